This is an optimization exercise on Yosys and OpenROAD, whose aim is small area, not a production implementation.
RTL that was checked went through simulation tests only; none was proved equivalent to the original.
Order is by start time. A run may have started before the one above it ended, and the first run may already hold edits.
The series may have gaps, and a smaller design here may also do less where the tests do not look.
No functional check of the RTL was part of runs 1 and 3 to 7.

**design/flow/config.mk**
```make
export PLATFORM = sky130hd
export DESIGN_NAME = audio_lpf
export DESIGN_NICKNAME = audio_lpf
export VERILOG_FILES = /design/flow/design.v
export SDC_FILE = /design/flow/constraint.sdc
export NUM_CORES = 4
export LEC_CHECK = 0
export CAP_MARGIN = 20
export CORE_MARGIN = 2
export CORE_UTILIZATION = 40
export SLEW_MARGIN = 20
```
**design/flow/constraint.sdc**
```tcl
create_clock -name core_clock -period 10.0 [get_ports {clk}]
set_input_delay 2.0000 -clock core_clock [delete_from_list [all_inputs] [get_ports {clk}]]
set_output_delay 2.0000 -clock core_clock [all_outputs]
set_load 0.01 [all_outputs]
```
**design/flow/design.v**
```verilog
module fir (
    input  wire               clk,
    input  wire               rst_n,
    input  wire               valid_in,
    input  wire signed [31:0] x_in,
    output reg                valid_out,
    output wire signed [31:0] y_out
);
    reg  [2:0]  ph;             
    reg  [18:0] acc0;
    reg  [18:0] acc1;
    reg  [17:0] acc2;
    reg  [13:0] acc3;
    wire [18:0] nxt0;
    wire [18:0] nxt1;
    wire [17:0] nxt2;
    wire [13:0] nxt3;
    wire vin = valid_in;
    wire [15:0] xv = x_in[15:0];
    wire ph0 = vin & (ph == 3'd0);
    wire ph1 = vin & (ph == 3'd1);
    wire ph2 = vin & (ph == 3'd2);
    wire ph3 = vin & (ph == 3'd3);
    wire ph4 = vin & (ph == 3'd4);
    wire ph5 = vin & (ph == 3'd5);
    wire ph6 = vin & (ph == 3'd6);
    wire ph7 = vin & (ph == 3'd7);
    wire shift = ph0;
    wire s0_one0 = (ph0 | ph2 | ph3 | ph4 | ph7);
    wire s0_two0 = (ph1 | ph6);
    wire s0_neg0 = (ph0 | ph1 | ph2 | ph6);
    wire n4 = (((s0_one0 & xv[0])) ^ s0_neg0);
    wire n5 = (((s0_one0 & xv[1]) | (s0_two0 & xv[0])) ^ s0_neg0);
    wire n6 = (((s0_one0 & xv[2]) | (s0_two0 & xv[1])) ^ s0_neg0);
    wire n7 = (((s0_one0 & xv[3]) | (s0_two0 & xv[2])) ^ s0_neg0);
    wire n8 = (((s0_one0 & xv[4]) | (s0_two0 & xv[3])) ^ s0_neg0);
    wire n9 = (((s0_one0 & xv[5]) | (s0_two0 & xv[4])) ^ s0_neg0);
    wire n10 = (((s0_one0 & xv[6]) | (s0_two0 & xv[5])) ^ s0_neg0);
    wire n11 = (((s0_one0 & xv[7]) | (s0_two0 & xv[6])) ^ s0_neg0);
    wire n12 = (((s0_one0 & xv[8]) | (s0_two0 & xv[7])) ^ s0_neg0);
    wire n13 = (((s0_one0 & xv[9]) | (s0_two0 & xv[8])) ^ s0_neg0);
    wire n14 = (((s0_one0 & xv[10]) | (s0_two0 & xv[9])) ^ s0_neg0);
    wire n15 = (((s0_one0 & xv[11]) | (s0_two0 & xv[10])) ^ s0_neg0);
    wire n16 = (((s0_one0 & xv[12]) | (s0_two0 & xv[11])) ^ s0_neg0);
    wire n17 = (((s0_one0 & xv[13]) | (s0_two0 & xv[12])) ^ s0_neg0);
    wire n18 = (((s0_one0 & xv[14]) | (s0_two0 & xv[13])) ^ s0_neg0);
    wire n19 = (((s0_one0 & xv[15]) | (s0_two0 & xv[14])) ^ s0_neg0);
    wire n20 = (((s0_one0 & xv[15]) | (s0_two0 & xv[15])) ^ s0_neg0);
    wire n21 = ~((((s0_one0 & xv[15]) | (s0_two0 & xv[15])) ^ s0_neg0));
    wire s0_one1 = (ph0 | ph1 | ph3 | ph4 | ph5 | ph6 | ph7);
    wire s0_two1 = 1'b0;
    wire s0_neg1 = (ph4 | ph6 | ph7);
    wire n25 = (((s0_one1 & xv[0])) ^ s0_neg1);
    wire n26 = (((s0_one1 & xv[1])) ^ s0_neg1);
    wire n27 = (((s0_one1 & xv[2])) ^ s0_neg1);
    wire n28 = (((s0_one1 & xv[3])) ^ s0_neg1);
    wire n29 = (((s0_one1 & xv[4])) ^ s0_neg1);
    wire n30 = (((s0_one1 & xv[5])) ^ s0_neg1);
    wire n31 = (((s0_one1 & xv[6])) ^ s0_neg1);
    wire n32 = (((s0_one1 & xv[7])) ^ s0_neg1);
    wire n33 = (((s0_one1 & xv[8])) ^ s0_neg1);
    wire n34 = (((s0_one1 & xv[9])) ^ s0_neg1);
    wire n35 = (((s0_one1 & xv[10])) ^ s0_neg1);
    wire n36 = (((s0_one1 & xv[11])) ^ s0_neg1);
    wire n37 = (((s0_one1 & xv[12])) ^ s0_neg1);
    wire n38 = (((s0_one1 & xv[13])) ^ s0_neg1);
    wire n39 = (((s0_one1 & xv[14])) ^ s0_neg1);
    wire n40 = (((s0_one1 & xv[15])) ^ s0_neg1);
    wire n41 = (((s0_one1 & xv[15])) ^ s0_neg1);
    wire n42 = ~((((s0_one1 & xv[15])) ^ s0_neg1));
    wire s0_one2 = (ph0 | ph4 | ph5);
    wire s0_two2 = (ph1 | ph2 | ph3);
    wire s0_neg2 = (ph0 | ph1 | ph2 | ph3 | ph4 | ph5);
    wire n46 = (((s0_one2 & xv[0])) ^ s0_neg2);
    wire n47 = (((s0_one2 & xv[1]) | (s0_two2 & xv[0])) ^ s0_neg2);
    wire n48 = (((s0_one2 & xv[2]) | (s0_two2 & xv[1])) ^ s0_neg2);
    wire n49 = (((s0_one2 & xv[3]) | (s0_two2 & xv[2])) ^ s0_neg2);
    wire n50 = (((s0_one2 & xv[4]) | (s0_two2 & xv[3])) ^ s0_neg2);
    wire n51 = (((s0_one2 & xv[5]) | (s0_two2 & xv[4])) ^ s0_neg2);
    wire n52 = (((s0_one2 & xv[6]) | (s0_two2 & xv[5])) ^ s0_neg2);
    wire n53 = (((s0_one2 & xv[7]) | (s0_two2 & xv[6])) ^ s0_neg2);
    wire n54 = (((s0_one2 & xv[8]) | (s0_two2 & xv[7])) ^ s0_neg2);
    wire n55 = (((s0_one2 & xv[9]) | (s0_two2 & xv[8])) ^ s0_neg2);
    wire n56 = (((s0_one2 & xv[10]) | (s0_two2 & xv[9])) ^ s0_neg2);
    wire n57 = (((s0_one2 & xv[11]) | (s0_two2 & xv[10])) ^ s0_neg2);
    wire n58 = (((s0_one2 & xv[12]) | (s0_two2 & xv[11])) ^ s0_neg2);
    wire n59 = (((s0_one2 & xv[13]) | (s0_two2 & xv[12])) ^ s0_neg2);
    wire n60 = (((s0_one2 & xv[14]) | (s0_two2 & xv[13])) ^ s0_neg2);
    wire n61 = (((s0_one2 & xv[15]) | (s0_two2 & xv[14])) ^ s0_neg2);
    wire n62 = (((s0_one2 & xv[15]) | (s0_two2 & xv[15])) ^ s0_neg2);
    wire n63 = ~((((s0_one2 & xv[15]) | (s0_two2 & xv[15])) ^ s0_neg2));
    wire s0_sb = vin & ~xv[15];
    wire n65 = ~s0_sb;
    wire n66 = (shift ? acc1[0] : acc0[0]);
    wire n67 = (shift ? acc1[1] : acc0[1]);
    wire n68 = (shift ? acc1[2] : acc0[2]);
    wire n69 = (shift ? acc1[3] : acc0[3]);
    wire n70 = (shift ? acc1[4] : acc0[4]);
    wire n71 = (shift ? acc1[5] : acc0[5]);
    wire n72 = (shift ? acc1[6] : acc0[6]);
    wire n73 = (shift ? acc1[7] : acc0[7]);
    wire n74 = (shift ? acc1[8] : acc0[8]);
    wire n75 = (shift ? acc1[9] : acc0[9]);
    wire n76 = (shift ? acc1[10] : acc0[10]);
    wire n77 = (shift ? acc1[11] : acc0[11]);
    wire n78 = (shift ? acc1[12] : acc0[12]);
    wire n79 = (shift ? acc1[13] : acc0[13]);
    wire n80 = (shift ? acc1[14] : acc0[14]);
    wire n81 = (shift ? acc1[15] : acc0[15]);
    wire n82 = (shift ? acc1[16] : acc0[16]);
    wire n83 = (shift ? acc1[17] : acc0[17]);
    wire n84 = ~(shift ? acc1[18] : acc0[18]);
    wire n85 = n8 ^ n27;
    wire n86 = n8 & n27;
    wire n87 = n9 ^ n28;
    wire n88 = n9 & n28;
    wire n89 = n10 ^ n29;
    wire n90 = n10 & n29;
    wire n91 = n11 ^ n30;
    wire n92 = n11 & n30;
    wire n93 = n12 ^ n31;
    wire n94 = n12 & n31;
    wire n95 = n13 ^ n32;
    wire n96 = n13 & n32;
    wire n97 = n14 ^ n33 ^ n52;
    wire n98 = (n14 & n33) | (n14 & n52) | (n33 & n52);
    wire n99 = s0_sb ^ n66;
    wire n100 = s0_sb & n66;
    wire n101 = n15 ^ n34 ^ n53;
    wire n102 = (n15 & n34) | (n15 & n53) | (n34 & n53);
    wire n103 = n67 ^ 1'b1;
    wire n104 = n67 & 1'b1;
    wire n105 = n16 ^ n35 ^ n54;
    wire n106 = (n16 & n35) | (n16 & n54) | (n35 & n54);
    wire n107 = n68 ^ 1'b1;
    wire n108 = n68 & 1'b1;
    wire n109 = n17 ^ n36 ^ n55;
    wire n110 = (n17 & n36) | (n17 & n55) | (n36 & n55);
    wire n111 = n69 ^ 1'b1;
    wire n112 = n69 & 1'b1;
    wire n113 = n18 ^ n37 ^ n56;
    wire n114 = (n18 & n37) | (n18 & n56) | (n37 & n56);
    wire n115 = n70 ^ 1'b1;
    wire n116 = n70 & 1'b1;
    wire n117 = n19 ^ n38 ^ n57;
    wire n118 = (n19 & n38) | (n19 & n57) | (n38 & n57);
    wire n119 = n71 ^ 1'b1;
    wire n120 = n71 & 1'b1;
    wire n121 = n20 ^ n39 ^ n58;
    wire n122 = (n20 & n39) | (n20 & n58) | (n39 & n58);
    wire n123 = n72 ^ 1'b1;
    wire n124 = n72 & 1'b1;
    wire n125 = n21 ^ n40 ^ n59;
    wire n126 = (n21 & n40) | (n21 & n59) | (n40 & n59);
    wire n127 = n41 ^ n60;
    wire n128 = n41 & n60;
    wire n129 = n4 ^ s0_neg0;
    wire n130 = n4 & s0_neg0;
    wire n131 = n6 ^ n25;
    wire n132 = n6 & n25;
    wire n133 = n7 ^ n26;
    wire n134 = n7 & n26;
    wire n135 = n85 ^ n46 ^ s0_neg2;
    wire n136 = (n85 & n46) | (n85 & s0_neg2) | (n46 & s0_neg2);
    wire n137 = n87 ^ n47 ^ 1'b1;
    wire n138 = (n87 & n47) | (n87 & 1'b1) | (n47 & 1'b1);
    wire n139 = n89 ^ n48 ^ 1'b1;
    wire n140 = (n89 & n48) | (n89 & 1'b1) | (n48 & 1'b1);
    wire n141 = n91 ^ n49 ^ 1'b1;
    wire n142 = (n91 & n49) | (n91 & 1'b1) | (n49 & 1'b1);
    wire n143 = n93 ^ n50 ^ 1'b1;
    wire n144 = (n93 & n50) | (n93 & 1'b1) | (n50 & 1'b1);
    wire n145 = n95 ^ n51 ^ 1'b1;
    wire n146 = (n95 & n51) | (n95 & 1'b1) | (n51 & 1'b1);
    wire n147 = n97 ^ n99 ^ 1'b1;
    wire n148 = (n97 & n99) | (n97 & 1'b1) | (n99 & 1'b1);
    wire n149 = n101 ^ n103 ^ n98;
    wire n150 = (n101 & n103) | (n101 & n98) | (n103 & n98);
    wire n151 = n105 ^ n107 ^ n102;
    wire n152 = (n105 & n107) | (n105 & n102) | (n107 & n102);
    wire n153 = n109 ^ n111 ^ n106;
    wire n154 = (n109 & n111) | (n109 & n106) | (n111 & n106);
    wire n155 = n113 ^ n115 ^ n110;
    wire n156 = (n113 & n115) | (n113 & n110) | (n115 & n110);
    wire n157 = n117 ^ n119 ^ n114;
    wire n158 = (n117 & n119) | (n117 & n114) | (n119 & n114);
    wire n159 = n121 ^ n123 ^ n118;
    wire n160 = (n121 & n123) | (n121 & n118) | (n123 & n118);
    wire n161 = n125 ^ n73 ^ n122;
    wire n162 = (n125 & n73) | (n125 & n122) | (n73 & n122);
    wire n163 = n127 ^ n74 ^ 1'b1;
    wire n164 = (n127 & n74) | (n127 & 1'b1) | (n74 & 1'b1);
    wire n165 = n42 ^ n61 ^ n75;
    wire n166 = (n42 & n61) | (n42 & n75) | (n61 & n75);
    wire n167 = n62 ^ n76;
    wire n168 = n62 & n76;
    wire n169 = n129 ^ n65;
    wire n170 = n129 & n65;
    wire n171 = n5 ^ 1'b1 ^ n130;
    wire n172 = (n5 & 1'b1) | (n5 & n130) | (1'b1 & n130);
    wire n173 = n131 ^ s0_neg1 ^ 1'b1;
    wire n174 = (n131 & s0_neg1) | (n131 & 1'b1) | (s0_neg1 & 1'b1);
    wire n175 = n133 ^ 1'b1 ^ n132;
    wire n176 = (n133 & 1'b1) | (n133 & n132) | (1'b1 & n132);
    wire n177 = n135 ^ 1'b1 ^ n134;
    wire n178 = (n135 & 1'b1) | (n135 & n134) | (1'b1 & n134);
    wire n179 = n137 ^ n86 ^ n136;
    wire n180 = (n137 & n86) | (n137 & n136) | (n86 & n136);
    wire n181 = n139 ^ n88 ^ n138;
    wire n182 = (n139 & n88) | (n139 & n138) | (n88 & n138);
    wire n183 = n141 ^ n90 ^ n140;
    wire n184 = (n141 & n90) | (n141 & n140) | (n90 & n140);
    wire n185 = n143 ^ n92 ^ n142;
    wire n186 = (n143 & n92) | (n143 & n142) | (n92 & n142);
    wire n187 = n145 ^ n94 ^ n144;
    wire n188 = (n145 & n94) | (n145 & n144) | (n94 & n144);
    wire n189 = n147 ^ n96 ^ n146;
    wire n190 = (n147 & n96) | (n147 & n146) | (n96 & n146);
    wire n191 = n149 ^ n100 ^ n148;
    wire n192 = (n149 & n100) | (n149 & n148) | (n100 & n148);
    wire n193 = n151 ^ n104 ^ n150;
    wire n194 = (n151 & n104) | (n151 & n150) | (n104 & n150);
    wire n195 = n153 ^ n108 ^ n152;
    wire n196 = (n153 & n108) | (n153 & n152) | (n108 & n152);
    wire n197 = n155 ^ n112 ^ n154;
    wire n198 = (n155 & n112) | (n155 & n154) | (n112 & n154);
    wire n199 = n157 ^ n116 ^ n156;
    wire n200 = (n157 & n116) | (n157 & n156) | (n116 & n156);
    wire n201 = n159 ^ n120 ^ n158;
    wire n202 = (n159 & n120) | (n159 & n158) | (n120 & n158);
    wire n203 = n161 ^ n124 ^ n160;
    wire n204 = (n161 & n124) | (n161 & n160) | (n124 & n160);
    wire n205 = n163 ^ n126 ^ n162;
    wire n206 = (n163 & n126) | (n163 & n162) | (n126 & n162);
    wire n207 = n165 ^ n128 ^ n164;
    wire n208 = (n165 & n128) | (n165 & n164) | (n128 & n164);
    wire n209 = n167 ^ 1'b1 ^ n166;
    wire n210 = (n167 & 1'b1) | (n167 & n166) | (1'b1 & n166);
    wire n211 = n63 ^ n77 ^ n168;
    wire n212 = (n63 & n77) | (n63 & n168) | (n77 & n168);
    wire n213 = n78 ^ 1'b1;
    wire n214 = n78 & 1'b1;
    wire n215 = n79 ^ 1'b1;
    wire n216 = n79 & 1'b1;
    wire n217 = n80 ^ 1'b1;
    wire n218 = n80 & 1'b1;
    wire n219 = n81 ^ 1'b1;
    wire n220 = n81 & 1'b1;
    wire n221 = n82 ^ 1'b1;
    wire n222 = n82 & 1'b1;
    wire n223 = n83 ^ 1'b1;
    wire n224 = n83 & 1'b1;
    wire n225 = n169 & 1'b1;
    wire n226 = (n171 & n170) | (n171 & n225) | (n170 & n225);
    wire n227 = (n173 & n172) | (n173 & n226) | (n172 & n226);
    wire n228 = (n175 & n174) | (n175 & n227) | (n174 & n227);
    wire n229 = (n177 & n176) | (n177 & n228) | (n176 & n228);
    wire n230 = (n179 & n178) | (n179 & n229) | (n178 & n229);
    wire n231 = (n181 & n180) | (n181 & n230) | (n180 & n230);
    wire n232 = (n183 & n182) | (n183 & n231) | (n182 & n231);
    wire n233 = (n185 & n184) | (n185 & n232) | (n184 & n232);
    wire n234 = (n187 & n186) | (n187 & n233) | (n186 & n233);
    wire n235 = n189 ^ n188 ^ n234;
    wire n236 = (n189 & n188) | (n189 & n234) | (n188 & n234);
    wire n237 = n191 ^ n190 ^ n236;
    wire n238 = (n191 & n190) | (n191 & n236) | (n190 & n236);
    wire n239 = n193 ^ n192 ^ n238;
    wire n240 = (n193 & n192) | (n193 & n238) | (n192 & n238);
    wire n241 = n195 ^ n194 ^ n240;
    wire n242 = (n195 & n194) | (n195 & n240) | (n194 & n240);
    wire n243 = n197 ^ n196 ^ n242;
    wire n244 = (n197 & n196) | (n197 & n242) | (n196 & n242);
    wire n245 = n199 ^ n198 ^ n244;
    wire n246 = (n199 & n198) | (n199 & n244) | (n198 & n244);
    wire n247 = n201 ^ n200 ^ n246;
    wire n248 = (n201 & n200) | (n201 & n246) | (n200 & n246);
    wire n249 = n203 ^ n202 ^ n248;
    wire n250 = (n203 & n202) | (n203 & n248) | (n202 & n248);
    wire n251 = n205 ^ n204 ^ n250;
    wire n252 = (n205 & n204) | (n205 & n250) | (n204 & n250);
    wire n253 = n207 ^ n206 ^ n252;
    wire n254 = (n207 & n206) | (n207 & n252) | (n206 & n252);
    wire n255 = n209 ^ n208 ^ n254;
    wire n256 = (n209 & n208) | (n209 & n254) | (n208 & n254);
    wire n257 = n211 ^ n210 ^ n256;
    wire n258 = (n211 & n210) | (n211 & n256) | (n210 & n256);
    wire n259 = n213 ^ n212 ^ n258;
    wire n260 = (n213 & n212) | (n213 & n258) | (n212 & n258);
    wire n261 = n215 ^ n214 ^ n260;
    wire n262 = (n215 & n214) | (n215 & n260) | (n214 & n260);
    wire n263 = n217 ^ n216 ^ n262;
    wire n264 = (n217 & n216) | (n217 & n262) | (n216 & n262);
    wire n265 = n219 ^ n218 ^ n264;
    wire n266 = (n219 & n218) | (n219 & n264) | (n218 & n264);
    wire n267 = n221 ^ n220 ^ n266;
    wire n268 = (n221 & n220) | (n221 & n266) | (n220 & n266);
    wire n269 = n223 ^ n222 ^ n268;
    wire n270 = (n223 & n222) | (n223 & n268) | (n222 & n268);
    wire n271 = n84 ^ n224 ^ n270;
    wire n272 = (n84 & n224) | (n84 & n270) | (n224 & n270);
    wire s1_one0 = (ph0 | ph3 | ph4 | ph5 | ph7);
    wire s1_two0 = (ph1 | ph2 | ph6);
    wire s1_neg0 = (ph0 | ph1 | ph2 | ph5 | ph6);
    wire n276 = (((s1_one0 & xv[0])) ^ s1_neg0);
    wire n277 = (((s1_one0 & xv[1]) | (s1_two0 & xv[0])) ^ s1_neg0);
    wire n278 = (((s1_one0 & xv[2]) | (s1_two0 & xv[1])) ^ s1_neg0);
    wire n279 = (((s1_one0 & xv[3]) | (s1_two0 & xv[2])) ^ s1_neg0);
    wire n280 = (((s1_one0 & xv[4]) | (s1_two0 & xv[3])) ^ s1_neg0);
    wire n281 = (((s1_one0 & xv[5]) | (s1_two0 & xv[4])) ^ s1_neg0);
    wire n282 = (((s1_one0 & xv[6]) | (s1_two0 & xv[5])) ^ s1_neg0);
    wire n283 = (((s1_one0 & xv[7]) | (s1_two0 & xv[6])) ^ s1_neg0);
    wire n284 = (((s1_one0 & xv[8]) | (s1_two0 & xv[7])) ^ s1_neg0);
    wire n285 = (((s1_one0 & xv[9]) | (s1_two0 & xv[8])) ^ s1_neg0);
    wire n286 = (((s1_one0 & xv[10]) | (s1_two0 & xv[9])) ^ s1_neg0);
    wire n287 = (((s1_one0 & xv[11]) | (s1_two0 & xv[10])) ^ s1_neg0);
    wire n288 = (((s1_one0 & xv[12]) | (s1_two0 & xv[11])) ^ s1_neg0);
    wire n289 = (((s1_one0 & xv[13]) | (s1_two0 & xv[12])) ^ s1_neg0);
    wire n290 = (((s1_one0 & xv[14]) | (s1_two0 & xv[13])) ^ s1_neg0);
    wire n291 = (((s1_one0 & xv[15]) | (s1_two0 & xv[14])) ^ s1_neg0);
    wire n292 = (((s1_one0 & xv[15]) | (s1_two0 & xv[15])) ^ s1_neg0);
    wire n293 = ~((((s1_one0 & xv[15]) | (s1_two0 & xv[15])) ^ s1_neg0));
    wire s1_one1 = (ph0 | ph3 | ph5 | ph7);
    wire s1_two1 = (ph4);
    wire s1_neg1 = (ph3 | ph4 | ph5);
    wire n297 = (((s1_one1 & xv[0])) ^ s1_neg1);
    wire n298 = (((s1_one1 & xv[1]) | (s1_two1 & xv[0])) ^ s1_neg1);
    wire n299 = (((s1_one1 & xv[2]) | (s1_two1 & xv[1])) ^ s1_neg1);
    wire n300 = (((s1_one1 & xv[3]) | (s1_two1 & xv[2])) ^ s1_neg1);
    wire n301 = (((s1_one1 & xv[4]) | (s1_two1 & xv[3])) ^ s1_neg1);
    wire n302 = (((s1_one1 & xv[5]) | (s1_two1 & xv[4])) ^ s1_neg1);
    wire n303 = (((s1_one1 & xv[6]) | (s1_two1 & xv[5])) ^ s1_neg1);
    wire n304 = (((s1_one1 & xv[7]) | (s1_two1 & xv[6])) ^ s1_neg1);
    wire n305 = (((s1_one1 & xv[8]) | (s1_two1 & xv[7])) ^ s1_neg1);
    wire n306 = (((s1_one1 & xv[9]) | (s1_two1 & xv[8])) ^ s1_neg1);
    wire n307 = (((s1_one1 & xv[10]) | (s1_two1 & xv[9])) ^ s1_neg1);
    wire n308 = (((s1_one1 & xv[11]) | (s1_two1 & xv[10])) ^ s1_neg1);
    wire n309 = (((s1_one1 & xv[12]) | (s1_two1 & xv[11])) ^ s1_neg1);
    wire n310 = (((s1_one1 & xv[13]) | (s1_two1 & xv[12])) ^ s1_neg1);
    wire n311 = (((s1_one1 & xv[14]) | (s1_two1 & xv[13])) ^ s1_neg1);
    wire n312 = (((s1_one1 & xv[15]) | (s1_two1 & xv[14])) ^ s1_neg1);
    wire n313 = (((s1_one1 & xv[15]) | (s1_two1 & xv[15])) ^ s1_neg1);
    wire n314 = ~((((s1_one1 & xv[15]) | (s1_two1 & xv[15])) ^ s1_neg1));
    wire s1_one2 = (ph1 | ph6 | ph7);
    wire s1_two2 = (ph3 | ph5);
    wire s1_neg2 = (ph3 | ph5);
    wire n318 = (((s1_one2 & xv[0])) ^ s1_neg2);
    wire n319 = (((s1_one2 & xv[1]) | (s1_two2 & xv[0])) ^ s1_neg2);
    wire n320 = (((s1_one2 & xv[2]) | (s1_two2 & xv[1])) ^ s1_neg2);
    wire n321 = (((s1_one2 & xv[3]) | (s1_two2 & xv[2])) ^ s1_neg2);
    wire n322 = (((s1_one2 & xv[4]) | (s1_two2 & xv[3])) ^ s1_neg2);
    wire n323 = (((s1_one2 & xv[5]) | (s1_two2 & xv[4])) ^ s1_neg2);
    wire n324 = (((s1_one2 & xv[6]) | (s1_two2 & xv[5])) ^ s1_neg2);
    wire n325 = (((s1_one2 & xv[7]) | (s1_two2 & xv[6])) ^ s1_neg2);
    wire n326 = (((s1_one2 & xv[8]) | (s1_two2 & xv[7])) ^ s1_neg2);
    wire n327 = (((s1_one2 & xv[9]) | (s1_two2 & xv[8])) ^ s1_neg2);
    wire n328 = (((s1_one2 & xv[10]) | (s1_two2 & xv[9])) ^ s1_neg2);
    wire n329 = (((s1_one2 & xv[11]) | (s1_two2 & xv[10])) ^ s1_neg2);
    wire n330 = (((s1_one2 & xv[12]) | (s1_two2 & xv[11])) ^ s1_neg2);
    wire n331 = (((s1_one2 & xv[13]) | (s1_two2 & xv[12])) ^ s1_neg2);
    wire n332 = (((s1_one2 & xv[14]) | (s1_two2 & xv[13])) ^ s1_neg2);
    wire n333 = (((s1_one2 & xv[15]) | (s1_two2 & xv[14])) ^ s1_neg2);
    wire n334 = (((s1_one2 & xv[15]) | (s1_two2 & xv[15])) ^ s1_neg2);
    wire n335 = ~((((s1_one2 & xv[15]) | (s1_two2 & xv[15])) ^ s1_neg2));
    wire s1_one3 = (ph0 | ph2 | ph5 | ph6);
    wire s1_two3 = (ph3);
    wire s1_neg3 = (ph2 | ph3 | ph5);
    wire n339 = (((s1_one3 & xv[0])) ^ s1_neg3);
    wire n340 = (((s1_one3 & xv[1]) | (s1_two3 & xv[0])) ^ s1_neg3);
    wire n341 = (((s1_one3 & xv[2]) | (s1_two3 & xv[1])) ^ s1_neg3);
    wire n342 = (((s1_one3 & xv[3]) | (s1_two3 & xv[2])) ^ s1_neg3);
    wire n343 = (((s1_one3 & xv[4]) | (s1_two3 & xv[3])) ^ s1_neg3);
    wire n344 = (((s1_one3 & xv[5]) | (s1_two3 & xv[4])) ^ s1_neg3);
    wire n345 = (((s1_one3 & xv[6]) | (s1_two3 & xv[5])) ^ s1_neg3);
    wire n346 = (((s1_one3 & xv[7]) | (s1_two3 & xv[6])) ^ s1_neg3);
    wire n347 = (((s1_one3 & xv[8]) | (s1_two3 & xv[7])) ^ s1_neg3);
    wire n348 = (((s1_one3 & xv[9]) | (s1_two3 & xv[8])) ^ s1_neg3);
    wire n349 = (((s1_one3 & xv[10]) | (s1_two3 & xv[9])) ^ s1_neg3);
    wire n350 = (((s1_one3 & xv[11]) | (s1_two3 & xv[10])) ^ s1_neg3);
    wire n351 = (((s1_one3 & xv[12]) | (s1_two3 & xv[11])) ^ s1_neg3);
    wire n352 = (((s1_one3 & xv[13]) | (s1_two3 & xv[12])) ^ s1_neg3);
    wire n353 = (((s1_one3 & xv[14]) | (s1_two3 & xv[13])) ^ s1_neg3);
    wire n354 = (((s1_one3 & xv[15]) | (s1_two3 & xv[14])) ^ s1_neg3);
    wire n355 = (((s1_one3 & xv[15]) | (s1_two3 & xv[15])) ^ s1_neg3);
    wire n356 = ~((((s1_one3 & xv[15]) | (s1_two3 & xv[15])) ^ s1_neg3));
    wire s1_one4 = (ph4 | ph5);
    wire s1_two4 = (ph0 | ph1 | ph2 | ph3);
    wire s1_neg4 = 1'b0;
    wire n360 = (s1_one4 & xv[0]);
    wire n361 = (s1_one4 & xv[1]) | (s1_two4 & xv[0]);
    wire n362 = (s1_one4 & xv[2]) | (s1_two4 & xv[1]);
    wire n363 = (s1_one4 & xv[3]) | (s1_two4 & xv[2]);
    wire n364 = (s1_one4 & xv[4]) | (s1_two4 & xv[3]);
    wire n365 = (s1_one4 & xv[5]) | (s1_two4 & xv[4]);
    wire n366 = (s1_one4 & xv[6]) | (s1_two4 & xv[5]);
    wire n367 = (s1_one4 & xv[7]) | (s1_two4 & xv[6]);
    wire n368 = (s1_one4 & xv[8]) | (s1_two4 & xv[7]);
    wire n369 = (s1_one4 & xv[9]) | (s1_two4 & xv[8]);
    wire n370 = (s1_one4 & xv[10]) | (s1_two4 & xv[9]);
    wire n371 = (s1_one4 & xv[11]) | (s1_two4 & xv[10]);
    wire n372 = (s1_one4 & xv[12]) | (s1_two4 & xv[11]);
    wire n373 = (s1_one4 & xv[13]) | (s1_two4 & xv[12]);
    wire n374 = (s1_one4 & xv[14]) | (s1_two4 & xv[13]);
    wire n375 = (s1_one4 & xv[15]) | (s1_two4 & xv[14]);
    wire n376 = (s1_one4 & xv[15]) | (s1_two4 & xv[15]);
    wire n377 = ~((s1_one4 & xv[15]) | (s1_two4 & xv[15]));
    wire s1_sb = vin & xv[15];
    wire n379 = ~s1_sb;
    wire n380 = (shift ? acc2[0] : acc1[0]);
    wire n381 = (shift ? acc2[1] : acc1[1]);
    wire n382 = (shift ? acc2[2] : acc1[2]);
    wire n383 = (shift ? acc2[3] : acc1[3]);
    wire n384 = (shift ? acc2[4] : acc1[4]);
    wire n385 = (shift ? acc2[5] : acc1[5]);
    wire n386 = (shift ? acc2[6] : acc1[6]);
    wire n387 = (shift ? acc2[7] : acc1[7]);
    wire n388 = (shift ? acc2[8] : acc1[8]);
    wire n389 = (shift ? acc2[9] : acc1[9]);
    wire n390 = (shift ? acc2[10] : acc1[10]);
    wire n391 = (shift ? acc2[11] : acc1[11]);
    wire n392 = (shift ? acc2[12] : acc1[12]);
    wire n393 = (shift ? acc2[13] : acc1[13]);
    wire n394 = (shift ? acc2[14] : acc1[14]);
    wire n395 = (shift ? acc2[15] : acc1[15]);
    wire n396 = (shift ? acc2[16] : acc1[16]);
    wire n397 = (shift ? acc2[17] : acc1[17]);
    wire n398 = ~(shift ? acc2[17] : acc1[18]);
    wire n399 = n286 ^ n305 ^ n324;
    wire n400 = (n286 & n305) | (n286 & n324) | (n305 & n324);
    wire n401 = n287 ^ n306 ^ n325;
    wire n402 = (n287 & n306) | (n287 & n325) | (n306 & n325);
    wire n403 = n288 ^ n307 ^ n326;
    wire n404 = (n288 & n307) | (n288 & n326) | (n307 & n326);
    wire n405 = n289 ^ n308 ^ n327;
    wire n406 = (n289 & n308) | (n289 & n327) | (n308 & n327);
    wire n407 = n290 ^ n309 ^ n328;
    wire n408 = (n290 & n309) | (n290 & n328) | (n309 & n328);
    wire n409 = n291 ^ n310 ^ n329;
    wire n410 = (n291 & n310) | (n291 & n329) | (n310 & n329);
    wire n411 = n292 ^ n311 ^ n330;
    wire n412 = (n292 & n311) | (n292 & n330) | (n311 & n330);
    wire n413 = n293 ^ n312;
    wire n414 = n293 & n312;
    wire n415 = n313 ^ n332;
    wire n416 = n313 & n332;
    wire n417 = n280 ^ n299;
    wire n418 = n280 & n299;
    wire n419 = n281 ^ n300;
    wire n420 = n281 & n300;
    wire n421 = n282 ^ n301 ^ n320;
    wire n422 = (n282 & n301) | (n282 & n320) | (n301 & n320);
    wire n423 = n339 ^ s1_neg3;
    wire n424 = n339 & s1_neg3;
    wire n425 = n283 ^ n302 ^ n321;
    wire n426 = (n283 & n302) | (n283 & n321) | (n302 & n321);
    wire n427 = n340 ^ 1'b1;
    wire n428 = n340 & 1'b1;
    wire n429 = n284 ^ n303 ^ n322;
    wire n430 = (n284 & n303) | (n284 & n322) | (n303 & n322);
    wire n431 = n341 ^ n360 ^ 1'b1;
    wire n432 = (n341 & n360) | (n341 & 1'b1) | (n360 & 1'b1);
    wire n433 = n285 ^ n304 ^ n323;
    wire n434 = (n285 & n304) | (n285 & n323) | (n304 & n323);
    wire n435 = n342 ^ n361 ^ 1'b1;
    wire n436 = (n342 & n361) | (n342 & 1'b1) | (n361 & 1'b1);
    wire n437 = n399 ^ n343 ^ n362;
    wire n438 = (n399 & n343) | (n399 & n362) | (n343 & n362);
    wire n439 = s1_sb ^ n380 ^ 1'b1;
    wire n440 = (s1_sb & n380) | (s1_sb & 1'b1) | (n380 & 1'b1);
    wire n441 = n401 ^ n344 ^ n363;
    wire n442 = (n401 & n344) | (n401 & n363) | (n344 & n363);
    wire n443 = n381 ^ 1'b1 ^ n400;
    wire n444 = (n381 & 1'b1) | (n381 & n400) | (1'b1 & n400);
    wire n445 = n403 ^ n345 ^ n364;
    wire n446 = (n403 & n345) | (n403 & n364) | (n345 & n364);
    wire n447 = n382 ^ 1'b1 ^ n402;
    wire n448 = (n382 & 1'b1) | (n382 & n402) | (1'b1 & n402);
    wire n449 = n405 ^ n346 ^ n365;
    wire n450 = (n405 & n346) | (n405 & n365) | (n346 & n365);
    wire n451 = n383 ^ 1'b1 ^ n404;
    wire n452 = (n383 & 1'b1) | (n383 & n404) | (1'b1 & n404);
    wire n453 = n407 ^ n347 ^ n366;
    wire n454 = (n407 & n347) | (n407 & n366) | (n347 & n366);
    wire n455 = n384 ^ 1'b1 ^ n406;
    wire n456 = (n384 & 1'b1) | (n384 & n406) | (1'b1 & n406);
    wire n457 = n409 ^ n348 ^ n367;
    wire n458 = (n409 & n348) | (n409 & n367) | (n348 & n367);
    wire n459 = n385 ^ 1'b1 ^ n408;
    wire n460 = (n385 & 1'b1) | (n385 & n408) | (1'b1 & n408);
    wire n461 = n411 ^ n349 ^ n368;
    wire n462 = (n411 & n349) | (n411 & n368) | (n349 & n368);
    wire n463 = n386 ^ 1'b1 ^ n410;
    wire n464 = (n386 & 1'b1) | (n386 & n410) | (1'b1 & n410);
    wire n465 = n413 ^ n331 ^ n350;
    wire n466 = (n413 & n331) | (n413 & n350) | (n331 & n350);
    wire n467 = n369 ^ n387 ^ n412;
    wire n468 = (n369 & n387) | (n369 & n412) | (n387 & n412);
    wire n469 = n415 ^ n351 ^ n370;
    wire n470 = (n415 & n351) | (n415 & n370) | (n351 & n370);
    wire n471 = n388 ^ 1'b1 ^ n414;
    wire n472 = (n388 & 1'b1) | (n388 & n414) | (1'b1 & n414);
    wire n473 = n314 ^ n333 ^ n352;
    wire n474 = (n314 & n333) | (n314 & n352) | (n333 & n352);
    wire n475 = n371 ^ n389 ^ n416;
    wire n476 = (n371 & n389) | (n371 & n416) | (n389 & n416);
    wire n477 = n334 ^ n353 ^ n372;
    wire n478 = (n334 & n353) | (n334 & n372) | (n353 & n372);
    wire n479 = n390 ^ 1'b1;
    wire n480 = n390 & 1'b1;
    wire n481 = n335 ^ n354 ^ n373;
    wire n482 = (n335 & n354) | (n335 & n373) | (n354 & n373);
    wire n483 = n355 ^ n374;
    wire n484 = n355 & n374;
    wire n485 = n276 ^ s1_neg0;
    wire n486 = n276 & s1_neg0;
    wire n487 = n278 ^ n297;
    wire n488 = n278 & n297;
    wire n489 = n279 ^ n298;
    wire n490 = n279 & n298;
    wire n491 = n417 ^ n318 ^ s1_neg2;
    wire n492 = (n417 & n318) | (n417 & s1_neg2) | (n318 & s1_neg2);
    wire n493 = n419 ^ n319 ^ 1'b1;
    wire n494 = (n419 & n319) | (n419 & 1'b1) | (n319 & 1'b1);
    wire n495 = n421 ^ n423 ^ 1'b1;
    wire n496 = (n421 & n423) | (n421 & 1'b1) | (n423 & 1'b1);
    wire n497 = n425 ^ n427 ^ n422;
    wire n498 = (n425 & n427) | (n425 & n422) | (n427 & n422);
    wire n499 = n429 ^ n431 ^ n426;
    wire n500 = (n429 & n431) | (n429 & n426) | (n431 & n426);
    wire n501 = n433 ^ n435 ^ n430;
    wire n502 = (n433 & n435) | (n433 & n430) | (n435 & n430);
    wire n503 = n437 ^ n439 ^ n434;
    wire n504 = (n437 & n439) | (n437 & n434) | (n439 & n434);
    wire n505 = n441 ^ n443 ^ n438;
    wire n506 = (n441 & n443) | (n441 & n438) | (n443 & n438);
    wire n507 = n445 ^ n447 ^ n442;
    wire n508 = (n445 & n447) | (n445 & n442) | (n447 & n442);
    wire n509 = n449 ^ n451 ^ n446;
    wire n510 = (n449 & n451) | (n449 & n446) | (n451 & n446);
    wire n511 = n453 ^ n455 ^ n450;
    wire n512 = (n453 & n455) | (n453 & n450) | (n455 & n450);
    wire n513 = n457 ^ n459 ^ n454;
    wire n514 = (n457 & n459) | (n457 & n454) | (n459 & n454);
    wire n515 = n461 ^ n463 ^ n458;
    wire n516 = (n461 & n463) | (n461 & n458) | (n463 & n458);
    wire n517 = n465 ^ n467 ^ n462;
    wire n518 = (n465 & n467) | (n465 & n462) | (n467 & n462);
    wire n519 = n469 ^ n471 ^ n466;
    wire n520 = (n469 & n471) | (n469 & n466) | (n471 & n466);
    wire n521 = n473 ^ n475 ^ n470;
    wire n522 = (n473 & n475) | (n473 & n470) | (n475 & n470);
    wire n523 = n477 ^ n479 ^ n474;
    wire n524 = (n477 & n479) | (n477 & n474) | (n479 & n474);
    wire n525 = n481 ^ n391 ^ n478;
    wire n526 = (n481 & n391) | (n481 & n478) | (n391 & n478);
    wire n527 = n483 ^ n392 ^ 1'b1;
    wire n528 = (n483 & n392) | (n483 & 1'b1) | (n392 & 1'b1);
    wire n529 = n356 ^ n375 ^ n393;
    wire n530 = (n356 & n375) | (n356 & n393) | (n375 & n393);
    wire n531 = n376 ^ n394;
    wire n532 = n376 & n394;
    wire n533 = n485 ^ n379;
    wire n534 = n485 & n379;
    wire n535 = n277 ^ 1'b1 ^ n486;
    wire n536 = (n277 & 1'b1) | (n277 & n486) | (1'b1 & n486);
    wire n537 = n487 ^ s1_neg1 ^ 1'b1;
    wire n538 = (n487 & s1_neg1) | (n487 & 1'b1) | (s1_neg1 & 1'b1);
    wire n539 = n489 ^ 1'b1 ^ n488;
    wire n540 = (n489 & 1'b1) | (n489 & n488) | (1'b1 & n488);
    wire n541 = n491 ^ 1'b1 ^ n490;
    wire n542 = (n491 & 1'b1) | (n491 & n490) | (1'b1 & n490);
    wire n543 = n493 ^ n418 ^ n492;
    wire n544 = (n493 & n418) | (n493 & n492) | (n418 & n492);
    wire n545 = n495 ^ n420 ^ n494;
    wire n546 = (n495 & n420) | (n495 & n494) | (n420 & n494);
    wire n547 = n497 ^ n424 ^ n496;
    wire n548 = (n497 & n424) | (n497 & n496) | (n424 & n496);
    wire n549 = n499 ^ n428 ^ n498;
    wire n550 = (n499 & n428) | (n499 & n498) | (n428 & n498);
    wire n551 = n501 ^ n432 ^ n500;
    wire n552 = (n501 & n432) | (n501 & n500) | (n432 & n500);
    wire n553 = n503 ^ n436 ^ n502;
    wire n554 = (n503 & n436) | (n503 & n502) | (n436 & n502);
    wire n555 = n505 ^ n440 ^ n504;
    wire n556 = (n505 & n440) | (n505 & n504) | (n440 & n504);
    wire n557 = n507 ^ n444 ^ n506;
    wire n558 = (n507 & n444) | (n507 & n506) | (n444 & n506);
    wire n559 = n509 ^ n448 ^ n508;
    wire n560 = (n509 & n448) | (n509 & n508) | (n448 & n508);
    wire n561 = n511 ^ n452 ^ n510;
    wire n562 = (n511 & n452) | (n511 & n510) | (n452 & n510);
    wire n563 = n513 ^ n456 ^ n512;
    wire n564 = (n513 & n456) | (n513 & n512) | (n456 & n512);
    wire n565 = n515 ^ n460 ^ n514;
    wire n566 = (n515 & n460) | (n515 & n514) | (n460 & n514);
    wire n567 = n517 ^ n464 ^ n516;
    wire n568 = (n517 & n464) | (n517 & n516) | (n464 & n516);
    wire n569 = n519 ^ n468 ^ n518;
    wire n570 = (n519 & n468) | (n519 & n518) | (n468 & n518);
    wire n571 = n521 ^ n472 ^ n520;
    wire n572 = (n521 & n472) | (n521 & n520) | (n472 & n520);
    wire n573 = n523 ^ n476 ^ n522;
    wire n574 = (n523 & n476) | (n523 & n522) | (n476 & n522);
    wire n575 = n525 ^ n480 ^ n524;
    wire n576 = (n525 & n480) | (n525 & n524) | (n480 & n524);
    wire n577 = n527 ^ n482 ^ n526;
    wire n578 = (n527 & n482) | (n527 & n526) | (n482 & n526);
    wire n579 = n529 ^ n484 ^ n528;
    wire n580 = (n529 & n484) | (n529 & n528) | (n484 & n528);
    wire n581 = n531 ^ 1'b1 ^ n530;
    wire n582 = (n531 & 1'b1) | (n531 & n530) | (1'b1 & n530);
    wire n583 = n377 ^ n395 ^ n532;
    wire n584 = (n377 & n395) | (n377 & n532) | (n395 & n532);
    wire n585 = n396 ^ 1'b1;
    wire n586 = n396 & 1'b1;
    wire n587 = n397 ^ 1'b1;
    wire n588 = n397 & 1'b1;
    wire n589 = n533 & 1'b1;
    wire n590 = (n535 & n534) | (n535 & n589) | (n534 & n589);
    wire n591 = (n537 & n536) | (n537 & n590) | (n536 & n590);
    wire n592 = (n539 & n538) | (n539 & n591) | (n538 & n591);
    wire n593 = (n541 & n540) | (n541 & n592) | (n540 & n592);
    wire n594 = (n543 & n542) | (n543 & n593) | (n542 & n593);
    wire n595 = (n545 & n544) | (n545 & n594) | (n544 & n594);
    wire n596 = (n547 & n546) | (n547 & n595) | (n546 & n595);
    wire n597 = (n549 & n548) | (n549 & n596) | (n548 & n596);
    wire n598 = (n551 & n550) | (n551 & n597) | (n550 & n597);
    wire n599 = n553 ^ n552 ^ n598;
    wire n600 = (n553 & n552) | (n553 & n598) | (n552 & n598);
    wire n601 = n555 ^ n554 ^ n600;
    wire n602 = (n555 & n554) | (n555 & n600) | (n554 & n600);
    wire n603 = n557 ^ n556 ^ n602;
    wire n604 = (n557 & n556) | (n557 & n602) | (n556 & n602);
    wire n605 = n559 ^ n558 ^ n604;
    wire n606 = (n559 & n558) | (n559 & n604) | (n558 & n604);
    wire n607 = n561 ^ n560 ^ n606;
    wire n608 = (n561 & n560) | (n561 & n606) | (n560 & n606);
    wire n609 = n563 ^ n562 ^ n608;
    wire n610 = (n563 & n562) | (n563 & n608) | (n562 & n608);
    wire n611 = n565 ^ n564 ^ n610;
    wire n612 = (n565 & n564) | (n565 & n610) | (n564 & n610);
    wire n613 = n567 ^ n566 ^ n612;
    wire n614 = (n567 & n566) | (n567 & n612) | (n566 & n612);
    wire n615 = n569 ^ n568 ^ n614;
    wire n616 = (n569 & n568) | (n569 & n614) | (n568 & n614);
    wire n617 = n571 ^ n570 ^ n616;
    wire n618 = (n571 & n570) | (n571 & n616) | (n570 & n616);
    wire n619 = n573 ^ n572 ^ n618;
    wire n620 = (n573 & n572) | (n573 & n618) | (n572 & n618);
    wire n621 = n575 ^ n574 ^ n620;
    wire n622 = (n575 & n574) | (n575 & n620) | (n574 & n620);
    wire n623 = n577 ^ n576 ^ n622;
    wire n624 = (n577 & n576) | (n577 & n622) | (n576 & n622);
    wire n625 = n579 ^ n578 ^ n624;
    wire n626 = (n579 & n578) | (n579 & n624) | (n578 & n624);
    wire n627 = n581 ^ n580 ^ n626;
    wire n628 = (n581 & n580) | (n581 & n626) | (n580 & n626);
    wire n629 = n583 ^ n582 ^ n628;
    wire n630 = (n583 & n582) | (n583 & n628) | (n582 & n628);
    wire n631 = n585 ^ n584 ^ n630;
    wire n632 = (n585 & n584) | (n585 & n630) | (n584 & n630);
    wire n633 = n587 ^ n586 ^ n632;
    wire n634 = (n587 & n586) | (n587 & n632) | (n586 & n632);
    wire n635 = n398 ^ n588 ^ n634;
    wire n636 = (n398 & n588) | (n398 & n634) | (n588 & n634);
    wire s2_one0 = (ph0 | ph2 | ph3 | ph4 | ph7);
    wire s2_two0 = (ph1 | ph5 | ph6);
    wire s2_neg0 = (ph1 | ph2 | ph5 | ph6 | ph7);
    wire n640 = (((s2_one0 & xv[0])) ^ s2_neg0);
    wire n641 = (((s2_one0 & xv[1]) | (s2_two0 & xv[0])) ^ s2_neg0);
    wire n642 = (((s2_one0 & xv[2]) | (s2_two0 & xv[1])) ^ s2_neg0);
    wire n643 = (((s2_one0 & xv[3]) | (s2_two0 & xv[2])) ^ s2_neg0);
    wire n644 = (((s2_one0 & xv[4]) | (s2_two0 & xv[3])) ^ s2_neg0);
    wire n645 = (((s2_one0 & xv[5]) | (s2_two0 & xv[4])) ^ s2_neg0);
    wire n646 = (((s2_one0 & xv[6]) | (s2_two0 & xv[5])) ^ s2_neg0);
    wire n647 = (((s2_one0 & xv[7]) | (s2_two0 & xv[6])) ^ s2_neg0);
    wire n648 = (((s2_one0 & xv[8]) | (s2_two0 & xv[7])) ^ s2_neg0);
    wire n649 = (((s2_one0 & xv[9]) | (s2_two0 & xv[8])) ^ s2_neg0);
    wire n650 = (((s2_one0 & xv[10]) | (s2_two0 & xv[9])) ^ s2_neg0);
    wire n651 = (((s2_one0 & xv[11]) | (s2_two0 & xv[10])) ^ s2_neg0);
    wire n652 = (((s2_one0 & xv[12]) | (s2_two0 & xv[11])) ^ s2_neg0);
    wire n653 = (((s2_one0 & xv[13]) | (s2_two0 & xv[12])) ^ s2_neg0);
    wire n654 = (((s2_one0 & xv[14]) | (s2_two0 & xv[13])) ^ s2_neg0);
    wire n655 = (((s2_one0 & xv[15]) | (s2_two0 & xv[14])) ^ s2_neg0);
    wire n656 = (((s2_one0 & xv[15]) | (s2_two0 & xv[15])) ^ s2_neg0);
    wire n657 = ~((((s2_one0 & xv[15]) | (s2_two0 & xv[15])) ^ s2_neg0));
    wire s2_one1 = (ph0 | ph2 | ph4 | ph7);
    wire s2_two1 = (ph3);
    wire s2_neg1 = (ph2 | ph3 | ph4);
    wire n661 = (((s2_one1 & xv[0])) ^ s2_neg1);
    wire n662 = (((s2_one1 & xv[1]) | (s2_two1 & xv[0])) ^ s2_neg1);
    wire n663 = (((s2_one1 & xv[2]) | (s2_two1 & xv[1])) ^ s2_neg1);
    wire n664 = (((s2_one1 & xv[3]) | (s2_two1 & xv[2])) ^ s2_neg1);
    wire n665 = (((s2_one1 & xv[4]) | (s2_two1 & xv[3])) ^ s2_neg1);
    wire n666 = (((s2_one1 & xv[5]) | (s2_two1 & xv[4])) ^ s2_neg1);
    wire n667 = (((s2_one1 & xv[6]) | (s2_two1 & xv[5])) ^ s2_neg1);
    wire n668 = (((s2_one1 & xv[7]) | (s2_two1 & xv[6])) ^ s2_neg1);
    wire n669 = (((s2_one1 & xv[8]) | (s2_two1 & xv[7])) ^ s2_neg1);
    wire n670 = (((s2_one1 & xv[9]) | (s2_two1 & xv[8])) ^ s2_neg1);
    wire n671 = (((s2_one1 & xv[10]) | (s2_two1 & xv[9])) ^ s2_neg1);
    wire n672 = (((s2_one1 & xv[11]) | (s2_two1 & xv[10])) ^ s2_neg1);
    wire n673 = (((s2_one1 & xv[12]) | (s2_two1 & xv[11])) ^ s2_neg1);
    wire n674 = (((s2_one1 & xv[13]) | (s2_two1 & xv[12])) ^ s2_neg1);
    wire n675 = (((s2_one1 & xv[14]) | (s2_two1 & xv[13])) ^ s2_neg1);
    wire n676 = (((s2_one1 & xv[15]) | (s2_two1 & xv[14])) ^ s2_neg1);
    wire n677 = (((s2_one1 & xv[15]) | (s2_two1 & xv[15])) ^ s2_neg1);
    wire n678 = ~((((s2_one1 & xv[15]) | (s2_two1 & xv[15])) ^ s2_neg1));
    wire s2_one2 = (ph0 | ph1 | ph6);
    wire s2_two2 = (ph2 | ph4);
    wire s2_neg2 = (ph2 | ph4);
    wire n682 = (((s2_one2 & xv[0])) ^ s2_neg2);
    wire n683 = (((s2_one2 & xv[1]) | (s2_two2 & xv[0])) ^ s2_neg2);
    wire n684 = (((s2_one2 & xv[2]) | (s2_two2 & xv[1])) ^ s2_neg2);
    wire n685 = (((s2_one2 & xv[3]) | (s2_two2 & xv[2])) ^ s2_neg2);
    wire n686 = (((s2_one2 & xv[4]) | (s2_two2 & xv[3])) ^ s2_neg2);
    wire n687 = (((s2_one2 & xv[5]) | (s2_two2 & xv[4])) ^ s2_neg2);
    wire n688 = (((s2_one2 & xv[6]) | (s2_two2 & xv[5])) ^ s2_neg2);
    wire n689 = (((s2_one2 & xv[7]) | (s2_two2 & xv[6])) ^ s2_neg2);
    wire n690 = (((s2_one2 & xv[8]) | (s2_two2 & xv[7])) ^ s2_neg2);
    wire n691 = (((s2_one2 & xv[9]) | (s2_two2 & xv[8])) ^ s2_neg2);
    wire n692 = (((s2_one2 & xv[10]) | (s2_two2 & xv[9])) ^ s2_neg2);
    wire n693 = (((s2_one2 & xv[11]) | (s2_two2 & xv[10])) ^ s2_neg2);
    wire n694 = (((s2_one2 & xv[12]) | (s2_two2 & xv[11])) ^ s2_neg2);
    wire n695 = (((s2_one2 & xv[13]) | (s2_two2 & xv[12])) ^ s2_neg2);
    wire n696 = (((s2_one2 & xv[14]) | (s2_two2 & xv[13])) ^ s2_neg2);
    wire n697 = (((s2_one2 & xv[15]) | (s2_two2 & xv[14])) ^ s2_neg2);
    wire n698 = (((s2_one2 & xv[15]) | (s2_two2 & xv[15])) ^ s2_neg2);
    wire n699 = ~((((s2_one2 & xv[15]) | (s2_two2 & xv[15])) ^ s2_neg2));
    wire s2_one3 = (ph1 | ph2 | ph5 | ph7);
    wire s2_two3 = (ph4);
    wire s2_neg3 = (ph2 | ph4 | ph5);
    wire n703 = (((s2_one3 & xv[0])) ^ s2_neg3);
    wire n704 = (((s2_one3 & xv[1]) | (s2_two3 & xv[0])) ^ s2_neg3);
    wire n705 = (((s2_one3 & xv[2]) | (s2_two3 & xv[1])) ^ s2_neg3);
    wire n706 = (((s2_one3 & xv[3]) | (s2_two3 & xv[2])) ^ s2_neg3);
    wire n707 = (((s2_one3 & xv[4]) | (s2_two3 & xv[3])) ^ s2_neg3);
    wire n708 = (((s2_one3 & xv[5]) | (s2_two3 & xv[4])) ^ s2_neg3);
    wire n709 = (((s2_one3 & xv[6]) | (s2_two3 & xv[5])) ^ s2_neg3);
    wire n710 = (((s2_one3 & xv[7]) | (s2_two3 & xv[6])) ^ s2_neg3);
    wire n711 = (((s2_one3 & xv[8]) | (s2_two3 & xv[7])) ^ s2_neg3);
    wire n712 = (((s2_one3 & xv[9]) | (s2_two3 & xv[8])) ^ s2_neg3);
    wire n713 = (((s2_one3 & xv[10]) | (s2_two3 & xv[9])) ^ s2_neg3);
    wire n714 = (((s2_one3 & xv[11]) | (s2_two3 & xv[10])) ^ s2_neg3);
    wire n715 = (((s2_one3 & xv[12]) | (s2_two3 & xv[11])) ^ s2_neg3);
    wire n716 = (((s2_one3 & xv[13]) | (s2_two3 & xv[12])) ^ s2_neg3);
    wire n717 = (((s2_one3 & xv[14]) | (s2_two3 & xv[13])) ^ s2_neg3);
    wire n718 = (((s2_one3 & xv[15]) | (s2_two3 & xv[14])) ^ s2_neg3);
    wire n719 = (((s2_one3 & xv[15]) | (s2_two3 & xv[15])) ^ s2_neg3);
    wire n720 = ~((((s2_one3 & xv[15]) | (s2_two3 & xv[15])) ^ s2_neg3));
    wire s2_one4 = (ph2 | ph3);
    wire s2_two4 = (ph4 | ph5 | ph6 | ph7);
    wire s2_neg4 = 1'b0;
    wire n724 = (s2_one4 & xv[0]);
    wire n725 = (s2_one4 & xv[1]) | (s2_two4 & xv[0]);
    wire n726 = (s2_one4 & xv[2]) | (s2_two4 & xv[1]);
    wire n727 = (s2_one4 & xv[3]) | (s2_two4 & xv[2]);
    wire n728 = (s2_one4 & xv[4]) | (s2_two4 & xv[3]);
    wire n729 = (s2_one4 & xv[5]) | (s2_two4 & xv[4]);
    wire n730 = (s2_one4 & xv[6]) | (s2_two4 & xv[5]);
    wire n731 = (s2_one4 & xv[7]) | (s2_two4 & xv[6]);
    wire n732 = (s2_one4 & xv[8]) | (s2_two4 & xv[7]);
    wire n733 = (s2_one4 & xv[9]) | (s2_two4 & xv[8]);
    wire n734 = (s2_one4 & xv[10]) | (s2_two4 & xv[9]);
    wire n735 = (s2_one4 & xv[11]) | (s2_two4 & xv[10]);
    wire n736 = (s2_one4 & xv[12]) | (s2_two4 & xv[11]);
    wire n737 = (s2_one4 & xv[13]) | (s2_two4 & xv[12]);
    wire n738 = (s2_one4 & xv[14]) | (s2_two4 & xv[13]);
    wire n739 = (s2_one4 & xv[15]) | (s2_two4 & xv[14]);
    wire n740 = (s2_one4 & xv[15]) | (s2_two4 & xv[15]);
    wire n741 = ~((s2_one4 & xv[15]) | (s2_two4 & xv[15]));
    wire s2_sb = vin & xv[15];
    wire n743 = ~s2_sb;
    wire n744 = (shift ? acc3[0] : acc2[0]);
    wire n745 = (shift ? acc3[1] : acc2[1]);
    wire n746 = (shift ? acc3[2] : acc2[2]);
    wire n747 = (shift ? acc3[3] : acc2[3]);
    wire n748 = (shift ? acc3[4] : acc2[4]);
    wire n749 = (shift ? acc3[5] : acc2[5]);
    wire n750 = (shift ? acc3[6] : acc2[6]);
    wire n751 = (shift ? acc3[7] : acc2[7]);
    wire n752 = (shift ? acc3[8] : acc2[8]);
    wire n753 = (shift ? acc3[9] : acc2[9]);
    wire n754 = (shift ? acc3[10] : acc2[10]);
    wire n755 = (shift ? acc3[11] : acc2[11]);
    wire n756 = (shift ? acc3[12] : acc2[12]);
    wire n757 = (shift ? acc3[13] : acc2[13]);
    wire n758 = (shift ? acc3[13] : acc2[14]);
    wire n759 = (shift ? acc3[13] : acc2[15]);
    wire n760 = (shift ? acc3[13] : acc2[16]);
    wire n761 = ~(shift ? acc3[13] : acc2[17]);
    wire n762 = n650 ^ n669 ^ n688;
    wire n763 = (n650 & n669) | (n650 & n688) | (n669 & n688);
    wire n764 = n651 ^ n670 ^ n689;
    wire n765 = (n651 & n670) | (n651 & n689) | (n670 & n689);
    wire n766 = n652 ^ n671 ^ n690;
    wire n767 = (n652 & n671) | (n652 & n690) | (n671 & n690);
    wire n768 = n653 ^ n672 ^ n691;
    wire n769 = (n653 & n672) | (n653 & n691) | (n672 & n691);
    wire n770 = n654 ^ n673 ^ n692;
    wire n771 = (n654 & n673) | (n654 & n692) | (n673 & n692);
    wire n772 = n655 ^ n674 ^ n693;
    wire n773 = (n655 & n674) | (n655 & n693) | (n674 & n693);
    wire n774 = n656 ^ n675 ^ n694;
    wire n775 = (n656 & n675) | (n656 & n694) | (n675 & n694);
    wire n776 = n657 ^ n676;
    wire n777 = n657 & n676;
    wire n778 = n677 ^ n696;
    wire n779 = n677 & n696;
    wire n780 = n644 ^ n663;
    wire n781 = n644 & n663;
    wire n782 = n645 ^ n664;
    wire n783 = n645 & n664;
    wire n784 = n646 ^ n665 ^ n684;
    wire n785 = (n646 & n665) | (n646 & n684) | (n665 & n684);
    wire n786 = n703 ^ s2_neg3;
    wire n787 = n703 & s2_neg3;
    wire n788 = n647 ^ n666 ^ n685;
    wire n789 = (n647 & n666) | (n647 & n685) | (n666 & n685);
    wire n790 = n704 ^ 1'b1;
    wire n791 = n704 & 1'b1;
    wire n792 = n648 ^ n667 ^ n686;
    wire n793 = (n648 & n667) | (n648 & n686) | (n667 & n686);
    wire n794 = n705 ^ n724 ^ 1'b1;
    wire n795 = (n705 & n724) | (n705 & 1'b1) | (n724 & 1'b1);
    wire n796 = n649 ^ n668 ^ n687;
    wire n797 = (n649 & n668) | (n649 & n687) | (n668 & n687);
    wire n798 = n706 ^ n725 ^ 1'b1;
    wire n799 = (n706 & n725) | (n706 & 1'b1) | (n725 & 1'b1);
    wire n800 = n762 ^ n707 ^ n726;
    wire n801 = (n762 & n707) | (n762 & n726) | (n707 & n726);
    wire n802 = s2_sb ^ n744 ^ 1'b1;
    wire n803 = (s2_sb & n744) | (s2_sb & 1'b1) | (n744 & 1'b1);
    wire n804 = n764 ^ n708 ^ n727;
    wire n805 = (n764 & n708) | (n764 & n727) | (n708 & n727);
    wire n806 = n745 ^ 1'b1 ^ n763;
    wire n807 = (n745 & 1'b1) | (n745 & n763) | (1'b1 & n763);
    wire n808 = n766 ^ n709 ^ n728;
    wire n809 = (n766 & n709) | (n766 & n728) | (n709 & n728);
    wire n810 = n746 ^ 1'b1 ^ n765;
    wire n811 = (n746 & 1'b1) | (n746 & n765) | (1'b1 & n765);
    wire n812 = n768 ^ n710 ^ n729;
    wire n813 = (n768 & n710) | (n768 & n729) | (n710 & n729);
    wire n814 = n747 ^ 1'b1 ^ n767;
    wire n815 = (n747 & 1'b1) | (n747 & n767) | (1'b1 & n767);
    wire n816 = n770 ^ n711 ^ n730;
    wire n817 = (n770 & n711) | (n770 & n730) | (n711 & n730);
    wire n818 = n748 ^ 1'b1 ^ n769;
    wire n819 = (n748 & 1'b1) | (n748 & n769) | (1'b1 & n769);
    wire n820 = n772 ^ n712 ^ n731;
    wire n821 = (n772 & n712) | (n772 & n731) | (n712 & n731);
    wire n822 = n749 ^ 1'b1 ^ n771;
    wire n823 = (n749 & 1'b1) | (n749 & n771) | (1'b1 & n771);
    wire n824 = n774 ^ n713 ^ n732;
    wire n825 = (n774 & n713) | (n774 & n732) | (n713 & n732);
    wire n826 = n750 ^ 1'b1 ^ n773;
    wire n827 = (n750 & 1'b1) | (n750 & n773) | (1'b1 & n773);
    wire n828 = n776 ^ n695 ^ n714;
    wire n829 = (n776 & n695) | (n776 & n714) | (n695 & n714);
    wire n830 = n733 ^ n751 ^ n775;
    wire n831 = (n733 & n751) | (n733 & n775) | (n751 & n775);
    wire n832 = n778 ^ n715 ^ n734;
    wire n833 = (n778 & n715) | (n778 & n734) | (n715 & n734);
    wire n834 = n752 ^ 1'b1 ^ n777;
    wire n835 = (n752 & 1'b1) | (n752 & n777) | (1'b1 & n777);
    wire n836 = n678 ^ n697 ^ n716;
    wire n837 = (n678 & n697) | (n678 & n716) | (n697 & n716);
    wire n838 = n735 ^ n753 ^ n779;
    wire n839 = (n735 & n753) | (n735 & n779) | (n753 & n779);
    wire n840 = n698 ^ n717 ^ n736;
    wire n841 = (n698 & n717) | (n698 & n736) | (n717 & n736);
    wire n842 = n754 ^ 1'b1;
    wire n843 = n754 & 1'b1;
    wire n844 = n699 ^ n718 ^ n737;
    wire n845 = (n699 & n718) | (n699 & n737) | (n718 & n737);
    wire n846 = n719 ^ n738;
    wire n847 = n719 & n738;
    wire n848 = n640 ^ s2_neg0;
    wire n849 = n640 & s2_neg0;
    wire n850 = n642 ^ n661;
    wire n851 = n642 & n661;
    wire n852 = n643 ^ n662;
    wire n853 = n643 & n662;
    wire n854 = n780 ^ n682 ^ s2_neg2;
    wire n855 = (n780 & n682) | (n780 & s2_neg2) | (n682 & s2_neg2);
    wire n856 = n782 ^ n683 ^ 1'b1;
    wire n857 = (n782 & n683) | (n782 & 1'b1) | (n683 & 1'b1);
    wire n858 = n784 ^ n786 ^ 1'b1;
    wire n859 = (n784 & n786) | (n784 & 1'b1) | (n786 & 1'b1);
    wire n860 = n788 ^ n790 ^ n785;
    wire n861 = (n788 & n790) | (n788 & n785) | (n790 & n785);
    wire n862 = n792 ^ n794 ^ n789;
    wire n863 = (n792 & n794) | (n792 & n789) | (n794 & n789);
    wire n864 = n796 ^ n798 ^ n793;
    wire n865 = (n796 & n798) | (n796 & n793) | (n798 & n793);
    wire n866 = n800 ^ n802 ^ n797;
    wire n867 = (n800 & n802) | (n800 & n797) | (n802 & n797);
    wire n868 = n804 ^ n806 ^ n801;
    wire n869 = (n804 & n806) | (n804 & n801) | (n806 & n801);
    wire n870 = n808 ^ n810 ^ n805;
    wire n871 = (n808 & n810) | (n808 & n805) | (n810 & n805);
    wire n872 = n812 ^ n814 ^ n809;
    wire n873 = (n812 & n814) | (n812 & n809) | (n814 & n809);
    wire n874 = n816 ^ n818 ^ n813;
    wire n875 = (n816 & n818) | (n816 & n813) | (n818 & n813);
    wire n876 = n820 ^ n822 ^ n817;
    wire n877 = (n820 & n822) | (n820 & n817) | (n822 & n817);
    wire n878 = n824 ^ n826 ^ n821;
    wire n879 = (n824 & n826) | (n824 & n821) | (n826 & n821);
    wire n880 = n828 ^ n830 ^ n825;
    wire n881 = (n828 & n830) | (n828 & n825) | (n830 & n825);
    wire n882 = n832 ^ n834 ^ n829;
    wire n883 = (n832 & n834) | (n832 & n829) | (n834 & n829);
    wire n884 = n836 ^ n838 ^ n833;
    wire n885 = (n836 & n838) | (n836 & n833) | (n838 & n833);
    wire n886 = n840 ^ n842 ^ n837;
    wire n887 = (n840 & n842) | (n840 & n837) | (n842 & n837);
    wire n888 = n844 ^ n755 ^ n841;
    wire n889 = (n844 & n755) | (n844 & n841) | (n755 & n841);
    wire n890 = n846 ^ n756 ^ 1'b1;
    wire n891 = (n846 & n756) | (n846 & 1'b1) | (n756 & 1'b1);
    wire n892 = n720 ^ n739 ^ n757;
    wire n893 = (n720 & n739) | (n720 & n757) | (n739 & n757);
    wire n894 = n740 ^ n758;
    wire n895 = n740 & n758;
    wire n896 = n848 ^ n743;
    wire n897 = n848 & n743;
    wire n898 = n641 ^ 1'b1 ^ n849;
    wire n899 = (n641 & 1'b1) | (n641 & n849) | (1'b1 & n849);
    wire n900 = n850 ^ s2_neg1 ^ 1'b1;
    wire n901 = (n850 & s2_neg1) | (n850 & 1'b1) | (s2_neg1 & 1'b1);
    wire n902 = n852 ^ 1'b1 ^ n851;
    wire n903 = (n852 & 1'b1) | (n852 & n851) | (1'b1 & n851);
    wire n904 = n854 ^ 1'b1 ^ n853;
    wire n905 = (n854 & 1'b1) | (n854 & n853) | (1'b1 & n853);
    wire n906 = n856 ^ n781 ^ n855;
    wire n907 = (n856 & n781) | (n856 & n855) | (n781 & n855);
    wire n908 = n858 ^ n783 ^ n857;
    wire n909 = (n858 & n783) | (n858 & n857) | (n783 & n857);
    wire n910 = n860 ^ n787 ^ n859;
    wire n911 = (n860 & n787) | (n860 & n859) | (n787 & n859);
    wire n912 = n862 ^ n791 ^ n861;
    wire n913 = (n862 & n791) | (n862 & n861) | (n791 & n861);
    wire n914 = n864 ^ n795 ^ n863;
    wire n915 = (n864 & n795) | (n864 & n863) | (n795 & n863);
    wire n916 = n866 ^ n799 ^ n865;
    wire n917 = (n866 & n799) | (n866 & n865) | (n799 & n865);
    wire n918 = n868 ^ n803 ^ n867;
    wire n919 = (n868 & n803) | (n868 & n867) | (n803 & n867);
    wire n920 = n870 ^ n807 ^ n869;
    wire n921 = (n870 & n807) | (n870 & n869) | (n807 & n869);
    wire n922 = n872 ^ n811 ^ n871;
    wire n923 = (n872 & n811) | (n872 & n871) | (n811 & n871);
    wire n924 = n874 ^ n815 ^ n873;
    wire n925 = (n874 & n815) | (n874 & n873) | (n815 & n873);
    wire n926 = n876 ^ n819 ^ n875;
    wire n927 = (n876 & n819) | (n876 & n875) | (n819 & n875);
    wire n928 = n878 ^ n823 ^ n877;
    wire n929 = (n878 & n823) | (n878 & n877) | (n823 & n877);
    wire n930 = n880 ^ n827 ^ n879;
    wire n931 = (n880 & n827) | (n880 & n879) | (n827 & n879);
    wire n932 = n882 ^ n831 ^ n881;
    wire n933 = (n882 & n831) | (n882 & n881) | (n831 & n881);
    wire n934 = n884 ^ n835 ^ n883;
    wire n935 = (n884 & n835) | (n884 & n883) | (n835 & n883);
    wire n936 = n886 ^ n839 ^ n885;
    wire n937 = (n886 & n839) | (n886 & n885) | (n839 & n885);
    wire n938 = n888 ^ n843 ^ n887;
    wire n939 = (n888 & n843) | (n888 & n887) | (n843 & n887);
    wire n940 = n890 ^ n845 ^ n889;
    wire n941 = (n890 & n845) | (n890 & n889) | (n845 & n889);
    wire n942 = n892 ^ n847 ^ n891;
    wire n943 = (n892 & n847) | (n892 & n891) | (n847 & n891);
    wire n944 = n894 ^ 1'b1 ^ n893;
    wire n945 = (n894 & 1'b1) | (n894 & n893) | (1'b1 & n893);
    wire n946 = n741 ^ n759 ^ n895;
    wire n947 = (n741 & n759) | (n741 & n895) | (n759 & n895);
    wire n948 = n760 ^ 1'b1;
    wire n949 = n760 & 1'b1;
    wire n950 = n896 & 1'b1;
    wire n951 = (n898 & n897) | (n898 & n950) | (n897 & n950);
    wire n952 = (n900 & n899) | (n900 & n951) | (n899 & n951);
    wire n953 = (n902 & n901) | (n902 & n952) | (n901 & n952);
    wire n954 = (n904 & n903) | (n904 & n953) | (n903 & n953);
    wire n955 = (n906 & n905) | (n906 & n954) | (n905 & n954);
    wire n956 = (n908 & n907) | (n908 & n955) | (n907 & n955);
    wire n957 = (n910 & n909) | (n910 & n956) | (n909 & n956);
    wire n958 = (n912 & n911) | (n912 & n957) | (n911 & n957);
    wire n959 = (n914 & n913) | (n914 & n958) | (n913 & n958);
    wire n960 = n916 ^ n915 ^ n959;
    wire n961 = (n916 & n915) | (n916 & n959) | (n915 & n959);
    wire n962 = n918 ^ n917 ^ n961;
    wire n963 = (n918 & n917) | (n918 & n961) | (n917 & n961);
    wire n964 = n920 ^ n919 ^ n963;
    wire n965 = (n920 & n919) | (n920 & n963) | (n919 & n963);
    wire n966 = n922 ^ n921 ^ n965;
    wire n967 = (n922 & n921) | (n922 & n965) | (n921 & n965);
    wire n968 = n924 ^ n923 ^ n967;
    wire n969 = (n924 & n923) | (n924 & n967) | (n923 & n967);
    wire n970 = n926 ^ n925 ^ n969;
    wire n971 = (n926 & n925) | (n926 & n969) | (n925 & n969);
    wire n972 = n928 ^ n927 ^ n971;
    wire n973 = (n928 & n927) | (n928 & n971) | (n927 & n971);
    wire n974 = n930 ^ n929 ^ n973;
    wire n975 = (n930 & n929) | (n930 & n973) | (n929 & n973);
    wire n976 = n932 ^ n931 ^ n975;
    wire n977 = (n932 & n931) | (n932 & n975) | (n931 & n975);
    wire n978 = n934 ^ n933 ^ n977;
    wire n979 = (n934 & n933) | (n934 & n977) | (n933 & n977);
    wire n980 = n936 ^ n935 ^ n979;
    wire n981 = (n936 & n935) | (n936 & n979) | (n935 & n979);
    wire n982 = n938 ^ n937 ^ n981;
    wire n983 = (n938 & n937) | (n938 & n981) | (n937 & n981);
    wire n984 = n940 ^ n939 ^ n983;
    wire n985 = (n940 & n939) | (n940 & n983) | (n939 & n983);
    wire n986 = n942 ^ n941 ^ n985;
    wire n987 = (n942 & n941) | (n942 & n985) | (n941 & n985);
    wire n988 = n944 ^ n943 ^ n987;
    wire n989 = (n944 & n943) | (n944 & n987) | (n943 & n987);
    wire n990 = n946 ^ n945 ^ n989;
    wire n991 = (n946 & n945) | (n946 & n989) | (n945 & n989);
    wire n992 = n948 ^ n947 ^ n991;
    wire n993 = (n948 & n947) | (n948 & n991) | (n947 & n991);
    wire n994 = n761 ^ n949 ^ n993;
    wire n995 = (n761 & n949) | (n761 & n993) | (n949 & n993);
    wire s3_one0 = (ph0 | ph3 | ph4 | ph5 | ph7);
    wire s3_two0 = (ph1 | ph6);
    wire s3_neg0 = (ph1 | ph5 | ph6 | ph7);
    wire n999 = (((s3_one0 & xv[0])) ^ s3_neg0);
    wire n1000 = (((s3_one0 & xv[1]) | (s3_two0 & xv[0])) ^ s3_neg0);
    wire n1001 = (((s3_one0 & xv[2]) | (s3_two0 & xv[1])) ^ s3_neg0);
    wire n1002 = (((s3_one0 & xv[3]) | (s3_two0 & xv[2])) ^ s3_neg0);
    wire n1003 = (((s3_one0 & xv[4]) | (s3_two0 & xv[3])) ^ s3_neg0);
    wire n1004 = (((s3_one0 & xv[5]) | (s3_two0 & xv[4])) ^ s3_neg0);
    wire n1005 = (((s3_one0 & xv[6]) | (s3_two0 & xv[5])) ^ s3_neg0);
    wire n1006 = (((s3_one0 & xv[7]) | (s3_two0 & xv[6])) ^ s3_neg0);
    wire n1007 = (((s3_one0 & xv[8]) | (s3_two0 & xv[7])) ^ s3_neg0);
    wire n1008 = (((s3_one0 & xv[9]) | (s3_two0 & xv[8])) ^ s3_neg0);
    wire n1009 = (((s3_one0 & xv[10]) | (s3_two0 & xv[9])) ^ s3_neg0);
    wire n1010 = (((s3_one0 & xv[11]) | (s3_two0 & xv[10])) ^ s3_neg0);
    wire n1011 = (((s3_one0 & xv[12]) | (s3_two0 & xv[11])) ^ s3_neg0);
    wire n1012 = (((s3_one0 & xv[13]) | (s3_two0 & xv[12])) ^ s3_neg0);
    wire n1013 = (((s3_one0 & xv[14]) | (s3_two0 & xv[13])) ^ s3_neg0);
    wire n1014 = (((s3_one0 & xv[15]) | (s3_two0 & xv[14])) ^ s3_neg0);
    wire n1015 = (((s3_one0 & xv[15]) | (s3_two0 & xv[15])) ^ s3_neg0);
    wire n1016 = ~((((s3_one0 & xv[15]) | (s3_two0 & xv[15])) ^ s3_neg0));
    wire s3_one1 = (ph0 | ph1 | ph2 | ph3 | ph4 | ph6 | ph7);
    wire s3_two1 = 1'b0;
    wire s3_neg1 = (ph0 | ph1 | ph3);
    wire n1020 = (((s3_one1 & xv[0])) ^ s3_neg1);
    wire n1021 = (((s3_one1 & xv[1])) ^ s3_neg1);
    wire n1022 = (((s3_one1 & xv[2])) ^ s3_neg1);
    wire n1023 = (((s3_one1 & xv[3])) ^ s3_neg1);
    wire n1024 = (((s3_one1 & xv[4])) ^ s3_neg1);
    wire n1025 = (((s3_one1 & xv[5])) ^ s3_neg1);
    wire n1026 = (((s3_one1 & xv[6])) ^ s3_neg1);
    wire n1027 = (((s3_one1 & xv[7])) ^ s3_neg1);
    wire n1028 = (((s3_one1 & xv[8])) ^ s3_neg1);
    wire n1029 = (((s3_one1 & xv[9])) ^ s3_neg1);
    wire n1030 = (((s3_one1 & xv[10])) ^ s3_neg1);
    wire n1031 = (((s3_one1 & xv[11])) ^ s3_neg1);
    wire n1032 = (((s3_one1 & xv[12])) ^ s3_neg1);
    wire n1033 = (((s3_one1 & xv[13])) ^ s3_neg1);
    wire n1034 = (((s3_one1 & xv[14])) ^ s3_neg1);
    wire n1035 = (((s3_one1 & xv[15])) ^ s3_neg1);
    wire n1036 = (((s3_one1 & xv[15])) ^ s3_neg1);
    wire n1037 = ~((((s3_one1 & xv[15])) ^ s3_neg1));
    wire s3_one2 = (ph2 | ph3 | ph7);
    wire s3_two2 = (ph4 | ph5 | ph6);
    wire s3_neg2 = (ph2 | ph3 | ph4 | ph5 | ph6 | ph7);
    wire n1041 = (((s3_one2 & xv[0])) ^ s3_neg2);
    wire n1042 = (((s3_one2 & xv[1]) | (s3_two2 & xv[0])) ^ s3_neg2);
    wire n1043 = (((s3_one2 & xv[2]) | (s3_two2 & xv[1])) ^ s3_neg2);
    wire n1044 = (((s3_one2 & xv[3]) | (s3_two2 & xv[2])) ^ s3_neg2);
    wire n1045 = (((s3_one2 & xv[4]) | (s3_two2 & xv[3])) ^ s3_neg2);
    wire n1046 = (((s3_one2 & xv[5]) | (s3_two2 & xv[4])) ^ s3_neg2);
    wire n1047 = (((s3_one2 & xv[6]) | (s3_two2 & xv[5])) ^ s3_neg2);
    wire n1048 = (((s3_one2 & xv[7]) | (s3_two2 & xv[6])) ^ s3_neg2);
    wire n1049 = (((s3_one2 & xv[8]) | (s3_two2 & xv[7])) ^ s3_neg2);
    wire n1050 = (((s3_one2 & xv[9]) | (s3_two2 & xv[8])) ^ s3_neg2);
    wire n1051 = (((s3_one2 & xv[10]) | (s3_two2 & xv[9])) ^ s3_neg2);
    wire n1052 = (((s3_one2 & xv[11]) | (s3_two2 & xv[10])) ^ s3_neg2);
    wire n1053 = (((s3_one2 & xv[12]) | (s3_two2 & xv[11])) ^ s3_neg2);
    wire n1054 = (((s3_one2 & xv[13]) | (s3_two2 & xv[12])) ^ s3_neg2);
    wire n1055 = (((s3_one2 & xv[14]) | (s3_two2 & xv[13])) ^ s3_neg2);
    wire n1056 = (((s3_one2 & xv[15]) | (s3_two2 & xv[14])) ^ s3_neg2);
    wire n1057 = (((s3_one2 & xv[15]) | (s3_two2 & xv[15])) ^ s3_neg2);
    wire n1058 = ~((((s3_one2 & xv[15]) | (s3_two2 & xv[15])) ^ s3_neg2));
    wire s3_sb = vin & ~xv[15];
    wire n1060 = ~s3_sb;
    wire n1061 = (~shift & acc3[0]);
    wire n1062 = (~shift & acc3[1]);
    wire n1063 = (~shift & acc3[2]);
    wire n1064 = (~shift & acc3[3]);
    wire n1065 = (~shift & acc3[4]);
    wire n1066 = (~shift & acc3[5]);
    wire n1067 = (~shift & acc3[6]);
    wire n1068 = (~shift & acc3[7]);
    wire n1069 = (~shift & acc3[8]);
    wire n1070 = (~shift & acc3[9]);
    wire n1071 = (~shift & acc3[10]);
    wire n1072 = (~shift & acc3[11]);
    wire n1073 = (~shift & acc3[12]);
    wire n1074 = ~(~shift & acc3[13]);
    wire n1075 = n1003 ^ n1022;
    wire n1076 = n1003 & n1022;
    wire n1077 = n1004 ^ n1023;
    wire n1078 = n1004 & n1023;
    wire n1079 = n1005 ^ n1024;
    wire n1080 = n1005 & n1024;
    wire n1081 = n1006 ^ n1025;
    wire n1082 = n1006 & n1025;
    wire n1083 = n1007 ^ n1026;
    wire n1084 = n1007 & n1026;
    wire n1085 = n1008 ^ n1027;
    wire n1086 = n1008 & n1027;
    wire n1087 = n1009 ^ n1028 ^ n1047;
    wire n1088 = (n1009 & n1028) | (n1009 & n1047) | (n1028 & n1047);
    wire n1089 = s3_sb ^ n1061;
    wire n1090 = s3_sb & n1061;
    wire n1091 = n1010 ^ n1029 ^ n1048;
    wire n1092 = (n1010 & n1029) | (n1010 & n1048) | (n1029 & n1048);
    wire n1093 = n1062 ^ 1'b1;
    wire n1094 = n1062 & 1'b1;
    wire n1095 = n1011 ^ n1030 ^ n1049;
    wire n1096 = (n1011 & n1030) | (n1011 & n1049) | (n1030 & n1049);
    wire n1097 = n1063 ^ 1'b1;
    wire n1098 = n1063 & 1'b1;
    wire n1099 = n1012 ^ n1031 ^ n1050;
    wire n1100 = (n1012 & n1031) | (n1012 & n1050) | (n1031 & n1050);
    wire n1101 = n1064 ^ 1'b1;
    wire n1102 = n1064 & 1'b1;
    wire n1103 = n1013 ^ n1032 ^ n1051;
    wire n1104 = (n1013 & n1032) | (n1013 & n1051) | (n1032 & n1051);
    wire n1105 = n1065 ^ 1'b1;
    wire n1106 = n1065 & 1'b1;
    wire n1107 = n1014 ^ n1033 ^ n1052;
    wire n1108 = (n1014 & n1033) | (n1014 & n1052) | (n1033 & n1052);
    wire n1109 = n1066 ^ 1'b1;
    wire n1110 = n1066 & 1'b1;
    wire n1111 = n1015 ^ n1034 ^ n1053;
    wire n1112 = (n1015 & n1034) | (n1015 & n1053) | (n1034 & n1053);
    wire n1113 = n1067 ^ 1'b1;
    wire n1114 = n1067 & 1'b1;
    wire n1115 = n1016 ^ n1035 ^ n1054;
    wire n1116 = (n1016 & n1035) | (n1016 & n1054) | (n1035 & n1054);
    wire n1117 = n1036 ^ n1055;
    wire n1118 = n1036 & n1055;
    wire n1119 = n999 ^ s3_neg0;
    wire n1120 = n999 & s3_neg0;
    wire n1121 = n1001 ^ n1020;
    wire n1122 = n1001 & n1020;
    wire n1123 = n1002 ^ n1021;
    wire n1124 = n1002 & n1021;
    wire n1125 = n1075 ^ n1041 ^ s3_neg2;
    wire n1126 = (n1075 & n1041) | (n1075 & s3_neg2) | (n1041 & s3_neg2);
    wire n1127 = n1077 ^ n1042 ^ 1'b1;
    wire n1128 = (n1077 & n1042) | (n1077 & 1'b1) | (n1042 & 1'b1);
    wire n1129 = n1079 ^ n1043 ^ 1'b1;
    wire n1130 = (n1079 & n1043) | (n1079 & 1'b1) | (n1043 & 1'b1);
    wire n1131 = n1081 ^ n1044 ^ 1'b1;
    wire n1132 = (n1081 & n1044) | (n1081 & 1'b1) | (n1044 & 1'b1);
    wire n1133 = n1083 ^ n1045 ^ 1'b1;
    wire n1134 = (n1083 & n1045) | (n1083 & 1'b1) | (n1045 & 1'b1);
    wire n1135 = n1085 ^ n1046 ^ 1'b1;
    wire n1136 = (n1085 & n1046) | (n1085 & 1'b1) | (n1046 & 1'b1);
    wire n1137 = n1087 ^ n1089 ^ 1'b1;
    wire n1138 = (n1087 & n1089) | (n1087 & 1'b1) | (n1089 & 1'b1);
    wire n1139 = n1091 ^ n1093 ^ n1088;
    wire n1140 = (n1091 & n1093) | (n1091 & n1088) | (n1093 & n1088);
    wire n1141 = n1095 ^ n1097 ^ n1092;
    wire n1142 = (n1095 & n1097) | (n1095 & n1092) | (n1097 & n1092);
    wire n1143 = n1099 ^ n1101 ^ n1096;
    wire n1144 = (n1099 & n1101) | (n1099 & n1096) | (n1101 & n1096);
    wire n1145 = n1103 ^ n1105 ^ n1100;
    wire n1146 = (n1103 & n1105) | (n1103 & n1100) | (n1105 & n1100);
    wire n1147 = n1107 ^ n1109 ^ n1104;
    wire n1148 = (n1107 & n1109) | (n1107 & n1104) | (n1109 & n1104);
    wire n1149 = n1111 ^ n1113 ^ n1108;
    wire n1150 = (n1111 & n1113) | (n1111 & n1108) | (n1113 & n1108);
    wire n1151 = n1115 ^ n1068 ^ n1112;
    wire n1152 = (n1115 & n1068) | (n1115 & n1112) | (n1068 & n1112);
    wire n1153 = n1117 ^ n1069 ^ 1'b1;
    wire n1154 = (n1117 & n1069) | (n1117 & 1'b1) | (n1069 & 1'b1);
    wire n1155 = n1037 ^ n1056 ^ n1070;
    wire n1156 = (n1037 & n1056) | (n1037 & n1070) | (n1056 & n1070);
    wire n1157 = n1057 ^ n1071;
    wire n1158 = n1057 & n1071;
    wire n1159 = n1119 ^ n1060;
    wire n1160 = n1119 & n1060;
    wire n1161 = n1000 ^ 1'b1 ^ n1120;
    wire n1162 = (n1000 & 1'b1) | (n1000 & n1120) | (1'b1 & n1120);
    wire n1163 = n1121 ^ s3_neg1 ^ 1'b1;
    wire n1164 = (n1121 & s3_neg1) | (n1121 & 1'b1) | (s3_neg1 & 1'b1);
    wire n1165 = n1123 ^ 1'b1 ^ n1122;
    wire n1166 = (n1123 & 1'b1) | (n1123 & n1122) | (1'b1 & n1122);
    wire n1167 = n1125 ^ 1'b1 ^ n1124;
    wire n1168 = (n1125 & 1'b1) | (n1125 & n1124) | (1'b1 & n1124);
    wire n1169 = n1127 ^ n1076 ^ n1126;
    wire n1170 = (n1127 & n1076) | (n1127 & n1126) | (n1076 & n1126);
    wire n1171 = n1129 ^ n1078 ^ n1128;
    wire n1172 = (n1129 & n1078) | (n1129 & n1128) | (n1078 & n1128);
    wire n1173 = n1131 ^ n1080 ^ n1130;
    wire n1174 = (n1131 & n1080) | (n1131 & n1130) | (n1080 & n1130);
    wire n1175 = n1133 ^ n1082 ^ n1132;
    wire n1176 = (n1133 & n1082) | (n1133 & n1132) | (n1082 & n1132);
    wire n1177 = n1135 ^ n1084 ^ n1134;
    wire n1178 = (n1135 & n1084) | (n1135 & n1134) | (n1084 & n1134);
    wire n1179 = n1137 ^ n1086 ^ n1136;
    wire n1180 = (n1137 & n1086) | (n1137 & n1136) | (n1086 & n1136);
    wire n1181 = n1139 ^ n1090 ^ n1138;
    wire n1182 = (n1139 & n1090) | (n1139 & n1138) | (n1090 & n1138);
    wire n1183 = n1141 ^ n1094 ^ n1140;
    wire n1184 = (n1141 & n1094) | (n1141 & n1140) | (n1094 & n1140);
    wire n1185 = n1143 ^ n1098 ^ n1142;
    wire n1186 = (n1143 & n1098) | (n1143 & n1142) | (n1098 & n1142);
    wire n1187 = n1145 ^ n1102 ^ n1144;
    wire n1188 = (n1145 & n1102) | (n1145 & n1144) | (n1102 & n1144);
    wire n1189 = n1147 ^ n1106 ^ n1146;
    wire n1190 = (n1147 & n1106) | (n1147 & n1146) | (n1106 & n1146);
    wire n1191 = n1149 ^ n1110 ^ n1148;
    wire n1192 = (n1149 & n1110) | (n1149 & n1148) | (n1110 & n1148);
    wire n1193 = n1151 ^ n1114 ^ n1150;
    wire n1194 = (n1151 & n1114) | (n1151 & n1150) | (n1114 & n1150);
    wire n1195 = n1153 ^ n1116 ^ n1152;
    wire n1196 = (n1153 & n1116) | (n1153 & n1152) | (n1116 & n1152);
    wire n1197 = n1155 ^ n1118 ^ n1154;
    wire n1198 = (n1155 & n1118) | (n1155 & n1154) | (n1118 & n1154);
    wire n1199 = n1157 ^ 1'b1 ^ n1156;
    wire n1200 = (n1157 & 1'b1) | (n1157 & n1156) | (1'b1 & n1156);
    wire n1201 = n1058 ^ n1072 ^ n1158;
    wire n1202 = (n1058 & n1072) | (n1058 & n1158) | (n1072 & n1158);
    wire n1203 = n1073 ^ 1'b1;
    wire n1204 = n1073 & 1'b1;
    wire n1205 = n1159 & 1'b1;
    wire n1206 = (n1161 & n1160) | (n1161 & n1205) | (n1160 & n1205);
    wire n1207 = (n1163 & n1162) | (n1163 & n1206) | (n1162 & n1206);
    wire n1208 = (n1165 & n1164) | (n1165 & n1207) | (n1164 & n1207);
    wire n1209 = (n1167 & n1166) | (n1167 & n1208) | (n1166 & n1208);
    wire n1210 = (n1169 & n1168) | (n1169 & n1209) | (n1168 & n1209);
    wire n1211 = (n1171 & n1170) | (n1171 & n1210) | (n1170 & n1210);
    wire n1212 = (n1173 & n1172) | (n1173 & n1211) | (n1172 & n1211);
    wire n1213 = (n1175 & n1174) | (n1175 & n1212) | (n1174 & n1212);
    wire n1214 = (n1177 & n1176) | (n1177 & n1213) | (n1176 & n1213);
    wire n1215 = n1179 ^ n1178 ^ n1214;
    wire n1216 = (n1179 & n1178) | (n1179 & n1214) | (n1178 & n1214);
    wire n1217 = n1181 ^ n1180 ^ n1216;
    wire n1218 = (n1181 & n1180) | (n1181 & n1216) | (n1180 & n1216);
    wire n1219 = n1183 ^ n1182 ^ n1218;
    wire n1220 = (n1183 & n1182) | (n1183 & n1218) | (n1182 & n1218);
    wire n1221 = n1185 ^ n1184 ^ n1220;
    wire n1222 = (n1185 & n1184) | (n1185 & n1220) | (n1184 & n1220);
    wire n1223 = n1187 ^ n1186 ^ n1222;
    wire n1224 = (n1187 & n1186) | (n1187 & n1222) | (n1186 & n1222);
    wire n1225 = n1189 ^ n1188 ^ n1224;
    wire n1226 = (n1189 & n1188) | (n1189 & n1224) | (n1188 & n1224);
    wire n1227 = n1191 ^ n1190 ^ n1226;
    wire n1228 = (n1191 & n1190) | (n1191 & n1226) | (n1190 & n1226);
    wire n1229 = n1193 ^ n1192 ^ n1228;
    wire n1230 = (n1193 & n1192) | (n1193 & n1228) | (n1192 & n1228);
    wire n1231 = n1195 ^ n1194 ^ n1230;
    wire n1232 = (n1195 & n1194) | (n1195 & n1230) | (n1194 & n1230);
    wire n1233 = n1197 ^ n1196 ^ n1232;
    wire n1234 = (n1197 & n1196) | (n1197 & n1232) | (n1196 & n1232);
    wire n1235 = n1199 ^ n1198 ^ n1234;
    wire n1236 = (n1199 & n1198) | (n1199 & n1234) | (n1198 & n1234);
    wire n1237 = n1201 ^ n1200 ^ n1236;
    wire n1238 = (n1201 & n1200) | (n1201 & n1236) | (n1200 & n1236);
    wire n1239 = n1203 ^ n1202 ^ n1238;
    wire n1240 = (n1203 & n1202) | (n1203 & n1238) | (n1202 & n1238);
    wire n1241 = n1074 ^ n1204 ^ n1240;
    wire n1242 = (n1074 & n1204) | (n1074 & n1240) | (n1204 & n1240);
    assign nxt0 = {n271, n269, n267, n265, n263, n261, n259, n257, n255, n253, n251, n249, n247, n245, n243, n241, n239, n237, n235};
    assign nxt1 = {n635, n633, n631, n629, n627, n625, n623, n621, n619, n617, n615, n613, n611, n609, n607, n605, n603, n601, n599};
    assign nxt2 = {n994, n992, n990, n988, n986, n984, n982, n980, n978, n976, n974, n972, n970, n968, n966, n964, n962, n960};
    assign nxt3 = {n1241, n1239, n1237, n1235, n1233, n1231, n1229, n1227, n1225, n1223, n1221, n1219, n1217, n1215};
    always @(posedge clk) begin
        acc0 <= nxt0;
    end
    always @(posedge clk or negedge rst_n) begin
        if (!rst_n) begin
            ph        <= 3'd0;
            acc1      <= 19'd0;
            acc2      <= 18'd0;
            acc3      <= 14'd0;
            valid_out <= 1'b0;
        end else begin
            if (vin) ph <= ph + 3'd1;
            acc1      <= nxt1;
            acc2      <= nxt2;
            acc3      <= nxt3;
            valid_out <= ph7;
        end
    end
    assign y_out = {{13{acc0[18]}}, acc0};
endmodule
module audio_lpf (
    input  wire               clk,
    input  wire               rst_n,
    input  wire               valid_in,
    input  wire signed [31:0] x_in,
    output wire               valid_out,
    output wire signed [31:0] y_out
);
    fir u_fir_lpr (
        .clk(clk), .rst_n(rst_n), .valid_in(valid_in), .x_in(x_in),
        .valid_out(valid_out), .y_out(y_out));
endmodule
```
**design/flow/run.sh**
```bash
#!/bin/bash
# synth_recipe.tcl (not shown) runs the flow's synth.tcl, then flattens the netlist and writes it again
# the make line also repeats each setting of config.mk as NAME=value (left out here)
make -C /OpenROAD-flow-scripts/flow DESIGN_CONFIG=/design/flow/config.mk WORK_HOME=/design/flow/orfs CLKGATE_MAP_FILE= SYNTH_SCRIPT=/design/flow/synth_recipe.tcl finish
```
==> results.txt, run 1 <==
* Status: finished with violations
* Layout Check Failures: setup timing
* CP Depth at 35
* Antenna Cells at 0
* Worst setup SP type: primary input
* Num CTS Buffers at 9
* CTS max path bufs at 2
* Synth unique cells at 69
* FILL cells at 3564
* Initial core utilization at 40.5%
* Critical R2R Capture: u_fir_lpr.acc1[17]
* Die ar. at 39700 sq um
* Post-route ant nets at 0
* Clk_skew at 0.0115 ns
* Endpoints failing hold at 0
* Post-Place Setup Slack at -2.24 ns
* Site Rows at 71
* Flop-to-flop setup slack at -0.65 ns
* Setup crit start: valid_in
* Worst r2r path cells at 38
* Critical path's top delay family: adder cells
* CP arrival at 11.57 ns
* Clock transition at path regs at 0.06 ns
* Commonest non-fill, non-tap cell in the layout: inv_1
* Syn_nets at 2039
* Area grow syn2layout at 22.4%
* Synthesized area per cell at 9.29 sq um
* Area post-placement at 17800 sq um
* Finished Layout Cells at 2328
* CP Capture Type: flop
* HPWL after DPL at 36.2 mm
* Clk Latency, worst-skew pair at 0.36 ns
* Synth Cell Area at 15300 sq um
* Worst r2r src: u_fir_lpr.ph[0]
* # IOs at 68
* WL per Instance at 19.6 microns
* Synth Instances at 1644
* Slew at the pin closest to its max-slew limit at 0.825 ns
* CP max FO at 7
* CTS Sinks at 74
* I/O Buffers at 51
* Tcrit/Tclk final at 113%
* Placed Cells at 2288
* Yosys top cell area share at 33.0%
* Post-route setup slack at -1.28 ns
* DR DRC count at 0
* Total Routed Length at 45.6 mm
* Hold buffers post-CTS at 0
* Vias per inst at 5.36
* Fmax achieved at 88.7 MHz
* Compound-Gate Fraction of Synth Area at 17.7%
* Worst slew margin at 45.0%
* Register bit count reported by yosys at 74
* Slowest CP cell: fa_1
* Chip Height at 199 microns
* End of the critical path: u_fir_lpr.acc1[17]
* Total of max-cap violations at 0
* Placer Congestion at 0.911
* GRT Resource Usage Total at 24.1%
* Worst path most repeated cell: fa_2
* GR Overflow Total at 0
* Share of layout cells above drive strength 1 at 26.9%
* Main combinational cell family by area after synthesis: adder cells
* Vias at 12479
* Most frequent cells in the layout: inv_1 (249), buf_4 (245), fa_1 (190)
* Setup CP Type: in2reg
* Hold Path Class: reg2reg
* Yosys top cell by area: fa_1
* Crit-path max cell delay at 0.56 ns
* # H-tree levels at 3
* Fin util at 49.6%
* Number of DRC markers in iteration 0 at 687
* Largest net degree at the start of global routing at 56
* Final Instance Area at 18700 sq um
* Mux share of post-synthesis cell area at 4.34%
* RSZ-0062 raised after global routing: yes
* Initial antenna violation count at 1
* Post-synthesis adder-cell area fraction at 42.1%
* First-pass GRT wire length at 73.0 mm
* Width of the die at 199 microns
* Fraction of registers with async set/reset at 74.3%
* Max-slew violations at 0
* Ys Warns at 1
* CTS tree: yes
* CP required at 10.30 ns
* Area share of and/or/nand/nor cells after synthesis at 6.75%
* Main synth FF type: dfrtp_1
* Sequential fraction of the synthesis area at 11.5%
* Top post-synthesis cells by area: fa_1 (33%), dfrtp_1 (9.0%), ha_1 (8.9%)
* Bufs and invs on worst path at 9
* Final setup vio count at 15
* Placeable core region at 37700 sq um
* 1st-pass router iterations at 5
* Root buf cell: clkbuf_16
* Min Clock Period, post-route at 11.28 ns
* Final net count at 2207
* Number of global-route vias before repair at 13240
* Number of synthesized flops with an enable pin at 0
* Post-synthesis xor/xnor area fraction at 5.62%
through the flow:
step                      setup TNS (ns)  hold WS (ns)
after floorplan                    -9.00         0.491
after global placement            -29.82         0.588
after detailed placement          -31.51         0.593
after CTS                         -11.57         0.610
after global routing              -12.95         0.653
final                              -9.16         0.591
layout make-up:
| class | instances | area [sq um] | area share, % |
|---|---|---|---|
| clock buffer | 10 | 239 | 1.28 |
| clock inverter | 6 | 73.8 | 0.395 |
| inverter | 278 | 1040 | 5.58 |
| multi-input combinational | 1127 | 12200 | 65.4 |
| sequential | 74 | 1760 | 9.40 |
| tap | 511 | 639 | 3.42 |
| timing repair buffer | 322 | 2720 | 14.5 |
timing repair:
action | CTS | global route
buffers inserted | 20 | 7
gates resized for setup | 68 | 52
gates cloned | 1 | 1
pin swaps | 18 | 31
endpoints found under the setup margin | 24 | 20
metal layers:
layer	routed length [microns]	up-vias	GRT usage [%]
met2	20900	442	39.4
li1	-	5728	-
met4	1880	2	9.33
met3	3340	93	4.05
met5	13	-	0
met1	19500	6214	32.1
cells by family (layout without fill, tap and decap cells):
kind of cell	after synthesis	after routing
xor+xnor	98	98
compound gates	375	375
mux	63	63
flops	74	74
buf+inv	443	616
simple gates	228	228
fa+ha+maj	363	363
how the worst min path moves through the flow:
stage	start	slack, ns	end	cells past startpoint
detailed placement	u_fir_lpr.acc2[17]	0.59	u_fir_lpr.acc2[17]	3
CTS	u_fir_lpr.acc2[17]	0.61	u_fir_lpr.acc2[17]	3
floorplan	u_fir_lpr.ph[0]	0.49	u_fir_lpr.ph[0]	1
global placement	u_fir_lpr.acc1[18]	0.59	u_fir_lpr.acc1[18]	3
finish	u_fir_lpr.acc2[17]	0.59	u_fir_lpr.acc2[17]	3
global route	u_fir_lpr.ph[0]	0.65	u_fir_lpr.ph[0]	2
Yosys cell counts (all sizes together), types with 19 or more instances:
| library cell | instances |
|---|---|
| a21oi | 65 |
| ha | 108 |
| dfrtp | 55 |
| nand2 | 117 |
| and2 | 21 |
| a211oi | 32 |
| xnor2 | 57 |
| xor2 | 41 |
| o21ai | 41 |
| inv | 278 |
| clkbuf | 82 |
| nor2 | 39 |
| mux2 | 22 |
| fa | 252 |
| mux2i | 41 |
| a22oi | 76 |
| dfxtp | 19 |
| a221oi | 25 |
| a221o | 25 |
| buf | 83 |
worst reg2reg max path, delay by kind of cell, from the launching register on:
kind                       cells  cell delay [ns]
adders and majority gates     23             8.37
AOI/OAI and AO/OA              5             0.75
buffers and inverters          7             0.61
DFF                            1             0.42
and+or+nand+nor                2             0.29
xor gates and xnor gates       1             0.14
sequential cells by signal (all words and copies together), names as in the netlist:
signal	count
u_fir_lpr.acc0	19
u_fir_lpr.ph	3
u_fir_lpr.acc1	19
u_fir_lpr.valid_out	1
u_fir_lpr.acc2	18
u_fir_lpr.acc3	14
Power of run 1 is left out: the tool's default activity adds up to more than one toggle a clock period on the data nets, which glitch-free logic cannot reach.
==> inputs of run 2 (changes only) <==
==> design/flow/design.v (replaced) <==
module fir (
    input  wire               clk,
    input  wire               rst_n,
    input  wire               valid_in,
    input  wire signed [31:0] x_in,
    output reg                valid_out,
    output wire signed [31:0] y_out
);
    reg  [2:0]  ph;             
    reg  [18:0] acc0;
    wire [18:0] nxt0;
    reg  pl0, pm0;    
    reg  [18:0] acc1;
    wire [18:0] nxt1;
    reg  pl1, pm1;    
    reg  [17:0] acc2;
    wire [17:0] nxt2;
    reg  pl2, pm2;    
    reg  [13:0] acc3;
    wire [13:0] nxt3;
    reg  pl3, pm3;    
    wire vin = valid_in;
    wire [15:0] xv = x_in[15:0] & {16{vin}};    
    wire p0 = (ph == 3'd0);
    wire p1 = (ph == 3'd1);
    wire p2 = (ph == 3'd2);
    wire p3 = (ph == 3'd3);
    wire p4 = (ph == 3'd4);
    wire p5 = (ph == 3'd5);
    wire p6 = (ph == 3'd6);
    wire p7 = (ph == 3'd7);
    wire shift = vin & p0;
    wire s0_one0 = (p0 | p2 | p3 | p4 | p7);
    wire s0_two0 = (p1 | p6);
    wire s0_neg0 = (p0 | p1 | p2 | p6);
    wire n1 = (((s0_one0 & xv[0])) ^ s0_neg0);
    wire n2 = (((s0_one0 & xv[1]) | (s0_two0 & xv[0])) ^ s0_neg0);
    wire n3 = (((s0_one0 & xv[2]) | (s0_two0 & xv[1])) ^ s0_neg0);
    wire n4 = (((s0_one0 & xv[3]) | (s0_two0 & xv[2])) ^ s0_neg0);
    wire n5 = (((s0_one0 & xv[4]) | (s0_two0 & xv[3])) ^ s0_neg0);
    wire n6 = (((s0_one0 & xv[5]) | (s0_two0 & xv[4])) ^ s0_neg0);
    wire n7 = (((s0_one0 & xv[6]) | (s0_two0 & xv[5])) ^ s0_neg0);
    wire n8 = (((s0_one0 & xv[7]) | (s0_two0 & xv[6])) ^ s0_neg0);
    wire n9 = (((s0_one0 & xv[8]) | (s0_two0 & xv[7])) ^ s0_neg0);
    wire n10 = (((s0_one0 & xv[9]) | (s0_two0 & xv[8])) ^ s0_neg0);
    wire n11 = (((s0_one0 & xv[10]) | (s0_two0 & xv[9])) ^ s0_neg0);
    wire n12 = (((s0_one0 & xv[11]) | (s0_two0 & xv[10])) ^ s0_neg0);
    wire n13 = (((s0_one0 & xv[12]) | (s0_two0 & xv[11])) ^ s0_neg0);
    wire n14 = (((s0_one0 & xv[13]) | (s0_two0 & xv[12])) ^ s0_neg0);
    wire n15 = (((s0_one0 & xv[14]) | (s0_two0 & xv[13])) ^ s0_neg0);
    wire n16 = (((s0_one0 & xv[15]) | (s0_two0 & xv[14])) ^ s0_neg0);
    wire n17 = (((s0_one0 & xv[15]) | (s0_two0 & xv[15])) ^ s0_neg0);
    wire n18 = ~((((s0_one0 & xv[15]) | (s0_two0 & xv[15])) ^ s0_neg0));
    wire s0_one1 = (p0 | p1 | p3 | p4 | p5 | p6 | p7);
    wire s0_two1 = 1'b0;
    wire s0_neg1 = (p4 | p6 | p7);
    wire n19 = (((s0_one1 & xv[0])) ^ s0_neg1);
    wire n20 = (((s0_one1 & xv[1])) ^ s0_neg1);
    wire n21 = (((s0_one1 & xv[2])) ^ s0_neg1);
    wire n22 = (((s0_one1 & xv[3])) ^ s0_neg1);
    wire n23 = (((s0_one1 & xv[4])) ^ s0_neg1);
    wire n24 = (((s0_one1 & xv[5])) ^ s0_neg1);
    wire n25 = (((s0_one1 & xv[6])) ^ s0_neg1);
    wire n26 = (((s0_one1 & xv[7])) ^ s0_neg1);
    wire n27 = (((s0_one1 & xv[8])) ^ s0_neg1);
    wire n28 = (((s0_one1 & xv[9])) ^ s0_neg1);
    wire n29 = (((s0_one1 & xv[10])) ^ s0_neg1);
    wire n30 = (((s0_one1 & xv[11])) ^ s0_neg1);
    wire n31 = (((s0_one1 & xv[12])) ^ s0_neg1);
    wire n32 = (((s0_one1 & xv[13])) ^ s0_neg1);
    wire n33 = (((s0_one1 & xv[14])) ^ s0_neg1);
    wire n34 = (((s0_one1 & xv[15])) ^ s0_neg1);
    wire n35 = (((s0_one1 & xv[15])) ^ s0_neg1);
    wire n36 = ~((((s0_one1 & xv[15])) ^ s0_neg1));
    wire s0_one2 = (p0 | p4 | p5);
    wire s0_two2 = (p1 | p2 | p3);
    wire s0_neg2 = (p0 | p1 | p2 | p3 | p4 | p5);
    wire n37 = (((s0_one2 & xv[0])) ^ s0_neg2);
    wire n38 = (((s0_one2 & xv[1]) | (s0_two2 & xv[0])) ^ s0_neg2);
    wire n39 = (((s0_one2 & xv[2]) | (s0_two2 & xv[1])) ^ s0_neg2);
    wire n40 = (((s0_one2 & xv[3]) | (s0_two2 & xv[2])) ^ s0_neg2);
    wire n41 = (((s0_one2 & xv[4]) | (s0_two2 & xv[3])) ^ s0_neg2);
    wire n42 = (((s0_one2 & xv[5]) | (s0_two2 & xv[4])) ^ s0_neg2);
    wire n43 = (((s0_one2 & xv[6]) | (s0_two2 & xv[5])) ^ s0_neg2);
    wire n44 = (((s0_one2 & xv[7]) | (s0_two2 & xv[6])) ^ s0_neg2);
    wire n45 = (((s0_one2 & xv[8]) | (s0_two2 & xv[7])) ^ s0_neg2);
    wire n46 = (((s0_one2 & xv[9]) | (s0_two2 & xv[8])) ^ s0_neg2);
    wire n47 = (((s0_one2 & xv[10]) | (s0_two2 & xv[9])) ^ s0_neg2);
    wire n48 = (((s0_one2 & xv[11]) | (s0_two2 & xv[10])) ^ s0_neg2);
    wire n49 = (((s0_one2 & xv[12]) | (s0_two2 & xv[11])) ^ s0_neg2);
    wire n50 = (((s0_one2 & xv[13]) | (s0_two2 & xv[12])) ^ s0_neg2);
    wire n51 = (((s0_one2 & xv[14]) | (s0_two2 & xv[13])) ^ s0_neg2);
    wire n52 = (((s0_one2 & xv[15]) | (s0_two2 & xv[14])) ^ s0_neg2);
    wire n53 = (((s0_one2 & xv[15]) | (s0_two2 & xv[15])) ^ s0_neg2);
    wire n54 = ~((((s0_one2 & xv[15]) | (s0_two2 & xv[15])) ^ s0_neg2));
    wire s0_sb = ~xv[15];
    wire n55 = (shift ? acc1[0] : acc0[0]);
    wire n56 = (shift ? acc1[1] : acc0[1]);
    wire n57 = (shift ? acc1[2] : acc0[2]);
    wire n58 = (shift ? acc1[3] : acc0[3]);
    wire n59 = (shift ? acc1[4] : acc0[4]);
    wire n60 = (shift ? acc1[5] : acc0[5]);
    wire n61 = (shift ? acc1[6] : acc0[6]);
    wire n62 = (shift ? acc1[7] : acc0[7]);
    wire n63 = (shift ? acc1[8] : acc0[8]);
    wire n64 = (shift ? acc1[9] : acc0[9]);
    wire n65 = (shift ? acc1[10] : acc0[10]);
    wire n66 = (shift ? acc1[11] : acc0[11]);
    wire n67 = (shift ? acc1[12] : acc0[12]);
    wire n68 = (shift ? acc1[13] : acc0[13]);
    wire n69 = (shift ? acc1[14] : acc0[14]);
    wire n70 = (shift ? acc1[15] : acc0[15]);
    wire n71 = (shift ? acc1[16] : acc0[16]);
    wire n72 = (shift ? acc1[17] : acc0[17]);
    wire n73 = ~(shift ? acc1[18] : acc0[18]);
    wire n74 = (shift ? pl1 : pl0);
    wire n75 = (shift ? pm1 : pm0);
    wire n76 = ~n62;
    wire n77 = ~n62;
    wire n78 = ~n75;
    wire n79 = ~n67;
    wire n80 = ~n67;
    wire n81 = ~n67;
    wire n82 = ~n67;
    wire n83 = ~n67;
    wire n84 = ~n67;
    wire n85, n86;
    wire n87, n88;
    wire n89, n90;
    wire n91, n92;
    wire n93, n94;
    wire n95, n96;
    wire n97, n98;
    wire n99, n100;
    wire n101, n102;
    wire n103, n104;
    wire n105, n106;
    wire n107, n108;
    wire n109, n110;
    wire n111, n112;
    wire n113, n114;
    wire n115, n116;
    wire n117, n118;
    wire n119, n120;
    wire n121, n122;
    wire n123, n124;
    wire n125, n126;
    wire n127, n128;
    wire n129, n130;
    wire n131, n132;
    wire n133, n134;
    wire n135, n136;
    wire n137, n138;
    wire n139, n140;
    wire n141, n142;
    wire n143, n144;
    wire n145, n146;
    wire n147, n148;
    wire n149, n150;
    wire n151, n152;
    wire n153, n154;
    wire n155, n156;
    wire n157, n158;
    wire n159, n160;
    wire n161, n162;
    wire n163, n164;
    wire n165, n166;
    wire n167, n168;
    wire n169, n170;
    wire n171, n172;
    wire n173, n174;
    wire n175, n176;
    wire n177, n178;
    wire n179, n180;
    wire n181, n182;
    wire n183, n184;
    wire n185, n186;
    wire n187, n188;
    wire n189, n190;
    wire n191, n192;
    wire n193, n194;
    wire n195, n196;
    wire n197, n198;
    wire n199, n200;
    wire n201, n202;
    wire n203, n204;
    wire n205, n206;
    wire n207, n208;
    wire n209, n210;
    wire n211, n212;
    wire n213, n214;
    wire n215 = n157 & s0_sb;
    wire n216 = (n159 & n158) | (n159 & n215) | (n158 & n215);
    wire n217 = (n161 & n160) | (n161 & n216) | (n160 & n216);
    wire n218 = (n163 & n162) | (n163 & n217) | (n162 & n217);
    wire n219 = (n165 & n164) | (n165 & n218) | (n164 & n218);
    wire n220 = (n167 & n166) | (n167 & n219) | (n166 & n219);
    wire n221 = (n169 & n168) | (n169 & n220) | (n168 & n220);
    wire n222 = (n171 & n170) | (n171 & n221) | (n170 & n221);
    wire n223 = (n173 & n172) | (n173 & n222) | (n172 & n222);
    wire n224 = (n175 & n174) | (n175 & n223) | (n174 & n223);
    wire n225, n226;
    wire n227, n228;
    wire n229, n230;
    wire n231, n232;
    wire n233, n234;
    wire n235, n236;
    wire n237, n238;
    wire n239, n240;
    wire n241, n242;
    wire n243, n244;
    wire n245, n246;
    wire n247, n248;
    wire n249, n250;
    wire n251, n252;
    wire n253, n254;
    wire n255, n256;
    wire n257, n258;
    wire n259, n260;
    wire n261 = n213 ^ n212 ^ n260;
    wire s1_one0 = (p0 | p3 | p4 | p5 | p7);
    wire s1_two0 = (p1 | p2 | p6);
    wire s1_neg0 = (p0 | p1 | p2 | p5 | p6);
    wire n262 = (((s1_one0 & xv[0])) ^ s1_neg0);
    wire n263 = (((s1_one0 & xv[1]) | (s1_two0 & xv[0])) ^ s1_neg0);
    wire n264 = (((s1_one0 & xv[2]) | (s1_two0 & xv[1])) ^ s1_neg0);
    wire n265 = (((s1_one0 & xv[3]) | (s1_two0 & xv[2])) ^ s1_neg0);
    wire n266 = (((s1_one0 & xv[4]) | (s1_two0 & xv[3])) ^ s1_neg0);
    wire n267 = (((s1_one0 & xv[5]) | (s1_two0 & xv[4])) ^ s1_neg0);
    wire n268 = (((s1_one0 & xv[6]) | (s1_two0 & xv[5])) ^ s1_neg0);
    wire n269 = (((s1_one0 & xv[7]) | (s1_two0 & xv[6])) ^ s1_neg0);
    wire n270 = (((s1_one0 & xv[8]) | (s1_two0 & xv[7])) ^ s1_neg0);
    wire n271 = (((s1_one0 & xv[9]) | (s1_two0 & xv[8])) ^ s1_neg0);
    wire n272 = (((s1_one0 & xv[10]) | (s1_two0 & xv[9])) ^ s1_neg0);
    wire n273 = (((s1_one0 & xv[11]) | (s1_two0 & xv[10])) ^ s1_neg0);
    wire n274 = (((s1_one0 & xv[12]) | (s1_two0 & xv[11])) ^ s1_neg0);
    wire n275 = (((s1_one0 & xv[13]) | (s1_two0 & xv[12])) ^ s1_neg0);
    wire n276 = (((s1_one0 & xv[14]) | (s1_two0 & xv[13])) ^ s1_neg0);
    wire n277 = (((s1_one0 & xv[15]) | (s1_two0 & xv[14])) ^ s1_neg0);
    wire n278 = (((s1_one0 & xv[15]) | (s1_two0 & xv[15])) ^ s1_neg0);
    wire n279 = ~((((s1_one0 & xv[15]) | (s1_two0 & xv[15])) ^ s1_neg0));
    wire s1_one1 = (p0 | p3 | p5 | p7);
    wire s1_two1 = (p4);
    wire s1_neg1 = (p3 | p4 | p5);
    wire n280 = (((s1_one1 & xv[0])) ^ s1_neg1);
    wire n281 = (((s1_one1 & xv[1]) | (s1_two1 & xv[0])) ^ s1_neg1);
    wire n282 = (((s1_one1 & xv[2]) | (s1_two1 & xv[1])) ^ s1_neg1);
    wire n283 = (((s1_one1 & xv[3]) | (s1_two1 & xv[2])) ^ s1_neg1);
    wire n284 = (((s1_one1 & xv[4]) | (s1_two1 & xv[3])) ^ s1_neg1);
    wire n285 = (((s1_one1 & xv[5]) | (s1_two1 & xv[4])) ^ s1_neg1);
    wire n286 = (((s1_one1 & xv[6]) | (s1_two1 & xv[5])) ^ s1_neg1);
    wire n287 = (((s1_one1 & xv[7]) | (s1_two1 & xv[6])) ^ s1_neg1);
    wire n288 = (((s1_one1 & xv[8]) | (s1_two1 & xv[7])) ^ s1_neg1);
    wire n289 = (((s1_one1 & xv[9]) | (s1_two1 & xv[8])) ^ s1_neg1);
    wire n290 = (((s1_one1 & xv[10]) | (s1_two1 & xv[9])) ^ s1_neg1);
    wire n291 = (((s1_one1 & xv[11]) | (s1_two1 & xv[10])) ^ s1_neg1);
    wire n292 = (((s1_one1 & xv[12]) | (s1_two1 & xv[11])) ^ s1_neg1);
    wire n293 = (((s1_one1 & xv[13]) | (s1_two1 & xv[12])) ^ s1_neg1);
    wire n294 = (((s1_one1 & xv[14]) | (s1_two1 & xv[13])) ^ s1_neg1);
    wire n295 = (((s1_one1 & xv[15]) | (s1_two1 & xv[14])) ^ s1_neg1);
    wire n296 = (((s1_one1 & xv[15]) | (s1_two1 & xv[15])) ^ s1_neg1);
    wire n297 = ~((((s1_one1 & xv[15]) | (s1_two1 & xv[15])) ^ s1_neg1));
    wire s1_one2 = (p1 | p6 | p7);
    wire s1_two2 = (p3 | p5);
    wire s1_neg2 = (p3 | p5);
    wire n298 = (((s1_one2 & xv[0])) ^ s1_neg2);
    wire n299 = (((s1_one2 & xv[1]) | (s1_two2 & xv[0])) ^ s1_neg2);
    wire n300 = (((s1_one2 & xv[2]) | (s1_two2 & xv[1])) ^ s1_neg2);
    wire n301 = (((s1_one2 & xv[3]) | (s1_two2 & xv[2])) ^ s1_neg2);
    wire n302 = (((s1_one2 & xv[4]) | (s1_two2 & xv[3])) ^ s1_neg2);
    wire n303 = (((s1_one2 & xv[5]) | (s1_two2 & xv[4])) ^ s1_neg2);
    wire n304 = (((s1_one2 & xv[6]) | (s1_two2 & xv[5])) ^ s1_neg2);
    wire n305 = (((s1_one2 & xv[7]) | (s1_two2 & xv[6])) ^ s1_neg2);
    wire n306 = (((s1_one2 & xv[8]) | (s1_two2 & xv[7])) ^ s1_neg2);
    wire n307 = (((s1_one2 & xv[9]) | (s1_two2 & xv[8])) ^ s1_neg2);
    wire n308 = (((s1_one2 & xv[10]) | (s1_two2 & xv[9])) ^ s1_neg2);
    wire n309 = (((s1_one2 & xv[11]) | (s1_two2 & xv[10])) ^ s1_neg2);
    wire n310 = (((s1_one2 & xv[12]) | (s1_two2 & xv[11])) ^ s1_neg2);
    wire n311 = (((s1_one2 & xv[13]) | (s1_two2 & xv[12])) ^ s1_neg2);
    wire n312 = (((s1_one2 & xv[14]) | (s1_two2 & xv[13])) ^ s1_neg2);
    wire n313 = (((s1_one2 & xv[15]) | (s1_two2 & xv[14])) ^ s1_neg2);
    wire n314 = (((s1_one2 & xv[15]) | (s1_two2 & xv[15])) ^ s1_neg2);
    wire n315 = ~((((s1_one2 & xv[15]) | (s1_two2 & xv[15])) ^ s1_neg2));
    wire s1_one3 = (p0 | p2 | p5 | p6);
    wire s1_two3 = (p3);
    wire s1_neg3 = (p2 | p3 | p5);
    wire n316 = (((s1_one3 & xv[0])) ^ s1_neg3);
    wire n317 = (((s1_one3 & xv[1]) | (s1_two3 & xv[0])) ^ s1_neg3);
    wire n318 = (((s1_one3 & xv[2]) | (s1_two3 & xv[1])) ^ s1_neg3);
    wire n319 = (((s1_one3 & xv[3]) | (s1_two3 & xv[2])) ^ s1_neg3);
    wire n320 = (((s1_one3 & xv[4]) | (s1_two3 & xv[3])) ^ s1_neg3);
    wire n321 = (((s1_one3 & xv[5]) | (s1_two3 & xv[4])) ^ s1_neg3);
    wire n322 = (((s1_one3 & xv[6]) | (s1_two3 & xv[5])) ^ s1_neg3);
    wire n323 = (((s1_one3 & xv[7]) | (s1_two3 & xv[6])) ^ s1_neg3);
    wire n324 = (((s1_one3 & xv[8]) | (s1_two3 & xv[7])) ^ s1_neg3);
    wire n325 = (((s1_one3 & xv[9]) | (s1_two3 & xv[8])) ^ s1_neg3);
    wire n326 = (((s1_one3 & xv[10]) | (s1_two3 & xv[9])) ^ s1_neg3);
    wire n327 = (((s1_one3 & xv[11]) | (s1_two3 & xv[10])) ^ s1_neg3);
    wire n328 = (((s1_one3 & xv[12]) | (s1_two3 & xv[11])) ^ s1_neg3);
    wire n329 = (((s1_one3 & xv[13]) | (s1_two3 & xv[12])) ^ s1_neg3);
    wire n330 = (((s1_one3 & xv[14]) | (s1_two3 & xv[13])) ^ s1_neg3);
    wire n331 = (((s1_one3 & xv[15]) | (s1_two3 & xv[14])) ^ s1_neg3);
    wire n332 = (((s1_one3 & xv[15]) | (s1_two3 & xv[15])) ^ s1_neg3);
    wire n333 = ~((((s1_one3 & xv[15]) | (s1_two3 & xv[15])) ^ s1_neg3));
    wire s1_one4 = (p4 | p5);
    wire s1_two4 = (p0 | p1 | p2 | p3);
    wire s1_neg4 = 1'b0;
    wire n334 = (s1_one4 & xv[0]);
    wire n335 = (s1_one4 & xv[1]) | (s1_two4 & xv[0]);
    wire n336 = (s1_one4 & xv[2]) | (s1_two4 & xv[1]);
    wire n337 = (s1_one4 & xv[3]) | (s1_two4 & xv[2]);
    wire n338 = (s1_one4 & xv[4]) | (s1_two4 & xv[3]);
    wire n339 = (s1_one4 & xv[5]) | (s1_two4 & xv[4]);
    wire n340 = (s1_one4 & xv[6]) | (s1_two4 & xv[5]);
    wire n341 = (s1_one4 & xv[7]) | (s1_two4 & xv[6]);
    wire n342 = (s1_one4 & xv[8]) | (s1_two4 & xv[7]);
    wire n343 = (s1_one4 & xv[9]) | (s1_two4 & xv[8]);
    wire n344 = (s1_one4 & xv[10]) | (s1_two4 & xv[9]);
    wire n345 = (s1_one4 & xv[11]) | (s1_two4 & xv[10]);
    wire n346 = (s1_one4 & xv[12]) | (s1_two4 & xv[11]);
    wire n347 = (s1_one4 & xv[13]) | (s1_two4 & xv[12]);
    wire n348 = (s1_one4 & xv[14]) | (s1_two4 & xv[13]);
    wire n349 = (s1_one4 & xv[15]) | (s1_two4 & xv[14]);
    wire n350 = (s1_one4 & xv[15]) | (s1_two4 & xv[15]);
    wire n351 = ~((s1_one4 & xv[15]) | (s1_two4 & xv[15]));
    wire s1_sb = xv[15];
    wire n352 = (shift ? acc2[0] : acc1[0]);
    wire n353 = (shift ? acc2[1] : acc1[1]);
    wire n354 = (shift ? acc2[2] : acc1[2]);
    wire n355 = (shift ? acc2[3] : acc1[3]);
    wire n356 = (shift ? acc2[4] : acc1[4]);
    wire n357 = (shift ? acc2[5] : acc1[5]);
    wire n358 = (shift ? acc2[6] : acc1[6]);
    wire n359 = (shift ? acc2[7] : acc1[7]);
    wire n360 = (shift ? acc2[8] : acc1[8]);
    wire n361 = (shift ? acc2[9] : acc1[9]);
    wire n362 = (shift ? acc2[10] : acc1[10]);
    wire n363 = (shift ? acc2[11] : acc1[11]);
    wire n364 = (shift ? acc2[12] : acc1[12]);
    wire n365 = (shift ? acc2[13] : acc1[13]);
    wire n366 = (shift ? acc2[14] : acc1[14]);
    wire n367 = (shift ? acc2[15] : acc1[15]);
    wire n368 = (shift ? acc2[16] : acc1[16]);
    wire n369 = (shift ? acc2[17] : acc1[17]);
    wire n370 = ~(shift ? acc2[17] : acc1[18]);
    wire n371 = (shift ? pl2 : pl1);
    wire n372 = (shift ? pm2 : pm1);
    wire n373 = ~n359;
    wire n374 = ~n359;
    wire n375 = ~n372;
    wire n376 = ~n364;
    wire n377 = ~n366;
    wire n378 = ~n368;
    wire n379 = ~n368;
    wire n380, n381;
    wire n382, n383;
    wire n384, n385;
    wire n386, n387;
    wire n388, n389;
    wire n390, n391;
    wire n392, n393;
    wire n394, n395;
    wire n396, n397;
    wire n398, n399;
    wire n400, n401;
    wire n402, n403;
    wire n404, n405;
    wire n406, n407;
    wire n408, n409;
    wire n410, n411;
    wire n412, n413;
    wire n414, n415;
    wire n416, n417;
    wire n418, n419;
    wire n420, n421;
    wire n422, n423;
    wire n424, n425;
    wire n426, n427;
    wire n428, n429;
    wire n430, n431;
    wire n432, n433;
    wire n434, n435;
    wire n436, n437;
    wire n438, n439;
    wire n440, n441;
    wire n442, n443;
    wire n444, n445;
    wire n446, n447;
    wire n448, n449;
    wire n450, n451;
    wire n452, n453;
    wire n454, n455;
    wire n456, n457;
    wire n458, n459;
    wire n460, n461;
    wire n462, n463;
    wire n464, n465;
    wire n466, n467;
    wire n468, n469;
    wire n470, n471;
    wire n472, n473;
    wire n474, n475;
    wire n476, n477;
    wire n478, n479;
    wire n480, n481;
    wire n482, n483;
    wire n484, n485;
    wire n486, n487;
    wire n488, n489;
    wire n490, n491;
    wire n492, n493;
    wire n494, n495;
    wire n496, n497;
    wire n498, n499;
    wire n500, n501;
    wire n502, n503;
    wire n504, n505;
    wire n506, n507;
    wire n508, n509;
    wire n510, n511;
    wire n512, n513;
    wire n514, n515;
    wire n516, n517;
    wire n518, n519;
    wire n520, n521;
    wire n522, n523;
    wire n524, n525;
    wire n526, n527;
    wire n528, n529;
    wire n530, n531;
    wire n532, n533;
    wire n534, n535;
    wire n536, n537;
    wire n538, n539;
    wire n540, n541;
    wire n542, n543;
    wire n544, n545;
    wire n546, n547;
    wire n548, n549;
    wire n550, n551;
    wire n552, n553;
    wire n554, n555;
    wire n556, n557;
    wire n558, n559;
    wire n560, n561;
    wire n562, n563;
    wire n564, n565;
    wire n566, n567;
    wire n568, n569;
    wire n570, n571;
    wire n572, n573;
    wire n574, n575;
    wire n576, n577;
    wire n578 = n520 & s1_sb;
    wire n579 = (n522 & n521) | (n522 & n578) | (n521 & n578);
    wire n580 = (n524 & n523) | (n524 & n579) | (n523 & n579);
    wire n581 = (n526 & n525) | (n526 & n580) | (n525 & n580);
    wire n582 = (n528 & n527) | (n528 & n581) | (n527 & n581);
    wire n583 = (n530 & n529) | (n530 & n582) | (n529 & n582);
    wire n584 = (n532 & n531) | (n532 & n583) | (n531 & n583);
    wire n585 = (n534 & n533) | (n534 & n584) | (n533 & n584);
    wire n586 = (n536 & n535) | (n536 & n585) | (n535 & n585);
    wire n587 = (n538 & n537) | (n538 & n586) | (n537 & n586);
    wire n588, n589;
    wire n590, n591;
    wire n592, n593;
    wire n594, n595;
    wire n596, n597;
    wire n598, n599;
    wire n600, n601;
    wire n602, n603;
    wire n604, n605;
    wire n606, n607;
    wire n608, n609;
    wire n610, n611;
    wire n612, n613;
    wire n614, n615;
    wire n616, n617;
    wire n618, n619;
    wire n620, n621;
    wire n622, n623;
    wire n624 = n576 ^ n575 ^ n623;
    wire s2_one0 = (p0 | p2 | p3 | p4 | p7);
    wire s2_two0 = (p1 | p5 | p6);
    wire s2_neg0 = (p1 | p2 | p5 | p6 | p7);
    wire n625 = (((s2_one0 & xv[0])) ^ s2_neg0);
    wire n626 = (((s2_one0 & xv[1]) | (s2_two0 & xv[0])) ^ s2_neg0);
    wire n627 = (((s2_one0 & xv[2]) | (s2_two0 & xv[1])) ^ s2_neg0);
    wire n628 = (((s2_one0 & xv[3]) | (s2_two0 & xv[2])) ^ s2_neg0);
    wire n629 = (((s2_one0 & xv[4]) | (s2_two0 & xv[3])) ^ s2_neg0);
    wire n630 = (((s2_one0 & xv[5]) | (s2_two0 & xv[4])) ^ s2_neg0);
    wire n631 = (((s2_one0 & xv[6]) | (s2_two0 & xv[5])) ^ s2_neg0);
    wire n632 = (((s2_one0 & xv[7]) | (s2_two0 & xv[6])) ^ s2_neg0);
    wire n633 = (((s2_one0 & xv[8]) | (s2_two0 & xv[7])) ^ s2_neg0);
    wire n634 = (((s2_one0 & xv[9]) | (s2_two0 & xv[8])) ^ s2_neg0);
    wire n635 = (((s2_one0 & xv[10]) | (s2_two0 & xv[9])) ^ s2_neg0);
    wire n636 = (((s2_one0 & xv[11]) | (s2_two0 & xv[10])) ^ s2_neg0);
    wire n637 = (((s2_one0 & xv[12]) | (s2_two0 & xv[11])) ^ s2_neg0);
    wire n638 = (((s2_one0 & xv[13]) | (s2_two0 & xv[12])) ^ s2_neg0);
    wire n639 = (((s2_one0 & xv[14]) | (s2_two0 & xv[13])) ^ s2_neg0);
    wire n640 = (((s2_one0 & xv[15]) | (s2_two0 & xv[14])) ^ s2_neg0);
    wire n641 = (((s2_one0 & xv[15]) | (s2_two0 & xv[15])) ^ s2_neg0);
    wire n642 = ~((((s2_one0 & xv[15]) | (s2_two0 & xv[15])) ^ s2_neg0));
    wire s2_one1 = (p0 | p2 | p4 | p7);
    wire s2_two1 = (p3);
    wire s2_neg1 = (p2 | p3 | p4);
    wire n643 = (((s2_one1 & xv[0])) ^ s2_neg1);
    wire n644 = (((s2_one1 & xv[1]) | (s2_two1 & xv[0])) ^ s2_neg1);
    wire n645 = (((s2_one1 & xv[2]) | (s2_two1 & xv[1])) ^ s2_neg1);
    wire n646 = (((s2_one1 & xv[3]) | (s2_two1 & xv[2])) ^ s2_neg1);
    wire n647 = (((s2_one1 & xv[4]) | (s2_two1 & xv[3])) ^ s2_neg1);
    wire n648 = (((s2_one1 & xv[5]) | (s2_two1 & xv[4])) ^ s2_neg1);
    wire n649 = (((s2_one1 & xv[6]) | (s2_two1 & xv[5])) ^ s2_neg1);
    wire n650 = (((s2_one1 & xv[7]) | (s2_two1 & xv[6])) ^ s2_neg1);
    wire n651 = (((s2_one1 & xv[8]) | (s2_two1 & xv[7])) ^ s2_neg1);
    wire n652 = (((s2_one1 & xv[9]) | (s2_two1 & xv[8])) ^ s2_neg1);
    wire n653 = (((s2_one1 & xv[10]) | (s2_two1 & xv[9])) ^ s2_neg1);
    wire n654 = (((s2_one1 & xv[11]) | (s2_two1 & xv[10])) ^ s2_neg1);
    wire n655 = (((s2_one1 & xv[12]) | (s2_two1 & xv[11])) ^ s2_neg1);
    wire n656 = (((s2_one1 & xv[13]) | (s2_two1 & xv[12])) ^ s2_neg1);
    wire n657 = (((s2_one1 & xv[14]) | (s2_two1 & xv[13])) ^ s2_neg1);
    wire n658 = (((s2_one1 & xv[15]) | (s2_two1 & xv[14])) ^ s2_neg1);
    wire n659 = (((s2_one1 & xv[15]) | (s2_two1 & xv[15])) ^ s2_neg1);
    wire n660 = ~((((s2_one1 & xv[15]) | (s2_two1 & xv[15])) ^ s2_neg1));
    wire s2_one2 = (p0 | p1 | p6);
    wire s2_two2 = (p2 | p4);
    wire s2_neg2 = (p2 | p4);
    wire n661 = (((s2_one2 & xv[0])) ^ s2_neg2);
    wire n662 = (((s2_one2 & xv[1]) | (s2_two2 & xv[0])) ^ s2_neg2);
    wire n663 = (((s2_one2 & xv[2]) | (s2_two2 & xv[1])) ^ s2_neg2);
    wire n664 = (((s2_one2 & xv[3]) | (s2_two2 & xv[2])) ^ s2_neg2);
    wire n665 = (((s2_one2 & xv[4]) | (s2_two2 & xv[3])) ^ s2_neg2);
    wire n666 = (((s2_one2 & xv[5]) | (s2_two2 & xv[4])) ^ s2_neg2);
    wire n667 = (((s2_one2 & xv[6]) | (s2_two2 & xv[5])) ^ s2_neg2);
    wire n668 = (((s2_one2 & xv[7]) | (s2_two2 & xv[6])) ^ s2_neg2);
    wire n669 = (((s2_one2 & xv[8]) | (s2_two2 & xv[7])) ^ s2_neg2);
    wire n670 = (((s2_one2 & xv[9]) | (s2_two2 & xv[8])) ^ s2_neg2);
    wire n671 = (((s2_one2 & xv[10]) | (s2_two2 & xv[9])) ^ s2_neg2);
    wire n672 = (((s2_one2 & xv[11]) | (s2_two2 & xv[10])) ^ s2_neg2);
    wire n673 = (((s2_one2 & xv[12]) | (s2_two2 & xv[11])) ^ s2_neg2);
    wire n674 = (((s2_one2 & xv[13]) | (s2_two2 & xv[12])) ^ s2_neg2);
    wire n675 = (((s2_one2 & xv[14]) | (s2_two2 & xv[13])) ^ s2_neg2);
    wire n676 = (((s2_one2 & xv[15]) | (s2_two2 & xv[14])) ^ s2_neg2);
    wire n677 = (((s2_one2 & xv[15]) | (s2_two2 & xv[15])) ^ s2_neg2);
    wire n678 = ~((((s2_one2 & xv[15]) | (s2_two2 & xv[15])) ^ s2_neg2));
    wire s2_one3 = (p1 | p2 | p5 | p7);
    wire s2_two3 = (p4);
    wire s2_neg3 = (p2 | p4 | p5);
    wire n679 = (((s2_one3 & xv[0])) ^ s2_neg3);
    wire n680 = (((s2_one3 & xv[1]) | (s2_two3 & xv[0])) ^ s2_neg3);
    wire n681 = (((s2_one3 & xv[2]) | (s2_two3 & xv[1])) ^ s2_neg3);
    wire n682 = (((s2_one3 & xv[3]) | (s2_two3 & xv[2])) ^ s2_neg3);
    wire n683 = (((s2_one3 & xv[4]) | (s2_two3 & xv[3])) ^ s2_neg3);
    wire n684 = (((s2_one3 & xv[5]) | (s2_two3 & xv[4])) ^ s2_neg3);
    wire n685 = (((s2_one3 & xv[6]) | (s2_two3 & xv[5])) ^ s2_neg3);
    wire n686 = (((s2_one3 & xv[7]) | (s2_two3 & xv[6])) ^ s2_neg3);
    wire n687 = (((s2_one3 & xv[8]) | (s2_two3 & xv[7])) ^ s2_neg3);
    wire n688 = (((s2_one3 & xv[9]) | (s2_two3 & xv[8])) ^ s2_neg3);
    wire n689 = (((s2_one3 & xv[10]) | (s2_two3 & xv[9])) ^ s2_neg3);
    wire n690 = (((s2_one3 & xv[11]) | (s2_two3 & xv[10])) ^ s2_neg3);
    wire n691 = (((s2_one3 & xv[12]) | (s2_two3 & xv[11])) ^ s2_neg3);
    wire n692 = (((s2_one3 & xv[13]) | (s2_two3 & xv[12])) ^ s2_neg3);
    wire n693 = (((s2_one3 & xv[14]) | (s2_two3 & xv[13])) ^ s2_neg3);
    wire n694 = (((s2_one3 & xv[15]) | (s2_two3 & xv[14])) ^ s2_neg3);
    wire n695 = (((s2_one3 & xv[15]) | (s2_two3 & xv[15])) ^ s2_neg3);
    wire n696 = ~((((s2_one3 & xv[15]) | (s2_two3 & xv[15])) ^ s2_neg3));
    wire s2_one4 = (p2 | p3);
    wire s2_two4 = (p4 | p5 | p6 | p7);
    wire s2_neg4 = 1'b0;
    wire n697 = (s2_one4 & xv[0]);
    wire n698 = (s2_one4 & xv[1]) | (s2_two4 & xv[0]);
    wire n699 = (s2_one4 & xv[2]) | (s2_two4 & xv[1]);
    wire n700 = (s2_one4 & xv[3]) | (s2_two4 & xv[2]);
    wire n701 = (s2_one4 & xv[4]) | (s2_two4 & xv[3]);
    wire n702 = (s2_one4 & xv[5]) | (s2_two4 & xv[4]);
    wire n703 = (s2_one4 & xv[6]) | (s2_two4 & xv[5]);
    wire n704 = (s2_one4 & xv[7]) | (s2_two4 & xv[6]);
    wire n705 = (s2_one4 & xv[8]) | (s2_two4 & xv[7]);
    wire n706 = (s2_one4 & xv[9]) | (s2_two4 & xv[8]);
    wire n707 = (s2_one4 & xv[10]) | (s2_two4 & xv[9]);
    wire n708 = (s2_one4 & xv[11]) | (s2_two4 & xv[10]);
    wire n709 = (s2_one4 & xv[12]) | (s2_two4 & xv[11]);
    wire n710 = (s2_one4 & xv[13]) | (s2_two4 & xv[12]);
    wire n711 = (s2_one4 & xv[14]) | (s2_two4 & xv[13]);
    wire n712 = (s2_one4 & xv[15]) | (s2_two4 & xv[14]);
    wire n713 = (s2_one4 & xv[15]) | (s2_two4 & xv[15]);
    wire n714 = ~((s2_one4 & xv[15]) | (s2_two4 & xv[15]));
    wire s2_sb = xv[15];
    wire n715 = (shift ? acc3[0] : acc2[0]);
    wire n716 = (shift ? acc3[1] : acc2[1]);
    wire n717 = (shift ? acc3[2] : acc2[2]);
    wire n718 = (shift ? acc3[3] : acc2[3]);
    wire n719 = (shift ? acc3[4] : acc2[4]);
    wire n720 = (shift ? acc3[5] : acc2[5]);
    wire n721 = (shift ? acc3[6] : acc2[6]);
    wire n722 = (shift ? acc3[7] : acc2[7]);
    wire n723 = (shift ? acc3[8] : acc2[8]);
    wire n724 = (shift ? acc3[9] : acc2[9]);
    wire n725 = (shift ? acc3[10] : acc2[10]);
    wire n726 = (shift ? acc3[11] : acc2[11]);
    wire n727 = (shift ? acc3[12] : acc2[12]);
    wire n728 = (shift ? acc3[13] : acc2[13]);
    wire n729 = (shift ? acc3[13] : acc2[14]);
    wire n730 = (shift ? acc3[13] : acc2[15]);
    wire n731 = (shift ? acc3[13] : acc2[16]);
    wire n732 = ~(shift ? acc3[13] : acc2[17]);
    wire n733 = (shift ? pl3 : pl2);
    wire n734 = (shift ? pm3 : pm2);
    wire n735 = ~n722;
    wire n736 = ~n722;
    wire n737 = ~n734;
    wire n738 = ~n727;
    wire n739 = ~n729;
    wire n740 = ~n731;
    wire n741, n742;
    wire n743, n744;
    wire n745, n746;
    wire n747, n748;
    wire n749, n750;
    wire n751, n752;
    wire n753, n754;
    wire n755, n756;
    wire n757, n758;
    wire n759, n760;
    wire n761, n762;
    wire n763, n764;
    wire n765, n766;
    wire n767, n768;
    wire n769, n770;
    wire n771, n772;
    wire n773, n774;
    wire n775, n776;
    wire n777, n778;
    wire n779, n780;
    wire n781, n782;
    wire n783, n784;
    wire n785, n786;
    wire n787, n788;
    wire n789, n790;
    wire n791, n792;
    wire n793, n794;
    wire n795, n796;
    wire n797, n798;
    wire n799, n800;
    wire n801, n802;
    wire n803, n804;
    wire n805, n806;
    wire n807, n808;
    wire n809, n810;
    wire n811, n812;
    wire n813, n814;
    wire n815, n816;
    wire n817, n818;
    wire n819, n820;
    wire n821, n822;
    wire n823, n824;
    wire n825, n826;
    wire n827, n828;
    wire n829, n830;
    wire n831, n832;
    wire n833, n834;
    wire n835, n836;
    wire n837, n838;
    wire n839, n840;
    wire n841, n842;
    wire n843, n844;
    wire n845, n846;
    wire n847, n848;
    wire n849, n850;
    wire n851, n852;
    wire n853, n854;
    wire n855, n856;
    wire n857, n858;
    wire n859, n860;
    wire n861, n862;
    wire n863, n864;
    wire n865, n866;
    wire n867, n868;
    wire n869, n870;
    wire n871, n872;
    wire n873, n874;
    wire n875, n876;
    wire n877, n878;
    wire n879, n880;
    wire n881, n882;
    wire n883, n884;
    wire n885, n886;
    wire n887, n888;
    wire n889, n890;
    wire n891, n892;
    wire n893, n894;
    wire n895, n896;
    wire n897, n898;
    wire n899, n900;
    wire n901, n902;
    wire n903, n904;
    wire n905, n906;
    wire n907, n908;
    wire n909, n910;
    wire n911, n912;
    wire n913, n914;
    wire n915, n916;
    wire n917, n918;
    wire n919, n920;
    wire n921, n922;
    wire n923, n924;
    wire n925, n926;
    wire n927, n928;
    wire n929, n930;
    wire n931, n932;
    wire n933, n934;
    wire n935, n936;
    wire n937 = n881 & s2_sb;
    wire n938 = (n883 & n882) | (n883 & n937) | (n882 & n937);
    wire n939 = (n885 & n884) | (n885 & n938) | (n884 & n938);
    wire n940 = (n887 & n886) | (n887 & n939) | (n886 & n939);
    wire n941 = (n889 & n888) | (n889 & n940) | (n888 & n940);
    wire n942 = (n891 & n890) | (n891 & n941) | (n890 & n941);
    wire n943 = (n893 & n892) | (n893 & n942) | (n892 & n942);
    wire n944 = (n895 & n894) | (n895 & n943) | (n894 & n943);
    wire n945 = (n897 & n896) | (n897 & n944) | (n896 & n944);
    wire n946 = (n899 & n898) | (n899 & n945) | (n898 & n945);
    wire n947, n948;
    wire n949, n950;
    wire n951, n952;
    wire n953, n954;
    wire n955, n956;
    wire n957, n958;
    wire n959, n960;
    wire n961, n962;
    wire n963, n964;
    wire n965, n966;
    wire n967, n968;
    wire n969, n970;
    wire n971, n972;
    wire n973, n974;
    wire n975, n976;
    wire n977, n978;
    wire n979, n980;
    wire n981 = n935 ^ n934 ^ n980;
    wire s3_one0 = (p0 | p3 | p4 | p5 | p7);
    wire s3_two0 = (p1 | p6);
    wire s3_neg0 = (p1 | p5 | p6 | p7);
    wire n982 = (((s3_one0 & xv[0])) ^ s3_neg0);
    wire n983 = (((s3_one0 & xv[1]) | (s3_two0 & xv[0])) ^ s3_neg0);
    wire n984 = (((s3_one0 & xv[2]) | (s3_two0 & xv[1])) ^ s3_neg0);
    wire n985 = (((s3_one0 & xv[3]) | (s3_two0 & xv[2])) ^ s3_neg0);
    wire n986 = (((s3_one0 & xv[4]) | (s3_two0 & xv[3])) ^ s3_neg0);
    wire n987 = (((s3_one0 & xv[5]) | (s3_two0 & xv[4])) ^ s3_neg0);
    wire n988 = (((s3_one0 & xv[6]) | (s3_two0 & xv[5])) ^ s3_neg0);
    wire n989 = (((s3_one0 & xv[7]) | (s3_two0 & xv[6])) ^ s3_neg0);
    wire n990 = (((s3_one0 & xv[8]) | (s3_two0 & xv[7])) ^ s3_neg0);
    wire n991 = (((s3_one0 & xv[9]) | (s3_two0 & xv[8])) ^ s3_neg0);
    wire n992 = (((s3_one0 & xv[10]) | (s3_two0 & xv[9])) ^ s3_neg0);
    wire n993 = (((s3_one0 & xv[11]) | (s3_two0 & xv[10])) ^ s3_neg0);
    wire n994 = (((s3_one0 & xv[12]) | (s3_two0 & xv[11])) ^ s3_neg0);
    wire n995 = (((s3_one0 & xv[13]) | (s3_two0 & xv[12])) ^ s3_neg0);
    wire n996 = (((s3_one0 & xv[14]) | (s3_two0 & xv[13])) ^ s3_neg0);
    wire n997 = (((s3_one0 & xv[15]) | (s3_two0 & xv[14])) ^ s3_neg0);
    wire n998 = (((s3_one0 & xv[15]) | (s3_two0 & xv[15])) ^ s3_neg0);
    wire n999 = ~((((s3_one0 & xv[15]) | (s3_two0 & xv[15])) ^ s3_neg0));
    wire s3_one1 = (p0 | p1 | p2 | p3 | p4 | p6 | p7);
    wire s3_two1 = 1'b0;
    wire s3_neg1 = (p0 | p1 | p3);
    wire n1000 = (((s3_one1 & xv[0])) ^ s3_neg1);
    wire n1001 = (((s3_one1 & xv[1])) ^ s3_neg1);
    wire n1002 = (((s3_one1 & xv[2])) ^ s3_neg1);
    wire n1003 = (((s3_one1 & xv[3])) ^ s3_neg1);
    wire n1004 = (((s3_one1 & xv[4])) ^ s3_neg1);
    wire n1005 = (((s3_one1 & xv[5])) ^ s3_neg1);
    wire n1006 = (((s3_one1 & xv[6])) ^ s3_neg1);
    wire n1007 = (((s3_one1 & xv[7])) ^ s3_neg1);
    wire n1008 = (((s3_one1 & xv[8])) ^ s3_neg1);
    wire n1009 = (((s3_one1 & xv[9])) ^ s3_neg1);
    wire n1010 = (((s3_one1 & xv[10])) ^ s3_neg1);
    wire n1011 = (((s3_one1 & xv[11])) ^ s3_neg1);
    wire n1012 = (((s3_one1 & xv[12])) ^ s3_neg1);
    wire n1013 = (((s3_one1 & xv[13])) ^ s3_neg1);
    wire n1014 = (((s3_one1 & xv[14])) ^ s3_neg1);
    wire n1015 = (((s3_one1 & xv[15])) ^ s3_neg1);
    wire n1016 = (((s3_one1 & xv[15])) ^ s3_neg1);
    wire n1017 = ~((((s3_one1 & xv[15])) ^ s3_neg1));
    wire s3_one2 = (p2 | p3 | p7);
    wire s3_two2 = (p4 | p5 | p6);
    wire s3_neg2 = (p2 | p3 | p4 | p5 | p6 | p7);
    wire n1018 = (((s3_one2 & xv[0])) ^ s3_neg2);
    wire n1019 = (((s3_one2 & xv[1]) | (s3_two2 & xv[0])) ^ s3_neg2);
    wire n1020 = (((s3_one2 & xv[2]) | (s3_two2 & xv[1])) ^ s3_neg2);
    wire n1021 = (((s3_one2 & xv[3]) | (s3_two2 & xv[2])) ^ s3_neg2);
    wire n1022 = (((s3_one2 & xv[4]) | (s3_two2 & xv[3])) ^ s3_neg2);
    wire n1023 = (((s3_one2 & xv[5]) | (s3_two2 & xv[4])) ^ s3_neg2);
    wire n1024 = (((s3_one2 & xv[6]) | (s3_two2 & xv[5])) ^ s3_neg2);
    wire n1025 = (((s3_one2 & xv[7]) | (s3_two2 & xv[6])) ^ s3_neg2);
    wire n1026 = (((s3_one2 & xv[8]) | (s3_two2 & xv[7])) ^ s3_neg2);
    wire n1027 = (((s3_one2 & xv[9]) | (s3_two2 & xv[8])) ^ s3_neg2);
    wire n1028 = (((s3_one2 & xv[10]) | (s3_two2 & xv[9])) ^ s3_neg2);
    wire n1029 = (((s3_one2 & xv[11]) | (s3_two2 & xv[10])) ^ s3_neg2);
    wire n1030 = (((s3_one2 & xv[12]) | (s3_two2 & xv[11])) ^ s3_neg2);
    wire n1031 = (((s3_one2 & xv[13]) | (s3_two2 & xv[12])) ^ s3_neg2);
    wire n1032 = (((s3_one2 & xv[14]) | (s3_two2 & xv[13])) ^ s3_neg2);
    wire n1033 = (((s3_one2 & xv[15]) | (s3_two2 & xv[14])) ^ s3_neg2);
    wire n1034 = (((s3_one2 & xv[15]) | (s3_two2 & xv[15])) ^ s3_neg2);
    wire n1035 = ~((((s3_one2 & xv[15]) | (s3_two2 & xv[15])) ^ s3_neg2));
    wire s3_sb = ~xv[15];
    wire n1036 = (~shift & acc3[0]);
    wire n1037 = (~shift & acc3[1]);
    wire n1038 = (~shift & acc3[2]);
    wire n1039 = (~shift & acc3[3]);
    wire n1040 = (~shift & acc3[4]);
    wire n1041 = (~shift & acc3[5]);
    wire n1042 = (~shift & acc3[6]);
    wire n1043 = (~shift & acc3[7]);
    wire n1044 = (~shift & acc3[8]);
    wire n1045 = (~shift & acc3[9]);
    wire n1046 = (~shift & acc3[10]);
    wire n1047 = (~shift & acc3[11]);
    wire n1048 = (~shift & acc3[12]);
    wire n1049 = ~(~shift & acc3[13]);
    wire n1050 = (~shift & pl3);
    wire n1051 = (~shift & pm3);
    wire n1052 = ~n1043;
    wire n1053 = ~n1043;
    wire n1054 = ~n1051;
    wire n1055 = ~n1048;
    wire n1056, n1057;
    wire n1058, n1059;
    wire n1060, n1061;
    wire n1062, n1063;
    wire n1064, n1065;
    wire n1066, n1067;
    wire n1068, n1069;
    wire n1070, n1071;
    wire n1072, n1073;
    wire n1074, n1075;
    wire n1076, n1077;
    wire n1078, n1079;
    wire n1080, n1081;
    wire n1082, n1083;
    wire n1084, n1085;
    wire n1086, n1087;
    wire n1088, n1089;
    wire n1090, n1091;
    wire n1092, n1093;
    wire n1094, n1095;
    wire n1096, n1097;
    wire n1098, n1099;
    wire n1100, n1101;
    wire n1102, n1103;
    wire n1104, n1105;
    wire n1106, n1107;
    wire n1108, n1109;
    wire n1110, n1111;
    wire n1112, n1113;
    wire n1114, n1115;
    wire n1116, n1117;
    wire n1118, n1119;
    wire n1120, n1121;
    wire n1122, n1123;
    wire n1124, n1125;
    wire n1126, n1127;
    wire n1128, n1129;
    wire n1130, n1131;
    wire n1132, n1133;
    wire n1134, n1135;
    wire n1136, n1137;
    wire n1138, n1139;
    wire n1140, n1141;
    wire n1142, n1143;
    wire n1144, n1145;
    wire n1146, n1147;
    wire n1148, n1149;
    wire n1150, n1151;
    wire n1152, n1153;
    wire n1154, n1155;
    wire n1156, n1157;
    wire n1158, n1159;
    wire n1160, n1161;
    wire n1162, n1163;
    wire n1164, n1165;
    wire n1166, n1167;
    wire n1168, n1169;
    wire n1170, n1171;
    wire n1172, n1173;
    wire n1174, n1175;
    wire n1176 = n1128 & s3_sb;
    wire n1177 = (n1130 & n1129) | (n1130 & n1176) | (n1129 & n1176);
    wire n1178 = (n1132 & n1131) | (n1132 & n1177) | (n1131 & n1177);
    wire n1179 = (n1134 & n1133) | (n1134 & n1178) | (n1133 & n1178);
    wire n1180 = (n1136 & n1135) | (n1136 & n1179) | (n1135 & n1179);
    wire n1181 = (n1138 & n1137) | (n1138 & n1180) | (n1137 & n1180);
    wire n1182 = (n1140 & n1139) | (n1140 & n1181) | (n1139 & n1181);
    wire n1183 = (n1142 & n1141) | (n1142 & n1182) | (n1141 & n1182);
    wire n1184 = (n1144 & n1143) | (n1144 & n1183) | (n1143 & n1183);
    wire n1185 = (n1146 & n1145) | (n1146 & n1184) | (n1145 & n1184);
    wire n1186, n1187;
    wire n1188, n1189;
    wire n1190, n1191;
    wire n1192, n1193;
    wire n1194, n1195;
    wire n1196, n1197;
    wire n1198, n1199;
    wire n1200, n1201;
    wire n1202, n1203;
    wire n1204, n1205;
    wire n1206, n1207;
    wire n1208, n1209;
    wire n1210, n1211;
    wire n1212 = n1174 ^ n1173 ^ n1211;
    wire n1213, n1214;
    wire n1215, n1216;
    wire n1217, n1218;
    wire n1219, n1220;
    wire n1221, n1222;
    wire n1223, n1224;
    wire n1225, n1226;
    wire n1227, n1228;
    wire n1229, n1230;
    wire n1231, n1232;
    wire n1233, n1234;
    wire n1235, n1236;
    wire n1237, n1238;
    wire n1239, n1240;
    wire n1241, n1242;
    wire n1243, n1244;
    wire n1245, n1246;
    wire n1247, n1248;
    wire n1249 = acc0[18] ^ n1248;
    ha u_ha1 (.a(n5), .b(n21), .s(n85), .co(n86));
    ha u_ha2 (.a(n6), .b(n22), .s(n87), .co(n88));
    ha u_ha3 (.a(n7), .b(n23), .s(n89), .co(n90));
    ha u_ha4 (.a(n8), .b(n24), .s(n91), .co(n92));
    ha u_ha5 (.a(n9), .b(n25), .s(n93), .co(n94));
    ha u_ha6 (.a(n10), .b(n26), .s(n95), .co(n96));
    fa u_fa1 (.a(n11), .b(n27), .c(n43), .s(n97), .co(n98));
    ha u_ha7 (.a(n12), .b(n28), .s(n99), .co(n100));
    ha u_ha8 (.a(n13), .b(n29), .s(n101), .co(n102));
    ha u_ha9 (.a(n14), .b(n30), .s(n103), .co(n104));
    ha u_ha10 (.a(n15), .b(n31), .s(n105), .co(n106));
    ha u_ha11 (.a(n16), .b(n32), .s(n107), .co(n108));
    ha u_ha12 (.a(n17), .b(n33), .s(n109), .co(n110));
    ha u_ha13 (.a(n18), .b(n34), .s(n111), .co(n112));
    ha u_ha14 (.a(n35), .b(n51), .s(n113), .co(n114));
    ha u_ha15 (.a(n36), .b(n52), .s(n115), .co(n116));
    ha u_ha16 (.a(n3), .b(n19), .s(n117), .co(n118));
    ha u_ha17 (.a(n4), .b(n20), .s(n119), .co(n120));
    fa u_fa2 (.a(n85), .b(n37), .c(s0_neg2), .s(n121), .co(n122));
    fa u_fa3 (.a(n87), .b(n38), .c(s0_sb), .s(n123), .co(n124));
    fa u_fa4 (.a(n89), .b(n39), .c(s0_sb), .s(n125), .co(n126));
    fa u_fa5 (.a(n91), .b(n40), .c(s0_sb), .s(n127), .co(n128));
    fa u_fa6 (.a(n93), .b(n41), .c(s0_sb), .s(n129), .co(n130));
    fa u_fa7 (.a(n95), .b(n42), .c(s0_sb), .s(n131), .co(n132));
    fa u_fa8 (.a(n97), .b(n55), .c(n74), .s(n133), .co(n134));
    fa u_fa9 (.a(n99), .b(n44), .c(n56), .s(n135), .co(n136));
    fa u_fa10 (.a(n101), .b(n45), .c(n57), .s(n137), .co(n138));
    fa u_fa11 (.a(n103), .b(n46), .c(n58), .s(n139), .co(n140));
    fa u_fa12 (.a(n105), .b(n47), .c(n59), .s(n141), .co(n142));
    fa u_fa13 (.a(n107), .b(n48), .c(n60), .s(n143), .co(n144));
    fa u_fa14 (.a(n109), .b(n49), .c(n61), .s(n145), .co(n146));
    fa u_fa15 (.a(n111), .b(n50), .c(n76), .s(n147), .co(n148));
    fa u_fa16 (.a(n113), .b(n63), .c(n77), .s(n149), .co(n150));
    fa u_fa17 (.a(n115), .b(n64), .c(n62), .s(n151), .co(n152));
    fa u_fa18 (.a(n53), .b(n65), .c(n78), .s(n153), .co(n154));
    ha u_ha18 (.a(n54), .b(n66), .s(n155), .co(n156));
    ha u_ha19 (.a(n1), .b(s0_neg0), .s(n157), .co(n158));
    ha u_ha20 (.a(n2), .b(s0_sb), .s(n159), .co(n160));
    fa u_fa19 (.a(n117), .b(s0_neg1), .c(s0_sb), .s(n161), .co(n162));
    fa u_fa20 (.a(n119), .b(s0_sb), .c(n118), .s(n163), .co(n164));
    fa u_fa21 (.a(n121), .b(s0_sb), .c(n120), .s(n165), .co(n166));
    fa u_fa22 (.a(n123), .b(n86), .c(n122), .s(n167), .co(n168));
    fa u_fa23 (.a(n125), .b(n88), .c(n124), .s(n169), .co(n170));
    fa u_fa24 (.a(n127), .b(n90), .c(n126), .s(n171), .co(n172));
    fa u_fa25 (.a(n129), .b(n92), .c(n128), .s(n173), .co(n174));
    fa u_fa26 (.a(n131), .b(n94), .c(n130), .s(n175), .co(n176));
    fa u_fa27 (.a(n133), .b(n96), .c(n132), .s(n177), .co(n178));
    fa u_fa28 (.a(n135), .b(n98), .c(n134), .s(n179), .co(n180));
    fa u_fa29 (.a(n137), .b(n100), .c(n136), .s(n181), .co(n182));
    fa u_fa30 (.a(n139), .b(n102), .c(n138), .s(n183), .co(n184));
    fa u_fa31 (.a(n141), .b(n104), .c(n140), .s(n185), .co(n186));
    fa u_fa32 (.a(n143), .b(n106), .c(n142), .s(n187), .co(n188));
    fa u_fa33 (.a(n145), .b(n108), .c(n144), .s(n189), .co(n190));
    fa u_fa34 (.a(n147), .b(n110), .c(n146), .s(n191), .co(n192));
    fa u_fa35 (.a(n149), .b(n112), .c(n148), .s(n193), .co(n194));
    fa u_fa36 (.a(n151), .b(n114), .c(n150), .s(n195), .co(n196));
    fa u_fa37 (.a(n153), .b(n116), .c(n152), .s(n197), .co(n198));
    fa u_fa38 (.a(n155), .b(n75), .c(n154), .s(n199), .co(n200));
    ha u_ha21 (.a(n79), .b(n156), .s(n201), .co(n202));
    ha u_ha22 (.a(n68), .b(n80), .s(n203), .co(n204));
    ha u_ha23 (.a(n69), .b(n81), .s(n205), .co(n206));
    ha u_ha24 (.a(n70), .b(n82), .s(n207), .co(n208));
    ha u_ha25 (.a(n71), .b(n83), .s(n209), .co(n210));
    ha u_ha26 (.a(n72), .b(n84), .s(n211), .co(n212));
    ha u_ha27 (.a(n73), .b(n67), .s(n213), .co(n214));
    ha u_ha28 (.a(n177), .b(n176), .s(n225), .co(n226));
    fa u_fa39 (.a(n179), .b(n178), .c(n226), .s(n227), .co(n228));
    fa u_fa40 (.a(n181), .b(n180), .c(n228), .s(n229), .co(n230));
    fa u_fa41 (.a(n183), .b(n182), .c(n230), .s(n231), .co(n232));
    fa u_fa42 (.a(n185), .b(n184), .c(n232), .s(n233), .co(n234));
    fa u_fa43 (.a(n187), .b(n186), .c(n234), .s(n235), .co(n236));
    fa u_fa44 (.a(n189), .b(n188), .c(n236), .s(n237), .co(n238));
    fa u_fa45 (.a(n191), .b(n190), .c(n238), .s(n239), .co(n240));
    fa u_fa46 (.a(n193), .b(n192), .c(n240), .s(n241), .co(n242));
    fa u_fa47 (.a(n195), .b(n194), .c(n242), .s(n243), .co(n244));
    ha u_ha29 (.a(n197), .b(n196), .s(n245), .co(n246));
    fa u_fa48 (.a(n199), .b(n198), .c(n246), .s(n247), .co(n248));
    fa u_fa49 (.a(n201), .b(n200), .c(n248), .s(n249), .co(n250));
    fa u_fa50 (.a(n203), .b(n202), .c(n250), .s(n251), .co(n252));
    fa u_fa51 (.a(n205), .b(n204), .c(n252), .s(n253), .co(n254));
    fa u_fa52 (.a(n207), .b(n206), .c(n254), .s(n255), .co(n256));
    fa u_fa53 (.a(n209), .b(n208), .c(n256), .s(n257), .co(n258));
    fa u_fa54 (.a(n211), .b(n210), .c(n258), .s(n259), .co(n260));
    ha u_ha30 (.a(n272), .b(n288), .s(n380), .co(n381));
    ha u_ha31 (.a(n273), .b(n289), .s(n382), .co(n383));
    ha u_ha32 (.a(n274), .b(n290), .s(n384), .co(n385));
    ha u_ha33 (.a(n275), .b(n291), .s(n386), .co(n387));
    ha u_ha34 (.a(n276), .b(n292), .s(n388), .co(n389));
    ha u_ha35 (.a(n277), .b(n293), .s(n390), .co(n391));
    ha u_ha36 (.a(n278), .b(n294), .s(n392), .co(n393));
    ha u_ha37 (.a(n279), .b(n295), .s(n394), .co(n395));
    ha u_ha38 (.a(n296), .b(n312), .s(n396), .co(n397));
    ha u_ha39 (.a(n297), .b(n313), .s(n398), .co(n399));
    ha u_ha40 (.a(n266), .b(n282), .s(n400), .co(n401));
    ha u_ha41 (.a(n267), .b(n283), .s(n402), .co(n403));
    fa u_fa55 (.a(n268), .b(n284), .c(n300), .s(n404), .co(n405));
    ha u_ha42 (.a(n316), .b(s1_neg3), .s(n406), .co(n407));
    fa u_fa56 (.a(n269), .b(n285), .c(n301), .s(n408), .co(n409));
    ha u_ha43 (.a(n317), .b(s1_sb), .s(n410), .co(n411));
    fa u_fa57 (.a(n270), .b(n286), .c(n302), .s(n412), .co(n413));
    fa u_fa58 (.a(n318), .b(n334), .c(s1_sb), .s(n414), .co(n415));
    fa u_fa59 (.a(n271), .b(n287), .c(n303), .s(n416), .co(n417));
    fa u_fa60 (.a(n319), .b(n335), .c(s1_sb), .s(n418), .co(n419));
    fa u_fa61 (.a(n380), .b(n304), .c(n320), .s(n420), .co(n421));
    fa u_fa62 (.a(n336), .b(n352), .c(n371), .s(n422), .co(n423));
    fa u_fa63 (.a(n382), .b(n305), .c(n321), .s(n424), .co(n425));
    fa u_fa64 (.a(n337), .b(n353), .c(n381), .s(n426), .co(n427));
    fa u_fa65 (.a(n384), .b(n306), .c(n322), .s(n428), .co(n429));
    fa u_fa66 (.a(n338), .b(n354), .c(n383), .s(n430), .co(n431));
    fa u_fa67 (.a(n386), .b(n307), .c(n323), .s(n432), .co(n433));
    fa u_fa68 (.a(n339), .b(n355), .c(n385), .s(n434), .co(n435));
    fa u_fa69 (.a(n388), .b(n308), .c(n324), .s(n436), .co(n437));
    fa u_fa70 (.a(n340), .b(n356), .c(n387), .s(n438), .co(n439));
    fa u_fa71 (.a(n390), .b(n309), .c(n325), .s(n440), .co(n441));
    fa u_fa72 (.a(n341), .b(n357), .c(n389), .s(n442), .co(n443));
    fa u_fa73 (.a(n392), .b(n310), .c(n326), .s(n444), .co(n445));
    fa u_fa74 (.a(n342), .b(n358), .c(n391), .s(n446), .co(n447));
    fa u_fa75 (.a(n394), .b(n311), .c(n327), .s(n448), .co(n449));
    fa u_fa76 (.a(n343), .b(n373), .c(n393), .s(n450), .co(n451));
    fa u_fa77 (.a(n396), .b(n328), .c(n344), .s(n452), .co(n453));
    fa u_fa78 (.a(n360), .b(n374), .c(n395), .s(n454), .co(n455));
    fa u_fa79 (.a(n398), .b(n329), .c(n345), .s(n456), .co(n457));
    fa u_fa80 (.a(n361), .b(n359), .c(n397), .s(n458), .co(n459));
    fa u_fa81 (.a(n314), .b(n330), .c(n346), .s(n460), .co(n461));
    fa u_fa82 (.a(n362), .b(n375), .c(n399), .s(n462), .co(n463));
    fa u_fa83 (.a(n315), .b(n331), .c(n347), .s(n464), .co(n465));
    ha u_ha44 (.a(n363), .b(n372), .s(n466), .co(n467));
    ha u_ha45 (.a(n332), .b(n348), .s(n468), .co(n469));
    ha u_ha46 (.a(n333), .b(n349), .s(n470), .co(n471));
    ha u_ha47 (.a(n264), .b(n280), .s(n472), .co(n473));
    ha u_ha48 (.a(n265), .b(n281), .s(n474), .co(n475));
    fa u_fa84 (.a(n400), .b(n298), .c(s1_neg2), .s(n476), .co(n477));
    fa u_fa85 (.a(n402), .b(n299), .c(s1_sb), .s(n478), .co(n479));
    fa u_fa86 (.a(n404), .b(n406), .c(s1_sb), .s(n480), .co(n481));
    fa u_fa87 (.a(n408), .b(n410), .c(n405), .s(n482), .co(n483));
    fa u_fa88 (.a(n412), .b(n414), .c(n409), .s(n484), .co(n485));
    fa u_fa89 (.a(n416), .b(n418), .c(n413), .s(n486), .co(n487));
    fa u_fa90 (.a(n420), .b(n422), .c(n417), .s(n488), .co(n489));
    fa u_fa91 (.a(n424), .b(n426), .c(n421), .s(n490), .co(n491));
    fa u_fa92 (.a(n428), .b(n430), .c(n425), .s(n492), .co(n493));
    fa u_fa93 (.a(n432), .b(n434), .c(n429), .s(n494), .co(n495));
    fa u_fa94 (.a(n436), .b(n438), .c(n433), .s(n496), .co(n497));
    fa u_fa95 (.a(n440), .b(n442), .c(n437), .s(n498), .co(n499));
    fa u_fa96 (.a(n444), .b(n446), .c(n441), .s(n500), .co(n501));
    fa u_fa97 (.a(n448), .b(n450), .c(n445), .s(n502), .co(n503));
    fa u_fa98 (.a(n452), .b(n454), .c(n449), .s(n504), .co(n505));
    fa u_fa99 (.a(n456), .b(n458), .c(n453), .s(n506), .co(n507));
    fa u_fa100 (.a(n460), .b(n462), .c(n457), .s(n508), .co(n509));
    fa u_fa101 (.a(n464), .b(n466), .c(n461), .s(n510), .co(n511));
    fa u_fa102 (.a(n468), .b(n376), .c(n465), .s(n512), .co(n513));
    fa u_fa103 (.a(n470), .b(n365), .c(n364), .s(n514), .co(n515));
    ha u_ha49 (.a(n350), .b(n377), .s(n516), .co(n517));
    ha u_ha50 (.a(n351), .b(n367), .s(n518), .co(n519));
    ha u_ha51 (.a(n262), .b(s1_neg0), .s(n520), .co(n521));
    ha u_ha52 (.a(n263), .b(s1_sb), .s(n522), .co(n523));
    fa u_fa104 (.a(n472), .b(s1_neg1), .c(s1_sb), .s(n524), .co(n525));
    fa u_fa105 (.a(n474), .b(s1_sb), .c(n473), .s(n526), .co(n527));
    fa u_fa106 (.a(n476), .b(s1_sb), .c(n475), .s(n528), .co(n529));
    fa u_fa107 (.a(n478), .b(n401), .c(n477), .s(n530), .co(n531));
    fa u_fa108 (.a(n480), .b(n403), .c(n479), .s(n532), .co(n533));
    fa u_fa109 (.a(n482), .b(n407), .c(n481), .s(n534), .co(n535));
    fa u_fa110 (.a(n484), .b(n411), .c(n483), .s(n536), .co(n537));
    fa u_fa111 (.a(n486), .b(n415), .c(n485), .s(n538), .co(n539));
    fa u_fa112 (.a(n488), .b(n419), .c(n487), .s(n540), .co(n541));
    fa u_fa113 (.a(n490), .b(n423), .c(n489), .s(n542), .co(n543));
    fa u_fa114 (.a(n492), .b(n427), .c(n491), .s(n544), .co(n545));
    fa u_fa115 (.a(n494), .b(n431), .c(n493), .s(n546), .co(n547));
    fa u_fa116 (.a(n496), .b(n435), .c(n495), .s(n548), .co(n549));
    fa u_fa117 (.a(n498), .b(n439), .c(n497), .s(n550), .co(n551));
    fa u_fa118 (.a(n500), .b(n443), .c(n499), .s(n552), .co(n553));
    fa u_fa119 (.a(n502), .b(n447), .c(n501), .s(n554), .co(n555));
    fa u_fa120 (.a(n504), .b(n451), .c(n503), .s(n556), .co(n557));
    fa u_fa121 (.a(n506), .b(n455), .c(n505), .s(n558), .co(n559));
    fa u_fa122 (.a(n508), .b(n459), .c(n507), .s(n560), .co(n561));
    fa u_fa123 (.a(n510), .b(n463), .c(n509), .s(n562), .co(n563));
    fa u_fa124 (.a(n512), .b(n467), .c(n511), .s(n564), .co(n565));
    fa u_fa125 (.a(n514), .b(n469), .c(n513), .s(n566), .co(n567));
    fa u_fa126 (.a(n516), .b(n471), .c(n515), .s(n568), .co(n569));
    fa u_fa127 (.a(n518), .b(n366), .c(n517), .s(n570), .co(n571));
    ha u_ha53 (.a(n378), .b(n519), .s(n572), .co(n573));
    ha u_ha54 (.a(n369), .b(n379), .s(n574), .co(n575));
    ha u_ha55 (.a(n370), .b(n368), .s(n576), .co(n577));
    ha u_ha56 (.a(n540), .b(n539), .s(n588), .co(n589));
    fa u_fa128 (.a(n542), .b(n541), .c(n589), .s(n590), .co(n591));
    fa u_fa129 (.a(n544), .b(n543), .c(n591), .s(n592), .co(n593));
    fa u_fa130 (.a(n546), .b(n545), .c(n593), .s(n594), .co(n595));
    fa u_fa131 (.a(n548), .b(n547), .c(n595), .s(n596), .co(n597));
    fa u_fa132 (.a(n550), .b(n549), .c(n597), .s(n598), .co(n599));
    fa u_fa133 (.a(n552), .b(n551), .c(n599), .s(n600), .co(n601));
    fa u_fa134 (.a(n554), .b(n553), .c(n601), .s(n602), .co(n603));
    fa u_fa135 (.a(n556), .b(n555), .c(n603), .s(n604), .co(n605));
    fa u_fa136 (.a(n558), .b(n557), .c(n605), .s(n606), .co(n607));
    ha u_ha57 (.a(n560), .b(n559), .s(n608), .co(n609));
    fa u_fa137 (.a(n562), .b(n561), .c(n609), .s(n610), .co(n611));
    fa u_fa138 (.a(n564), .b(n563), .c(n611), .s(n612), .co(n613));
    fa u_fa139 (.a(n566), .b(n565), .c(n613), .s(n614), .co(n615));
    fa u_fa140 (.a(n568), .b(n567), .c(n615), .s(n616), .co(n617));
    fa u_fa141 (.a(n570), .b(n569), .c(n617), .s(n618), .co(n619));
    fa u_fa142 (.a(n572), .b(n571), .c(n619), .s(n620), .co(n621));
    fa u_fa143 (.a(n574), .b(n573), .c(n621), .s(n622), .co(n623));
    ha u_ha58 (.a(n635), .b(n651), .s(n741), .co(n742));
    ha u_ha59 (.a(n636), .b(n652), .s(n743), .co(n744));
    ha u_ha60 (.a(n637), .b(n653), .s(n745), .co(n746));
    ha u_ha61 (.a(n638), .b(n654), .s(n747), .co(n748));
    ha u_ha62 (.a(n639), .b(n655), .s(n749), .co(n750));
    ha u_ha63 (.a(n640), .b(n656), .s(n751), .co(n752));
    ha u_ha64 (.a(n641), .b(n657), .s(n753), .co(n754));
    ha u_ha65 (.a(n642), .b(n658), .s(n755), .co(n756));
    ha u_ha66 (.a(n659), .b(n675), .s(n757), .co(n758));
    ha u_ha67 (.a(n660), .b(n676), .s(n759), .co(n760));
    ha u_ha68 (.a(n629), .b(n645), .s(n761), .co(n762));
    ha u_ha69 (.a(n630), .b(n646), .s(n763), .co(n764));
    fa u_fa144 (.a(n631), .b(n647), .c(n663), .s(n765), .co(n766));
    ha u_ha70 (.a(n679), .b(s2_neg3), .s(n767), .co(n768));
    fa u_fa145 (.a(n632), .b(n648), .c(n664), .s(n769), .co(n770));
    ha u_ha71 (.a(n680), .b(s2_sb), .s(n771), .co(n772));
    fa u_fa146 (.a(n633), .b(n649), .c(n665), .s(n773), .co(n774));
    fa u_fa147 (.a(n681), .b(n697), .c(s2_sb), .s(n775), .co(n776));
    fa u_fa148 (.a(n634), .b(n650), .c(n666), .s(n777), .co(n778));
    fa u_fa149 (.a(n682), .b(n698), .c(s2_sb), .s(n779), .co(n780));
    fa u_fa150 (.a(n741), .b(n667), .c(n683), .s(n781), .co(n782));
    fa u_fa151 (.a(n699), .b(n715), .c(n733), .s(n783), .co(n784));
    fa u_fa152 (.a(n743), .b(n668), .c(n684), .s(n785), .co(n786));
    fa u_fa153 (.a(n700), .b(n716), .c(n742), .s(n787), .co(n788));
    fa u_fa154 (.a(n745), .b(n669), .c(n685), .s(n789), .co(n790));
    fa u_fa155 (.a(n701), .b(n717), .c(n744), .s(n791), .co(n792));
    fa u_fa156 (.a(n747), .b(n670), .c(n686), .s(n793), .co(n794));
    fa u_fa157 (.a(n702), .b(n718), .c(n746), .s(n795), .co(n796));
    fa u_fa158 (.a(n749), .b(n671), .c(n687), .s(n797), .co(n798));
    fa u_fa159 (.a(n703), .b(n719), .c(n748), .s(n799), .co(n800));
    fa u_fa160 (.a(n751), .b(n672), .c(n688), .s(n801), .co(n802));
    fa u_fa161 (.a(n704), .b(n720), .c(n750), .s(n803), .co(n804));
    fa u_fa162 (.a(n753), .b(n673), .c(n689), .s(n805), .co(n806));
    fa u_fa163 (.a(n705), .b(n721), .c(n752), .s(n807), .co(n808));
    fa u_fa164 (.a(n755), .b(n674), .c(n690), .s(n809), .co(n810));
    fa u_fa165 (.a(n706), .b(n735), .c(n754), .s(n811), .co(n812));
    fa u_fa166 (.a(n757), .b(n691), .c(n707), .s(n813), .co(n814));
    fa u_fa167 (.a(n723), .b(n736), .c(n756), .s(n815), .co(n816));
    fa u_fa168 (.a(n759), .b(n692), .c(n708), .s(n817), .co(n818));
    fa u_fa169 (.a(n724), .b(n722), .c(n758), .s(n819), .co(n820));
    fa u_fa170 (.a(n677), .b(n693), .c(n709), .s(n821), .co(n822));
    fa u_fa171 (.a(n725), .b(n737), .c(n760), .s(n823), .co(n824));
    fa u_fa172 (.a(n678), .b(n694), .c(n710), .s(n825), .co(n826));
    ha u_ha72 (.a(n726), .b(n734), .s(n827), .co(n828));
    ha u_ha73 (.a(n695), .b(n711), .s(n829), .co(n830));
    ha u_ha74 (.a(n696), .b(n712), .s(n831), .co(n832));
    ha u_ha75 (.a(n627), .b(n643), .s(n833), .co(n834));
    ha u_ha76 (.a(n628), .b(n644), .s(n835), .co(n836));
    fa u_fa173 (.a(n761), .b(n661), .c(s2_neg2), .s(n837), .co(n838));
    fa u_fa174 (.a(n763), .b(n662), .c(s2_sb), .s(n839), .co(n840));
    fa u_fa175 (.a(n765), .b(n767), .c(s2_sb), .s(n841), .co(n842));
    fa u_fa176 (.a(n769), .b(n771), .c(n766), .s(n843), .co(n844));
    fa u_fa177 (.a(n773), .b(n775), .c(n770), .s(n845), .co(n846));
    fa u_fa178 (.a(n777), .b(n779), .c(n774), .s(n847), .co(n848));
    fa u_fa179 (.a(n781), .b(n783), .c(n778), .s(n849), .co(n850));
    fa u_fa180 (.a(n785), .b(n787), .c(n782), .s(n851), .co(n852));
    fa u_fa181 (.a(n789), .b(n791), .c(n786), .s(n853), .co(n854));
    fa u_fa182 (.a(n793), .b(n795), .c(n790), .s(n855), .co(n856));
    fa u_fa183 (.a(n797), .b(n799), .c(n794), .s(n857), .co(n858));
    fa u_fa184 (.a(n801), .b(n803), .c(n798), .s(n859), .co(n860));
    fa u_fa185 (.a(n805), .b(n807), .c(n802), .s(n861), .co(n862));
    fa u_fa186 (.a(n809), .b(n811), .c(n806), .s(n863), .co(n864));
    fa u_fa187 (.a(n813), .b(n815), .c(n810), .s(n865), .co(n866));
    fa u_fa188 (.a(n817), .b(n819), .c(n814), .s(n867), .co(n868));
    fa u_fa189 (.a(n821), .b(n823), .c(n818), .s(n869), .co(n870));
    fa u_fa190 (.a(n825), .b(n827), .c(n822), .s(n871), .co(n872));
    fa u_fa191 (.a(n829), .b(n738), .c(n826), .s(n873), .co(n874));
    fa u_fa192 (.a(n831), .b(n728), .c(n727), .s(n875), .co(n876));
    ha u_ha77 (.a(n713), .b(n739), .s(n877), .co(n878));
    ha u_ha78 (.a(n714), .b(n730), .s(n879), .co(n880));
    ha u_ha79 (.a(n625), .b(s2_neg0), .s(n881), .co(n882));
    ha u_ha80 (.a(n626), .b(s2_sb), .s(n883), .co(n884));
    fa u_fa193 (.a(n833), .b(s2_neg1), .c(s2_sb), .s(n885), .co(n886));
    fa u_fa194 (.a(n835), .b(s2_sb), .c(n834), .s(n887), .co(n888));
    fa u_fa195 (.a(n837), .b(s2_sb), .c(n836), .s(n889), .co(n890));
    fa u_fa196 (.a(n839), .b(n762), .c(n838), .s(n891), .co(n892));
    fa u_fa197 (.a(n841), .b(n764), .c(n840), .s(n893), .co(n894));
    fa u_fa198 (.a(n843), .b(n768), .c(n842), .s(n895), .co(n896));
    fa u_fa199 (.a(n845), .b(n772), .c(n844), .s(n897), .co(n898));
    fa u_fa200 (.a(n847), .b(n776), .c(n846), .s(n899), .co(n900));
    fa u_fa201 (.a(n849), .b(n780), .c(n848), .s(n901), .co(n902));
    fa u_fa202 (.a(n851), .b(n784), .c(n850), .s(n903), .co(n904));
    fa u_fa203 (.a(n853), .b(n788), .c(n852), .s(n905), .co(n906));
    fa u_fa204 (.a(n855), .b(n792), .c(n854), .s(n907), .co(n908));
    fa u_fa205 (.a(n857), .b(n796), .c(n856), .s(n909), .co(n910));
    fa u_fa206 (.a(n859), .b(n800), .c(n858), .s(n911), .co(n912));
    fa u_fa207 (.a(n861), .b(n804), .c(n860), .s(n913), .co(n914));
    fa u_fa208 (.a(n863), .b(n808), .c(n862), .s(n915), .co(n916));
    fa u_fa209 (.a(n865), .b(n812), .c(n864), .s(n917), .co(n918));
    fa u_fa210 (.a(n867), .b(n816), .c(n866), .s(n919), .co(n920));
    fa u_fa211 (.a(n869), .b(n820), .c(n868), .s(n921), .co(n922));
    fa u_fa212 (.a(n871), .b(n824), .c(n870), .s(n923), .co(n924));
    fa u_fa213 (.a(n873), .b(n828), .c(n872), .s(n925), .co(n926));
    fa u_fa214 (.a(n875), .b(n830), .c(n874), .s(n927), .co(n928));
    fa u_fa215 (.a(n877), .b(n832), .c(n876), .s(n929), .co(n930));
    fa u_fa216 (.a(n879), .b(n729), .c(n878), .s(n931), .co(n932));
    ha u_ha81 (.a(n740), .b(n880), .s(n933), .co(n934));
    ha u_ha82 (.a(n732), .b(n731), .s(n935), .co(n936));
    ha u_ha83 (.a(n901), .b(n900), .s(n947), .co(n948));
    fa u_fa217 (.a(n903), .b(n902), .c(n948), .s(n949), .co(n950));
    fa u_fa218 (.a(n905), .b(n904), .c(n950), .s(n951), .co(n952));
    fa u_fa219 (.a(n907), .b(n906), .c(n952), .s(n953), .co(n954));
    fa u_fa220 (.a(n909), .b(n908), .c(n954), .s(n955), .co(n956));
    fa u_fa221 (.a(n911), .b(n910), .c(n956), .s(n957), .co(n958));
    fa u_fa222 (.a(n913), .b(n912), .c(n958), .s(n959), .co(n960));
    fa u_fa223 (.a(n915), .b(n914), .c(n960), .s(n961), .co(n962));
    fa u_fa224 (.a(n917), .b(n916), .c(n962), .s(n963), .co(n964));
    fa u_fa225 (.a(n919), .b(n918), .c(n964), .s(n965), .co(n966));
    ha u_ha84 (.a(n921), .b(n920), .s(n967), .co(n968));
    fa u_fa226 (.a(n923), .b(n922), .c(n968), .s(n969), .co(n970));
    fa u_fa227 (.a(n925), .b(n924), .c(n970), .s(n971), .co(n972));
    fa u_fa228 (.a(n927), .b(n926), .c(n972), .s(n973), .co(n974));
    fa u_fa229 (.a(n929), .b(n928), .c(n974), .s(n975), .co(n976));
    fa u_fa230 (.a(n931), .b(n930), .c(n976), .s(n977), .co(n978));
    fa u_fa231 (.a(n933), .b(n932), .c(n978), .s(n979), .co(n980));
    ha u_ha85 (.a(n986), .b(n1002), .s(n1056), .co(n1057));
    ha u_ha86 (.a(n987), .b(n1003), .s(n1058), .co(n1059));
    ha u_ha87 (.a(n988), .b(n1004), .s(n1060), .co(n1061));
    ha u_ha88 (.a(n989), .b(n1005), .s(n1062), .co(n1063));
    ha u_ha89 (.a(n990), .b(n1006), .s(n1064), .co(n1065));
    ha u_ha90 (.a(n991), .b(n1007), .s(n1066), .co(n1067));
    fa u_fa232 (.a(n992), .b(n1008), .c(n1024), .s(n1068), .co(n1069));
    ha u_ha91 (.a(n993), .b(n1009), .s(n1070), .co(n1071));
    ha u_ha92 (.a(n994), .b(n1010), .s(n1072), .co(n1073));
    ha u_ha93 (.a(n995), .b(n1011), .s(n1074), .co(n1075));
    ha u_ha94 (.a(n996), .b(n1012), .s(n1076), .co(n1077));
    ha u_ha95 (.a(n997), .b(n1013), .s(n1078), .co(n1079));
    ha u_ha96 (.a(n998), .b(n1014), .s(n1080), .co(n1081));
    ha u_ha97 (.a(n999), .b(n1015), .s(n1082), .co(n1083));
    ha u_ha98 (.a(n1016), .b(n1032), .s(n1084), .co(n1085));
    ha u_ha99 (.a(n1017), .b(n1033), .s(n1086), .co(n1087));
    ha u_ha100 (.a(n984), .b(n1000), .s(n1088), .co(n1089));
    ha u_ha101 (.a(n985), .b(n1001), .s(n1090), .co(n1091));
    fa u_fa233 (.a(n1056), .b(n1018), .c(s3_neg2), .s(n1092), .co(n1093));
    fa u_fa234 (.a(n1058), .b(n1019), .c(s3_sb), .s(n1094), .co(n1095));
    fa u_fa235 (.a(n1060), .b(n1020), .c(s3_sb), .s(n1096), .co(n1097));
    fa u_fa236 (.a(n1062), .b(n1021), .c(s3_sb), .s(n1098), .co(n1099));
    fa u_fa237 (.a(n1064), .b(n1022), .c(s3_sb), .s(n1100), .co(n1101));
    fa u_fa238 (.a(n1066), .b(n1023), .c(s3_sb), .s(n1102), .co(n1103));
    fa u_fa239 (.a(n1068), .b(n1036), .c(n1050), .s(n1104), .co(n1105));
    fa u_fa240 (.a(n1070), .b(n1025), .c(n1037), .s(n1106), .co(n1107));
    fa u_fa241 (.a(n1072), .b(n1026), .c(n1038), .s(n1108), .co(n1109));
    fa u_fa242 (.a(n1074), .b(n1027), .c(n1039), .s(n1110), .co(n1111));
    fa u_fa243 (.a(n1076), .b(n1028), .c(n1040), .s(n1112), .co(n1113));
    fa u_fa244 (.a(n1078), .b(n1029), .c(n1041), .s(n1114), .co(n1115));
    fa u_fa245 (.a(n1080), .b(n1030), .c(n1042), .s(n1116), .co(n1117));
    fa u_fa246 (.a(n1082), .b(n1031), .c(n1052), .s(n1118), .co(n1119));
    fa u_fa247 (.a(n1084), .b(n1044), .c(n1053), .s(n1120), .co(n1121));
    fa u_fa248 (.a(n1086), .b(n1045), .c(n1043), .s(n1122), .co(n1123));
    fa u_fa249 (.a(n1034), .b(n1046), .c(n1054), .s(n1124), .co(n1125));
    ha u_ha102 (.a(n1035), .b(n1047), .s(n1126), .co(n1127));
    ha u_ha103 (.a(n982), .b(s3_neg0), .s(n1128), .co(n1129));
    ha u_ha104 (.a(n983), .b(s3_sb), .s(n1130), .co(n1131));
    fa u_fa250 (.a(n1088), .b(s3_neg1), .c(s3_sb), .s(n1132), .co(n1133));
    fa u_fa251 (.a(n1090), .b(s3_sb), .c(n1089), .s(n1134), .co(n1135));
    fa u_fa252 (.a(n1092), .b(s3_sb), .c(n1091), .s(n1136), .co(n1137));
    fa u_fa253 (.a(n1094), .b(n1057), .c(n1093), .s(n1138), .co(n1139));
    fa u_fa254 (.a(n1096), .b(n1059), .c(n1095), .s(n1140), .co(n1141));
    fa u_fa255 (.a(n1098), .b(n1061), .c(n1097), .s(n1142), .co(n1143));
    fa u_fa256 (.a(n1100), .b(n1063), .c(n1099), .s(n1144), .co(n1145));
    fa u_fa257 (.a(n1102), .b(n1065), .c(n1101), .s(n1146), .co(n1147));
    fa u_fa258 (.a(n1104), .b(n1067), .c(n1103), .s(n1148), .co(n1149));
    fa u_fa259 (.a(n1106), .b(n1069), .c(n1105), .s(n1150), .co(n1151));
    fa u_fa260 (.a(n1108), .b(n1071), .c(n1107), .s(n1152), .co(n1153));
    fa u_fa261 (.a(n1110), .b(n1073), .c(n1109), .s(n1154), .co(n1155));
    fa u_fa262 (.a(n1112), .b(n1075), .c(n1111), .s(n1156), .co(n1157));
    fa u_fa263 (.a(n1114), .b(n1077), .c(n1113), .s(n1158), .co(n1159));
    fa u_fa264 (.a(n1116), .b(n1079), .c(n1115), .s(n1160), .co(n1161));
    fa u_fa265 (.a(n1118), .b(n1081), .c(n1117), .s(n1162), .co(n1163));
    fa u_fa266 (.a(n1120), .b(n1083), .c(n1119), .s(n1164), .co(n1165));
    fa u_fa267 (.a(n1122), .b(n1085), .c(n1121), .s(n1166), .co(n1167));
    fa u_fa268 (.a(n1124), .b(n1087), .c(n1123), .s(n1168), .co(n1169));
    fa u_fa269 (.a(n1126), .b(n1051), .c(n1125), .s(n1170), .co(n1171));
    ha u_ha105 (.a(n1055), .b(n1127), .s(n1172), .co(n1173));
    ha u_ha106 (.a(n1049), .b(n1048), .s(n1174), .co(n1175));
    ha u_ha107 (.a(n1148), .b(n1147), .s(n1186), .co(n1187));
    fa u_fa270 (.a(n1150), .b(n1149), .c(n1187), .s(n1188), .co(n1189));
    fa u_fa271 (.a(n1152), .b(n1151), .c(n1189), .s(n1190), .co(n1191));
    fa u_fa272 (.a(n1154), .b(n1153), .c(n1191), .s(n1192), .co(n1193));
    fa u_fa273 (.a(n1156), .b(n1155), .c(n1193), .s(n1194), .co(n1195));
    fa u_fa274 (.a(n1158), .b(n1157), .c(n1195), .s(n1196), .co(n1197));
    fa u_fa275 (.a(n1160), .b(n1159), .c(n1197), .s(n1198), .co(n1199));
    fa u_fa276 (.a(n1162), .b(n1161), .c(n1199), .s(n1200), .co(n1201));
    fa u_fa277 (.a(n1164), .b(n1163), .c(n1201), .s(n1202), .co(n1203));
    fa u_fa278 (.a(n1166), .b(n1165), .c(n1203), .s(n1204), .co(n1205));
    ha u_ha108 (.a(n1168), .b(n1167), .s(n1206), .co(n1207));
    fa u_fa279 (.a(n1170), .b(n1169), .c(n1207), .s(n1208), .co(n1209));
    fa u_fa280 (.a(n1172), .b(n1171), .c(n1209), .s(n1210), .co(n1211));
    ha u_ha109 (.a(acc0[0]), .b(pl0), .s(n1213), .co(n1214));
    ha u_ha110 (.a(acc0[1]), .b(n1214), .s(n1215), .co(n1216));
    ha u_ha111 (.a(acc0[2]), .b(n1216), .s(n1217), .co(n1218));
    ha u_ha112 (.a(acc0[3]), .b(n1218), .s(n1219), .co(n1220));
    ha u_ha113 (.a(acc0[4]), .b(n1220), .s(n1221), .co(n1222));
    ha u_ha114 (.a(acc0[5]), .b(n1222), .s(n1223), .co(n1224));
    ha u_ha115 (.a(acc0[6]), .b(n1224), .s(n1225), .co(n1226));
    ha u_ha116 (.a(acc0[7]), .b(n1226), .s(n1227), .co(n1228));
    ha u_ha117 (.a(acc0[8]), .b(n1228), .s(n1229), .co(n1230));
    ha u_ha118 (.a(acc0[9]), .b(n1230), .s(n1231), .co(n1232));
    fa u_fa281 (.a(acc0[10]), .b(n1232), .c(pm0), .s(n1233), .co(n1234));
    ha u_ha119 (.a(acc0[11]), .b(n1234), .s(n1235), .co(n1236));
    ha u_ha120 (.a(acc0[12]), .b(n1236), .s(n1237), .co(n1238));
    ha u_ha121 (.a(acc0[13]), .b(n1238), .s(n1239), .co(n1240));
    ha u_ha122 (.a(acc0[14]), .b(n1240), .s(n1241), .co(n1242));
    ha u_ha123 (.a(acc0[15]), .b(n1242), .s(n1243), .co(n1244));
    ha u_ha124 (.a(acc0[16]), .b(n1244), .s(n1245), .co(n1246));
    ha u_ha125 (.a(acc0[17]), .b(n1246), .s(n1247), .co(n1248));
    assign nxt0 = {n261, n259, n257, n255, n253, n251, n249, n247, n245, n243, n241, n239, n237, n235, n233, n231, n229, n227, n225};
    assign nxt1 = {n624, n622, n620, n618, n616, n614, n612, n610, n608, n606, n604, n602, n600, n598, n596, n594, n592, n590, n588};
    assign nxt2 = {n981, n979, n977, n975, n973, n971, n969, n967, n965, n963, n961, n959, n957, n955, n953, n951, n949, n947};
    assign nxt3 = {n1212, n1210, n1208, n1206, n1204, n1202, n1200, n1198, n1196, n1194, n1192, n1190, n1188, n1186};
    always @(posedge clk) begin
        acc0 <= nxt0;
        pl0  <= n224;
        pm0  <= n244;
    end
    always @(posedge clk or negedge rst_n) begin
        if (!rst_n) begin
            ph        <= 3'd0;
            acc1 <= 19'd0;
            pl1 <= 1'b0;
            pm1 <= 1'b0;
            acc2 <= 18'd0;
            pl2 <= 1'b0;
            pm2 <= 1'b0;
            acc3 <= 14'd0;
            pl3 <= 1'b0;
            pm3 <= 1'b0;
            valid_out <= 1'b0;
        end else begin
            if (vin) ph <= ph + 3'd1;
            acc1 <= nxt1;
            pl1 <= n587;
            pm1 <= n607;
            acc2 <= nxt2;
            pl2 <= n946;
            pm2 <= n966;
            acc3 <= nxt3;
            pl3 <= n1185;
            pm3 <= n1205;
            valid_out <= vin & p7;
        end
    end
    wire [18:0] y = {n1249, n1247, n1245, n1243, n1241, n1239, n1237, n1235, n1233, n1231, n1229, n1227, n1225, n1223, n1221, n1219, n1217, n1215, n1213};
    assign y_out = {{13{y[18]}}, y};
endmodule
module fa (input wire a, input wire b, input wire c, output wire s, output wire co);
    assign s  = a ^ b ^ c;
    assign co = (a & b) | (a & c) | (b & c);
endmodule
module ha (input wire a, input wire b, output wire s, output wire co);
    assign s  = a ^ b;
    assign co = a & b;
endmodule
module audio_lpf (
    input  wire               clk,
    input  wire               rst_n,
    input  wire               valid_in,
    input  wire signed [31:0] x_in,
    output wire               valid_out,
    output wire signed [31:0] y_out
);
    fir u_fir_lpr (
        .clk(clk), .rst_n(rst_n), .valid_in(valid_in), .x_in(x_in),
        .valid_out(valid_out), .y_out(y_out));
endmodule
--- a/design/flow/config.mk
+++ b/design/flow/config.mk
@@ -9,3 +9,4 @@
 export CORE_MARGIN = 2
 export CORE_UTILIZATION = 40
 export SLEW_MARGIN = 20
+export SYNTH_HIERARCHICAL = 1
==> run 2 against run 1 <==
Against the previous run: now clean on timing, DRC and antenna; fmax rose by 20%; critical path depth fell by 17; sequential share of layout area rose by 2.1 points; largest cell class unchanged.
==> results.txt, run 2 <==
* Status: complete, no violations
* Largest regs: u_fir_lpr.acc0 x19, u_fir_lpr.acc1 x19, u_fir_lpr.acc2 x18
* Fraction of registers with async set/reset at 74.4%
* Antenna Cells at 0
* Post-Route Setup TNS at 0 ns
* Top-count cell post-synth: fa_1
* Vias per inst at 5.81
* Placer Congestion at 0.915
* Ys Warns at 7
* Post-CTS Setup Repair Bufs at 0
* Endpoints failing hold at 0
* Clk_skew at 0.00664 ns
* Synth unique cells at 52
* Number of synthesized flops with an enable pin at 0
* Area grow syn2layout at 7.30%
* GRT Resource Usage Total at 21.1%
* Slowest CP cell: clkdlybuf4s50_1
* Hold Path Class: reg2reg
* Vias at 11623
* Largest net degree at the start of global routing at 62
* GR Overflow Total at 0
* CP max FO at 17
* Metal2 WL at 19.7 mm
* Commonest cells in the netlist: fa_1 (281), o22ai_1 (153), xnor2_1 (143)
* HPWL after DPL at 32.6 mm
* Width of the die at 203 microns
* Worst path most repeated cell: fa_1
* Tcrit/Tclk final at 93.9%
* Min Clock Period, post-route at 9.39 ns
* WL per Instance at 20.9 microns
* Synthesized area per cell at 10.4 sq um
* # H-tree levels at 3
* CP Capture Type: flop
* Site Rows at 72
* Synth Instances at 1517
* Most frequent cells in the layout: fa_1 (281), o22ai_1 (153), xnor2_1 (143)
* Worst setup SP type: primary input
* Clock transition at path regs at 0.07 ns
* CTS tree: yes
* Reg area at 1950 sq um
* Sequential fraction of the synthesis area at 12.3%
* Num CTS Buffers at 9
* RSZ-0062 raised after global routing: no
* Commonest non-fill, non-tap cell in the layout: fa_1
* Setup CP Type: in2reg
* CP required at 10.23 ns
* Number of global-route vias before repair at 12450
* Total of max-cap violations at 0
* Final setup vio count at 0
* Register bit count reported by yosys at 82
* Slew at the pin closest to its max-slew limit at 1.07 ns
* Initial core utilization at 40.8%
* Worst-path cell chain: clkdlybuf4s50_1 -> nand2_1 -> o22ai_1 -> xnor2_1 -> ha_1 -> fa_1 -> fa_1 -> fa_1 -> ha_1 -> fa_1 -> fa_1 -> fa_1 -> fa_1 -> fa_1 -> fa_1 -> fa_1 -> fa_1 -> fa_1
* CTS Sinks at 82
* Total Routed Length at 41.8 mm
* # IOs at 68
* Placeable core region at 38800 sq um
* CTS max path bufs at 2
* Main synth FF type: dfrtp_1
* Initial antenna violation count at 0
* Yosys top cell by area: fa_1
* Number of DRC markers in iteration 0 at 998
* DRT met1 WL at 18.4 mm
* FILL cells at 3570
* First-pass GRT wire length at 68.1 mm
* Hold buffers post-CTS at 0
* Post_cts resized at 0
* 1st-pass router iterations at 5
* I/O Buffers at 51
* DR DRC count at 0
* Root buf cell: clkbuf_16
* Share of layout cells above drive strength 1 at 11.8%
* Met3 wire length at 2.39 mm
* Max-slew violations at 0
* Syn_nets at 1965
* Crit-path max cell delay at 0.91 ns
* Critical path's top delay family: adder cells
* Bufs and invs on worst path at 1
* Clk Latency, worst-skew pair at 0.35 ns
* Die ar. at 41200 sq um
* Synth Cell Area at 15800 sq um
* Worst slew margin at 28.4%
* Yosys top cell area share at 35.5%
* Fmax achieved at 106 MHz
* Chip Height at 203 microns
* Multi-input logic area at 12900 sq um
* Top sig layer: met4
* CP arrival at 9.62 ns
* Top post-synthesis cells by area: fa_1 (36%), ha_1 (10%), dfrtp_1 (9.6%)
* Post-route ant nets at 0
* Final net count at 1927
[run 2: cell count changes after synthesis, sizes merged, moves of 33 or more]
cell   change
nor2      +35
inv      -241
a22oi     -51
nand2     -33
o22ai    +147
xnor2     +86
a21oi     -43
[run 2: cell families (layout without fill, tap and decap cells)]
group	after synthesis	in the layout	synth area share, %
buf+inv	209	176	6.55
simple gates	258	258	7.81
fa+ha+maj	413	413	46.0
xor+xnor	162	162	8.97
mux	58	58	4.02
compound gates	335	335	14.4
flops	82	82	12.3
[run 2: layout make-up]
type | count | area share (%)
multi-input combinational | 1226 | 75.9
sequential | 82 | 11.5
timing repair buffer | 123 | 6.23
tap | 518 | 3.82
clock buffer | 11 | 1.55
inverter | 37 | 0.818
clock inverter | 5 | 0.243
[run 2: modules after synthesis (local to each module, per instance), a selection]
module	area, sq um	cells inside	copies in the design	flip-flops and latches
fir	8640	1111	1	82
ha	12.5	1	125	0
fa	20.0	1	281	0
[run 2: metal layers]
| layer | GRT usage (%) | up-vias |
|---|---|---|
| met4 | 8.16 | 0 |
| met2 | 34.1 | 406 |
| met3 | 2.55 | 66 |
| met5 | 0 | - |
| li1 | - | 5194 |
| met1 | 29.1 | 5957 |
[run 2: path summary, 6_finish.rpt]
kind                            startpoint                  to  slack (ns)  depth (start not counted)
max in group asynchronous            rst_n   u_fir_lpr.acc1[4]        7.65                          2
setup reg to reg           u_fir_lpr.ph[2]   u_fir_lpr.acc1[9]        1.44                         19
hold / removal             u_fir_lpr.ph[0]     u_fir_lpr.ph[0]        0.71                          1
setup / recovery                  valid_in   u_fir_lpr.acc1[9]        0.61                         18
hold reg to reg            u_fir_lpr.ph[0]     u_fir_lpr.ph[0]        0.71                          1
min in group asynchronous            rst_n  u_fir_lpr.acc2[12]        1.82                          2
[run 2: metrics by stage]
step	utilization (%)	worst slack, ns	instances	hold WS, ns	cell area [sq um]
floorplan	-	1.48	1517	0.644	15800
global placement	42.9	0.381	1986	0.697	16700
detailed placement	42.9	0.342	1986	0.700	16700
CTS	43.7	0.718	2002	0.710	17000
global route	43.7	0.392	2002	0.765	17000
finish	43.7	0.609	2002	0.708	17000
Power of run 2 is left out for the same reason.
## Run 3: large edit since run 2, in outline
design/flow/design.v: 1392 -> 1156 lines; modules unchanged: 3
  fir: edited, 1372 -> 1136 lines, shown in part
==> module fir, changes in run 3, first 62 of 1981 lines <==
@@ -115,34 +115,39 @@
     wire n73 = ~(shift ? acc1[18] : acc0[18]);
     wire n74 = (shift ? pl1 : pl0);
     wire n75 = (shift ? pm1 : pm0);
-    wire n76 = ~n62;
-    wire n77 = ~n62;
-    wire n78 = ~n75;
+    wire n76 = ~n18;
+    wire n77 = ~n35;
+    wire n78 = ~n53;
     wire n79 = ~n67;
-    wire n80 = ~n67;
-    wire n81 = ~n67;
-    wire n82 = ~n67;
-    wire n83 = ~n67;
-    wire n84 = ~n67;
-    wire n85, n86;
+    wire n80 = ~n68;
+    wire n81 = ~n69;
+    wire n82 = ~n70;
+    wire n83 = ~n71;
+    wire n84 = ~n72;
+    wire n85 = (s0_neg0 & s0_sb) | (s0_neg0 & n1) | (s0_sb & n1);
+    wire n86 = (s0_sb & n2) | (s0_sb & n85) | (n2 & n85);
     wire n87, n88;
-    wire n89, n90;
-    wire n91, n92;
+    wire n89 = (n19 & n87) | (n19 & n86) | (n87 & n86);
+    wire n90, n91;
+    wire n92 = (n88 & n90) | (n88 & n89) | (n90 & n89);
     wire n93, n94;
     wire n95, n96;
-    wire n97, n98;
-    wire n99, n100;
-    wire n101, n102;
+    wire n97 = (n93 & n95) | (n93 & n92) | (n95 & n92);
+    wire n98, n99;
+    wire n100, n101;
+    wire n102 = (n96 & n100) | (n96 & n97) | (n100 & n97);
     wire n103, n104;
     wire n105, n106;
-    wire n107, n108;
-    wire n109, n110;
-    wire n111, n112;
+    wire n107 = (n101 & n105) | (n101 & n102) | (n105 & n102);
+    wire n108, n109;
+    wire n110, n111;
+    wire n112 = (n106 & n110) | (n106 & n107) | (n110 & n107);
     wire n113, n114;
     wire n115, n116;
-    wire n117, n118;
-    wire n119, n120;
-    wire n121, n122;
+    wire n117 = (n111 & n115) | (n111 & n112) | (n115 & n112);
+    wire n118, n119;
+    wire n120, n121;
+    wire n122 = (n116 & n120) | (n116 & n117) | (n120 & n117);
     wire n123, n124;
     wire n125, n126;
     wire n127, n128;
@@ -183,175 +188,173 @@
     wire n197, n198;
==> run 3 against run 2 <==
Against the previous run: still clean; synthesized area fell by 12%; count of clock-buffer cells in the layout fell by 2; utilization rose by 0.15 points; critical endpoint unchanged.
==> results.txt, run 3 <==
* Status: complete, no violations
* Metal2 WL at 17.9 mm
* CP max FO at 17
* Hold buffers post-CTS at 0
* CP required at 10.23 ns
* Slew at the pin closest to its max-slew limit at 0.985 ns
* Number of DRC markers in iteration 0 at 806
* Num CTS Buffers at 9
* Syn_nets at 1664
* Setup CP Type: in2reg
* Commonest non-fill, non-tap cell in the layout: fa_1
* Final net count at 1633
* Clock transition at path regs at 0.07 ns
* Synthesized area per cell at 10.5 sq um
* CTS Sinks at 82
* Yosys top cell by area: fa_1
* Hold Path Class: reg2reg
* GR Overflow Total at 0
* Worst slew margin at 33.0%
* Vias per inst at 5.81
* Worst r2r src: u_fir_lpr.ph[1]
* Top sig layer: met4
* Total of max-cap violations at 0
* Post_cts resized at 0
* Worst r2r path cells at 21
* Sequential fraction of the synthesis area at 14.0%
* Min Clock Period, post-route at 9.18 ns
* RSZ-0062 raised after global routing: no
* Register bit count reported by yosys at 82
* Critical R2R Capture: u_fir_lpr.acc1[9]
* Commonest cells in the netlist: fa_1 (275), o22ai_1 (150), xnor2_1 (98)
* Max-slew violations at 0
* Die ar. at 36300 sq um
* End of the critical path: u_fir_lpr.acc1[9]
* 1st-pass router iterations at 5
* Post-Route Setup TNS at 0 ns
* Share of layout cells above drive strength 1 at 12.4%
* Number of synthesized flops with an enable pin at 0
* DR DRC count at 0
* Synth Instances at 1330
* Setup crit start: valid_in
* Root buf cell: clkbuf_16
* Worst setup SP type: primary input
* Synth Cell Area at 13900 sq um
* Fraction of registers with async set/reset at 74.4%
* Width of the die at 190 microns
* Most frequent cells in the layout: fa_1 (275), o22ai_1 (150), xnor2_1 (98)
* HPWL after DPL at 29.1 mm
* Vias at 10216
* Synth unique cells at 60
* DRT met1 WL at 16.6 mm
* # IOs at 68
* Main synth FF type: dfrtp_1
* Fmax achieved at 109 MHz
* GRT Resource Usage Total at 22.3%
* Placeable core region at 34400 sq um
* Tcrit/Tclk final at 91.8%
* Site Rows at 68
* Post-route ant nets at 0
* Antenna Cells at 0
* Chip Height at 190 microns
* Number of global-route vias before repair at 11129
* First-pass GRT wire length at 62.9 mm
* Flop-to-flop setup slack at 1.68 ns
* Total Routed Length at 38.7 mm
* Ys Warns at 7
* CTS max path bufs at 2
* Largest regs: u_fir_lpr.acc0 x19, u_fir_lpr.acc1 x19, u_fir_lpr.acc2 x18
* CP Capture Type: flop
* Top post-synthesis cells by area: fa_1 (40%), dfrtp_1 (11%), o22ai_1 (6.7%)
* WL per Instance at 22.0 microns
* Area grow syn2layout at 8.49%
* Largest net degree at the start of global routing at 62
* Clk Latency, worst-skew pair at 0.36 ns
* Clk_skew at 0.00955 ns
* Placer Congestion at 0.911
* Endpoints failing hold at 0
* I/O Buffers at 51
* Met3 wire length at 3.53 mm
* Initial core utilization at 40.5%
* Initial antenna violation count at 0
* # H-tree levels at 3
* Final setup vio count at 0
* Top-count cell post-synth: fa_1
* Post-CTS Setup Repair Bufs at 0
* CP arrival at 9.42 ns
* Yosys top cell area share at 39.6%
* CTS tree: yes
==> run 3: cell types whose count changed after synthesis, moves of 25 or more <==
cell	change
ha_1	-108
xor2_1	+52
xnor2_1	-45
a21oi_1	+35
o21ai_0	-33
buf_2	-25
clkbuf_1	+25
==> run 3: kinds of logic (layout without fill, tap and decap cells) <==
family          Yosys count  count (layout)  synth area share [%]
flops                    82              82                  14.0
xor+xnor                169             169                  10.6
buf+inv                 203             177                  6.69
fa+ha+maj               309             309                  42.5
mux                      64              64                  5.11
simple gates            207             207                  6.95
compound gates          296             296                  14.1
==> run 3: worst min path at each step <==
stage / startpoint / end / slack [ns] / cells after the start
6_report: u_fir_lpr.acc2[17] / u_fir_lpr.acc2[17] / 0.60 / 3
2_1_floorplan: u_fir_lpr.acc1[18] / u_fir_lpr.acc1[18] / 0.56 / 3
3_5_place_dp: u_fir_lpr.acc1[18] / u_fir_lpr.acc1[18] / 0.59 / 3
4_1_cts: u_fir_lpr.acc2[17] / u_fir_lpr.acc2[17] / 0.60 / 3
5_1_grt: u_fir_lpr.acc1[18] / u_fir_lpr.acc1[18] / 0.63 / 3
3_3_place_gp: u_fir_lpr.acc1[18] / u_fir_lpr.acc1[18] / 0.59 / 3
==> run 3: area by class of cell <==
type	count	area, sq um
repair buffers	124	1050
flip-flops and latches	82	1950
clock buffers	9	225
well taps	455	569
inverters	37	139
clock inverters	7	78.8
fillers	3272	19300
multi-input cells	1045	11100
==> run 3: modules after synthesis, one instance, submodules excluded, excerpt <==
module,times used,flip-flops and latches
fa,275,0
fir,1,82
ha,17,0
==> run 3: per-layer routing <==
metal,track usage (%),vias to the layer above
met5,0,-
met3,4.56,51
met2,34.9,450
li1,-,4458
met4,6.20,0
met1,31.5,5257
==> run 3: worst max-delay path, cell delays in order <==
cell and delay (ns):
clkdlybuf4s50_1 0.90, nand2_1 0.54, o22ai_1 0.35, xnor2_1 0.18, fa_1 0.46, fa_1 0.46, fa_1 0.41, fa_1 0.43
fa_1 0.44, fa_1 0.41, fa_1 0.40, fa_1 0.39, fa_1 0.42, fa_1 0.40, fa_1 0.39, fa_1 0.39
fa_1 0.43
==> run 3: per-stage QoR <==
step / hold WS, ns / std cells / worst slack [ns] / area, sq um / utilization [%]
2_1_floorplan: 0.561 / 1330 / 1.23 / 13900 / -
3_3_place_gp: 0.589 / 1743 / 0.594 / 14800 / 43.0
3_5_place_dp: 0.592 / 1743 / 0.525 / 14800 / 43.0
5_1_grt: 0.630 / 1759 / 0.648 / 15100 / 43.9
4_1_cts: 0.605 / 1759 / 0.912 / 15100 / 43.9
6_report: 0.600 / 1759 / 0.817 / 15100 / 43.9
Power of run 3 is left out for the same reason.
==> inputs of run 4 (changes only) <==
==> design/flow/design.v (replaced) <==
module fir (
    input  wire               clk,
    input  wire               rst_n,
    input  wire               valid_in,
    input  wire signed [31:0] x_in,
    output reg                valid_out,
    output wire signed [31:0] y_out
);
    reg  [2:0]  ph;             
    reg  [18:0] acc0;    
    wire [18:0] nxt0;
    reg  pl0, pm0;    
    reg  [18:0] acc1;    
    wire [18:0] nxt1;
    reg  pl1, pm1;    
    reg  [17:0] acc2;    
    wire [17:0] nxt2;
    reg  pl2, pm2;    
    reg  [13:0] acc3;    
    wire [13:0] nxt3;
    reg  pl3, pm3;    
    wire vin = valid_in;
    wire [15:0] xv = x_in[15:0] & {16{vin}};    
    wire [15:0] xn = ~xv;
    wire p0 = (ph == 3'd0);
    wire p1 = (ph == 3'd1);
    wire p2 = (ph == 3'd2);
    wire p3 = (ph == 3'd3);
    wire p4 = (ph == 3'd4);
    wire p5 = (ph == 3'd5);
    wire p6 = (ph == 3'd6);
    wire p7 = (ph == 3'd7);
    wire shift = vin & p0;
    wire n1 = (p3 | p4 | p7);
    wire n2 = (p0 | p2);
    wire n3 = (p1 | p6);
    wire n4 = (p0 | p1 | p2 | p6);
    wire n5 = ~((n1 & xv[0]) | (n2 & xn[0]) | n3);
    wire n6 = ~((n1 & xv[1]) | (n2 & xn[1]) | (n3 & xn[0]));
    wire n7 = ~((n1 & xv[2]) | (n2 & xn[2]) | (n3 & xn[1]));
    wire n8 = ~((n1 & xv[3]) | (n2 & xn[3]) | (n3 & xn[2]));
    wire n9 = ~((n1 & xv[4]) | (n2 & xn[4]) | (n3 & xn[3]));
    wire n10 = ~((n1 & xv[5]) | (n2 & xn[5]) | (n3 & xn[4]));
    wire n11 = ~((n1 & xv[6]) | (n2 & xn[6]) | (n3 & xn[5]));
    wire n12 = ~((n1 & xv[7]) | (n2 & xn[7]) | (n3 & xn[6]));
    wire n13 = ~((n1 & xv[8]) | (n2 & xn[8]) | (n3 & xn[7]));
    wire n14 = ~((n1 & xv[9]) | (n2 & xn[9]) | (n3 & xn[8]));
    wire n15 = ~((n1 & xv[10]) | (n2 & xn[10]) | (n3 & xn[9]));
    wire n16 = ~((n1 & xv[11]) | (n2 & xn[11]) | (n3 & xn[10]));
    wire n17 = ~((n1 & xv[12]) | (n2 & xn[12]) | (n3 & xn[11]));
    wire n18 = ~((n1 & xv[13]) | (n2 & xn[13]) | (n3 & xn[12]));
    wire n19 = ~((n1 & xv[14]) | (n2 & xn[14]) | (n3 & xn[13]));
    wire n20 = ~((n1 & xv[15]) | (n2 & xn[15]) | (n3 & xn[14]));
    wire n21 = ~((n1 & xv[15]) | (n2 & xn[15]) | (n3 & xn[15]));
    wire n22 = (n1 & xv[15]) | (n2 & xn[15]) | (n3 & xn[15]);
    wire n23 = ~n4;
    wire n24 = (p0 | p1 | p3 | p5);
    wire n25 = (p4 | p6 | p7);
    wire n26 = (p4 | p6 | p7);
    wire n27 = ~((n24 & xv[0]) | (n25 & xn[0]));
    wire n28 = ~((n24 & xv[1]) | (n25 & xn[1]));
    wire n29 = ~((n24 & xv[2]) | (n25 & xn[2]));
    wire n30 = ~((n24 & xv[3]) | (n25 & xn[3]));
    wire n31 = ~((n24 & xv[4]) | (n25 & xn[4]));
    wire n32 = ~((n24 & xv[5]) | (n25 & xn[5]));
    wire n33 = ~((n24 & xv[6]) | (n25 & xn[6]));
    wire n34 = ~((n24 & xv[7]) | (n25 & xn[7]));
    wire n35 = ~((n24 & xv[8]) | (n25 & xn[8]));
    wire n36 = ~((n24 & xv[9]) | (n25 & xn[9]));
    wire n37 = ~((n24 & xv[10]) | (n25 & xn[10]));
    wire n38 = ~((n24 & xv[11]) | (n25 & xn[11]));
    wire n39 = ~((n24 & xv[12]) | (n25 & xn[12]));
    wire n40 = ~((n24 & xv[13]) | (n25 & xn[13]));
    wire n41 = ~((n24 & xv[14]) | (n25 & xn[14]));
    wire n42 = ~((n24 & xv[15]) | (n25 & xn[15]));
    wire n43 = ~((n24 & xv[15]) | (n25 & xn[15]));
    wire n44 = (n24 & xv[15]) | (n25 & xn[15]);
    wire n45 = ~n26;
    wire n46 = (p0 | p4 | p5);
    wire n47 = (p1 | p2 | p3);
    wire n48 = (p0 | p1 | p2 | p3 | p4 | p5);
    wire n49 = ~((n46 & xn[0]) | n47);
    wire n50 = ~((n46 & xn[1]) | (n47 & xn[0]));
    wire n51 = ~((n46 & xn[2]) | (n47 & xn[1]));
    wire n52 = ~((n46 & xn[3]) | (n47 & xn[2]));
    wire n53 = ~((n46 & xn[4]) | (n47 & xn[3]));
    wire n54 = ~((n46 & xn[5]) | (n47 & xn[4]));
    wire n55 = ~((n46 & xn[6]) | (n47 & xn[5]));
    wire n56 = ~((n46 & xn[7]) | (n47 & xn[6]));
    wire n57 = ~((n46 & xn[8]) | (n47 & xn[7]));
    wire n58 = ~((n46 & xn[9]) | (n47 & xn[8]));
    wire n59 = ~((n46 & xn[10]) | (n47 & xn[9]));
    wire n60 = ~((n46 & xn[11]) | (n47 & xn[10]));
    wire n61 = ~((n46 & xn[12]) | (n47 & xn[11]));
    wire n62 = ~((n46 & xn[13]) | (n47 & xn[12]));
    wire n63 = ~((n46 & xn[14]) | (n47 & xn[13]));
    wire n64 = ~((n46 & xn[15]) | (n47 & xn[14]));
    wire n65 = ~((n46 & xn[15]) | (n47 & xn[15]));
    wire n66 = (n46 & xn[15]) | (n47 & xn[15]);
    wire n67 = ~n48;
    wire s0_sbn = xv[15];
    wire n68 = (shift ? acc1[0] : acc0[0]);
    wire n69 = (shift ? acc1[1] : acc0[1]);
    wire n70 = (shift ? acc1[2] : acc0[2]);
    wire n71 = (shift ? acc1[3] : acc0[3]);
    wire n72 = (shift ? acc1[4] : acc0[4]);
    wire n73 = (shift ? acc1[5] : acc0[5]);
    wire n74 = (shift ? acc1[6] : acc0[6]);
    wire n75 = (shift ? acc1[7] : acc0[7]);
    wire n76 = (shift ? acc1[8] : acc0[8]);
    wire n77 = (shift ? acc1[9] : acc0[9]);
    wire n78 = (shift ? acc1[10] : acc0[10]);
    wire n79 = (shift ? acc1[11] : acc0[11]);
    wire n80 = (shift ? acc1[12] : acc0[12]);
    wire n81 = (shift ? acc1[13] : acc0[13]);
    wire n82 = (shift ? acc1[14] : acc0[14]);
    wire n83 = (shift ? acc1[15] : acc0[15]);
    wire n84 = (shift ? acc1[16] : acc0[16]);
    wire n85 = (shift ? acc1[17] : acc0[17]);
    wire n86 = ~(shift ? acc1[18] : acc0[18]);
    wire n87 = (shift ? pl1 : pl0);
    wire n88 = (shift ? pm1 : pm0);
    wire n89 = ~n22;
    wire n90 = ~n43;
    wire n91 = ~n65;
    wire n92 = ~n80;
    wire n93 = ~n81;
    wire n94 = ~n82;
    wire n95 = ~n83;
    wire n96 = ~n84;
    wire n97 = ~n85;
    wire n98 = (n23 & s0_sbn) | (n23 & n5) | (s0_sbn & n5);
    wire n99 = (s0_sbn & n6) | (s0_sbn & n98) | (n6 & n98);
    wire n100, n101;
    wire n102 = (n27 & n100) | (n27 & n99) | (n100 & n99);
    wire n103, n104;
    wire n105 = (n101 & n103) | (n101 & n102) | (n103 & n102);
    wire n106, n107;
    wire n108, n109;
    wire n110 = (n106 & n108) | (n106 & n105) | (n108 & n105);
    wire n111, n112;
    wire n113, n114;
    wire n115 = (n109 & n113) | (n109 & n110) | (n113 & n110);
    wire n116, n117;
    wire n118, n119;
    wire n120 = (n114 & n118) | (n114 & n115) | (n118 & n115);
    wire n121, n122;
    wire n123, n124;
    wire n125 = (n119 & n123) | (n119 & n120) | (n123 & n120);
    wire n126, n127;
    wire n128, n129;
    wire n130 = (n124 & n128) | (n124 & n125) | (n128 & n125);
    wire n131, n132;
    wire n133, n134;
    wire n135 = (n129 & n133) | (n129 & n130) | (n133 & n130);
    wire n136, n137;
    wire n138, n139;
    wire n140, n141;
    wire n142, n143;
    wire n144, n145;
    wire n146, n147;
    wire n148, n149;
    wire n150, n151;
    wire n152, n153;
    wire n154, n155;
    wire n156, n157;
    wire n158, n159;
    wire n160, n161;
    wire n162, n163;
    wire n164, n165;
    wire n166, n167;
    wire n168, n169;
    wire n170, n171;
    wire n172, n173;
    wire n174, n175;
    wire n176, n177;
    wire n178, n179;
    wire n180, n181;
    wire n182, n183;
    wire n184, n185;
    wire n186, n187;
    wire n188, n189;
    wire n190, n191;
    wire n192, n193;
    wire n194, n195;
    wire n196, n197;
    wire n198, n199;
    wire n200, n201;
    wire n202, n203;
    wire n204, n205;
    wire n206, n207;
    wire n208, n209;
    wire n210, n211;
    wire n212, n213;
    wire n214, n215;
    wire n216 = n86 ^ n85 ^ n215;
    wire n217 = (p3 | p4 | p7);
    wire n218 = (p0 | p5);
    wire n219 = (p1 | p2 | p6);
    wire n220 = (p0 | p5);
    wire n221 = ~((n217 & xv[0]) | (n218 & xn[0]));
    wire n222 = ~((n217 & xv[1]) | (n218 & xn[1]) | (n219 & xv[0]));
    wire n223 = ~((n217 & xv[2]) | (n218 & xn[2]) | (n219 & xv[1]));
    wire n224 = ~((n217 & xv[3]) | (n218 & xn[3]) | (n219 & xv[2]));
    wire n225 = ~((n217 & xv[4]) | (n218 & xn[4]) | (n219 & xv[3]));
    wire n226 = ~((n217 & xv[5]) | (n218 & xn[5]) | (n219 & xv[4]));
    wire n227 = ~((n217 & xv[6]) | (n218 & xn[6]) | (n219 & xv[5]));
    wire n228 = ~((n217 & xv[7]) | (n218 & xn[7]) | (n219 & xv[6]));
    wire n229 = ~((n217 & xv[8]) | (n218 & xn[8]) | (n219 & xv[7]));
    wire n230 = ~((n217 & xv[9]) | (n218 & xn[9]) | (n219 & xv[8]));
    wire n231 = ~((n217 & xv[10]) | (n218 & xn[10]) | (n219 & xv[9]));
    wire n232 = ~((n217 & xv[11]) | (n218 & xn[11]) | (n219 & xv[10]));
    wire n233 = ~((n217 & xv[12]) | (n218 & xn[12]) | (n219 & xv[11]));
    wire n234 = ~((n217 & xv[13]) | (n218 & xn[13]) | (n219 & xv[12]));
    wire n235 = ~((n217 & xv[14]) | (n218 & xn[14]) | (n219 & xv[13]));
    wire n236 = ~((n217 & xv[15]) | (n218 & xn[15]) | (n219 & xv[14]));
    wire n237 = (n217 & xv[15]) | (n218 & xn[15]) | (n219 & xv[15]);
    wire n238 = ~n220;
    wire n239 = (p0 | p7);
    wire n240 = (p1 | p2 | p3 | p5 | p6);
    wire n241 = (p4);
    wire n242 = (p1 | p2 | p3 | p5 | p6);
    wire n243 = ~((n239 & xv[0]) | (n240 & xn[0]));
    wire n244 = ~((n239 & xv[1]) | (n240 & xn[1]) | (n241 & xv[0]));
    wire n245 = ~((n239 & xv[2]) | (n240 & xn[2]) | (n241 & xv[1]));
    wire n246 = ~((n239 & xv[3]) | (n240 & xn[3]) | (n241 & xv[2]));
    wire n247 = ~((n239 & xv[4]) | (n240 & xn[4]) | (n241 & xv[3]));
    wire n248 = ~((n239 & xv[5]) | (n240 & xn[5]) | (n241 & xv[4]));
    wire n249 = ~((n239 & xv[6]) | (n240 & xn[6]) | (n241 & xv[5]));
    wire n250 = ~((n239 & xv[7]) | (n240 & xn[7]) | (n241 & xv[6]));
    wire n251 = ~((n239 & xv[8]) | (n240 & xn[8]) | (n241 & xv[7]));
    wire n252 = ~((n239 & xv[9]) | (n240 & xn[9]) | (n241 & xv[8]));
    wire n253 = ~((n239 & xv[10]) | (n240 & xn[10]) | (n241 & xv[9]));
    wire n254 = ~((n239 & xv[11]) | (n240 & xn[11]) | (n241 & xv[10]));
    wire n255 = ~((n239 & xv[12]) | (n240 & xn[12]) | (n241 & xv[11]));
    wire n256 = ~((n239 & xv[13]) | (n240 & xn[13]) | (n241 & xv[12]));
    wire n257 = ~((n239 & xv[14]) | (n240 & xn[14]) | (n241 & xv[13]));
    wire n258 = ~((n239 & xv[15]) | (n240 & xn[15]) | (n241 & xv[14]));
    wire n259 = (n239 & xv[15]) | (n240 & xn[15]) | (n241 & xv[15]);
    wire n260 = ~n242;
    wire n261 = (p1 | p6 | p7);
    wire n262 = (p4);
    wire n263 = (p3 | p5);
    wire n264 = (p4);
    wire n265 = ~((n261 & xv[0]) | (n262 & xn[0]));
    wire n266 = ~((n261 & xv[1]) | (n262 & xn[1]) | (n263 & xv[0]));
    wire n267 = ~((n261 & xv[2]) | (n262 & xn[2]) | (n263 & xv[1]));
    wire n268 = ~((n261 & xv[3]) | (n262 & xn[3]) | (n263 & xv[2]));
    wire n269 = ~((n261 & xv[4]) | (n262 & xn[4]) | (n263 & xv[3]));
    wire n270 = ~((n261 & xv[5]) | (n262 & xn[5]) | (n263 & xv[4]));
    wire n271 = ~((n261 & xv[6]) | (n262 & xn[6]) | (n263 & xv[5]));
    wire n272 = ~((n261 & xv[7]) | (n262 & xn[7]) | (n263 & xv[6]));
    wire n273 = ~((n261 & xv[8]) | (n262 & xn[8]) | (n263 & xv[7]));
    wire n274 = ~((n261 & xv[9]) | (n262 & xn[9]) | (n263 & xv[8]));
    wire n275 = ~((n261 & xv[10]) | (n262 & xn[10]) | (n263 & xv[9]));
    wire n276 = ~((n261 & xv[11]) | (n262 & xn[11]) | (n263 & xv[10]));
    wire n277 = ~((n261 & xv[12]) | (n262 & xn[12]) | (n263 & xv[11]));
    wire n278 = ~((n261 & xv[13]) | (n262 & xn[13]) | (n263 & xv[12]));
    wire n279 = ~((n261 & xv[14]) | (n262 & xn[14]) | (n263 & xv[13]));
    wire n280 = ~((n261 & xv[15]) | (n262 & xn[15]) | (n263 & xv[14]));
    wire n281 = (n261 & xv[15]) | (n262 & xn[15]) | (n263 & xv[15]);
    wire n282 = ~n264;
    wire n283 = (p0 | p3 | p6);
    wire n284 = (p2);
    wire n285 = (p5);
    wire n286 = (p2);
    wire n287 = ~((n283 & xv[0]) | (n284 & xn[0]));
    wire n288 = ~((n283 & xv[1]) | (n284 & xn[1]) | (n285 & xv[0]));
    wire n289 = ~((n283 & xv[2]) | (n284 & xn[2]) | (n285 & xv[1]));
    wire n290 = ~((n283 & xv[3]) | (n284 & xn[3]) | (n285 & xv[2]));
    wire n291 = ~((n283 & xv[4]) | (n284 & xn[4]) | (n285 & xv[3]));
    wire n292 = ~((n283 & xv[5]) | (n284 & xn[5]) | (n285 & xv[4]));
    wire n293 = ~((n283 & xv[6]) | (n284 & xn[6]) | (n285 & xv[5]));
    wire n294 = ~((n283 & xv[7]) | (n284 & xn[7]) | (n285 & xv[6]));
    wire n295 = ~((n283 & xv[8]) | (n284 & xn[8]) | (n285 & xv[7]));
    wire n296 = ~((n283 & xv[9]) | (n284 & xn[9]) | (n285 & xv[8]));
    wire n297 = ~((n283 & xv[10]) | (n284 & xn[10]) | (n285 & xv[9]));
    wire n298 = ~((n283 & xv[11]) | (n284 & xn[11]) | (n285 & xv[10]));
    wire n299 = ~((n283 & xv[12]) | (n284 & xn[12]) | (n285 & xv[11]));
    wire n300 = ~((n283 & xv[13]) | (n284 & xn[13]) | (n285 & xv[12]));
    wire n301 = ~((n283 & xv[14]) | (n284 & xn[14]) | (n285 & xv[13]));
    wire n302 = ~((n283 & xv[15]) | (n284 & xn[15]) | (n285 & xv[14]));
    wire n303 = (n283 & xv[15]) | (n284 & xn[15]) | (n285 & xv[15]);
    wire n304 = ~n286;
    wire n305 = (p3 | p4);
    wire n306 = (p0 | p1 | p2);
    wire n307 = ~((n305 & xv[0]));
    wire n308 = ~((n305 & xv[1]) | (n306 & xv[0]));
    wire n309 = ~((n305 & xv[2]) | (n306 & xv[1]));
    wire n310 = ~((n305 & xv[3]) | (n306 & xv[2]));
    wire n311 = ~((n305 & xv[4]) | (n306 & xv[3]));
    wire n312 = ~((n305 & xv[5]) | (n306 & xv[4]));
    wire n313 = ~((n305 & xv[6]) | (n306 & xv[5]));
    wire n314 = ~((n305 & xv[7]) | (n306 & xv[6]));
    wire n315 = ~((n305 & xv[8]) | (n306 & xv[7]));
    wire n316 = ~((n305 & xv[9]) | (n306 & xv[8]));
    wire n317 = ~((n305 & xv[10]) | (n306 & xv[9]));
    wire n318 = ~((n305 & xv[11]) | (n306 & xv[10]));
    wire n319 = ~((n305 & xv[12]) | (n306 & xv[11]));
    wire n320 = ~((n305 & xv[13]) | (n306 & xv[12]));
    wire n321 = ~((n305 & xv[14]) | (n306 & xv[13]));
    wire n322 = ~((n305 & xv[15]) | (n306 & xv[14]));
    wire n323 = (n305 & xv[15]) | (n306 & xv[15]);
    wire s1_sbn = xn[15];
    wire n324 = (shift ? acc2[0] : acc1[0]);
    wire n325 = (shift ? acc2[1] : acc1[1]);
    wire n326 = (shift ? acc2[2] : acc1[2]);
    wire n327 = (shift ? acc2[3] : acc1[3]);
    wire n328 = (shift ? acc2[4] : acc1[4]);
    wire n329 = (shift ? acc2[5] : acc1[5]);
    wire n330 = (shift ? acc2[6] : acc1[6]);
    wire n331 = (shift ? acc2[7] : acc1[7]);
    wire n332 = (shift ? acc2[8] : acc1[8]);
    wire n333 = (shift ? acc2[9] : acc1[9]);
    wire n334 = (shift ? acc2[10] : acc1[10]);
    wire n335 = (shift ? acc2[11] : acc1[11]);
    wire n336 = (shift ? acc2[12] : acc1[12]);
    wire n337 = (shift ? acc2[13] : acc1[13]);
    wire n338 = (shift ? acc2[14] : acc1[14]);
    wire n339 = (shift ? acc2[15] : acc1[15]);
    wire n340 = (shift ? acc2[16] : acc1[16]);
    wire n341 = (shift ? acc2[17] : acc1[17]);
    wire n342 = ~(shift ? acc2[17] : acc1[18]);
    wire n343 = (shift ? pl2 : pl1);
    wire n344 = (shift ? pm2 : pm1);
    wire n345 = ~n237;
    wire n346 = ~n258;
    wire n347 = ~n280;
    wire n348 = ~n302;
    wire n349 = ~n322;
    wire n350 = ~n339;
    wire n351 = ~n340;
    wire n352 = ~n341;
    wire n353 = (n238 & s1_sbn) | (n238 & n221) | (s1_sbn & n221);
    wire n354 = (s1_sbn & n222) | (s1_sbn & n353) | (n222 & n353);
    wire n355, n356;
    wire n357 = (n243 & n355) | (n243 & n354) | (n355 & n354);
    wire n358, n359;
    wire n360 = (n356 & n358) | (n356 & n357) | (n358 & n357);
    wire n361, n362;
    wire n363, n364;
    wire n365 = (n361 & n363) | (n361 & n360) | (n363 & n360);
    wire n366, n367;
    wire n368, n369;
    wire n370 = (n364 & n368) | (n364 & n365) | (n368 & n365);
    wire n371, n372;
    wire n373, n374;
    wire n375, n376;
    wire n377 = (n369 & n375) | (n369 & n370) | (n375 & n370);
    wire n378, n379;
    wire n380, n381;
    wire n382, n383;
    wire n384 = (n380 & n382) | (n380 & n377) | (n382 & n377);
    wire n385, n386;
    wire n387, n388;
    wire n389, n390;
    wire n391, n392;
    wire n393 = n391 | n384;
    wire n394, n395;
    wire n396, n397;
    wire n398, n399;
    wire n400, n401;
    wire n402 = (n400 & n392) | (n400 & n393) | (n392 & n393);
    wire n403, n404;
    wire n405, n406;
    wire n407, n408;
    wire n409, n410;
    wire n411, n412;
    wire n413, n414;
    wire n415, n416;
    wire n417, n418;
    wire n419, n420;
    wire n421, n422;
    wire n423, n424;
    wire n425, n426;
    wire n427, n428;
    wire n429, n430;
    wire n431, n432;
    wire n433, n434;
    wire n435, n436;
    wire n437, n438;
    wire n439, n440;
    wire n441, n442;
    wire n443, n444;
    wire n445, n446;
    wire n447, n448;
    wire n449, n450;
    wire n451, n452;
    wire n453, n454;
    wire n455, n456;
    wire n457, n458;
    wire n459, n460;
    wire n461, n462;
    wire n463, n464;
    wire n465, n466;
    wire n467, n468;
    wire n469, n470;
    wire n471, n472;
    wire n473, n474;
    wire n475, n476;
    wire n477, n478;
    wire n479, n480;
    wire n481, n482;
    wire n483, n484;
    wire n485, n486;
    wire n487, n488;
    wire n489, n490;
    wire n491, n492;
    wire n493, n494;
    wire n495, n496;
    wire n497, n498;
    wire n499, n500;
    wire n501, n502;
    wire n503, n504;
    wire n505, n506;
    wire n507, n508;
    wire n509, n510;
    wire n511, n512;
    wire n513, n514;
    wire n515, n516;
    wire n517, n518;
    wire n519, n520;
    wire n521, n522;
    wire n523, n524;
    wire n525, n526;
    wire n527, n528;
    wire n529, n530;
    wire n531, n532;
    wire n533, n534;
    wire n535 = n342 ^ n341 ^ n534;
    wire n536 = (p0 | p3 | p4);
    wire n537 = (p2 | p7);
    wire n538 = (p1 | p5 | p6);
    wire n539 = (p2 | p7);
    wire n540 = ~((n536 & xv[0]) | (n537 & xn[0]));
    wire n541 = ~((n536 & xv[1]) | (n537 & xn[1]) | (n538 & xv[0]));
    wire n542 = ~((n536 & xv[2]) | (n537 & xn[2]) | (n538 & xv[1]));
    wire n543 = ~((n536 & xv[3]) | (n537 & xn[3]) | (n538 & xv[2]));
    wire n544 = ~((n536 & xv[4]) | (n537 & xn[4]) | (n538 & xv[3]));
    wire n545 = ~((n536 & xv[5]) | (n537 & xn[5]) | (n538 & xv[4]));
    wire n546 = ~((n536 & xv[6]) | (n537 & xn[6]) | (n538 & xv[5]));
    wire n547 = ~((n536 & xv[7]) | (n537 & xn[7]) | (n538 & xv[6]));
    wire n548 = ~((n536 & xv[8]) | (n537 & xn[8]) | (n538 & xv[7]));
    wire n549 = ~((n536 & xv[9]) | (n537 & xn[9]) | (n538 & xv[8]));
    wire n550 = ~((n536 & xv[10]) | (n537 & xn[10]) | (n538 & xv[9]));
    wire n551 = ~((n536 & xv[11]) | (n537 & xn[11]) | (n538 & xv[10]));
    wire n552 = ~((n536 & xv[12]) | (n537 & xn[12]) | (n538 & xv[11]));
    wire n553 = ~((n536 & xv[13]) | (n537 & xn[13]) | (n538 & xv[12]));
    wire n554 = ~((n536 & xv[14]) | (n537 & xn[14]) | (n538 & xv[13]));
    wire n555 = ~((n536 & xv[15]) | (n537 & xn[15]) | (n538 & xv[14]));
    wire n556 = (n536 & xv[15]) | (n537 & xn[15]) | (n538 & xv[15]);
    wire n557 = ~n539;
    wire n558 = (p0 | p7);
    wire n559 = (p1 | p2 | p4 | p5 | p6);
    wire n560 = (p3);
    wire n561 = (p1 | p2 | p4 | p5 | p6);
    wire n562 = ~((n558 & xv[0]) | (n559 & xn[0]));
    wire n563 = ~((n558 & xv[1]) | (n559 & xn[1]) | (n560 & xv[0]));
    wire n564 = ~((n558 & xv[2]) | (n559 & xn[2]) | (n560 & xv[1]));
    wire n565 = ~((n558 & xv[3]) | (n559 & xn[3]) | (n560 & xv[2]));
    wire n566 = ~((n558 & xv[4]) | (n559 & xn[4]) | (n560 & xv[3]));
    wire n567 = ~((n558 & xv[5]) | (n559 & xn[5]) | (n560 & xv[4]));
    wire n568 = ~((n558 & xv[6]) | (n559 & xn[6]) | (n560 & xv[5]));
    wire n569 = ~((n558 & xv[7]) | (n559 & xn[7]) | (n560 & xv[6]));
    wire n570 = ~((n558 & xv[8]) | (n559 & xn[8]) | (n560 & xv[7]));
    wire n571 = ~((n558 & xv[9]) | (n559 & xn[9]) | (n560 & xv[8]));
    wire n572 = ~((n558 & xv[10]) | (n559 & xn[10]) | (n560 & xv[9]));
    wire n573 = ~((n558 & xv[11]) | (n559 & xn[11]) | (n560 & xv[10]));
    wire n574 = ~((n558 & xv[12]) | (n559 & xn[12]) | (n560 & xv[11]));
    wire n575 = ~((n558 & xv[13]) | (n559 & xn[13]) | (n560 & xv[12]));
    wire n576 = ~((n558 & xv[14]) | (n559 & xn[14]) | (n560 & xv[13]));
    wire n577 = ~((n558 & xv[15]) | (n559 & xn[15]) | (n560 & xv[14]));
    wire n578 = (n558 & xv[15]) | (n559 & xn[15]) | (n560 & xv[15]);
    wire n579 = ~n561;
    wire n580 = (p0 | p1 | p6);
    wire n581 = (p3);
    wire n582 = (p2 | p4);
    wire n583 = (p3);
    wire n584 = ~((n580 & xv[0]) | (n581 & xn[0]));
    wire n585 = ~((n580 & xv[1]) | (n581 & xn[1]) | (n582 & xv[0]));
    wire n586 = ~((n580 & xv[2]) | (n581 & xn[2]) | (n582 & xv[1]));
    wire n587 = ~((n580 & xv[3]) | (n581 & xn[3]) | (n582 & xv[2]));
    wire n588 = ~((n580 & xv[4]) | (n581 & xn[4]) | (n582 & xv[3]));
    wire n589 = ~((n580 & xv[5]) | (n581 & xn[5]) | (n582 & xv[4]));
    wire n590 = ~((n580 & xv[6]) | (n581 & xn[6]) | (n582 & xv[5]));
    wire n591 = ~((n580 & xv[7]) | (n581 & xn[7]) | (n582 & xv[6]));
    wire n592 = ~((n580 & xv[8]) | (n581 & xn[8]) | (n582 & xv[7]));
    wire n593 = ~((n580 & xv[9]) | (n581 & xn[9]) | (n582 & xv[8]));
    wire n594 = ~((n580 & xv[10]) | (n581 & xn[10]) | (n582 & xv[9]));
    wire n595 = ~((n580 & xv[11]) | (n581 & xn[11]) | (n582 & xv[10]));
    wire n596 = ~((n580 & xv[12]) | (n581 & xn[12]) | (n582 & xv[11]));
    wire n597 = ~((n580 & xv[13]) | (n581 & xn[13]) | (n582 & xv[12]));
    wire n598 = ~((n580 & xv[14]) | (n581 & xn[14]) | (n582 & xv[13]));
    wire n599 = ~((n580 & xv[15]) | (n581 & xn[15]) | (n582 & xv[14]));
    wire n600 = (n580 & xv[15]) | (n581 & xn[15]) | (n582 & xv[15]);
    wire n601 = ~n583;
    wire n602 = (p1 | p4 | p7);
    wire n603 = (p5);
    wire n604 = (p2);
    wire n605 = (p5);
    wire n606 = ~((n602 & xv[0]) | (n603 & xn[0]));
    wire n607 = ~((n602 & xv[1]) | (n603 & xn[1]) | (n604 & xv[0]));
    wire n608 = ~((n602 & xv[2]) | (n603 & xn[2]) | (n604 & xv[1]));
    wire n609 = ~((n602 & xv[3]) | (n603 & xn[3]) | (n604 & xv[2]));
    wire n610 = ~((n602 & xv[4]) | (n603 & xn[4]) | (n604 & xv[3]));
    wire n611 = ~((n602 & xv[5]) | (n603 & xn[5]) | (n604 & xv[4]));
    wire n612 = ~((n602 & xv[6]) | (n603 & xn[6]) | (n604 & xv[5]));
    wire n613 = ~((n602 & xv[7]) | (n603 & xn[7]) | (n604 & xv[6]));
    wire n614 = ~((n602 & xv[8]) | (n603 & xn[8]) | (n604 & xv[7]));
    wire n615 = ~((n602 & xv[9]) | (n603 & xn[9]) | (n604 & xv[8]));
    wire n616 = ~((n602 & xv[10]) | (n603 & xn[10]) | (n604 & xv[9]));
    wire n617 = ~((n602 & xv[11]) | (n603 & xn[11]) | (n604 & xv[10]));
    wire n618 = ~((n602 & xv[12]) | (n603 & xn[12]) | (n604 & xv[11]));
    wire n619 = ~((n602 & xv[13]) | (n603 & xn[13]) | (n604 & xv[12]));
    wire n620 = ~((n602 & xv[14]) | (n603 & xn[14]) | (n604 & xv[13]));
    wire n621 = ~((n602 & xv[15]) | (n603 & xn[15]) | (n604 & xv[14]));
    wire n622 = (n602 & xv[15]) | (n603 & xn[15]) | (n604 & xv[15]);
    wire n623 = ~n605;
    wire n624 = (p3 | p4);
    wire n625 = (p5 | p6 | p7);
    wire n626 = ~((n624 & xv[0]));
    wire n627 = ~((n624 & xv[1]) | (n625 & xv[0]));
    wire n628 = ~((n624 & xv[2]) | (n625 & xv[1]));
    wire n629 = ~((n624 & xv[3]) | (n625 & xv[2]));
    wire n630 = ~((n624 & xv[4]) | (n625 & xv[3]));
    wire n631 = ~((n624 & xv[5]) | (n625 & xv[4]));
    wire n632 = ~((n624 & xv[6]) | (n625 & xv[5]));
    wire n633 = ~((n624 & xv[7]) | (n625 & xv[6]));
    wire n634 = ~((n624 & xv[8]) | (n625 & xv[7]));
    wire n635 = ~((n624 & xv[9]) | (n625 & xv[8]));
    wire n636 = ~((n624 & xv[10]) | (n625 & xv[9]));
    wire n637 = ~((n624 & xv[11]) | (n625 & xv[10]));
    wire n638 = ~((n624 & xv[12]) | (n625 & xv[11]));
    wire n639 = ~((n624 & xv[13]) | (n625 & xv[12]));
    wire n640 = ~((n624 & xv[14]) | (n625 & xv[13]));
    wire n641 = ~((n624 & xv[15]) | (n625 & xv[14]));
    wire n642 = (n624 & xv[15]) | (n625 & xv[15]);
    wire s2_sbn = xn[15];
    wire n643 = (shift ? acc3[0] : acc2[0]);
    wire n644 = (shift ? acc3[1] : acc2[1]);
    wire n645 = (shift ? acc3[2] : acc2[2]);
    wire n646 = (shift ? acc3[3] : acc2[3]);
    wire n647 = (shift ? acc3[4] : acc2[4]);
    wire n648 = (shift ? acc3[5] : acc2[5]);
    wire n649 = (shift ? acc3[6] : acc2[6]);
    wire n650 = (shift ? acc3[7] : acc2[7]);
    wire n651 = (shift ? acc3[8] : acc2[8]);
    wire n652 = (shift ? acc3[9] : acc2[9]);
    wire n653 = (shift ? acc3[10] : acc2[10]);
    wire n654 = (shift ? acc3[11] : acc2[11]);
    wire n655 = (shift ? acc3[12] : acc2[12]);
    wire n656 = (shift ? acc3[13] : acc2[13]);
    wire n657 = (shift ? acc3[13] : acc2[14]);
    wire n658 = (shift ? acc3[13] : acc2[15]);
    wire n659 = (shift ? acc3[13] : acc2[16]);
    wire n660 = ~(shift ? acc3[13] : acc2[17]);
    wire n661 = (shift ? pl3 : pl2);
    wire n662 = (shift ? pm3 : pm2);
    wire n663 = ~n556;
    wire n664 = ~n577;
    wire n665 = ~n599;
    wire n666 = ~n621;
    wire n667 = ~n641;
    wire n668 = ~n658;
    wire n669 = ~n659;
    wire n670 = (n557 & s2_sbn) | (n557 & n540) | (s2_sbn & n540);
    wire n671 = (s2_sbn & n541) | (s2_sbn & n670) | (n541 & n670);
    wire n672, n673;
    wire n674 = (n562 & n672) | (n562 & n671) | (n672 & n671);
    wire n675, n676;
    wire n677 = (n673 & n675) | (n673 & n674) | (n675 & n674);
    wire n678, n679;
    wire n680, n681;
    wire n682 = (n678 & n680) | (n678 & n677) | (n680 & n677);
    wire n683, n684;
    wire n685, n686;
    wire n687 = (n681 & n685) | (n681 & n682) | (n685 & n682);
    wire n688, n689;
    wire n690, n691;
    wire n692, n693;
    wire n694 = (n686 & n692) | (n686 & n687) | (n692 & n687);
    wire n695, n696;
    wire n697, n698;
    wire n699, n700;
    wire n701 = (n697 & n699) | (n697 & n694) | (n699 & n694);
    wire n702, n703;
    wire n704, n705;
    wire n706, n707;
    wire n708, n709;
    wire n710 = n708 | n701;
    wire n711, n712;
    wire n713, n714;
    wire n715, n716;
    wire n717, n718;
    wire n719 = (n717 & n709) | (n717 & n710) | (n709 & n710);
    wire n720, n721;
    wire n722, n723;
    wire n724, n725;
    wire n726, n727;
    wire n728, n729;
    wire n730, n731;
    wire n732, n733;
    wire n734, n735;
    wire n736, n737;
    wire n738, n739;
    wire n740, n741;
    wire n742, n743;
    wire n744, n745;
    wire n746, n747;
    wire n748, n749;
    wire n750, n751;
    wire n752, n753;
    wire n754, n755;
    wire n756, n757;
    wire n758, n759;
    wire n760, n761;
    wire n762, n763;
    wire n764, n765;
    wire n766, n767;
    wire n768, n769;
    wire n770, n771;
    wire n772, n773;
    wire n774, n775;
    wire n776, n777;
    wire n778, n779;
    wire n780, n781;
    wire n782, n783;
    wire n784, n785;
    wire n786, n787;
    wire n788, n789;
    wire n790, n791;
    wire n792, n793;
    wire n794, n795;
    wire n796, n797;
    wire n798, n799;
    wire n800, n801;
    wire n802, n803;
    wire n804, n805;
    wire n806, n807;
    wire n808, n809;
    wire n810, n811;
    wire n812, n813;
    wire n814, n815;
    wire n816, n817;
    wire n818, n819;
    wire n820, n821;
    wire n822, n823;
    wire n824, n825;
    wire n826, n827;
    wire n828, n829;
    wire n830, n831;
    wire n832, n833;
    wire n834, n835;
    wire n836, n837;
    wire n838, n839;
    wire n840, n841;
    wire n842, n843;
    wire n844, n845;
    wire n846, n847;
    wire n848, n849;
    wire n850 = n660 ^ n659 ^ n849;
    wire n851 = (p0 | p3 | p4);
    wire n852 = (p5 | p7);
    wire n853 = (p1 | p6);
    wire n854 = (p1 | p5 | p6 | p7);
    wire n855 = ~((n851 & xv[0]) | (n852 & xn[0]) | n853);
    wire n856 = ~((n851 & xv[1]) | (n852 & xn[1]) | (n853 & xn[0]));
    wire n857 = ~((n851 & xv[2]) | (n852 & xn[2]) | (n853 & xn[1]));
    wire n858 = ~((n851 & xv[3]) | (n852 & xn[3]) | (n853 & xn[2]));
    wire n859 = ~((n851 & xv[4]) | (n852 & xn[4]) | (n853 & xn[3]));
    wire n860 = ~((n851 & xv[5]) | (n852 & xn[5]) | (n853 & xn[4]));
    wire n861 = ~((n851 & xv[6]) | (n852 & xn[6]) | (n853 & xn[5]));
    wire n862 = ~((n851 & xv[7]) | (n852 & xn[7]) | (n853 & xn[6]));
    wire n863 = ~((n851 & xv[8]) | (n852 & xn[8]) | (n853 & xn[7]));
    wire n864 = ~((n851 & xv[9]) | (n852 & xn[9]) | (n853 & xn[8]));
    wire n865 = ~((n851 & xv[10]) | (n852 & xn[10]) | (n853 & xn[9]));
    wire n866 = ~((n851 & xv[11]) | (n852 & xn[11]) | (n853 & xn[10]));
    wire n867 = ~((n851 & xv[12]) | (n852 & xn[12]) | (n853 & xn[11]));
    wire n868 = ~((n851 & xv[13]) | (n852 & xn[13]) | (n853 & xn[12]));
    wire n869 = ~((n851 & xv[14]) | (n852 & xn[14]) | (n853 & xn[13]));
    wire n870 = ~((n851 & xv[15]) | (n852 & xn[15]) | (n853 & xn[14]));
    wire n871 = ~((n851 & xv[15]) | (n852 & xn[15]) | (n853 & xn[15]));
    wire n872 = (n851 & xv[15]) | (n852 & xn[15]) | (n853 & xn[15]);
    wire n873 = ~n854;
    wire n874 = (p2 | p4 | p6 | p7);
    wire n875 = (p0 | p1 | p3);
    wire n876 = (p0 | p1 | p3);
    wire n877 = ~((n874 & xv[0]) | (n875 & xn[0]));
    wire n878 = ~((n874 & xv[1]) | (n875 & xn[1]));
    wire n879 = ~((n874 & xv[2]) | (n875 & xn[2]));
    wire n880 = ~((n874 & xv[3]) | (n875 & xn[3]));
    wire n881 = ~((n874 & xv[4]) | (n875 & xn[4]));
    wire n882 = ~((n874 & xv[5]) | (n875 & xn[5]));
    wire n883 = ~((n874 & xv[6]) | (n875 & xn[6]));
    wire n884 = ~((n874 & xv[7]) | (n875 & xn[7]));
    wire n885 = ~((n874 & xv[8]) | (n875 & xn[8]));
    wire n886 = ~((n874 & xv[9]) | (n875 & xn[9]));
    wire n887 = ~((n874 & xv[10]) | (n875 & xn[10]));
    wire n888 = ~((n874 & xv[11]) | (n875 & xn[11]));
    wire n889 = ~((n874 & xv[12]) | (n875 & xn[12]));
    wire n890 = ~((n874 & xv[13]) | (n875 & xn[13]));
    wire n891 = ~((n874 & xv[14]) | (n875 & xn[14]));
    wire n892 = ~((n874 & xv[15]) | (n875 & xn[15]));
    wire n893 = ~((n874 & xv[15]) | (n875 & xn[15]));
    wire n894 = (n874 & xv[15]) | (n875 & xn[15]);
    wire n895 = ~n876;
    wire n896 = (p2 | p3 | p7);
    wire n897 = (p4 | p5 | p6);
    wire n898 = (p2 | p3 | p4 | p5 | p6 | p7);
    wire n899 = ~((n896 & xn[0]) | n897);
    wire n900 = ~((n896 & xn[1]) | (n897 & xn[0]));
    wire n901 = ~((n896 & xn[2]) | (n897 & xn[1]));
    wire n902 = ~((n896 & xn[3]) | (n897 & xn[2]));
    wire n903 = ~((n896 & xn[4]) | (n897 & xn[3]));
    wire n904 = ~((n896 & xn[5]) | (n897 & xn[4]));
    wire n905 = ~((n896 & xn[6]) | (n897 & xn[5]));
    wire n906 = ~((n896 & xn[7]) | (n897 & xn[6]));
    wire n907 = ~((n896 & xn[8]) | (n897 & xn[7]));
    wire n908 = ~((n896 & xn[9]) | (n897 & xn[8]));
    wire n909 = ~((n896 & xn[10]) | (n897 & xn[9]));
    wire n910 = ~((n896 & xn[11]) | (n897 & xn[10]));
    wire n911 = ~((n896 & xn[12]) | (n897 & xn[11]));
    wire n912 = ~((n896 & xn[13]) | (n897 & xn[12]));
    wire n913 = ~((n896 & xn[14]) | (n897 & xn[13]));
    wire n914 = ~((n896 & xn[15]) | (n897 & xn[14]));
    wire n915 = ~((n896 & xn[15]) | (n897 & xn[15]));
    wire n916 = (n896 & xn[15]) | (n897 & xn[15]);
    wire n917 = ~n898;
    wire s3_sbn = xv[15];
    wire n918 = (shift | acc3[0]);
    wire n919 = (shift | acc3[1]);
    wire n920 = (shift | acc3[2]);
    wire n921 = (shift | acc3[3]);
    wire n922 = (shift | acc3[4]);
    wire n923 = (shift | acc3[5]);
    wire n924 = (shift | acc3[6]);
    wire n925 = (shift | acc3[7]);
    wire n926 = (shift | acc3[8]);
    wire n927 = (shift | acc3[9]);
    wire n928 = (shift | acc3[10]);
    wire n929 = (shift | acc3[11]);
    wire n930 = (shift | acc3[12]);
    wire n931 = ~(shift | acc3[13]);
    wire n932 = (shift | pl3);
    wire n933 = (shift | pm3);
    wire n934 = ~n872;
    wire n935 = ~n893;
    wire n936 = ~n915;
    wire n937 = ~n930;
    wire n938 = (n873 & s3_sbn) | (n873 & n855) | (s3_sbn & n855);
    wire n939 = (s3_sbn & n856) | (s3_sbn & n938) | (n856 & n938);
    wire n940, n941;
    wire n942 = (n877 & n940) | (n877 & n939) | (n940 & n939);
    wire n943, n944;
    wire n945 = (n941 & n943) | (n941 & n942) | (n943 & n942);
    wire n946, n947;
    wire n948, n949;
    wire n950 = (n946 & n948) | (n946 & n945) | (n948 & n945);
    wire n951, n952;
    wire n953, n954;
    wire n955 = (n949 & n953) | (n949 & n950) | (n953 & n950);
    wire n956, n957;
    wire n958, n959;
    wire n960 = (n954 & n958) | (n954 & n955) | (n958 & n955);
    wire n961, n962;
    wire n963, n964;
    wire n965 = (n959 & n963) | (n959 & n960) | (n963 & n960);
    wire n966, n967;
    wire n968, n969;
    wire n970 = (n964 & n968) | (n964 & n965) | (n968 & n965);
    wire n971, n972;
    wire n973, n974;
    wire n975 = (n969 & n973) | (n969 & n970) | (n973 & n970);
    wire n976, n977;
    wire n978, n979;
    wire n980, n981;
    wire n982, n983;
    wire n984, n985;
    wire n986, n987;
    wire n988, n989;
    wire n990, n991;
    wire n992, n993;
    wire n994, n995;
    wire n996, n997;
    wire n998, n999;
    wire n1000, n1001;
    wire n1002, n1003;
    wire n1004, n1005;
    wire n1006, n1007;
    wire n1008, n1009;
    wire n1010, n1011;
    wire n1012, n1013;
    wire n1014, n1015;
    wire n1016, n1017;
    wire n1018, n1019;
    wire n1020, n1021;
    wire n1022, n1023;
    wire n1024, n1025;
    wire n1026, n1027;
    wire n1028, n1029;
    wire n1030, n1031;
    wire n1032, n1033;
    wire n1034, n1035;
    wire n1036, n1037;
    wire n1038, n1039;
    wire n1040, n1041;
    wire n1042, n1043;
    wire n1044, n1045;
    wire n1046 = n931 ^ n930 ^ n1045;
    wire n1047 = acc0[0] ^ pl0;
    wire n1048 = acc0[0] | pl0;
    wire n1049 = acc0[1] ^ n1048;
    wire n1050 = acc0[1] | n1048;
    wire n1051 = acc0[2] ^ n1050;
    wire n1052 = acc0[2] | n1050;
    wire n1053 = acc0[3] ^ n1052;
    wire n1054 = acc0[3] | n1052;
    wire n1055 = acc0[4] ^ n1054;
    wire n1056 = acc0[4] | n1054;
    wire n1057 = acc0[5] ^ n1056;
    wire n1058 = acc0[5] | n1056;
    wire n1059 = acc0[6] ^ n1058;
    wire n1060 = acc0[6] | n1058;
    wire n1061 = acc0[7] ^ n1060;
    wire n1062 = acc0[7] | n1060;
    wire n1063 = acc0[8] ^ n1062;
    wire n1064 = acc0[8] | n1062;
    wire n1065 = acc0[9] ^ n1064;
    wire n1066 = acc0[9] | n1064;
    wire n1067, n1068;
    wire n1069 = ~n1067;
    wire n1070 = acc0[11] ^ n1068;
    wire n1071 = acc0[11] | n1068;
    wire n1072 = acc0[12] ^ n1071;
    wire n1073 = acc0[12] | n1071;
    wire n1074 = acc0[13] ^ n1073;
    wire n1075 = acc0[13] | n1073;
    wire n1076 = acc0[14] ^ n1075;
    wire n1077 = acc0[14] | n1075;
    wire n1078 = acc0[15] ^ n1077;
    wire n1079 = acc0[15] | n1077;
    wire n1080 = acc0[16] ^ n1079;
    wire n1081 = acc0[16] | n1079;
    wire n1082 = acc0[17] ^ n1081;
    wire n1083 = acc0[17] | n1081;
    wire n1084 = acc0[18] ^ n1083;
    fa u_fa1 (.a(n45), .b(s0_sbn), .c(n7), .s(n100), .co(n101));
    fa u_fa2 (.a(s0_sbn), .b(n8), .c(n28), .s(n103), .co(n104));
    fa u_fa3 (.a(n67), .b(s0_sbn), .c(n9), .s(n106), .co(n107));
    fa u_fa4 (.a(n29), .b(n49), .c(n104), .s(n108), .co(n109));
    fa u_fa5 (.a(s0_sbn), .b(n10), .c(n30), .s(n111), .co(n112));
    fa u_fa6 (.a(n50), .b(n107), .c(n111), .s(n113), .co(n114));
    fa u_fa7 (.a(s0_sbn), .b(n11), .c(n31), .s(n116), .co(n117));
    fa u_fa8 (.a(n51), .b(n112), .c(n116), .s(n118), .co(n119));
    fa u_fa9 (.a(s0_sbn), .b(n12), .c(n32), .s(n121), .co(n122));
    fa u_fa10 (.a(n52), .b(n117), .c(n121), .s(n123), .co(n124));
    fa u_fa11 (.a(s0_sbn), .b(n13), .c(n33), .s(n126), .co(n127));
    fa u_fa12 (.a(n53), .b(n122), .c(n126), .s(n128), .co(n129));
    fa u_fa13 (.a(s0_sbn), .b(n14), .c(n34), .s(n131), .co(n132));
    fa u_fa14 (.a(n54), .b(n127), .c(n131), .s(n133), .co(n134));
    fa u_fa15 (.a(n15), .b(n35), .c(n55), .s(n136), .co(n137));
    fa u_fa16 (.a(n68), .b(n87), .c(n132), .s(n138), .co(n139));
    fa u_fa17 (.a(n136), .b(n134), .c(n138), .s(n140), .co(n141));
    fa u_fa18 (.a(n16), .b(n36), .c(n56), .s(n142), .co(n143));
    fa u_fa19 (.a(n69), .b(n137), .c(n142), .s(n144), .co(n145));
    fa u_fa20 (.a(n139), .b(n144), .c(n141), .s(n146), .co(n147));
    fa u_fa21 (.a(n17), .b(n37), .c(n57), .s(n148), .co(n149));
    fa u_fa22 (.a(n70), .b(n143), .c(n148), .s(n150), .co(n151));
    fa u_fa23 (.a(n145), .b(n150), .c(n147), .s(n152), .co(n153));
    fa u_fa24 (.a(n18), .b(n38), .c(n58), .s(n154), .co(n155));
    fa u_fa25 (.a(n71), .b(n149), .c(n154), .s(n156), .co(n157));
    fa u_fa26 (.a(n151), .b(n156), .c(n153), .s(n158), .co(n159));
    fa u_fa27 (.a(n19), .b(n39), .c(n59), .s(n160), .co(n161));
    fa u_fa28 (.a(n72), .b(n155), .c(n160), .s(n162), .co(n163));
    fa u_fa29 (.a(n157), .b(n162), .c(n159), .s(n164), .co(n165));
    fa u_fa30 (.a(n20), .b(n40), .c(n60), .s(n166), .co(n167));
    fa u_fa31 (.a(n73), .b(n161), .c(n166), .s(n168), .co(n169));
    fa u_fa32 (.a(n163), .b(n168), .c(n165), .s(n170), .co(n171));
    fa u_fa33 (.a(n21), .b(n41), .c(n61), .s(n172), .co(n173));
    fa u_fa34 (.a(n74), .b(n167), .c(n172), .s(n174), .co(n175));
    fa u_fa35 (.a(n169), .b(n174), .c(n171), .s(n176), .co(n177));
    fa u_fa36 (.a(n42), .b(n62), .c(n75), .s(n178), .co(n179));
    fa u_fa37 (.a(n89), .b(n173), .c(n178), .s(n180), .co(n181));
    fa u_fa38 (.a(n175), .b(n180), .c(n177), .s(n182), .co(n183));
    fa u_fa39 (.a(n63), .b(n76), .c(n22), .s(n184), .co(n185));
    fa u_fa40 (.a(n90), .b(n179), .c(n184), .s(n186), .co(n187));
    fa u_fa41 (.a(n181), .b(n186), .c(n183), .s(n188), .co(n189));
    fa u_fa42 (.a(n44), .b(n64), .c(n77), .s(n190), .co(n191));
    fa u_fa43 (.a(n43), .b(n185), .c(n190), .s(n192), .co(n193));
    fa u_fa44 (.a(n187), .b(n192), .c(n189), .s(n194), .co(n195));
    fa u_fa45 (.a(n78), .b(n88), .c(n91), .s(n196), .co(n197));
    fa u_fa46 (.a(n191), .b(n196), .c(n193), .s(n198), .co(n199));
    fa u_fa47 (.a(n66), .b(n79), .c(n65), .s(n200), .co(n201));
    fa u_fa48 (.a(n197), .b(n200), .c(n199), .s(n202), .co(n203));
    fa u_fa49 (.a(n92), .b(n201), .c(n203), .s(n204), .co(n205));
    fa u_fa50 (.a(n80), .b(n93), .c(n205), .s(n206), .co(n207));
    fa u_fa51 (.a(n81), .b(n94), .c(n207), .s(n208), .co(n209));
    fa u_fa52 (.a(n82), .b(n95), .c(n209), .s(n210), .co(n211));
    fa u_fa53 (.a(n83), .b(n96), .c(n211), .s(n212), .co(n213));
    fa u_fa54 (.a(n84), .b(n97), .c(n213), .s(n214), .co(n215));
    fa u_fa55 (.a(n260), .b(s1_sbn), .c(n223), .s(n355), .co(n356));
    fa u_fa56 (.a(s1_sbn), .b(n224), .c(n244), .s(n358), .co(n359));
    fa u_fa57 (.a(n282), .b(s1_sbn), .c(n225), .s(n361), .co(n362));
    fa u_fa58 (.a(n245), .b(n265), .c(n359), .s(n363), .co(n364));
    fa u_fa59 (.a(s1_sbn), .b(n226), .c(n246), .s(n366), .co(n367));
    fa u_fa60 (.a(n266), .b(n362), .c(n366), .s(n368), .co(n369));
    fa u_fa61 (.a(n304), .b(s1_sbn), .c(n227), .s(n371), .co(n372));
    fa u_fa62 (.a(n247), .b(n267), .c(n287), .s(n373), .co(n374));
    fa u_fa63 (.a(n367), .b(n371), .c(n373), .s(n375), .co(n376));
    fa u_fa64 (.a(s1_sbn), .b(n228), .c(n248), .s(n378), .co(n379));
    fa u_fa65 (.a(n268), .b(n288), .c(n372), .s(n380), .co(n381));
    fa u_fa66 (.a(n374), .b(n378), .c(n376), .s(n382), .co(n383));
    fa u_fa67 (.a(s1_sbn), .b(n229), .c(n249), .s(n385), .co(n386));
    fa u_fa68 (.a(n269), .b(n289), .c(n307), .s(n387), .co(n388));
    fa u_fa69 (.a(n379), .b(n385), .c(n387), .s(n389), .co(n390));
    fa u_fa70 (.a(n381), .b(n389), .c(n383), .s(n391), .co(n392));
    fa u_fa71 (.a(s1_sbn), .b(n230), .c(n250), .s(n394), .co(n395));
    fa u_fa72 (.a(n270), .b(n290), .c(n308), .s(n396), .co(n397));
    fa u_fa73 (.a(n386), .b(n388), .c(n394), .s(n398), .co(n399));
    fa u_fa74 (.a(n396), .b(n390), .c(n398), .s(n400), .co(n401));
    fa u_fa75 (.a(n231), .b(n251), .c(n271), .s(n403), .co(n404));
    fa u_fa76 (.a(n291), .b(n309), .c(n324), .s(n405), .co(n406));
    fa u_fa77 (.a(n343), .b(n395), .c(n397), .s(n407), .co(n408));
    fa u_fa78 (.a(n403), .b(n405), .c(n399), .s(n409), .co(n410));
    fa u_fa79 (.a(n407), .b(n401), .c(n409), .s(n411), .co(n412));
    fa u_fa80 (.a(n232), .b(n252), .c(n272), .s(n413), .co(n414));
    fa u_fa81 (.a(n292), .b(n310), .c(n325), .s(n415), .co(n416));
    fa u_fa82 (.a(n404), .b(n406), .c(n413), .s(n417), .co(n418));
    fa u_fa83 (.a(n415), .b(n408), .c(n417), .s(n419), .co(n420));
    fa u_fa84 (.a(n410), .b(n419), .c(n412), .s(n421), .co(n422));
    fa u_fa85 (.a(n233), .b(n253), .c(n273), .s(n423), .co(n424));
    fa u_fa86 (.a(n293), .b(n311), .c(n326), .s(n425), .co(n426));
    fa u_fa87 (.a(n414), .b(n416), .c(n423), .s(n427), .co(n428));
    fa u_fa88 (.a(n425), .b(n418), .c(n427), .s(n429), .co(n430));
    fa u_fa89 (.a(n420), .b(n429), .c(n422), .s(n431), .co(n432));
    fa u_fa90 (.a(n234), .b(n254), .c(n274), .s(n433), .co(n434));
    fa u_fa91 (.a(n294), .b(n312), .c(n327), .s(n435), .co(n436));
    fa u_fa92 (.a(n424), .b(n426), .c(n433), .s(n437), .co(n438));
    fa u_fa93 (.a(n435), .b(n428), .c(n437), .s(n439), .co(n440));
    fa u_fa94 (.a(n430), .b(n439), .c(n432), .s(n441), .co(n442));
    fa u_fa95 (.a(n235), .b(n255), .c(n275), .s(n443), .co(n444));
    fa u_fa96 (.a(n295), .b(n313), .c(n328), .s(n445), .co(n446));
    fa u_fa97 (.a(n434), .b(n436), .c(n443), .s(n447), .co(n448));
    fa u_fa98 (.a(n445), .b(n438), .c(n447), .s(n449), .co(n450));
    fa u_fa99 (.a(n440), .b(n449), .c(n442), .s(n451), .co(n452));
    fa u_fa100 (.a(n236), .b(n256), .c(n276), .s(n453), .co(n454));
    fa u_fa101 (.a(n296), .b(n314), .c(n329), .s(n455), .co(n456));
    fa u_fa102 (.a(n444), .b(n446), .c(n453), .s(n457), .co(n458));
    fa u_fa103 (.a(n455), .b(n448), .c(n457), .s(n459), .co(n460));
    fa u_fa104 (.a(n450), .b(n459), .c(n452), .s(n461), .co(n462));
    fa u_fa105 (.a(n257), .b(n277), .c(n297), .s(n463), .co(n464));
    fa u_fa106 (.a(n315), .b(n330), .c(n345), .s(n465), .co(n466));
    fa u_fa107 (.a(n454), .b(n456), .c(n463), .s(n467), .co(n468));
    fa u_fa108 (.a(n465), .b(n458), .c(n467), .s(n469), .co(n470));
    fa u_fa109 (.a(n460), .b(n469), .c(n462), .s(n471), .co(n472));
    fa u_fa110 (.a(n278), .b(n298), .c(n316), .s(n473), .co(n474));
    fa u_fa111 (.a(n331), .b(n237), .c(n346), .s(n475), .co(n476));
    fa u_fa112 (.a(n464), .b(n466), .c(n473), .s(n477), .co(n478));
    fa u_fa113 (.a(n475), .b(n468), .c(n477), .s(n479), .co(n480));
    fa u_fa114 (.a(n470), .b(n479), .c(n472), .s(n481), .co(n482));
    fa u_fa115 (.a(n259), .b(n279), .c(n299), .s(n483), .co(n484));
    fa u_fa116 (.a(n317), .b(n332), .c(n258), .s(n485), .co(n486));
    fa u_fa117 (.a(n474), .b(n476), .c(n483), .s(n487), .co(n488));
    fa u_fa118 (.a(n485), .b(n478), .c(n487), .s(n489), .co(n490));
    fa u_fa119 (.a(n480), .b(n489), .c(n482), .s(n491), .co(n492));
    fa u_fa120 (.a(n300), .b(n318), .c(n333), .s(n493), .co(n494));
    fa u_fa121 (.a(n347), .b(n484), .c(n486), .s(n495), .co(n496));
    fa u_fa122 (.a(n493), .b(n488), .c(n495), .s(n497), .co(n498));
    fa u_fa123 (.a(n490), .b(n497), .c(n492), .s(n499), .co(n500));
    fa u_fa124 (.a(n281), .b(n301), .c(n319), .s(n501), .co(n502));
    fa u_fa125 (.a(n334), .b(n344), .c(n280), .s(n503), .co(n504));
    fa u_fa126 (.a(n494), .b(n501), .c(n503), .s(n505), .co(n506));
    fa u_fa127 (.a(n496), .b(n505), .c(n498), .s(n507), .co(n508));
    fa u_fa128 (.a(n320), .b(n335), .c(n348), .s(n509), .co(n510));
    fa u_fa129 (.a(n502), .b(n504), .c(n509), .s(n511), .co(n512));
    fa u_fa130 (.a(n506), .b(n511), .c(n508), .s(n513), .co(n514));
    fa u_fa131 (.a(n303), .b(n321), .c(n336), .s(n515), .co(n516));
    fa u_fa132 (.a(n302), .b(n510), .c(n515), .s(n517), .co(n518));
    fa u_fa133 (.a(n512), .b(n517), .c(n514), .s(n519), .co(n520));
    fa u_fa134 (.a(n337), .b(n349), .c(n516), .s(n521), .co(n522));
    fa u_fa135 (.a(n518), .b(n521), .c(n520), .s(n523), .co(n524));
    fa u_fa136 (.a(n323), .b(n338), .c(n322), .s(n525), .co(n526));
    fa u_fa137 (.a(n525), .b(n522), .c(n524), .s(n527), .co(n528));
    fa u_fa138 (.a(n350), .b(n526), .c(n528), .s(n529), .co(n530));
    fa u_fa139 (.a(n339), .b(n351), .c(n530), .s(n531), .co(n532));
    fa u_fa140 (.a(n340), .b(n352), .c(n532), .s(n533), .co(n534));
    fa u_fa141 (.a(n579), .b(s2_sbn), .c(n542), .s(n672), .co(n673));
    fa u_fa142 (.a(s2_sbn), .b(n543), .c(n563), .s(n675), .co(n676));
    fa u_fa143 (.a(n601), .b(s2_sbn), .c(n544), .s(n678), .co(n679));
    fa u_fa144 (.a(n564), .b(n584), .c(n676), .s(n680), .co(n681));
    fa u_fa145 (.a(s2_sbn), .b(n545), .c(n565), .s(n683), .co(n684));
    fa u_fa146 (.a(n585), .b(n679), .c(n683), .s(n685), .co(n686));
    fa u_fa147 (.a(n623), .b(s2_sbn), .c(n546), .s(n688), .co(n689));
    fa u_fa148 (.a(n566), .b(n586), .c(n606), .s(n690), .co(n691));
    fa u_fa149 (.a(n684), .b(n688), .c(n690), .s(n692), .co(n693));
    fa u_fa150 (.a(s2_sbn), .b(n547), .c(n567), .s(n695), .co(n696));
    fa u_fa151 (.a(n587), .b(n607), .c(n689), .s(n697), .co(n698));
    fa u_fa152 (.a(n691), .b(n695), .c(n693), .s(n699), .co(n700));
    fa u_fa153 (.a(s2_sbn), .b(n548), .c(n568), .s(n702), .co(n703));
    fa u_fa154 (.a(n588), .b(n608), .c(n626), .s(n704), .co(n705));
    fa u_fa155 (.a(n696), .b(n702), .c(n704), .s(n706), .co(n707));
    fa u_fa156 (.a(n698), .b(n706), .c(n700), .s(n708), .co(n709));
    fa u_fa157 (.a(s2_sbn), .b(n549), .c(n569), .s(n711), .co(n712));
    fa u_fa158 (.a(n589), .b(n609), .c(n627), .s(n713), .co(n714));
    fa u_fa159 (.a(n703), .b(n705), .c(n711), .s(n715), .co(n716));
    fa u_fa160 (.a(n713), .b(n707), .c(n715), .s(n717), .co(n718));
    fa u_fa161 (.a(n550), .b(n570), .c(n590), .s(n720), .co(n721));
    fa u_fa162 (.a(n610), .b(n628), .c(n643), .s(n722), .co(n723));
    fa u_fa163 (.a(n661), .b(n712), .c(n714), .s(n724), .co(n725));
    fa u_fa164 (.a(n720), .b(n722), .c(n716), .s(n726), .co(n727));
    fa u_fa165 (.a(n724), .b(n718), .c(n726), .s(n728), .co(n729));
    fa u_fa166 (.a(n551), .b(n571), .c(n591), .s(n730), .co(n731));
    fa u_fa167 (.a(n611), .b(n629), .c(n644), .s(n732), .co(n733));
    fa u_fa168 (.a(n721), .b(n723), .c(n730), .s(n734), .co(n735));
    fa u_fa169 (.a(n732), .b(n725), .c(n734), .s(n736), .co(n737));
    fa u_fa170 (.a(n727), .b(n736), .c(n729), .s(n738), .co(n739));
    fa u_fa171 (.a(n552), .b(n572), .c(n592), .s(n740), .co(n741));
    fa u_fa172 (.a(n612), .b(n630), .c(n645), .s(n742), .co(n743));
    fa u_fa173 (.a(n731), .b(n733), .c(n740), .s(n744), .co(n745));
    fa u_fa174 (.a(n742), .b(n735), .c(n744), .s(n746), .co(n747));
    fa u_fa175 (.a(n737), .b(n746), .c(n739), .s(n748), .co(n749));
    fa u_fa176 (.a(n553), .b(n573), .c(n593), .s(n750), .co(n751));
    fa u_fa177 (.a(n613), .b(n631), .c(n646), .s(n752), .co(n753));
    fa u_fa178 (.a(n741), .b(n743), .c(n750), .s(n754), .co(n755));
    fa u_fa179 (.a(n752), .b(n745), .c(n754), .s(n756), .co(n757));
    fa u_fa180 (.a(n747), .b(n756), .c(n749), .s(n758), .co(n759));
    fa u_fa181 (.a(n554), .b(n574), .c(n594), .s(n760), .co(n761));
    fa u_fa182 (.a(n614), .b(n632), .c(n647), .s(n762), .co(n763));
    fa u_fa183 (.a(n751), .b(n753), .c(n760), .s(n764), .co(n765));
    fa u_fa184 (.a(n762), .b(n755), .c(n764), .s(n766), .co(n767));
    fa u_fa185 (.a(n757), .b(n766), .c(n759), .s(n768), .co(n769));
    fa u_fa186 (.a(n555), .b(n575), .c(n595), .s(n770), .co(n771));
    fa u_fa187 (.a(n615), .b(n633), .c(n648), .s(n772), .co(n773));
    fa u_fa188 (.a(n761), .b(n763), .c(n770), .s(n774), .co(n775));
    fa u_fa189 (.a(n772), .b(n765), .c(n774), .s(n776), .co(n777));
    fa u_fa190 (.a(n767), .b(n776), .c(n769), .s(n778), .co(n779));
    fa u_fa191 (.a(n576), .b(n596), .c(n616), .s(n780), .co(n781));
    fa u_fa192 (.a(n634), .b(n649), .c(n663), .s(n782), .co(n783));
    fa u_fa193 (.a(n771), .b(n773), .c(n780), .s(n784), .co(n785));
    fa u_fa194 (.a(n782), .b(n775), .c(n784), .s(n786), .co(n787));
    fa u_fa195 (.a(n777), .b(n786), .c(n779), .s(n788), .co(n789));
    fa u_fa196 (.a(n597), .b(n617), .c(n635), .s(n790), .co(n791));
    fa u_fa197 (.a(n650), .b(n556), .c(n664), .s(n792), .co(n793));
    fa u_fa198 (.a(n781), .b(n783), .c(n790), .s(n794), .co(n795));
    fa u_fa199 (.a(n792), .b(n785), .c(n794), .s(n796), .co(n797));
    fa u_fa200 (.a(n787), .b(n796), .c(n789), .s(n798), .co(n799));
    fa u_fa201 (.a(n578), .b(n598), .c(n618), .s(n800), .co(n801));
    fa u_fa202 (.a(n636), .b(n651), .c(n577), .s(n802), .co(n803));
    fa u_fa203 (.a(n791), .b(n793), .c(n800), .s(n804), .co(n805));
    fa u_fa204 (.a(n802), .b(n795), .c(n804), .s(n806), .co(n807));
    fa u_fa205 (.a(n797), .b(n806), .c(n799), .s(n808), .co(n809));
    fa u_fa206 (.a(n619), .b(n637), .c(n652), .s(n810), .co(n811));
    fa u_fa207 (.a(n665), .b(n801), .c(n803), .s(n812), .co(n813));
    fa u_fa208 (.a(n810), .b(n805), .c(n812), .s(n814), .co(n815));
    fa u_fa209 (.a(n807), .b(n814), .c(n809), .s(n816), .co(n817));
    fa u_fa210 (.a(n600), .b(n620), .c(n638), .s(n818), .co(n819));
    fa u_fa211 (.a(n653), .b(n662), .c(n599), .s(n820), .co(n821));
    fa u_fa212 (.a(n811), .b(n818), .c(n820), .s(n822), .co(n823));
    fa u_fa213 (.a(n813), .b(n822), .c(n815), .s(n824), .co(n825));
    fa u_fa214 (.a(n639), .b(n654), .c(n666), .s(n826), .co(n827));
    fa u_fa215 (.a(n819), .b(n821), .c(n826), .s(n828), .co(n829));
    fa u_fa216 (.a(n823), .b(n828), .c(n825), .s(n830), .co(n831));
    fa u_fa217 (.a(n622), .b(n640), .c(n655), .s(n832), .co(n833));
    fa u_fa218 (.a(n621), .b(n827), .c(n832), .s(n834), .co(n835));
    fa u_fa219 (.a(n829), .b(n834), .c(n831), .s(n836), .co(n837));
    fa u_fa220 (.a(n656), .b(n667), .c(n833), .s(n838), .co(n839));
    fa u_fa221 (.a(n835), .b(n838), .c(n837), .s(n840), .co(n841));
    fa u_fa222 (.a(n642), .b(n657), .c(n641), .s(n842), .co(n843));
    fa u_fa223 (.a(n842), .b(n839), .c(n841), .s(n844), .co(n845));
    fa u_fa224 (.a(n668), .b(n843), .c(n845), .s(n846), .co(n847));
    fa u_fa225 (.a(n658), .b(n669), .c(n847), .s(n848), .co(n849));
    fa u_fa226 (.a(n895), .b(s3_sbn), .c(n857), .s(n940), .co(n941));
    fa u_fa227 (.a(s3_sbn), .b(n858), .c(n878), .s(n943), .co(n944));
    fa u_fa228 (.a(n917), .b(s3_sbn), .c(n859), .s(n946), .co(n947));
    fa u_fa229 (.a(n879), .b(n899), .c(n944), .s(n948), .co(n949));
    fa u_fa230 (.a(s3_sbn), .b(n860), .c(n880), .s(n951), .co(n952));
    fa u_fa231 (.a(n900), .b(n947), .c(n951), .s(n953), .co(n954));
    fa u_fa232 (.a(s3_sbn), .b(n861), .c(n881), .s(n956), .co(n957));
    fa u_fa233 (.a(n901), .b(n952), .c(n956), .s(n958), .co(n959));
    fa u_fa234 (.a(s3_sbn), .b(n862), .c(n882), .s(n961), .co(n962));
    fa u_fa235 (.a(n902), .b(n957), .c(n961), .s(n963), .co(n964));
    fa u_fa236 (.a(s3_sbn), .b(n863), .c(n883), .s(n966), .co(n967));
    fa u_fa237 (.a(n903), .b(n962), .c(n966), .s(n968), .co(n969));
    fa u_fa238 (.a(s3_sbn), .b(n864), .c(n884), .s(n971), .co(n972));
    fa u_fa239 (.a(n904), .b(n967), .c(n971), .s(n973), .co(n974));
    fa u_fa240 (.a(n865), .b(n885), .c(n905), .s(n976), .co(n977));
    fa u_fa241 (.a(n918), .b(n932), .c(n972), .s(n978), .co(n979));
    fa u_fa242 (.a(n976), .b(n974), .c(n978), .s(n980), .co(n981));
    fa u_fa243 (.a(n866), .b(n886), .c(n906), .s(n982), .co(n983));
    fa u_fa244 (.a(n919), .b(n977), .c(n982), .s(n984), .co(n985));
    fa u_fa245 (.a(n979), .b(n984), .c(n981), .s(n986), .co(n987));
    fa u_fa246 (.a(n867), .b(n887), .c(n907), .s(n988), .co(n989));
    fa u_fa247 (.a(n920), .b(n983), .c(n988), .s(n990), .co(n991));
    fa u_fa248 (.a(n985), .b(n990), .c(n987), .s(n992), .co(n993));
    fa u_fa249 (.a(n868), .b(n888), .c(n908), .s(n994), .co(n995));
    fa u_fa250 (.a(n921), .b(n989), .c(n994), .s(n996), .co(n997));
    fa u_fa251 (.a(n991), .b(n996), .c(n993), .s(n998), .co(n999));
    fa u_fa252 (.a(n869), .b(n889), .c(n909), .s(n1000), .co(n1001));
    fa u_fa253 (.a(n922), .b(n995), .c(n1000), .s(n1002), .co(n1003));
    fa u_fa254 (.a(n997), .b(n1002), .c(n999), .s(n1004), .co(n1005));
    fa u_fa255 (.a(n870), .b(n890), .c(n910), .s(n1006), .co(n1007));
    fa u_fa256 (.a(n923), .b(n1001), .c(n1006), .s(n1008), .co(n1009));
    fa u_fa257 (.a(n1003), .b(n1008), .c(n1005), .s(n1010), .co(n1011));
    fa u_fa258 (.a(n871), .b(n891), .c(n911), .s(n1012), .co(n1013));
    fa u_fa259 (.a(n924), .b(n1007), .c(n1012), .s(n1014), .co(n1015));
    fa u_fa260 (.a(n1009), .b(n1014), .c(n1011), .s(n1016), .co(n1017));
    fa u_fa261 (.a(n892), .b(n912), .c(n925), .s(n1018), .co(n1019));
    fa u_fa262 (.a(n934), .b(n1013), .c(n1018), .s(n1020), .co(n1021));
    fa u_fa263 (.a(n1015), .b(n1020), .c(n1017), .s(n1022), .co(n1023));
    fa u_fa264 (.a(n913), .b(n926), .c(n872), .s(n1024), .co(n1025));
    fa u_fa265 (.a(n935), .b(n1019), .c(n1024), .s(n1026), .co(n1027));
    fa u_fa266 (.a(n1021), .b(n1026), .c(n1023), .s(n1028), .co(n1029));
    fa u_fa267 (.a(n894), .b(n914), .c(n927), .s(n1030), .co(n1031));
    fa u_fa268 (.a(n893), .b(n1025), .c(n1030), .s(n1032), .co(n1033));
    fa u_fa269 (.a(n1027), .b(n1032), .c(n1029), .s(n1034), .co(n1035));
    fa u_fa270 (.a(n928), .b(n933), .c(n936), .s(n1036), .co(n1037));
    fa u_fa271 (.a(n1031), .b(n1036), .c(n1033), .s(n1038), .co(n1039));
    fa u_fa272 (.a(n916), .b(n929), .c(n915), .s(n1040), .co(n1041));
    fa u_fa273 (.a(n1037), .b(n1040), .c(n1039), .s(n1042), .co(n1043));
    fa u_fa274 (.a(n937), .b(n1041), .c(n1043), .s(n1044), .co(n1045));
    fa u_fa275 (.a(acc0[10]), .b(n1066), .c(pm0), .s(n1067), .co(n1068));
    assign nxt0 = {n216, n214, n212, n210, n208, n206, n204, n202, n198, n194, n188, n182, n176, n170, n164, n158, n152, n146, n140};
    assign nxt1 = {n535, n533, n531, n529, n527, n523, n519, n513, n507, n499, n491, n481, n471, n461, n451, n441, n431, n421, n411};
    assign nxt2 = {n850, n848, n846, n844, n840, n836, n830, n824, n816, n808, n798, n788, n778, n768, n758, n748, n738, n728};
    assign nxt3 = {n1046, n1044, n1042, n1038, n1034, n1028, n1022, n1016, n1010, n1004, n998, n992, n986, n980};
    always @(posedge clk) begin
        acc0 <= nxt0;
        pl0  <= n135;
        pm0  <= n195;
    end
    always @(posedge clk or negedge rst_n) begin
        if (!rst_n) begin
            ph        <= 3'd0;
            acc1 <= {19{1'b1}};
            pl1 <= 1'b1;
            pm1 <= 1'b1;
            acc2 <= {18{1'b1}};
            pl2 <= 1'b1;
            pm2 <= 1'b1;
            acc3 <= {14{1'b1}};
            pl3 <= 1'b1;
            pm3 <= 1'b1;
            valid_out <= 1'b0;
        end else begin
            if (vin) ph <= ph + 3'd1;
            acc1 <= nxt1;
            pl1 <= n402;
            pm1 <= n500;
            acc2 <= nxt2;
            pl2 <= n719;
            pm2 <= n817;
            acc3 <= nxt3;
            pl3 <= n975;
            pm3 <= n1035;
            valid_out <= vin & p7;
        end
    end
    wire [18:0] y = {n1084, n1082, n1080, n1078, n1076, n1074, n1072, n1070, n1069, n1065, n1063, n1061, n1059, n1057, n1055, n1053, n1051, n1049, n1047};
    assign y_out = {{13{y[18]}}, y};
endmodule
module fa (input wire a, input wire b, input wire c, output wire s, output wire co);
    assign s  = a ^ b ^ c;
    assign co = (a & b) | (a & c) | (b & c);
endmodule
module audio_lpf (
    input  wire               clk,
    input  wire               rst_n,
    input  wire               valid_in,
    input  wire signed [31:0] x_in,
    output wire               valid_out,
    output wire signed [31:0] y_out
);
    fir u_fir_lpr (
        .clk(clk), .rst_n(rst_n), .valid_in(valid_in), .x_in(x_in),
        .valid_out(valid_out), .y_out(y_out));
endmodule
==> run 4 against run 3 <==
Against the previous run: critical endpoint is now u_fir_lpr.acc2[9]; sequential cell count did not move; still clean on timing, DRC and antenna; largest cell class unchanged; critical path type unchanged; cell area decreased by 2.9%; worst hold slack improved by 0.056 ns; register-to-register slack improved by 0.07 ns; synthesized cell count rose by 11%.
==> results.txt, run 4 <==
* Status: complete, no violations
* Initial core utilization at 40.4%
* CTS tree: yes
* Commonest cells in the netlist: fa_1 (275), a21oi_1 (213), nand2_1 (200)
* Clk Latency, worst-skew pair at 0.36 ns
* Final setup vio count at 0
* CP Capture Type: flop
* Ys Warns at 7
* Area share of and/or/nand/nor cells after synthesis at 12.1%
* Synth Cell Area at 13500 sq um
* Width of the die at 188 microns
* Placeable core region at 33400 sq um
* HPWL after DPL at 32.0 mm
* Yosys top cell area share at 40.8%
* Post-CTS Setup Repair Bufs at 0
* Root buf cell: clkbuf_16
* CTS Sinks at 82
* 1st-pass router iterations at 8
* CP max FO at 15
* Tcrit/Tclk final at 90.3%
* Min Clock Period, post-route at 9.03 ns
* # IOs at 68
* CP required at 10.29 ns
* Commonest non-fill, non-tap cell in the layout: fa_1
* Hold Path Stages at 3
* Top post-synthesis cells by area: fa_1 (41%), dfstp_2 (11%), a21oi_1 (7.9%)
* Post-route ant nets at 0
* Sequential fraction of the synthesis area at 15.0%
* Share of layout cells above drive strength 1 at 11.2%
* Number of synthesized flops with an enable pin at 0
* Top-count cell post-synth: fa_1
* Setup CP Type: in2reg
* Die ar. at 35200 sq um
* Mux share of post-synthesis cell area at 0.928%
* Num CTS Buffers at 9
* Synth Instances at 1479
* Syn_nets at 1813
* Slew at the pin closest to its max-slew limit at 1.00 ns
* Total of max-cap violations at 0
* Worst r2r path cells at 21
* Largest net degree at the start of global routing at 65
* Post-synthesis xor/xnor area fraction at 0.649%
* Largest regs: u_fir_lpr.acc0 x19, u_fir_lpr.acc1 x19, u_fir_lpr.acc2 x18
* Area post-placement at 14300 sq um
* Vias at 11452
* Compound-Gate Fraction of Synth Area at 20.3%
* Yosys top cell by area: fa_1
* Main synth FF type: dfstp_2
* Placer Congestion at 0.955
* Worst r2r src: u_fir_lpr.ph[1]
* Final net count at 1771
* Vias per inst at 6.06
* Chip Height at 188 microns
* Worst slew margin at 33.0%
* CP arrival at 9.32 ns
* I/O Buffers at 51
* Clock transition at path regs at 0.06 ns
* Site Rows at 67
* Synthesized area per cell at 9.12 sq um
* Number of global-route vias before repair at 12144
* Setup crit start: valid_in
* Final Instance Area at 14600 sq um
* GR Overflow Total at 0
* Area grow syn2layout at 8.58%
* Hold Path Sink: u_fir_lpr.acc1[18]
* GRT Resource Usage Total at 24.7%
* Most frequent cells in the layout: fa_1 (275), a21oi_1 (213), nand2_1 (198)
* Main combinational cell family by area after synthesis: adder cells
* Max-slew violations at 0
* Post_cts resized at 0
* Hold Path Class: reg2reg
* WL per Instance at 22.2 microns
* DR DRC count at 0
* Initial antenna violation count at 0
* Antenna Cells at 0
* Fmax achieved at 111 MHz
* Post-Route Setup TNS at 0 ns
* Fraction of registers with async set/reset at 74.4%
* Total Routed Length at 42.0 mm
* Synth unique cells at 64
* Hold buffers post-CTS at 0
* Register bit count reported by yosys at 82
* RSZ-0062 raised after global routing: no
* Number of DRC markers in iteration 0 at 1149
* Flop-to-flop setup slack at 1.75 ns
* Worst setup SP type: primary input
* Worst Hold Launch: u_fir_lpr.acc1[18]
* First-pass GRT wire length at 67.6 mm
* # H-tree levels at 3
* Clk_skew at 0.0141 ns
* Post-synthesis adder-cell area fraction at 43.6%
* CTS max path bufs at 2
* Critical R2R Capture: u_fir_lpr.acc2[9]
* Endpoints failing hold at 0
-- run 4: logic make-up after synthesis --
logic type / count (synthesis)
buffers and inverters: 233
muxes: 11
DFF: 82
adders and majority gates: 306
xor gates and xnor gates: 10
AOI/OAI and AO/OA: 451
and+or+nand+nor: 386
-- run 4: modules after synthesis (local to each module, per instance), a selection --
module | times used | flops+latches
fa | 275 | 0
fir | 1 | 82
-- run 4: layout make-up --
cell class / instances / area (sq um)
clock buffer: 12 / 236
clock inverter: 4 / 76.3
fill: 3301 / 18700
inverter: 57 / 214
multi-input combinational: 1164 / 10500
sequential: 82 / 2020
tap: 448 / 561
timing repair buffer: 123 / 1070
-- run 4: per-stage QoR --
step / util (%) / cells / setup WS [ns] / hold WS [ns]
6_report: 43.9 / 1890 / 0.971 / 0.656
5_1_grt: 43.9 / 1890 / 0.821 / 0.687
4_1_cts: 43.9 / 1890 / 1.06 / 0.648
3_5_place_dp: 42.9 / 1874 / 0.670 / 0.639
3_3_place_gp: 42.9 / 1874 / 0.662 / 0.632
2_1_floorplan: - / 1479 / 0.940 / 0.560
-- run 4: worst max path at each step --
stage                             end  cells past startpoint  slack (ns)
global placement    u_fir_lpr.acc1[9]                     16        0.66
finish              u_fir_lpr.acc2[9]                     16        0.97
floorplan           u_fir_lpr.acc1[9]                     17        0.94
CTS                 u_fir_lpr.acc1[9]                     16        1.06
detailed placement  u_fir_lpr.acc1[9]                     16        0.67
global route        u_fir_lpr.acc2[9]                     19        0.82
-- run 4: worst max-delay path: stages --
cell and delay [ns]:
clkdlybuf4s50_1 0.86, and2_1 0.76, a21oi_1 0.24, fa_1 0.55, fa_1 0.43, fa_1 0.42, fa_1 0.43, fa_1 0.40
fa_1 0.39, fa_1 0.39, fa_1 0.39, fa_1 0.39, fa_1 0.39, fa_1 0.39, fa_1 0.40, fa_1 0.49
-- run 4: metal layers --
layer	share of wire, %	vias up	global-route usage (%)
li1	-	4917	-
met1	39	5777	33.0
met2	48	650	39.9
met3	8.9	108	4.34
met4	4.0	0	10.2
met5	0	-	0
Power of run 4 is left out for the same reason.
==> inputs of run 5 (changes only) <==
--- a/design/flow/design.v
+++ b/design/flow/design.v
@@ -36,22 +36,22 @@
     wire n3 = (p1 | p6);
     wire n4 = (p0 | p1 | p2 | p6);
     wire n5 = ~((n1 & xv[0]) | (n2 & xn[0]) | n3);
-    wire n6 = ~((n1 & xv[1]) | (n2 & xn[1]) | (n3 & xn[0]));
-    wire n7 = ~((n1 & xv[2]) | (n2 & xn[2]) | (n3 & xn[1]));
-    wire n8 = ~((n1 & xv[3]) | (n2 & xn[3]) | (n3 & xn[2]));
-    wire n9 = ~((n1 & xv[4]) | (n2 & xn[4]) | (n3 & xn[3]));
-    wire n10 = ~((n1 & xv[5]) | (n2 & xn[5]) | (n3 & xn[4]));
-    wire n11 = ~((n1 & xv[6]) | (n2 & xn[6]) | (n3 & xn[5]));
-    wire n12 = ~((n1 & xv[7]) | (n2 & xn[7]) | (n3 & xn[6]));
-    wire n13 = ~((n1 & xv[8]) | (n2 & xn[8]) | (n3 & xn[7]));
-    wire n14 = ~((n1 & xv[9]) | (n2 & xn[9]) | (n3 & xn[8]));
-    wire n15 = ~((n1 & xv[10]) | (n2 & xn[10]) | (n3 & xn[9]));
-    wire n16 = ~((n1 & xv[11]) | (n2 & xn[11]) | (n3 & xn[10]));
-    wire n17 = ~((n1 & xv[12]) | (n2 & xn[12]) | (n3 & xn[11]));
-    wire n18 = ~((n1 & xv[13]) | (n2 & xn[13]) | (n3 & xn[12]));
-    wire n19 = ~((n1 & xv[14]) | (n2 & xn[14]) | (n3 & xn[13]));
-    wire n20 = ~((n1 & xv[15]) | (n2 & xn[15]) | (n3 & xn[14]));
-    wire n21 = ~((n1 & xv[15]) | (n2 & xn[15]) | (n3 & xn[15]));
+    wire n6;
+    wire n7;
+    wire n8;
+    wire n9;
+    wire n10;
+    wire n11;
+    wire n12;
+    wire n13;
+    wire n14;
+    wire n15;
+    wire n16;
+    wire n17;
+    wire n18;
+    wire n19;
+    wire n20;
+    wire n21;
     wire n22 = (n1 & xv[15]) | (n2 & xn[15]) | (n3 & xn[15]);
     wire n23 = ~n4;
     wire n24 = (p0 | p1 | p3 | p5);
@@ -199,21 +199,21 @@
     wire n219 = (p1 | p2 | p6);
     wire n220 = (p0 | p5);
     wire n221 = ~((n217 & xv[0]) | (n218 & xn[0]));
-    wire n222 = ~((n217 & xv[1]) | (n218 & xn[1]) | (n219 & xv[0]));
-    wire n223 = ~((n217 & xv[2]) | (n218 & xn[2]) | (n219 & xv[1]));
-    wire n224 = ~((n217 & xv[3]) | (n218 & xn[3]) | (n219 & xv[2]));
-    wire n225 = ~((n217 & xv[4]) | (n218 & xn[4]) | (n219 & xv[3]));
-    wire n226 = ~((n217 & xv[5]) | (n218 & xn[5]) | (n219 & xv[4]));
-    wire n227 = ~((n217 & xv[6]) | (n218 & xn[6]) | (n219 & xv[5]));
-    wire n228 = ~((n217 & xv[7]) | (n218 & xn[7]) | (n219 & xv[6]));
-    wire n229 = ~((n217 & xv[8]) | (n218 & xn[8]) | (n219 & xv[7]));
-    wire n230 = ~((n217 & xv[9]) | (n218 & xn[9]) | (n219 & xv[8]));
-    wire n231 = ~((n217 & xv[10]) | (n218 & xn[10]) | (n219 & xv[9]));
-    wire n232 = ~((n217 & xv[11]) | (n218 & xn[11]) | (n219 & xv[10]));
-    wire n233 = ~((n217 & xv[12]) | (n218 & xn[12]) | (n219 & xv[11]));
-    wire n234 = ~((n217 & xv[13]) | (n218 & xn[13]) | (n219 & xv[12]));
-    wire n235 = ~((n217 & xv[14]) | (n218 & xn[14]) | (n219 & xv[13]));
-    wire n236 = ~((n217 & xv[15]) | (n218 & xn[15]) | (n219 & xv[14]));
+    wire n222;
+    wire n223;
+    wire n224;
+    wire n225;
+    wire n226;
+    wire n227;
+    wire n228;
+    wire n229;
+    wire n230;
+    wire n231;
+    wire n232;
+    wire n233;
+    wire n234;
+    wire n235;
+    wire n236;
     wire n237 = (n217 & xv[15]) | (n218 & xn[15]) | (n219 & xv[15]);
     wire n238 = ~n220;
     wire n239 = (p0 | p7);
@@ -221,21 +221,21 @@
     wire n241 = (p4);
     wire n242 = (p1 | p2 | p3 | p5 | p6);
     wire n243 = ~((n239 & xv[0]) | (n240 & xn[0]));
-    wire n244 = ~((n239 & xv[1]) | (n240 & xn[1]) | (n241 & xv[0]));
-    wire n245 = ~((n239 & xv[2]) | (n240 & xn[2]) | (n241 & xv[1]));
-    wire n246 = ~((n239 & xv[3]) | (n240 & xn[3]) | (n241 & xv[2]));
-    wire n247 = ~((n239 & xv[4]) | (n240 & xn[4]) | (n241 & xv[3]));
-    wire n248 = ~((n239 & xv[5]) | (n240 & xn[5]) | (n241 & xv[4]));
-    wire n249 = ~((n239 & xv[6]) | (n240 & xn[6]) | (n241 & xv[5]));
-    wire n250 = ~((n239 & xv[7]) | (n240 & xn[7]) | (n241 & xv[6]));
-    wire n251 = ~((n239 & xv[8]) | (n240 & xn[8]) | (n241 & xv[7]));
-    wire n252 = ~((n239 & xv[9]) | (n240 & xn[9]) | (n241 & xv[8]));
-    wire n253 = ~((n239 & xv[10]) | (n240 & xn[10]) | (n241 & xv[9]));
-    wire n254 = ~((n239 & xv[11]) | (n240 & xn[11]) | (n241 & xv[10]));
-    wire n255 = ~((n239 & xv[12]) | (n240 & xn[12]) | (n241 & xv[11]));
-    wire n256 = ~((n239 & xv[13]) | (n240 & xn[13]) | (n241 & xv[12]));
-    wire n257 = ~((n239 & xv[14]) | (n240 & xn[14]) | (n241 & xv[13]));
-    wire n258 = ~((n239 & xv[15]) | (n240 & xn[15]) | (n241 & xv[14]));
+    wire n244;
+    wire n245;
+    wire n246;
+    wire n247;
+    wire n248;
+    wire n249;
+    wire n250;
+    wire n251;
+    wire n252;
+    wire n253;
+    wire n254;
+    wire n255;
+    wire n256;
+    wire n257;
+    wire n258;
     wire n259 = (n239 & xv[15]) | (n240 & xn[15]) | (n241 & xv[15]);
     wire n260 = ~n242;
     wire n261 = (p1 | p6 | p7);
@@ -243,21 +243,21 @@
     wire n263 = (p3 | p5);
     wire n264 = (p4);
     wire n265 = ~((n261 & xv[0]) | (n262 & xn[0]));
-    wire n266 = ~((n261 & xv[1]) | (n262 & xn[1]) | (n263 & xv[0]));
-    wire n267 = ~((n261 & xv[2]) | (n262 & xn[2]) | (n263 & xv[1]));
-    wire n268 = ~((n261 & xv[3]) | (n262 & xn[3]) | (n263 & xv[2]));
-    wire n269 = ~((n261 & xv[4]) | (n262 & xn[4]) | (n263 & xv[3]));
-    wire n270 = ~((n261 & xv[5]) | (n262 & xn[5]) | (n263 & xv[4]));
-    wire n271 = ~((n261 & xv[6]) | (n262 & xn[6]) | (n263 & xv[5]));
-    wire n272 = ~((n261 & xv[7]) | (n262 & xn[7]) | (n263 & xv[6]));
-    wire n273 = ~((n261 & xv[8]) | (n262 & xn[8]) | (n263 & xv[7]));
-    wire n274 = ~((n261 & xv[9]) | (n262 & xn[9]) | (n263 & xv[8]));
-    wire n275 = ~((n261 & xv[10]) | (n262 & xn[10]) | (n263 & xv[9]));
-    wire n276 = ~((n261 & xv[11]) | (n262 & xn[11]) | (n263 & xv[10]));
-    wire n277 = ~((n261 & xv[12]) | (n262 & xn[12]) | (n263 & xv[11]));
-    wire n278 = ~((n261 & xv[13]) | (n262 & xn[13]) | (n263 & xv[12]));
-    wire n279 = ~((n261 & xv[14]) | (n262 & xn[14]) | (n263 & xv[13]));
-    wire n280 = ~((n261 & xv[15]) | (n262 & xn[15]) | (n263 & xv[14]));
+    wire n266;
+    wire n267;
+    wire n268;
+    wire n269;
+    wire n270;
+    wire n271;
+    wire n272;
+    wire n273;
+    wire n274;
+    wire n275;
+    wire n276;
+    wire n277;
+    wire n278;
+    wire n279;
+    wire n280;
     wire n281 = (n261 & xv[15]) | (n262 & xn[15]) | (n263 & xv[15]);
     wire n282 = ~n264;
     wire n283 = (p0 | p3 | p6);
@@ -265,21 +265,21 @@
     wire n285 = (p5);
     wire n286 = (p2);
     wire n287 = ~((n283 & xv[0]) | (n284 & xn[0]));
-    wire n288 = ~((n283 & xv[1]) | (n284 & xn[1]) | (n285 & xv[0]));
-    wire n289 = ~((n283 & xv[2]) | (n284 & xn[2]) | (n285 & xv[1]));
-    wire n290 = ~((n283 & xv[3]) | (n284 & xn[3]) | (n285 & xv[2]));
-    wire n291 = ~((n283 & xv[4]) | (n284 & xn[4]) | (n285 & xv[3]));
-    wire n292 = ~((n283 & xv[5]) | (n284 & xn[5]) | (n285 & xv[4]));
-    wire n293 = ~((n283 & xv[6]) | (n284 & xn[6]) | (n285 & xv[5]));
-    wire n294 = ~((n283 & xv[7]) | (n284 & xn[7]) | (n285 & xv[6]));
-    wire n295 = ~((n283 & xv[8]) | (n284 & xn[8]) | (n285 & xv[7]));
-    wire n296 = ~((n283 & xv[9]) | (n284 & xn[9]) | (n285 & xv[8]));
-    wire n297 = ~((n283 & xv[10]) | (n284 & xn[10]) | (n285 & xv[9]));
-    wire n298 = ~((n283 & xv[11]) | (n284 & xn[11]) | (n285 & xv[10]));
-    wire n299 = ~((n283 & xv[12]) | (n284 & xn[12]) | (n285 & xv[11]));
-    wire n300 = ~((n283 & xv[13]) | (n284 & xn[13]) | (n285 & xv[12]));
-    wire n301 = ~((n283 & xv[14]) | (n284 & xn[14]) | (n285 & xv[13]));
-    wire n302 = ~((n283 & xv[15]) | (n284 & xn[15]) | (n285 & xv[14]));
+    wire n288;
+    wire n289;
+    wire n290;
+    wire n291;
+    wire n292;
+    wire n293;
+    wire n294;
+    wire n295;
+    wire n296;
+    wire n297;
+    wire n298;
+    wire n299;
+    wire n300;
+    wire n301;
+    wire n302;
     wire n303 = (n283 & xv[15]) | (n284 & xn[15]) | (n285 & xv[15]);
     wire n304 = ~n286;
     wire n305 = (p3 | p4);
@@ -433,21 +433,21 @@
     wire n538 = (p1 | p5 | p6);
     wire n539 = (p2 | p7);
     wire n540 = ~((n536 & xv[0]) | (n537 & xn[0]));
-    wire n541 = ~((n536 & xv[1]) | (n537 & xn[1]) | (n538 & xv[0]));
-    wire n542 = ~((n536 & xv[2]) | (n537 & xn[2]) | (n538 & xv[1]));
-    wire n543 = ~((n536 & xv[3]) | (n537 & xn[3]) | (n538 & xv[2]));
-    wire n544 = ~((n536 & xv[4]) | (n537 & xn[4]) | (n538 & xv[3]));
-    wire n545 = ~((n536 & xv[5]) | (n537 & xn[5]) | (n538 & xv[4]));
-    wire n546 = ~((n536 & xv[6]) | (n537 & xn[6]) | (n538 & xv[5]));
-    wire n547 = ~((n536 & xv[7]) | (n537 & xn[7]) | (n538 & xv[6]));
-    wire n548 = ~((n536 & xv[8]) | (n537 & xn[8]) | (n538 & xv[7]));
-    wire n549 = ~((n536 & xv[9]) | (n537 & xn[9]) | (n538 & xv[8]));
-    wire n550 = ~((n536 & xv[10]) | (n537 & xn[10]) | (n538 & xv[9]));
-    wire n551 = ~((n536 & xv[11]) | (n537 & xn[11]) | (n538 & xv[10]));
-    wire n552 = ~((n536 & xv[12]) | (n537 & xn[12]) | (n538 & xv[11]));
-    wire n553 = ~((n536 & xv[13]) | (n537 & xn[13]) | (n538 & xv[12]));
-    wire n554 = ~((n536 & xv[14]) | (n537 & xn[14]) | (n538 & xv[13]));
-    wire n555 = ~((n536 & xv[15]) | (n537 & xn[15]) | (n538 & xv[14]));
+    wire n541;
+    wire n542;
+    wire n543;
+    wire n544;
+    wire n545;
+    wire n546;
+    wire n547;
+    wire n548;
+    wire n549;
+    wire n550;
+    wire n551;
+    wire n552;
+    wire n553;
+    wire n554;
+    wire n555;
     wire n556 = (n536 & xv[15]) | (n537 & xn[15]) | (n538 & xv[15]);
     wire n557 = ~n539;
     wire n558 = (p0 | p7);
@@ -455,21 +455,21 @@
     wire n560 = (p3);
     wire n561 = (p1 | p2 | p4 | p5 | p6);
     wire n562 = ~((n558 & xv[0]) | (n559 & xn[0]));
-    wire n563 = ~((n558 & xv[1]) | (n559 & xn[1]) | (n560 & xv[0]));
-    wire n564 = ~((n558 & xv[2]) | (n559 & xn[2]) | (n560 & xv[1]));
-    wire n565 = ~((n558 & xv[3]) | (n559 & xn[3]) | (n560 & xv[2]));
-    wire n566 = ~((n558 & xv[4]) | (n559 & xn[4]) | (n560 & xv[3]));
-    wire n567 = ~((n558 & xv[5]) | (n559 & xn[5]) | (n560 & xv[4]));
-    wire n568 = ~((n558 & xv[6]) | (n559 & xn[6]) | (n560 & xv[5]));
-    wire n569 = ~((n558 & xv[7]) | (n559 & xn[7]) | (n560 & xv[6]));
-    wire n570 = ~((n558 & xv[8]) | (n559 & xn[8]) | (n560 & xv[7]));
-    wire n571 = ~((n558 & xv[9]) | (n559 & xn[9]) | (n560 & xv[8]));
-    wire n572 = ~((n558 & xv[10]) | (n559 & xn[10]) | (n560 & xv[9]));
-    wire n573 = ~((n558 & xv[11]) | (n559 & xn[11]) | (n560 & xv[10]));
-    wire n574 = ~((n558 & xv[12]) | (n559 & xn[12]) | (n560 & xv[11]));
-    wire n575 = ~((n558 & xv[13]) | (n559 & xn[13]) | (n560 & xv[12]));
-    wire n576 = ~((n558 & xv[14]) | (n559 & xn[14]) | (n560 & xv[13]));
-    wire n577 = ~((n558 & xv[15]) | (n559 & xn[15]) | (n560 & xv[14]));
+    wire n563;
+    wire n564;
+    wire n565;
+    wire n566;
+    wire n567;
+    wire n568;
+    wire n569;
+    wire n570;
+    wire n571;
+    wire n572;
+    wire n573;
+    wire n574;
+    wire n575;
+    wire n576;
+    wire n577;
     wire n578 = (n558 & xv[15]) | (n559 & xn[15]) | (n560 & xv[15]);
     wire n579 = ~n561;
     wire n580 = (p0 | p1 | p6);
@@ -477,21 +477,21 @@
     wire n582 = (p2 | p4);
     wire n583 = (p3);
     wire n584 = ~((n580 & xv[0]) | (n581 & xn[0]));
-    wire n585 = ~((n580 & xv[1]) | (n581 & xn[1]) | (n582 & xv[0]));
-    wire n586 = ~((n580 & xv[2]) | (n581 & xn[2]) | (n582 & xv[1]));
-    wire n587 = ~((n580 & xv[3]) | (n581 & xn[3]) | (n582 & xv[2]));
-    wire n588 = ~((n580 & xv[4]) | (n581 & xn[4]) | (n582 & xv[3]));
-    wire n589 = ~((n580 & xv[5]) | (n581 & xn[5]) | (n582 & xv[4]));
-    wire n590 = ~((n580 & xv[6]) | (n581 & xn[6]) | (n582 & xv[5]));
-    wire n591 = ~((n580 & xv[7]) | (n581 & xn[7]) | (n582 & xv[6]));
-    wire n592 = ~((n580 & xv[8]) | (n581 & xn[8]) | (n582 & xv[7]));
-    wire n593 = ~((n580 & xv[9]) | (n581 & xn[9]) | (n582 & xv[8]));
-    wire n594 = ~((n580 & xv[10]) | (n581 & xn[10]) | (n582 & xv[9]));
-    wire n595 = ~((n580 & xv[11]) | (n581 & xn[11]) | (n582 & xv[10]));
-    wire n596 = ~((n580 & xv[12]) | (n581 & xn[12]) | (n582 & xv[11]));
-    wire n597 = ~((n580 & xv[13]) | (n581 & xn[13]) | (n582 & xv[12]));
-    wire n598 = ~((n580 & xv[14]) | (n581 & xn[14]) | (n582 & xv[13]));
-    wire n599 = ~((n580 & xv[15]) | (n581 & xn[15]) | (n582 & xv[14]));
+    wire n585;
+    wire n586;
+    wire n587;
+    wire n588;
+    wire n589;
+    wire n590;
+    wire n591;
+    wire n592;
+    wire n593;
+    wire n594;
+    wire n595;
+    wire n596;
+    wire n597;
+    wire n598;
+    wire n599;
     wire n600 = (n580 & xv[15]) | (n581 & xn[15]) | (n582 & xv[15]);
     wire n601 = ~n583;
     wire n602 = (p1 | p4 | p7);
@@ -499,21 +499,21 @@
     wire n604 = (p2);
     wire n605 = (p5);
     wire n606 = ~((n602 & xv[0]) | (n603 & xn[0]));
-    wire n607 = ~((n602 & xv[1]) | (n603 & xn[1]) | (n604 & xv[0]));
-    wire n608 = ~((n602 & xv[2]) | (n603 & xn[2]) | (n604 & xv[1]));
-    wire n609 = ~((n602 & xv[3]) | (n603 & xn[3]) | (n604 & xv[2]));
-    wire n610 = ~((n602 & xv[4]) | (n603 & xn[4]) | (n604 & xv[3]));
-    wire n611 = ~((n602 & xv[5]) | (n603 & xn[5]) | (n604 & xv[4]));
-    wire n612 = ~((n602 & xv[6]) | (n603 & xn[6]) | (n604 & xv[5]));
-    wire n613 = ~((n602 & xv[7]) | (n603 & xn[7]) | (n604 & xv[6]));
-    wire n614 = ~((n602 & xv[8]) | (n603 & xn[8]) | (n604 & xv[7]));
-    wire n615 = ~((n602 & xv[9]) | (n603 & xn[9]) | (n604 & xv[8]));
-    wire n616 = ~((n602 & xv[10]) | (n603 & xn[10]) | (n604 & xv[9]));
-    wire n617 = ~((n602 & xv[11]) | (n603 & xn[11]) | (n604 & xv[10]));
-    wire n618 = ~((n602 & xv[12]) | (n603 & xn[12]) | (n604 & xv[11]));
-    wire n619 = ~((n602 & xv[13]) | (n603 & xn[13]) | (n604 & xv[12]));
-    wire n620 = ~((n602 & xv[14]) | (n603 & xn[14]) | (n604 & xv[13]));
-    wire n621 = ~((n602 & xv[15]) | (n603 & xn[15]) | (n604 & xv[14]));
+    wire n607;
+    wire n608;
+    wire n609;
+    wire n610;
+    wire n611;
+    wire n612;
+    wire n613;
+    wire n614;
+    wire n615;
+    wire n616;
+    wire n617;
+    wire n618;
+    wire n619;
+    wire n620;
+    wire n621;
     wire n622 = (n602 & xv[15]) | (n603 & xn[15]) | (n604 & xv[15]);
     wire n623 = ~n605;
     wire n624 = (p3 | p4);
@@ -664,22 +664,22 @@
     wire n853 = (p1 | p6);
     wire n854 = (p1 | p5 | p6 | p7);
     wire n855 = ~((n851 & xv[0]) | (n852 & xn[0]) | n853);
-    wire n856 = ~((n851 & xv[1]) | (n852 & xn[1]) | (n853 & xn[0]));
-    wire n857 = ~((n851 & xv[2]) | (n852 & xn[2]) | (n853 & xn[1]));
-    wire n858 = ~((n851 & xv[3]) | (n852 & xn[3]) | (n853 & xn[2]));
-    wire n859 = ~((n851 & xv[4]) | (n852 & xn[4]) | (n853 & xn[3]));
-    wire n860 = ~((n851 & xv[5]) | (n852 & xn[5]) | (n853 & xn[4]));
-    wire n861 = ~((n851 & xv[6]) | (n852 & xn[6]) | (n853 & xn[5]));
-    wire n862 = ~((n851 & xv[7]) | (n852 & xn[7]) | (n853 & xn[6]));
-    wire n863 = ~((n851 & xv[8]) | (n852 & xn[8]) | (n853 & xn[7]));
-    wire n864 = ~((n851 & xv[9]) | (n852 & xn[9]) | (n853 & xn[8]));
-    wire n865 = ~((n851 & xv[10]) | (n852 & xn[10]) | (n853 & xn[9]));
-    wire n866 = ~((n851 & xv[11]) | (n852 & xn[11]) | (n853 & xn[10]));
-    wire n867 = ~((n851 & xv[12]) | (n852 & xn[12]) | (n853 & xn[11]));
-    wire n868 = ~((n851 & xv[13]) | (n852 & xn[13]) | (n853 & xn[12]));
-    wire n869 = ~((n851 & xv[14]) | (n852 & xn[14]) | (n853 & xn[13]));
-    wire n870 = ~((n851 & xv[15]) | (n852 & xn[15]) | (n853 & xn[14]));
-    wire n871 = ~((n851 & xv[15]) | (n852 & xn[15]) | (n853 & xn[15]));
+    wire n856;
+    wire n857;
+    wire n858;
+    wire n859;
+    wire n860;
+    wire n861;
+    wire n862;
+    wire n863;
+    wire n864;
+    wire n865;
+    wire n866;
+    wire n867;
+    wire n868;
+    wire n869;
+    wire n870;
+    wire n871;
     wire n872 = (n851 & xv[15]) | (n852 & xn[15]) | (n853 & xn[15]);
     wire n873 = ~n854;
     wire n874 = (p2 | p4 | p6 | p7);
@@ -844,6 +844,22 @@
     wire n1082 = acc0[17] ^ n1081;
     wire n1083 = acc0[17] | n1081;
     wire n1084 = acc0[18] ^ n1083;
+    aoi222 u_bn6 (.a1(n1), .a2(xv[1]), .b1(n2), .b2(xn[1]), .c1(n3), .c2(xn[0]), .y(n6));
+    aoi222 u_bn7 (.a1(n1), .a2(xv[2]), .b1(n2), .b2(xn[2]), .c1(n3), .c2(xn[1]), .y(n7));
+    aoi222 u_bn8 (.a1(n1), .a2(xv[3]), .b1(n2), .b2(xn[3]), .c1(n3), .c2(xn[2]), .y(n8));
+    aoi222 u_bn9 (.a1(n1), .a2(xv[4]), .b1(n2), .b2(xn[4]), .c1(n3), .c2(xn[3]), .y(n9));
+    aoi222 u_bn10 (.a1(n1), .a2(xv[5]), .b1(n2), .b2(xn[5]), .c1(n3), .c2(xn[4]), .y(n10));
+    aoi222 u_bn11 (.a1(n1), .a2(xv[6]), .b1(n2), .b2(xn[6]), .c1(n3), .c2(xn[5]), .y(n11));
+    aoi222 u_bn12 (.a1(n1), .a2(xv[7]), .b1(n2), .b2(xn[7]), .c1(n3), .c2(xn[6]), .y(n12));
+    aoi222 u_bn13 (.a1(n1), .a2(xv[8]), .b1(n2), .b2(xn[8]), .c1(n3), .c2(xn[7]), .y(n13));
+    aoi222 u_bn14 (.a1(n1), .a2(xv[9]), .b1(n2), .b2(xn[9]), .c1(n3), .c2(xn[8]), .y(n14));
+    aoi222 u_bn15 (.a1(n1), .a2(xv[10]), .b1(n2), .b2(xn[10]), .c1(n3), .c2(xn[9]), .y(n15));
+    aoi222 u_bn16 (.a1(n1), .a2(xv[11]), .b1(n2), .b2(xn[11]), .c1(n3), .c2(xn[10]), .y(n16));
+    aoi222 u_bn17 (.a1(n1), .a2(xv[12]), .b1(n2), .b2(xn[12]), .c1(n3), .c2(xn[11]), .y(n17));
+    aoi222 u_bn18 (.a1(n1), .a2(xv[13]), .b1(n2), .b2(xn[13]), .c1(n3), .c2(xn[12]), .y(n18));
+    aoi222 u_bn19 (.a1(n1), .a2(xv[14]), .b1(n2), .b2(xn[14]), .c1(n3), .c2(xn[13]), .y(n19));
+    aoi222 u_bn20 (.a1(n1), .a2(xv[15]), .b1(n2), .b2(xn[15]), .c1(n3), .c2(xn[14]), .y(n20));
+    aoi222 u_bn21 (.a1(n1), .a2(xv[15]), .b1(n2), .b2(xn[15]), .c1(n3), .c2(xn[15]), .y(n21));
     fa u_fa1 (.a(n45), .b(s0_sbn), .c(n7), .s(n100), .co(n101));
     fa u_fa2 (.a(s0_sbn), .b(n8), .c(n28), .s(n103), .co(n104));
     fa u_fa3 (.a(n67), .b(s0_sbn), .c(n9), .s(n106), .co(n107));
@@ -898,6 +914,66 @@
     fa u_fa52 (.a(n82), .b(n95), .c(n209), .s(n210), .co(n211));
     fa u_fa53 (.a(n83), .b(n96), .c(n211), .s(n212), .co(n213));
     fa u_fa54 (.a(n84), .b(n97), .c(n213), .s(n214), .co(n215));
+    aoi222 u_bn222 (.a1(n217), .a2(xv[1]), .b1(n218), .b2(xn[1]), .c1(n219), .c2(xv[0]), .y(n222));
+    aoi222 u_bn223 (.a1(n217), .a2(xv[2]), .b1(n218), .b2(xn[2]), .c1(n219), .c2(xv[1]), .y(n223));
+    aoi222 u_bn224 (.a1(n217), .a2(xv[3]), .b1(n218), .b2(xn[3]), .c1(n219), .c2(xv[2]), .y(n224));
+    aoi222 u_bn225 (.a1(n217), .a2(xv[4]), .b1(n218), .b2(xn[4]), .c1(n219), .c2(xv[3]), .y(n225));
+    aoi222 u_bn226 (.a1(n217), .a2(xv[5]), .b1(n218), .b2(xn[5]), .c1(n219), .c2(xv[4]), .y(n226));
+    aoi222 u_bn227 (.a1(n217), .a2(xv[6]), .b1(n218), .b2(xn[6]), .c1(n219), .c2(xv[5]), .y(n227));
+    aoi222 u_bn228 (.a1(n217), .a2(xv[7]), .b1(n218), .b2(xn[7]), .c1(n219), .c2(xv[6]), .y(n228));
+    aoi222 u_bn229 (.a1(n217), .a2(xv[8]), .b1(n218), .b2(xn[8]), .c1(n219), .c2(xv[7]), .y(n229));
+    aoi222 u_bn230 (.a1(n217), .a2(xv[9]), .b1(n218), .b2(xn[9]), .c1(n219), .c2(xv[8]), .y(n230));
+    aoi222 u_bn231 (.a1(n217), .a2(xv[10]), .b1(n218), .b2(xn[10]), .c1(n219), .c2(xv[9]), .y(n231));
+    aoi222 u_bn232 (.a1(n217), .a2(xv[11]), .b1(n218), .b2(xn[11]), .c1(n219), .c2(xv[10]), .y(n232));
+    aoi222 u_bn233 (.a1(n217), .a2(xv[12]), .b1(n218), .b2(xn[12]), .c1(n219), .c2(xv[11]), .y(n233));
+    aoi222 u_bn234 (.a1(n217), .a2(xv[13]), .b1(n218), .b2(xn[13]), .c1(n219), .c2(xv[12]), .y(n234));
+    aoi222 u_bn235 (.a1(n217), .a2(xv[14]), .b1(n218), .b2(xn[14]), .c1(n219), .c2(xv[13]), .y(n235));
+    aoi222 u_bn236 (.a1(n217), .a2(xv[15]), .b1(n218), .b2(xn[15]), .c1(n219), .c2(xv[14]), .y(n236));
+    aoi222 u_bn244 (.a1(n239), .a2(xv[1]), .b1(n240), .b2(xn[1]), .c1(n241), .c2(xv[0]), .y(n244));
+    aoi222 u_bn245 (.a1(n239), .a2(xv[2]), .b1(n240), .b2(xn[2]), .c1(n241), .c2(xv[1]), .y(n245));
+    aoi222 u_bn246 (.a1(n239), .a2(xv[3]), .b1(n240), .b2(xn[3]), .c1(n241), .c2(xv[2]), .y(n246));
+    aoi222 u_bn247 (.a1(n239), .a2(xv[4]), .b1(n240), .b2(xn[4]), .c1(n241), .c2(xv[3]), .y(n247));
+    aoi222 u_bn248 (.a1(n239), .a2(xv[5]), .b1(n240), .b2(xn[5]), .c1(n241), .c2(xv[4]), .y(n248));
+    aoi222 u_bn249 (.a1(n239), .a2(xv[6]), .b1(n240), .b2(xn[6]), .c1(n241), .c2(xv[5]), .y(n249));
+    aoi222 u_bn250 (.a1(n239), .a2(xv[7]), .b1(n240), .b2(xn[7]), .c1(n241), .c2(xv[6]), .y(n250));
+    aoi222 u_bn251 (.a1(n239), .a2(xv[8]), .b1(n240), .b2(xn[8]), .c1(n241), .c2(xv[7]), .y(n251));
+    aoi222 u_bn252 (.a1(n239), .a2(xv[9]), .b1(n240), .b2(xn[9]), .c1(n241), .c2(xv[8]), .y(n252));
+    aoi222 u_bn253 (.a1(n239), .a2(xv[10]), .b1(n240), .b2(xn[10]), .c1(n241), .c2(xv[9]), .y(n253));
+    aoi222 u_bn254 (.a1(n239), .a2(xv[11]), .b1(n240), .b2(xn[11]), .c1(n241), .c2(xv[10]), .y(n254));
+    aoi222 u_bn255 (.a1(n239), .a2(xv[12]), .b1(n240), .b2(xn[12]), .c1(n241), .c2(xv[11]), .y(n255));
+    aoi222 u_bn256 (.a1(n239), .a2(xv[13]), .b1(n240), .b2(xn[13]), .c1(n241), .c2(xv[12]), .y(n256));
+    aoi222 u_bn257 (.a1(n239), .a2(xv[14]), .b1(n240), .b2(xn[14]), .c1(n241), .c2(xv[13]), .y(n257));
+    aoi222 u_bn258 (.a1(n239), .a2(xv[15]), .b1(n240), .b2(xn[15]), .c1(n241), .c2(xv[14]), .y(n258));
+    aoi222 u_bn266 (.a1(n261), .a2(xv[1]), .b1(n262), .b2(xn[1]), .c1(n263), .c2(xv[0]), .y(n266));
+    aoi222 u_bn267 (.a1(n261), .a2(xv[2]), .b1(n262), .b2(xn[2]), .c1(n263), .c2(xv[1]), .y(n267));
+    aoi222 u_bn268 (.a1(n261), .a2(xv[3]), .b1(n262), .b2(xn[3]), .c1(n263), .c2(xv[2]), .y(n268));
+    aoi222 u_bn269 (.a1(n261), .a2(xv[4]), .b1(n262), .b2(xn[4]), .c1(n263), .c2(xv[3]), .y(n269));
+    aoi222 u_bn270 (.a1(n261), .a2(xv[5]), .b1(n262), .b2(xn[5]), .c1(n263), .c2(xv[4]), .y(n270));
+    aoi222 u_bn271 (.a1(n261), .a2(xv[6]), .b1(n262), .b2(xn[6]), .c1(n263), .c2(xv[5]), .y(n271));
+    aoi222 u_bn272 (.a1(n261), .a2(xv[7]), .b1(n262), .b2(xn[7]), .c1(n263), .c2(xv[6]), .y(n272));
+    aoi222 u_bn273 (.a1(n261), .a2(xv[8]), .b1(n262), .b2(xn[8]), .c1(n263), .c2(xv[7]), .y(n273));
+    aoi222 u_bn274 (.a1(n261), .a2(xv[9]), .b1(n262), .b2(xn[9]), .c1(n263), .c2(xv[8]), .y(n274));
+    aoi222 u_bn275 (.a1(n261), .a2(xv[10]), .b1(n262), .b2(xn[10]), .c1(n263), .c2(xv[9]), .y(n275));
+    aoi222 u_bn276 (.a1(n261), .a2(xv[11]), .b1(n262), .b2(xn[11]), .c1(n263), .c2(xv[10]), .y(n276));
+    aoi222 u_bn277 (.a1(n261), .a2(xv[12]), .b1(n262), .b2(xn[12]), .c1(n263), .c2(xv[11]), .y(n277));
+    aoi222 u_bn278 (.a1(n261), .a2(xv[13]), .b1(n262), .b2(xn[13]), .c1(n263), .c2(xv[12]), .y(n278));
+    aoi222 u_bn279 (.a1(n261), .a2(xv[14]), .b1(n262), .b2(xn[14]), .c1(n263), .c2(xv[13]), .y(n279));
+    aoi222 u_bn280 (.a1(n261), .a2(xv[15]), .b1(n262), .b2(xn[15]), .c1(n263), .c2(xv[14]), .y(n280));
+    aoi222 u_bn288 (.a1(n283), .a2(xv[1]), .b1(n284), .b2(xn[1]), .c1(n285), .c2(xv[0]), .y(n288));
+    aoi222 u_bn289 (.a1(n283), .a2(xv[2]), .b1(n284), .b2(xn[2]), .c1(n285), .c2(xv[1]), .y(n289));
+    aoi222 u_bn290 (.a1(n283), .a2(xv[3]), .b1(n284), .b2(xn[3]), .c1(n285), .c2(xv[2]), .y(n290));
+    aoi222 u_bn291 (.a1(n283), .a2(xv[4]), .b1(n284), .b2(xn[4]), .c1(n285), .c2(xv[3]), .y(n291));
+    aoi222 u_bn292 (.a1(n283), .a2(xv[5]), .b1(n284), .b2(xn[5]), .c1(n285), .c2(xv[4]), .y(n292));
+    aoi222 u_bn293 (.a1(n283), .a2(xv[6]), .b1(n284), .b2(xn[6]), .c1(n285), .c2(xv[5]), .y(n293));
+    aoi222 u_bn294 (.a1(n283), .a2(xv[7]), .b1(n284), .b2(xn[7]), .c1(n285), .c2(xv[6]), .y(n294));
+    aoi222 u_bn295 (.a1(n283), .a2(xv[8]), .b1(n284), .b2(xn[8]), .c1(n285), .c2(xv[7]), .y(n295));
+    aoi222 u_bn296 (.a1(n283), .a2(xv[9]), .b1(n284), .b2(xn[9]), .c1(n285), .c2(xv[8]), .y(n296));
+    aoi222 u_bn297 (.a1(n283), .a2(xv[10]), .b1(n284), .b2(xn[10]), .c1(n285), .c2(xv[9]), .y(n297));
+    aoi222 u_bn298 (.a1(n283), .a2(xv[11]), .b1(n284), .b2(xn[11]), .c1(n285), .c2(xv[10]), .y(n298));
+    aoi222 u_bn299 (.a1(n283), .a2(xv[12]), .b1(n284), .b2(xn[12]), .c1(n285), .c2(xv[11]), .y(n299));
+    aoi222 u_bn300 (.a1(n283), .a2(xv[13]), .b1(n284), .b2(xn[13]), .c1(n285), .c2(xv[12]), .y(n300));
+    aoi222 u_bn301 (.a1(n283), .a2(xv[14]), .b1(n284), .b2(xn[14]), .c1(n285), .c2(xv[13]), .y(n301));
+    aoi222 u_bn302 (.a1(n283), .a2(xv[15]), .b1(n284), .b2(xn[15]), .c1(n285), .c2(xv[14]), .y(n302));
     fa u_fa55 (.a(n260), .b(s1_sbn), .c(n223), .s(n355), .co(n356));
     fa u_fa56 (.a(s1_sbn), .b(n224), .c(n244), .s(n358), .co(n359));
     fa u_fa57 (.a(n282), .b(s1_sbn), .c(n225), .s(n361), .co(n362));
@@ -984,6 +1060,66 @@
     fa u_fa138 (.a(n350), .b(n526), .c(n528), .s(n529), .co(n530));
     fa u_fa139 (.a(n339), .b(n351), .c(n530), .s(n531), .co(n532));
     fa u_fa140 (.a(n340), .b(n352), .c(n532), .s(n533), .co(n534));
+    aoi222 u_bn541 (.a1(n536), .a2(xv[1]), .b1(n537), .b2(xn[1]), .c1(n538), .c2(xv[0]), .y(n541));
+    aoi222 u_bn542 (.a1(n536), .a2(xv[2]), .b1(n537), .b2(xn[2]), .c1(n538), .c2(xv[1]), .y(n542));
+    aoi222 u_bn543 (.a1(n536), .a2(xv[3]), .b1(n537), .b2(xn[3]), .c1(n538), .c2(xv[2]), .y(n543));
+    aoi222 u_bn544 (.a1(n536), .a2(xv[4]), .b1(n537), .b2(xn[4]), .c1(n538), .c2(xv[3]), .y(n544));
+    aoi222 u_bn545 (.a1(n536), .a2(xv[5]), .b1(n537), .b2(xn[5]), .c1(n538), .c2(xv[4]), .y(n545));
+    aoi222 u_bn546 (.a1(n536), .a2(xv[6]), .b1(n537), .b2(xn[6]), .c1(n538), .c2(xv[5]), .y(n546));
+    aoi222 u_bn547 (.a1(n536), .a2(xv[7]), .b1(n537), .b2(xn[7]), .c1(n538), .c2(xv[6]), .y(n547));
+    aoi222 u_bn548 (.a1(n536), .a2(xv[8]), .b1(n537), .b2(xn[8]), .c1(n538), .c2(xv[7]), .y(n548));
+    aoi222 u_bn549 (.a1(n536), .a2(xv[9]), .b1(n537), .b2(xn[9]), .c1(n538), .c2(xv[8]), .y(n549));
+    aoi222 u_bn550 (.a1(n536), .a2(xv[10]), .b1(n537), .b2(xn[10]), .c1(n538), .c2(xv[9]), .y(n550));
+    aoi222 u_bn551 (.a1(n536), .a2(xv[11]), .b1(n537), .b2(xn[11]), .c1(n538), .c2(xv[10]), .y(n551));
+    aoi222 u_bn552 (.a1(n536), .a2(xv[12]), .b1(n537), .b2(xn[12]), .c1(n538), .c2(xv[11]), .y(n552));
+    aoi222 u_bn553 (.a1(n536), .a2(xv[13]), .b1(n537), .b2(xn[13]), .c1(n538), .c2(xv[12]), .y(n553));
+    aoi222 u_bn554 (.a1(n536), .a2(xv[14]), .b1(n537), .b2(xn[14]), .c1(n538), .c2(xv[13]), .y(n554));
+    aoi222 u_bn555 (.a1(n536), .a2(xv[15]), .b1(n537), .b2(xn[15]), .c1(n538), .c2(xv[14]), .y(n555));
+    aoi222 u_bn563 (.a1(n558), .a2(xv[1]), .b1(n559), .b2(xn[1]), .c1(n560), .c2(xv[0]), .y(n563));
+    aoi222 u_bn564 (.a1(n558), .a2(xv[2]), .b1(n559), .b2(xn[2]), .c1(n560), .c2(xv[1]), .y(n564));
+    aoi222 u_bn565 (.a1(n558), .a2(xv[3]), .b1(n559), .b2(xn[3]), .c1(n560), .c2(xv[2]), .y(n565));
+    aoi222 u_bn566 (.a1(n558), .a2(xv[4]), .b1(n559), .b2(xn[4]), .c1(n560), .c2(xv[3]), .y(n566));
+    aoi222 u_bn567 (.a1(n558), .a2(xv[5]), .b1(n559), .b2(xn[5]), .c1(n560), .c2(xv[4]), .y(n567));
+    aoi222 u_bn568 (.a1(n558), .a2(xv[6]), .b1(n559), .b2(xn[6]), .c1(n560), .c2(xv[5]), .y(n568));
+    aoi222 u_bn569 (.a1(n558), .a2(xv[7]), .b1(n559), .b2(xn[7]), .c1(n560), .c2(xv[6]), .y(n569));
+    aoi222 u_bn570 (.a1(n558), .a2(xv[8]), .b1(n559), .b2(xn[8]), .c1(n560), .c2(xv[7]), .y(n570));
+    aoi222 u_bn571 (.a1(n558), .a2(xv[9]), .b1(n559), .b2(xn[9]), .c1(n560), .c2(xv[8]), .y(n571));
+    aoi222 u_bn572 (.a1(n558), .a2(xv[10]), .b1(n559), .b2(xn[10]), .c1(n560), .c2(xv[9]), .y(n572));
+    aoi222 u_bn573 (.a1(n558), .a2(xv[11]), .b1(n559), .b2(xn[11]), .c1(n560), .c2(xv[10]), .y(n573));
+    aoi222 u_bn574 (.a1(n558), .a2(xv[12]), .b1(n559), .b2(xn[12]), .c1(n560), .c2(xv[11]), .y(n574));
+    aoi222 u_bn575 (.a1(n558), .a2(xv[13]), .b1(n559), .b2(xn[13]), .c1(n560), .c2(xv[12]), .y(n575));
+    aoi222 u_bn576 (.a1(n558), .a2(xv[14]), .b1(n559), .b2(xn[14]), .c1(n560), .c2(xv[13]), .y(n576));
+    aoi222 u_bn577 (.a1(n558), .a2(xv[15]), .b1(n559), .b2(xn[15]), .c1(n560), .c2(xv[14]), .y(n577));
+    aoi222 u_bn585 (.a1(n580), .a2(xv[1]), .b1(n581), .b2(xn[1]), .c1(n582), .c2(xv[0]), .y(n585));
+    aoi222 u_bn586 (.a1(n580), .a2(xv[2]), .b1(n581), .b2(xn[2]), .c1(n582), .c2(xv[1]), .y(n586));
+    aoi222 u_bn587 (.a1(n580), .a2(xv[3]), .b1(n581), .b2(xn[3]), .c1(n582), .c2(xv[2]), .y(n587));
+    aoi222 u_bn588 (.a1(n580), .a2(xv[4]), .b1(n581), .b2(xn[4]), .c1(n582), .c2(xv[3]), .y(n588));
+    aoi222 u_bn589 (.a1(n580), .a2(xv[5]), .b1(n581), .b2(xn[5]), .c1(n582), .c2(xv[4]), .y(n589));
+    aoi222 u_bn590 (.a1(n580), .a2(xv[6]), .b1(n581), .b2(xn[6]), .c1(n582), .c2(xv[5]), .y(n590));
+    aoi222 u_bn591 (.a1(n580), .a2(xv[7]), .b1(n581), .b2(xn[7]), .c1(n582), .c2(xv[6]), .y(n591));
+    aoi222 u_bn592 (.a1(n580), .a2(xv[8]), .b1(n581), .b2(xn[8]), .c1(n582), .c2(xv[7]), .y(n592));
+    aoi222 u_bn593 (.a1(n580), .a2(xv[9]), .b1(n581), .b2(xn[9]), .c1(n582), .c2(xv[8]), .y(n593));
+    aoi222 u_bn594 (.a1(n580), .a2(xv[10]), .b1(n581), .b2(xn[10]), .c1(n582), .c2(xv[9]), .y(n594));
+    aoi222 u_bn595 (.a1(n580), .a2(xv[11]), .b1(n581), .b2(xn[11]), .c1(n582), .c2(xv[10]), .y(n595));
+    aoi222 u_bn596 (.a1(n580), .a2(xv[12]), .b1(n581), .b2(xn[12]), .c1(n582), .c2(xv[11]), .y(n596));
+    aoi222 u_bn597 (.a1(n580), .a2(xv[13]), .b1(n581), .b2(xn[13]), .c1(n582), .c2(xv[12]), .y(n597));
+    aoi222 u_bn598 (.a1(n580), .a2(xv[14]), .b1(n581), .b2(xn[14]), .c1(n582), .c2(xv[13]), .y(n598));
+    aoi222 u_bn599 (.a1(n580), .a2(xv[15]), .b1(n581), .b2(xn[15]), .c1(n582), .c2(xv[14]), .y(n599));
+    aoi222 u_bn607 (.a1(n602), .a2(xv[1]), .b1(n603), .b2(xn[1]), .c1(n604), .c2(xv[0]), .y(n607));
+    aoi222 u_bn608 (.a1(n602), .a2(xv[2]), .b1(n603), .b2(xn[2]), .c1(n604), .c2(xv[1]), .y(n608));
+    aoi222 u_bn609 (.a1(n602), .a2(xv[3]), .b1(n603), .b2(xn[3]), .c1(n604), .c2(xv[2]), .y(n609));
+    aoi222 u_bn610 (.a1(n602), .a2(xv[4]), .b1(n603), .b2(xn[4]), .c1(n604), .c2(xv[3]), .y(n610));
+    aoi222 u_bn611 (.a1(n602), .a2(xv[5]), .b1(n603), .b2(xn[5]), .c1(n604), .c2(xv[4]), .y(n611));
+    aoi222 u_bn612 (.a1(n602), .a2(xv[6]), .b1(n603), .b2(xn[6]), .c1(n604), .c2(xv[5]), .y(n612));
+    aoi222 u_bn613 (.a1(n602), .a2(xv[7]), .b1(n603), .b2(xn[7]), .c1(n604), .c2(xv[6]), .y(n613));
+    aoi222 u_bn614 (.a1(n602), .a2(xv[8]), .b1(n603), .b2(xn[8]), .c1(n604), .c2(xv[7]), .y(n614));
+    aoi222 u_bn615 (.a1(n602), .a2(xv[9]), .b1(n603), .b2(xn[9]), .c1(n604), .c2(xv[8]), .y(n615));
+    aoi222 u_bn616 (.a1(n602), .a2(xv[10]), .b1(n603), .b2(xn[10]), .c1(n604), .c2(xv[9]), .y(n616));
+    aoi222 u_bn617 (.a1(n602), .a2(xv[11]), .b1(n603), .b2(xn[11]), .c1(n604), .c2(xv[10]), .y(n617));
+    aoi222 u_bn618 (.a1(n602), .a2(xv[12]), .b1(n603), .b2(xn[12]), .c1(n604), .c2(xv[11]), .y(n618));
+    aoi222 u_bn619 (.a1(n602), .a2(xv[13]), .b1(n603), .b2(xn[13]), .c1(n604), .c2(xv[12]), .y(n619));
+    aoi222 u_bn620 (.a1(n602), .a2(xv[14]), .b1(n603), .b2(xn[14]), .c1(n604), .c2(xv[13]), .y(n620));
+    aoi222 u_bn621 (.a1(n602), .a2(xv[15]), .b1(n603), .b2(xn[15]), .c1(n604), .c2(xv[14]), .y(n621));
     fa u_fa141 (.a(n579), .b(s2_sbn), .c(n542), .s(n672), .co(n673));
     fa u_fa142 (.a(s2_sbn), .b(n543), .c(n563), .s(n675), .co(n676));
     fa u_fa143 (.a(n601), .b(s2_sbn), .c(n544), .s(n678), .co(n679));
@@ -1069,6 +1205,22 @@
     fa u_fa223 (.a(n842), .b(n839), .c(n841), .s(n844), .co(n845));
     fa u_fa224 (.a(n668), .b(n843), .c(n845), .s(n846), .co(n847));
     fa u_fa225 (.a(n658), .b(n669), .c(n847), .s(n848), .co(n849));
+    aoi222 u_bn856 (.a1(n851), .a2(xv[1]), .b1(n852), .b2(xn[1]), .c1(n853), .c2(xn[0]), .y(n856));
+    aoi222 u_bn857 (.a1(n851), .a2(xv[2]), .b1(n852), .b2(xn[2]), .c1(n853), .c2(xn[1]), .y(n857));
+    aoi222 u_bn858 (.a1(n851), .a2(xv[3]), .b1(n852), .b2(xn[3]), .c1(n853), .c2(xn[2]), .y(n858));
+    aoi222 u_bn859 (.a1(n851), .a2(xv[4]), .b1(n852), .b2(xn[4]), .c1(n853), .c2(xn[3]), .y(n859));
+    aoi222 u_bn860 (.a1(n851), .a2(xv[5]), .b1(n852), .b2(xn[5]), .c1(n853), .c2(xn[4]), .y(n860));
+    aoi222 u_bn861 (.a1(n851), .a2(xv[6]), .b1(n852), .b2(xn[6]), .c1(n853), .c2(xn[5]), .y(n861));
+    aoi222 u_bn862 (.a1(n851), .a2(xv[7]), .b1(n852), .b2(xn[7]), .c1(n853), .c2(xn[6]), .y(n862));
+    aoi222 u_bn863 (.a1(n851), .a2(xv[8]), .b1(n852), .b2(xn[8]), .c1(n853), .c2(xn[7]), .y(n863));
+    aoi222 u_bn864 (.a1(n851), .a2(xv[9]), .b1(n852), .b2(xn[9]), .c1(n853), .c2(xn[8]), .y(n864));
+    aoi222 u_bn865 (.a1(n851), .a2(xv[10]), .b1(n852), .b2(xn[10]), .c1(n853), .c2(xn[9]), .y(n865));
+    aoi222 u_bn866 (.a1(n851), .a2(xv[11]), .b1(n852), .b2(xn[11]), .c1(n853), .c2(xn[10]), .y(n866));
+    aoi222 u_bn867 (.a1(n851), .a2(xv[12]), .b1(n852), .b2(xn[12]), .c1(n853), .c2(xn[11]), .y(n867));
+    aoi222 u_bn868 (.a1(n851), .a2(xv[13]), .b1(n852), .b2(xn[13]), .c1(n853), .c2(xn[12]), .y(n868));
+    aoi222 u_bn869 (.a1(n851), .a2(xv[14]), .b1(n852), .b2(xn[14]), .c1(n853), .c2(xn[13]), .y(n869));
+    aoi222 u_bn870 (.a1(n851), .a2(xv[15]), .b1(n852), .b2(xn[15]), .c1(n853), .c2(xn[14]), .y(n870));
+    aoi222 u_bn871 (.a1(n851), .a2(xv[15]), .b1(n852), .b2(xn[15]), .c1(n853), .c2(xn[15]), .y(n871));
     fa u_fa226 (.a(n895), .b(s3_sbn), .c(n857), .s(n940), .co(n941));
     fa u_fa227 (.a(s3_sbn), .b(n858), .c(n878), .s(n943), .co(n944));
     fa u_fa228 (.a(n917), .b(s3_sbn), .c(n859), .s(n946), .co(n947));
@@ -1158,6 +1310,13 @@
     wire [18:0] y = {n1084, n1082, n1080, n1078, n1076, n1074, n1072, n1070, n1069, n1065, n1063, n1061, n1059, n1057, n1055, n1053, n1051, n1049, n1047};
     assign y_out = {{13{y[18]}}, y};
 endmodule
+module aoi222 (input wire a1, input wire a2, input wire b1, input wire b2,
+               input wire c1, input wire c2, output wire y);
+    assign y = ~((a1 & a2) | (b1 & b2) | (c1 & c2));
+endmodule
+module aoi22 (input wire a1, input wire a2, input wire b1, input wire b2, output wire y);
+    assign y = ~((a1 & a2) | (b1 & b2));
+endmodule
 module fa (input wire a, input wire b, input wire c, output wire s, output wire co);
     assign s  = a ^ b ^ c;
     assign co = (a & b) | (a & c) | (b & c);
==> run 5 against run 4 <==
Against the previous run: synthesized cell count is 18% lower; wire length shrank 3.4%; global-route usage up 0.51 points; die area down 4.8%; cell area decreased by 4.4%; via count down 3.9%; utilization up 0.47 points; first-iteration DRC count up 89%; sequential cell count stayed put; sequential share of layout area up 0.64 points; cell count decreased by 13%.
==> results.txt, run 5 <==
* Post_cts resized at 0
* Most frequent cells in the layout: fa_1 (275), nand2_1 (194), a222oi_1 (155)
* Initial antenna violation count at 0
* Chip Height at 183 microns
* Post-route ant nets at 0
* Synth Instances at 1216
* Antenna Cells at 0
* Synth unique cells at 59
* I/O Buffers at 51
* First-pass GRT wire length at 65.6 mm
* Number of synthesized flops with an enable pin at 0
* Tcrit/Tclk final at 92.0%
* Hold Path Stages at 1
* Initial core utilization at 40.6%
* Finished Layout Cells at 1645
* Final net count at 1572
* Worst slew margin at 24.3%
* Number of DRC markers in iteration 0 at 2177
* Share of layout cells above drive strength 1 at 11.1%
* Largest net degree at the start of global routing at 62
* Setup CP Type: in2reg
* CP arrival at 9.50 ns
* 1st-pass router iterations at 14
* Die ar. at 33500 sq um
* Hold Path Class: reg2reg
* Worst r2r path cells at 17
* Final setup vio count at 0
* Endpoints failing hold at 0
* FILL cells at 3044
* Number of global-route vias before repair at 11690
* Max-slew violations at 0
* Vias at 11009
* GRT Resource Usage Total at 25.2%
* CP Capture Type: flop
* Fraction of registers with async set/reset at 74.4%
* HPWL after DPL at 28.7 mm
* Placed Cells at 1629
* Synthesized area per cell at 10.5 sq um
* Clk Latency, worst-skew pair at 0.37 ns
* CTS max path bufs at 2
* Slowest CP cell: clkdlybuf4s50_1
* CTS Sinks at 82
* Area grow syn2layout at 9.18%
* Clk_skew at 0.0180 ns
* Total Routed Length at 40.6 mm
* Fmax achieved at 109 MHz
* Worst setup SP type: primary input
* WL per Instance at 24.7 microns
* Hold Path Sink: u_fir_lpr.ph[0]
* Yosys top cell by area: fa_1
* Width of the die at 183 microns
* Crit-path max cell delay at 0.78 ns
* Worst r2r src: u_fir_lpr.ph[2]
* Site Rows at 65
* Hold buffers post-CTS at 0
* Ys Warns at 7
* Flop-to-flop setup slack at 1.50 ns
* Main synth FF type: dfstp_2
* Status: complete, no violations
* Post-Route Setup TNS at 0 ns
* Syn_nets at 1550
* CTS tree: yes
* Critical R2R Capture: u_fir_lpr.acc2[9]
* Synth Cell Area at 12800 sq um
* Min Clock Period, post-route at 9.20 ns
* Min Hold Slack at 0.631 ns
* DR DRC count at 0
* Slew at the pin closest to its max-slew limit at 1.13 ns
* Post-Place Setup Slack at 0.476 ns
* Register bit count reported by yosys at 82
* Num CTS Buffers at 9
* Commonest cells in the netlist: fa_1 (275), nand2_1 (196), a222oi_1 (155)
* Clock transition at path regs at 0.06 ns
* Worst path most repeated cell: fa_1
* Root buf cell: clkbuf_16
* Worst Hold Launch: u_fir_lpr.ph[0]
* CP max FO at 12
* Worst-path cell chain: clkdlybuf4s50_1 -> nand2_1 -> inv_1 -> a222oi_1 -> fa_1 -> fa_1 -> fa_1 -> fa_1 -> fa_1 -> fa_1 -> fa_1 -> fa_1 -> fa_1 -> fa_1 -> fa_1 -> fa_1 -> fa_1
* Largest regs: u_fir_lpr.acc0 x19, u_fir_lpr.acc1 x19, u_fir_lpr.acc2 x18
* Post-route setup slack at 0.796 ns
* # H-tree levels at 3
* Placer Congestion at 0.930
* Top-count cell post-synth: fa_1
* RSZ-0062 raised after global routing: no
* CP required at 10.29 ns
* Commonest non-fill, non-tap cell in the layout: fa_1
* GR Overflow Total at 0
* Top post-synthesis cells by area: fa_1 (43%), a222oi_1 (12%), dfstp_2 (12%)
* Vias per inst at 6.69
* Sequential fraction of the synthesis area at 15.7%
* # IOs at 68
* Placeable core region at 31600 sq um
* Yosys top cell area share at 42.9%
* Post-CTS Setup Repair Bufs at 0
* Total of max-cap violations at 0
==> run 5: changes by cell type in the layout (fill, tap and decap cells not counted), moves of 5 or more <==
cell / delta
a21oi_1: -162
a221oi_1: -41
a222oi_1: +154
a31oi_1: -5
and2_1: -18
buf_4: -17
inv_1: +21
nor2_1: -60
o22ai_1: -46
==> run 5: worst max-delay path by stage <==
stage	endpoint	startpoint	depth (start not counted)
final	u_fir_lpr.acc2[9]	valid_in	17
after global routing	u_fir_lpr.acc2[9]	valid_in	17
after CTS	u_fir_lpr.acc1[9]	valid_in	17
after detailed placement	u_fir_lpr.acc1[9]	valid_in	17
after global placement	u_fir_lpr.acc2[9]	valid_in	17
after floorplan	u_fir_lpr.acc1[9]	valid_in	16
==> run 5: per-layer routing <==
layer | track usage [%] | vias to the layer above | part of all wire (%)
li1 | - | 4487 | -
met1 | 34.4 | 5586 | 39
met2 | 39.2 | 808 | 46
met3 | 4.65 | 128 | 11
met4 | 11.5 | 0 | 4.2
met5 | 0 | - | 0
==> run 5: cell families (layout without fill, tap and decap cells) <==
group | Yosys count | after routing | share of synthesized area (%)
DFF | 82 | 82 | 15.7
buffers and inverters | 169 | 196 | 6.19
xor gates and xnor gates | 10 | 10 | 0.683
and+or+nand+nor | 298 | 298 | 9.72
adders and majority gates | 306 | 306 | 45.8
muxes | 7 | 7 | 0.556
AOI/OAI and AO/OA | 344 | 344 | 21.3
==> run 5: layout make-up <==
cell class / count / area, sq um / area share [%]
clock buffers: 11 / 233 / 1.66
well taps: 402 / 503 / 3.59
inverters: 76 / 285 / 2.04
flip-flops and latches: 82 / 2020 / 14.4
clock inverters: 5 / 37.5 / 0.268
repair buffers: 104 / 903 / 6.45
multi-input cells: 965 / 10000 / 71.6
==> run 5: modules after synthesis (local to each module, per instance), a selection <==
module,copies in the design,flops+latches,cells,cell area [sq um]
fa,275,0,1,20.0
aoi222,152,0,1,10.0
fir,1,82,789,5790
==> run 5: through the flow <==
| step | area, sq um | util (%) |
|---|---|---|
| 2_1_floorplan | 12800 | - |
| 3_3_place_gp | 13700 | 43.5 |
| 3_5_place_dp | 13700 | 43.5 |
| 4_1_cts | 14000 | 44.3 |
| 5_1_grt | 14000 | 44.4 |
| 6_report | 14000 | 44.4 |
==> run 5: critical path, delay by kind of cell <==
family                     cells  cell delay [ns]
AOI/OAI and AO/OA              1             0.48
adders and majority gates     13             5.44
buffers and inverters          2             1.10
and+or+nand+nor                1             0.45
Power of run 5 is left out for the same reason.
==> inputs of run 6 (changes only) <==
--- a/design/flow/design.v
+++ b/design/flow/design.v
@@ -31,6 +31,10 @@
     wire p6 = (ph == 3'd6);
     wire p7 = (ph == 3'd7);
     wire shift = vin & p0;
+    reg  first;                 
+    wire hold  = ~shift;
+    wire take  = shift & ~first;
+    wire clear = shift & first;
     wire n1 = (p3 | p4 | p7);
     wire n2 = (p0 | p2);
     wire n3 = (p1 | p6);
@@ -99,27 +103,27 @@
     wire n66 = (n46 & xn[15]) | (n47 & xn[15]);
     wire n67 = ~n48;
     wire s0_sbn = xv[15];
-    wire n68 = (shift ? acc1[0] : acc0[0]);
-    wire n69 = (shift ? acc1[1] : acc0[1]);
-    wire n70 = (shift ? acc1[2] : acc0[2]);
-    wire n71 = (shift ? acc1[3] : acc0[3]);
-    wire n72 = (shift ? acc1[4] : acc0[4]);
-    wire n73 = (shift ? acc1[5] : acc0[5]);
-    wire n74 = (shift ? acc1[6] : acc0[6]);
-    wire n75 = (shift ? acc1[7] : acc0[7]);
-    wire n76 = (shift ? acc1[8] : acc0[8]);
-    wire n77 = (shift ? acc1[9] : acc0[9]);
-    wire n78 = (shift ? acc1[10] : acc0[10]);
-    wire n79 = (shift ? acc1[11] : acc0[11]);
-    wire n80 = (shift ? acc1[12] : acc0[12]);
-    wire n81 = (shift ? acc1[13] : acc0[13]);
-    wire n82 = (shift ? acc1[14] : acc0[14]);
-    wire n83 = (shift ? acc1[15] : acc0[15]);
-    wire n84 = (shift ? acc1[16] : acc0[16]);
-    wire n85 = (shift ? acc1[17] : acc0[17]);
-    wire n86 = ~(shift ? acc1[18] : acc0[18]);
-    wire n87 = (shift ? pl1 : pl0);
-    wire n88 = (shift ? pm1 : pm0);
+    wire n68 = ((hold & acc0[0]) | (take & acc1[0]) | clear);
+    wire n69 = ((hold & acc0[1]) | (take & acc1[1]) | clear);
+    wire n70 = ((hold & acc0[2]) | (take & acc1[2]) | clear);
+    wire n71 = ((hold & acc0[3]) | (take & acc1[3]) | clear);
+    wire n72 = ((hold & acc0[4]) | (take & acc1[4]) | clear);
+    wire n73 = ((hold & acc0[5]) | (take & acc1[5]) | clear);
+    wire n74 = ((hold & acc0[6]) | (take & acc1[6]) | clear);
+    wire n75 = ((hold & acc0[7]) | (take & acc1[7]) | clear);
+    wire n76 = ((hold & acc0[8]) | (take & acc1[8]) | clear);
+    wire n77 = ((hold & acc0[9]) | (take & acc1[9]) | clear);
+    wire n78 = ((hold & acc0[10]) | (take & acc1[10]) | clear);
+    wire n79 = ((hold & acc0[11]) | (take & acc1[11]) | clear);
+    wire n80 = ((hold & acc0[12]) | (take & acc1[12]) | clear);
+    wire n81 = ((hold & acc0[13]) | (take & acc1[13]) | clear);
+    wire n82 = ((hold & acc0[14]) | (take & acc1[14]) | clear);
+    wire n83 = ((hold & acc0[15]) | (take & acc1[15]) | clear);
+    wire n84 = ((hold & acc0[16]) | (take & acc1[16]) | clear);
+    wire n85 = ((hold & acc0[17]) | (take & acc1[17]) | clear);
+    wire n86 = ~((hold & acc0[18]) | (take & acc1[18]) | clear);
+    wire n87 = ((hold & pl0) | (take & pl1) | clear);
+    wire n88 = ((hold & pm0) | (take & pm1) | clear);
     wire n89 = ~n22;
     wire n90 = ~n43;
     wire n91 = ~n65;
@@ -302,27 +306,27 @@
     wire n322 = ~((n305 & xv[15]) | (n306 & xv[14]));
     wire n323 = (n305 & xv[15]) | (n306 & xv[15]);
     wire s1_sbn = xn[15];
-    wire n324 = (shift ? acc2[0] : acc1[0]);
-    wire n325 = (shift ? acc2[1] : acc1[1]);
-    wire n326 = (shift ? acc2[2] : acc1[2]);
-    wire n327 = (shift ? acc2[3] : acc1[3]);
-    wire n328 = (shift ? acc2[4] : acc1[4]);
-    wire n329 = (shift ? acc2[5] : acc1[5]);
-    wire n330 = (shift ? acc2[6] : acc1[6]);
-    wire n331 = (shift ? acc2[7] : acc1[7]);
-    wire n332 = (shift ? acc2[8] : acc1[8]);
-    wire n333 = (shift ? acc2[9] : acc1[9]);
-    wire n334 = (shift ? acc2[10] : acc1[10]);
-    wire n335 = (shift ? acc2[11] : acc1[11]);
-    wire n336 = (shift ? acc2[12] : acc1[12]);
-    wire n337 = (shift ? acc2[13] : acc1[13]);
-    wire n338 = (shift ? acc2[14] : acc1[14]);
-    wire n339 = (shift ? acc2[15] : acc1[15]);
-    wire n340 = (shift ? acc2[16] : acc1[16]);
-    wire n341 = (shift ? acc2[17] : acc1[17]);
-    wire n342 = ~(shift ? acc2[17] : acc1[18]);
-    wire n343 = (shift ? pl2 : pl1);
-    wire n344 = (shift ? pm2 : pm1);
+    wire n324 = ((hold & acc1[0]) | (take & acc2[0]) | clear);
+    wire n325 = ((hold & acc1[1]) | (take & acc2[1]) | clear);
+    wire n326 = ((hold & acc1[2]) | (take & acc2[2]) | clear);
+    wire n327 = ((hold & acc1[3]) | (take & acc2[3]) | clear);
+    wire n328 = ((hold & acc1[4]) | (take & acc2[4]) | clear);
+    wire n329 = ((hold & acc1[5]) | (take & acc2[5]) | clear);
+    wire n330 = ((hold & acc1[6]) | (take & acc2[6]) | clear);
+    wire n331 = ((hold & acc1[7]) | (take & acc2[7]) | clear);
+    wire n332 = ((hold & acc1[8]) | (take & acc2[8]) | clear);
+    wire n333 = ((hold & acc1[9]) | (take & acc2[9]) | clear);
+    wire n334 = ((hold & acc1[10]) | (take & acc2[10]) | clear);
+    wire n335 = ((hold & acc1[11]) | (take & acc2[11]) | clear);
+    wire n336 = ((hold & acc1[12]) | (take & acc2[12]) | clear);
+    wire n337 = ((hold & acc1[13]) | (take & acc2[13]) | clear);
+    wire n338 = ((hold & acc1[14]) | (take & acc2[14]) | clear);
+    wire n339 = ((hold & acc1[15]) | (take & acc2[15]) | clear);
+    wire n340 = ((hold & acc1[16]) | (take & acc2[16]) | clear);
+    wire n341 = ((hold & acc1[17]) | (take & acc2[17]) | clear);
+    wire n342 = ~((hold & acc1[18]) | (take & acc2[17]) | clear);
+    wire n343 = ((hold & pl1) | (take & pl2) | clear);
+    wire n344 = ((hold & pm1) | (take & pm2) | clear);
     wire n345 = ~n237;
     wire n346 = ~n258;
     wire n347 = ~n280;
@@ -536,26 +540,26 @@
     wire n641 = ~((n624 & xv[15]) | (n625 & xv[14]));
     wire n642 = (n624 & xv[15]) | (n625 & xv[15]);
     wire s2_sbn = xn[15];
-    wire n643 = (shift ? acc3[0] : acc2[0]);
-    wire n644 = (shift ? acc3[1] : acc2[1]);
-    wire n645 = (shift ? acc3[2] : acc2[2]);
-    wire n646 = (shift ? acc3[3] : acc2[3]);
-    wire n647 = (shift ? acc3[4] : acc2[4]);
-    wire n648 = (shift ? acc3[5] : acc2[5]);
-    wire n649 = (shift ? acc3[6] : acc2[6]);
-    wire n650 = (shift ? acc3[7] : acc2[7]);
-    wire n651 = (shift ? acc3[8] : acc2[8]);
-    wire n652 = (shift ? acc3[9] : acc2[9]);
-    wire n653 = (shift ? acc3[10] : acc2[10]);
-    wire n654 = (shift ? acc3[11] : acc2[11]);
-    wire n655 = (shift ? acc3[12] : acc2[12]);
-    wire n656 = (shift ? acc3[13] : acc2[13]);
-    wire n657 = (shift ? acc3[13] : acc2[14]);
-    wire n658 = (shift ? acc3[13] : acc2[15]);
-    wire n659 = (shift ? acc3[13] : acc2[16]);
-    wire n660 = ~(shift ? acc3[13] : acc2[17]);
-    wire n661 = (shift ? pl3 : pl2);
-    wire n662 = (shift ? pm3 : pm2);
+    wire n643 = ((hold & acc2[0]) | (take & acc3[0]) | clear);
+    wire n644 = ((hold & acc2[1]) | (take & acc3[1]) | clear);
+    wire n645 = ((hold & acc2[2]) | (take & acc3[2]) | clear);
+    wire n646 = ((hold & acc2[3]) | (take & acc3[3]) | clear);
+    wire n647 = ((hold & acc2[4]) | (take & acc3[4]) | clear);
+    wire n648 = ((hold & acc2[5]) | (take & acc3[5]) | clear);
+    wire n649 = ((hold & acc2[6]) | (take & acc3[6]) | clear);
+    wire n650 = ((hold & acc2[7]) | (take & acc3[7]) | clear);
+    wire n651 = ((hold & acc2[8]) | (take & acc3[8]) | clear);
+    wire n652 = ((hold & acc2[9]) | (take & acc3[9]) | clear);
+    wire n653 = ((hold & acc2[10]) | (take & acc3[10]) | clear);
+    wire n654 = ((hold & acc2[11]) | (take & acc3[11]) | clear);
+    wire n655 = ((hold & acc2[12]) | (take & acc3[12]) | clear);
+    wire n656 = ((hold & acc2[13]) | (take & acc3[13]) | clear);
+    wire n657 = ((hold & acc2[14]) | (take & acc3[13]) | clear);
+    wire n658 = ((hold & acc2[15]) | (take & acc3[13]) | clear);
+    wire n659 = ((hold & acc2[16]) | (take & acc3[13]) | clear);
+    wire n660 = ~((hold & acc2[17]) | (take & acc3[13]) | clear);
+    wire n661 = ((hold & pl2) | (take & pl3) | clear);
+    wire n662 = ((hold & pm2) | (take & pm3) | clear);
     wire n663 = ~n556;
     wire n664 = ~n577;
     wire n665 = ~n599;
@@ -1279,31 +1283,24 @@
         acc0 <= nxt0;
         pl0  <= n135;
         pm0  <= n195;
+        acc1 <= nxt1;
+        pl1  <= n402;
+        pm1  <= n500;
+        acc2 <= nxt2;
+        pl2  <= n719;
+        pm2  <= n817;
+        acc3 <= nxt3;
+        pl3  <= n975;
+        pm3  <= n1035;
     end
     always @(posedge clk or negedge rst_n) begin
         if (!rst_n) begin
             ph        <= 3'd0;
-            acc1 <= {19{1'b1}};
-            pl1 <= 1'b1;
-            pm1 <= 1'b1;
-            acc2 <= {18{1'b1}};
-            pl2 <= 1'b1;
-            pm2 <= 1'b1;
-            acc3 <= {14{1'b1}};
-            pl3 <= 1'b1;
-            pm3 <= 1'b1;
+            first <= 1'b1;
             valid_out <= 1'b0;
         end else begin
             if (vin) ph <= ph + 3'd1;
-            acc1 <= nxt1;
-            pl1 <= n402;
-            pm1 <= n500;
-            acc2 <= nxt2;
-            pl2 <= n719;
-            pm2 <= n817;
-            acc3 <= nxt3;
-            pl3 <= n975;
-            pm3 <= n1035;
+            if (vin) first <= 1'b0;
             valid_out <= vin & p7;
         end
     end
==> run 6 against run 5 <==
Against the previous run: still clean on timing, DRC and antenna; clock skew is 0.0095 ns lower; cell count increased by 1.5%; sequential share of layout area is 2.3 points lower; die area fell by 1.4%; wire length increased by 0.88%; via count is essentially flat; critical path type unchanged.
==> results.txt, run 6 <==
* Status: complete, no violations
* HPWL after DPL at 29.2 mm
* Top-count cell post-synth: fa_1
* Most frequent cells in the layout: fa_1 (275), a222oi_1 (154), nand2_1 (144)
* Yosys top cell area share at 43.6%
* Post_cts resized at 0
* Syn_nets at 1571
* Fraction of registers with async set/reset at 6.02%
* Crit-path max cell delay at 0.77 ns
* Site Rows at 65
* Commonest non-fill, non-tap cell in the layout: fa_1
* 1st-pass router iterations at 13
* Finished Layout Cells at 1670
* CTS tree: yes
* Final net count at 1597
* Ys Warns at 7
* Root buf cell: clkbuf_16
* Chip Height at 182 microns
* CP required at 10.24 ns
* Antenna Cells at 0
* Slew at the pin closest to its max-slew limit at 1.05 ns
* Clock transition at path regs at 0.07 ns
* Number of DRC markers in iteration 0 at 2330
* Max-slew violations at 0
* First-pass GRT wire length at 65.2 mm
* Worst r2r path cells at 18
* Critical path's top delay family: adder cells
* Post-Route Setup TNS at 0 ns
* Total Routed Length at 40.9 mm
* CP Depth at 17
* RSZ-0062 raised after global routing: no
* Clk_skew at 0.00849 ns
* Placeable core region at 31300 sq um
* Main synth FF type: dfxtp_1
* Share of layout cells above drive strength 1 at 7.65%
* Slowest CP cell: clkdlybuf4s50_1
* Worst path most repeated cell: fa_1
* Synth unique cells at 60
* Post-route ant nets at 0
* Worst setup SP type: primary input
* CTS max path bufs at 2
* Post-route setup slack at 0.884 ns
* Vias at 11020
* Min Clock Period, post-route at 9.12 ns
* Worst r2r src: u_fir_lpr.ph[0]
* GRT Resource Usage Total at 25.1%
* # IOs at 68
* Final setup vio count at 0
* Hold Path Class: reg2reg
* Critical R2R Capture: u_fir_lpr.acc1[9]
* Fin util at 44.3%
* Die ar. at 33000 sq um
* CTS Sinks at 83
* Register bit count reported by yosys at 83
* Largest net degree at the start of global routing at 45
* Worst-path cell chain: clkdlybuf4s50_1 -> nand2_1 -> inv_1 -> a222oi_1 -> fa_1 -> fa_1 -> fa_1 -> fa_1 -> fa_1 -> fa_1 -> fa_1 -> fa_1 -> fa_1 -> fa_1 -> fa_1 -> fa_1 -> fa_1
* Clk Latency, worst-skew pair at 0.36 ns
* Endpoints failing hold at 0
* Synth Cell Area at 12600 sq um
* # H-tree levels at 3
* Vias per inst at 6.60
* CP arrival at 9.35 ns
* Sequential fraction of the synthesis area at 13.4%
* Worst slew margin at 30.2%
* Number of synthesized flops with an enable pin at 0
* GR Overflow Total at 0
* I/O Buffers at 51
* CP max FO at 14
* Largest regs: u_fir_lpr.acc0 x19, u_fir_lpr.acc1 x19, u_fir_lpr.acc2 x18
* Area grow syn2layout at 9.83%
* DR DRC count at 0
* Post-Place Setup Slack at 0.608 ns
* Initial antenna violation count at 0
* Hold Path Stages at 3
* Synth Instances at 1237
* Synthesized area per cell at 10.2 sq um
* Setup CP Type: in2reg
* Width of the die at 182 microns
* Hold buffers post-CTS at 0
* Placed Cells at 1654
* Num CTS Buffers at 9
* Tcrit/Tclk final at 91.2%
* WL per Instance at 24.5 microns
* CP Capture Type: flop
* Number of global-route vias before repair at 11305
* Initial core utilization at 40.4%
* Commonest cells in the netlist: fa_1 (275), a222oi_1 (154), nand2_1 (146)
* Placer Congestion at 0.928
* Top post-synthesis cells by area: fa_1 (44%), dfxtp_1 (12%), a222oi_1 (12%)
* Hold Path Sink: u_fir_lpr.acc2[17]
* Worst Hold Launch: u_fir_lpr.acc2[17]
* Bufs and invs on worst path at 2
* Total of max-cap violations at 0
* Yosys top cell by area: fa_1
* Flop-to-flop setup slack at 1.43 ns
* Post-CTS Setup Repair Bufs at 0
* Fmax achieved at 110 MHz
-- run 6: changes by cell type after synthesis, moves of 4 or more --
| cell | change |
|---|---|
| dfxtp_1 | +57 |
| dfstp_2 | -56 |
| o21ai_0 | +55 |
| nand2_1 | -50 |
| maj3_1 | -7 |
| a31oi_1 | +5 |
| a21o_1 | -4 |
| and2_1 | -4 |
| inv_2 | +4 |
| nor2_1 | +4 |
-- run 6: cells by family after synthesis --
| family | count (synthesis) | synth area share [%] |
|---|---|---|
| AO/OA/AOI/OAI | 408 | 24.1 |
| adder cells (fa/ha/maj) | 301 | 46.1 |
| AND/OR/NAND/NOR | 250 | 8.37 |
| buffers and inverters | 177 | 6.56 |
| flip-flops | 83 | 13.4 |
| XOR/XNOR | 11 | 0.763 |
| multiplexers | 7 | 0.723 |
-- run 6: worst max path at each step --
| stage | startpoint | end |
|---|---|---|
| floorplan | valid_in | u_fir_lpr.acc1[9] |
| detailed placement | valid_in | u_fir_lpr.acc2[9] |
| finish | valid_in | u_fir_lpr.acc2[9] |
| global placement | valid_in | u_fir_lpr.acc2[9] |
| global route | valid_in | u_fir_lpr.acc2[9] |
| CTS | valid_in | u_fir_lpr.acc2[9] |
-- run 6: area by class of cell --
cell class / instances / area (sq um)
flip-flops and latches: 83 / 1690
clock inverters: 7 / 67.6
inverters: 80 / 300
multi-input cells: 977 / 10100
well taps: 402 / 503
clock buffers: 9 / 225
repair buffers: 112 / 968
fillers: 2990 / 17400
-- run 6: per-module statistics from Yosys, one instance, submodules excluded, a selection --
module	area [sq um]	cells inside	copies in the design
fir	5610	810	1
fa	20.0	1	275
aoi222	10.0	1	152
-- run 6: stage by stage --
stage                     hold WS, ns  cell area (sq um)
after floorplan                 0.570              12600
after global routing            0.659              13900
after detailed placement        0.616              13600
final                           0.630              13900
after global placement          0.613              13600
after CTS                       0.636              13900
-- run 6: worst register-to-register path: stages (launching register included) --
cell	delay (ns)
dfrtp_1	0.56
inv_1	0.12
ha_1	0.45
mux2i_4	0.56
nand2_1	0.70
a222oi_1	0.65
fa_1	0.51
fa_1	0.43
fa_1	0.44
fa_1	0.42
fa_1	0.41
fa_1	0.39
fa_1	0.39
fa_1	0.40
fa_1	0.40
fa_1	0.42
fa_1	0.39
fa_1	0.38
fa_1	0.42
-- run 6: layer usage --
| layer | share of wire (%) | routed length (microns) | vias to the layer above | track usage [%] |
|---|---|---|---|---|
| li1 | - | - | 4637 | - |
| met5 | 0 | 0 | - | 0 |
| met4 | 4.0 | 1640 | 0 | 10.7 |
| met2 | 45 | 18600 | 767 | 38.6 |
| met1 | 39 | 16100 | 5506 | 34.8 |
| met3 | 11 | 4620 | 110 | 4.91 |
Power of run 6 is left out for the same reason.
==> inputs of run 7 (changes only) <==
==> design/flow/flow/run.sh (new file) <==
#!/bin/bash
# Own flow: the standard layout (standard.sh, unchanged synthesis and steps),
# with the I/O port buffers that global placement inserts made from the
# smallest buffer cell, sky130_fd_sc_hd__buf_1, instead of the default choice.
# Each ORFS step keeps its full log under orfs/logs/; this script's own output
# goes to flow_run.log in the work folder.
set -euo pipefail
exec > >(tee -a flow_run.log) 2>&1
echo "run.sh: $(date -u) in $(pwd)"
bash standard.sh "BUFFER_PORTS_ARGS=-buffer_cell sky130_fd_sc_hd__buf_1" finish
echo "run.sh: done $(date -u)"
==> design/flow/standard.sh (new file) <==
#!/bin/bash
# synth_recipe.tcl (not shown) runs the flow's synth.tcl, then flattens the netlist and writes it again
# the make line also repeats each setting of config.mk as NAME=value (left out here)
make -C /OpenROAD-flow-scripts/flow DESIGN_CONFIG=/design/flow/config.mk WORK_HOME=/design/flow/orfs CLKGATE_MAP_FILE= SYNTH_SCRIPT=/design/flow/synth_recipe.tcl "${@:-finish}"
removed: design/flow/run.sh
==> run 7 against run 6 <==
Against the previous run: fmax is 3.6% higher; sequential share of layout area is 0.33 points higher; largest cell class unchanged; synthesized area did not move; non-clock buffer count shrank 5; cell area is 2.7% lower; count of clock-buffer cells in the layout is 1 higher; register-to-register slack gained 0.04 ns; critical path depth did not move; clock skew is 0.0011 ns higher; via count down 0.83%.
==> results.txt, run 7 <==
* Syn_nets at 1571
* Status: complete, no violations
* Hold buffers post-CTS at 0
* Min Hold Slack at 0.633 ns
* Setup CP Type: in2reg
* Synth Cell Area at 12600 sq um
* First-pass GRT wire length at 64.2 mm
* Post-CTS Setup Repair Bufs at 0
* Clock transition at path regs at 0.07 ns
* Commonest non-fill, non-tap cell in the layout: fa_1
* Post-route setup slack at 1.20 ns
* GRT Resource Usage Total at 24.9%
* Clk Latency, worst-skew pair at 0.36 ns
* Area grow syn2layout at 6.92%
* Max-slew violations at 0
* CTS max path bufs at 2
* Synthesized area per cell at 10.2 sq um
* Finished Layout Cells at 1666
* Clk_skew at 0.00959 ns
* Most frequent cells in the layout: fa_1 (275), a222oi_1 (154), nand2_1 (144)
* Post-route ant nets at 0
* Sequential fraction of the synthesis area at 13.4%
* CTS Sinks at 83
* Min Clock Period, post-route at 8.80 ns
* Share of layout cells above drive strength 1 at 7.21%
* Initial core utilization at 40.4%
* Top-count cell post-synth: fa_1
* Tcrit/Tclk final at 88.0%
* Worst setup SP type: primary input
* Die ar. at 33000 sq um
* Fmax achieved at 114 MHz
* Worst slew margin at 30.2%
* Final setup vio count at 0
* Largest regs: u_fir_lpr.acc0 x19, u_fir_lpr.acc1 x19, u_fir_lpr.acc2 x18
* CP arrival at 9.04 ns
* Post-Route Setup TNS at 0 ns
* Number of global-route vias before repair at 11341
* Number of synthesized flops with an enable pin at 0
* GR Overflow Total at 0
* Register bit count reported by yosys at 83
* Total Routed Length at 40.3 mm
* Commonest cells in the netlist: fa_1 (275), a222oi_1 (154), nand2_1 (146)
* CP required at 10.24 ns
* Site Rows at 65
* CP Capture Type: flop
* Vias per inst at 6.56
* Top post-synthesis cells by area: fa_1 (44%), dfxtp_1 (12%), a222oi_1 (12%)
* Placed Cells at 1649
* Post_cts resized at 0
* Width of the die at 182 microns
* Largest net degree at the start of global routing at 45
* Num CTS Buffers at 9
* # IOs at 68
* CTS tree: yes
* Placer Congestion at 0.940
* Yosys top cell by area: fa_1
* Chip Height at 182 microns
* # H-tree levels at 3
* RSZ-0062 raised after global routing: no
* DR DRC count at 0
* Final net count at 1592
* Yosys top cell area share at 43.6%
* Fraction of registers with async set/reset at 6.02%
* HPWL after DPL at 28.8 mm
* Hold Path Class: reg2reg
* Synth Instances at 1237
* Initial antenna violation count at 1
* Placeable core region at 31300 sq um
* Vias at 10928
* Post-Place Setup Slack at 0.902 ns
* Slew at the pin closest to its max-slew limit at 1.04 ns
* I/O Buffers at 51
* Main synth FF type: dfxtp_1
* Endpoints failing hold at 0
* 1st-pass router iterations at 12
* WL per Instance at 24.2 microns
* CP max FO at 14
* Ys Warns at 7
* Root buf cell: clkbuf_16
* Total of max-cap violations at 0
* Number of DRC markers in iteration 0 at 2158
* Synth unique cells at 60
-- run 7: cell counts after synthesis --
Identical to the previous run, type by type.
-- run 7: stage by stage --
stage | cell area, sq um | util (%)
after floorplan | 12600 | -
after global placement | 13200 | 42.2
after detailed placement | 13200 | 42.2
after CTS | 13500 | 43.1
after global routing | 13500 | 43.1
final | 13500 | 43.1
-- run 7: logic make-up after synthesis --
group | synth area share [%]
AO/OA/AOI/OAI | 24.1
XOR/XNOR | 0.763
adder cells (fa/ha/maj) | 46.1
buffers and inverters | 6.56
flip-flops | 13.4
multiplexers | 0.723
AND/OR/NAND/NOR | 8.37
-- run 7: per-module statistics from Yosys, one instance, submodules excluded, excerpt --
module  copies in the design  cells
aoi222                   152      1
fa                       275      1
fir                        1    810
-- run 7: metal layers --
metal / routed length (microns) / global-route usage (%) / share of wire [%] / vias to the layer above
li1: - / - / - / 4629
met4: 1510 / 11.4 / 3.7 / 0
met1: 15900 / 32.8 / 39 / 5475
met3: 4430 / 6.38 / 11 / 98
met2: 18600 / 38.5 / 46 / 726
met5: 0 / 0.889 / 0 / -
-- run 7: cell type report --
| class | count | area [sq um] |
|---|---|---|
| antenna | 1 | 2.50 |
| clock buffer | 10 | 229 |
| clock inverter | 6 | 50.0 |
| fill | 2958 | 17800 |
| inverter | 80 | 300 |
| multi-input combinational | 977 | 10100 |
| sequential | 83 | 1690 |
| tap | 402 | 503 |
| timing repair buffer | 107 | 612 |
-- run 7: final timing paths --
check	from	to	slack, ns	cells past startpoint
hold reg to reg	u_fir_lpr.acc2[17]	u_fir_lpr.acc2[17]	0.63	3
setup reg to reg	u_fir_lpr.ph[2]	u_fir_lpr.acc2[9]	1.47	18
max in group asynchronous	rst_n	u_fir_lpr.first	8.07	1
setup / recovery	valid_in	u_fir_lpr.acc2[9]	1.20	17
min in group asynchronous	rst_n	u_fir_lpr.valid_out	1.56	1
hold / removal	u_fir_lpr.acc2[17]	u_fir_lpr.acc2[17]	0.63	3
-- run 7: critical path, cell delays in order --
cell,delay [ns]
buf_1,0.42
nand2_1,0.31
inv_1,0.53
a222oi_1,0.26
fa_1,0.56
fa_1,0.42
fa_1,0.44
fa_1,0.42
fa_1,0.39
fa_1,0.44
fa_1,0.43
fa_1,0.39
fa_1,0.41
fa_1,0.40
fa_1,0.40
fa_1,0.38
fa_1,0.42
Power of run 7 is left out for the same reason.
==> inputs of run 8 (changes only) <==
--- a/design/flow/design.v
+++ b/design/flow/design.v
@@ -811,41 +811,41 @@
     wire n1042, n1043;
     wire n1044, n1045;
     wire n1046 = n931 ^ n930 ^ n1045;
-    wire n1047 = acc0[0] ^ pl0;
+    wire n1047;
     wire n1048 = acc0[0] | pl0;
-    wire n1049 = acc0[1] ^ n1048;
+    wire n1049;
     wire n1050 = acc0[1] | n1048;
-    wire n1051 = acc0[2] ^ n1050;
+    wire n1051;
     wire n1052 = acc0[2] | n1050;
-    wire n1053 = acc0[3] ^ n1052;
+    wire n1053;
     wire n1054 = acc0[3] | n1052;
-    wire n1055 = acc0[4] ^ n1054;
+    wire n1055;
     wire n1056 = acc0[4] | n1054;
-    wire n1057 = acc0[5] ^ n1056;
+    wire n1057;
     wire n1058 = acc0[5] | n1056;
-    wire n1059 = acc0[6] ^ n1058;
+    wire n1059;
     wire n1060 = acc0[6] | n1058;
-    wire n1061 = acc0[7] ^ n1060;
+    wire n1061;
     wire n1062 = acc0[7] | n1060;
-    wire n1063 = acc0[8] ^ n1062;
+    wire n1063;
     wire n1064 = acc0[8] | n1062;
-    wire n1065 = acc0[9] ^ n1064;
+    wire n1065;
     wire n1066 = acc0[9] | n1064;
     wire n1067, n1068;
     wire n1069 = ~n1067;
-    wire n1070 = acc0[11] ^ n1068;
+    wire n1070;
     wire n1071 = acc0[11] | n1068;
-    wire n1072 = acc0[12] ^ n1071;
+    wire n1072;
     wire n1073 = acc0[12] | n1071;
-    wire n1074 = acc0[13] ^ n1073;
+    wire n1074;
     wire n1075 = acc0[13] | n1073;
-    wire n1076 = acc0[14] ^ n1075;
+    wire n1076;
     wire n1077 = acc0[14] | n1075;
-    wire n1078 = acc0[15] ^ n1077;
+    wire n1078;
     wire n1079 = acc0[15] | n1077;
-    wire n1080 = acc0[16] ^ n1079;
+    wire n1080;
     wire n1081 = acc0[16] | n1079;
-    wire n1082 = acc0[17] ^ n1081;
+    wire n1082;
     wire n1083 = acc0[17] | n1081;
     wire n1084 = acc0[18] ^ n1083;
     aoi222 u_bn6 (.a1(n1), .a2(xv[1]), .b1(n2), .b2(xn[1]), .c1(n3), .c2(xn[0]), .y(n6));
@@ -1274,7 +1274,24 @@
     fa u_fa272 (.a(n916), .b(n929), .c(n915), .s(n1040), .co(n1041));
     fa u_fa273 (.a(n1037), .b(n1040), .c(n1039), .s(n1042), .co(n1043));
     fa u_fa274 (.a(n937), .b(n1041), .c(n1043), .s(n1044), .co(n1045));
+    xor2c u_xo1 (.a(acc0[0]), .b(pl0), .y(n1047));
+    xor2c u_xo2 (.a(acc0[1]), .b(n1048), .y(n1049));
+    xor2c u_xo3 (.a(acc0[2]), .b(n1050), .y(n1051));
+    xor2c u_xo4 (.a(acc0[3]), .b(n1052), .y(n1053));
+    xor2c u_xo5 (.a(acc0[4]), .b(n1054), .y(n1055));
+    xor2c u_xo6 (.a(acc0[5]), .b(n1056), .y(n1057));
+    xor2c u_xo7 (.a(acc0[6]), .b(n1058), .y(n1059));
+    xor2c u_xo8 (.a(acc0[7]), .b(n1060), .y(n1061));
+    xor2c u_xo9 (.a(acc0[8]), .b(n1062), .y(n1063));
+    xor2c u_xo10 (.a(acc0[9]), .b(n1064), .y(n1065));
     fa u_fa275 (.a(acc0[10]), .b(n1066), .c(pm0), .s(n1067), .co(n1068));
+    xor2c u_xo11 (.a(acc0[11]), .b(n1068), .y(n1070));
+    xor2c u_xo12 (.a(acc0[12]), .b(n1071), .y(n1072));
+    xor2c u_xo13 (.a(acc0[13]), .b(n1073), .y(n1074));
+    xor2c u_xo14 (.a(acc0[14]), .b(n1075), .y(n1076));
+    xor2c u_xo15 (.a(acc0[15]), .b(n1077), .y(n1078));
+    xor2c u_xo16 (.a(acc0[16]), .b(n1079), .y(n1080));
+    xor2c u_xo17 (.a(acc0[17]), .b(n1081), .y(n1082));
     assign nxt0 = {n216, n214, n212, n210, n208, n206, n204, n202, n198, n194, n188, n182, n176, n170, n164, n158, n152, n146, n140};
     assign nxt1 = {n535, n533, n531, n529, n527, n523, n519, n513, n507, n499, n491, n481, n471, n461, n451, n441, n431, n421, n411};
     assign nxt2 = {n850, n848, n846, n844, n840, n836, n830, n824, n816, n808, n798, n788, n778, n768, n758, n748, n738, n728};
@@ -1314,6 +1331,12 @@
 module aoi22 (input wire a1, input wire a2, input wire b1, input wire b2, output wire y);
     assign y = ~((a1 & a2) | (b1 & b2));
 endmodule
+module xnor2c (input wire a, input wire b, output wire y);
+    assign y = ~(a ^ b);
+endmodule
+module xor2c (input wire a, input wire b, output wire y);
+    assign y = a ^ b;
+endmodule
 module fa (input wire a, input wire b, input wire c, output wire s, output wire co);
     assign s  = a ^ b ^ c;
     assign co = (a & b) | (a & c) | (b & c);
--- a/design/flow/config.mk
+++ b/design/flow/config.mk
@@ -5,8 +5,11 @@
 export SDC_FILE = /design/flow/constraint.sdc
 export NUM_CORES = 4
 export LEC_CHECK = 0
-export CAP_MARGIN = 20
+export CAP_MARGIN = 0
+export CELL_PAD_IN_SITES_DETAIL_PLACEMENT = 1
+export CELL_PAD_IN_SITES_GLOBAL_PLACEMENT = 1
 export CORE_MARGIN = 2
 export CORE_UTILIZATION = 40
-export SLEW_MARGIN = 20
+export CTS_BUF_LIST = sky130_fd_sc_hd__clkbuf_8
+export SLEW_MARGIN = 0
 export SYNTH_HIERARCHICAL = 1
==> run 8 against run 7 <==
Against the previous run: critical endpoint is now u_fir_lpr.acc1[9]; die area is 0.79% lower; count of clock-buffer cells in the layout is 1 higher; critical path depth stayed put; highest routed layer unchanged.
==> results.txt, run 8 <==
* Mux share of post-synthesis cell area at 0.489%
* Number of DRC markers in iteration 0 at 1600
* Area grow syn2layout at 6.99%
* Crit-path max cell delay at 0.70 ns
* M1 GR Usage at 38.7%
* Slowest CP cell: buf_1
* Post-Route Setup TNS at 0 ns
* Share of layout cells above drive strength 1 at 7.97%
* Hold buffers post-CTS at 0
* Tcrit/Tclk final at 91.8%
* Clock transition at path regs at 0.09 ns
* CTS max path bufs at 2
* CTS tree: yes
* Area share of and/or/nand/nor cells after synthesis at 9.69%
* 1st-pass router iterations at 14
* Yosys top cell area share at 43.9%
* Initial core utilization at 40.8%
* Fmax achieved at 109 MHz
* Total Routed Length at 44.2 mm
* Status: complete, no violations
* Critical path's top delay family: adder cells
* Max-slew violations at 0
* Slew at the pin closest to its max-slew limit at 0.969 ns
* Worst r2r src: u_fir_lpr.ph[2]
* Vias at 10805
* First-pass GRT wire length at 70.3 mm
* WL per Instance at 26.6 microns
* CP max FO at 12
* Largest regs: u_fir_lpr.acc0 x19, u_fir_lpr.acc1 x19, u_fir_lpr.acc2 x18
* Synthesized area per cell at 10.2 sq um
* Hold Path Sink: u_fir_lpr.acc2[17]
* RSZ-0062 raised after global routing: no
* Number of synthesized flops with an enable pin at 0
* Placer Congestion at 0.873
* Worst path most repeated cell: fa_1
* CP required at 10.28 ns
* Total of max-cap violations at 0
* Synth unique cells at 55
* Chip Height at 181 microns
* Die ar. at 32800 sq um
* Antenna Cells at 0
* Largest net degree at the start of global routing at 40
* DR DRC count at 0
* Width of the die at 181 microns
* Synth Instances at 1234
* Compound-Gate Fraction of Synth Area at 23.7%
* Post-synthesis xor/xnor area fraction at 1.89%
* Initial antenna violation count at 0
* Critical R2R Capture: u_fir_lpr.acc1[9]
* Worst setup SP type: primary input
* GRT Resource Usage Total at 27.7%
* Post-CTS Setup Repair Bufs at 0
* GR Util met3 at 5.26%
* Commonest cells in the netlist: fa_1 (275), nand2_1 (165), a222oi_1 (155)
* Bufs and invs on worst path at 2
* Top-count cell post-synth: fa_1
* Post-synthesis adder-cell area fraction at 45.0%
* Post_cts resized at 0
* Main combinational cell family by area after synthesis: adder cells
* Vias per inst at 6.49
* Top Usage Layer GRT: met2
* Ys Warns at 7
* HPWL after DPL at 32.6 mm
* Most frequent cells in the layout: fa_1 (275), nand2_1 (163), a222oi_1 (155)
* # IOs at 68
* Register bit count reported by yosys at 83
* Met2 Usage GRT at 44.5%
* Clk_skew at 0.0157 ns
* Worst slew margin at 35.4%
* Root buf cell: clkbuf_8
* Main synth FF type: dfxtp_1
* Number of global-route vias before repair at 11858
* Min Clock Period, post-route at 9.18 ns
* Syn_nets at 1551
* Commonest non-fill, non-tap cell in the layout: fa_1
* Site Rows at 64
* Hold Path Stages at 3
* Post-route setup slack at 0.822 ns
* Clk Latency, worst-skew pair at 0.40 ns
* Hold Path Class: reg2reg
* FILL cells at 3484
* Num CTS Buffers at 9
* Post-route ant nets at 0
* Setup CP Type: in2reg
* Worst Hold Launch: u_fir_lpr.acc2[17]
* Post-Place Setup Slack at 0.558 ns
* Worst r2r path cells at 19
* Placeable core region at 30700 sq um
* Endpoints failing hold at 0
* Yosys top cell by area: fa_1
* Flop-to-flop setup slack at 1.64 ns
* CP Capture Type: flop
* I/O Buffers at 51
* Top post-synthesis cells by area: fa_1 (44%), dfxtp_1 (12%), a222oi_1 (12%)
* Fraction of registers with async set/reset at 6.02%
* Sequential fraction of the synthesis area at 13.5%
* CTS Sinks at 83
* GR Overflow Total at 0
* Synth Cell Area at 12500 sq um
* CP arrival at 9.45 ns
* Final net count at 1580
* Worst-path cell chain: buf_1 -> nand2_1 -> inv_1 -> a222oi_1 -> fa_1 -> fa_1 -> fa_1 -> fa_1 -> fa_1 -> fa_1 -> fa_1 -> fa_1 -> fa_1 -> fa_1 -> fa_1 -> fa_1 -> fa_1
* Final setup vio count at 0
* # H-tree levels at 3
[run 8: kinds of logic after synthesis]
| logic type | count (synthesis) |
|---|---|
| AOI/OAI and AO/OA | 395 |
| adders and majority gates | 287 |
| and+or+nand+nor | 279 |
| buffers and inverters | 157 |
| DFF | 83 |
| xor gates and xnor gates | 27 |
| muxes | 6 |
[run 8: per-stage QoR]
step / std cells / cell area (sq um) / hold slack, ns / util (%)
final: 1664 / 13400 / 0.632 / 43.6
after global routing: 1664 / 13400 / 0.676 / 43.6
after CTS: 1664 / 13400 / 0.646 / 43.6
after detailed placement: 1648 / 13200 / 0.622 / 43.0
after global placement: 1648 / 13200 / 0.612 / 43.0
after floorplan: 1234 / 12500 / 0.565 / -
[run 8: layout make-up]
type	count	area, sq um	area share, %
clock buffer	11	151	1.13
multi-input combinational	994	10100	75.6
timing repair buffer	115	672	5.01
tap	396	495	3.70
sequential	83	1690	12.6
inverter	60	225	1.68
clock inverter	5	35.0	0.261
[run 8: how the worst max path moves through the flow]
stage / start / endpoint / cells past startpoint
6_report: valid_in / u_fir_lpr.acc1[9] / 17
4_1_cts: valid_in / u_fir_lpr.acc2[9] / 17
3_3_place_gp: valid_in / u_fir_lpr.acc1[9] / 17
2_1_floorplan: valid_in / u_fir_lpr.acc1[9] / 17
5_1_grt: valid_in / u_fir_lpr.acc2[9] / 17
3_5_place_dp: valid_in / u_fir_lpr.acc2[9] / 17
[run 8: layer usage]
metal / vias up / wire (microns)
met4: 0 / 924
met1: 5607 / 19300
li1: 4609 / -
met2: 541 / 20200
met3: 48 / 3810
met5: - / 0
[run 8: worst register-to-register path: stages, from the launching register on]
cell,delay [ns]
dfrtp_1,0.87
inv_1,0.27
ha_1,0.43
inv_1,0.35
nand3_1,0.15
buf_4,0.24
a222oi_1,0.43
fa_1,0.51
fa_1,0.43
fa_1,0.45
fa_1,0.43
fa_1,0.40
fa_1,0.40
fa_1,0.41
fa_1,0.42
fa_1,0.43
fa_1,0.40
fa_1,0.39
fa_1,0.39
fa_1,0.43
[run 8: Yosys stat by module, one instance, submodules excluded, excerpt]
| module | copies in the design | flops+latches |
|---|---|---|
| fir | 1 | 83 |
| aoi222 | 152 | 0 |
| fa | 275 | 0 |
| xor2c | 17 | 0 |
Power of run 8 is left out for the same reason.
==> inputs of run 9 (changes only) <==
==> design/flow/run.sh (new file) <==
#!/bin/bash
# synth_recipe.tcl (not shown) runs the flow's synth.tcl, then flattens the netlist and writes it again
# the make line also repeats each setting of config.mk as NAME=value (left out here)
make -C /OpenROAD-flow-scripts/flow DESIGN_CONFIG=/design/flow/config.mk WORK_HOME=/design/flow/orfs CLKGATE_MAP_FILE= SYNTH_SCRIPT=/design/flow/synth_recipe.tcl finish
==> design/flow/config.mk (replaced) <==
export PLATFORM = sky130hd
export DESIGN_NAME = audio_lpf
export DESIGN_NICKNAME = audio_lpf
export VERILOG_FILES = /design/flow/design.v
export SDC_FILE = /design/flow/constraint.sdc
export NUM_CORES = 4
export LEC_CHECK = 0
export CAP_MARGIN = 20
export CELL_PAD_IN_SITES_DETAIL_PLACEMENT = 1
export CELL_PAD_IN_SITES_GLOBAL_PLACEMENT = 1
export CORE_MARGIN = 2
export CORE_UTILIZATION = 40
export SLEW_MARGIN = 20
export SYNTH_HIERARCHICAL = 1
removed: design/flow/flow/run.sh
removed: design/flow/standard.sh
==> run 9 against run 8 <==
Against the previous run: still clean on timing, DRC and antenna; wire length hardly changed; sequential share of layout area is 0.35 points lower; register-to-register slack worse by 0.11 ns; first-iteration DRC count is 12% higher; non-clock buffer count is 4 lower; global-route usage is 0.057 points higher.
==> results.txt, run 9 <==
* Status: complete, no violations
* Number of synthesized flops with an enable pin at 0
* Antenna Cells at 0
* 1st-pass router iterations at 11
* Initial core utilization at 40.8%
* Commonest cells in the netlist: fa_1 (275), nand2_1 (165), a222oi_1 (155)
* Clock transition at path regs at 0.06 ns
* CTS tree: yes
* Fmax achieved at 109 MHz
* Placer Congestion at 0.875
* Number of global-route vias before repair at 11861
* Worst slew margin at 37.5%
* Chip Height at 181 microns
* Placed Cells at 1644
* Vias per inst at 6.44
* Root buf cell: clkbuf_16
* Initial antenna violation count at 0
* CTS Sinks at 83
* Tcrit/Tclk final at 91.6%
* Synth Instances at 1234
* Fraction of registers with async set/reset at 6.02%
* Register bit count reported by yosys at 83
* Slew at the pin closest to its max-slew limit at 0.937 ns
* Yosys top cell by area: fa_1
* Top post-synthesis cells by area: fa_1 (44%), dfxtp_1 (12%), a222oi_1 (12%)
* GR Overflow Total at 0
* Finished Layout Cells at 1659
* Sequential fraction of the synthesis area at 13.5%
* Main synth FF type: dfxtp_1
* DR DRC count at 0
* Clk_skew at 0.0123 ns
* Post-CTS Setup Repair Bufs at 0
* CTS max path bufs at 2
* WL per Instance at 26.7 microns
* Final net count at 1576
* Share of layout cells above drive strength 1 at 7.60%
* Post-synthesis adder-cell area fraction at 45.0%
* Largest regs: u_fir_lpr.acc0 x19, u_fir_lpr.acc1 x19, u_fir_lpr.acc2 x18
* Post-synthesis xor/xnor area fraction at 1.89%
* Ys Warns at 7
* Mux share of post-synthesis cell area at 0.489%
* Min Clock Period, post-route at 9.16 ns
* Site Rows at 64
* # H-tree levels at 3
* Area grow syn2layout at 10.0%
* Vias at 10691
* Area share of and/or/nand/nor cells after synthesis at 9.69%
* Flop-to-flop setup slack at 1.53 ns
* Commonest non-fill, non-tap cell in the layout: fa_1
* RSZ-0062 raised after global routing: no
* Synth Cell Area at 12500 sq um
* CP max FO at 18
* HPWL after DPL at 32.2 mm
* Total Routed Length at 44.2 mm
* First-pass GRT wire length at 70.6 mm
* Hold Path Class: reg2reg
* CP Capture Type: flop
* Worst setup SP type: primary input
* Most frequent cells in the layout: fa_1 (275), nand2_1 (163), a222oi_1 (155)
* GRT Resource Usage Total at 27.8%
* Max-slew violations at 0
* Setup CP Type: in2reg
* CP required at 10.22 ns
* Total of max-cap violations at 0
* Synth unique cells at 55
* Fin util at 44.8%
* Endpoints failing hold at 0
* # IOs at 68
* CP arrival at 9.38 ns
* Synthesized area per cell at 10.2 sq um
* Width of the die at 181 microns
* Yosys top cell area share at 43.9%
* Die ar. at 32800 sq um
* Compound-Gate Fraction of Synth Area at 23.7%
* Top-count cell post-synth: fa_1
* Hold buffers post-CTS at 0
* Clk Latency, worst-skew pair at 0.35 ns
* Num CTS Buffers at 9
* Largest net degree at the start of global routing at 40
* Syn_nets at 1551
* Final setup vio count at 0
* Post-Route Setup TNS at 0 ns
* Placeable core region at 30700 sq um
* Post-route ant nets at 0
* Main combinational cell family by area after synthesis: adder cells
* I/O Buffers at 51
* Number of DRC markers in iteration 0 at 1788
* Post_cts resized at 0
## run 9: Yosys stat by module, one instance, submodules excluded, a selection
module  times used  flops+latches
aoi222         152              0
xor2c           17              0
fir              1             83
fa             275              0
## run 9: final timing paths
path / start / endpoint / depth (start not counted)
max in group asynchronous: rst_n / u_fir_lpr.first / 1
worst min register to register: u_fir_lpr.acc2[17] / u_fir_lpr.acc2[17] / 3
worst max register to register: u_fir_lpr.ph[2] / u_fir_lpr.acc1[9] / 20
min in group asynchronous: rst_n / u_fir_lpr.valid_out / 1
worst min-delay path: u_fir_lpr.acc2[17] / u_fir_lpr.acc2[17] / 3
worst max-delay path: valid_in / u_fir_lpr.acc1[9] / 18
## run 9: cell type report
type,instances,area (sq um)
Clock buffer,11,243
Clock inverter,4,26.3
Fill cell,3408,17000
Inverter,60,225
Multi-Input combinational cell,994,10100
Sequential cell,83,1690
Tap cell,396,495
Timing Repair Buffer,111,961
## run 9: cell families (layout without fill, tap and decap cells)
family | count (synthesis) | after routing
AO/OA/AOI/OAI | 395 | 395
XOR/XNOR | 27 | 27
adder cells (fa/ha/maj) | 287 | 287
buffers and inverters | 157 | 186
flip-flops | 83 | 83
multiplexers | 6 | 6
AND/OR/NAND/NOR | 279 | 279
## run 9: layer usage
metal | GRT usage [%] | share of wire (%)
met1 | 39.0 | 43
met5 | 0 | 0
met3 | 4.88 | 8.6
met4 | 6.83 | 2.2
met2 | 44.8 | 46
## run 9: worst max-delay path, stage by stage
cell and delay [ns]:
clkdlybuf4s50_1 0.39, buf_4 0.22, nand2_1 0.39, inv_1 0.39
a222oi_1 0.49, fa_1 0.50, fa_1 0.46, fa_1 0.41
fa_1 0.42, fa_1 0.42, fa_1 0.40, fa_1 0.40
fa_1 0.42, fa_1 0.40, fa_1 0.40, fa_1 0.40
fa_1 0.39, fa_1 0.45
## run 9: through the flow
step	setup slack [ns]	area (sq um)	hold slack [ns]
final	0.842	13800	0.636
after global routing	0.670	13800	0.690
after CTS	0.915	13800	0.643
after detailed placement	0.531	13500	0.627
after global placement	0.622	13500	0.610
after floorplan	0.654	12500	0.565
Power of run 9 is left out for the same reason.
==> inputs of run 10 (changes only) <==
==> design/flow/flow/run.sh (new file) <==
#!/bin/bash
# Own flow: the standard layout (standard.sh, unchanged synthesis and steps),
# with the I/O port buffers that global placement inserts made from the
# smallest buffer cell, sky130_fd_sc_hd__buf_1, instead of the default choice.
# Each ORFS step keeps its full log under orfs/logs/; this script's own output
# goes to flow_run.log in the work folder.
set -euo pipefail
exec > >(tee -a flow_run.log) 2>&1
echo "run.sh: $(date -u) in $(pwd)"
bash standard.sh "BUFFER_PORTS_ARGS=-buffer_cell sky130_fd_sc_hd__buf_1" finish
echo "run.sh: done $(date -u)"
==> design/flow/standard.sh (new file) <==
#!/bin/bash
# synth_recipe.tcl (not shown) runs the flow's synth.tcl, then flattens the netlist and writes it again
# the make line also repeats each setting of config.mk as NAME=value (left out here)
make -C /OpenROAD-flow-scripts/flow DESIGN_CONFIG=/design/flow/config.mk WORK_HOME=/design/flow/orfs CLKGATE_MAP_FILE= SYNTH_SCRIPT=/design/flow/synth_recipe.tcl "${@:-finish}"
--- a/design/flow/config.mk
+++ b/design/flow/config.mk
@@ -10,5 +10,6 @@
 export CELL_PAD_IN_SITES_GLOBAL_PLACEMENT = 1
 export CORE_MARGIN = 2
 export CORE_UTILIZATION = 40
+export CTS_BUF_LIST = sky130_fd_sc_hd__clkbuf_4 sky130_fd_sc_hd__clkbuf_16
 export SLEW_MARGIN = 20
 export SYNTH_HIERARCHICAL = 1
removed: design/flow/run.sh
==> run 10 against run 9 <==
Against the previous run: worst hold slack worse by 0.0075 ns; sequential share of layout area up 0.27 points; first-iteration DRC count is 8.1% lower; critical path type unchanged.
==> results.txt, run 10 <==
* Crit-path max cell delay at 0.67 ns
* Final Instance Area at 13500 sq um
* Top post-synthesis cells by area: fa_1 (44%), dfxtp_1 (12%), a222oi_1 (12%)
* Met2 Usage GRT at 44.4%
* 1st-pass router iterations at 12
* Final setup vio count at 0
* Placeable core region at 30700 sq um
* Setup crit start: valid_in
* Commonest cells in the netlist: fa_1 (275), nand2_1 (165), a222oi_1 (155)
* Min Clock Period, post-route at 9.18 ns
* Max-slew violations at 0
* HPWL after DPL at 32.6 mm
* Clk_skew at 0.00788 ns
* Area grow syn2layout at 7.64%
* I/O Buffers at 51
* WL per Instance at 26.5 microns
* Post-CTS Setup Repair Bufs at 0
* Final net count at 1580
* Flop-to-flop setup slack at 1.67 ns
* Post_cts resized at 0
* Endpoints failing hold at 0
* Ys Warns at 7
* Hold Path Class: reg2reg
* Tcrit/Tclk final at 91.8%
* CP max FO at 12
* Commonest non-fill, non-tap cell in the layout: fa_1
* Vias per inst at 6.46
* CTS max path bufs at 2
* Critical path's top delay family: adder cells
* CP Capture Type: flop
* Slew at the pin closest to its max-slew limit at 0.938 ns
* CP required at 10.24 ns
* Number of DRC markers in iteration 0 at 1644
* Min Hold Slack at 0.628 ns
* Syn_nets at 1551
* M1 GR Usage at 38.8%
* # H-tree levels at 3
* End of the critical path: u_fir_lpr.acc1[9]
* GR Overflow Total at 0
* GRT Resource Usage Total at 27.7%
* Synthesized area per cell at 10.2 sq um
* Site Rows at 64
* Worst setup SP type: primary input
* Initial core utilization at 40.8%
* Most frequent cells in the layout: fa_1 (275), nand2_1 (163), a222oi_1 (155)
* CP arrival at 9.42 ns
* Top Usage Layer GRT: met2
* Total Routed Length at 44.2 mm
* Worst slew margin at 37.5%
* Synth Instances at 1234
* GR Util met3 at 5.12%
* First-pass GRT wire length at 70.4 mm
* Post-Route Setup TNS at 0 ns
* Bufs and invs on worst path at 2
* Antenna Cells at 0
* Hold buffers post-CTS at 0
* Yosys top cell by area: fa_1
* Sequential fraction of the synthesis area at 13.5%
* Number of synthesized flops with an enable pin at 0
* Largest net degree at the start of global routing at 40
* Post-route ant nets at 0
* Yosys top cell area share at 43.9%
* Initial antenna violation count at 0
* Top-count cell post-synth: fa_1
* Fmax achieved at 109 MHz
* Status: complete, no violations
* Largest regs: u_fir_lpr.acc0 x19, u_fir_lpr.acc1 x19, u_fir_lpr.acc2 x18
* Worst-path cell chain: buf_1 -> nand2_1 -> inv_1 -> a222oi_1 -> fa_1 -> fa_1 -> fa_1 -> fa_1 -> fa_1 -> fa_1 -> fa_1 -> fa_1 -> fa_1 -> fa_1 -> fa_1 -> fa_1 -> fa_1
* Die ar. at 32800 sq um
* Synth Cell Area at 12500 sq um
* Vias at 10754
* Root buf cell: clkbuf_16
* Num CTS Buffers at 9
* # IOs at 68
* Main synth FF type: dfxtp_1
* Placer Congestion at 0.873
* Chip Height at 181 microns
* Slowest CP cell: buf_1
* RSZ-0062 raised after global routing: no
* Area post-placement at 13200 sq um
* Total of max-cap violations at 0
* CTS Sinks at 83
* Share of layout cells above drive strength 1 at 7.81%
* Register bit count reported by yosys at 83
* Worst path most repeated cell: fa_1
* Worst r2r src: u_fir_lpr.ph[2]
* Clk Latency, worst-skew pair at 0.36 ns
* DR DRC count at 0
* Width of the die at 181 microns
* Fraction of registers with async set/reset at 6.02%
* Clock transition at path regs at 0.06 ns
* CTS tree: yes
* Setup CP Type: in2reg
* CP Depth at 17
* Critical R2R Capture: u_fir_lpr.acc1[9]
* Number of global-route vias before repair at 11862
* Synth unique cells at 55
* Worst r2r path cells at 19
[run 10: area by class of cell]
type | instances | area (sq um)
Multi-Input combinational cell | 994 | 10100
Clock buffer | 9 | 225
Fill cell | 3481 | 17300
Sequential cell | 83 | 1690
Clock inverter | 7 | 42.5
Inverter | 60 | 225
Timing Repair Buffer | 115 | 672
Tap cell | 396 | 495
[run 10: how the worst min path moves through the flow]
stage               slack [ns]  cells after the start                  to          startpoint
CTS                       0.64                      3  u_fir_lpr.acc2[17]  u_fir_lpr.acc2[17]
floorplan                 0.57                      1     u_fir_lpr.ph[0]     u_fir_lpr.ph[0]
finish                    0.63                      3  u_fir_lpr.acc2[17]  u_fir_lpr.acc2[17]
global placement          0.61                      3  u_fir_lpr.acc2[17]  u_fir_lpr.acc2[17]
detailed placement        0.62                      3  u_fir_lpr.acc2[17]  u_fir_lpr.acc2[17]
global route              0.67                      1     u_fir_lpr.first     u_fir_lpr.first
[run 10: worst register-to-register path, stage by stage (launching register included)]
cell and delay, ns:
dfrtp_1 0.86, inv_1 0.26, ha_1 0.43, inv_1 0.34
nand3_1 0.14, buf_4 0.23, a222oi_1 0.44, fa_1 0.51
fa_1 0.43, fa_1 0.45, fa_1 0.44, fa_1 0.40
fa_1 0.40, fa_1 0.41, fa_1 0.41, fa_1 0.43
fa_1 0.40, fa_1 0.39, fa_1 0.39, fa_1 0.43
[run 10: cells by family (layout without fill, tap and decap cells)]
kind of cell,Yosys count,count (layout),synth area share (%)
fa+ha+maj,287,287,45.0
compound gates,395,395,23.7
flops,83,83,13.5
simple gates,279,279,9.69
xor+xnor,27,27,1.89
buf+inv,157,191,5.69
mux,6,6,0.489
[run 10: through the flow]
stage	setup WS (ns)	util, %	instances
after floorplan	0.654	-	1234
after global placement	0.576	43.0	1648
after detailed placement	0.558	43.0	1648
after CTS	0.938	43.9	1664
after global routing	0.559	43.9	1664
final	0.818	43.9	1664
[run 10: modules after synthesis (local to each module, per instance), excerpt]
module / copies in the design / cells / cell area, sq um / flip-flops and latches
fa: 275 / 1 / 20.0 / 0
fir: 1 / 790 / 5360 / 83
xor2c: 17 / 1 / 8.76 / 0
aoi222: 152 / 1 / 10.0 / 0
[run 10: metal layers]
metal,up-vias,routed length (microns)
li1,4615,-
met1,5536,18800
met2,549,20200
met3,54,4180
met4,0,923
met5,-,0
Power of run 10 is left out for the same reason.
==> inputs of run 11 (changes only) <==
--- a/design/flow/config.mk
+++ b/design/flow/config.mk
@@ -10,6 +10,6 @@
 export CELL_PAD_IN_SITES_GLOBAL_PLACEMENT = 1
 export CORE_MARGIN = 2
 export CORE_UTILIZATION = 40
-export CTS_BUF_LIST = sky130_fd_sc_hd__clkbuf_4 sky130_fd_sc_hd__clkbuf_16
+export CTS_BUF_LIST = sky130_fd_sc_hd__clkbuf_8
 export SLEW_MARGIN = 20
 export SYNTH_HIERARCHICAL = 1
==> run 11 against run 10 <==
Against the previous run: setup slack improved by 0.0045 ns; wire length increased by 0.21%; first-iteration DRC count decreased by 2.7%; cell area decreased by 0.60%; die area unchanged; clock skew increased by 0.0078 ns; synthesized area unchanged; sequential share of layout area increased by 0.076 points; non-clock buffer count unchanged; critical path depth unchanged; fmax about the same.
==> results.txt, run 11 <==
* Status: complete, no violations
* Clk Latency, worst-skew pair at 0.40 ns
* Tcrit/Tclk final at 91.8%
* Main synth FF type: dfxtp_1
* Width of the die at 181 microns
* Num CTS Buffers at 9
* Critical path's top delay family: adder cells
* HPWL after DPL at 32.6 mm
* M1 GR Usage at 38.7%
* Largest net degree at the start of global routing at 40
* Crit-path max cell delay at 0.70 ns
* Post-CTS Setup Repair Bufs at 0
* Top post-synthesis cells by area: fa_1 (44%), dfxtp_1 (12%), a222oi_1 (12%)
* Final net count at 1580
* Slew at the pin closest to its max-slew limit at 0.969 ns
* Top-count cell post-synth: fa_1
* Worst slew margin at 35.4%
* Worst setup SP type: primary input
* First-pass GRT wire length at 70.3 mm
* WL per Instance at 26.6 microns
* Final setup vio count at 0
* # IOs at 68
* Synth unique cells at 55
* CTS tree: yes
* 1st-pass router iterations at 14
* Syn_nets at 1551
* Number of synthesized flops with an enable pin at 0
* Area grow syn2layout at 6.99%
* Worst-path cell chain: buf_1 -> nand2_1 -> inv_1 -> a222oi_1 -> fa_1 -> fa_1 -> fa_1 -> fa_1 -> fa_1 -> fa_1 -> fa_1 -> fa_1 -> fa_1 -> fa_1 -> fa_1 -> fa_1 -> fa_1
* Total of max-cap violations at 0
* Share of layout cells above drive strength 1 at 7.97%
* GRT Resource Usage Total at 27.7%
* FILL cells at 3484
* Min Hold Slack at 0.632 ns
* Site Rows at 64
* Most frequent cells in the layout: fa_1 (275), nand2_1 (163), a222oi_1 (155)
* Register bit count reported by yosys at 83
* CP required at 10.28 ns
* Slowest CP cell: buf_1
* Commonest cells in the netlist: fa_1 (275), nand2_1 (165), a222oi_1 (155)
* Root buf cell: clkbuf_8
* Fmax achieved at 109 MHz
* Post-Route Setup TNS at 0 ns
* I/O Buffers at 51
* Setup CP Type: in2reg
* Placeable core region at 30700 sq um
* Max-slew violations at 0
* Min Clock Period, post-route at 9.18 ns
* Post-route ant nets at 0
* Endpoints failing hold at 0
* Yosys top cell by area: fa_1
* Commonest non-fill, non-tap cell in the layout: fa_1
* Worst path most repeated cell: fa_1
* Clock transition at path regs at 0.09 ns
* Met2 Usage GRT at 44.5%
* Antenna Cells at 0
* CP Capture Type: flop
* DR DRC count at 0
* Synth Instances at 1234
* Synthesized area per cell at 10.2 sq um
* Fraction of registers with async set/reset at 6.02%
* Hold Path Class: reg2reg
* CP max FO at 12
* CTS Sinks at 83
* Chip Height at 181 microns
* GR Overflow Total at 0
* Number of global-route vias before repair at 11858
* Number of DRC markers in iteration 0 at 1600
* Bufs and invs on worst path at 2
* RSZ-0062 raised after global routing: no
* Synth Cell Area at 12500 sq um
* Initial core utilization at 40.8%
* CP arrival at 9.45 ns
* Largest regs: u_fir_lpr.acc0 x19, u_fir_lpr.acc1 x19, u_fir_lpr.acc2 x18
* Clk_skew at 0.0157 ns
* Total Routed Length at 44.2 mm
* Vias per inst at 6.49
* Ys Warns at 7
* Yosys top cell area share at 43.9%
* GR Util met3 at 5.26%
* Hold buffers post-CTS at 0
* Post_cts resized at 0
* Initial antenna violation count at 0
* Sequential fraction of the synthesis area at 13.5%
* Top Usage Layer GRT: met2
* CTS max path bufs at 2
* Die ar. at 32800 sq um
* Placer Congestion at 0.873
* Vias at 10805
* # H-tree levels at 3
==> run 11: logic make-up after synthesis <==
kind of cell    after synthesis  share of synthesized area [%]
fa+ha+maj                   287                           45.0
buf+inv                     157                           5.69
simple gates                279                           9.69
mux                           6                          0.489
xor+xnor                     27                           1.89
compound gates              395                           23.7
flops                        83                           13.5
==> run 11: worst reg2reg max path: stages (launching register included) <==
cell and delay, ns:
dfrtp_1 0.87, inv_1 0.27, ha_1 0.43, inv_1 0.35, nand3_1 0.15, buf_4 0.24, a222oi_1 0.43, fa_1 0.51
fa_1 0.43, fa_1 0.45, fa_1 0.43, fa_1 0.40, fa_1 0.40, fa_1 0.41, fa_1 0.42, fa_1 0.43
fa_1 0.40, fa_1 0.39, fa_1 0.39, fa_1 0.43
==> run 11: path summary, 6_finish.rpt <==
kind / slack (ns) / end / depth (start not counted) / startpoint
hold / removal: 0.63 / u_fir_lpr.acc2[17] / 3 / u_fir_lpr.acc2[17]
hold reg to reg: 0.63 / u_fir_lpr.acc2[17] / 3 / u_fir_lpr.acc2[17]
max in group asynchronous: 8.20 / u_fir_lpr.first / 1 / rst_n
setup / recovery: 0.82 / u_fir_lpr.acc1[9] / 17 / valid_in
min in group asynchronous: 1.48 / u_fir_lpr.valid_out / 1 / rst_n
setup reg to reg: 1.64 / u_fir_lpr.acc1[9] / 19 / u_fir_lpr.ph[2]
==> run 11: stage by stage <==
stage / utilization (%) / worst slack, ns / instances / area [sq um]
2_1_floorplan: - / 0.654 / 1234 / 12500
3_3_place_gp: 43.0 / 0.576 / 1648 / 13200
3_5_place_dp: 43.0 / 0.558 / 1648 / 13200
4_1_cts: 43.6 / 1.00 / 1664 / 13400
5_1_grt: 43.6 / 0.617 / 1664 / 13400
6_report: 43.6 / 0.822 / 1664 / 13400
==> run 11: cell type report <==
cell class              count  area (sq um)  area share (%)
repair buffers            115           672            5.01
multi-input cells         994         10100            75.6
well taps                 396           495            3.70
clock inverters             5          35.0           0.261
inverters                  60           225            1.68
flip-flops and latches     83          1690            12.6
clock buffers              11           151            1.13
==> run 11: layer usage <==
layer / vias to the layer above / share of wire (%)
met1: 5607 / 44
met5: - / 0
met3: 48 / 8.6
met2: 541 / 46
li1: 4609 / -
met4: 0 / 2.1
==> run 11: Yosys stat by module (local to each module, per instance), excerpt <==
module / area, sq um / flops+latches
xor2c: 8.76 / 0
fa: 20.0 / 0
aoi222: 10.0 / 0
fir: 5360 / 83
Power of run 11 is left out for the same reason.
==> inputs of run 12 (changes only) <==
--- a/design/flow/config.mk
+++ b/design/flow/config.mk
@@ -11,5 +11,6 @@
 export CORE_MARGIN = 2
 export CORE_UTILIZATION = 40
 export CTS_BUF_LIST = sky130_fd_sc_hd__clkbuf_8
+export GPL_TIMING_DRIVEN = 0
 export SLEW_MARGIN = 20
 export SYNTH_HIERARCHICAL = 1
==> run 12 against run 11 <==
Against the previous run: critical path type unchanged; wire length rose by 5.6%; utilization rose by 0.51 points; die area did not move; sequential cell count did not move; setup slack got worse by 0.049 ns; cell area rose by 1.2%; highest routed layer unchanged; first-iteration DRC count rose by 23%; register-to-register slack got worse by 0.44 ns; still clean.
==> results.txt, run 12 <==
* Worst-path cell chain: buf_2 -> clkbuf_1 -> nand2_1 -> inv_1 -> a222oi_1 -> fa_1 -> fa_1 -> fa_1 -> fa_1 -> fa_1 -> fa_1 -> fa_1 -> fa_1 -> fa_1 -> fa_1 -> fa_1 -> fa_1 -> fa_1
* Width of the die at 181 microns
* 1st-pass router iterations at 14
* Number of global-route vias before repair at 12103
* Hold Path Stages at 3
* Tcrit/Tclk final at 92.3%
* Fraction of registers with async set/reset at 6.02%
* # H-tree levels at 3
* Share of layout cells above drive strength 1 at 7.36%
* Fmax achieved at 108 MHz
* # IOs at 68
* CP Depth at 18
* Post-Route Setup TNS at 0 ns
* Fin util at 44.1%
* Clock transition at path regs at 0.09 ns
* Total Routed Length at 46.7 mm
* Critical path's top delay family: adder cells
* Final setup vio count at 0
* Num CTS Buffers at 9
* Hold Path Class: reg2reg
* First-pass GRT wire length at 73.7 mm
* Post-route ant nets at 0
* Min Clock Period, post-route at 9.23 ns
* Post-CTS Setup Repair Bufs at 0
* CP Capture Type: flop
* GRT Resource Usage Total at 29.6%
* HPWL after DPL at 34.5 mm
* Post_cts resized at 0
* Vias per inst at 6.45
* WL per Instance at 27.5 microns
* Endpoints failing hold at 0
* CTS max path bufs at 2
* Clk Latency, worst-skew pair at 0.40 ns
* Top-count cell post-synth: fa_1
* Number of synthesized flops with an enable pin at 0
* Worst setup SP type: primary input
* Syn_nets at 1551
* Area grow syn2layout at 8.25%
* Antenna Cells at 0
* Status: complete, no violations
* Slew at the pin closest to its max-slew limit at 1.11 ns
* Worst Hold Launch: u_fir_lpr.acc2[17]
* Initial core utilization at 40.8%
* Yosys top cell area share at 43.9%
* Clk_skew at 0.0143 ns
* Initial antenna violation count at 0
* Synth Cell Area at 12500 sq um
* CP required at 10.28 ns
* Crit-path max cell delay at 0.71 ns
* Root buf cell: clkbuf_8
* Placeable core region at 30700 sq um
* Number of DRC markers in iteration 0 at 1967
* RSZ-0062 raised after global routing: no
* Final net count at 1617
* Setup CP Type: in2reg
* CTS Sinks at 83
* Largest regs: u_fir_lpr.acc0 x19, u_fir_lpr.acc1 x19, u_fir_lpr.acc2 x18
* Worst path most repeated cell: fa_1
* Commonest cells in the netlist: fa_1 (275), nand2_1 (165), a222oi_1 (155)
* Worst r2r src: u_fir_lpr.ph[2]
* Max-slew violations at 0
* Flop-to-flop setup slack at 1.20 ns
* Synth Instances at 1234
* Largest net degree at the start of global routing at 39
* Main synth FF type: dfxtp_1
* CP arrival at 9.51 ns
* Sequential fraction of the synthesis area at 13.5%
* CP max FO at 20
* Register bit count reported by yosys at 83
* Bufs and invs on worst path at 3
* Commonest non-fill, non-tap cell in the layout: fa_1
* Worst slew margin at 25.8%
* Site Rows at 64
* Most frequent cells in the layout: fa_1 (275), nand2_1 (165), a222oi_1 (155)
* Min Hold Slack at 0.646 ns
* Yosys top cell by area: fa_1
* Critical R2R Capture: u_fir_lpr.acc2[9]
* Ys Warns at 7
* Hold buffers post-CTS at 0
* Die ar. at 32800 sq um
* Hold Path Sink: u_fir_lpr.acc2[17]
* Synthesized area per cell at 10.2 sq um
* Slowest CP cell: inv_1
* Vias at 10971
* GR Overflow Total at 0
* I/O Buffers at 50
* DR DRC count at 0
* Chip Height at 181 microns
* Worst r2r path cells at 19
* Total of max-cap violations at 0
* Placer Congestion at 0.849
* Top post-synthesis cells by area: fa_1 (44%), dfxtp_1 (12%), a222oi_1 (12%)
* CTS tree: yes
* Synth unique cells at 55
-- run 12: cell counts after synthesis --
No cell type changed its count.
-- run 12: modules after synthesis, one instance, submodules excluded, a selection --
module  flip-flops and latches  area, sq um  times used  cells inside
fir                         83         5360           1           790
fa                           0         20.0         275             1
aoi222                       0         10.0         152             1
xor2c                        0         8.76          17             1
-- run 12: worst register-to-register path: cells and delay by family (launching register included) --
kind,cells,cell delay (ns)
compound gates,1,0.33
fa+ha+maj,14,6.26
buf+inv,3,1.26
flops,1,0.47
simple gates,1,0.35
-- run 12: worst max-delay path by stage --
stage / start / to / slack (ns)
floorplan: valid_in / u_fir_lpr.acc1[9] / 0.65
global placement: valid_in / u_fir_lpr.acc1[9] / -1.23
detailed placement: valid_in / u_fir_lpr.acc2[9] / 0.48
CTS: valid_in / u_fir_lpr.acc1[9] / 0.91
global route: valid_in / u_fir_lpr.acc1[9] / 0.60
finish: valid_in / u_fir_lpr.acc1[9] / 0.77
-- run 12: layer usage --
metal	share of wire, %	global-route usage (%)
met1	43	41.4
met2	44	46.0
met3	9.4	6.27
met4	3.3	9.89
met5	0	0
-- run 12: cells by family (layout without fill, tap and decap cells) --
group,Yosys count,in the layout,share of synthesized area (%)
adder cells (fa/ha/maj),287,287,45.0
XOR/XNOR,27,27,1.89
multiplexers,6,6,0.489
buffers and inverters,157,228,5.69
AND/OR/NAND/NOR,279,279,9.69
flip-flops,83,83,13.5
AO/OA/AOI/OAI,395,395,23.7
-- run 12: metrics by stage --
step,setup WS (ns),instance area (sq um),std cells
global placement,-1.23,13200,1680
floorplan,0.654,12500,1234
finish,0.773,13600,1701
global route,0.600,13600,1701
CTS,0.906,13600,1701
detailed placement,0.479,13300,1685
-- run 12: area by class of cell --
type,count,area [sq um]
buffer,97,513
fill,3495,17200
clock inverter,7,101
clock buffer,9,124
inverter,60,225
tap,396,495
sequential,83,1690
multi-input combinational,994,10100
timing repair buffer,55,270
Power of run 12 is left out for the same reason.
==> inputs of run 13 (changes only) <==
--- a/design/flow/config.mk
+++ b/design/flow/config.mk
@@ -11,6 +11,6 @@
 export CORE_MARGIN = 2
 export CORE_UTILIZATION = 40
 export CTS_BUF_LIST = sky130_fd_sc_hd__clkbuf_8
-export GPL_TIMING_DRIVEN = 0
+export PLACE_DENSITY = 0.75
 export SLEW_MARGIN = 20
 export SYNTH_HIERARCHICAL = 1
==> run 13 against run 12 <==
Against the previous run: still clean on timing, DRC and antenna; cell count shrank 2.6%; cell area fell by 1.3%; register-to-register slack improved by 0.32 ns; worst hold slack lost 0.0067 ns; clock skew grew 0.0064 ns; wire length shrank 9.6%; utilization fell by 0.55 points; synthesized area is the same; highest routed layer unchanged.
==> results.txt, run 13 <==
* Width of the die at 181 microns
* M1 GR Usage at 34.9%
* Vias per inst at 6.67
* Antenna Cells at 0
* Min Clock Period, post-route at 8.86 ns
* 1st-pass router iterations at 13
* Clock transition at path regs at 0.10 ns
* Placer Congestion at 0.898
* Largest regs: u_fir_lpr.acc0 x19, u_fir_lpr.acc1 x19, u_fir_lpr.acc2 x18
* Fraction of registers with async set/reset at 6.02%
* Synth unique cells at 55
* Most frequent cells in the layout: fa_1 (275), nand2_1 (163), a222oi_1 (155)
* Post-CTS Setup Repair Bufs at 0
* Worst slew margin at 32.5%
* Largest net degree at the start of global routing at 40
* Ys Warns at 7
* DR DRC count at 0
* Top Usage Layer GRT: met2
* GR Util met3 at 5.64%
* Met2 Usage GRT at 41.7%
* Top post-synthesis cells by area: fa_1 (44%), dfxtp_1 (12%), a222oi_1 (12%)
* Hold Path Class: reg2reg
* Number of global-route vias before repair at 11993
* Final setup vio count at 0
* Final net count at 1573
* Synth Cell Area at 12500 sq um
* Register bit count reported by yosys at 83
* GRT Resource Usage Total at 26.2%
* Root buf cell: clkbuf_8
* Area grow syn2layout at 6.89%
* Clk Latency, worst-skew pair at 0.40 ns
* CP max FO at 27
* Post-route ant nets at 0
* Site Rows at 64
* GR Overflow Total at 0
* Total Routed Length at 42.2 mm
* CTS max path bufs at 2
* Top-count cell post-synth: fa_1
* Tcrit/Tclk final at 88.6%
* Yosys top cell area share at 43.9%
* Num CTS Buffers at 9
* Synth Instances at 1234
* I/O Buffers at 51
* Post-Route Setup TNS at 0 ns
* Vias at 11060
* Number of synthesized flops with an enable pin at 0
* Initial antenna violation count at 0
* CP arrival at 9.14 ns
* Hold buffers post-CTS at 0
* Commonest cells in the netlist: fa_1 (275), nand2_1 (165), a222oi_1 (155)
* HPWL after DPL at 30.5 mm
* # H-tree levels at 3
* Status: complete, no violations
* Slew at the pin closest to its max-slew limit at 1.01 ns
* Endpoints failing hold at 0
* Main synth FF type: dfxtp_1
* CTS Sinks at 83
* Fmax achieved at 113 MHz
* Post_cts resized at 0
* Yosys top cell by area: fa_1
* Share of layout cells above drive strength 1 at 7.38%
* Sequential fraction of the synthesis area at 13.5%
* RSZ-0062 raised after global routing: no
* Syn_nets at 1551
* Worst setup SP type: primary input
* Chip Height at 181 microns
* Number of DRC markers in iteration 0 at 2103
* Total of max-cap violations at 0
* Commonest non-fill, non-tap cell in the layout: fa_1
* CTS tree: yes
* Clk_skew at 0.0207 ns
* CP required at 10.28 ns
* Initial core utilization at 40.8%
* Placeable core region at 30700 sq um
* Synthesized area per cell at 10.2 sq um
* Setup CP Type: in2reg
* First-pass GRT wire length at 68.1 mm
* Die ar. at 32800 sq um
* CP Capture Type: flop
* Max-slew violations at 0
* # IOs at 68
* WL per Instance at 25.5 microns
==> run 13: cell counts after synthesis <==
No cell type changed its count.
==> run 13: per-module statistics from Yosys, one instance, submodules excluded, excerpt <==
| module | area [sq um] | copies in the design | cells inside | flops+latches |
|---|---|---|---|---|
| aoi222 | 10.0 | 152 | 1 | 0 |
| fa | 20.0 | 275 | 1 | 0 |
| fir | 5360 | 1 | 790 | 83 |
| xor2c | 8.76 | 17 | 1 | 0 |
==> run 13: area by class of cell <==
| class | count | area [sq um] |
|---|---|---|
| clock buffers | 10 | 138 |
| clock inverters | 6 | 88.8 |
| fillers | 3443 | 17400 |
| inverters | 60 | 225 |
| multi-input cells | 994 | 10100 |
| flip-flops and latches | 83 | 1690 |
| well taps | 396 | 495 |
| repair buffers | 108 | 619 |
==> run 13: per-layer routing <==
metal,vias up,routed length [microns]
met2,718,19600
met5,-,0
li1,4583,-
met1,5638,16500
met3,121,4430
met4,0,1710
==> run 13: kinds of logic (layout without fill, tap and decap cells) <==
kind of cell	Yosys count	after routing	share of synthesized area, %
fa+ha+maj	287	287	45.0
compound gates	395	395	23.7
xor+xnor	27	27	1.89
simple gates	279	279	9.69
flops	83	83	13.5
mux	6	6	0.489
buf+inv	157	184	5.69
==> run 13: critical path, cell delays in order <==
cell      delay [ns]
buf_1           0.07
buf_4           0.34
nand2_1         0.34
inv_1           0.55
a222oi_1        0.27
fa_1            0.60
fa_1            0.45
fa_1            0.40
fa_1            0.44
fa_1            0.40
fa_1            0.40
fa_1            0.42
fa_1            0.40
fa_1            0.41
fa_1            0.39
fa_1            0.39
fa_1            0.39
fa_1            0.43
==> run 13: path summary, 6_finish.rpt <==
check / startpoint / end / slack (ns) / cells after the start
min in group asynchronous: rst_n / u_fir_lpr.valid_out / 1.49 / 1
min reg2reg: u_fir_lpr.acc2[17] / u_fir_lpr.acc2[17] / 0.64 / 3
min: u_fir_lpr.acc2[17] / u_fir_lpr.acc2[17] / 0.64 / 3
max reg2reg: u_fir_lpr.ph[1] / u_fir_lpr.acc2[9] / 1.52 / 18
max in group asynchronous: rst_n / u_fir_lpr.first / 8.17 / 1
max: valid_in / u_fir_lpr.acc2[9] / 1.14 / 18
==> run 13: stage by stage <==
step,utilization [%],worst slack [ns],instances,hold WS [ns],area (sq um)
2_1_floorplan,-,0.654,1234,0.565,12500
3_3_place_gp,42.8,0.936,1641,0.614,13200
3_5_place_dp,42.8,0.857,1641,0.630,13200
4_1_cts,43.6,1.29,1657,0.652,13400
5_1_grt,43.6,0.998,1657,0.702,13400
6_report,43.6,1.14,1657,0.639,13400
Power of run 13 is left out for the same reason.
==> inputs of run 14 (changes only) <==
--- a/design/flow/design.v
+++ b/design/flow/design.v
@@ -103,27 +103,27 @@
     wire n66 = (n46 & xn[15]) | (n47 & xn[15]);
     wire n67 = ~n48;
     wire s0_sbn = xv[15];
-    wire n68 = ((hold & acc0[0]) | (take & acc1[0]) | clear);
-    wire n69 = ((hold & acc0[1]) | (take & acc1[1]) | clear);
-    wire n70 = ((hold & acc0[2]) | (take & acc1[2]) | clear);
-    wire n71 = ((hold & acc0[3]) | (take & acc1[3]) | clear);
-    wire n72 = ((hold & acc0[4]) | (take & acc1[4]) | clear);
-    wire n73 = ((hold & acc0[5]) | (take & acc1[5]) | clear);
-    wire n74 = ((hold & acc0[6]) | (take & acc1[6]) | clear);
-    wire n75 = ((hold & acc0[7]) | (take & acc1[7]) | clear);
-    wire n76 = ((hold & acc0[8]) | (take & acc1[8]) | clear);
-    wire n77 = ((hold & acc0[9]) | (take & acc1[9]) | clear);
-    wire n78 = ((hold & acc0[10]) | (take & acc1[10]) | clear);
-    wire n79 = ((hold & acc0[11]) | (take & acc1[11]) | clear);
-    wire n80 = ((hold & acc0[12]) | (take & acc1[12]) | clear);
-    wire n81 = ((hold & acc0[13]) | (take & acc1[13]) | clear);
-    wire n82 = ((hold & acc0[14]) | (take & acc1[14]) | clear);
-    wire n83 = ((hold & acc0[15]) | (take & acc1[15]) | clear);
-    wire n84 = ((hold & acc0[16]) | (take & acc1[16]) | clear);
-    wire n85 = ((hold & acc0[17]) | (take & acc1[17]) | clear);
+    wire n68;
+    wire n69;
+    wire n70;
+    wire n71;
+    wire n72;
+    wire n73;
+    wire n74;
+    wire n75;
+    wire n76;
+    wire n77;
+    wire n78;
+    wire n79;
+    wire n80;
+    wire n81;
+    wire n82;
+    wire n83;
+    wire n84;
+    wire n85;
     wire n86 = ~((hold & acc0[18]) | (take & acc1[18]) | clear);
-    wire n87 = ((hold & pl0) | (take & pl1) | clear);
-    wire n88 = ((hold & pm0) | (take & pm1) | clear);
+    wire n87;
+    wire n88;
     wire n89 = ~n22;
     wire n90 = ~n43;
     wire n91 = ~n65;
@@ -306,27 +306,27 @@
     wire n322 = ~((n305 & xv[15]) | (n306 & xv[14]));
     wire n323 = (n305 & xv[15]) | (n306 & xv[15]);
     wire s1_sbn = xn[15];
-    wire n324 = ((hold & acc1[0]) | (take & acc2[0]) | clear);
-    wire n325 = ((hold & acc1[1]) | (take & acc2[1]) | clear);
-    wire n326 = ((hold & acc1[2]) | (take & acc2[2]) | clear);
-    wire n327 = ((hold & acc1[3]) | (take & acc2[3]) | clear);
-    wire n328 = ((hold & acc1[4]) | (take & acc2[4]) | clear);
-    wire n329 = ((hold & acc1[5]) | (take & acc2[5]) | clear);
-    wire n330 = ((hold & acc1[6]) | (take & acc2[6]) | clear);
-    wire n331 = ((hold & acc1[7]) | (take & acc2[7]) | clear);
-    wire n332 = ((hold & acc1[8]) | (take & acc2[8]) | clear);
-    wire n333 = ((hold & acc1[9]) | (take & acc2[9]) | clear);
-    wire n334 = ((hold & acc1[10]) | (take & acc2[10]) | clear);
-    wire n335 = ((hold & acc1[11]) | (take & acc2[11]) | clear);
-    wire n336 = ((hold & acc1[12]) | (take & acc2[12]) | clear);
-    wire n337 = ((hold & acc1[13]) | (take & acc2[13]) | clear);
-    wire n338 = ((hold & acc1[14]) | (take & acc2[14]) | clear);
-    wire n339 = ((hold & acc1[15]) | (take & acc2[15]) | clear);
-    wire n340 = ((hold & acc1[16]) | (take & acc2[16]) | clear);
-    wire n341 = ((hold & acc1[17]) | (take & acc2[17]) | clear);
+    wire n324;
+    wire n325;
+    wire n326;
+    wire n327;
+    wire n328;
+    wire n329;
+    wire n330;
+    wire n331;
+    wire n332;
+    wire n333;
+    wire n334;
+    wire n335;
+    wire n336;
+    wire n337;
+    wire n338;
+    wire n339;
+    wire n340;
+    wire n341;
     wire n342 = ~((hold & acc1[18]) | (take & acc2[17]) | clear);
-    wire n343 = ((hold & pl1) | (take & pl2) | clear);
-    wire n344 = ((hold & pm1) | (take & pm2) | clear);
+    wire n343;
+    wire n344;
     wire n345 = ~n237;
     wire n346 = ~n258;
     wire n347 = ~n280;
@@ -540,26 +540,26 @@
     wire n641 = ~((n624 & xv[15]) | (n625 & xv[14]));
     wire n642 = (n624 & xv[15]) | (n625 & xv[15]);
     wire s2_sbn = xn[15];
-    wire n643 = ((hold & acc2[0]) | (take & acc3[0]) | clear);
-    wire n644 = ((hold & acc2[1]) | (take & acc3[1]) | clear);
-    wire n645 = ((hold & acc2[2]) | (take & acc3[2]) | clear);
-    wire n646 = ((hold & acc2[3]) | (take & acc3[3]) | clear);
-    wire n647 = ((hold & acc2[4]) | (take & acc3[4]) | clear);
-    wire n648 = ((hold & acc2[5]) | (take & acc3[5]) | clear);
-    wire n649 = ((hold & acc2[6]) | (take & acc3[6]) | clear);
-    wire n650 = ((hold & acc2[7]) | (take & acc3[7]) | clear);
-    wire n651 = ((hold & acc2[8]) | (take & acc3[8]) | clear);
-    wire n652 = ((hold & acc2[9]) | (take & acc3[9]) | clear);
-    wire n653 = ((hold & acc2[10]) | (take & acc3[10]) | clear);
-    wire n654 = ((hold & acc2[11]) | (take & acc3[11]) | clear);
-    wire n655 = ((hold & acc2[12]) | (take & acc3[12]) | clear);
-    wire n656 = ((hold & acc2[13]) | (take & acc3[13]) | clear);
-    wire n657 = ((hold & acc2[14]) | (take & acc3[13]) | clear);
-    wire n658 = ((hold & acc2[15]) | (take & acc3[13]) | clear);
-    wire n659 = ((hold & acc2[16]) | (take & acc3[13]) | clear);
+    wire n643;
+    wire n644;
+    wire n645;
+    wire n646;
+    wire n647;
+    wire n648;
+    wire n649;
+    wire n650;
+    wire n651;
+    wire n652;
+    wire n653;
+    wire n654;
+    wire n655;
+    wire n656;
+    wire n657;
+    wire n658;
+    wire n659;
     wire n660 = ~((hold & acc2[17]) | (take & acc3[13]) | clear);
-    wire n661 = ((hold & pl2) | (take & pl3) | clear);
-    wire n662 = ((hold & pm2) | (take & pm3) | clear);
+    wire n661;
+    wire n662;
     wire n663 = ~n556;
     wire n664 = ~n577;
     wire n665 = ~n599;
@@ -864,6 +864,26 @@
     aoi222 u_bn19 (.a1(n1), .a2(xv[14]), .b1(n2), .b2(xn[14]), .c1(n3), .c2(xn[13]), .y(n19));
     aoi222 u_bn20 (.a1(n1), .a2(xv[15]), .b1(n2), .b2(xn[15]), .c1(n3), .c2(xn[14]), .y(n20));
     aoi222 u_bn21 (.a1(n1), .a2(xv[15]), .b1(n2), .b2(xn[15]), .c1(n3), .c2(xn[15]), .y(n21));
+    opsel u_op1 (.h(hold), .a(acc0[0]), .t(take), .b(acc1[0]), .c(clear), .y(n68));
+    opsel u_op2 (.h(hold), .a(acc0[1]), .t(take), .b(acc1[1]), .c(clear), .y(n69));
+    opsel u_op3 (.h(hold), .a(acc0[2]), .t(take), .b(acc1[2]), .c(clear), .y(n70));
+    opsel u_op4 (.h(hold), .a(acc0[3]), .t(take), .b(acc1[3]), .c(clear), .y(n71));
+    opsel u_op5 (.h(hold), .a(acc0[4]), .t(take), .b(acc1[4]), .c(clear), .y(n72));
+    opsel u_op6 (.h(hold), .a(acc0[5]), .t(take), .b(acc1[5]), .c(clear), .y(n73));
+    opsel u_op7 (.h(hold), .a(acc0[6]), .t(take), .b(acc1[6]), .c(clear), .y(n74));
+    opsel u_op8 (.h(hold), .a(acc0[7]), .t(take), .b(acc1[7]), .c(clear), .y(n75));
+    opsel u_op9 (.h(hold), .a(acc0[8]), .t(take), .b(acc1[8]), .c(clear), .y(n76));
+    opsel u_op10 (.h(hold), .a(acc0[9]), .t(take), .b(acc1[9]), .c(clear), .y(n77));
+    opsel u_op11 (.h(hold), .a(acc0[10]), .t(take), .b(acc1[10]), .c(clear), .y(n78));
+    opsel u_op12 (.h(hold), .a(acc0[11]), .t(take), .b(acc1[11]), .c(clear), .y(n79));
+    opsel u_op13 (.h(hold), .a(acc0[12]), .t(take), .b(acc1[12]), .c(clear), .y(n80));
+    opsel u_op14 (.h(hold), .a(acc0[13]), .t(take), .b(acc1[13]), .c(clear), .y(n81));
+    opsel u_op15 (.h(hold), .a(acc0[14]), .t(take), .b(acc1[14]), .c(clear), .y(n82));
+    opsel u_op16 (.h(hold), .a(acc0[15]), .t(take), .b(acc1[15]), .c(clear), .y(n83));
+    opsel u_op17 (.h(hold), .a(acc0[16]), .t(take), .b(acc1[16]), .c(clear), .y(n84));
+    opsel u_op18 (.h(hold), .a(acc0[17]), .t(take), .b(acc1[17]), .c(clear), .y(n85));
+    opsel u_op19 (.h(hold), .a(pl0), .t(take), .b(pl1), .c(clear), .y(n87));
+    opsel u_op20 (.h(hold), .a(pm0), .t(take), .b(pm1), .c(clear), .y(n88));
     fa u_fa1 (.a(n45), .b(s0_sbn), .c(n7), .s(n100), .co(n101));
     fa u_fa2 (.a(s0_sbn), .b(n8), .c(n28), .s(n103), .co(n104));
     fa u_fa3 (.a(n67), .b(s0_sbn), .c(n9), .s(n106), .co(n107));
@@ -978,6 +998,26 @@
     aoi222 u_bn300 (.a1(n283), .a2(xv[13]), .b1(n284), .b2(xn[13]), .c1(n285), .c2(xv[12]), .y(n300));
     aoi222 u_bn301 (.a1(n283), .a2(xv[14]), .b1(n284), .b2(xn[14]), .c1(n285), .c2(xv[13]), .y(n301));
     aoi222 u_bn302 (.a1(n283), .a2(xv[15]), .b1(n284), .b2(xn[15]), .c1(n285), .c2(xv[14]), .y(n302));
+    opsel u_op21 (.h(hold), .a(acc1[0]), .t(take), .b(acc2[0]), .c(clear), .y(n324));
+    opsel u_op22 (.h(hold), .a(acc1[1]), .t(take), .b(acc2[1]), .c(clear), .y(n325));
+    opsel u_op23 (.h(hold), .a(acc1[2]), .t(take), .b(acc2[2]), .c(clear), .y(n326));
+    opsel u_op24 (.h(hold), .a(acc1[3]), .t(take), .b(acc2[3]), .c(clear), .y(n327));
+    opsel u_op25 (.h(hold), .a(acc1[4]), .t(take), .b(acc2[4]), .c(clear), .y(n328));
+    opsel u_op26 (.h(hold), .a(acc1[5]), .t(take), .b(acc2[5]), .c(clear), .y(n329));
+    opsel u_op27 (.h(hold), .a(acc1[6]), .t(take), .b(acc2[6]), .c(clear), .y(n330));
+    opsel u_op28 (.h(hold), .a(acc1[7]), .t(take), .b(acc2[7]), .c(clear), .y(n331));
+    opsel u_op29 (.h(hold), .a(acc1[8]), .t(take), .b(acc2[8]), .c(clear), .y(n332));
+    opsel u_op30 (.h(hold), .a(acc1[9]), .t(take), .b(acc2[9]), .c(clear), .y(n333));
+    opsel u_op31 (.h(hold), .a(acc1[10]), .t(take), .b(acc2[10]), .c(clear), .y(n334));
+    opsel u_op32 (.h(hold), .a(acc1[11]), .t(take), .b(acc2[11]), .c(clear), .y(n335));
+    opsel u_op33 (.h(hold), .a(acc1[12]), .t(take), .b(acc2[12]), .c(clear), .y(n336));
+    opsel u_op34 (.h(hold), .a(acc1[13]), .t(take), .b(acc2[13]), .c(clear), .y(n337));
+    opsel u_op35 (.h(hold), .a(acc1[14]), .t(take), .b(acc2[14]), .c(clear), .y(n338));
+    opsel u_op36 (.h(hold), .a(acc1[15]), .t(take), .b(acc2[15]), .c(clear), .y(n339));
+    opsel u_op37 (.h(hold), .a(acc1[16]), .t(take), .b(acc2[16]), .c(clear), .y(n340));
+    opsel u_op38 (.h(hold), .a(acc1[17]), .t(take), .b(acc2[17]), .c(clear), .y(n341));
+    opsel u_op39 (.h(hold), .a(pl1), .t(take), .b(pl2), .c(clear), .y(n343));
+    opsel u_op40 (.h(hold), .a(pm1), .t(take), .b(pm2), .c(clear), .y(n344));
     fa u_fa55 (.a(n260), .b(s1_sbn), .c(n223), .s(n355), .co(n356));
     fa u_fa56 (.a(s1_sbn), .b(n224), .c(n244), .s(n358), .co(n359));
     fa u_fa57 (.a(n282), .b(s1_sbn), .c(n225), .s(n361), .co(n362));
@@ -1124,6 +1164,25 @@
     aoi222 u_bn619 (.a1(n602), .a2(xv[13]), .b1(n603), .b2(xn[13]), .c1(n604), .c2(xv[12]), .y(n619));
     aoi222 u_bn620 (.a1(n602), .a2(xv[14]), .b1(n603), .b2(xn[14]), .c1(n604), .c2(xv[13]), .y(n620));
     aoi222 u_bn621 (.a1(n602), .a2(xv[15]), .b1(n603), .b2(xn[15]), .c1(n604), .c2(xv[14]), .y(n621));
+    opsel u_op41 (.h(hold), .a(acc2[0]), .t(take), .b(acc3[0]), .c(clear), .y(n643));
+    opsel u_op42 (.h(hold), .a(acc2[1]), .t(take), .b(acc3[1]), .c(clear), .y(n644));
+    opsel u_op43 (.h(hold), .a(acc2[2]), .t(take), .b(acc3[2]), .c(clear), .y(n645));
+    opsel u_op44 (.h(hold), .a(acc2[3]), .t(take), .b(acc3[3]), .c(clear), .y(n646));
+    opsel u_op45 (.h(hold), .a(acc2[4]), .t(take), .b(acc3[4]), .c(clear), .y(n647));
+    opsel u_op46 (.h(hold), .a(acc2[5]), .t(take), .b(acc3[5]), .c(clear), .y(n648));
+    opsel u_op47 (.h(hold), .a(acc2[6]), .t(take), .b(acc3[6]), .c(clear), .y(n649));
+    opsel u_op48 (.h(hold), .a(acc2[7]), .t(take), .b(acc3[7]), .c(clear), .y(n650));
+    opsel u_op49 (.h(hold), .a(acc2[8]), .t(take), .b(acc3[8]), .c(clear), .y(n651));
+    opsel u_op50 (.h(hold), .a(acc2[9]), .t(take), .b(acc3[9]), .c(clear), .y(n652));
+    opsel u_op51 (.h(hold), .a(acc2[10]), .t(take), .b(acc3[10]), .c(clear), .y(n653));
+    opsel u_op52 (.h(hold), .a(acc2[11]), .t(take), .b(acc3[11]), .c(clear), .y(n654));
+    opsel u_op53 (.h(hold), .a(acc2[12]), .t(take), .b(acc3[12]), .c(clear), .y(n655));
+    opsel u_op54 (.h(hold), .a(acc2[13]), .t(take), .b(acc3[13]), .c(clear), .y(n656));
+    opsel u_op55 (.h(hold), .a(acc2[14]), .t(take), .b(acc3[13]), .c(clear), .y(n657));
+    opsel u_op56 (.h(hold), .a(acc2[15]), .t(take), .b(acc3[13]), .c(clear), .y(n658));
+    opsel u_op57 (.h(hold), .a(acc2[16]), .t(take), .b(acc3[13]), .c(clear), .y(n659));
+    opsel u_op58 (.h(hold), .a(pl2), .t(take), .b(pl3), .c(clear), .y(n661));
+    opsel u_op59 (.h(hold), .a(pm2), .t(take), .b(pm3), .c(clear), .y(n662));
     fa u_fa141 (.a(n579), .b(s2_sbn), .c(n542), .s(n672), .co(n673));
     fa u_fa142 (.a(s2_sbn), .b(n543), .c(n563), .s(n675), .co(n676));
     fa u_fa143 (.a(n601), .b(s2_sbn), .c(n544), .s(n678), .co(n679));
@@ -1331,6 +1390,9 @@
 module aoi22 (input wire a1, input wire a2, input wire b1, input wire b2, output wire y);
     assign y = ~((a1 & a2) | (b1 & b2));
 endmodule
+module opsel (input wire h, input wire a, input wire t, input wire b, input wire c, output wire y);
+    assign y = (h & a) | (t & b) | c;
+endmodule
 module xnor2c (input wire a, input wire b, output wire y);
     assign y = ~(a ^ b);
 endmodule
--- a/design/flow/config.mk
+++ b/design/flow/config.mk
@@ -11,6 +11,5 @@
 export CORE_MARGIN = 2
 export CORE_UTILIZATION = 40
 export CTS_BUF_LIST = sky130_fd_sc_hd__clkbuf_8
-export PLACE_DENSITY = 0.75
 export SLEW_MARGIN = 20
 export SYNTH_HIERARCHICAL = 1
==> run 14 against run 13 <==
Against the previous run: still clean on timing, DRC and antenna; cell count decreased by 5.0%; sequential share of layout area about the same; largest cell class unchanged; first-iteration DRC count decreased by 8.1%; critical path type unchanged; wire length increased by 9.1%.
==> results.txt, run 14 <==
* Hold Path Class: reg2reg
* CP arrival at 9.55 ns
* Placeable core region at 30400 sq um
* Clk Latency, worst-skew pair at 0.41 ns
* Syn_nets at 1432
* # H-tree levels at 3
* First-pass GRT wire length at 71.8 mm
* Synth Instances at 1115
* Compound-Gate Fraction of Synth Area at 25.6%
* Main combinational cell family by area after synthesis: adder cells
* Top-count cell post-synth: fa_1
* Post-synthesis xor/xnor area fraction at 1.92%
* Chip Height at 179 microns
* Setup CP Type: in2reg
* Mux share of post-synthesis cell area at 0.244%
* Vias per inst at 6.92
* Status: complete, no violations
* Synth unique cells at 49
* Hold buffers post-CTS at 0
* Num CTS Buffers at 9
* Share of layout cells above drive strength 1 at 9.08%
* Most frequent cells in the layout: fa_1 (275), a222oi_1 (154), dfxtp_1 (78)
* Slew at the pin closest to its max-slew limit at 0.984 ns
* Largest net degree at the start of global routing at 63
* Commonest non-fill, non-tap cell in the layout: fa_1
* I/O Buffers at 51
* Clock transition at path regs at 0.09 ns
* Area grow syn2layout at 8.76%
* CTS max path bufs at 2
* Endpoints failing hold at 0
* Vias at 10897
* Final net count at 1490
* FILL cells at 3386
* Worst-path cell chain: buf_1 -> nand2_1 -> inv_1 -> a222oi_1 -> fa_1 -> fa_1 -> fa_1 -> fa_1 -> fa_1 -> fa_1 -> fa_1 -> fa_1 -> fa_1 -> fa_1 -> fa_1 -> fa_1 -> fa_1
* Initial core utilization at 40.4%
* Slowest CP cell: buf_1
* Register bit count reported by yosys at 83
* Placer Congestion at 0.871
* Yosys top cell by area: fa_1
* CP required at 10.29 ns
* Post-route setup slack at 0.743 ns
* CTS Sinks at 83
* Synth Cell Area at 12300 sq um
* Post-route ant nets at 0
* Final setup vio count at 0
* GR Overflow Total at 0
* Min Clock Period, post-route at 9.26 ns
* Worst setup SP type: primary input
* # IOs at 68
* Crit-path max cell delay at 0.71 ns
* 1st-pass router iterations at 13
* Total of max-cap violations at 0
* CP Capture Type: flop
* Initial antenna violation count at 0
* RSZ-0062 raised after global routing: no
* Post_cts resized at 0
* Width of the die at 179 microns
* Largest regs: u_fir_lpr.acc0 x19, u_fir_lpr.acc1 x19, u_fir_lpr.acc2 x18
* Site Rows at 64
* Main synth FF type: dfxtp_1
* Sequential fraction of the synthesis area at 13.7%
* Ys Warns at 7
* Area share of and/or/nand/nor cells after synthesis at 7.64%
* Number of global-route vias before repair at 11877
* Worst slew margin at 34.4%
* Root buf cell: clkbuf_8
* Post-CTS Setup Repair Bufs at 0
* Max-slew violations at 0
* Post-Route Setup TNS at 0 ns
* Post-Place Setup Slack at 0.421 ns
* Number of DRC markers in iteration 0 at 1932
* Tcrit/Tclk final at 92.6%
* Fmax achieved at 108 MHz
* Yosys top cell area share at 44.7%
* Commonest cells in the netlist: fa_1 (275), a222oi_1 (154), dfxtp_1 (78)
* Worst path most repeated cell: fa_1
* Antenna Cells at 0
* Top post-synthesis cells by area: fa_1 (45%), dfxtp_1 (13%), a222oi_1 (13%)
* GRT Resource Usage Total at 28.9%
* HPWL after DPL at 32.8 mm
* Total Routed Length at 46.1 mm
* DR DRC count at 0
* Post-synthesis adder-cell area fraction at 45.8%
* Number of synthesized flops with an enable pin at 0
* Clk_skew at 0.0186 ns
* CP max FO at 16
* CTS tree: yes
* WL per Instance at 29.3 microns
* Die ar. at 32200 sq um
* Fraction of registers with async set/reset at 6.02%
* Synthesized area per cell at 11.0 sq um
run 14: changes by cell type in the layout (fill, tap and decap cells not counted), moves of 4 or more:
cell and delta:
a21oi_1 +9, a221o_1 +61, buf_4 +7, nand2_1 -100, nor2_1 +6, nor3_1 +11, o211ai_1 -5, o21a_1 -4
o21ai_0 -55
run 14: worst paths after layout:
kind / from / end / slack [ns] / cells after the start
setup reg to reg: u_fir_lpr.ph[2] / u_fir_lpr.acc1[9] / 1.32 / 18
max in group asynchronous: rst_n / u_fir_lpr.first / 8.30 / 1
min in group asynchronous: rst_n / u_fir_lpr.valid_out / 1.43 / 1
setup / recovery: valid_in / u_fir_lpr.acc1[9] / 0.74 / 17
hold / removal: u_fir_lpr.acc1[18] / u_fir_lpr.acc1[18] / 0.56 / 2
hold reg to reg: u_fir_lpr.acc1[18] / u_fir_lpr.acc1[18] / 0.56 / 2
run 14: Yosys stat by module (local to each module, per instance), a selection:
module | flip-flops and latches | cell area [sq um] | cells | copies in the design
opsel | 0 | 10.0 | 1 | 59
xor2c | 0 | 8.76 | 1 | 17
fir | 83 | 4540 | 612 | 1
fa | 0 | 20.0 | 1 | 275
aoi222 | 0 | 10.0 | 1 | 152
run 14: final cells by class:
type                    count  area, sq um  share of cell area [%]
well taps                 396          495                    3.70
clock inverters             6          113                   0.841
clock buffers              10          138                    1.03
inverters                  63          236                    1.77
multi-input cells         900        10000                    74.9
repair buffers            116          692                    5.17
flip-flops and latches     83         1690                    12.6
run 14: per-stage QoR:
stage          cells  area [sq um]  hold WS, ns  util (%)
2_1_floorplan   1115         12300        0.499         -
3_3_place_gp    1558         13100        0.528      43.2
3_5_place_dp    1558         13100        0.549      43.2
4_1_cts         1574         13400        0.573      44.0
5_1_grt         1574         13400        0.595      44.0
6_report        1574         13400        0.561      44.0
run 14: worst max-delay path: cells and delay by family:
family	cells	cell delay, ns
adder cells (fa/ha/maj)	13	5.54
buffers and inverters	2	1.09
AO/OA/AOI/OAI	1	0.18
AND/OR/NAND/NOR	1	0.71
run 14: cell families (layout without fill, tap and decap cells):
family          count (synthesis)  after routing
xor+xnor                       27             27
mux                             3              3
simple gates                  199            199
flops                          83             83
compound gates                384            384
fa+ha+maj                     287            287
buf+inv                       132            195
run 14: per-layer routing:
metal | track usage (%) | part of all wire, % | up-vias
met5 | 1.48 | 0.14 | -
met4 | 8.36 | 2.3 | 2
met3 | 5.90 | 8.9 | 69
met2 | 45.5 | 47 | 601
met1 | 40.4 | 42 | 5783
li1 | - | - | 4442
Power of run 14 is left out for the same reason.
==> inputs of run 15 (changes only) <==
--- a/design/flow/config.mk
+++ b/design/flow/config.mk
@@ -9,7 +9,8 @@
 export CELL_PAD_IN_SITES_DETAIL_PLACEMENT = 1
 export CELL_PAD_IN_SITES_GLOBAL_PLACEMENT = 1
 export CORE_MARGIN = 2
-export CORE_UTILIZATION = 40
+export CORE_UTILIZATION = 55
 export CTS_BUF_LIST = sky130_fd_sc_hd__clkbuf_8
+export PLACE_DENSITY = 0.75
 export SLEW_MARGIN = 20
 export SYNTH_HIERARCHICAL = 1
==> run 15 against run 14 <==
Against the previous run: still clean; fmax up 1.8%; count of clock-buffer cells in the layout down 1; die area down 27%; cell area down 1.4%; via count up 1.3%; utilization up 16 points; clock skew up 0.0011 ns; global-route usage up 9.1 points; first-iteration DRC count up 20%; synthesized cell count unchanged; wire length down 4.1%; non-clock buffer count unchanged; critical path type unchanged; largest cell class unchanged.
==> results.txt, run 15 <==
* CTS Sinks at 83
* Reg area at 1690 sq um
* Final net count at 1490
* RSZ-0062 raised after global routing: no
* # IOs at 68
* Number of DRC markers in iteration 0 at 2317
* Synth Cell Area at 12300 sq um
* Register bit count reported by yosys at 83
* Worst slew margin at 33.7%
* CTS tree: yes
* Hold Path Class: reg2reg
* WL per Instance at 30.3 microns
* Tcrit/Tclk final at 90.9%
* CP required at 10.27 ns
* Worst r2r src: u_fir_lpr.ph[2]
* Largest net degree at the start of global routing at 44
* Most frequent cells in the layout: fa_1 (275), a222oi_1 (154), dfxtp_1 (78)
* First-pass GRT wire length at 69.8 mm
* Synth unique cells at 49
* Synthesized area per cell at 11.0 sq um
* Chip Height at 154 microns
* Root buf cell: clkbuf_8
* CTS max path bufs at 2
* CP Capture Type: flop
* Total of max-cap violations at 0
* Setup CP Type: in2reg
* Initial antenna violation count at 0
* Vias at 11044
* Total Routed Length at 44.2 mm
* FILL cells at 2369
* Yosys top cell area share at 44.7%
* Critical R2R Capture: u_fir_lpr.acc1[9]
* Top-count cell post-synth: fa_1
* Die ar. at 23600 sq um
* Commonest non-fill, non-tap cell in the layout: fa_1
* Post-Route Setup TNS at 0 ns
* 1st-pass router iterations at 14
* DR DRC count at 0
* Yosys top cell by area: fa_1
* Main synth FF type: dfxtp_1
* GRT Resource Usage Total at 38.0%
* # H-tree levels at 3
* Syn_nets at 1432
* Num CTS Buffers at 9
* GR Overflow Total at 0
* Hold buffers post-CTS at 0
* Sequential fraction of the synthesis area at 13.7%
* Commonest cells in the netlist: fa_1 (275), a222oi_1 (154), dfxtp_1 (78)
* Share of layout cells above drive strength 1 at 9.00%
* Antenna Cells at 0
* Max-slew violations at 0
* Placer Congestion at 0.895
* Slew at the pin closest to its max-slew limit at 0.995 ns
* Largest regs: u_fir_lpr.acc0 x19, u_fir_lpr.acc1 x19, u_fir_lpr.acc2 x18
* Clock transition at path regs at 0.10 ns
* Clk Latency, worst-skew pair at 0.40 ns
* Ys Warns at 7
* CP arrival at 9.36 ns
* Post_cts resized at 0
* Area grow syn2layout at 7.29%
* Final setup vio count at 0
* HPWL after DPL at 31.6 mm
* Post-CTS Setup Repair Bufs at 0
* Status: complete, no violations
* Flop-to-flop setup slack at 1.34 ns
* Hold Path Sink: u_fir_lpr.acc1[18]
* Number of global-route vias before repair at 12039
* Multi-input logic area at 10000 sq um
* CP max FO at 21
* Worst setup SP type: primary input
* Vias per inst at 7.57
* Hold Path Stages at 2
* Min Clock Period, post-route at 9.09 ns
* Number of synthesized flops with an enable pin at 0
* Fmax achieved at 110 MHz
* Worst Hold Launch: u_fir_lpr.acc1[18]
* I/O Buffers at 51
* Synth Instances at 1115
* Placeable core region at 21900 sq um
* Width of the die at 154 microns
* Worst r2r path cells at 18
* Fraction of registers with async set/reset at 6.02%
* Site Rows at 54
* Endpoints failing hold at 0
* Initial core utilization at 56.2%
* Clk_skew at 0.0197 ns
* Top post-synthesis cells by area: fa_1 (45%), dfxtp_1 (13%), a222oi_1 (13%)
* Post-route ant nets at 0
run 15: cell counts after synthesis:
Identical to the previous run, type by type.
run 15: through the flow:
stage	hold slack, ns	area, sq um	instances	setup slack [ns]	util (%)
final	0.565	13200	1458	0.909	60.3
after global routing	0.609	13200	1458	0.803	60.3
after CTS	0.572	13200	1458	1.13	60.3
after detailed placement	0.539	13000	1442	0.720	59.3
after global placement	0.523	13000	1442	0.824	59.3
after floorplan	0.499	12300	1115	0.588	-
run 15: modules after synthesis (local to each module, per instance), excerpt:
module  flip-flops and latches  copies in the design  cells  area (sq um)
aoi222                       0                   152      1          10.0
xor2c                        0                    17      1          8.76
opsel                        0                    59      1          10.0
fir                         83                     1    612          4540
fa                           0                   275      1          20.0
run 15: logic make-up (layout without fill, tap and decap cells):
kind of cell | count (synthesis) | after routing | synth area share, %
AND/OR/NAND/NOR | 199 | 199 | 7.64
multiplexers | 3 | 3 | 0.244
adder cells (fa/ha/maj) | 287 | 287 | 45.8
XOR/XNOR | 27 | 27 | 1.92
buffers and inverters | 132 | 195 | 5.05
flip-flops | 83 | 83 | 13.7
AO/OA/AOI/OAI | 384 | 384 | 25.6
run 15: metal layers:
layer  vias to the layer above  wire length [microns]  track usage, %
met2                       850                  20500            58.7
met1                      5629                  16900            53.2
li1                       4439                      -               -
met5                         -                      0               0
met4                         0                   1520            13.3
met3                       126                   5260            8.65
run 15: final cells by class:
type / instances / area share (%)
Multi-Input combinational cell: 900 / 75.9
Clock inverter: 7 / 0.805
Sequential cell: 83 / 12.8
Tap cell: 280 / 2.65
Timing Repair Buffer: 116 / 5.14
Inverter: 63 / 1.79
Clock buffer: 9 / 0.938
run 15: worst max-delay path, cell delays in order:
cell and delay (ns):
buf_1 0.72, nand2_1 0.55, inv_1 0.58, a222oi_1 0.26, fa_1 0.62, fa_1 0.43
fa_1 0.48, fa_1 0.43, fa_1 0.42, fa_1 0.40, fa_1 0.41, fa_1 0.42
fa_1 0.41, fa_1 0.40, fa_1 0.39, fa_1 0.44
run 15: worst max path at each step:
stage	end	slack, ns	startpoint	cells after the start
3_3_place_gp	u_fir_lpr.acc2[9]	0.82	valid_in	17
3_5_place_dp	u_fir_lpr.acc1[9]	0.72	valid_in	16
4_1_cts	u_fir_lpr.acc2[9]	1.13	valid_in	17
6_report	u_fir_lpr.acc1[9]	0.91	valid_in	16
2_1_floorplan	u_fir_lpr.acc1[9]	0.59	valid_in	17
5_1_grt	u_fir_lpr.acc1[9]	0.80	valid_in	16
Power of run 15 is left out for the same reason.
==> inputs of run 16 (changes only) <==
--- a/design/flow/config.mk
+++ b/design/flow/config.mk
@@ -9,7 +9,7 @@
 export CELL_PAD_IN_SITES_DETAIL_PLACEMENT = 1
 export CELL_PAD_IN_SITES_GLOBAL_PLACEMENT = 1
 export CORE_MARGIN = 2
-export CORE_UTILIZATION = 55
+export CORE_UTILIZATION = 40
 export CTS_BUF_LIST = sky130_fd_sc_hd__clkbuf_8
 export PLACE_DENSITY = 0.75
 export SLEW_MARGIN = 20
==> run 16 against run 15 <==
Against the previous run: critical endpoint unchanged; register-to-register slack better by 0.25 ns; still clean on timing, DRC and antenna; first-iteration DRC count up 2.6%; setup slack better by 0.12 ns; clock skew down 0.0086 ns; fmax up 1.3%; wire length up 3.7%; count of clock-buffer cells in the layout unchanged; via count up 1.3%.
==> results.txt, run 16 <==
* GR Overflow Total at 0
* Min Hold Slack at 0.558 ns
* FILL cells at 3362
* Top post-synthesis cells by area: fa_1 (45%), dfxtp_1 (13%), a222oi_1 (13%)
* Most frequent cells in the layout: fa_1 (275), a222oi_1 (154), dfxtp_1 (78)
* Post-Route Setup TNS at 0 ns
* Post-CTS Setup Repair Bufs at 0
* Post-route ant nets at 0
* Main synth FF type: dfxtp_1
* Clk Latency, worst-skew pair at 0.41 ns
* Commonest non-fill, non-tap cell in the layout: fa_1
* # H-tree levels at 3
* CTS Sinks at 83
* Sequential fraction of the synthesis area at 13.7%
* Synth unique cells at 49
* WL per Instance at 29.2 microns
* I/O Buffers at 51
* CP required at 10.29 ns
* Endpoints failing hold at 0
* Initial antenna violation count at 0
* Hold buffers post-CTS at 0
* HPWL after DPL at 32.4 mm
* Slew at the pin closest to its max-slew limit at 1.03 ns
* Antenna Cells at 0
* Placer Congestion at 0.894
* Worst slew margin at 31.5%
* 1st-pass router iterations at 14
* Yosys top cell area share at 44.7%
* Largest net degree at the start of global routing at 58
* Total Routed Length at 45.8 mm
* Top-count cell post-synth: fa_1
* DR DRC count at 0
* RSZ-0062 raised after global routing: no
* Total of max-cap violations at 0
* GRT Resource Usage Total at 28.6%
* Multi-input logic area at 10000 sq um
* Setup CP Type: in2reg
* Share of layout cells above drive strength 1 at 8.85%
* CP Capture Type: flop
* Worst setup SP type: primary input
* Synth Cell Area at 12300 sq um
* Number of DRC markers in iteration 0 at 2377
* Die ar. at 32200 sq um
* Hold Path Class: reg2reg
* Synth Instances at 1115
* Chip Height at 179 microns
* CP arrival at 9.27 ns
* Final setup vio count at 0
* Synthesized area per cell at 11.0 sq um
* Reg area at 1690 sq um
* Vias per inst at 7.12
* First-pass GRT wire length at 72.2 mm
* Placeable core region at 30400 sq um
* Clk_skew at 0.0111 ns
* CP max FO at 12
* Final net count at 1487
* Syn_nets at 1432
* Min Clock Period, post-route at 8.98 ns
* Tcrit/Tclk final at 89.8%
* Vias at 11190
* Clock transition at path regs at 0.11 ns
* Yosys top cell by area: fa_1
* Register bit count reported by yosys at 83
* # IOs at 68
* CTS max path bufs at 2
* Fmax achieved at 111 MHz
* CTS tree: yes
* Site Rows at 64
* Largest regs: u_fir_lpr.acc0 x19, u_fir_lpr.acc1 x19, u_fir_lpr.acc2 x18
* Max-slew violations at 0
* Post_cts resized at 0
* Number of synthesized flops with an enable pin at 0
* Width of the die at 179 microns
* Area grow syn2layout at 8.39%
* Commonest cells in the netlist: fa_1 (275), a222oi_1 (154), dfxtp_1 (78)
* Fraction of registers with async set/reset at 6.02%
* Initial core utilization at 40.4%
* Num CTS Buffers at 9
* Root buf cell: clkbuf_8
* Status: complete, no violations
* Number of global-route vias before repair at 12388
* Ys Warns at 7
-- run 16: cell type report --
cell class / instances / area share, %
Inverter: 63 / 1.77
Clock buffer: 9 / 0.929
Timing Repair Buffer: 113 / 5.11
Multi-Input combinational cell: 900 / 75.1
Sequential cell: 83 / 12.7
Tap cell: 396 / 3.71
Clock inverter: 7 / 0.713
-- run 16: kinds of logic after synthesis --
group | share of synthesized area (%)
AO/OA/AOI/OAI | 25.6
multiplexers | 0.244
adder cells (fa/ha/maj) | 45.8
flip-flops | 13.7
XOR/XNOR | 1.92
AND/OR/NAND/NOR | 7.64
buffers and inverters | 5.05
-- run 16: per-layer routing --
metal | track usage, % | routed length (microns) | vias up
met4 | 13.1 | 1870 | 0
met5 | 0 | 0 | -
met1 | 36.9 | 16900 | 5741
met2 | 46.4 | 21700 | 876
li1 | - | - | 4429
met3 | 5.83 | 5310 | 144
-- run 16: per-stage QoR --
step	cells	cell area [sq um]	setup WS [ns]	utilization, %
2_1_floorplan	1115	12300	0.588	-
3_3_place_gp	1555	13100	0.819	43.1
3_5_place_dp	1555	13100	0.744	43.1
4_1_cts	1571	13300	1.19	43.8
5_1_grt	1571	13300	1.01	43.8
6_report	1571	13300	1.02	43.8
-- run 16: worst paths after layout --
| kind | startpoint | to | slack, ns | cells past startpoint |
|---|---|---|---|---|
| min | u_fir_lpr.first | u_fir_lpr.first | 0.56 | 1 |
| min reg2reg | u_fir_lpr.first | u_fir_lpr.first | 0.56 | 1 |
| max in group asynchronous | rst_n | u_fir_lpr.first | 8.31 | 1 |
| max | valid_in | u_fir_lpr.acc1[9] | 1.02 | 17 |
| max reg2reg | u_fir_lpr.ph[2] | u_fir_lpr.acc1[9] | 1.59 | 18 |
| min in group asynchronous | rst_n | u_fir_lpr.valid_out | 1.42 | 1 |
-- run 16: modules after synthesis (local to each module, per instance), a selection --
module / flip-flops and latches / cells inside / times used
aoi222: 0 / 1 / 152
fa: 0 / 1 / 275
fir: 83 / 612 / 1
opsel: 0 / 1 / 59
xor2c: 0 / 1 / 17
-- run 16: critical path: stages --
cell	delay, ns
buf_1	0.45
nand2_1	0.45
inv_1	0.53
a222oi_1	0.26
fa_1	0.55
fa_1	0.45
fa_1	0.45
fa_1	0.44
fa_1	0.41
fa_1	0.43
fa_1	0.40
fa_1	0.40
fa_1	0.39
fa_1	0.43
fa_1	0.40
fa_1	0.39
fa_1	0.43
Power of run 16 is left out for the same reason.
==> inputs of run 17 (changes only) <==
--- a/design/flow/config.mk
+++ b/design/flow/config.mk
@@ -6,8 +6,6 @@
 export NUM_CORES = 4
 export LEC_CHECK = 0
 export CAP_MARGIN = 20
-export CELL_PAD_IN_SITES_DETAIL_PLACEMENT = 1
-export CELL_PAD_IN_SITES_GLOBAL_PLACEMENT = 1
 export CORE_MARGIN = 2
 export CORE_UTILIZATION = 40
 export CTS_BUF_LIST = sky130_fd_sc_hd__clkbuf_8
==> run 17 against run 16 <==
Against the previous run: die area unchanged; still clean on timing, DRC and antenna; clock skew up 0.0035 ns; wire length down 7.9%; critical path depth unchanged.
==> results.txt, run 17 <==
* Flop-to-flop setup slack at 1.46 ns
* CP required at 10.26 ns
* Antenna Cells at 0
* CP Depth at 17
* Placed Cells at 1552
* HPWL after DPL at 28.4 mm
* CTS Sinks at 83
* Chip Height at 179 microns
* Multi-input logic area at 10000 sq um
* Commonest non-fill, non-tap cell in the layout: fa_1
* Worst slew margin at 28.9%
* Largest regs: u_fir_lpr.acc0 x19, u_fir_lpr.acc1 x19, u_fir_lpr.acc2 x18
* Synth Cell Area at 12300 sq um
* CP arrival at 9.18 ns
* Met2 Usage GRT at 40.5%
* Tcrit/Tclk final at 89.2%
* CP max FO at 13
* Hold Path Sink: u_fir_lpr.acc1[18]
* Register bit count reported by yosys at 83
* Top post-synthesis cells by area: fa_1 (45%), dfxtp_1 (13%), a222oi_1 (13%)
* Worst-path cell chain: buf_1 -> nand2_1 -> inv_1 -> a222oi_1 -> fa_1 -> fa_1 -> fa_1 -> fa_1 -> fa_1 -> fa_1 -> fa_1 -> fa_1 -> fa_1 -> fa_1 -> fa_1 -> fa_1 -> fa_1
* Max-slew violations at 0
* Min Hold Slack at 0.586 ns
* Syn_nets at 1432
* Sequential fraction of the synthesis area at 13.7%
* Min Clock Period, post-route at 8.92 ns
* Worst r2r path cells at 19
* # IOs at 68
* Site Rows at 64
* Worst path most repeated cell: fa_1
* Clock transition at path regs at 0.10 ns
* Placer Congestion at 0.978
* # H-tree levels at 3
* Commonest cells in the netlist: fa_1 (275), a222oi_1 (154), dfxtp_1 (78)
* Worst Hold Launch: u_fir_lpr.acc1[18]
* Post-route setup slack at 1.08 ns
* DR DRC count at 0
* Post-CTS Setup Repair Bufs at 0
* Number of global-route vias before repair at 12078
* 1st-pass router iterations at 20
* I/O Buffers at 51
* Num CTS Buffers at 9
* Post_cts resized at 0
* Fraction of registers with async set/reset at 6.02%
* First-pass GRT wire length at 66.7 mm
* Vias at 11336
* Width of the die at 179 microns
* Number of DRC markers in iteration 0 at 2209
* M1 GR Usage at 32.8%
* CTS max path bufs at 2
* RSZ-0062 raised after global routing: no
* Initial core utilization at 40.4%
* Ys Warns at 7
* Reg area at 1690 sq um
* Clk_skew at 0.0145 ns
* Crit-path max cell delay at 0.58 ns
* Slew at the pin closest to its max-slew limit at 1.06 ns
* FILL cells at 2868
* Largest net degree at the start of global routing at 56
* Synth unique cells at 49
* Post-Place Setup Slack at 0.917 ns
* Share of layout cells above drive strength 1 at 8.45%
* Synthesized area per cell at 11.0 sq um
* Yosys top cell by area: fa_1
* Initial antenna violation count at 0
* Critical path's top delay family: adder cells
* Post-route ant nets at 0
* Hold Path Class: reg2reg
* GR Overflow Total at 0
* WL per Instance at 26.9 microns
* Bufs and invs on worst path at 2
* Area grow syn2layout at 7.92%
* Hold Path Stages at 2
* Fmax achieved at 112 MHz
* Total of max-cap violations at 0
* CTS tree: yes
* Most frequent cells in the layout: fa_1 (275), a222oi_1 (154), dfxtp_1 (78)
* Post-Route Setup TNS at 0 ns
* CP Capture Type: flop
* Top-count cell post-synth: fa_1
* Final setup vio count at 0
* Number of synthesized flops with an enable pin at 0
* Hold buffers post-CTS at 0
* Vias per inst at 7.23
* Clk Latency, worst-skew pair at 0.38 ns
* Setup CP Type: in2reg
* Root buf cell: clkbuf_8
* Die ar. at 32200 sq um
* Synth Instances at 1115
* Endpoints failing hold at 0
* Worst r2r src: u_fir_lpr.ph[2]
* GRT Resource Usage Total at 26.0%
* Final net count at 1484
* Critical R2R Capture: u_fir_lpr.acc1[9]
* Top Usage Layer GRT: met2
* Placeable core region at 30400 sq um
* Status: complete, no violations
* Finished Layout Cells at 1568
* Main synth FF type: dfxtp_1
* Total Routed Length at 42.2 mm
* Slowest CP cell: fa_1
* Worst setup SP type: primary input
* Yosys top cell area share at 44.7%
* GR Util met3 at 6.60%
-- run 17: worst reg2reg max path: cells and delay by family, from the launching register on --
family / cells / cell delay, ns
buf+inv: 3 / 0.75
fa+ha+maj: 14 / 5.79
compound gates: 1 / 0.60
flops: 1 / 0.76
simple gates: 1 / 0.53
-- run 17: layer usage --
layer,up-vias,share of wire (%),routed length (microns)
li1,4429,-,-
met1,5662,35,14900
met2,1055,46,19200
met3,190,14,5700
met4,0,5.7,2420
met5,-,0,0
-- run 17: worst max path at each step --
stage / slack (ns) / from / to
global route: 1.03 / valid_in / u_fir_lpr.acc1[9]
finish: 1.08 / valid_in / u_fir_lpr.acc1[9]
global placement: 0.98 / valid_in / u_fir_lpr.acc1[9]
floorplan: 0.59 / valid_in / u_fir_lpr.acc1[9]
CTS: 1.31 / valid_in / u_fir_lpr.acc1[9]
detailed placement: 0.92 / valid_in / u_fir_lpr.acc1[9]
-- run 17: cell families (layout without fill, tap and decap cells) --
group,count (synthesis),after routing,share of synthesized area [%]
AOI/OAI and AO/OA,384,384,25.6
and+or+nand+nor,199,199,7.64
adders and majority gates,287,287,45.8
DFF,83,83,13.7
xor gates and xnor gates,27,27,1.92
muxes,3,3,0.244
buffers and inverters,132,189,5.05
-- run 17: layout make-up --
| type | instances | share of cell area [%] |
|---|---|---|
| Clock buffer | 9 | 0.933 |
| Clock inverter | 7 | 0.575 |
| Inverter | 63 | 1.78 |
| Multi-Input combinational cell | 900 | 75.4 |
| Sequential cell | 83 | 12.7 |
| Tap cell | 396 | 3.73 |
| Timing Repair Buffer | 110 | 4.87 |
-- run 17: stage by stage --
step	utilization [%]	area, sq um
global route	43.7	13300
global placement	43.0	13100
CTS	43.7	13300
detailed placement	43.0	13100
finish	43.7	13300
floorplan	-	12300
-- run 17: modules after synthesis (local to each module, per instance), a selection --
module / cell area, sq um / cells inside
fa: 20.0 / 1
fir: 4540 / 612
aoi222: 10.0 / 1
xor2c: 8.76 / 1
opsel: 10.0 / 1
Power of run 17 is left out for the same reason.

re-timing with driven ports:
In the flow no input, the clock included, has a driving cell. The finished layouts below were timed again as built, in two steps.
Step 1 assumes that a clkbuf_16 drives the clock port and a buf_2 every other input.
Step 2, shift: input delay + t, output delay - t, t = (earliest + latest rising clock arrival at the registers) / 2. This alone moves slack from input paths to output paths.
Slacks: ideal / step 1 / step 2; pairs: ideal / step 1.
run	t, ns	setup WS [ns]	worst setup path at the end	clock arrival spread, ns
run 1	0.406	-1.276 / -1.272 / -1.679	input to register	0.011 / 0.011
run 2	0.402	0.609 / 0.637 / 0.235	input to register	0.008 / 0.008
run 3	0.396	0.817 / 0.836 / 0.440	input to register	0.011 / 0.011
run 4	0.393	0.971 / 0.981 / 0.588	input to register	0.014 / 0.014
run 5	0.404	0.796 / 0.815 / 0.411	input to register	0.019 / 0.018
run 6	0.402	0.884 / 0.902 / 0.500	input to register	0.010 / 0.009
run 7	0.401	1.204 / 1.088 / 0.687	input to register	0.010 / 0.010
run 8	0.440	0.822 / 0.836 / 0.397	input to register	0.016 / 0.017
run 9	0.397	0.842 / 0.866 / 0.469	input to register	0.012 / 0.012
run 10	0.409	0.818 / 0.836 / 0.427	input to register	0.009 / 0.009
run 11	0.440	0.822 / 0.836 / 0.397	input to register	0.016 / 0.017
run 12	0.440	0.773 / 0.792 / 0.353	input to register	0.015 / 0.015
run 13	0.438	1.138 / 1.162 / 0.724	input to register	0.022 / 0.022
run 14	0.450	0.743 / 0.760 / 0.311	input to register	0.019 / 0.019
run 15	0.433	0.909 / 0.928 / 0.495	input to register	0.019 / 0.020
run 16	0.442	1.024 / 1.013 / 0.571	input to register	0.011 / 0.012
run 17	0.417	1.080 / 1.096 / 0.679	input to register	0.015 / 0.014
For run 7, which loses most, drivers alone change the setup slack by -0.116 ns; drivers and shift together by -0.517 ns.
